Source: an optimization exercise on an open RTL-to-GDS flow (aim: small area and a short achievable clock period). Production flows keep margins and buffers that such runs may drop.
Where RTL was checked, it was by simulation tests only, not by an equivalence proof against the original.
Runs are listed by start time; runs that overlapped did not see each other's results, and the first one shown may already differ from the original design.
The series may have gaps, and a smaller design here may also do less where the tests do not look.
Function not checked in runs 7, 9 and 11 to 13: the RTL went through the layout flow alone.
Power and IR drop assume default switching activity.

## flow/design.v

```verilog
module TLB(
    input clk,
    input reset,
    output io_req_ready,
    input  io_req_valid,
    input [6:0] io_req_bits_asid,
    input [27:0] io_req_bits_vpn,
    input  io_req_bits_passthrough,
    input  io_req_bits_instruction,
    input  io_req_bits_store,
    output io_resp_miss,
    output[19:0] io_resp_ppn,
    output io_resp_xcpt_ld,
    output io_resp_xcpt_st,
    output io_resp_xcpt_if,
    output[7:0] io_resp_hit_idx,
    input  io_ptw_req_ready,
    output io_ptw_req_valid,
    output[26:0] io_ptw_req_bits_addr,
    output[1:0] io_ptw_req_bits_prv,
    output io_ptw_req_bits_store,
    output io_ptw_req_bits_fetch,
    input  io_ptw_resp_valid,
    input  io_ptw_resp_bits_error,
    input [19:0] io_ptw_resp_bits_pte_ppn,
    input [2:0] io_ptw_resp_bits_pte_reserved_for_software,
    input  io_ptw_resp_bits_pte_d,
    input  io_ptw_resp_bits_pte_r,
    input [3:0] io_ptw_resp_bits_pte_typ,
    input  io_ptw_resp_bits_pte_v,
    input  io_ptw_status_sd,
    input [30:0] io_ptw_status_zero2,
    input  io_ptw_status_sd_rv32,
    input [8:0] io_ptw_status_zero1,
    input [4:0] io_ptw_status_vm,
    input  io_ptw_status_mprv,
    input [1:0] io_ptw_status_xs,
    input [1:0] io_ptw_status_fs,
    input [1:0] io_ptw_status_prv3,
    input  io_ptw_status_ie3,
    input [1:0] io_ptw_status_prv2,
    input  io_ptw_status_ie2,
    input [1:0] io_ptw_status_prv1,
    input  io_ptw_status_ie1,
    input [1:0] io_ptw_status_prv,
    input  io_ptw_status_ie,
    input  io_ptw_invalidate
);
  reg [1:0]   state;           
  reg [32:0]  refill_tag;      
  reg [2:0]   refill_idx;
  reg         refill_store;
  reg         refill_fetch;
  reg [7:1]   plru;
  reg [7:0]   vb;
  reg [32:0]  tag [0:7];
  reg [19:0]  ppn [0:7];
  reg [7:0]   f_low, f_a, f_ws, f_xs, f_xu, f_nds, f_b;
  wire [1:0] priv = (io_ptw_status_mprv & ~io_req_bits_instruction) ?
                    io_ptw_status_prv1 : io_ptw_status_prv;
  wire priv_s = (priv == 2'h1);
  wire vm_on = io_ptw_status_vm[3] & ~priv[1] & ~io_req_bits_passthrough;
  wire bad_va = io_req_bits_vpn[27] ^ io_req_bits_vpn[26];
  wire [32:0] key = {io_req_bits_asid[5:0], io_req_bits_vpn[26:0]};
  wire [7:0] hits;
  wire [7:0] dmiss;       
  wire [7:0] e_ld, e_st, e_if;
  wire [7:0] errv;
  genvar i;
  generate
    for (i = 0; i < 8; i = i + 1) begin : ent
      wire uok = priv_s | f_low[i];
      assign hits[i] = vb[i] & (tag[i][26:0] == key[26:0]) &
                       (tag[i][32:27] == key[32:27]) &
                       (tag[i][26] == io_req_bits_vpn[27]);
      assign dmiss[i] = io_req_bits_store & f_nds[i] & uok;
      assign e_ld[i] = ~(f_a[i] & uok);
      assign e_st[i] = ~(f_ws[i] & uok);
      assign e_if[i] = dmiss[i] ? ~f_b[i] : ~(priv_s ? f_xs[i] : f_xu[i]);
      assign errv[i] = ~f_nds[i] & f_b[i];
    end
  endgenerate
  wire [7:0] tag_hits = hits & ~dmiss;
  wire tag_hit = |tag_hits;
  reg [19:0] hit_ppn;
  integer k;
  always @(*) begin
    hit_ppn = 20'h0;
    for (k = 0; k < 8; k = k + 1)
      hit_ppn = hit_ppn | (hits[k] ? ppn[k] : 20'h0);
  end
  wire [19:0] va = io_req_bits_vpn[19:0];
  wire va_rx = (va[19:18] == 2'b00);
  wire va_r  = (va[19:3] == 17'h08000);
  wire va_rw = (va >= 20'h40008) & (va <= 20'h40010);
  assign io_resp_hit_idx = hits;
  assign io_resp_ppn = vm_on ? hit_ppn : va;
  assign io_resp_miss = vm_on & ~bad_va & ~tag_hit;
  assign io_resp_xcpt_ld = bad_va | (vm_on ? |(hits & e_ld) : ~(va_rx | va_r | va_rw));
  assign io_resp_xcpt_st = bad_va | (vm_on ? |(hits & e_st) : ~(va_rx | va_rw));
  assign io_resp_xcpt_if = bad_va | (vm_on ? |(hits & e_if) : ~va_rx);
  assign io_req_ready = (state == 2'h0);
  assign io_ptw_req_valid = (state == 2'h1);
  assign io_ptw_req_bits_addr = refill_tag[26:0];
  assign io_ptw_req_bits_prv = io_ptw_status_prv;
  assign io_ptw_req_bits_store = refill_store;
  assign io_ptw_req_bits_fetch = refill_fetch;
  wire hidx2 = |hits[7:4];
  wire hidx1 = hits[7] | hits[6] | hits[3] | hits[2];
  wire hidx0 = hits[7] | hits[5] | hits[3] | hits[1];
  wire v2 = plru[1];
  wire v1 = v2 ? plru[3] : plru[2];
  wire v0 = v2 ? (v1 ? plru[7] : plru[6]) : (v1 ? plru[5] : plru[4]);
  wire [2:0] first_inv = ~vb[0] ? 3'd0 : ~vb[1] ? 3'd1 : ~vb[2] ? 3'd2 :
                         ~vb[3] ? 3'd3 : ~vb[4] ? 3'd4 : ~vb[5] ? 3'd5 :
                         ~vb[6] ? 3'd6 : 3'd7;
  wire [2:0] repl = (&vb) ? {v2, v1, v0} : first_inv;
  wire [3:0] typ = io_ptw_resp_bits_pte_typ;
  wire [19:0] np = io_ptw_resp_bits_pte_ppn;
  wire n_rx = (np[19:18] == 2'b00);
  wire n_rw2 = (np >= 20'h40008) & (np <= 20'h40010);
  wire n_rr = n_rx | (np[19:3] == 17'h08000) | n_rw2;
  wire n_rw = n_rx | n_rw2;
  wire n_base = ~io_ptw_resp_bits_error & io_ptw_resp_bits_pte_v & (typ >= 4'h2);
  wire n_low = ~typ[3];
  wire n_a = n_base & n_rr;
  wire n_ws = n_base & typ[0] & n_rw;
  wire n_xs = n_base & typ[1] & (typ >= 4'h4) & n_rx;
  wire n_xu = n_base & n_low & typ[1] & n_rx;
  wire n_nds = n_base & typ[0] & ~io_ptw_resp_bits_pte_d;
  wire n_b = n_nds ? n_rx : io_ptw_resp_bits_error;
  wire accept = io_req_ready & io_req_valid;
  wire [7:0] clear_mask = io_ptw_invalidate ? 8'hff : (errv | (hits & dmiss));
  wire fill = (state == 2'h2) & io_ptw_resp_valid;
  integer j;
  always @(posedge clk) begin
    if (reset)
      state <= 2'h0;
    else if (io_ptw_resp_valid)
      state <= 2'h0;
    else if (state == 2'h2 && io_ptw_invalidate)
      state <= 2'h3;
    else if (state == 2'h1 && io_ptw_req_ready)
      state <= io_ptw_invalidate ? 2'h3 : 2'h2;
    else if (state == 2'h1 && io_ptw_invalidate)
      state <= 2'h0;
    else if (accept & io_resp_miss)
      state <= 2'h1;
    if (io_req_ready) begin
      refill_tag <= key;
      refill_idx <= repl;
      refill_store <= io_req_bits_store;
      refill_fetch <= io_req_bits_instruction;
    end
    if (reset)
      plru <= 7'h0;
    else if (io_req_valid & vm_on & tag_hit) begin
      plru[1] <= ~hidx2;
      if (~hidx2) plru[2] <= ~hidx1; else plru[3] <= ~hidx1;
      case ({hidx2, hidx1})
        2'd0: plru[4] <= ~hidx0;
        2'd1: plru[5] <= ~hidx0;
        2'd2: plru[6] <= ~hidx0;
        default: plru[7] <= ~hidx0;
      endcase
    end
    if (reset)
      vb <= 8'h0;
    else if (io_ptw_invalidate | accept)
      vb <= vb & ~clear_mask;
    else if (fill)
      vb[refill_idx] <= 1'b1;
    for (j = 0; j < 8; j = j + 1)
      if (io_ptw_resp_valid && refill_idx == j) begin
        tag[j] <= refill_tag;
        ppn[j] <= np;
        f_low[j] <= n_low;
        f_a[j] <= n_a;
        f_ws[j] <= n_ws;
        f_xs[j] <= n_xs;
        f_xu[j] <= n_xu;
        f_nds[j] <= n_nds;
        f_b[j] <= n_b;
      end
  end
endmodule
```

## flow/run.sh

```bash
#!/bin/bash
# synth_recipe.tcl (not shown) runs the flow's synth.tcl, then flattens the netlist and writes it again
# the make line also repeats each setting of config.mk as NAME=value (left out here)
make -C /OpenROAD-flow-scripts/flow DESIGN_CONFIG=/design/flow/config.mk WORK_HOME=/design/flow/orfs CLKGATE_MAP_FILE= SYNTH_SCRIPT=/design/flow/synth_recipe.tcl finish
```

## flow/config.mk

```make
export PLATFORM = sky130hd
export DESIGN_NAME = TLB
export DESIGN_NICKNAME = TLB
export VERILOG_FILES = /design/flow/design.v
export SDC_FILE = /design/flow/constraint.sdc
export NUM_CORES = 4
export LEC_CHECK = 0
export CAP_MARGIN = 20
export CORE_MARGIN = 2
export CORE_UTILIZATION = 40
export SLEW_MARGIN = 20
```

## flow/constraint.sdc

```tcl
create_clock -name core_clock -period 6.5 [get_ports {clk}]
set_input_delay 1.3000 -clock core_clock [delete_from_list [all_inputs] [get_ports {clk}]]
set_output_delay 1.3000 -clock core_clock [all_outputs]
set_load 0.01 [all_outputs]
```

==> results of run 1 <==
routing by layer:
| metal | global-route usage, % | vias to the layer above | part of all wire (%) |
|---|---|---|---|
| met5 | 0 | - | 0 |
| met4 | 5.02 | 0 | 2.0 |
| met3 | 2.96 | 91 | 6.1 |
| met2 | 34.6 | 484 | 47 |
| met1 | 31.6 | 6681 | 45 |
| li1 | - | 5743 | - |
worst paths after layout:
kind	to	slack, ns	cells after the start
worst max-delay path	io_resp_ppn[6]	0.11	11
worst min-delay path	plru[5]	0.49	2
worst max register to register	state[0]	3.67	8
worst min register to register	plru[5]	0.49	2
worst reg2reg max path: stages (launching register included):
cell	delay, ns
edfxtp_1	0.39
xnor2_1	0.16
nand4_1	0.23
nor2_1	0.09
nand4_1	0.29
o22ai_1	0.20
or4_1	0.61
or4_1	0.46
a2111oi_2	0.30
through the flow:
stage	setup slack (ns)	power (mW)	hold WS (ns)
global placement	0.291	4.35	0.464
finish	0.108	7.30	0.488
detailed placement	0.270	4.36	0.481
floorplan	1.92	4.14	0.448
CTS	0.237	7.36	0.494
global route	0.116	7.51	0.519
synth_stat cells, drive strengths merged (3+ instances only):
master | n | share of area [%]
and4 | 7 | 0.28
o21ai | 32 | 0.79
nor4 | 21 | 0.59
nand3b | 4 | 0.14
xor2 | 13 | 0.51
a31oi | 24 | 0.68
nor2b | 8 | 0.23
ha | 7 | 0.39
a22oi | 46 | 1.6
a22o | 23 | 0.91
a211oi | 7 | 0.24
a21o | 23 | 0.78
nor3b | 4 | 0.14
clkbuf | 29 | 0.49
nand2b | 14 | 0.39
inv | 17 | 0.29
and2 | 7 | 0.21
nand4 | 68 | 1.9
edfxtp | 518 | 70
a221oi | 23 | 0.91
o211ai | 3 | 0.10
dfxtp | 17 | 1.5
and3 | 6 | 0.17
o22ai | 4 | 0.14
nor2 | 36 | 0.61
buf | 68 | 2.3
o211a | 7 | 0.32
o2111ai | 3 | 0.12
mux2 | 7 | 0.35
nand2 | 21 | 0.35
xnor2 | 248 | 9.8
nand3 | 12 | 0.27
nor3 | 21 | 0.47
mux2i | 15 | 0.68
a21oi | 23 | 0.52
layout make-up:
cell class	instances	area (sq um)	area share [%]
Timing Repair Buffer	220	2150	8.13
Tap cell	748	936	3.55
Clock inverter	31	285	1.08
Inverter	17	63.8	0.242
Sequential cell	535	15900	60.2
Clock buffer	66	1420	5.36
Multi-Input combinational cell	756	5660	21.4
cell families after synthesis:
kind of cell	after synthesis
simple gates	239
fa+ha+maj	7
buf+inv	114
flops	535
xor+xnor	261
mux	22
compound gates	227
where the power goes:
part / switching [mW] / leakage, nW / total, mW / internal [mW]
Combinational: 0.222 / 2.54 / 0.401 / 0.179
Sequential: 0.0546 / 4.97 / 3.88 / 3.83
Clock: 1.28 / 0.823 / 3.02 / 1.74
Total: 1.56 / 8.33 / 7.30 / 5.75
sequential cells by signal, summed over array words and instances (netlist names):
signal,flops
f_xu,8
f_b,8
f_nds,8
state,2
f_xs,8
refill_tag,33
f_a,8
tag,264
refill_fetch,1
plru,7
f_ws,8
vb,8
refill_store,1
refill_idx,3
ppn,160
f_low,8
==> flow_summary.html, run 1 <==
<table>
<tr><th>Metric</th><th>Value</th></tr>
<tr><th colspan="2">Clock tree</th></tr>
<tr><td>Clock buffer count from CTS</td><td>between 50 and 60</td></tr>
<tr><td>Root buf cell</td><td>clkbuf_16</td></tr>
<tr><td>Maximum buffer depth of the clock tree</td><td>3</td></tr>
<tr><td>Clock sinks</td><td>approximately 540</td></tr>
<tr><td>Number of buffers inserted to repair setup after CTS</td><td>0</td></tr>
<tr><td>H-tree depth</td><td>2</td></tr>
<tr><td>Clock slew at the register clock pins of the worst setup and hold paths</td><td>0.06 ns</td></tr>
<tr><td>Count of hold buffers inserted by post-cts repair</td><td>0</td></tr>
<tr><td>Clock latency at the later pin of the worst-skew pair</td><td>0.60 ns</td></tr>
<tr><td>TritonCTS clock tree</td><td>built</td></tr>
<tr><td>Total of cells resized after clock tree synthesis</td><td>0</td></tr>
<tr><th colspan="2">Floorplanning</th></tr>
<tr><td>Die Area</td><td>about 0.057 sq mm</td></tr>
<tr><td>Core outline area</td><td>between 0.05 and 0.06 sq mm</td></tr>
<tr><td>Starting Density</td><td>40.4%</td></tr>
<tr><td>DIE HEIGHT</td><td>about 240 microns</td></tr>
<tr><td>Number of placed I/O pins</td><td>204</td></tr>
<tr><td>Width of the die</td><td>approximately 240 microns</td></tr>
<tr><td>Placement Rows</td><td>86</td></tr>
<tr><th colspan="2">STA</th></tr>
<tr><td>Final cycle utilization of the critical path</td><td>98.3%</td></tr>
<tr><td>Slew at the pin closest to its max-slew limit</td><td>around 1.1 ns</td></tr>
<tr><td>Final setup viols</td><td>0</td></tr>
<tr><td>Max-slew headroom</td><td>roughly 28%</td></tr>
<tr><td>Hold violation count in the final report</td><td>0</td></tr>
<tr><td>Period minus WS final</td><td>~6.4 ns</td></tr>
<tr><td>Final setup skew</td><td>approximately 0.03 ns</td></tr>
<tr><td>Unrepaired setup endpoints after global routing</td><td>no</td></tr>
<tr><td>Total Negative Setup Slacks</td><td>0 ns</td></tr>
<tr><td>Max-slew violation total from the final report</td><td>0</td></tr>
<tr><td>Fmax</td><td>~160 MHz</td></tr>
<tr><th colspan="2">Power and ir drop</th></tr>
<tr><td>Pwr Density</td><td>between 200 and 300 mW/mm^2</td></tr>
<tr><td>Leakage power</td><td>8.33 nW</td></tr>
<tr><td>Highest ir drop seen on vdd</td><td>180 uV</td></tr>
<tr><th colspan="2">Worst setup path</th></tr>
<tr><td>Startpoint-to-endpoint class of the critical path</td><td>primary input to output pin</td></tr>
<tr><td>Critical path startpoint</td><td>io_req_bits_asid[0]</td></tr>
<tr><td>Most frequent CP cell</td><td>clkdlybuf4s50_1</td></tr>
<tr><td>Data required, critical path</td><td>5.20 ns</td></tr>
<tr><td>Buffer and inverter count on the worst path</td><td>4</td></tr>
<tr><td>Arrival time of the worst setup path</td><td>around 5 ns</td></tr>
<tr><td>Ordered cell list for the critical path</td><td>clkdlybuf4s50_1, xnor2_1, nand4_1, nor2_1, and4_1, buf_12, a22oi_1, a31oi_1, buf_4, a21o_1, clkdlybuf4s50_1</td></tr>
<tr><td>CP max-delay cell</td><td>clkdlybuf4s50_1</td></tr>
<tr><td>Startpoint type of the worst setup path</td><td>primary input</td></tr>
<tr><td>Slowest stage delay, CP</td><td>0.73 ns</td></tr>
<tr><td>Kind of end point of the critical path</td><td>output pin</td></tr>
<tr><td>Startpoint of the most critical register-to-register path</td><td>tag[6][32]</td></tr>
<tr><td>Worst-path fanout max</td><td>25</td></tr>
<tr><td>Worst path top cell family by delay</td><td>buffers and inverters</td></tr>
<tr><th colspan="2">Layout</th></tr>
<tr><td>End-of-flow core utilization</td><td>approximately half</td></tr>
<tr><td>Total number of nets in the final design</td><td>roughly 1700</td></tr>
<tr><td>Syn-to-layout area delta</td><td>18.9%</td></tr>
<tr><td>Fill cell instance count of the final layout</td><td>approximately 4700</td></tr>
<tr><td>Leading cell type in the layout, fill and taps excluded</td><td>edfxtp_1</td></tr>
<tr><td>Final instance area</td><td>~0.026 sq mm</td></tr>
<tr><td>Count of inserted antenna diode cells</td><td>0</td></tr>
<tr><td>Most frequent cells in the layout</td><td>518 x edfxtp_1, 248 x xnor2_1, 140 x clkdlybuf4s50_1, 69 x buf_4, 67 x nand4_1</td></tr>
<tr><td>Finished Layout Cells</td><td>about 2400</td></tr>
<tr><td>Share of layout cells above drive strength 1</td><td>approximately 11%</td></tr>
<tr><th colspan="2">Synthesis</th></tr>
<tr><td>Xor/xnor share of the synthesized area</td><td>10.3%</td></tr>
<tr><td>Post-synthesis compound-gate area fraction</td><td>under 10%</td></tr>
<tr><td>Largest family of logic cells by synthesized area</td><td>XOR/XNOR gates</td></tr>
<tr><td>Total of warnings raised by yosys</td><td>3</td></tr>
<tr><td>Synth cell types</td><td>between 50 and 60</td></tr>
<tr><td>Gate Count Post-Synth</td><td>around 1400</td></tr>
<tr><td>Cell area after synthesis</td><td>between 0.02 and 0.025 sq mm</td></tr>
<tr><td>FF+latch count, synth</td><td>535</td></tr>
<tr><td>Adder-cell share of the synthesized area</td><td>0.394%</td></tr>
<tr><td>Avg Inst Size Synth</td><td>between 15 and 20 sq um</td></tr>
<tr><td>Post-synthesis simple-gate area fraction</td><td>just over 6%</td></tr>
<tr><td>Mux contribution to synthesized area</td><td>between 1 and 1.5%</td></tr>
<tr><td>Share of synthesized registers carrying an async set or reset</td><td>0%</td></tr>
<tr><td>Predominant post-synthesis flop cell</td><td>edfxtp_1</td></tr>
<tr><td>Sequential fraction of the synthesis area</td><td>71.6%</td></tr>
<tr><td>Count of flip-flops with a built-in enable after synthesis</td><td>between 500 and 600</td></tr>
<tr><th colspan="2">Placement</th></tr>
<tr><td>Routability congestion estimate from global placement</td><td>between 0.8 and 0.9</td></tr>
<tr><td>PortBufs</td><td>140</td></tr>
<tr><td>Half-perimeter wire length after placement</td><td>roughly 40000 microns</td></tr>
<tr><td>Placed instance count</td><td>around 2300</td></tr>
<tr><td>Post-placement cell area</td><td>roughly 0.025 sq mm</td></tr>
<tr><th colspan="2">Route</th></tr>
<tr><td>Overall routed net length</td><td>a little over 60000 microns</td></tr>
<tr><td>Via density per instance</td><td>between 5 and 6</td></tr>
<tr><td>WL per Instance</td><td>roughly 26 microns</td></tr>
<tr><td>Initial DRC count</td><td>around 1300</td></tr>
<tr><td>DRC Markers</td><td>0</td></tr>
<tr><td>TritonRoute pass-1 iters</td><td>5</td></tr>
<tr><td>Vias post-DR</td><td>13000</td></tr>
<tr><td>Final ANT Viol Nets</td><td>0</td></tr>
<tr><th colspan="2">Outcome</th></tr>
<tr><td>Run status</td><td>complete, no violations</td></tr>
<tr><th colspan="2">Run</th></tr>
<tr><td>Maxcap violations</td><td>0</td></tr>
<tr><th colspan="2">Worst hold path</th></tr>
<tr><td>Startpoint of the worst hold path</td><td>plru[5]</td></tr>
<tr><td>Path type of the worst min-delay path</td><td>flip-flop to flip-flop</td></tr>
<tr><th colspan="2">Global routing</th></tr>
<tr><td>Wire length of the first global-routing pass</td><td>about 90000 microns</td></tr>
<tr><td>Number of global-route vias before repair</td><td>roughly 13000</td></tr>
<tr><td>Maximum number of pins on one net before global-route repair</td><td>61</td></tr>
<tr><td>Total Routing Usage GR</td><td>21.7%</td></tr>
<tr><td>Initial antenna violation count</td><td>0</td></tr>
<tr><td>Overall overflow remaining after global route</td><td>0</td></tr>
</table>
==> inputs of run 2 (changes only) <==
--- a/flow/config.mk
+++ b/flow/config.mk
@@ -10,2 +10,3 @@
 export CORE_UTILIZATION = 40
+export SETUP_SLACK_MARGIN = 2.8
 export SLEW_MARGIN = 20
==> flow_summary.html, run 2 <==
<table>
<tr><th>Metric</th><th>Value</th></tr>
<tr><th colspan="2">Outcome</th></tr>
<tr><td>Run status</td><td>complete, no violations (unchanged)</td></tr>
<tr><th colspan="2">Synthesis</th></tr>
<tr><td>Proportion of netlist area held by the largest area contributor</td><td>70.0% (unchanged)</td></tr>
<tr><td>Sequential fraction of the synthesis area</td><td>71.6% (unchanged)</td></tr>
<tr><td>Post-synthesis simple-gate area fraction</td><td>6.17% (unchanged)</td></tr>
<tr><td>Mux contribution to synthesized area</td><td>1.03% (unchanged)</td></tr>
<tr><td>Adder-cell share of the synthesized area</td><td>0.394% (unchanged)</td></tr>
<tr><td>Largest family of logic cells by synthesized area</td><td>XOR/XNOR gates (unchanged)</td></tr>
<tr><td>Cell area after synthesis</td><td>0.0222 sq mm (unchanged)</td></tr>
<tr><td>Predominant post-synthesis flop cell</td><td>edfxtp_1 (unchanged)</td></tr>
<tr><td>Total of warnings raised by yosys</td><td>3 (unchanged)</td></tr>
<tr><td>Share of synthesized registers carrying an async set or reset</td><td>0% (unchanged)</td></tr>
<tr><td>Synth cell types</td><td>58 (unchanged)</td></tr>
<tr><td>Xor/xnor share of the synthesized area</td><td>10.3% (unchanged)</td></tr>
<tr><td>Count of flip-flops with a built-in enable after synthesis</td><td>518 (unchanged)</td></tr>
<tr><td>Post-synthesis compound-gate area fraction</td><td>7.43% (unchanged)</td></tr>
<tr><td>Avg Inst Size Synth</td><td>15.8 sq um (unchanged)</td></tr>
<tr><td>FF+latch count, synth</td><td>535 (unchanged)</td></tr>
<tr><td>Top cell types by occurrence after synthesis</td><td>518 x edfxtp_1, 248 x xnor2_1, 67 x nand4_1, 59 x buf_4, 46 x a22oi_1 (unchanged)</td></tr>
<tr><td>Post-synth top area cell</td><td>edfxtp_1 (unchanged)</td></tr>
<tr><td>Most frequent cell after synthesis</td><td>edfxtp_1 (unchanged)</td></tr>
<tr><td>Gate Count Post-Synth</td><td>1405 (unchanged)</td></tr>
<tr><td>Leading cell types by total area after synthesis</td><td>edfxtp_1 70%, xnor2_1 9.8%, buf_4 2.0%, nand4_1 1.9%, a22oi_1 1.6% (unchanged)</td></tr>
<tr><th colspan="2">Floorplanning</th></tr>
<tr><td>Width of the die</td><td>240 microns (unchanged)</td></tr>
<tr><td>Die Area</td><td>0.0574 sq mm (unchanged)</td></tr>
<tr><td>Starting Density</td><td>40.4% (unchanged)</td></tr>
<tr><td>DIE HEIGHT</td><td>240 microns (unchanged)</td></tr>
<tr><td>Placement Rows</td><td>86 (unchanged)</td></tr>
<tr><td>Core outline area</td><td>0.0550 sq mm (unchanged)</td></tr>
<tr><td>Number of placed I/O pins</td><td>204 (unchanged)</td></tr>
<tr><th colspan="2">Layout</th></tr>
<tr><td>Count of inserted antenna diode cells</td><td>0 (unchanged)</td></tr>
<tr><td>Total number of nets in the final design</td><td>1858 (was 1729)</td></tr>
<tr><td>End-of-flow core utilization</td><td>53.0% (was 48.0%)</td></tr>
<tr><td>Share of layout cells above drive strength 1</td><td>29.3% (was 11.1%)</td></tr>
<tr><td>Syn-to-layout area delta</td><td>31.1% (was 18.9%)</td></tr>
<tr><td>Register name with the most flops</td><td>tag (unchanged)</td></tr>
<tr><td>Most frequent cells in the layout</td><td>518 x edfxtp_1, 197 x xnor2_1, 115 x buf_4, 67 x nand4_1, 67 x clkdlybuf4s50_1 (was 518 x edfxtp_1, 248 x xnor2_1, 140 x clkdlybuf4s50_1, 69 x buf_4, 67 x nand4_1)</td></tr>
<tr><td>Leading cell type in the layout, fill and taps excluded</td><td>edfxtp_1 (unchanged)</td></tr>
<tr><td>Largest registers in the final layout</td><td>tag (264), ppn (160), refill_tag (33) (unchanged)</td></tr>
<tr><td>Number of flip-flops in the largest register</td><td>264 (unchanged)</td></tr>
<tr><td>Final instance area</td><td>0.0291 sq mm (was 0.0264 sq mm)</td></tr>
<tr><th colspan="2">STA</th></tr>
<tr><td>Max-slew violation total from the final report</td><td>0 (unchanged)</td></tr>
<tr><td>Unrepaired setup endpoints after global routing</td><td>yes (was no)</td></tr>
<tr><td>Fmax</td><td>199 MHz (was 156 MHz)</td></tr>
<tr><td>Final setup viols</td><td>0 (unchanged)</td></tr>
<tr><td>Total Negative Setup Slacks</td><td>0 ns (unchanged)</td></tr>
<tr><td>Slew at the pin closest to its max-slew limit</td><td>1.13 ns (was 1.08 ns)</td></tr>
<tr><td>Period minus WS final</td><td>5.03 ns (was 6.39 ns)</td></tr>
<tr><td>Max-slew headroom</td><td>24.7% (was 27.9%)</td></tr>
<tr><td>Final cycle utilization of the critical path</td><td>77.4% (was 98.3%)</td></tr>
<tr><td>Final setup skew</td><td>0.0365 ns (was 0.0301 ns)</td></tr>
<tr><td>Hold violation count in the final report</td><td>0 (unchanged)</td></tr>
<tr><th colspan="2">Route</th></tr>
<tr><td>Overall routed net length</td><td>68500 microns (was 62000 microns)</td></tr>
<tr><td>Vias post-DR</td><td>13900 (was 13000)</td></tr>
<tr><td>Via density per instance</td><td>5.55 (was 5.48)</td></tr>
<tr><td>TritonRoute pass-1 iters</td><td>5 (unchanged)</td></tr>
<tr><td>Initial DRC count</td><td>1574 (was 1297)</td></tr>
<tr><td>Final ANT Viol Nets</td><td>0 (unchanged)</td></tr>
<tr><td>DRC Markers</td><td>0 (unchanged)</td></tr>
<tr><td>WL per Instance</td><td>27.4 microns (was 26.1 microns)</td></tr>
<tr><th colspan="2">Clock tree</th></tr>
<tr><td>Clock slew at the register clock pins of the worst setup and hold paths</td><td>0.06 ns (about the same)</td></tr>
<tr><td>Count of hold buffers inserted by post-cts repair</td><td>0 (unchanged)</td></tr>
<tr><td>Clock sinks</td><td>535 (unchanged)</td></tr>
<tr><td>Clock latency at the later pin of the worst-skew pair</td><td>0.63 ns (was 0.60 ns)</td></tr>
<tr><td>TritonCTS clock tree</td><td>built (unchanged)</td></tr>
<tr><td>Maximum buffer depth of the clock tree</td><td>3 (unchanged)</td></tr>
<tr><td>Clock buffer count from CTS</td><td>54 (was 53)</td></tr>
<tr><td>Root buf cell</td><td>clkbuf_16 (unchanged)</td></tr>
<tr><td>H-tree depth</td><td>2 (unchanged)</td></tr>
<tr><th colspan="2">Worst setup path</th></tr>
<tr><td>FF-to-FF End</td><td>state[0] (unchanged)</td></tr>
<tr><td>Worst-case register-to-register setup slack</td><td>3.57 ns (was 3.67 ns)</td></tr>
<tr><td>Startpoint-to-endpoint class of the critical path</td><td>primary input to output pin (unchanged)</td></tr>
<tr><td>Worst-path fanout max</td><td>6 (was 25)</td></tr>
<tr><td>Slowest stage delay, CP</td><td>0.47 ns (was 0.73 ns)</td></tr>
<tr><td>Kind of end point of the critical path</td><td>output pin (unchanged)</td></tr>
<tr><td>Arrival time of the worst setup path</td><td>3.73 ns (was 5.09 ns)</td></tr>
<tr><td>Worst reg-to-reg path cell count</td><td>10 (was 8)</td></tr>
<tr><td>Startpoint of the most critical register-to-register path</td><td>tag[1][6] (was tag[6][32])</td></tr>
<tr><td>Critical path startpoint</td><td>io_req_bits_vpn[25] (was io_req_bits_asid[0])</td></tr>
<tr><td>Startpoint type of the worst setup path</td><td>primary input (unchanged)</td></tr>
<tr><td>CP max-delay cell</td><td>nor4_4 (was clkdlybuf4s50_1)</td></tr>
<tr><td>Ordered cell list for the critical path</td><td>buf_12, xnor2_4, nand4_1, nor4_4, and4_4, buf_6, buf_12, buf_16, buf_6, a221oi_2, a31oi_2, a21o_1, buf_2 (was clkdlybuf4s50_1, xnor2_1, nand4_1, nor2_1, and4_1, buf_12, a22oi_1, a31oi_1, buf_4, a21o_1, clkdlybuf4s50_1)</td></tr>
<tr><td>Data required, critical path</td><td>5.20 ns (about the same)</td></tr>
<tr><th colspan="2">Worst hold path</th></tr>
<tr><td>Worst Hold Endpoint</td><td>plru[6] (was plru[5])</td></tr>
<tr><td>Path type of the worst min-delay path</td><td>flip-flop to flip-flop (unchanged)</td></tr>
<tr><td>Cell depth of the worst hold path</td><td>2 (unchanged)</td></tr>
<tr><td>Startpoint of the worst hold path</td><td>plru[6] (was plru[5])</td></tr>
<tr><th colspan="2">Global routing</th></tr>
<tr><td>Wire length of the first global-routing pass</td><td>96400 microns (was 89400 microns)</td></tr>
<tr><td>Overall overflow remaining after global route</td><td>0 (unchanged)</td></tr>
<tr><td>Maximum number of pins on one net before global-route repair</td><td>61 (unchanged)</td></tr>
<tr><td>Number of global-route vias before repair</td><td>13700 (was 12600)</td></tr>
<tr><td>Total Routing Usage GR</td><td>23.8% (was 21.7%)</td></tr>
<tr><td>Initial antenna violation count</td><td>2 (was 0)</td></tr>
<tr><th colspan="2">Placement</th></tr>
<tr><td>Half-perimeter wire length after placement</td><td>39300 microns (was 40000 microns)</td></tr>
<tr><td>PortBufs</td><td>140 (unchanged)</td></tr>
<tr><td>Post-placement cell area</td><td>0.0248 sq mm (was 0.0247 sq mm)</td></tr>
<tr><td>Routability congestion estimate from global placement</td><td>0.864 (was 0.870)</td></tr>
<tr><th colspan="2">Power and ir drop</th></tr>
<tr><td>Leakage power</td><td>9.74 nW (was 8.33 nW)</td></tr>
<tr><td>Pwr Density</td><td>252 mW/mm^2 (was 277 mW/mm^2)</td></tr>
<tr><td>Highest ir drop seen on vdd</td><td>209 uV (was 180 uV)</td></tr>
<tr><th colspan="2">Run</th></tr>
<tr><td>Maxcap violations</td><td>0 (unchanged)</td></tr>
</table>
## run 2: cell counts after synthesis
Identical to the previous run, type by type.
## run 2: cell type report
| class | count | area [sq um] |
|---|---|---|
| fill | 4451 | 25900 |
| sequential | 535 | 15900 |
| multi-input combinational | 756 | 6660 |
| timing repair buffer | 348 | 3900 |
| clock buffer | 74 | 1460 |
| tap | 748 | 936 |
| clock inverter | 23 | 201 |
| inverter | 17 | 68.8 |
## run 2: cells by family after synthesis
| group | Yosys count |
|---|---|
| multiplexers | 22 |
| buffers and inverters | 114 |
| XOR/XNOR | 261 |
| AND/OR/NAND/NOR | 239 |
| adder cells (fa/ha/maj) | 7 |
| AO/OA/AOI/OAI | 227 |
| flip-flops | 535 |
## run 2: worst max-delay path by stage
stage / to
2_1_floorplan: io_resp_xcpt_ld
3_3_place_gp: io_resp_ppn[6]
3_5_place_dp: io_resp_ppn[6]
4_1_cts: io_resp_ppn[13]
5_1_grt: io_resp_ppn[7]
6_report: io_resp_ppn[5]
## run 2: report_power, final
group | leakage, nW | internal, mW | switching [mW]
Combinational | 3.96 | 0.228 | 0.247
Clock | 0.809 | 1.65 | 1.33
Sequential | 4.97 | 3.83 | 0.0573
## run 2: routing by layer
metal	wire [microns]	vias to the layer above	track usage, %
met5	0	-	0
met4	2210	0	8.14
met3	5420	117	4.64
met2	32200	622	37.7
met1	28700	7120	33.0
li1	-	6018	-
## run 2: what timing repair did
item	4_1_cts	5_1_grt
cloned	17	0
endpoints found under the setup margin	39	32
resized for setup	536	59
pin swaps	115	77
buffers inserted	113	22
## run 2: per-stage QoR
step	total power, mW	hold WS (ns)	instances	setup WS (ns)
global placement	4.36	0.461	2251	0.385
global route	7.54	0.510	2501	1.41
detailed placement	4.36	0.469	2251	0.377
finish	7.34	0.485	2501	1.47
CTS	7.36	0.483	2478	1.57
floorplan	4.16	0.448	1405	2.30
## run 2: worst max-delay path: cells and delay by family
kind	cells	cell delay (ns)
AO/OA/AOI/OAI	3	0.47
XOR/XNOR	1	0.17
buffers and inverters	6	0.72
AND/OR/NAND/NOR	3	1.06
==> inputs of run 3 (changes only) <==
--- a/flow/config.mk
+++ b/flow/config.mk
@@ -10,3 +10,3 @@
 export CORE_UTILIZATION = 40
-export SETUP_SLACK_MARGIN = 2.8
+export SETUP_SLACK_MARGIN = 2.0
 export SLEW_MARGIN = 20
==> flow_summary.html, run 3 <==
<table>
<tr><th>Metric</th><th>Value</th></tr>
<tr><th colspan="2">Outcome</th></tr>
<tr><td>Run status</td><td>complete, no violations (unchanged)</td></tr>
<tr><th colspan="2">Layout</th></tr>
<tr><td>Total area of multi-input combinational cells</td><td>0.00680 sq mm (was 0.00666 sq mm)</td></tr>
<tr><td>Syn-to-layout area delta</td><td>32.9% (was 31.1%)</td></tr>
<tr><td>Most frequent cells in the layout</td><td>518 x edfxtp_1, 177 x xnor2_1, 140 x buf_4, 67 x nand4_1, 67 x clkdlybuf4s50_1 (was 518 x edfxtp_1, 197 x xnor2_1, 115 x buf_4, 67 x nand4_1, 67 x clkdlybuf4s50_1)</td></tr>
<tr><td>Largest registers in the final layout</td><td>tag (264), ppn (160), refill_tag (33) (unchanged)</td></tr>
<tr><td>Count of inserted antenna diode cells</td><td>0 (unchanged)</td></tr>
<tr><td>Share of layout cells above drive strength 1</td><td>30.8% (was 29.3%)</td></tr>
<tr><td>Leading cell type in the layout, fill and taps excluded</td><td>edfxtp_1 (unchanged)</td></tr>
<tr><td>Register area</td><td>0.0159 sq mm (unchanged)</td></tr>
<tr><td>Total number of nets in the final design</td><td>1891 (was 1858)</td></tr>
<tr><td>Fill cell instance count of the final layout</td><td>4332 (was 4451)</td></tr>
<tr><td>Number of flip-flops in the largest register</td><td>264 (unchanged)</td></tr>
<tr><td>Register name with the most flops</td><td>tag (unchanged)</td></tr>
<tr><th colspan="2">Worst setup path</th></tr>
<tr><td>Most frequent CP cell</td><td>buf_6</td></tr>
<tr><td>Startpoint-to-endpoint class of the critical path</td><td>primary input to output pin (unchanged)</td></tr>
<tr><td>Worst-case register-to-register setup slack</td><td>3.45 ns (was 3.57 ns)</td></tr>
<tr><td>Buffer and inverter count on the worst path</td><td>8 (was 6)</td></tr>
<tr><td>Startpoint of the most critical register-to-register path</td><td>tag[0][25] (was tag[1][6])</td></tr>
<tr><td>Kind of end point of the critical path</td><td>output pin (unchanged)</td></tr>
<tr><td>Worst path top cell family by delay</td><td>buffers and inverters (was simple AND/OR/NAND/NOR gates)</td></tr>
<tr><td>Data required, critical path</td><td>5.20 ns (about the same)</td></tr>
<tr><td>Startpoint type of the worst setup path</td><td>primary input (unchanged)</td></tr>
<tr><td>Worst reg-to-reg path cell count</td><td>13 (was 10)</td></tr>
<tr><td>FF-to-FF End</td><td>state[0] (unchanged)</td></tr>
<tr><td>Worst-path fanout max</td><td>6 (unchanged)</td></tr>
<tr><td>Arrival time of the worst setup path</td><td>3.75 ns (was 3.73 ns)</td></tr>
<tr><td>Ordered cell list for the critical path</td><td>clkbuf_4, buf_8, xnor2_2, nand4_1, buf_6, nor4_4, and4_4, buf_6, buf_16, buf_12, a221oi_2, a31oi_1, buf_4, a21o_1, buf_2 (was buf_12, xnor2_4, nand4_1, nor4_4, and4_4, buf_6, buf_12, buf_16, buf_6, a221oi_2, a31oi_2, a21o_1, buf_2)</td></tr>
<tr><td>CP max-delay cell</td><td>and4_4 (was nor4_4)</td></tr>
<tr><td>Slowest stage delay, CP</td><td>0.34 ns (was 0.47 ns)</td></tr>
<tr><th colspan="2">Synthesis</th></tr>
<tr><td>Sequential fraction of the synthesis area</td><td>71.6% (unchanged)</td></tr>
<tr><td>Total of warnings raised by yosys</td><td>3 (unchanged)</td></tr>
<tr><td>Synth cell types</td><td>58 (unchanged)</td></tr>
<tr><td>Share of synthesized registers carrying an async set or reset</td><td>0% (unchanged)</td></tr>
<tr><td>Predominant post-synthesis flop cell</td><td>edfxtp_1 (unchanged)</td></tr>
<tr><td>Count of flip-flops with a built-in enable after synthesis</td><td>518 (unchanged)</td></tr>
<tr><td>Most frequent cell after synthesis</td><td>edfxtp_1 (unchanged)</td></tr>
<tr><td>Top cell types by occurrence after synthesis</td><td>518 x edfxtp_1, 248 x xnor2_1, 67 x nand4_1, 59 x buf_4, 46 x a22oi_1 (unchanged)</td></tr>
<tr><td>Avg Inst Size Synth</td><td>15.8 sq um (unchanged)</td></tr>
<tr><td>FF+latch count, synth</td><td>535 (unchanged)</td></tr>
<tr><td>Proportion of netlist area held by the largest area contributor</td><td>70.0% (unchanged)</td></tr>
<tr><td>Leading cell types by total area after synthesis</td><td>edfxtp_1 70%, xnor2_1 9.8%, buf_4 2.0%, nand4_1 1.9%, a22oi_1 1.6% (unchanged)</td></tr>
<tr><td>Cell area after synthesis</td><td>0.0222 sq mm (unchanged)</td></tr>
<tr><td>Gate Count Post-Synth</td><td>1405 (unchanged)</td></tr>
<tr><td>Post-synth top area cell</td><td>edfxtp_1 (unchanged)</td></tr>
<tr><th colspan="2">STA</th></tr>
<tr><td>Unrepaired setup endpoints after global routing</td><td>yes (unchanged)</td></tr>
<tr><td>Final cycle utilization of the critical path</td><td>77.6% (was 77.4%)</td></tr>
<tr><td>Post-route setup slack</td><td>1.45 ns (was 1.47 ns)</td></tr>
<tr><td>Hold violation count in the final report</td><td>0 (unchanged)</td></tr>
<tr><td>Final setup viols</td><td>0 (unchanged)</td></tr>
<tr><td>Final setup skew</td><td>0.0147 ns (was 0.0365 ns)</td></tr>
<tr><td>Period minus WS final</td><td>5.05 ns (was 5.03 ns)</td></tr>
<tr><td>Slew at the pin closest to its max-slew limit</td><td>1.14 ns (was 1.13 ns)</td></tr>
<tr><td>Max-slew headroom</td><td>23.8% (was 24.7%)</td></tr>
<tr><td>Total Negative Setup Slacks</td><td>0 ns (unchanged)</td></tr>
<tr><td>Max-slew violation total from the final report</td><td>0 (unchanged)</td></tr>
<tr><td>Fmax</td><td>198 MHz (was 199 MHz)</td></tr>
<tr><th colspan="2">Floorplanning</th></tr>
<tr><td>Width of the die</td><td>240 microns (unchanged)</td></tr>
<tr><td>Number of placed I/O pins</td><td>204 (unchanged)</td></tr>
<tr><td>Placement Rows</td><td>86 (unchanged)</td></tr>
<tr><td>Core outline area</td><td>0.0550 sq mm (unchanged)</td></tr>
<tr><td>Starting Density</td><td>40.4% (unchanged)</td></tr>
<tr><td>DIE HEIGHT</td><td>240 microns (unchanged)</td></tr>
<tr><td>Die Area</td><td>0.0574 sq mm (unchanged)</td></tr>
<tr><th colspan="2">Route</th></tr>
<tr><td>Overall routed net length</td><td>69500 microns (was 68500 microns)</td></tr>
<tr><td>Via density per instance</td><td>5.59 (was 5.55)</td></tr>
<tr><td>Final ANT Viol Nets</td><td>0 (unchanged)</td></tr>
<tr><td>TritonRoute pass-1 iters</td><td>6 (was 5)</td></tr>
<tr><td>DRC Markers</td><td>0 (unchanged)</td></tr>
<tr><td>WL per Instance</td><td>27.4 microns (about the same)</td></tr>
<tr><td>Vias post-DR</td><td>14200 (was 13900)</td></tr>
<tr><td>Initial DRC count</td><td>1671 (was 1574)</td></tr>
<tr><th colspan="2">Power and ir drop</th></tr>
<tr><td>Highest ir drop seen on vdd</td><td>179 uV (was 209 uV)</td></tr>
<tr><td>Pwr Density</td><td>247 mW/mm^2 (was 252 mW/mm^2)</td></tr>
<tr><td>Leakage power</td><td>10.0 nW (was 9.74 nW)</td></tr>
<tr><th colspan="2">Clock tree</th></tr>
<tr><td>Count of hold buffers inserted by post-cts repair</td><td>0 (unchanged)</td></tr>
<tr><td>Clock slew at the register clock pins of the worst setup and hold paths</td><td>0.06 ns (about the same)</td></tr>
<tr><td>Clock buffer count from CTS</td><td>52 (was 54)</td></tr>
<tr><td>H-tree depth</td><td>2 (unchanged)</td></tr>
<tr><td>TritonCTS clock tree</td><td>built (unchanged)</td></tr>
<tr><td>Maximum buffer depth of the clock tree</td><td>3 (unchanged)</td></tr>
<tr><td>Clock sinks</td><td>535 (unchanged)</td></tr>
<tr><td>Clock latency at the later pin of the worst-skew pair</td><td>0.62 ns (was 0.63 ns)</td></tr>
<tr><td>Root buf cell</td><td>clkbuf_16 (unchanged)</td></tr>
<tr><th colspan="2">Global routing</th></tr>
<tr><td>Maximum number of pins on one net before global-route repair</td><td>61 (unchanged)</td></tr>
<tr><td>Total Routing Usage GR</td><td>24.0% (was 23.8%)</td></tr>
<tr><td>Overall overflow remaining after global route</td><td>0 (unchanged)</td></tr>
<tr><td>Initial antenna violation count</td><td>1 (was 2)</td></tr>
<tr><td>Wire length of the first global-routing pass</td><td>97800 microns (was 96400 microns)</td></tr>
<tr><td>Number of global-route vias before repair</td><td>13700 (about the same)</td></tr>
<tr><th colspan="2">Worst hold path</th></tr>
<tr><td>Cell depth of the worst hold path</td><td>2 (unchanged)</td></tr>
<tr><td>Path type of the worst min-delay path</td><td>flip-flop to flip-flop (unchanged)</td></tr>
<tr><td>Startpoint of the worst hold path</td><td>plru[7] (was plru[6])</td></tr>
<tr><td>Worst Hold Endpoint</td><td>plru[7] (was plru[6])</td></tr>
<tr><th colspan="2">Placement</th></tr>
<tr><td>Half-perimeter wire length after placement</td><td>39400 microns (was 39300 microns)</td></tr>
<tr><td>PortBufs</td><td>140 (unchanged)</td></tr>
<tr><td>Setup WS pre-CTS</td><td>0.268 ns (was 0.377 ns)</td></tr>
<tr><td>Routability congestion estimate from global placement</td><td>0.817 (was 0.864)</td></tr>
<tr><th colspan="2">Run</th></tr>
<tr><td>Maxcap violations</td><td>0 (unchanged)</td></tr>
</table>
==> run 3: metal layers <==
layer | share of wire (%) | track usage [%]
met1 | 42 | 34.0
met2 | 47 | 37.7
met3 | 8.3 | 4.07
met4 | 3.0 | 7.73
met5 | 0.019 | 0
==> run 3: how the worst max path moves through the flow <==
stage | from | to | slack (ns) | cells after the start
2_1_floorplan | io_req_bits_vpn[7] | io_resp_ppn[17] | 2.03 | 11
3_3_place_gp | io_req_bits_vpn[24] | io_resp_ppn[19] | 0.25 | 12
3_5_place_dp | io_req_bits_vpn[24] | io_resp_ppn[19] | 0.27 | 12
4_1_cts | io_req_bits_asid[3] | io_resp_ppn[6] | 1.59 | 15
5_1_grt | io_req_bits_vpn[2] | io_resp_ppn[6] | 1.42 | 15
6_report | io_req_bits_vpn[2] | io_resp_ppn[6] | 1.45 | 15
==> run 3: area by class of cell <==
| cell class | instances | share of cell area [%] |
|---|---|---|
| Inverter | 17 | 0.225 |
| Clock inverter | 34 | 0.860 |
| Tap cell | 748 | 3.17 |
| Multi-Input combinational cell | 757 | 23.0 |
| Timing Repair Buffer | 382 | 14.3 |
| Sequential cell | 535 | 53.8 |
| Clock buffer | 63 | 4.55 |
==> run 3: where the power goes <==
group          internal, mW  switching, mW
Clock                  1.59           1.31
Sequential             3.83         0.0581
Combinational         0.258          0.261
==> run 3: cell families after synthesis <==
logic type      count (synthesis)  synth area share (%)
fa+ha+maj                       7                 0.394
flops                         535                  71.6
simple gates                  239                  6.17
xor+xnor                      261                  10.3
compound gates                227                  7.43
buf+inv                       114                  3.12
mux                            22                  1.03
==> run 3: what timing repair did <==
item,4_1_cts,5_1_grt
pin swaps,117,68
gates cloned,21,0
setup endpoints to repair,32,32
resized for setup,562,84
setup buffers,123,38
==> run 3: metrics by stage <==
stage          hold slack (ns)  cells  utilization, %  instance area (sq um)  power [mW]
2_1_floorplan            0.448   1405               -                  22200        4.14
3_3_place_gp             0.466   2256            44.6                  24500        4.35
3_5_place_dp             0.477   2256            44.6                  24500        4.35
4_1_cts                  0.486   2497            52.4                  28800        7.29
5_1_grt                  0.515   2536            53.7                  29500        7.49
6_report                 0.493   2536            53.7                  29500        7.31
==> run 3: worst reg2reg max path, delay by kind of cell (launching register included) <==
| family | cells | cell delay, ns |
|---|---|---|
| simple gates | 5 | 1.42 |
| buf+inv | 5 | 0.48 |
| flops | 1 | 0.46 |
| compound gates | 2 | 0.40 |
| xor+xnor | 1 | 0.18 |
==> inputs of run 4 (changes only) <==
--- a/flow/config.mk
+++ b/flow/config.mk
@@ -9,4 +9,5 @@
 export CORE_MARGIN = 2
-export CORE_UTILIZATION = 40
-export SETUP_SLACK_MARGIN = 2.0
+export CORE_UTILIZATION = 65
+export PLACE_DENSITY = 0.75
+export SETUP_SLACK_MARGIN = 2.8
 export SLEW_MARGIN = 20
==> flow_summary.html, run 4 <==
<table>
<tr><th>Metric</th><th>Value</th></tr>
<tr><th colspan="2">STA</th></tr>
<tr><td>Final cycle utilization of the critical path</td><td>80.9% (was 77.6%)</td></tr>
<tr><td>Period minus WS final</td><td>5.26 ns (was 5.05 ns)</td></tr>
<tr><td>Fmax</td><td>190 MHz (was 198 MHz)</td></tr>
<tr><td>Post-route setup slack</td><td>1.24 ns (was 1.45 ns)</td></tr>
<tr><td>Final setup viols</td><td>0 (unchanged)</td></tr>
<tr><td>Max-slew headroom</td><td>24.6% (was 23.8%)</td></tr>
<tr><td>Slew at the pin closest to its max-slew limit</td><td>1.13 ns (was 1.14 ns)</td></tr>
<tr><td>Total Negative Setup Slacks</td><td>0 ns (unchanged)</td></tr>
<tr><td>Hold violation count in the final report</td><td>0 (unchanged)</td></tr>
<tr><td>Final setup skew</td><td>0.0270 ns (was 0.0147 ns)</td></tr>
<tr><td>Max-slew violation total from the final report</td><td>0 (unchanged)</td></tr>
<tr><td>Unrepaired setup endpoints after global routing</td><td>yes (unchanged)</td></tr>
<tr><th colspan="2">Layout</th></tr>
<tr><td>Most frequent cells in the layout</td><td>518 x edfxtp_1, 182 x xnor2_1, 124 x buf_4, 67 x nand4_1, 67 x clkdlybuf4s50_1 (was 518 x edfxtp_1, 177 x xnor2_1, 140 x buf_4, 67 x nand4_1, 67 x clkdlybuf4s50_1)</td></tr>
<tr><td>End-of-flow core utilization</td><td>86.1% (was 53.7%)</td></tr>
<tr><td>Register name with the most flops</td><td>tag (unchanged)</td></tr>
<tr><td>Count of inserted antenna diode cells</td><td>0 (unchanged)</td></tr>
<tr><td>Total number of nets in the final design</td><td>1866 (was 1891)</td></tr>
<tr><td>Syn-to-layout area delta</td><td>30.3% (was 32.9%)</td></tr>
<tr><td>Leading cell type in the layout, fill and taps excluded</td><td>edfxtp_1 (unchanged)</td></tr>
<tr><td>Number of flip-flops in the largest register</td><td>264 (unchanged)</td></tr>
<tr><td>Largest registers in the final layout</td><td>tag (264), ppn (160), refill_tag (33) (unchanged)</td></tr>
<tr><td>Final instance area</td><td>0.0289 sq mm (was 0.0295 sq mm)</td></tr>
<tr><td>Share of layout cells above drive strength 1</td><td>30.5% (was 30.8%)</td></tr>
<tr><th colspan="2">Synthesis</th></tr>
<tr><td>Cell area after synthesis</td><td>0.0222 sq mm (unchanged)</td></tr>
<tr><td>FF+latch count, synth</td><td>535 (unchanged)</td></tr>
<tr><td>Total of warnings raised by yosys</td><td>3 (unchanged)</td></tr>
<tr><td>Proportion of netlist area held by the largest area contributor</td><td>70.0% (unchanged)</td></tr>
<tr><td>Share of synthesized registers carrying an async set or reset</td><td>0% (unchanged)</td></tr>
<tr><td>Predominant post-synthesis flop cell</td><td>edfxtp_1 (unchanged)</td></tr>
<tr><td>Top cell types by occurrence after synthesis</td><td>518 x edfxtp_1, 248 x xnor2_1, 67 x nand4_1, 59 x buf_4, 46 x a22oi_1 (unchanged)</td></tr>
<tr><td>Most frequent cell after synthesis</td><td>edfxtp_1 (unchanged)</td></tr>
<tr><td>Leading cell types by total area after synthesis</td><td>edfxtp_1 70%, xnor2_1 9.8%, buf_4 2.0%, nand4_1 1.9%, a22oi_1 1.6% (unchanged)</td></tr>
<tr><td>Count of flip-flops with a built-in enable after synthesis</td><td>518 (unchanged)</td></tr>
<tr><td>Avg Inst Size Synth</td><td>15.8 sq um (unchanged)</td></tr>
<tr><td>Sequential fraction of the synthesis area</td><td>71.6% (unchanged)</td></tr>
<tr><td>Gate Count Post-Synth</td><td>1405 (unchanged)</td></tr>
<tr><td>Synth cell types</td><td>58 (unchanged)</td></tr>
<tr><td>Post-synth top area cell</td><td>edfxtp_1 (unchanged)</td></tr>
<tr><th colspan="2">Worst setup path</th></tr>
<tr><td>Kind of end point of the critical path</td><td>output pin (unchanged)</td></tr>
<tr><td>Startpoint-to-endpoint class of the critical path</td><td>primary input to output pin (unchanged)</td></tr>
<tr><td>Startpoint of the most critical register-to-register path</td><td>tag[4][26] (was tag[0][25])</td></tr>
<tr><td>Data required, critical path</td><td>5.20 ns (about the same)</td></tr>
<tr><td>Worst reg-to-reg path cell count</td><td>11 (was 13)</td></tr>
<tr><td>Worst-case register-to-register setup slack</td><td>3.56 ns (was 3.45 ns)</td></tr>
<tr><td>FF-to-FF End</td><td>state[0] (unchanged)</td></tr>
<tr><td>Arrival time of the worst setup path</td><td>3.96 ns (was 3.75 ns)</td></tr>
<tr><td>Worst-path fanout max</td><td>6 (unchanged)</td></tr>
<tr><td>Startpoint type of the worst setup path</td><td>primary input (unchanged)</td></tr>
<tr><th colspan="2">Floorplanning</th></tr>
<tr><td>DIE HEIGHT</td><td>189 microns (was 240 microns)</td></tr>
<tr><td>Number of placed I/O pins</td><td>204 (unchanged)</td></tr>
<tr><td>Starting Density</td><td>66.1% (was 40.4%)</td></tr>
<tr><td>Placement Rows</td><td>67 (was 86)</td></tr>
<tr><td>Core outline area</td><td>0.0336 sq mm (was 0.0550 sq mm)</td></tr>
<tr><td>Die Area</td><td>0.0357 sq mm (was 0.0574 sq mm)</td></tr>
<tr><td>Width of the die</td><td>189 microns (was 240 microns)</td></tr>
<tr><th colspan="2">Placement</th></tr>
<tr><td>PortBufs</td><td>140 (unchanged)</td></tr>
<tr><td>Routability congestion estimate from global placement</td><td>0.887 (was 0.817)</td></tr>
<tr><td>Half-perimeter wire length after placement</td><td>36400 microns (was 39400 microns)</td></tr>
<tr><td>Post-placement cell area</td><td>0.0244 sq mm (was 0.0245 sq mm)</td></tr>
<tr><td>Setup WS pre-CTS</td><td>0.425 ns (was 0.268 ns)</td></tr>
<tr><th colspan="2">Global routing</th></tr>
<tr><td>Wire length of the first global-routing pass</td><td>96200 microns (was 97800 microns)</td></tr>
<tr><td>Overall overflow remaining after global route</td><td>0 (unchanged)</td></tr>
<tr><td>Initial antenna violation count</td><td>0 (was 1)</td></tr>
<tr><td>Maximum number of pins on one net before global-route repair</td><td>61 (unchanged)</td></tr>
<tr><td>Number of global-route vias before repair</td><td>14200 (was 13700)</td></tr>
<tr><td>Total Routing Usage GR</td><td>37.9% (was 24.0%)</td></tr>
<tr><th colspan="2">Outcome</th></tr>
<tr><td>Run status</td><td>complete, no violations (unchanged)</td></tr>
<tr><th colspan="2">Power and ir drop</th></tr>
<tr><td>Leakage power</td><td>9.88 nW (was 10.0 nW)</td></tr>
<tr><td>Highest ir drop seen on vdd</td><td>266 uV (was 179 uV)</td></tr>
<tr><td>Tot Pwr</td><td>7.40 mW (was 7.31 mW)</td></tr>
<tr><td>Pwr Density</td><td>256 mW/mm^2 (was 247 mW/mm^2)</td></tr>
<tr><th colspan="2">Route</th></tr>
<tr><td>Vias post-DR</td><td>15200 (was 14200)</td></tr>
<tr><td>TritonRoute pass-1 iters</td><td>6 (unchanged)</td></tr>
<tr><td>Final ANT Viol Nets</td><td>0 (unchanged)</td></tr>
<tr><td>Initial DRC count</td><td>2449 (was 1671)</td></tr>
<tr><td>WL per Instance</td><td>33.0 microns (was 27.4 microns)</td></tr>
<tr><td>Via density per instance</td><td>6.89 (was 5.59)</td></tr>
<tr><td>DRC Markers</td><td>0 (unchanged)</td></tr>
<tr><td>Overall routed net length</td><td>72800 microns (was 69500 microns)</td></tr>
<tr><th colspan="2">Worst hold path</th></tr>
<tr><td>Startpoint of the worst hold path</td><td>plru[4] (was plru[7])</td></tr>
<tr><td>Cell depth of the worst hold path</td><td>2 (unchanged)</td></tr>
<tr><td>Path type of the worst min-delay path</td><td>flip-flop to flip-flop (unchanged)</td></tr>
<tr><td>Worst Hold Endpoint</td><td>plru[4] (was plru[7])</td></tr>
<tr><th colspan="2">Clock tree</th></tr>
<tr><td>Maximum buffer depth of the clock tree</td><td>3 (unchanged)</td></tr>
<tr><td>Clock slew at the register clock pins of the worst setup and hold paths</td><td>0.06 ns (about the same)</td></tr>
<tr><td>Clock latency at the later pin of the worst-skew pair</td><td>0.60 ns (was 0.62 ns)</td></tr>
<tr><td>Count of hold buffers inserted by post-cts repair</td><td>0 (unchanged)</td></tr>
<tr><td>TritonCTS clock tree</td><td>built (unchanged)</td></tr>
<tr><td>H-tree depth</td><td>2 (unchanged)</td></tr>
<tr><td>Clock sinks</td><td>535 (unchanged)</td></tr>
<tr><td>Root buf cell</td><td>clkbuf_16 (unchanged)</td></tr>
<tr><td>Clock buffer count from CTS</td><td>52 (unchanged)</td></tr>
<tr><th colspan="2">Run</th></tr>
<tr><td>Maxcap violations</td><td>0 (unchanged)</td></tr>
</table>
==> run 4: cell counts after synthesis <==
No cell type changed its count.
==> run 4: power by group <==
part	switching, mW	leakage, nW	internal [mW]
sequential	0.0632	4.97	3.83
combinational	0.271	4.13	0.235
clock	1.32	0.788	1.69
==> run 4: critical path, cell delays in order <==
cell	delay [ns]
buf_8	0.10
buf_6	0.12
buf_6	0.12
buf_6	0.13
xnor2_4	0.16
nand4_1	0.23
nor4_2	0.40
and4_4	0.36
buf_6	0.13
buf_12	0.10
buf_16	0.14
a22oi_2	0.10
a31oi_2	0.24
a21o_1	0.18
buf_2	0.15
==> run 4: worst max path at each step <==
| stage | from | endpoint | slack (ns) | cells after the start |
|---|---|---|---|---|
| after detailed placement | io_req_bits_asid[3] | io_resp_xcpt_st | 0.42 | 11 |
| after floorplan | io_req_bits_vpn[26] | io_resp_xcpt_ld | 2.30 | 10 |
| after global routing | io_req_bits_vpn[24] | io_resp_ppn[6] | 1.25 | 15 |
| final | io_req_bits_vpn[24] | io_resp_ppn[6] | 1.24 | 15 |
| after global placement | io_req_bits_asid[3] | io_resp_xcpt_st | 0.45 | 11 |
| after CTS | io_req_bits_asid[1] | io_resp_ppn[8] | 1.55 | 14 |
==> run 4: layout make-up <==
type	count	area [sq um]
Inverter	17	66.3
Tap cell	448	561
Sequential cell	535	15900
Fill cell	1415	4670
Clock buffer	68	1380
Clock inverter	24	241
Timing Repair Buffer	356	3890
Multi-Input combinational cell	758	6910
==> run 4: cells by family (layout without fill, tap and decap cells) <==
| logic type | Yosys count | after routing | synth area share [%] |
|---|---|---|---|
| DFF | 535 | 535 | 71.6 |
| xor gates and xnor gates | 261 | 261 | 10.3 |
| and+or+nand+nor | 239 | 239 | 6.17 |
| AOI/OAI and AO/OA | 227 | 229 | 7.43 |
| buffers and inverters | 114 | 465 | 3.12 |
| muxes | 22 | 22 | 1.03 |
| adders and majority gates | 7 | 7 | 0.394 |
==> run 4: timing repair <==
action / CTS / global route
setup buffers: 104 / 43
cloned: 19 / 1
pin swaps: 104 / 79
gates resized for setup: 478 / 117
setup endpoints to repair: 39 / 32
endpoints found under the hold margin: 0 / 0
==> run 4: stage by stage <==
stage	hold slack, ns	cells
after floorplan	0.448	1405
after global placement	0.459	1947
after detailed placement	0.473	1947
after CTS	0.483	2162
after global routing	0.517	2206
final	0.485	2206
==> run 4: routing by layer <==
metal / wire length [microns] / vias to the layer above / global-route usage (%)
li1: - / 6038 / -
met1: 25300 / 7452 / 54.1
met2: 33300 / 1416 / 57.6
met3: 10300 / 291 / 8.74
met4: 3850 / 0 / 15.0
met5: 0 / - / 0
==> inputs of run 5 (changes only) <==
--- a/flow/config.mk
+++ b/flow/config.mk
@@ -9,4 +9,5 @@
 export CORE_MARGIN = 2
-export CORE_UTILIZATION = 65
-export PLACE_DENSITY = 0.75
+export CORE_UTILIZATION = 40
+export CTS_BUF_LIST = sky130_fd_sc_hd__clkbuf_8
+export CTS_CLUSTER_SIZE = 30
 export SETUP_SLACK_MARGIN = 2.8
==> flow_summary.html, run 5 <==
<table>
<tr><th>Metric</th><th>Value</th></tr>
<tr><th colspan="2">Synthesis</th></tr>
<tr><td>Post-synthesis simple-gate area fraction</td><td>6.17% (unchanged)</td></tr>
<tr><td>Leading cell types by total area after synthesis</td><td>edfxtp_1 70%, xnor2_1 9.8%, buf_4 2.0%, nand4_1 1.9%, a22oi_1 1.6% (unchanged)</td></tr>
<tr><td>Predominant post-synthesis flop cell</td><td>edfxtp_1 (unchanged)</td></tr>
<tr><td>Synth cell types</td><td>58 (unchanged)</td></tr>
<tr><td>Top cell types by occurrence after synthesis</td><td>518 x edfxtp_1, 248 x xnor2_1, 67 x nand4_1, 59 x buf_4, 46 x a22oi_1 (unchanged)</td></tr>
<tr><td>Post-synth top area cell</td><td>edfxtp_1 (unchanged)</td></tr>
<tr><td>Avg Inst Size Synth</td><td>15.8 sq um (unchanged)</td></tr>
<tr><td>Xor/xnor share of the synthesized area</td><td>10.3% (unchanged)</td></tr>
<tr><td>Largest family of logic cells by synthesized area</td><td>XOR/XNOR gates (unchanged)</td></tr>
<tr><td>Share of synthesized registers carrying an async set or reset</td><td>0% (unchanged)</td></tr>
<tr><td>Total of warnings raised by yosys</td><td>3 (unchanged)</td></tr>
<tr><td>Proportion of netlist area held by the largest area contributor</td><td>70.0% (unchanged)</td></tr>
<tr><td>FF+latch count, synth</td><td>535 (unchanged)</td></tr>
<tr><td>Post-synthesis compound-gate area fraction</td><td>7.43% (unchanged)</td></tr>
<tr><td>Count of flip-flops with a built-in enable after synthesis</td><td>518 (unchanged)</td></tr>
<tr><td>Sequential fraction of the synthesis area</td><td>71.6% (unchanged)</td></tr>
<tr><td>Adder-cell share of the synthesized area</td><td>0.394% (unchanged)</td></tr>
<tr><td>Most frequent cell after synthesis</td><td>edfxtp_1 (unchanged)</td></tr>
<tr><td>Cell area after synthesis</td><td>0.0222 sq mm (unchanged)</td></tr>
<tr><td>Gate Count Post-Synth</td><td>1405 (unchanged)</td></tr>
<tr><td>Mux contribution to synthesized area</td><td>1.03% (unchanged)</td></tr>
<tr><th colspan="2">STA</th></tr>
<tr><td>Unrepaired setup endpoints after global routing</td><td>yes (unchanged)</td></tr>
<tr><td>Hold violation count in the final report</td><td>0 (unchanged)</td></tr>
<tr><td>Final cycle utilization of the critical path</td><td>76.3% (was 80.9%)</td></tr>
<tr><td>Max-slew headroom</td><td>23.1% (was 24.6%)</td></tr>
<tr><td>Total Negative Setup Slacks</td><td>0 ns (unchanged)</td></tr>
<tr><td>Fmax</td><td>202 MHz (was 190 MHz)</td></tr>
<tr><td>Max-slew violation total from the final report</td><td>0 (unchanged)</td></tr>
<tr><td>Post-route setup slack</td><td>1.54 ns (was 1.24 ns)</td></tr>
<tr><td>Period minus WS final</td><td>4.96 ns (was 5.26 ns)</td></tr>
<tr><td>Final setup skew</td><td>0.0451 ns (was 0.0270 ns)</td></tr>
<tr><td>Final setup viols</td><td>0 (unchanged)</td></tr>
<tr><td>Slew at the pin closest to its max-slew limit</td><td>1.15 ns (was 1.13 ns)</td></tr>
<tr><th colspan="2">Route</th></tr>
<tr><td>Overall routed net length</td><td>68500 microns (was 72800 microns)</td></tr>
<tr><td>WL per Instance</td><td>26.7 microns (was 33.0 microns)</td></tr>
<tr><td>TritonRoute pass-1 iters</td><td>6 (unchanged)</td></tr>
<tr><td>Final ANT Viol Nets</td><td>0 (unchanged)</td></tr>
<tr><td>Initial DRC count</td><td>1533 (was 2449)</td></tr>
<tr><td>Vias post-DR</td><td>14100 (was 15200)</td></tr>
<tr><td>Via density per instance</td><td>5.50 (was 6.89)</td></tr>
<tr><td>DRC Markers</td><td>0 (unchanged)</td></tr>
<tr><th colspan="2">Worst setup path</th></tr>
<tr><td>FF-to-FF End</td><td>state[0] (unchanged)</td></tr>
<tr><td>Critical path startpoint</td><td>io_req_bits_vpn[5] (was io_req_bits_vpn[24])</td></tr>
<tr><td>Worst-case register-to-register setup slack</td><td>3.53 ns (was 3.56 ns)</td></tr>
<tr><td>Worst-path fanout max</td><td>5 (was 6)</td></tr>
<tr><td>Startpoint type of the worst setup path</td><td>primary input (unchanged)</td></tr>
<tr><td>Arrival time of the worst setup path</td><td>3.66 ns (was 3.96 ns)</td></tr>
<tr><td>Kind of end point of the critical path</td><td>output pin (unchanged)</td></tr>
<tr><td>Data required, critical path</td><td>5.20 ns (about the same)</td></tr>
<tr><td>Worst reg-to-reg path cell count</td><td>13 (was 11)</td></tr>
<tr><td>Startpoint-to-endpoint class of the critical path</td><td>primary input to output pin (unchanged)</td></tr>
<tr><td>Startpoint of the most critical register-to-register path</td><td>tag[0][25] (was tag[4][26])</td></tr>
<tr><td>Critical path endpoint</td><td>io_resp_ppn[6] (unchanged)</td></tr>
<tr><th colspan="2">Layout</th></tr>
<tr><td>Largest registers in the final layout</td><td>tag (264), ppn (160), refill_tag (33) (unchanged)</td></tr>
<tr><td>Total number of nets in the final design</td><td>1894 (was 1866)</td></tr>
<tr><td>Fill cell instance count of the final layout</td><td>4443 (was 1415)</td></tr>
<tr><td>Total area of multi-input combinational cells</td><td>0.00668 sq mm (was 0.00691 sq mm)</td></tr>
<tr><td>Finished Layout Cells</td><td>2566 (was 2206)</td></tr>
<tr><td>Share of layout cells above drive strength 1</td><td>30.5% (about the same)</td></tr>
<tr><td>Number of flip-flops in the largest register</td><td>264 (unchanged)</td></tr>
<tr><td>End-of-flow core utilization</td><td>52.9% (was 86.1%)</td></tr>
<tr><td>Syn-to-layout area delta</td><td>30.9% (was 30.3%)</td></tr>
<tr><td>Register area</td><td>0.0159 sq mm (unchanged)</td></tr>
<tr><td>Leading cell type in the layout, fill and taps excluded</td><td>edfxtp_1 (unchanged)</td></tr>
<tr><td>Most frequent cells in the layout</td><td>518 x edfxtp_1, 195 x xnor2_1, 113 x buf_4, 91 x clkbuf_8, 68 x buf_6 (was 518 x edfxtp_1, 182 x xnor2_1, 124 x buf_4, 67 x nand4_1, 67 x clkdlybuf4s50_1)</td></tr>
<tr><td>Register name with the most flops</td><td>tag (unchanged)</td></tr>
<tr><th colspan="2">Power and ir drop</th></tr>
<tr><td>Highest ir drop seen on vdd</td><td>155 uV (was 266 uV)</td></tr>
<tr><td>Pwr Density</td><td>243 mW/mm^2 (was 256 mW/mm^2)</td></tr>
<tr><td>Leakage power</td><td>9.87 nW (was 9.88 nW)</td></tr>
<tr><td>Tot Pwr</td><td>7.06 mW (was 7.40 mW)</td></tr>
<tr><th colspan="2">Floorplanning</th></tr>
<tr><td>Placement Rows</td><td>86 (was 67)</td></tr>
<tr><td>DIE HEIGHT</td><td>240 microns (was 189 microns)</td></tr>
<tr><td>Die Area</td><td>0.0574 sq mm (was 0.0357 sq mm)</td></tr>
<tr><td>Starting Density</td><td>40.4% (was 66.1%)</td></tr>
<tr><td>Number of placed I/O pins</td><td>204 (unchanged)</td></tr>
<tr><td>Core outline area</td><td>0.0550 sq mm (was 0.0336 sq mm)</td></tr>
<tr><td>Width of the die</td><td>240 microns (was 189 microns)</td></tr>
<tr><th colspan="2">Global routing</th></tr>
<tr><td>Overall overflow remaining after global route</td><td>0 (unchanged)</td></tr>
<tr><td>Number of global-route vias before repair</td><td>13900 (was 14200)</td></tr>
<tr><td>Total Routing Usage GR</td><td>23.9% (was 37.9%)</td></tr>
<tr><td>Maximum number of pins on one net before global-route repair</td><td>61 (unchanged)</td></tr>
<tr><td>Initial antenna violation count</td><td>3 (was 0)</td></tr>
<tr><td>Wire length of the first global-routing pass</td><td>97100 microns (was 96200 microns)</td></tr>
<tr><th colspan="2">Clock tree</th></tr>
<tr><td>Count of hold buffers inserted by post-cts repair</td><td>0 (unchanged)</td></tr>
<tr><td>TritonCTS clock tree</td><td>built (unchanged)</td></tr>
<tr><td>Clock latency at the later pin of the worst-skew pair</td><td>0.69 ns (was 0.60 ns)</td></tr>
<tr><td>Root buf cell</td><td>clkbuf_8 (was clkbuf_16)</td></tr>
<tr><td>H-tree depth</td><td>3 (was 2)</td></tr>
<tr><td>Clock slew at the register clock pins of the worst setup and hold paths</td><td>0.05 ns (was 0.06 ns)</td></tr>
<tr><td>Clock buffer count from CTS</td><td>87 (was 52)</td></tr>
<tr><td>Maximum buffer depth of the clock tree</td><td>3 (unchanged)</td></tr>
<tr><td>Clock sinks</td><td>535 (unchanged)</td></tr>
<tr><th colspan="2">Worst hold path</th></tr>
<tr><td>Cell depth of the worst hold path</td><td>2 (unchanged)</td></tr>
<tr><td>Path type of the worst min-delay path</td><td>flip-flop to flip-flop (unchanged)</td></tr>
<tr><th colspan="2">Placement</th></tr>
<tr><td>Half-perimeter wire length after placement</td><td>39300 microns (was 36400 microns)</td></tr>
<tr><td>Placed instance count</td><td>2251 (was 1947)</td></tr>
<tr><td>Routability congestion estimate from global placement</td><td>0.864 (was 0.887)</td></tr>
<tr><td>Setup WS pre-CTS</td><td>0.377 ns (was 0.425 ns)</td></tr>
<tr><td>PortBufs</td><td>140 (unchanged)</td></tr>
<tr><th colspan="2">Outcome</th></tr>
<tr><td>Run status</td><td>complete, no violations (unchanged)</td></tr>
<tr><th colspan="2">Run</th></tr>
<tr><td>Maxcap violations</td><td>0 (unchanged)</td></tr>
</table>
## run 5: cell counts after synthesis
Identical to the previous run, type by type.
## run 5: area by class of cell
| class | instances | area share (%) |
|---|---|---|
| multi-input cells | 756 | 23.0 |
| well taps | 748 | 3.22 |
| flip-flops and latches | 535 | 54.7 |
| clock inverters | 66 | 1.09 |
| clock buffers | 91 | 4.31 |
| diodes | 2 | 0.0172 |
| repair buffers | 351 | 13.4 |
| inverters | 17 | 0.245 |
## run 5: what timing repair did
item,CTS,global route
hold endpoints to repair,0,0
setup buffers,106,30
endpoints found under the setup margin,35,32
gates cloned,18,1
pin swaps,111,58
gates resized for setup,516,74
## run 5: power by group
group          total [mW]  internal (mW)  switching, mW
Sequential           3.89           3.83         0.0574
Combinational       0.476          0.228          0.248
Clock                2.69           1.34           1.35
Total                7.06           5.40           1.66
## run 5: how the worst min path moves through the flow
stage | from | end | slack [ns]
floorplan | plru[4] | plru[4] | 0.45
detailed placement | plru[7] | plru[7] | 0.47
finish | plru[6] | plru[6] | 0.48
CTS | plru[7] | plru[7] | 0.48
global placement | plru[4] | plru[4] | 0.46
global route | plru[7] | plru[7] | 0.51
## run 5: routing by layer
metal  wire [microns]  global-route usage, %
met5                7                      0
met4             1610                   7.80
met3             5110                   4.48
met2            32200                   37.7
met1            29500                   33.4
## run 5: cells by family after synthesis
group	Yosys count
AOI/OAI and AO/OA	227
adders and majority gates	7
and+or+nand+nor	239
DFF	535
xor gates and xnor gates	261
muxes	22
buffers and inverters	114
## run 5: critical path: stages
cell      delay, ns
buf_6          0.12
buf_8          0.13
xnor2_2        0.13
nand4_1        0.29
nor4_2         0.37
and3_4         0.28
buf_12         0.13
buf_16         0.12
a22o_1         0.15
a221oi_2       0.04
a31oi_2        0.26
a21o_1         0.18
buf_2          0.15
## run 5: per-stage QoR
| step | hold WS [ns] | cell area, sq um |
|---|---|---|
| CTS | 0.483 | 28400 |
| finish | 0.484 | 29100 |
| global route | 0.510 | 29100 |
| floorplan | 0.448 | 22900 |
| global placement | 0.461 | 24800 |
| detailed placement | 0.469 | 24800 |
==> inputs of run 6 (changes only) <==
--- a/flow/config.mk
+++ b/flow/config.mk
@@ -10,4 +10,5 @@
 export CORE_UTILIZATION = 40
-export CTS_BUF_LIST = sky130_fd_sc_hd__clkbuf_8
-export CTS_CLUSTER_SIZE = 30
+export CTS_BUF_LIST = sky130_fd_sc_hd__clkbuf_8 sky130_fd_sc_hd__clkbuf_16
+export CTS_CLUSTER_DIAMETER = 100
+export CTS_CLUSTER_SIZE = 20
 export SETUP_SLACK_MARGIN = 2.8
==> flow_summary.html, run 6 <==
<table>
<tr><th>Metric</th><th>Value</th></tr>
<tr><th colspan="2">Run</th></tr>
<tr><td>Maxcap violations</td><td>0 (unchanged)</td></tr>
<tr><th colspan="2">Placement</th></tr>
<tr><td>Half-perimeter wire length after placement</td><td>39300 microns (unchanged)</td></tr>
<tr><td>Routability congestion estimate from global placement</td><td>0.864 (unchanged)</td></tr>
<tr><td>PortBufs</td><td>140 (unchanged)</td></tr>
<tr><td>Setup WS pre-CTS</td><td>0.377 ns (unchanged)</td></tr>
<tr><th colspan="2">STA</th></tr>
<tr><td>Final hold slack</td><td>0.490 ns (was 0.484 ns)</td></tr>
<tr><td>Fmax</td><td>195 MHz (was 202 MHz)</td></tr>
<tr><td>Period minus WS final</td><td>5.13 ns (was 4.96 ns)</td></tr>
<tr><td>Max-slew violation total from the final report</td><td>0 (unchanged)</td></tr>
<tr><td>Final setup viols</td><td>0 (unchanged)</td></tr>
<tr><td>Final cycle utilization of the critical path</td><td>78.9% (was 76.3%)</td></tr>
<tr><td>Max-slew headroom</td><td>23.4% (was 23.1%)</td></tr>
<tr><td>Unrepaired setup endpoints after global routing</td><td>yes (unchanged)</td></tr>
<tr><td>Total Negative Setup Slacks</td><td>0 ns (unchanged)</td></tr>
<tr><td>Post-route setup slack</td><td>1.37 ns (was 1.54 ns)</td></tr>
<tr><td>Hold violation count in the final report</td><td>0 (unchanged)</td></tr>
<tr><td>Slew at the pin closest to its max-slew limit</td><td>1.15 ns (about the same)</td></tr>
<tr><td>Final setup skew</td><td>0.0307 ns (was 0.0451 ns)</td></tr>
<tr><th colspan="2">Global routing</th></tr>
<tr><td>Total Routing Usage GR</td><td>23.3% (was 23.9%)</td></tr>
<tr><td>Overall overflow remaining after global route</td><td>0 (unchanged)</td></tr>
<tr><td>Number of global-route vias before repair</td><td>13300 (was 13900)</td></tr>
<tr><td>Initial antenna violation count</td><td>2 (was 3)</td></tr>
<tr><td>Wire length of the first global-routing pass</td><td>95200 microns (was 97100 microns)</td></tr>
<tr><td>Maximum number of pins on one net before global-route repair</td><td>61 (unchanged)</td></tr>
<tr><th colspan="2">Route</th></tr>
<tr><td>TritonRoute pass-1 iters</td><td>5 (was 6)</td></tr>
<tr><td>DRC Markers</td><td>0 (unchanged)</td></tr>
<tr><td>Vias post-DR</td><td>13600 (was 14100)</td></tr>
<tr><td>Initial DRC count</td><td>1539 (was 1533)</td></tr>
<tr><td>WL per Instance</td><td>27.6 microns (was 26.7 microns)</td></tr>
<tr><td>Met3 layer wire length in the routed design</td><td>4890 microns (was 5110 microns)</td></tr>
<tr><td>Via density per instance</td><td>5.57 (was 5.50)</td></tr>
<tr><td>Max Used Layer</td><td>met4 (was met5)</td></tr>
<tr><td>DRT met1 WL</td><td>28900 microns (was 29500 microns)</td></tr>
<tr><td>Final ANT Viol Nets</td><td>0 (unchanged)</td></tr>
<tr><td>Overall routed net length</td><td>67600 microns (was 68500 microns)</td></tr>
<tr><td>Detailed route wirelength on metal2</td><td>32100 microns (was 32200 microns)</td></tr>
<tr><th colspan="2">Power and ir drop</th></tr>
<tr><td>Highest ir drop seen on vdd</td><td>216 uV (was 155 uV)</td></tr>
<tr><td>Leakage power</td><td>9.36 nW (was 9.87 nW)</td></tr>
<tr><td>Pwr Density</td><td>224 mW/mm^2 (was 243 mW/mm^2)</td></tr>
<tr><td>Tot Pwr</td><td>6.29 mW (was 7.06 mW)</td></tr>
<tr><th colspan="2">Layout</th></tr>
<tr><td>Syn-to-layout area delta</td><td>26.4% (was 30.9%)</td></tr>
<tr><td>Most frequent cells in the layout</td><td>518 x edfxtp_1, 201 x xnor2_1, 118 x buf_4, 67 x nand4_1, 67 x clkdlybuf4s50_1 (was 518 x edfxtp_1, 195 x xnor2_1, 113 x buf_4, 91 x clkbuf_8, 68 x buf_6)</td></tr>
<tr><td>Count of inserted antenna diode cells</td><td>0 (was 2)</td></tr>
<tr><td>Share of layout cells above drive strength 1</td><td>27.0% (was 30.5%)</td></tr>
<tr><td>Fill cell instance count of the final layout</td><td>4543 (was 4443)</td></tr>
<tr><td>Total number of nets in the final design</td><td>1826 (was 1894)</td></tr>
<tr><td>Largest registers in the final layout</td><td>tag (264), ppn (160), refill_tag (33) (unchanged)</td></tr>
<tr><td>Number of flip-flops in the largest register</td><td>264 (unchanged)</td></tr>
<tr><td>Register name with the most flops</td><td>tag (unchanged)</td></tr>
<tr><td>Leading cell type in the layout, fill and taps excluded</td><td>edfxtp_1 (unchanged)</td></tr>
<tr><th colspan="2">Synthesis</th></tr>
<tr><td>Gate Count Post-Synth</td><td>1405 (unchanged)</td></tr>
<tr><td>FF+latch count, synth</td><td>535 (unchanged)</td></tr>
<tr><td>Count of flip-flops with a built-in enable after synthesis</td><td>518 (unchanged)</td></tr>
<tr><td>Top cell types by occurrence after synthesis</td><td>518 x edfxtp_1, 248 x xnor2_1, 67 x nand4_1, 59 x buf_4, 46 x a22oi_1 (unchanged)</td></tr>
<tr><td>Sequential fraction of the synthesis area</td><td>71.6% (unchanged)</td></tr>
<tr><td>Share of synthesized registers carrying an async set or reset</td><td>0% (unchanged)</td></tr>
<tr><td>Post-synth top area cell</td><td>edfxtp_1 (unchanged)</td></tr>
<tr><td>Proportion of netlist area held by the largest area contributor</td><td>70.0% (unchanged)</td></tr>
<tr><td>Predominant post-synthesis flop cell</td><td>edfxtp_1 (unchanged)</td></tr>
<tr><td>Total of warnings raised by yosys</td><td>3 (unchanged)</td></tr>
<tr><td>Leading cell types by total area after synthesis</td><td>edfxtp_1 70%, xnor2_1 9.8%, buf_4 2.0%, nand4_1 1.9%, a22oi_1 1.6% (unchanged)</td></tr>
<tr><td>Avg Inst Size Synth</td><td>15.8 sq um (unchanged)</td></tr>
<tr><td>Synth cell types</td><td>58 (unchanged)</td></tr>
<tr><td>Most frequent cell after synthesis</td><td>edfxtp_1 (unchanged)</td></tr>
<tr><td>Cell area after synthesis</td><td>0.0222 sq mm (unchanged)</td></tr>
<tr><th colspan="2">Worst setup path</th></tr>
<tr><td>Startpoint type of the worst setup path</td><td>primary input (unchanged)</td></tr>
<tr><td>Worst-path fanout max</td><td>6 (was 5)</td></tr>
<tr><td>CP max-delay cell</td><td>nand4_1 (was nor4_2)</td></tr>
<tr><td>Kind of end point of the critical path</td><td>output pin (unchanged)</td></tr>
<tr><td>Arrival time of the worst setup path</td><td>3.83 ns (was 3.66 ns)</td></tr>
<tr><td>Startpoint-to-endpoint class of the critical path</td><td>primary input to output pin (unchanged)</td></tr>
<tr><td>Worst path top cell family by delay</td><td>buffers and inverters (was simple AND/OR/NAND/NOR gates)</td></tr>
<tr><td>Ordered cell list for the critical path</td><td>buf_6, buf_8, buf_4, xnor2_2, nand4_1, nor2_2, and4_4, buf_6, buf_12, buf_8, a22o_1, a221oi_2, a31oi_1, a21o_1, buf_2 (was buf_6, buf_8, xnor2_2, nand4_1, nor4_2, and3_4, buf_12, buf_16, a22o_1, a221oi_2, a31oi_2, a21o_1, buf_2)</td></tr>
<tr><td>Buffer and inverter count on the worst path</td><td>7 (was 5)</td></tr>
<tr><td>Slowest stage delay, CP</td><td>0.32 ns (was 0.37 ns)</td></tr>
<tr><td>Data required, critical path</td><td>5.20 ns (about the same)</td></tr>
<tr><th colspan="2">Clock tree</th></tr>
<tr><td>Root buf cell</td><td>clkbuf_16 (was clkbuf_8)</td></tr>
<tr><td>Maximum buffer depth of the clock tree</td><td>3 (unchanged)</td></tr>
<tr><td>Clock sinks</td><td>535 (unchanged)</td></tr>
<tr><td>TritonCTS clock tree</td><td>built (unchanged)</td></tr>
<tr><td>Count of hold buffers inserted by post-cts repair</td><td>0 (unchanged)</td></tr>
<tr><td>Clock slew at the register clock pins of the worst setup and hold paths</td><td>0.09 ns (was 0.05 ns)</td></tr>
<tr><td>H-tree depth</td><td>1 (was 3)</td></tr>
<tr><td>Clock buffer count from CTS</td><td>30 (was 87)</td></tr>
<tr><td>Clock latency at the later pin of the worst-skew pair</td><td>0.62 ns (was 0.69 ns)</td></tr>
<tr><th colspan="2">Floorplanning</th></tr>
<tr><td>Placement Rows</td><td>86 (unchanged)</td></tr>
<tr><td>Core outline area</td><td>0.0550 sq mm (unchanged)</td></tr>
<tr><td>DIE HEIGHT</td><td>240 microns (unchanged)</td></tr>
<tr><td>Die Area</td><td>0.0574 sq mm (unchanged)</td></tr>
<tr><td>Number of placed I/O pins</td><td>204 (unchanged)</td></tr>
<tr><td>Width of the die</td><td>240 microns (unchanged)</td></tr>
<tr><td>Starting Density</td><td>40.4% (unchanged)</td></tr>
<tr><th colspan="2">Worst hold path</th></tr>
<tr><td>Path type of the worst min-delay path</td><td>flip-flop to flip-flop (unchanged)</td></tr>
<tr><th colspan="2">Outcome</th></tr>
<tr><td>Run status</td><td>complete, no violations (unchanged)</td></tr>
</table>
[run 6: changes by cell type in the layout (fill, tap and decap cells not counted), sizes merged]
| cell | change |
|---|---|
| diode | -2 |
| dlygate4sd2 | +1 |
| bufinv | -1 |
| bufbuf | +2 |
| clkbuf | -60 |
| clkinv | -25 |
| inv | -13 |
| buf | -15 |
| clkinvlp | -1 |
[run 6: where the power goes]
part	internal, mW	switching (mW)	total [mW]
registers	3.82	0.0571	3.88
clock network	0.842	1.10	1.94
logic	0.226	0.248	0.474
[run 6: cell families after synthesis]
logic type	after synthesis	share of synthesized area [%]
adders and majority gates	7	0.394
AOI/OAI and AO/OA	227	7.43
and+or+nand+nor	239	6.17
xor gates and xnor gates	261	10.3
buffers and inverters	114	3.12
DFF	535	71.6
muxes	22	1.03
[run 6: worst paths after layout]
path                      start               to  slack, ns  cells after the start
min                     plru[7]          plru[7]       0.49                      2
max          io_req_bits_vpn[1]  io_resp_ppn[18]       1.37                     15
max reg2reg          tag[2][25]         state[0]       3.48                     11
min reg2reg             plru[7]          plru[7]       0.49                      2
[run 6: per-layer routing]
layer	track usage, %	vias up
li1	-	5926
met1	33.2	7068
met2	37.7	572
met3	3.22	82
met4	5.95	0
met5	0	-
[run 6: cell type report]
| type | instances | area, sq um | area share, % |
|---|---|---|---|
| clock inverter | 26 | 114 | 0.405 |
| tap | 748 | 936 | 3.33 |
| multi-input combinational | 756 | 6620 | 23.6 |
| sequential | 535 | 15900 | 56.6 |
| clock buffer | 30 | 751 | 2.67 |
| timing repair buffer | 340 | 3700 | 13.2 |
| inverter | 17 | 68.8 | 0.245 |
[run 6: worst reg2reg max path: stages, from the launching register on]
cell and delay [ns]:
edfxtp_1 0.46, xnor2_4 0.19, nand4_1 0.23, nor4_4 0.10
buf_4 0.15, buf_6 0.10, buf_6 0.10, nand4_1 0.21
o22ai_2 0.16, or4_4 0.47, or4_1 0.44, a2111oi_2 0.31
[run 6: what timing repair did]
| action | in CTS | in global routing |
|---|---|---|
| pin swaps | 117 | 69 |
| cloned | 15 | 1 |
| setup buffers | 102 | 26 |
| resized for setup | 524 | 43 |
| endpoints found under the setup margin | 39 | 32 |
[run 6: through the flow]
stage | utilization [%] | cells | instance area, sq um
2_1_floorplan | - | 1405 | 22900
3_3_place_gp | 45.0 | 2251 | 24800
3_5_place_dp | 45.0 | 2251 | 24800
4_1_cts | 50.2 | 2424 | 27600
5_1_grt | 51.1 | 2452 | 28100
6_report | 51.1 | 2452 | 28100
==> inputs of run 7 (changes only) <==
--- a/flow/design.v
+++ b/flow/design.v
@@ -64,3 +64,4 @@
   wire [32:0] key = {io_req_bits_asid[5:0], io_req_bits_vpn[26:0]};
-  wire [7:0] hits;
+  wire [7:0] hits;        
+  wire [7:0] vhits;       
   wire [7:0] dmiss;       
@@ -68,3 +69,4 @@
   wire [7:0] errv;
-  genvar i;
+  wire nvm = ~vm_on;
+  genvar i, b;
   generate
@@ -72,5 +74,2 @@
       wire uok = priv_s | f_low[i];
-      assign hits[i] = vb[i] & (tag[i][26:0] == key[26:0]) &
-                       (tag[i][32:27] == key[32:27]) &
-                       (tag[i][26] == io_req_bits_vpn[27]);
       assign dmiss[i] = io_req_bits_store & f_nds[i] & uok;
@@ -80,13 +79,38 @@
       assign errv[i] = ~f_nds[i] & f_b[i];
+      wire [35:0] m;
+      for (b = 0; b < 33; b = b + 1) begin : cmp
+        g_xnor2 x (.a(tag[i][b]), .b(key[b]), .y(m[b]));
+      end
+      g_xnor2 x27 (.a(tag[i][26]), .b(io_req_bits_vpn[27]), .y(m[33]));
+      assign m[34] = vb[i];
+      assign m[35] = 1'b1;
+      wire [8:0] gn;
+      for (b = 0; b < 8; b = b + 1) begin : l1
+        g_nand4 n (.a(m[4*b]), .b(m[4*b+1]), .c(m[4*b+2]), .d(m[4*b+3]), .y(gn[b]));
+      end
+      g_nand3 n8 (.a(m[32]), .b(m[33]), .c(m[34]), .y(gn[8]));
+      wire [2:0] h;
+      for (b = 0; b < 3; b = b + 1) begin : l2
+        g_nor3 o (.a(gn[3*b]), .b(gn[3*b+1]), .c(gn[3*b+2]), .y(h[b]));
+      end
+      g_and3 ha (.a(h[0]), .b(h[1]), .c(h[2]), .y(hits[i]));
+      g_and4 hv (.a(h[0]), .b(h[1]), .c(h[2]), .d(vm_on), .y(vhits[i]));
     end
   endgenerate
-  wire [7:0] tag_hits = hits & ~dmiss;
-  wire tag_hit = |tag_hits;
-  reg [19:0] hit_ppn;
-  integer k;
-  always @(*) begin
-    hit_ppn = 20'h0;
-    for (k = 0; k < 8; k = k + 1)
-      hit_ppn = hit_ppn | (hits[k] ? ppn[k] : 20'h0);
-  end
+  wire [7:0] ndm = ~dmiss;
+  wire taghit_vm, sel_ld, sel_st, sel_if;
+  g_sel8 s_th (.s(vhits), .d(ndm), .y(taghit_vm));
+  g_sel8 s_ld (.s(vhits), .d(e_ld), .y(sel_ld));
+  g_sel8 s_st (.s(vhits), .d(e_st), .y(sel_st));
+  g_sel8 s_if (.s(vhits), .d(e_if), .y(sel_if));
+  wire [19:0] sel_ppn;
+  generate
+    for (b = 0; b < 20; b = b + 1) begin : pb
+      g_sel8 s (.s(vhits),
+                .d({ppn[7][b], ppn[6][b], ppn[5][b], ppn[4][b],
+                    ppn[3][b], ppn[2][b], ppn[1][b], ppn[0][b]}),
+                .y(sel_ppn[b]));
+      g_ao21 o (.a1(nvm), .a2(io_req_bits_vpn[b]), .b1(sel_ppn[b]), .y(io_resp_ppn[b]));
+    end
+  endgenerate
   wire [19:0] va = io_req_bits_vpn[19:0];
@@ -96,7 +120,6 @@
   assign io_resp_hit_idx = hits;
-  assign io_resp_ppn = vm_on ? hit_ppn : va;
-  assign io_resp_miss = vm_on & ~bad_va & ~tag_hit;
-  assign io_resp_xcpt_ld = bad_va | (vm_on ? |(hits & e_ld) : ~(va_rx | va_r | va_rw));
-  assign io_resp_xcpt_st = bad_va | (vm_on ? |(hits & e_st) : ~(va_rx | va_rw));
-  assign io_resp_xcpt_if = bad_va | (vm_on ? |(hits & e_if) : ~va_rx);
+  assign io_resp_miss = vm_on & ~bad_va & ~taghit_vm;
+  assign io_resp_xcpt_ld = bad_va | sel_ld | (nvm & ~(va_rx | va_r | va_rw));
+  assign io_resp_xcpt_st = bad_va | sel_st | (nvm & ~(va_rx | va_rw));
+  assign io_resp_xcpt_if = bad_va | sel_if | (nvm & ~va_rx);
   assign io_req_ready = (state == 2'h0);
@@ -156,3 +179,3 @@
       plru <= 7'h0;
-    else if (io_req_valid & vm_on & tag_hit) begin
+    else if (io_req_valid & taghit_vm) begin
       plru[1] <= ~hidx2;
@@ -186 +209,33 @@
 endmodule
+module g_xnor2(input a, input b, output y);
+  assign y = ~(a ^ b);
+endmodule
+module g_nand4(input a, input b, input c, input d, output y);
+  assign y = ~(a & b & c & d);
+endmodule
+module g_nand3(input a, input b, input c, output y);
+  assign y = ~(a & b & c);
+endmodule
+module g_nor3(input a, input b, input c, output y);
+  assign y = ~(a | b | c);
+endmodule
+module g_and3(input a, input b, input c, output y);
+  assign y = a & b & c;
+endmodule
+module g_and4(input a, input b, input c, input d, output y);
+  assign y = a & b & c & d;
+endmodule
+module g_ao21(input a1, input a2, input b1, output y);
+  assign y = (a1 & a2) | b1;
+endmodule
+module g_sel8(input [7:0] s, input [7:0] d, output y);
+  wire [3:0] t;
+  g_a22oi a0 (.a1(s[0]), .a2(d[0]), .b1(s[1]), .b2(d[1]), .y(t[0]));
+  g_a22oi a1 (.a1(s[2]), .a2(d[2]), .b1(s[3]), .b2(d[3]), .y(t[1]));
+  g_a22oi a2 (.a1(s[4]), .a2(d[4]), .b1(s[5]), .b2(d[5]), .y(t[2]));
+  g_a22oi a3 (.a1(s[6]), .a2(d[6]), .b1(s[7]), .b2(d[7]), .y(t[3]));
+  g_nand4 n (.a(t[0]), .b(t[1]), .c(t[2]), .d(t[3]), .y(y));
+endmodule
+module g_a22oi(input a1, input a2, input b1, input b2, output y);
+  assign y = ~((a1 & a2) | (b1 & b2));
+endmodule
--- a/flow/config.mk
+++ b/flow/config.mk
@@ -15 +15,2 @@
 export SLEW_MARGIN = 20
+export SYNTH_HIERARCHICAL = 1
==> flow_summary.html, run 7 <==
<table>
<tr><th>Metric</th><th>Value</th></tr>
<tr><th colspan="2">Worst setup path</th></tr>
<tr><td>Slowest stage delay, CP</td><td>0.44 ns (was 0.32 ns)</td></tr>
<tr><td>Worst-case register-to-register setup slack</td><td>3.38 ns (was 3.48 ns)</td></tr>
<tr><td>Arrival time of the worst setup path</td><td>3.37 ns (was 3.83 ns)</td></tr>
<tr><td>CP max-delay cell</td><td>and4_4 (was nand4_1)</td></tr>
<tr><td>Ordered cell list for the critical path</td><td>buf_8, buf_8, xnor2_2, nand4_1, nor3_4, and4_4, buf_12, buf_6, a22oi_2, nand4_1, a21o_1, buf_2 (was buf_6, buf_8, buf_4, xnor2_2, nand4_1, nor2_2, and4_4, buf_6, buf_12, buf_8, a22o_1, a221oi_2, a31oi_1, a21o_1, buf_2)</td></tr>
<tr><td>Kind of end point of the critical path</td><td>output pin (unchanged)</td></tr>
<tr><td>Worst-path fanout max</td><td>8 (was 6)</td></tr>
<tr><td>FF-to-FF End</td><td>plru[7] (was state[0])</td></tr>
<tr><td>Startpoint of the most critical register-to-register path</td><td>tag[0][14] (was tag[2][25])</td></tr>
<tr><td>Worst reg-to-reg path cell count</td><td>14 (was 11)</td></tr>
<tr><td>Startpoint-to-endpoint class of the critical path</td><td>primary input to output pin (unchanged)</td></tr>
<tr><td>Startpoint type of the worst setup path</td><td>primary input (unchanged)</td></tr>
<tr><td>Data required, critical path</td><td>5.20 ns (about the same)</td></tr>
<tr><th colspan="2">STA</th></tr>
<tr><td>Final setup skew</td><td>0.0152 ns (was 0.0307 ns)</td></tr>
<tr><td>Period minus WS final</td><td>4.67 ns (was 5.13 ns)</td></tr>
<tr><td>Max-slew headroom</td><td>24.1% (was 23.4%)</td></tr>
<tr><td>Slew at the pin closest to its max-slew limit</td><td>1.14 ns (was 1.15 ns)</td></tr>
<tr><td>Final cycle utilization of the critical path</td><td>71.9% (was 78.9%)</td></tr>
<tr><td>Max-slew violation total from the final report</td><td>0 (unchanged)</td></tr>
<tr><td>Unrepaired setup endpoints after global routing</td><td>yes (unchanged)</td></tr>
<tr><td>Final setup viols</td><td>0 (unchanged)</td></tr>
<tr><td>Hold violation count in the final report</td><td>0 (unchanged)</td></tr>
<tr><td>Post-route setup slack</td><td>1.83 ns (was 1.37 ns)</td></tr>
<tr><td>Fmax</td><td>214 MHz (was 195 MHz)</td></tr>
<tr><td>Total Negative Setup Slacks</td><td>0 ns (unchanged)</td></tr>
<tr><th colspan="2">Placement</th></tr>
<tr><td>Post-placement cell area</td><td>0.0248 sq mm (about the same)</td></tr>
<tr><td>PortBufs</td><td>140 (unchanged)</td></tr>
<tr><td>Placed instance count</td><td>2213 (was 2251)</td></tr>
<tr><td>Half-perimeter wire length after placement</td><td>33900 microns (was 39300 microns)</td></tr>
<tr><td>Routability congestion estimate from global placement</td><td>0.802 (was 0.864)</td></tr>
<tr><td>Setup WS pre-CTS</td><td>0.397 ns (was 0.377 ns)</td></tr>
<tr><th colspan="2">Floorplanning</th></tr>
<tr><td>Number of placed I/O pins</td><td>204 (unchanged)</td></tr>
<tr><td>Starting Density</td><td>40.5% (was 40.4%)</td></tr>
<tr><td>Core outline area</td><td>0.0552 sq mm (was 0.0550 sq mm)</td></tr>
<tr><td>Die Area</td><td>0.0578 sq mm (was 0.0574 sq mm)</td></tr>
<tr><td>Width of the die</td><td>240 microns (about the same)</td></tr>
<tr><td>DIE HEIGHT</td><td>240 microns (about the same)</td></tr>
<tr><td>Placement Rows</td><td>86 (unchanged)</td></tr>
<tr><th colspan="2">Global routing</th></tr>
<tr><td>Wire length of the first global-routing pass</td><td>86600 microns (was 95200 microns)</td></tr>
<tr><td>Number of global-route vias before repair</td><td>13000 (was 13300)</td></tr>
<tr><td>Maximum number of pins on one net before global-route repair</td><td>61 (unchanged)</td></tr>
<tr><td>Initial antenna violation count</td><td>2 (unchanged)</td></tr>
<tr><td>Total Routing Usage GR</td><td>20.6% (was 23.3%)</td></tr>
<tr><td>Overall overflow remaining after global route</td><td>0 (unchanged)</td></tr>
<tr><th colspan="2">Synthesis</th></tr>
<tr><td>Avg Inst Size Synth</td><td>16.8 sq um (was 15.8 sq um)</td></tr>
<tr><td>Total of warnings raised by yosys</td><td>11 (was 3)</td></tr>
<tr><td>Predominant post-synthesis flop cell</td><td>edfxtp_1 (unchanged)</td></tr>
<tr><td>Proportion of netlist area held by the largest area contributor</td><td>69.6% (was 70.0%)</td></tr>
<tr><td>Most frequent cell after synthesis</td><td>edfxtp_1 (unchanged)</td></tr>
<tr><td>Sequential fraction of the synthesis area</td><td>71.1% (was 71.6%)</td></tr>
<tr><td>FF+latch count, synth</td><td>535 (unchanged)</td></tr>
<tr><td>Leading cell types by total area after synthesis</td><td>edfxtp_1 70%, xnor2_1 11%, a22oi_2 5.4%, nand4_1 2.6%, dfxtp_1 1.5% (was edfxtp_1 70%, xnor2_1 9.8%, buf_4 2.0%, nand4_1 1.9%, a22oi_1 1.6%)</td></tr>
<tr><td>Cell area after synthesis</td><td>0.0224 sq mm (was 0.0222 sq mm)</td></tr>
<tr><td>Post-synth top area cell</td><td>edfxtp_1 (unchanged)</td></tr>
<tr><td>Synth cell types</td><td>56 (was 58)</td></tr>
<tr><td>Share of synthesized registers carrying an async set or reset</td><td>0% (unchanged)</td></tr>
<tr><td>Top cell types by occurrence after synthesis</td><td>518 x edfxtp_1, 273 x xnor2_1, 96 x a22oi_2, 94 x nand4_1, 29 x buf_4 (was 518 x edfxtp_1, 248 x xnor2_1, 67 x nand4_1, 59 x buf_4, 46 x a22oi_1)</td></tr>
<tr><td>Gate Count Post-Synth</td><td>1330 (was 1405)</td></tr>
<tr><td>Count of flip-flops with a built-in enable after synthesis</td><td>518 (unchanged)</td></tr>
<tr><th colspan="2">Run</th></tr>
<tr><td>Maxcap violations</td><td>0 (unchanged)</td></tr>
<tr><th colspan="2">Clock tree</th></tr>
<tr><td>Clock sinks</td><td>535 (unchanged)</td></tr>
<tr><td>Clock latency at the later pin of the worst-skew pair</td><td>0.60 ns (was 0.62 ns)</td></tr>
<tr><td>TritonCTS clock tree</td><td>built (unchanged)</td></tr>
<tr><td>Maximum buffer depth of the clock tree</td><td>3 (unchanged)</td></tr>
<tr><td>Root buf cell</td><td>clkbuf_16 (unchanged)</td></tr>
<tr><td>Clock slew at the register clock pins of the worst setup and hold paths</td><td>0.09 ns (about the same)</td></tr>
<tr><td>Clock buffer count from CTS</td><td>30 (unchanged)</td></tr>
<tr><td>H-tree depth</td><td>1 (unchanged)</td></tr>
<tr><th colspan="2">Route</th></tr>
<tr><td>Vias post-DR</td><td>13000 (was 13600)</td></tr>
<tr><td>Overall routed net length</td><td>60000 microns (was 67600 microns)</td></tr>
<tr><td>Final ANT Viol Nets</td><td>0 (unchanged)</td></tr>
<tr><td>WL per Instance</td><td>25.0 microns (was 27.6 microns)</td></tr>
<tr><td>DRC Markers</td><td>0 (unchanged)</td></tr>
<tr><td>Initial DRC count</td><td>1063 (was 1539)</td></tr>
<tr><td>TritonRoute pass-1 iters</td><td>7 (was 5)</td></tr>
<tr><td>Via density per instance</td><td>5.43 (was 5.57)</td></tr>
<tr><th colspan="2">Layout</th></tr>
<tr><td>Final instance area</td><td>0.0279 sq mm (was 0.0281 sq mm)</td></tr>
<tr><td>Fill cell instance count of the final layout</td><td>4552 (was 4543)</td></tr>
<tr><td>Register name with the most flops</td><td>tag (unchanged)</td></tr>
<tr><td>Number of flip-flops in the largest register</td><td>264 (unchanged)</td></tr>
<tr><td>Syn-to-layout area delta</td><td>24.9% (was 26.4%)</td></tr>
<tr><td>Most frequent cells in the layout</td><td>518 x edfxtp_1, 223 x xnor2_1, 103 x buf_4, 96 x a22oi_2, 94 x nand4_1 (was 518 x edfxtp_1, 201 x xnor2_1, 118 x buf_4, 67 x nand4_1, 67 x clkdlybuf4s50_1)</td></tr>
<tr><td>Share of layout cells above drive strength 1</td><td>31.0% (was 27.0%)</td></tr>
<tr><td>Finished Layout Cells</td><td>2398 (was 2452)</td></tr>
<tr><td>End-of-flow core utilization</td><td>50.6% (was 51.1%)</td></tr>
<tr><td>Leading cell type in the layout, fill and taps excluded</td><td>edfxtp_1 (unchanged)</td></tr>
<tr><td>Count of inserted antenna diode cells</td><td>0 (unchanged)</td></tr>
<tr><td>Total number of nets in the final design</td><td>1785 (was 1826)</td></tr>
<tr><td>Largest registers in the final layout</td><td>tag (264), ppn (160), refill_tag (33) (unchanged)</td></tr>
<tr><th colspan="2">Power and ir drop</th></tr>
<tr><td>Highest ir drop seen on vdd</td><td>161 uV (was 216 uV)</td></tr>
<tr><td>Leakage power</td><td>9.23 nW (was 9.36 nW)</td></tr>
<tr><td>Pwr Density</td><td>223 mW/mm^2 (was 224 mW/mm^2)</td></tr>
<tr><th colspan="2">Worst hold path</th></tr>
<tr><td>Worst Hold Endpoint</td><td>plru[6] (was plru[7])</td></tr>
<tr><td>Path type of the worst min-delay path</td><td>flip-flop to flip-flop (unchanged)</td></tr>
<tr><td>Cell depth of the worst hold path</td><td>2 (unchanged)</td></tr>
<tr><td>Startpoint of the worst hold path</td><td>plru[6] (was plru[7])</td></tr>
<tr><th colspan="2">Outcome</th></tr>
<tr><td>Run status</td><td>complete, no violations (unchanged)</td></tr>
</table>
## run 7: cell count changes after synthesis, sizes merged, moves of 10 or more
| cell | delta |
|---|---|
| a31oi | -23 |
| nor2 | -16 |
| a221oi | -21 |
| a22o | -23 |
| a22oi | +50 |
| buf | -32 |
| clkbuf | -26 |
| nor4 | -10 |
| xnor2 | +25 |
| nor3 | +14 |
| nand2b | -10 |
| nand4 | +26 |
| xor2 | -12 |
| o21ai | -11 |
## run 7: per-module statistics from Yosys, one instance, submodules excluded, a selection
module,times used,flops+latches,area (sq um),cells inside
TLB,1,535,17700,806
g_a22oi,96,0,12.5,1
g_and3,8,0,6.26,1
g_and4,8,0,8.76,1
g_ao21,20,0,7.51,1
g_nand3,8,0,5.00,1
g_nand4,88,0,6.26,1
g_nor3,24,0,10.0,1
g_xnor2,272,0,8.76,1
## run 7: final cells by class
type	instances	area, sq um	share of cell area, %
timing repair inverter	1	6.26	0.0224
tap	748	936	3.35
inverter	22	87.6	0.314
sequential	535	15900	56.9
timing repair buffer	305	3210	11.5
clock inverter	12	47.5	0.170
clock buffer	31	776	2.78
multi-input combinational	744	6970	25.0
## run 7: power breakdown
part | switching [mW] | internal [mW] | leakage, nW
sequential | 0.0489 | 3.82 | 4.86
combinational | 0.228 | 0.207 | 3.93
clock | 1.06 | 0.853 | 0.445
total | 1.34 | 4.88 | 9.23
## run 7: how the worst max path moves through the flow
stage,startpoint,end,cells past startpoint
2_1_floorplan,io_req_bits_instruction,io_resp_miss,8
3_3_place_gp,io_req_bits_vpn[7],io_resp_ppn[4],11
3_5_place_dp,io_req_bits_vpn[7],io_resp_ppn[4],11
4_1_cts,io_req_bits_vpn[1],io_resp_ppn[19],12
5_1_grt,io_req_bits_vpn[3],io_resp_ppn[19],12
6_report,io_req_bits_vpn[3],io_resp_ppn[19],12
## run 7: worst max-delay path, delay by kind of cell
| kind | cells | cell delay [ns] |
|---|---|---|
| AOI/OAI and AO/OA | 2 | 0.19 |
| buffers and inverters | 5 | 0.66 |
| xor gates and xnor gates | 1 | 0.13 |
| and+or+nand+nor | 4 | 1.07 |
## run 7: kinds of logic after synthesis
kind of cell / synth area share (%)
compound gates: 8.49
xor+xnor: 10.7
fa+ha+maj: 0.392
buf+inv: 1.65
mux: 0.817
flops: 71.1
simple gates: 6.84
## run 7: per-stage QoR
stage / power, mW / hold WS, ns
global placement: 4.32 / 0.455
floorplan: 4.11 / 0.448
CTS: 6.24 / 0.490
global route: 6.41 / 0.517
detailed placement: 4.32 / 0.475
finish: 6.22 / 0.490
## run 7: timing repair
action	4_1_cts	5_1_grt
setup endpoints to repair	40	32
setup buffers	110	11
hold endpoints to repair	0	0
hold buffers	0	0
pin swaps	100	46
gates cloned	19	2
gates resized for setup	509	67
## run 7: metal layers
| layer | track usage, % | vias up | part of all wire [%] |
|---|---|---|---|
| met5 | 0 | - | 0.040 |
| met4 | 6.32 | 4 | 2.7 |
| met2 | 32.1 | 474 | 46 |
| met1 | 29.5 | 6653 | 44 |
| met3 | 3.75 | 90 | 7.3 |
| li1 | - | 5811 | - |
==> inputs of run 8 (changes only) <==
==> flow/design.v: back to that of run 1 <==
--- a/flow/config.mk
+++ b/flow/config.mk
@@ -7,2 +7,3 @@
 export LEC_CHECK = 0
+export ABC_AREA = 1
 export CAP_MARGIN = 20
@@ -15,2 +16 @@
 export SLEW_MARGIN = 20
-export SYNTH_HIERARCHICAL = 1
==> flow_summary.html, run 8 <==
<table>
<tr><th>Metric</th><th>Value</th></tr>
<tr><th colspan="2">Route</th></tr>
<tr><td>DRC Markers</td><td>0 (unchanged)</td></tr>
<tr><td>Vias post-DR</td><td>22800 (was 13000)</td></tr>
<tr><td>Final ANT Viol Nets</td><td>0 (unchanged)</td></tr>
<tr><td>Initial DRC count</td><td>3142 (was 1063)</td></tr>
<tr><td>TritonRoute pass-1 iters</td><td>6 (was 7)</td></tr>
<tr><td>Overall routed net length</td><td>116000 microns (was 60000 microns)</td></tr>
<tr><td>WL per Instance</td><td>28.2 microns (was 25.0 microns)</td></tr>
<tr><td>Via density per instance</td><td>5.57 (was 5.43)</td></tr>
<tr><th colspan="2">Global routing</th></tr>
<tr><td>Wire length of the first global-routing pass</td><td>158000 microns (was 86600 microns)</td></tr>
<tr><td>Number of global-route vias before repair</td><td>20700 (was 13000)</td></tr>
<tr><td>Initial antenna violation count</td><td>5 (was 2)</td></tr>
<tr><td>Overall overflow remaining after global route</td><td>0 (unchanged)</td></tr>
<tr><td>Maximum number of pins on one net before global-route repair</td><td>50 (was 61)</td></tr>
<tr><td>Total Routing Usage GR</td><td>33.8% (was 20.6%)</td></tr>
<tr><th colspan="2">Worst setup path</th></tr>
<tr><td>Worst reg-to-reg path cell count</td><td>17 (was 14)</td></tr>
<tr><td>Worst-case register-to-register setup slack</td><td>3.36 ns (was 3.38 ns)</td></tr>
<tr><td>Worst-path fanout max</td><td>5 (was 8)</td></tr>
<tr><td>Kind of end point of the critical path</td><td>output pin (unchanged)</td></tr>
<tr><td>Data required, critical path</td><td>5.20 ns (about the same)</td></tr>
<tr><td>Startpoint-to-endpoint class of the critical path</td><td>primary input to output pin (unchanged)</td></tr>
<tr><td>Arrival time of the worst setup path</td><td>3.48 ns (was 3.37 ns)</td></tr>
<tr><td>Critical path startpoint</td><td>io_req_bits_vpn[15] (was io_req_bits_vpn[3])</td></tr>
<tr><td>Startpoint of the most critical register-to-register path</td><td>tag[1][15] (was tag[0][14])</td></tr>
<tr><td>Startpoint type of the worst setup path</td><td>primary input (unchanged)</td></tr>
<tr><th colspan="2">Synthesis</th></tr>
<tr><td>Most frequent cell after synthesis</td><td>nand2_1 (was edfxtp_1)</td></tr>
<tr><td>Proportion of netlist area held by the largest area contributor</td><td>59.7% (was 69.6%)</td></tr>
<tr><td>Share of synthesized registers carrying an async set or reset</td><td>0% (unchanged)</td></tr>
<tr><td>Gate Count Post-Synth</td><td>2788 (was 1330)</td></tr>
<tr><td>Top cell types by occurrence after synthesis</td><td>1008 x nand2_1, 518 x edfxtp_1, 319 x inv_1, 278 x nor2_1, 109 x nand3_1 (was 518 x edfxtp_1, 273 x xnor2_1, 96 x a22oi_2, 94 x nand4_1, 29 x buf_4)</td></tr>
<tr><td>Count of flip-flops with a built-in enable after synthesis</td><td>518 (unchanged)</td></tr>
<tr><td>Avg Inst Size Synth</td><td>9.35 sq um (was 16.8 sq um)</td></tr>
<tr><td>Cell area after synthesis</td><td>0.0261 sq mm (was 0.0224 sq mm)</td></tr>
<tr><td>FF+latch count, synth</td><td>535 (unchanged)</td></tr>
<tr><td>Leading cell types by total area after synthesis</td><td>edfxtp_1 60%, nand2_1 15%, inv_1 4.6%, nor2_1 4.0%, nand4_1 2.4% (was edfxtp_1 70%, xnor2_1 11%, a22oi_2 5.4%, nand4_1 2.6%, dfxtp_1 1.5%)</td></tr>
<tr><td>Post-synth top area cell</td><td>edfxtp_1 (unchanged)</td></tr>
<tr><td>Synth cell types</td><td>49 (was 56)</td></tr>
<tr><td>Predominant post-synthesis flop cell</td><td>edfxtp_1 (unchanged)</td></tr>
<tr><td>Total of warnings raised by yosys</td><td>3 (was 11)</td></tr>
<tr><td>Sequential fraction of the synthesis area</td><td>61.0% (was 71.1%)</td></tr>
<tr><th colspan="2">STA</th></tr>
<tr><td>Final setup skew</td><td>0.0405 ns (was 0.0152 ns)</td></tr>
<tr><td>Post-route setup slack</td><td>1.72 ns (was 1.83 ns)</td></tr>
<tr><td>Fmax</td><td>209 MHz (was 214 MHz)</td></tr>
<tr><td>Hold violation count in the final report</td><td>0 (unchanged)</td></tr>
<tr><td>Total Negative Setup Slacks</td><td>0 ns (unchanged)</td></tr>
<tr><td>Final cycle utilization of the critical path</td><td>73.6% (was 71.9%)</td></tr>
<tr><td>Period minus WS final</td><td>4.78 ns (was 4.67 ns)</td></tr>
<tr><td>Max-slew headroom</td><td>31.4% (was 24.1%)</td></tr>
<tr><td>Max-slew violation total from the final report</td><td>0 (unchanged)</td></tr>
<tr><td>Final setup viols</td><td>0 (unchanged)</td></tr>
<tr><td>Unrepaired setup endpoints after global routing</td><td>yes (unchanged)</td></tr>
<tr><td>Slew at the pin closest to its max-slew limit</td><td>1.02 ns (was 1.14 ns)</td></tr>
<tr><th colspan="2">Placement</th></tr>
<tr><td>PortBufs</td><td>140 (unchanged)</td></tr>
<tr><td>Routability congestion estimate from global placement</td><td>1.02 (was 0.802)</td></tr>
<tr><td>Half-perimeter wire length after placement</td><td>82500 microns (was 33900 microns)</td></tr>
<tr><td>Setup WS pre-CTS</td><td>0.418 ns (was 0.397 ns)</td></tr>
<tr><td>Post-placement cell area</td><td>0.0298 sq mm (was 0.0248 sq mm)</td></tr>
<tr><th colspan="2">Layout</th></tr>
<tr><td>Most frequent cells in the layout</td><td>779 x nand2_1, 518 x edfxtp_1, 306 x inv_1, 212 x nor2_1, 208 x buf_4 (was 518 x edfxtp_1, 223 x xnor2_1, 103 x buf_4, 96 x a22oi_2, 94 x nand4_1)</td></tr>
<tr><td>End-of-flow core utilization</td><td>54.6% (was 50.6%)</td></tr>
<tr><td>Share of layout cells above drive strength 1</td><td>30.5% (was 31.0%)</td></tr>
<tr><td>Total number of nets in the final design</td><td>3371 (was 1785)</td></tr>
<tr><td>Leading cell type in the layout, fill and taps excluded</td><td>nand2_1 (was edfxtp_1)</td></tr>
<tr><td>Largest registers in the final layout</td><td>tag (264), ppn (160), refill_tag (33) (unchanged)</td></tr>
<tr><td>Number of flip-flops in the largest register</td><td>264 (unchanged)</td></tr>
<tr><td>Register name with the most flops</td><td>tag (unchanged)</td></tr>
<tr><td>Final instance area</td><td>0.0352 sq mm (was 0.0279 sq mm)</td></tr>
<tr><td>Syn-to-layout area delta</td><td>35.1% (was 24.9%)</td></tr>
<tr><th colspan="2">Floorplanning</th></tr>
<tr><td>Starting Density</td><td>40.4% (was 40.5%)</td></tr>
<tr><td>Die Area</td><td>0.0672 sq mm (was 0.0578 sq mm)</td></tr>
<tr><td>DIE HEIGHT</td><td>259 microns (was 240 microns)</td></tr>
<tr><td>Placement Rows</td><td>93 (was 86)</td></tr>
<tr><td>Width of the die</td><td>259 microns (was 240 microns)</td></tr>
<tr><td>Number of placed I/O pins</td><td>204 (unchanged)</td></tr>
<tr><td>Core outline area</td><td>0.0645 sq mm (was 0.0552 sq mm)</td></tr>
<tr><th colspan="2">Power and ir drop</th></tr>
<tr><td>Switching share of power</td><td>26.1% (was 21.5%)</td></tr>
<tr><td>Net switching component of the power</td><td>1.88 mW (was 1.34 mW)</td></tr>
<tr><td>Gate power share</td><td>12.2% (was 7.0%)</td></tr>
<tr><td>Clk network pwr share</td><td>33.2% (was 30.8%)</td></tr>
<tr><td>Tot Pwr</td><td>7.18 mW (was 6.22 mW)</td></tr>
<tr><td>Sequential Power Share</td><td>54.6% (was 62.2%)</td></tr>
<tr><td>Highest ir drop seen on vdd</td><td>228 uV (was 161 uV)</td></tr>
<tr><td>Pwr Density</td><td>204 mW/mm^2 (was 223 mW/mm^2)</td></tr>
<tr><td>Leakage power</td><td>14.8 nW (was 9.23 nW)</td></tr>
<tr><td>Internal Dissipation</td><td>5.30 mW (was 4.88 mW)</td></tr>
<tr><th colspan="2">Outcome</th></tr>
<tr><td>Run status</td><td>complete, no violations (unchanged)</td></tr>
<tr><th colspan="2">Clock tree</th></tr>
<tr><td>Clock buffer count from CTS</td><td>34 (was 30)</td></tr>
<tr><td>TritonCTS clock tree</td><td>built (unchanged)</td></tr>
<tr><td>Maximum buffer depth of the clock tree</td><td>3 (unchanged)</td></tr>
<tr><td>H-tree depth</td><td>2 (was 1)</td></tr>
<tr><td>Clock slew at the register clock pins of the worst setup and hold paths</td><td>0.08 ns (was 0.09 ns)</td></tr>
<tr><td>Clock sinks</td><td>535 (unchanged)</td></tr>
<tr><td>Root buf cell</td><td>clkbuf_16 (unchanged)</td></tr>
<tr><td>Clock latency at the later pin of the worst-skew pair</td><td>0.61 ns (was 0.60 ns)</td></tr>
<tr><td>Count of hold buffers inserted by post-cts repair</td><td>0 (unchanged)</td></tr>
<tr><th colspan="2">Run</th></tr>
<tr><td>Maxcap violations</td><td>0 (unchanged)</td></tr>
<tr><th colspan="2">Worst hold path</th></tr>
<tr><td>Startpoint of the worst hold path</td><td>plru[4] (was plru[6])</td></tr>
<tr><td>Path type of the worst min-delay path</td><td>flip-flop to flip-flop (unchanged)</td></tr>
<tr><td>Cell depth of the worst hold path</td><td>4 (was 2)</td></tr>
</table>
run 8: worst max-delay path, stage by stage:
cell and delay (ns):
buf_12 0.10, buf_8 0.12, nand2_4 0.05, buf_4 0.13
buf_6 0.10, buf_6 0.10, nand4_1 0.17, nor2_1 0.08
nand3_1 0.14, nor2_4 0.05, and2_4 0.18, buf_12 0.14
buf_16 0.14, nand2_2 0.05, nand4_1 0.16, o31ai_4 0.24
inv_1 0.06, buf_2 0.14
run 8: what timing repair did:
item,in CTS,in global routing
resized for setup,915,221
gates cloned,12,1
setup buffers,118,38
endpoints found under the setup margin,38,32
pin swaps,161,124
run 8: power by group through the flow:
stage                     Sequential, mW  Combinational (mW)  Clock, mW
after floorplan                     3.95               0.326          0
after global placement              3.99               0.667          0
after detailed placement            3.99               0.668          0
after CTS                           3.92               0.806       2.41
after global routing                3.92               0.909       2.52
final                               3.92               0.875       2.38
run 8: per-stage QoR:
| step | std cells | hold WS [ns] |
|---|---|---|
| after global placement | 3875 | 0.513 |
| after CTS | 4054 | 0.529 |
| after detailed placement | 3875 | 0.515 |
| after floorplan | 2788 | 0.479 |
| after global routing | 4093 | 0.571 |
| final | 4096 | 0.523 |
run 8: logic make-up (layout without fill, tap and decap cells):
kind of cell | Yosys count | count (layout) | share of synthesized area (%)
AOI/OAI and AO/OA | 149 | 149 | 3.57
muxes | 5 | 5 | 0.192
adders and majority gates | 7 | 7 | 0.336
other | 0 | 3 | 0
DFF | 535 | 535 | 61.0
xor gates and xnor gates | 53 | 53 | 1.78
and+or+nand+nor | 1598 | 1599 | 25.5
buffers and inverters | 441 | 890 | 7.66
run 8: cell type report:
type / count / area (sq um)
Sequential cell: 535 / 15900
Timing Repair inverter: 5 / 36.3
Clock inverter: 15 / 231
Fill cell: 5667 / 29300
Clock buffer: 34 / 851
Inverter: 354 / 1600
Antenna cell: 3 / 7.51
Multi-Input combinational cell: 1813 / 10600
Tap cell: 855 / 1070
Timing Repair Buffer: 482 / 4930
run 8: layer usage:
metal | part of all wire (%) | global-route usage (%)
met1 | 43 | 51.1
met2 | 43 | 50.6
met3 | 11 | 5.85
met4 | 2.7 | 8.13
met5 | 0.0095 | 0
run 8: final timing paths:
check / end
setup reg to reg: plru[5]
setup / recovery: io_resp_ppn[10]
hold / removal: plru[4]
hold reg to reg: plru[4]
==> inputs of run 9 (changes only) <==
--- a/flow/design.v
+++ b/flow/design.v
@@ -64,3 +64,4 @@
   wire [32:0] key = {io_req_bits_asid[5:0], io_req_bits_vpn[26:0]};
-  wire [7:0] hits;
+  wire [7:0] hits;        
+  wire [7:0] hits_b;      
   wire [7:0] dmiss;       
@@ -68,3 +69,3 @@
   wire [7:0] errv;
-  genvar i;
+  genvar i, b;
   generate
@@ -72,5 +73,2 @@
       wire uok = priv_s | f_low[i];
-      assign hits[i] = vb[i] & (tag[i][26:0] == key[26:0]) &
-                       (tag[i][32:27] == key[32:27]) &
-                       (tag[i][26] == io_req_bits_vpn[27]);
       assign dmiss[i] = io_req_bits_store & f_nds[i] & uok;
@@ -80,13 +78,38 @@
       assign errv[i] = ~f_nds[i] & f_b[i];
+      wire [35:0] m;
+      for (b = 0; b < 33; b = b + 1) begin : cmp
+        g_xnor2 x (.a(tag[i][b]), .b(key[b]), .y(m[b]));
+      end
+      g_xnor2 x27 (.a(tag[i][26]), .b(io_req_bits_vpn[27]), .y(m[33]));
+      assign m[34] = vb[i];
+      assign m[35] = 1'b1;
+      wire [8:0] gn;
+      for (b = 0; b < 8; b = b + 1) begin : l1
+        g_nand4 n (.a(m[4*b]), .b(m[4*b+1]), .c(m[4*b+2]), .d(m[4*b+3]), .y(gn[b]));
+      end
+      g_nand3 n8 (.a(m[32]), .b(m[33]), .c(m[34]), .y(gn[8]));
+      wire [2:0] h;
+      for (b = 0; b < 3; b = b + 1) begin : l2
+        g_nor3 o (.a(gn[3*b]), .b(gn[3*b+1]), .c(gn[3*b+2]), .y(h[b]));
+      end
+      g_and3 ha (.a(h[0]), .b(h[1]), .c(h[2]), .y(hits[i]));
+      g_and3 hb (.a(h[0]), .b(h[1]), .c(h[2]), .y(hits_b[i]));
     end
   endgenerate
-  wire [7:0] tag_hits = hits & ~dmiss;
-  wire tag_hit = |tag_hits;
-  reg [19:0] hit_ppn;
-  integer k;
-  always @(*) begin
-    hit_ppn = 20'h0;
-    for (k = 0; k < 8; k = k + 1)
-      hit_ppn = hit_ppn | (hits[k] ? ppn[k] : 20'h0);
-  end
+  wire [7:0] ndm = ~dmiss;
+  wire tag_hit, sel_ld, sel_st, sel_if;
+  g_sel8 s_th (.s(hits_b), .d(ndm), .y(tag_hit));
+  g_sel8 s_ld (.s(hits_b), .d(e_ld), .y(sel_ld));
+  g_sel8 s_st (.s(hits_b), .d(e_st), .y(sel_st));
+  g_sel8 s_if (.s(hits_b), .d(e_if), .y(sel_if));
+  wire [19:0] sel_ppn;
+  generate
+    for (b = 0; b < 20; b = b + 1) begin : pb
+      g_sel8 s (.s(b < 10 ? hits : hits_b),
+                .d({ppn[7][b], ppn[6][b], ppn[5][b], ppn[4][b],
+                    ppn[3][b], ppn[2][b], ppn[1][b], ppn[0][b]}),
+                .y(sel_ppn[b]));
+      g_mux2 o (.s(vm_on), .a1(sel_ppn[b]), .a0(io_req_bits_vpn[b]), .y(io_resp_ppn[b]));
+    end
+  endgenerate
   wire [19:0] va = io_req_bits_vpn[19:0];
@@ -96,7 +119,6 @@
   assign io_resp_hit_idx = hits;
-  assign io_resp_ppn = vm_on ? hit_ppn : va;
   assign io_resp_miss = vm_on & ~bad_va & ~tag_hit;
-  assign io_resp_xcpt_ld = bad_va | (vm_on ? |(hits & e_ld) : ~(va_rx | va_r | va_rw));
-  assign io_resp_xcpt_st = bad_va | (vm_on ? |(hits & e_st) : ~(va_rx | va_rw));
-  assign io_resp_xcpt_if = bad_va | (vm_on ? |(hits & e_if) : ~va_rx);
+  assign io_resp_xcpt_ld = bad_va | (vm_on ? sel_ld : ~(va_rx | va_r | va_rw));
+  assign io_resp_xcpt_st = bad_va | (vm_on ? sel_st : ~(va_rx | va_rw));
+  assign io_resp_xcpt_if = bad_va | (vm_on ? sel_if : ~va_rx);
   assign io_req_ready = (state == 2'h0);
@@ -186 +208,30 @@
 endmodule
+module g_xnor2(input a, input b, output y);
+  assign y = ~(a ^ b);
+endmodule
+module g_nand4(input a, input b, input c, input d, output y);
+  assign y = ~(a & b & c & d);
+endmodule
+module g_nand3(input a, input b, input c, output y);
+  assign y = ~(a & b & c);
+endmodule
+module g_nor3(input a, input b, input c, output y);
+  assign y = ~(a | b | c);
+endmodule
+module g_and3(input a, input b, input c, output y);
+  assign y = a & b & c;
+endmodule
+module g_mux2(input s, input a1, input a0, output y);
+  assign y = s ? a1 : a0;
+endmodule
+module g_sel8(input [7:0] s, input [7:0] d, output y);
+  wire [3:0] t;
+  g_a22oi a0 (.a1(s[0]), .a2(d[0]), .b1(s[1]), .b2(d[1]), .y(t[0]));
+  g_a22oi a1 (.a1(s[2]), .a2(d[2]), .b1(s[3]), .b2(d[3]), .y(t[1]));
+  g_a22oi a2 (.a1(s[4]), .a2(d[4]), .b1(s[5]), .b2(d[5]), .y(t[2]));
+  g_a22oi a3 (.a1(s[6]), .a2(d[6]), .b1(s[7]), .b2(d[7]), .y(t[3]));
+  g_nand4 n (.a(t[0]), .b(t[1]), .c(t[2]), .d(t[3]), .y(y));
+endmodule
+module g_a22oi(input a1, input a2, input b1, input b2, output y);
+  assign y = ~((a1 & a2) | (b1 & b2));
+endmodule
--- a/flow/config.mk
+++ b/flow/config.mk
@@ -7,3 +7,2 @@
 export LEC_CHECK = 0
-export ABC_AREA = 1
 export CAP_MARGIN = 20
@@ -16 +15,2 @@
 export SLEW_MARGIN = 20
+export SYNTH_HIERARCHICAL = 1
==> flow_summary.html, run 9 <==
<table>
<tr><th>Metric</th><th>Value</th></tr>
<tr><th colspan="2">Floorplanning</th></tr>
<tr><td>DIE HEIGHT</td><td>241 microns (was 259 microns)</td></tr>
<tr><td>Die Area</td><td>0.0581 sq mm (was 0.0672 sq mm)</td></tr>
<tr><td>Starting Density</td><td>40.6% (was 40.4%)</td></tr>
<tr><td>Placement Rows</td><td>86 (was 93)</td></tr>
<tr><td>Core outline area</td><td>0.0553 sq mm (was 0.0645 sq mm)</td></tr>
<tr><td>Width of the die</td><td>241 microns (was 259 microns)</td></tr>
<tr><td>Number of placed I/O pins</td><td>204 (unchanged)</td></tr>
<tr><th colspan="2">Route</th></tr>
<tr><td>DRC Markers</td><td>0 (unchanged)</td></tr>
<tr><td>Via density per instance</td><td>5.35 (was 5.57)</td></tr>
<tr><td>TritonRoute pass-1 iters</td><td>5 (was 6)</td></tr>
<tr><td>WL per Instance</td><td>24.1 microns (was 28.2 microns)</td></tr>
<tr><td>Overall routed net length</td><td>57600 microns (was 116000 microns)</td></tr>
<tr><td>Initial DRC count</td><td>1006 (was 3142)</td></tr>
<tr><td>Final ANT Viol Nets</td><td>0 (unchanged)</td></tr>
<tr><td>Vias post-DR</td><td>12800 (was 22800)</td></tr>
<tr><th colspan="2">Layout</th></tr>
<tr><td>Syn-to-layout area delta</td><td>25.8% (was 35.1%)</td></tr>
<tr><td>Most frequent cells in the layout</td><td>518 x edfxtp_1, 221 x xnor2_1, 111 x buf_4, 96 x a22oi_2, 92 x nand4_1 (was 779 x nand2_1, 518 x edfxtp_1, 306 x inv_1, 212 x nor2_1, 208 x buf_4)</td></tr>
<tr><td>Count of inserted antenna diode cells</td><td>0 (was 3)</td></tr>
<tr><td>Final instance area</td><td>0.0283 sq mm (was 0.0352 sq mm)</td></tr>
<tr><td>Share of layout cells above drive strength 1</td><td>32.7% (was 30.5%)</td></tr>
<tr><td>Largest registers in the final layout</td><td>tag (264), ppn (160), refill_tag (33) (unchanged)</td></tr>
<tr><td>Leading cell type in the layout, fill and taps excluded</td><td>edfxtp_1 (was nand2_1)</td></tr>
<tr><td>Register name with the most flops</td><td>tag (unchanged)</td></tr>
<tr><td>Total number of nets in the final design</td><td>1775 (was 3371)</td></tr>
<tr><td>End-of-flow core utilization</td><td>51.1% (was 54.6%)</td></tr>
<tr><td>Number of flip-flops in the largest register</td><td>264 (unchanged)</td></tr>
<tr><th colspan="2">Clock tree</th></tr>
<tr><td>Clock latency at the later pin of the worst-skew pair</td><td>0.62 ns (was 0.61 ns)</td></tr>
<tr><td>Clock buffer count from CTS</td><td>31 (was 34)</td></tr>
<tr><td>H-tree depth</td><td>1 (was 2)</td></tr>
<tr><td>Clock slew at the register clock pins of the worst setup and hold paths</td><td>0.09 ns (was 0.08 ns)</td></tr>
<tr><td>Count of hold buffers inserted by post-cts repair</td><td>0 (unchanged)</td></tr>
<tr><td>Clock sinks</td><td>535 (unchanged)</td></tr>
<tr><td>Maximum buffer depth of the clock tree</td><td>3 (unchanged)</td></tr>
<tr><td>TritonCTS clock tree</td><td>built (unchanged)</td></tr>
<tr><td>Root buf cell</td><td>clkbuf_16 (unchanged)</td></tr>
<tr><th colspan="2">Global routing</th></tr>
<tr><td>Overall overflow remaining after global route</td><td>0 (unchanged)</td></tr>
<tr><td>Maximum number of pins on one net before global-route repair</td><td>61 (was 50)</td></tr>
<tr><td>Number of global-route vias before repair</td><td>12500 (was 20700)</td></tr>
<tr><td>Total Routing Usage GR</td><td>19.5% (was 33.8%)</td></tr>
<tr><td>Initial antenna violation count</td><td>5 (unchanged)</td></tr>
<tr><td>Wire length of the first global-routing pass</td><td>82500 microns (was 158000 microns)</td></tr>
<tr><th colspan="2">Synthesis</th></tr>
<tr><td>Total of warnings raised by yosys</td><td>11 (was 3)</td></tr>
<tr><td>Post-synth top area cell</td><td>edfxtp_1 (unchanged)</td></tr>
<tr><td>Cell area after synthesis</td><td>0.0225 sq mm (was 0.0261 sq mm)</td></tr>
<tr><td>Count of flip-flops with a built-in enable after synthesis</td><td>518 (unchanged)</td></tr>
<tr><td>Share of synthesized registers carrying an async set or reset</td><td>0% (unchanged)</td></tr>
<tr><td>FF+latch count, synth</td><td>535 (unchanged)</td></tr>
<tr><td>Gate Count Post-Synth</td><td>1311 (was 2788)</td></tr>
<tr><td>Proportion of netlist area held by the largest area contributor</td><td>69.2% (was 59.7%)</td></tr>
<tr><td>Leading cell types by total area after synthesis</td><td>edfxtp_1 69%, xnor2_1 11%, a22oi_2 5.3%, nand4_1 2.6%, dfxtp_1 1.5% (was edfxtp_1 60%, nand2_1 15%, inv_1 4.6%, nor2_1 4.0%, nand4_1 2.4%)</td></tr>
<tr><td>Top cell types by occurrence after synthesis</td><td>518 x edfxtp_1, 273 x xnor2_1, 96 x a22oi_2, 92 x nand4_1, 29 x buf_4 (was 1008 x nand2_1, 518 x edfxtp_1, 319 x inv_1, 278 x nor2_1, 109 x nand3_1)</td></tr>
<tr><td>Predominant post-synthesis flop cell</td><td>edfxtp_1 (unchanged)</td></tr>
<tr><td>Avg Inst Size Synth</td><td>17.1 sq um (was 9.35 sq um)</td></tr>
<tr><td>Sequential fraction of the synthesis area</td><td>70.8% (was 61.0%)</td></tr>
<tr><td>Synth cell types</td><td>54 (was 49)</td></tr>
<tr><td>Most frequent cell after synthesis</td><td>edfxtp_1 (was nand2_1)</td></tr>
<tr><th colspan="2">Power and ir drop</th></tr>
<tr><td>Net switching component of the power</td><td>1.37 mW (was 1.88 mW)</td></tr>
<tr><td>Tot Pwr</td><td>6.30 mW (was 7.18 mW)</td></tr>
<tr><td>Gate power share</td><td>7.3% (was 12.2%)</td></tr>
<tr><td>Clk network pwr share</td><td>31.3% (was 33.2%)</td></tr>
<tr><td>Switching share of power</td><td>21.7% (was 26.1%)</td></tr>
<tr><td>Sequential Power Share</td><td>61.3% (was 54.6%)</td></tr>
<tr><td>Internal Dissipation</td><td>4.94 mW (was 5.30 mW)</td></tr>
<tr><td>Leakage power</td><td>9.44 nW (was 14.8 nW)</td></tr>
<tr><td>Pwr Density</td><td>223 mW/mm^2 (was 204 mW/mm^2)</td></tr>
<tr><td>Highest ir drop seen on vdd</td><td>236 uV (was 228 uV)</td></tr>
<tr><th colspan="2">Worst hold path</th></tr>
<tr><td>Path type of the worst min-delay path</td><td>flip-flop to flip-flop (unchanged)</td></tr>
<tr><td>Startpoint of the worst hold path</td><td>plru[5] (was plru[4])</td></tr>
<tr><td>Cell depth of the worst hold path</td><td>2 (was 4)</td></tr>
<tr><th colspan="2">Worst setup path</th></tr>
<tr><td>Worst-case register-to-register setup slack</td><td>2.25 ns (was 3.36 ns)</td></tr>
<tr><td>Startpoint-to-endpoint class of the critical path</td><td>primary input to output pin (unchanged)</td></tr>
<tr><td>Critical path startpoint</td><td>io_req_bits_vpn[10] (was io_req_bits_vpn[15])</td></tr>
<tr><td>Data required, critical path</td><td>5.20 ns (about the same)</td></tr>
<tr><td>Startpoint of the most critical register-to-register path</td><td>tag[2][11] (was tag[1][15])</td></tr>
<tr><td>Worst-path fanout max</td><td>6 (was 5)</td></tr>
<tr><td>Startpoint type of the worst setup path</td><td>primary input (unchanged)</td></tr>
<tr><td>Kind of end point of the critical path</td><td>output pin (unchanged)</td></tr>
<tr><td>Worst reg-to-reg path cell count</td><td>26 (was 17)</td></tr>
<tr><td>Arrival time of the worst setup path</td><td>3.32 ns (was 3.48 ns)</td></tr>
<tr><th colspan="2">Placement</th></tr>
<tr><td>Post-placement cell area</td><td>0.0250 sq mm (was 0.0298 sq mm)</td></tr>
<tr><td>PortBufs</td><td>140 (unchanged)</td></tr>
<tr><td>Setup WS pre-CTS</td><td>0.369 ns (was 0.418 ns)</td></tr>
<tr><td>Half-perimeter wire length after placement</td><td>34900 microns (was 82500 microns)</td></tr>
<tr><td>Routability congestion estimate from global placement</td><td>0.815 (was 1.02)</td></tr>
<tr><th colspan="2">STA</th></tr>
<tr><td>Post-route setup slack</td><td>1.88 ns (was 1.72 ns)</td></tr>
<tr><td>Final setup skew</td><td>0.0193 ns (was 0.0405 ns)</td></tr>
<tr><td>Total Negative Setup Slacks</td><td>0 ns (unchanged)</td></tr>
<tr><td>Final cycle utilization of the critical path</td><td>71.1% (was 73.6%)</td></tr>
<tr><td>Max-slew headroom</td><td>27.3% (was 31.4%)</td></tr>
<tr><td>Fmax</td><td>216 MHz (was 209 MHz)</td></tr>
<tr><td>Period minus WS final</td><td>4.62 ns (was 4.78 ns)</td></tr>
<tr><td>Max-slew violation total from the final report</td><td>0 (unchanged)</td></tr>
<tr><td>Slew at the pin closest to its max-slew limit</td><td>1.09 ns (was 1.02 ns)</td></tr>
<tr><td>Hold violation count in the final report</td><td>0 (unchanged)</td></tr>
<tr><td>Final setup viols</td><td>0 (unchanged)</td></tr>
<tr><td>Unrepaired setup endpoints after global routing</td><td>yes (unchanged)</td></tr>
<tr><th colspan="2">Outcome</th></tr>
<tr><td>Run status</td><td>complete, no violations (unchanged)</td></tr>
<tr><th colspan="2">Run</th></tr>
<tr><td>Maxcap violations</td><td>0 (unchanged)</td></tr>
</table>
run 9: changes by cell type in the layout (fill, tap and decap cells not counted), sizes merged, moves of 11 or more:
cell / delta
o21ai: -57
buf: -163
inv: -333
nand3: -87
nor2: -271
mux2: +28
xnor2: +227
a22oi: +96
mux2i: +11
and3: +17
or2: -21
nand2: -1003
o31ai: -11
nor2b: +15
run 9: what timing repair did:
| item | in CTS | in global routing |
|---|---|---|
| setup buffers | 103 | 19 |
| pin swaps | 114 | 71 |
| endpoints found under the setup margin | 43 | 34 |
| hold endpoints to repair | 0 | 0 |
| gates cloned | 7 | 2 |
| gates resized for setup | 589 | 68 |
run 9: through the flow:
| stage | std cells | hold slack, ns |
|---|---|---|
| floorplan | 1311 | 0.447 |
| global placement | 2213 | 0.461 |
| detailed placement | 2213 | 0.479 |
| CTS | 2369 | 0.494 |
| global route | 2390 | 0.518 |
| finish | 2390 | 0.491 |
run 9: layout make-up:
type	count	area (sq um)
clock buffers	32	790
clock inverters	14	77.6
fillers	4628	27100
inverters	8	30.0
multi-input cells	731	7120
flip-flops and latches	535	15900
well taps	748	936
repair buffers	322	3410
run 9: path summary, 6_finish.rpt:
kind                    end
max reg2reg        state[0]
min reg2reg         plru[5]
max          io_resp_ppn[9]
min                 plru[5]
run 9: kinds of logic (layout without fill, tap and decap cells):
logic type	count (synthesis)	in the layout	synth area share [%]
AO/OA/AOI/OAI	160	161	7.56
multiplexers	44	44	2.45
AND/OR/NAND/NOR	245	245	6.86
flip-flops	535	535	70.8
buffers and inverters	46	376	1.30
XOR/XNOR	274	274	10.7
adder cells (fa/ha/maj)	7	7	0.390
run 9: routing by layer:
| layer | vias to the layer above | share of wire, % | track usage, % |
|---|---|---|---|
| met2 | 385 | 49 | 32.2 |
| met5 | - | 0.11 | 0 |
| met4 | 10 | 2.4 | 4.49 |
| li1 | 5731 | - | - |
| met1 | 6587 | 43 | 27.5 |
| met3 | 73 | 5.8 | 2.62 |
run 9: per-module statistics from Yosys, one instance, submodules excluded, a selection:
module	copies in the design	cells	flip-flops and latches
g_nand3	8	1	0
g_nor3	24	1	0
TLB	1	787	535
g_xnor2	272	1	0
g_and3	16	1	0
g_mux2	20	1	0
g_nand4	88	1	0
g_a22oi	96	1	0
run 9: power groups by stage:
| stage | logic, mW | clock network (mW) | registers, mW |
|---|---|---|---|
| after floorplan | 0.183 | 0 | 3.93 |
| after global placement | 0.377 | 0 | 3.94 |
| after detailed placement | 0.381 | 0 | 3.95 |
| after CTS | 0.444 | 2.02 | 3.87 |
| after global routing | 0.491 | 2.12 | 3.87 |
| final | 0.462 | 1.97 | 3.87 |
run 9: worst max-delay path: stages:
cell and delay, ns:
buf_12 0.11, buf_12 0.14, buf_6 0.12, xnor2_2 0.11, nand4_1 0.14, nor3_4 0.07
and3_4 0.20, buf_12 0.14, buf_12 0.13, a22oi_2 0.13, nand4_1 0.23, mux2_4 0.35
buf_6 0.13
==> inputs of run 10 (changes only) <==
--- a/flow/design.v
+++ b/flow/design.v
@@ -61,3 +61,12 @@
   wire priv_s = (priv == 2'h1);
-  wire vm_on = io_ptw_status_vm[3] & ~priv[1] & ~io_req_bits_passthrough;
+  wire vm_on, vm_a, vm_b;
+  g_vm vm0 (.vm3(io_ptw_status_vm[3]), .pt(io_req_bits_passthrough), .mprv(io_ptw_status_mprv),
+            .instr(io_req_bits_instruction), .prv1_hi(io_ptw_status_prv1[1]),
+            .prv_hi(io_ptw_status_prv[1]), .y(vm_on));
+  g_vm vm1 (.vm3(io_ptw_status_vm[3]), .pt(io_req_bits_passthrough), .mprv(io_ptw_status_mprv),
+            .instr(io_req_bits_instruction), .prv1_hi(io_ptw_status_prv1[1]),
+            .prv_hi(io_ptw_status_prv[1]), .y(vm_a));
+  g_vm vm2 (.vm3(io_ptw_status_vm[3]), .pt(io_req_bits_passthrough), .mprv(io_ptw_status_mprv),
+            .instr(io_req_bits_instruction), .prv1_hi(io_ptw_status_prv1[1]),
+            .prv_hi(io_ptw_status_prv[1]), .y(vm_b));
   wire bad_va = io_req_bits_vpn[27] ^ io_req_bits_vpn[26];
@@ -65,3 +74,4 @@
   wire [7:0] hits;        
-  wire [7:0] hits_b;      
+  wire [7:0] vhits;       
+  wire [7:0] vhits_b;     
   wire [7:0] dmiss;       
@@ -69,2 +79,3 @@
   wire [7:0] errv;
+  wire nvm = ~vm_on;
   genvar i, b;
@@ -95,3 +106,4 @@
       g_and3 ha (.a(h[0]), .b(h[1]), .c(h[2]), .y(hits[i]));
-      g_and3 hb (.a(h[0]), .b(h[1]), .c(h[2]), .y(hits_b[i]));
+      g_and4 hv (.a(h[0]), .b(h[1]), .c(h[2]), .d(vm_a), .y(vhits[i]));
+      g_and4 hw (.a(h[0]), .b(h[1]), .c(h[2]), .d(vm_b), .y(vhits_b[i]));
     end
@@ -99,17 +111,2 @@
   wire [7:0] ndm = ~dmiss;
-  wire tag_hit, sel_ld, sel_st, sel_if;
-  g_sel8 s_th (.s(hits_b), .d(ndm), .y(tag_hit));
-  g_sel8 s_ld (.s(hits_b), .d(e_ld), .y(sel_ld));
-  g_sel8 s_st (.s(hits_b), .d(e_st), .y(sel_st));
-  g_sel8 s_if (.s(hits_b), .d(e_if), .y(sel_if));
-  wire [19:0] sel_ppn;
-  generate
-    for (b = 0; b < 20; b = b + 1) begin : pb
-      g_sel8 s (.s(b < 10 ? hits : hits_b),
-                .d({ppn[7][b], ppn[6][b], ppn[5][b], ppn[4][b],
-                    ppn[3][b], ppn[2][b], ppn[1][b], ppn[0][b]}),
-                .y(sel_ppn[b]));
-      g_mux2 o (.s(vm_on), .a1(sel_ppn[b]), .a0(io_req_bits_vpn[b]), .y(io_resp_ppn[b]));
-    end
-  endgenerate
   wire [19:0] va = io_req_bits_vpn[19:0];
@@ -118,7 +115,20 @@
   wire va_rw = (va >= 20'h40008) & (va <= 20'h40010);
+  wire c_ld = bad_va | (nvm & ~(va_rx | va_r | va_rw));
+  wire c_st = bad_va | (nvm & ~(va_rx | va_rw));
+  wire c_if = bad_va | (nvm & ~va_rx);
+  wire c_miss = nvm | bad_va;
+  g_sel8c s_ld (.s(vhits), .d(e_ld), .c(c_ld), .y(io_resp_xcpt_ld));
+  g_sel8c s_st (.s(vhits), .d(e_st), .c(c_st), .y(io_resp_xcpt_st));
+  g_sel8c s_if (.s(vhits_b), .d(e_if), .c(c_if), .y(io_resp_xcpt_if));
+  g_sel8cn s_m (.s(vhits_b), .d(ndm), .c(c_miss), .y(io_resp_miss));
+  generate
+    for (b = 0; b < 20; b = b + 1) begin : pb
+      g_sel8c s (.s(b < 10 ? vhits : vhits_b),
+                 .d({ppn[7][b], ppn[6][b], ppn[5][b], ppn[4][b],
+                     ppn[3][b], ppn[2][b], ppn[1][b], ppn[0][b]}),
+                 .c(nvm & va[b]), .y(io_resp_ppn[b]));
+    end
+  endgenerate
+  wire tlb_hit = vm_on & |(hits & ndm);
   assign io_resp_hit_idx = hits;
-  assign io_resp_miss = vm_on & ~bad_va & ~tag_hit;
-  assign io_resp_xcpt_ld = bad_va | (vm_on ? sel_ld : ~(va_rx | va_r | va_rw));
-  assign io_resp_xcpt_st = bad_va | (vm_on ? sel_st : ~(va_rx | va_rw));
-  assign io_resp_xcpt_if = bad_va | (vm_on ? sel_if : ~va_rx);
   assign io_req_ready = (state == 2'h0);
@@ -178,3 +188,3 @@
       plru <= 7'h0;
-    else if (io_req_valid & vm_on & tag_hit) begin
+    else if (io_req_valid & tlb_hit) begin
       plru[1] <= ~hidx2;
@@ -223,6 +233,10 @@
 endmodule
-module g_mux2(input s, input a1, input a0, output y);
-  assign y = s ? a1 : a0;
-endmodule
-module g_sel8(input [7:0] s, input [7:0] d, output y);
+module g_and4(input a, input b, input c, input d, output y);
+  assign y = a & b & c & d;
+endmodule
+module g_vm(input vm3, input pt, input mprv, input instr, input prv1_hi, input prv_hi,
+            output y);
+  assign y = vm3 & ~pt & ~((mprv & ~instr) ? prv1_hi : prv_hi);
+endmodule
+module g_sel8c(input [7:0] s, input [7:0] d, input c, output y);
   wire [3:0] t;
@@ -231,4 +245,15 @@
   g_a22oi a2 (.a1(s[4]), .a2(d[4]), .b1(s[5]), .b2(d[5]), .y(t[2]));
-  g_a22oi a3 (.a1(s[6]), .a2(d[6]), .b1(s[7]), .b2(d[7]), .y(t[3]));
+  g_a221oi a3 (.a1(s[6]), .a2(d[6]), .b1(s[7]), .b2(d[7]), .c1(c), .y(t[3]));
   g_nand4 n (.a(t[0]), .b(t[1]), .c(t[2]), .d(t[3]), .y(y));
+endmodule
+module g_sel8cn(input [7:0] s, input [7:0] d, input c, output y);
+  wire [3:0] t;
+  g_a22oi a0 (.a1(s[0]), .a2(d[0]), .b1(s[1]), .b2(d[1]), .y(t[0]));
+  g_a22oi a1 (.a1(s[2]), .a2(d[2]), .b1(s[3]), .b2(d[3]), .y(t[1]));
+  g_a22oi a2 (.a1(s[4]), .a2(d[4]), .b1(s[5]), .b2(d[5]), .y(t[2]));
+  g_a221oi a3 (.a1(s[6]), .a2(d[6]), .b1(s[7]), .b2(d[7]), .c1(c), .y(t[3]));
+  g_and4 n (.a(t[0]), .b(t[1]), .c(t[2]), .d(t[3]), .y(y));
+endmodule
+module g_a221oi(input a1, input a2, input b1, input b2, input c1, output y);
+  assign y = ~((a1 & a2) | (b1 & b2) | c1);
 endmodule
==> flow_summary.html, run 10 <==
<table>
<tr><th>Metric</th><th>Value</th></tr>
<tr><th colspan="2">Outcome</th></tr>
<tr><td>Run status</td><td>complete, no violations (unchanged)</td></tr>
<tr><th colspan="2">Worst setup path</th></tr>
<tr><td>Data required, critical path</td><td>5.20 ns (about the same)</td></tr>
<tr><td>Worst reg-to-reg path cell count</td><td>13 (was 26)</td></tr>
<tr><td>Startpoint-to-endpoint class of the critical path</td><td>primary input to output pin (unchanged)</td></tr>
<tr><td>Most frequent CP cell</td><td>nand4_1 (was buf_12)</td></tr>
<tr><td>CP max-delay cell</td><td>nor3_4 (was mux2_4)</td></tr>
<tr><td>Ordered cell list for the critical path</td><td>bufbuf_16, xnor2_1, nand4_1, nor3_4, and4_4, buf_12, buf_16, a221oi_2, nand4_1, buf_2 (was buf_12, buf_12, buf_6, xnor2_2, nand4_1, nor3_4, and3_4, buf_12, buf_12, a22oi_2, nand4_1, mux2_4, buf_6)</td></tr>
<tr><td>Startpoint type of the worst setup path</td><td>primary input (unchanged)</td></tr>
<tr><td>Kind of end point of the critical path</td><td>output pin (unchanged)</td></tr>
<tr><td>Worst-path fanout max</td><td>6 (unchanged)</td></tr>
<tr><td>Slowest stage delay, CP</td><td>0.39 ns (was 0.35 ns)</td></tr>
<tr><td>Arrival time of the worst setup path</td><td>3.28 ns (was 3.32 ns)</td></tr>
<tr><th colspan="2">Placement</th></tr>
<tr><td>PortBufs</td><td>140 (unchanged)</td></tr>
<tr><td>Half-perimeter wire length after placement</td><td>35400 microns (was 34900 microns)</td></tr>
<tr><td>Placed instance count</td><td>2225 (was 2213)</td></tr>
<tr><td>Setup WS pre-CTS</td><td>0.565 ns (was 0.369 ns)</td></tr>
<tr><td>Routability congestion estimate from global placement</td><td>0.850 (was 0.815)</td></tr>
<tr><td>Post-placement cell area</td><td>0.0249 sq mm (was 0.0250 sq mm)</td></tr>
<tr><th colspan="2">Floorplanning</th></tr>
<tr><td>Core outline area</td><td>0.0561 sq mm (was 0.0553 sq mm)</td></tr>
<tr><td>Number of placed I/O pins</td><td>204 (unchanged)</td></tr>
<tr><td>Width of the die</td><td>242 microns (was 241 microns)</td></tr>
<tr><td>Die Area</td><td>0.0584 sq mm (was 0.0581 sq mm)</td></tr>
<tr><td>Starting Density</td><td>40.3% (was 40.6%)</td></tr>
<tr><td>DIE HEIGHT</td><td>242 microns (was 241 microns)</td></tr>
<tr><td>Placement Rows</td><td>87 (was 86)</td></tr>
<tr><th colspan="2">Clock tree</th></tr>
<tr><td>Clock slew at the register clock pins of the worst setup and hold paths</td><td>0.09 ns (about the same)</td></tr>
<tr><td>Count of hold buffers inserted by post-cts repair</td><td>0 (unchanged)</td></tr>
<tr><td>Root buf cell</td><td>clkbuf_16 (unchanged)</td></tr>
<tr><td>Clock latency at the later pin of the worst-skew pair</td><td>0.60 ns (was 0.62 ns)</td></tr>
<tr><td>H-tree depth</td><td>1 (unchanged)</td></tr>
<tr><td>Clock sinks</td><td>535 (unchanged)</td></tr>
<tr><td>Clock buffer count from CTS</td><td>30 (was 31)</td></tr>
<tr><td>Maximum buffer depth of the clock tree</td><td>3 (unchanged)</td></tr>
<tr><td>TritonCTS clock tree</td><td>built (unchanged)</td></tr>
<tr><th colspan="2">Global routing</th></tr>
<tr><td>Overall overflow remaining after global route</td><td>0 (unchanged)</td></tr>
<tr><td>Wire length of the first global-routing pass</td><td>86100 microns (was 82500 microns)</td></tr>
<tr><td>Global routing usage on met1</td><td>27.3% (was 27.5%)</td></tr>
<tr><td>Initial antenna violation count</td><td>6 (was 5)</td></tr>
<tr><td>Number of global-route vias before repair</td><td>13000 (was 12500)</td></tr>
<tr><td>Maximum number of pins on one net before global-route repair</td><td>61 (unchanged)</td></tr>
<tr><td>GR peak layer</td><td>met2 (unchanged)</td></tr>
<tr><td>Met3 usage in global routing</td><td>2.60% (was 2.62%)</td></tr>
<tr><td>Met2 Use GR</td><td>33.0% (was 32.2%)</td></tr>
<tr><td>Total Routing Usage GR</td><td>19.7% (was 19.5%)</td></tr>
<tr><th colspan="2">Synthesis</th></tr>
<tr><td>Cell area after synthesis</td><td>0.0226 sq mm (was 0.0225 sq mm)</td></tr>
<tr><td>Total of warnings raised by yosys</td><td>11 (unchanged)</td></tr>
<tr><td>Post-synth top area cell</td><td>edfxtp_1 (unchanged)</td></tr>
<tr><td>Synth cell types</td><td>51 (was 54)</td></tr>
<tr><td>Gate Count Post-Synth</td><td>1350 (was 1311)</td></tr>
<tr><td>Sequential fraction of the synthesis area</td><td>70.4% (was 70.8%)</td></tr>
<tr><td>Share of synthesized registers carrying an async set or reset</td><td>0% (unchanged)</td></tr>
<tr><td>Count of flip-flops with a built-in enable after synthesis</td><td>518 (unchanged)</td></tr>
<tr><td>FF+latch count, synth</td><td>535 (unchanged)</td></tr>
<tr><td>Proportion of netlist area held by the largest area contributor</td><td>68.9% (was 69.2%)</td></tr>
<tr><td>Predominant post-synthesis flop cell</td><td>edfxtp_1 (unchanged)</td></tr>
<tr><td>Leading cell types by total area after synthesis</td><td>edfxtp_1 69%, xnor2_1 11%, a22oi_2 4.0%, nand4_1 2.5%, a221oi_2 1.6% (was edfxtp_1 69%, xnor2_1 11%, a22oi_2 5.3%, nand4_1 2.6%, dfxtp_1 1.5%)</td></tr>
<tr><td>Most frequent cell after synthesis</td><td>edfxtp_1 (unchanged)</td></tr>
<tr><td>Top cell types by occurrence after synthesis</td><td>518 x edfxtp_1, 274 x xnor2_1, 91 x nand4_1, 72 x a22oi_2, 29 x buf_4 (was 518 x edfxtp_1, 273 x xnor2_1, 96 x a22oi_2, 92 x nand4_1, 29 x buf_4)</td></tr>
<tr><td>Avg Inst Size Synth</td><td>16.7 sq um (was 17.1 sq um)</td></tr>
<tr><th colspan="2">Power and ir drop</th></tr>
<tr><td>Leakage power</td><td>9.46 nW (was 9.44 nW)</td></tr>
<tr><td>Pwr Density</td><td>221 mW/mm^2 (was 223 mW/mm^2)</td></tr>
<tr><td>Tot Pwr</td><td>6.28 mW (was 6.30 mW)</td></tr>
<tr><td>Highest ir drop seen on vdd</td><td>182 uV (was 236 uV)</td></tr>
<tr><th colspan="2">STA</th></tr>
<tr><td>Total Negative Setup Slacks</td><td>0 ns (unchanged)</td></tr>
<tr><td>Period minus WS final</td><td>4.58 ns (was 4.62 ns)</td></tr>
<tr><td>Slew at the pin closest to its max-slew limit</td><td>1.07 ns (was 1.09 ns)</td></tr>
<tr><td>Final cycle utilization of the critical path</td><td>70.4% (was 71.1%)</td></tr>
<tr><td>Max-slew headroom</td><td>28.6% (was 27.3%)</td></tr>
<tr><td>Post-route setup slack</td><td>1.92 ns (was 1.88 ns)</td></tr>
<tr><td>Unrepaired setup endpoints after global routing</td><td>yes (unchanged)</td></tr>
<tr><td>Max-slew violation total from the final report</td><td>0 (unchanged)</td></tr>
<tr><td>Final setup viols</td><td>0 (unchanged)</td></tr>
<tr><td>Hold violation count in the final report</td><td>0 (unchanged)</td></tr>
<tr><td>Final setup skew</td><td>0.0243 ns (was 0.0193 ns)</td></tr>
<tr><td>Final hold slack</td><td>0.482 ns (was 0.491 ns)</td></tr>
<tr><td>Fmax</td><td>219 MHz (was 216 MHz)</td></tr>
<tr><th colspan="2">Layout</th></tr>
<tr><td>Syn-to-layout area delta</td><td>25.7% (was 25.8%)</td></tr>
<tr><td>Share of layout cells above drive strength 1</td><td>30.0% (was 32.7%)</td></tr>
<tr><td>Count of inserted antenna diode cells</td><td>0 (unchanged)</td></tr>
<tr><td>Total number of nets in the final design</td><td>1777 (was 1775)</td></tr>
<tr><td>Leading cell type in the layout, fill and taps excluded</td><td>edfxtp_1 (unchanged)</td></tr>
<tr><td>Largest registers in the final layout</td><td>tag (264), ppn (160), refill_tag (33) (unchanged)</td></tr>
<tr><td>End-of-flow core utilization</td><td>50.6% (was 51.1%)</td></tr>
<tr><td>Number of flip-flops in the largest register</td><td>264 (unchanged)</td></tr>
<tr><td>Finished Layout Cells</td><td>2411 (was 2390)</td></tr>
<tr><td>Most frequent cells in the layout</td><td>518 x edfxtp_1, 215 x xnor2_1, 91 x nand4_1, 89 x buf_4, 72 x a22oi_2 (was 518 x edfxtp_1, 221 x xnor2_1, 111 x buf_4, 96 x a22oi_2, 92 x nand4_1)</td></tr>
<tr><td>Fill cell instance count of the final layout</td><td>4655 (was 4628)</td></tr>
<tr><td>Final instance area</td><td>0.0284 sq mm (was 0.0283 sq mm)</td></tr>
<tr><td>Register name with the most flops</td><td>tag (unchanged)</td></tr>
<tr><th colspan="2">Worst hold path</th></tr>
<tr><td>Cell depth of the worst hold path</td><td>2 (unchanged)</td></tr>
<tr><td>Path type of the worst min-delay path</td><td>flip-flop to flip-flop (unchanged)</td></tr>
<tr><th colspan="2">Route</th></tr>
<tr><td>Vias post-DR</td><td>13000 (was 12800)</td></tr>
<tr><td>Final ANT Viol Nets</td><td>0 (unchanged)</td></tr>
<tr><td>Via density per instance</td><td>5.38 (was 5.35)</td></tr>
<tr><td>WL per Instance</td><td>24.6 microns (was 24.1 microns)</td></tr>
<tr><td>Initial DRC count</td><td>1063 (was 1006)</td></tr>
<tr><td>DRC Markers</td><td>0 (unchanged)</td></tr>
<tr><td>Overall routed net length</td><td>59400 microns (was 57600 microns)</td></tr>
<tr><td>TritonRoute pass-1 iters</td><td>5 (unchanged)</td></tr>
<tr><th colspan="2">Run</th></tr>
<tr><td>Maxcap violations</td><td>0 (unchanged)</td></tr>
</table>
run 10: cell count changes in the layout (fill, tap and decap cells not counted), sizes merged, moves of 11 or more:
cell | before | now
buf | 243 | 210
inv | 22 | 50
a221oi | 2 | 24
a22oi | 96 | 74
mux2 | 28 | 9
o21ai | 7 | 26
and4 | 1 | 19
nor2b | 15 | 27
a21oi | 13 | 24
run 10: power breakdown:
| group | total [mW] | internal, mW | switching (mW) |
|---|---|---|---|
| Sequential | 3.87 | 3.82 | 0.0476 |
| Combinational | 0.465 | 0.234 | 0.231 |
| Clock | 1.95 | 0.864 | 1.08 |
| Total | 6.28 | 4.92 | 1.36 |
run 10: path summary, 6_finish.rpt:
path	start	to	slack, ns
setup reg to reg	tag[7][15]	plru[4]	3.37
setup / recovery	io_req_bits_vpn[2]	io_resp_xcpt_st	1.92
hold / removal	plru[6]	plru[6]	0.48
hold reg to reg	plru[6]	plru[6]	0.48
run 10: logic make-up (layout without fill, tap and decap cells):
kind of cell | after synthesis | in the layout | share of synthesized area (%)
flip-flops | 535 | 535 | 70.4
XOR/XNOR | 274 | 274 | 10.6
AND/OR/NAND/NOR | 263 | 264 | 7.62
AO/OA/AOI/OAI | 182 | 182 | 8.28
buffers and inverters | 64 | 368 | 1.55
multiplexers | 25 | 25 | 1.16
adder cells (fa/ha/maj) | 7 | 7 | 0.388
run 10: layer usage:
| metal | wire, microns | vias up |
|---|---|---|
| met3 | 3190 | 84 |
| met5 | 55 | - |
| met1 | 25900 | 6651 |
| li1 | - | 5815 |
| met2 | 29000 | 404 |
| met4 | 1140 | 10 |
run 10: per-module statistics from Yosys (local to each module, per instance), a selection:
module | times used | area [sq um] | flip-flops and latches | cells
g_nor3 | 24 | 10.0 | 0 | 1
g_and4 | 17 | 8.76 | 0 | 1
g_xnor2 | 272 | 8.76 | 0 | 1
g_nand4 | 87 | 6.26 | 0 | 1
g_and3 | 8 | 6.26 | 0 | 1
g_vm | 3 | 46.3 | 0 | 4
g_nand3 | 8 | 5.00 | 0 | 1
g_a221oi | 24 | 15.0 | 0 | 1
TLB | 1 | 17800 | 535 | 826
g_a22oi | 72 | 12.5 | 0 | 1
run 10: critical path, delay by kind of cell:
| family | cells | cell delay (ns) |
|---|---|---|
| compound gates | 1 | 0.07 |
| xor+xnor | 1 | 0.16 |
| buf+inv | 4 | 0.65 |
| simple gates | 4 | 1.09 |
run 10: final cells by class:
type | count | area [sq um] | area share, %
sequential | 535 | 15900 | 56.0
inverter | 25 | 93.8 | 0.331
clock buffer | 31 | 776 | 2.73
tap | 756 | 946 | 3.33
multi-input combinational | 752 | 7310 | 25.7
clock inverter | 25 | 96.3 | 0.339
timing repair buffer | 287 | 3270 | 11.5
run 10: repair_timing:
item	in CTS	in global routing
endpoints found under the setup margin	42	32
gates resized for setup	512	86
pin swaps	90	67
gates cloned	9	3
setup buffers	86	32
==> inputs of run 11 (changes only) <==
--- a/flow/design.v
+++ b/flow/design.v
@@ -74,4 +74,3 @@
   wire [7:0] hits;        
-  wire [7:0] vhits;       
-  wire [7:0] vhits_b;     
+  wire [7:0] vh [0:3];
   wire [7:0] dmiss;       
@@ -106,4 +105,6 @@
       g_and3 ha (.a(h[0]), .b(h[1]), .c(h[2]), .y(hits[i]));
-      g_and4 hv (.a(h[0]), .b(h[1]), .c(h[2]), .d(vm_a), .y(vhits[i]));
-      g_and4 hw (.a(h[0]), .b(h[1]), .c(h[2]), .d(vm_b), .y(vhits_b[i]));
+      g_and4 hv0 (.a(h[0]), .b(h[1]), .c(h[2]), .d(vm_a), .y(vh[0][i]));
+      g_and4 hv1 (.a(h[0]), .b(h[1]), .c(h[2]), .d(vm_a), .y(vh[1][i]));
+      g_and4 hv2 (.a(h[0]), .b(h[1]), .c(h[2]), .d(vm_b), .y(vh[2][i]));
+      g_and4 hv3 (.a(h[0]), .b(h[1]), .c(h[2]), .d(vm_b), .y(vh[3][i]));
     end
@@ -119,9 +120,9 @@
   wire c_miss = nvm | bad_va;
-  g_sel8c s_ld (.s(vhits), .d(e_ld), .c(c_ld), .y(io_resp_xcpt_ld));
-  g_sel8c s_st (.s(vhits), .d(e_st), .c(c_st), .y(io_resp_xcpt_st));
-  g_sel8c s_if (.s(vhits_b), .d(e_if), .c(c_if), .y(io_resp_xcpt_if));
-  g_sel8cn s_m (.s(vhits_b), .d(ndm), .c(c_miss), .y(io_resp_miss));
+  g_sel8c s_ld (.s(vh[0]), .d(e_ld), .c(c_ld), .y(io_resp_xcpt_ld));
+  g_sel8c s_st (.s(vh[1]), .d(e_st), .c(c_st), .y(io_resp_xcpt_st));
+  g_sel8c s_if (.s(vh[2]), .d(e_if), .c(c_if), .y(io_resp_xcpt_if));
+  g_sel8cn s_m (.s(vh[3]), .d(ndm), .c(c_miss), .y(io_resp_miss));
   generate
     for (b = 0; b < 20; b = b + 1) begin : pb
-      g_sel8c s (.s(b < 10 ? vhits : vhits_b),
+      g_sel8c s (.s(vh[b / 5]),
                  .d({ppn[7][b], ppn[6][b], ppn[5][b], ppn[4][b],
==> flow_summary.html, run 11 <==
<table>
<tr><th>Metric</th><th>Value</th></tr>
<tr><th colspan="2">Outcome</th></tr>
<tr><td>Run status</td><td>complete, no violations (unchanged)</td></tr>
<tr><th colspan="2">Worst setup path</th></tr>
<tr><td>CP max-delay cell</td><td>or4_4 (was nor3_4)</td></tr>
<tr><td>Worst-path fanout max</td><td>3 (was 6)</td></tr>
<tr><td>Startpoint type of the worst setup path</td><td>primary input (unchanged)</td></tr>
<tr><td>Critical path startpoint</td><td>io_req_bits_vpn[15] (was io_req_bits_vpn[2])</td></tr>
<tr><td>Kind of end point of the critical path</td><td>output pin (unchanged)</td></tr>
<tr><td>Startpoint of the most critical register-to-register path</td><td>tag[5][2] (was tag[7][15])</td></tr>
<tr><td>Startpoint-to-endpoint class of the critical path</td><td>primary input to output pin (unchanged)</td></tr>
<tr><td>Ordered cell list for the critical path</td><td>buf_12, or4_4, nor4b_4, and4_4, a21oi_4, a221oi_2, nand4_1, buf_2 (was bufbuf_16, xnor2_1, nand4_1, nor3_4, and4_4, buf_12, buf_16, a221oi_2, nand4_1, buf_2)</td></tr>
<tr><td>Data required, critical path</td><td>5.20 ns (about the same)</td></tr>
<tr><td>Arrival time of the worst setup path</td><td>3.27 ns (was 3.28 ns)</td></tr>
<tr><td>Worst reg-to-reg path cell count</td><td>12 (was 13)</td></tr>
<tr><td>Slowest stage delay, CP</td><td>0.56 ns (was 0.39 ns)</td></tr>
<tr><th colspan="2">Route</th></tr>
<tr><td>Via density per instance</td><td>5.42 (was 5.38)</td></tr>
<tr><td>Overall routed net length</td><td>60600 microns (was 59400 microns)</td></tr>
<tr><td>TritonRoute pass-1 iters</td><td>5 (unchanged)</td></tr>
<tr><td>DRC Markers</td><td>0 (unchanged)</td></tr>
<tr><td>Vias post-DR</td><td>13000 (about the same)</td></tr>
<tr><td>WL per Instance</td><td>25.2 microns (was 24.6 microns)</td></tr>
<tr><td>Initial DRC count</td><td>1115 (was 1063)</td></tr>
<tr><td>Final ANT Viol Nets</td><td>0 (unchanged)</td></tr>
<tr><th colspan="2">Power and ir drop</th></tr>
<tr><td>Net switching component of the power</td><td>1.38 mW (was 1.36 mW)</td></tr>
<tr><td>Clk network pwr share</td><td>31.0% (about the same)</td></tr>
<tr><td>Internal Dissipation</td><td>4.91 mW (was 4.92 mW)</td></tr>
<tr><td>Switching share of power</td><td>21.9% (was 21.7%)</td></tr>
<tr><td>Leakage power</td><td>9.30 nW (was 9.46 nW)</td></tr>
<tr><td>Gate power share</td><td>7.5% (was 7.4%)</td></tr>
<tr><td>Sequential Power Share</td><td>61.5% (was 61.6%)</td></tr>
<tr><td>Tot Pwr</td><td>6.29 mW (was 6.28 mW)</td></tr>
<tr><td>Pwr Density</td><td>224 mW/mm^2 (was 221 mW/mm^2)</td></tr>
<tr><td>Highest ir drop seen on vdd</td><td>187 uV (was 182 uV)</td></tr>
<tr><th colspan="2">Global routing</th></tr>
<tr><td>Initial antenna violation count</td><td>3 (was 6)</td></tr>
<tr><td>Maximum number of pins on one net before global-route repair</td><td>61 (unchanged)</td></tr>
<tr><td>Overall overflow remaining after global route</td><td>0 (unchanged)</td></tr>
<tr><td>Total Routing Usage GR</td><td>20.2% (was 19.7%)</td></tr>
<tr><td>Wire length of the first global-routing pass</td><td>88400 microns (was 86100 microns)</td></tr>
<tr><td>Number of global-route vias before repair</td><td>13100 (was 13000)</td></tr>
<tr><th colspan="2">Synthesis</th></tr>
<tr><td>Count of flip-flops with a built-in enable after synthesis</td><td>518 (unchanged)</td></tr>
<tr><td>Synth cell types</td><td>57 (was 51)</td></tr>
<tr><td>Post-synth top area cell</td><td>edfxtp_1 (unchanged)</td></tr>
<tr><td>Proportion of netlist area held by the largest area contributor</td><td>68.4% (was 68.9%)</td></tr>
<tr><td>FF+latch count, synth</td><td>535 (unchanged)</td></tr>
<tr><td>Leading cell types by total area after synthesis</td><td>edfxtp_1 68%, xnor2_1 11%, a22oi_2 4.0%, nand4_1 2.6%, a221oi_2 1.6% (was edfxtp_1 69%, xnor2_1 11%, a22oi_2 4.0%, nand4_1 2.5%, a221oi_2 1.6%)</td></tr>
<tr><td>Sequential fraction of the synthesis area</td><td>69.9% (was 70.4%)</td></tr>
<tr><td>Total of warnings raised by yosys</td><td>11 (unchanged)</td></tr>
<tr><td>Cell area after synthesis</td><td>0.0228 sq mm (was 0.0226 sq mm)</td></tr>
<tr><td>Avg Inst Size Synth</td><td>16.6 sq um (was 16.7 sq um)</td></tr>
<tr><td>Most frequent cell after synthesis</td><td>edfxtp_1 (unchanged)</td></tr>
<tr><td>Gate Count Post-Synth</td><td>1369 (was 1350)</td></tr>
<tr><td>Predominant post-synthesis flop cell</td><td>edfxtp_1 (unchanged)</td></tr>
<tr><td>Share of synthesized registers carrying an async set or reset</td><td>0% (unchanged)</td></tr>
<tr><td>Top cell types by occurrence after synthesis</td><td>518 x edfxtp_1, 273 x xnor2_1, 93 x nand4_1, 72 x a22oi_2, 34 x and4_1 (was 518 x edfxtp_1, 274 x xnor2_1, 91 x nand4_1, 72 x a22oi_2, 29 x buf_4)</td></tr>
<tr><th colspan="2">Clock tree</th></tr>
<tr><td>Clock sinks</td><td>535 (unchanged)</td></tr>
<tr><td>Count of hold buffers inserted by post-cts repair</td><td>0 (unchanged)</td></tr>
<tr><td>Clock buffer count from CTS</td><td>30 (unchanged)</td></tr>
<tr><td>Maximum buffer depth of the clock tree</td><td>3 (unchanged)</td></tr>
<tr><td>Clock latency at the later pin of the worst-skew pair</td><td>0.61 ns (was 0.60 ns)</td></tr>
<tr><td>TritonCTS clock tree</td><td>built (unchanged)</td></tr>
<tr><td>H-tree depth</td><td>1 (unchanged)</td></tr>
<tr><td>Root buf cell</td><td>clkbuf_16 (unchanged)</td></tr>
<tr><td>Clock slew at the register clock pins of the worst setup and hold paths</td><td>0.09 ns (about the same)</td></tr>
<tr><th colspan="2">Layout</th></tr>
<tr><td>Fill cell instance count of the final layout</td><td>4692 (was 4655)</td></tr>
<tr><td>Share of layout cells above drive strength 1</td><td>30.6% (was 30.0%)</td></tr>
<tr><td>Most frequent cells in the layout</td><td>518 x edfxtp_1, 202 x xnor2_1, 93 x nand4_1, 72 x a22oi_2, 69 x xnor2_2 (was 518 x edfxtp_1, 215 x xnor2_1, 91 x nand4_1, 89 x buf_4, 72 x a22oi_2)</td></tr>
<tr><td>Syn-to-layout area delta</td><td>23.7% (was 25.7%)</td></tr>
<tr><td>Register name with the most flops</td><td>tag (unchanged)</td></tr>
<tr><td>Largest registers in the final layout</td><td>tag (264), ppn (160), refill_tag (33) (unchanged)</td></tr>
<tr><td>Number of flip-flops in the largest register</td><td>264 (unchanged)</td></tr>
<tr><td>End-of-flow core utilization</td><td>50.0% (was 50.6%)</td></tr>
<tr><td>Finished Layout Cells</td><td>2402 (was 2411)</td></tr>
<tr><td>Count of inserted antenna diode cells</td><td>0 (unchanged)</td></tr>
<tr><td>Leading cell type in the layout, fill and taps excluded</td><td>edfxtp_1 (unchanged)</td></tr>
<tr><td>Final instance area</td><td>0.0281 sq mm (was 0.0284 sq mm)</td></tr>
<tr><td>Total number of nets in the final design</td><td>1768 (was 1777)</td></tr>
<tr><th colspan="2">STA</th></tr>
<tr><td>Period minus WS final</td><td>4.57 ns (was 4.58 ns)</td></tr>
<tr><td>Max-slew headroom</td><td>27.2% (was 28.6%)</td></tr>
<tr><td>Max-slew violation total from the final report</td><td>0 (unchanged)</td></tr>
<tr><td>Total Negative Setup Slacks</td><td>0 ns (unchanged)</td></tr>
<tr><td>Unrepaired setup endpoints after global routing</td><td>yes (unchanged)</td></tr>
<tr><td>Final setup viols</td><td>0 (unchanged)</td></tr>
<tr><td>Hold violation count in the final report</td><td>0 (unchanged)</td></tr>
<tr><td>Post-route setup slack</td><td>1.93 ns (was 1.92 ns)</td></tr>
<tr><td>Final cycle utilization of the critical path</td><td>70.3% (was 70.4%)</td></tr>
<tr><td>Slew at the pin closest to its max-slew limit</td><td>1.09 ns (was 1.07 ns)</td></tr>
<tr><td>Final setup skew</td><td>0.0309 ns (was 0.0243 ns)</td></tr>
<tr><td>Final hold slack</td><td>0.463 ns (was 0.482 ns)</td></tr>
<tr><td>Fmax</td><td>219 MHz (about the same)</td></tr>
<tr><th colspan="2">Worst hold path</th></tr>
<tr><td>Path type of the worst min-delay path</td><td>flip-flop to flip-flop (unchanged)</td></tr>
<tr><td>Startpoint of the worst hold path</td><td>plru[4] (was plru[6])</td></tr>
<tr><td>Cell depth of the worst hold path</td><td>2 (unchanged)</td></tr>
<tr><th colspan="2">Floorplanning</th></tr>
<tr><td>Placement Rows</td><td>87 (unchanged)</td></tr>
<tr><td>DIE HEIGHT</td><td>243 microns (was 242 microns)</td></tr>
<tr><td>Number of placed I/O pins</td><td>204 (unchanged)</td></tr>
<tr><td>Starting Density</td><td>40.4% (was 40.3%)</td></tr>
<tr><td>Die Area</td><td>0.0588 sq mm (was 0.0584 sq mm)</td></tr>
<tr><td>Width of the die</td><td>243 microns (was 242 microns)</td></tr>
<tr><td>Core outline area</td><td>0.0563 sq mm (was 0.0561 sq mm)</td></tr>
<tr><th colspan="2">Placement</th></tr>
<tr><td>Setup WS pre-CTS</td><td>0.592 ns (was 0.565 ns)</td></tr>
<tr><td>Post-placement cell area</td><td>0.0251 sq mm (was 0.0249 sq mm)</td></tr>
<tr><td>PortBufs</td><td>140 (unchanged)</td></tr>
<tr><td>Half-perimeter wire length after placement</td><td>37900 microns (was 35400 microns)</td></tr>
<tr><td>Routability congestion estimate from global placement</td><td>0.911 (was 0.850)</td></tr>
<tr><td>Placed instance count</td><td>2249 (was 2225)</td></tr>
<tr><th colspan="2">Run</th></tr>
<tr><td>Maxcap violations</td><td>0 (unchanged)</td></tr>
</table>
## run 11: cell type report
type	count	area [sq um]	area share, %
clock inverters	25	96.3	0.342
clock buffers	31	776	2.76
inverters	25	93.8	0.333
flip-flops and latches	535	15900	56.5
repair buffers	259	2830	10.0
well taps	756	946	3.36
multi-input cells	771	7510	26.7
## run 11: power groups by stage
stage / clock [mW] / combinational [mW] / sequential [mW]
finish: 1.95 / 0.472 / 3.87
global route: 2.11 / 0.501 / 3.88
CTS: 1.99 / 0.457 / 3.87
detailed placement: 0 / 0.392 / 3.95
global placement: 0 / 0.388 / 3.95
floorplan: 0 / 0.187 / 3.93
## run 11: worst max-delay path: cells and delay by family
family,cells,cell delay (ns)
AOI/OAI and AO/OA,2,0.26
buffers and inverters,2,0.33
and+or+nand+nor,4,1.39
## run 11: logic make-up (layout without fill, tap and decap cells)
| family | after synthesis | count (layout) | share of synthesized area [%] |
|---|---|---|---|
| AOI/OAI and AO/OA | 188 | 188 | 8.48 |
| xor gates and xnor gates | 274 | 274 | 10.5 |
| adders and majority gates | 7 | 7 | 0.385 |
| buffers and inverters | 63 | 340 | 1.52 |
| DFF | 535 | 535 | 69.9 |
| muxes | 22 | 22 | 1.01 |
| and+or+nand+nor | 280 | 280 | 8.20 |
## run 11: worst paths after layout
check | endpoint | slack (ns)
worst max-delay path | io_resp_xcpt_ld | 1.93
worst min-delay path | plru[4] | 0.46
worst max register to register | plru[4] | 3.45
worst min register to register | plru[4] | 0.46
## run 11: routing by layer
layer  vias up  routed length (microns)  GRT usage [%]  part of all wire, %
met5         -                       12              0                0.020
met2       404                    28800           32.8                   48
li1       5858                        -              -                    -
met4         2                     1140           4.63                  1.9
met1      6693                    26700           28.7                   44
met3        67                     3880           3.29                  6.4
## run 11: what timing repair did
| action | 4_1_cts | 5_1_grt |
|---|---|---|
| pin swaps | 134 | 90 |
| setup endpoints to repair | 41 | 32 |
| endpoints found under the hold margin | 0 | 0 |
| resized for setup | 607 | 59 |
| cloned | 7 | 0 |
| buffers inserted | 77 | 13 |
## run 11: modules after synthesis (local to each module, per instance), excerpt
module,area (sq um),flip-flops and latches
g_nor3,10.0,0
g_xnor2,8.76,0
g_nand4,6.26,0
g_and4,8.76,0
g_nand3,5.00,0
g_vm,46.3,0
g_a221oi,15.0,0
g_and3,6.26,0
g_a22oi,12.5,0
TLB,17800,535
==> inputs of run 12 (changes only) <==
--- a/flow/design.v
+++ b/flow/design.v
@@ -113,9 +113,5 @@
   wire [19:0] va = io_req_bits_vpn[19:0];
-  wire va_rx = (va[19:18] == 2'b00);
-  wire va_r  = (va[19:3] == 17'h08000);
-  wire va_rw = (va >= 20'h40008) & (va <= 20'h40010);
-  wire c_ld = bad_va | (nvm & ~(va_rx | va_r | va_rw));
-  wire c_st = bad_va | (nvm & ~(va_rx | va_rw));
-  wire c_if = bad_va | (nvm & ~va_rx);
-  wire c_miss = nvm | bad_va;
+  wire c_ld, c_st, c_if, c_miss;
+  g_cterms ct (.va(va), .v27(io_req_bits_vpn[27]), .v26(io_req_bits_vpn[26]), .vm(vm_on),
+               .c_ld(c_ld), .c_st(c_st), .c_if(c_if), .c_miss(c_miss));
   g_sel8c s_ld (.s(vh[0]), .d(e_ld), .c(c_ld), .y(io_resp_xcpt_ld));
@@ -257,2 +253,50 @@
 endmodule
+module g_cterms(input [19:0] va, input v27, input v26, input vm,
+                output c_ld, output c_st, output c_if, output c_miss);
+  wire bad, x_ok, n1, n2, n3, n4, n5, ha, hb, hi, lo_r, lo_w, z30;
+  g_xor2 xb (.a(v27), .b(v26), .y(bad));
+  g_nor2 xo (.a(va[19]), .b(va[18]), .y(x_ok));
+  g_nor3 o1 (.a(va[17]), .b(va[16]), .c(va[15]), .y(n1));
+  g_nor3 o2 (.a(va[14]), .b(va[13]), .c(va[12]), .y(n2));
+  g_nor3 o3 (.a(va[11]), .b(va[10]), .c(va[9]), .y(n3));
+  g_nor3 o4 (.a(va[8]), .b(va[7]), .c(va[6]), .y(n4));
+  g_nor3b o5 (.a(va[5]), .b(va[19]), .cn(va[18]), .y(n5));
+  g_nand3 a1 (.a(n1), .b(n2), .c(n3), .y(ha));
+  g_nand2 a2 (.a(n4), .b(n5), .y(hb));
+  g_nor2 hh (.a(ha), .b(hb), .y(hi));
+  g_nor4 z (.a(va[3]), .b(va[2]), .c(va[1]), .d(va[0]), .y(z30));
+  g_o41ai lr (.a1(va[3]), .a2(va[2]), .a3(va[1]), .a4(va[0]), .b1(va[4]), .y(lo_r));
+  g_mux2 lw (.s(va[4]), .a1(z30), .a0(va[3]), .y(lo_w));
+  g_cfin fl (.bad(bad), .vm(vm), .x_ok(x_ok), .hi(hi), .lo(lo_r), .y(c_ld));
+  g_cfin fs (.bad(bad), .vm(vm), .x_ok(x_ok), .hi(hi), .lo(lo_w), .y(c_st));
+  g_cfin fx (.bad(bad), .vm(vm), .x_ok(x_ok), .hi(1'b0), .lo(1'b0), .y(c_if));
+  g_or2b fm (.a(bad), .bn(vm), .y(c_miss));
+endmodule
+module g_cfin(input bad, input vm, input x_ok, input hi, input lo, output y);
+  assign y = bad | ~(vm | x_ok | (hi & lo));
+endmodule
+module g_xor2(input a, input b, output y);
+  assign y = a ^ b;
+endmodule
+module g_nor2(input a, input b, output y);
+  assign y = ~(a | b);
+endmodule
+module g_nand2(input a, input b, output y);
+  assign y = ~(a & b);
+endmodule
+module g_nor3b(input a, input b, input cn, output y);
+  assign y = ~(a | b | ~cn);
+endmodule
+module g_nor4(input a, input b, input c, input d, output y);
+  assign y = ~(a | b | c | d);
+endmodule
+module g_o41ai(input a1, input a2, input a3, input a4, input b1, output y);
+  assign y = ~((a1 | a2 | a3 | a4) & b1);
+endmodule
+module g_or2b(input a, input bn, output y);
+  assign y = a | ~bn;
+endmodule
+module g_mux2(input s, input a1, input a0, output y);
+  assign y = s ? a1 : a0;
+endmodule
 module g_a221oi(input a1, input a2, input b1, input b2, input c1, output y);
==> flow_summary.html, run 12 <==
<table>
<tr><th>Metric</th><th>Value</th></tr>
<tr><th colspan="2">STA</th></tr>
<tr><td>Period minus WS final</td><td>4.48 ns (was 4.57 ns)</td></tr>
<tr><td>Final hold slack</td><td>0.491 ns (was 0.463 ns)</td></tr>
<tr><td>Final cycle utilization of the critical path</td><td>68.9% (was 70.3%)</td></tr>
<tr><td>Post-route setup slack</td><td>2.02 ns (was 1.93 ns)</td></tr>
<tr><td>Slew at the pin closest to its max-slew limit</td><td>1.10 ns (was 1.09 ns)</td></tr>
<tr><td>Total Negative Setup Slacks</td><td>0 ns (unchanged)</td></tr>
<tr><td>Hold violation count in the final report</td><td>0 (unchanged)</td></tr>
<tr><td>Fmax</td><td>223 MHz (was 219 MHz)</td></tr>
<tr><td>Max-slew violation total from the final report</td><td>0 (unchanged)</td></tr>
<tr><td>Max-slew headroom</td><td>26.7% (was 27.2%)</td></tr>
<tr><td>Unrepaired setup endpoints after global routing</td><td>yes (unchanged)</td></tr>
<tr><td>Final setup skew</td><td>0.0250 ns (was 0.0309 ns)</td></tr>
<tr><td>Final setup viols</td><td>0 (unchanged)</td></tr>
<tr><th colspan="2">Synthesis</th></tr>
<tr><td>Post-synth top area cell</td><td>edfxtp_1 (unchanged)</td></tr>
<tr><td>Synth cell types</td><td>63 (was 57)</td></tr>
<tr><td>Leading cell types by total area after synthesis</td><td>edfxtp_1 68%, xnor2_1 10%, a22oi_2 3.9%, nand4_1 2.5%, a221oi_2 1.6% (was edfxtp_1 68%, xnor2_1 11%, a22oi_2 4.0%, nand4_1 2.6%, a221oi_2 1.6%)</td></tr>
<tr><td>Sequential fraction of the synthesis area</td><td>69.7% (was 69.9%)</td></tr>
<tr><td>FF+latch count, synth</td><td>535 (unchanged)</td></tr>
<tr><td>Gate Count Post-Synth</td><td>1372 (was 1369)</td></tr>
<tr><td>Top cell types by occurrence after synthesis</td><td>518 x edfxtp_1, 273 x xnor2_1, 90 x nand4_1, 72 x a22oi_2, 33 x and4_1 (was 518 x edfxtp_1, 273 x xnor2_1, 93 x nand4_1, 72 x a22oi_2, 34 x and4_1)</td></tr>
<tr><td>Proportion of netlist area held by the largest area contributor</td><td>68.2% (was 68.4%)</td></tr>
<tr><td>Predominant post-synthesis flop cell</td><td>edfxtp_1 (unchanged)</td></tr>
<tr><td>Total of warnings raised by yosys</td><td>11 (unchanged)</td></tr>
<tr><td>Count of flip-flops with a built-in enable after synthesis</td><td>518 (unchanged)</td></tr>
<tr><td>Avg Inst Size Synth</td><td>16.6 sq um (about the same)</td></tr>
<tr><td>Most frequent cell after synthesis</td><td>edfxtp_1 (unchanged)</td></tr>
<tr><td>Cell area after synthesis</td><td>0.0228 sq mm (about the same)</td></tr>
<tr><td>Share of synthesized registers carrying an async set or reset</td><td>0% (unchanged)</td></tr>
<tr><th colspan="2">Layout</th></tr>
<tr><td>Share of layout cells above drive strength 1</td><td>32.5% (was 30.6%)</td></tr>
<tr><td>Leading cell type in the layout, fill and taps excluded</td><td>edfxtp_1 (unchanged)</td></tr>
<tr><td>Fill cell instance count of the final layout</td><td>4762 (was 4692)</td></tr>
<tr><td>Most frequent cells in the layout</td><td>518 x edfxtp_1, 192 x xnor2_1, 90 x nand4_1, 87 x buf_4, 80 x xnor2_2 (was 518 x edfxtp_1, 202 x xnor2_1, 93 x nand4_1, 72 x a22oi_2, 69 x xnor2_2)</td></tr>
<tr><td>Number of flip-flops in the largest register</td><td>264 (unchanged)</td></tr>
<tr><td>Total area of multi-input combinational cells</td><td>0.00754 sq mm (was 0.00751 sq mm)</td></tr>
<tr><td>Syn-to-layout area delta</td><td>25.6% (was 23.7%)</td></tr>
<tr><td>Total number of nets in the final design</td><td>1808 (was 1768)</td></tr>
<tr><td>Register area</td><td>0.0159 sq mm (unchanged)</td></tr>
<tr><td>Register name with the most flops</td><td>tag (unchanged)</td></tr>
<tr><td>Largest registers in the final layout</td><td>tag (264), ppn (160), refill_tag (33) (unchanged)</td></tr>
<tr><td>Count of inserted antenna diode cells</td><td>0 (unchanged)</td></tr>
<tr><th colspan="2">Floorplanning</th></tr>
<tr><td>Die Area</td><td>0.0590 sq mm (was 0.0588 sq mm)</td></tr>
<tr><td>Core outline area</td><td>0.0564 sq mm (was 0.0563 sq mm)</td></tr>
<tr><td>Width of the die</td><td>243 microns (about the same)</td></tr>
<tr><td>DIE HEIGHT</td><td>243 microns (about the same)</td></tr>
<tr><td>Starting Density</td><td>40.5% (was 40.4%)</td></tr>
<tr><td>Number of placed I/O pins</td><td>204 (unchanged)</td></tr>
<tr><td>Placement Rows</td><td>87 (unchanged)</td></tr>
<tr><th colspan="2">Power and ir drop</th></tr>
<tr><td>Internal Dissipation</td><td>4.92 mW (was 4.91 mW)</td></tr>
<tr><td>Highest ir drop seen on vdd</td><td>206 uV (was 187 uV)</td></tr>
<tr><td>Gate power share</td><td>7.7% (was 7.5%)</td></tr>
<tr><td>Leakage power</td><td>9.63 nW (was 9.30 nW)</td></tr>
<tr><td>Pwr Density</td><td>219 mW/mm^2 (was 224 mW/mm^2)</td></tr>
<tr><td>Net switching component of the power</td><td>1.36 mW (was 1.38 mW)</td></tr>
<tr><td>Clk network pwr share</td><td>30.7% (was 31.0%)</td></tr>
<tr><td>Switching share of power</td><td>21.7% (was 21.9%)</td></tr>
<tr><td>Sequential Power Share</td><td>61.6% (was 61.5%)</td></tr>
<tr><td>Tot Pwr</td><td>6.28 mW (was 6.29 mW)</td></tr>
<tr><th colspan="2">Route</th></tr>
<tr><td>Via density per instance</td><td>5.45 (was 5.42)</td></tr>
<tr><td>Vias post-DR</td><td>13200 (was 13000)</td></tr>
<tr><td>TritonRoute pass-1 iters</td><td>5 (unchanged)</td></tr>
<tr><td>WL per Instance</td><td>24.9 microns (was 25.2 microns)</td></tr>
<tr><td>Overall routed net length</td><td>60500 microns (was 60600 microns)</td></tr>
<tr><td>DRC Markers</td><td>0 (unchanged)</td></tr>
<tr><td>Final ANT Viol Nets</td><td>0 (unchanged)</td></tr>
<tr><td>Initial DRC count</td><td>1151 (was 1115)</td></tr>
<tr><th colspan="2">Worst setup path</th></tr>
<tr><td>Slowest stage delay, CP</td><td>0.34 ns (was 0.56 ns)</td></tr>
<tr><td>Startpoint-to-endpoint class of the critical path</td><td>primary input to output pin (unchanged)</td></tr>
<tr><td>Worst reg-to-reg path cell count</td><td>13 (was 12)</td></tr>
<tr><td>Startpoint of the most critical register-to-register path</td><td>tag[1][21] (was tag[5][2])</td></tr>
<tr><td>Arrival time of the worst setup path</td><td>3.18 ns (was 3.27 ns)</td></tr>
<tr><td>Startpoint type of the worst setup path</td><td>primary input (unchanged)</td></tr>
<tr><td>Ordered cell list for the critical path</td><td>buf_8, nand2b_4, a2111oi_4, buf_6, buf_12, buf_16, buf_4, nor2b_1, a221oi_2, nand4_1, buf_2 (was buf_12, or4_4, nor4b_4, and4_4, a21oi_4, a221oi_2, nand4_1, buf_2)</td></tr>
<tr><td>Data required, critical path</td><td>5.20 ns (about the same)</td></tr>
<tr><td>Worst-case register-to-register setup slack</td><td>3.51 ns (was 3.45 ns)</td></tr>
<tr><td>CP max-delay cell</td><td>a2111oi_4 (was or4_4)</td></tr>
<tr><td>Kind of end point of the critical path</td><td>output pin (unchanged)</td></tr>
<tr><td>FF-to-FF End</td><td>plru[6] (was plru[4])</td></tr>
<tr><td>Worst-path fanout max</td><td>4 (was 3)</td></tr>
<tr><th colspan="2">Placement</th></tr>
<tr><td>Half-perimeter wire length after placement</td><td>36700 microns (was 37900 microns)</td></tr>
<tr><td>PortBufs</td><td>140 (unchanged)</td></tr>
<tr><td>Setup WS pre-CTS</td><td>0.598 ns (was 0.592 ns)</td></tr>
<tr><td>Routability congestion estimate from global placement</td><td>0.859 (was 0.911)</td></tr>
<tr><th colspan="2">Global routing</th></tr>
<tr><td>Wire length of the first global-routing pass</td><td>89000 microns (was 88400 microns)</td></tr>
<tr><td>Met2 Use GR</td><td>33.5% (was 32.8%)</td></tr>
<tr><td>Number of global-route vias before repair</td><td>13400 (was 13100)</td></tr>
<tr><td>Total Routing Usage GR</td><td>20.3% (was 20.2%)</td></tr>
<tr><td>Initial antenna violation count</td><td>4 (was 3)</td></tr>
<tr><td>Maximum number of pins on one net before global-route repair</td><td>61 (unchanged)</td></tr>
<tr><td>GR peak layer</td><td>met2 (unchanged)</td></tr>
<tr><td>Met3 usage in global routing</td><td>3.36% (was 3.29%)</td></tr>
<tr><td>Overall overflow remaining after global route</td><td>0 (unchanged)</td></tr>
<tr><td>Global routing usage on met1</td><td>28.1% (was 28.7%)</td></tr>
<tr><th colspan="2">Worst hold path</th></tr>
<tr><td>Path type of the worst min-delay path</td><td>flip-flop to flip-flop (unchanged)</td></tr>
<tr><td>Worst Hold Endpoint</td><td>plru[6] (was plru[4])</td></tr>
<tr><td>Startpoint of the worst hold path</td><td>plru[6] (was plru[4])</td></tr>
<tr><td>Cell depth of the worst hold path</td><td>2 (unchanged)</td></tr>
<tr><th colspan="2">Clock tree</th></tr>
<tr><td>Clock buffer count from CTS</td><td>30 (unchanged)</td></tr>
<tr><td>Clock slew at the register clock pins of the worst setup and hold paths</td><td>0.09 ns (about the same)</td></tr>
<tr><td>TritonCTS clock tree</td><td>built (unchanged)</td></tr>
<tr><td>Clock latency at the later pin of the worst-skew pair</td><td>0.61 ns (about the same)</td></tr>
<tr><td>Clock sinks</td><td>535 (unchanged)</td></tr>
<tr><td>Maximum buffer depth of the clock tree</td><td>3 (unchanged)</td></tr>
<tr><td>Root buf cell</td><td>clkbuf_16 (unchanged)</td></tr>
<tr><td>H-tree depth</td><td>1 (unchanged)</td></tr>
<tr><th colspan="2">Run</th></tr>
<tr><td>Maxcap violations</td><td>0 (unchanged)</td></tr>
<tr><th colspan="2">Outcome</th></tr>
<tr><td>Run status</td><td>complete, no violations (unchanged)</td></tr>
</table>
run 12: cell types whose count changed after synthesis, moves of 3 or more:
cell	before	now
or2b_1	0	5
mux2_1	4	0
mux2_2	4	8
nand2_1	17	8
or2_1	0	3
inv_1	24	28
nor3_2	24	28
a211oi_1	9	12
a21oi_1	22	15
nand4_1	93	90
nand2b_1	11	14
run 12: timing repair:
item	in CTS	in global routing
pin swaps	138	40
cloned	8	0
setup endpoints to repair	41	32
buffers inserted	120	15
gates resized for setup	635	24
hold buffers	0	0
run 12: cells by family (layout without fill, tap and decap cells):
kind of cell | after synthesis | count (layout) | synth area share, %
other | 1 | 2 | 0.0164
xor gates and xnor gates | 274 | 274 | 10.5
buffers and inverters | 67 | 369 | 1.59
adders and majority gates | 6 | 6 | 0.329
and+or+nand+nor | 279 | 279 | 8.33
AOI/OAI and AO/OA | 187 | 187 | 8.46
muxes | 23 | 23 | 1.08
DFF | 535 | 535 | 69.7
run 12: how the worst max path moves through the flow:
| stage | depth (start not counted) | start | end |
|---|---|---|---|
| after floorplan | 5 | io_ptw_status_prv1[1] | io_resp_miss |
| after global placement | 8 | io_req_bits_vpn[0] | io_resp_ppn[5] |
| after detailed placement | 8 | io_req_bits_vpn[2] | io_resp_ppn[5] |
| after CTS | 10 | io_req_bits_instruction | io_resp_xcpt_st |
| after global routing | 11 | io_req_bits_instruction | io_resp_xcpt_if |
| final | 11 | io_req_bits_instruction | io_resp_ppn[9] |
run 12: power by group through the flow:
stage | registers (mW) | logic [mW] | clock network (mW)
after floorplan | 3.93 | 0.188 | 0
after global placement | 3.95 | 0.386 | 0
after detailed placement | 3.95 | 0.389 | 0
after CTS | 3.87 | 0.472 | 1.97
after global routing | 3.88 | 0.513 | 2.08
final | 3.87 | 0.482 | 1.93
run 12: per-module statistics from Yosys, one instance, submodules excluded, excerpt:
module,flops+latches,copies in the design,cells
g_nand2,0,1,1
g_and4,0,33,1
g_xor2,0,1,1
g_cterms,0,1,1
g_or2b,0,1,1
g_a22oi,0,72,1
g_xnor2,0,272,1
run 12: per-stage QoR:
step | instance area (sq um) | cells | utilization (%)
2_1_floorplan | 22900 | 1373 | -
3_3_place_gp | 25100 | 2244 | 44.5
3_5_place_dp | 25100 | 2244 | 44.5
4_1_cts | 28400 | 2416 | 50.4
5_1_grt | 28600 | 2431 | 50.8
6_report | 28600 | 2431 | 50.8
run 12: area by class of cell:
type / count / share of cell area [%]
clock buffer: 31 / 2.71
clock inverter: 13 / 0.175
inverter: 28 / 0.367
multi-input combinational: 771 / 26.3
sequential: 535 / 55.5
tap: 756 / 3.30
timing repair buffer: 297 / 11.6
run 12: metal layers:
metal,vias to the layer above,wire length [microns]
met5,-,62
met4,8,1100
met3,67,3830
met2,425,29600
met1,6800,25900
li1,5943,-
run 12: critical path: cells and delay by family:
kind                   cells  cell delay [ns]
buffers and inverters      6             0.88
AOI/OAI and AO/OA          2             0.51
and+or+nand+nor            3             0.46
==> inputs of run 13 (changes only) <==
==> flow/flow/run.sh (new file) <==
#!/bin/bash
# The standard layout flow, except that the buffers put on the input and output
# ports are sky130_fd_sc_hd__buf_1 cells instead of the default delay buffer;
# timing repair resizes the ones on critical paths. The full output of the
# flow goes to standard.log in the folder this runs in.
set -euo pipefail
export BUFFER_PORTS_ARGS="-buffer_cell sky130_fd_sc_hd__buf_1"
bash standard.sh > standard.log 2>&1
==> flow/standard.sh (new file) <==
#!/bin/bash
# synth_recipe.tcl (not shown) runs the flow's synth.tcl, then flattens the netlist and writes it again
# the make line also repeats each setting of config.mk as NAME=value (left out here)
make -C /OpenROAD-flow-scripts/flow DESIGN_CONFIG=/design/flow/config.mk WORK_HOME=/design/flow/orfs CLKGATE_MAP_FILE= SYNTH_SCRIPT=/design/flow/synth_recipe.tcl "${@:-finish}"
removed: flow/run.sh
==> flow_summary.html, run 13 <==
<table>
<tr><th>Metric</th><th>Value</th></tr>
<tr><th colspan="2">Outcome</th></tr>
<tr><td>Run status</td><td>complete, no violations (unchanged)</td></tr>
<tr><th colspan="2">Clock tree</th></tr>
<tr><td>TritonCTS clock tree</td><td>built (unchanged)</td></tr>
<tr><td>Clock buffer count from CTS</td><td>30 (unchanged)</td></tr>
<tr><td>Clock slew at the register clock pins of the worst setup and hold paths</td><td>0.09 ns (about the same)</td></tr>
<tr><td>Maximum buffer depth of the clock tree</td><td>3 (unchanged)</td></tr>
<tr><td>Root buf cell</td><td>clkbuf_16 (unchanged)</td></tr>
<tr><td>Clock latency at the later pin of the worst-skew pair</td><td>0.60 ns (was 0.61 ns)</td></tr>
<tr><td>H-tree depth</td><td>1 (unchanged)</td></tr>
<tr><td>Clock sinks</td><td>535 (unchanged)</td></tr>
<tr><td>Count of hold buffers inserted by post-cts repair</td><td>0 (unchanged)</td></tr>
<tr><th colspan="2">Worst setup path</th></tr>
<tr><td>Startpoint-to-endpoint class of the critical path</td><td>primary input to output pin (unchanged)</td></tr>
<tr><td>Data required, critical path</td><td>5.20 ns (about the same)</td></tr>
<tr><td>Worst-case register-to-register setup slack</td><td>3.43 ns (was 3.51 ns)</td></tr>
<tr><td>Startpoint type of the worst setup path</td><td>primary input (unchanged)</td></tr>
<tr><td>Arrival time of the worst setup path</td><td>3.09 ns (was 3.18 ns)</td></tr>
<tr><td>Startpoint of the most critical register-to-register path</td><td>tag[5][9] (was tag[1][21])</td></tr>
<tr><td>Kind of end point of the critical path</td><td>output pin (unchanged)</td></tr>
<tr><td>FF-to-FF End</td><td>plru[6] (unchanged)</td></tr>
<tr><td>Worst reg-to-reg path cell count</td><td>15 (was 13)</td></tr>
<tr><td>Worst-path fanout max</td><td>11 (was 4)</td></tr>
<tr><th colspan="2">Power and ir drop</th></tr>
<tr><td>Internal Dissipation</td><td>4.90 mW (was 4.92 mW)</td></tr>
<tr><td>Highest ir drop seen on vdd</td><td>226 uV (was 206 uV)</td></tr>
<tr><td>Pwr Density</td><td>225 mW/mm^2 (was 219 mW/mm^2)</td></tr>
<tr><td>Switching share of power</td><td>21.7% (about the same)</td></tr>
<tr><td>Leakage power</td><td>9.24 nW (was 9.63 nW)</td></tr>
<tr><td>Sequential Power Share</td><td>61.8% (was 61.6%)</td></tr>
<tr><td>Clk network pwr share</td><td>30.9% (was 30.7%)</td></tr>
<tr><td>Gate power share</td><td>7.3% (was 7.7%)</td></tr>
<tr><td>Net switching component of the power</td><td>1.36 mW (about the same)</td></tr>
<tr><th colspan="2">Synthesis</th></tr>
<tr><td>Total of warnings raised by yosys</td><td>11 (unchanged)</td></tr>
<tr><td>Leading cell types by total area after synthesis</td><td>edfxtp_1 68%, xnor2_1 10%, a22oi_2 3.9%, nand4_1 2.5%, a221oi_2 1.6% (unchanged)</td></tr>
<tr><td>Top cell types by occurrence after synthesis</td><td>518 x edfxtp_1, 273 x xnor2_1, 90 x nand4_1, 72 x a22oi_2, 33 x and4_1 (unchanged)</td></tr>
<tr><td>Predominant post-synthesis flop cell</td><td>edfxtp_1 (unchanged)</td></tr>
<tr><td>Proportion of netlist area held by the largest area contributor</td><td>68.2% (unchanged)</td></tr>
<tr><td>Share of synthesized registers carrying an async set or reset</td><td>0% (unchanged)</td></tr>
<tr><td>Cell area after synthesis</td><td>0.0228 sq mm (unchanged)</td></tr>
<tr><td>Avg Inst Size Synth</td><td>16.6 sq um (unchanged)</td></tr>
<tr><td>Sequential fraction of the synthesis area</td><td>69.7% (unchanged)</td></tr>
<tr><td>Gate Count Post-Synth</td><td>1372 (unchanged)</td></tr>
<tr><td>Most frequent cell after synthesis</td><td>edfxtp_1 (unchanged)</td></tr>
<tr><td>Post-synth top area cell</td><td>edfxtp_1 (unchanged)</td></tr>
<tr><td>Count of flip-flops with a built-in enable after synthesis</td><td>518 (unchanged)</td></tr>
<tr><td>FF+latch count, synth</td><td>535 (unchanged)</td></tr>
<tr><td>Synth cell types</td><td>63 (unchanged)</td></tr>
<tr><th colspan="2">Route</th></tr>
<tr><td>Vias post-DR</td><td>13000 (was 13200)</td></tr>
<tr><td>TritonRoute pass-1 iters</td><td>5 (unchanged)</td></tr>
<tr><td>Initial DRC count</td><td>1080 (was 1151)</td></tr>
<tr><td>Final ANT Viol Nets</td><td>0 (unchanged)</td></tr>
<tr><td>Via density per instance</td><td>5.52 (was 5.45)</td></tr>
<tr><td>DRC Markers</td><td>0 (unchanged)</td></tr>
<tr><td>Overall routed net length</td><td>60300 microns (was 60500 microns)</td></tr>
<tr><td>WL per Instance</td><td>25.6 microns (was 24.9 microns)</td></tr>
<tr><th colspan="2">STA</th></tr>
<tr><td>Final setup skew</td><td>0.0130 ns (was 0.0250 ns)</td></tr>
<tr><td>Final cycle utilization of the critical path</td><td>67.6% (was 68.9%)</td></tr>
<tr><td>Fmax</td><td>228 MHz (was 223 MHz)</td></tr>
<tr><td>Period minus WS final</td><td>4.39 ns (was 4.48 ns)</td></tr>
<tr><td>Unrepaired setup endpoints after global routing</td><td>yes (unchanged)</td></tr>
<tr><td>Slew at the pin closest to its max-slew limit</td><td>1.11 ns (was 1.10 ns)</td></tr>
<tr><td>Final setup viols</td><td>0 (unchanged)</td></tr>
<tr><td>Hold violation count in the final report</td><td>0 (unchanged)</td></tr>
<tr><td>Max-slew violation total from the final report</td><td>0 (unchanged)</td></tr>
<tr><td>Max-slew headroom</td><td>25.8% (was 26.7%)</td></tr>
<tr><td>Total Negative Setup Slacks</td><td>0 ns (unchanged)</td></tr>
<tr><th colspan="2">Global routing</th></tr>
<tr><td>Overall overflow remaining after global route</td><td>0 (unchanged)</td></tr>
<tr><td>Wire length of the first global-routing pass</td><td>88100 microns (was 89000 microns)</td></tr>
<tr><td>Number of global-route vias before repair</td><td>13100 (was 13400)</td></tr>
<tr><td>Total Routing Usage GR</td><td>20.1% (was 20.3%)</td></tr>
<tr><td>Maximum number of pins on one net before global-route repair</td><td>61 (unchanged)</td></tr>
<tr><td>Initial antenna violation count</td><td>4 (unchanged)</td></tr>
<tr><th colspan="2">Layout</th></tr>
<tr><td>Total area of multi-input combinational cells</td><td>0.00783 sq mm (was 0.00754 sq mm)</td></tr>
<tr><td>Largest registers in the final layout</td><td>tag (264), ppn (160), refill_tag (33) (unchanged)</td></tr>
<tr><td>Count of inserted antenna diode cells</td><td>0 (unchanged)</td></tr>
<tr><td>Most frequent cells in the layout</td><td>518 x edfxtp_1, 167 x xnor2_1, 98 x xnor2_2, 90 x nand4_1, 72 x a22oi_2 (was 518 x edfxtp_1, 192 x xnor2_1, 90 x nand4_1, 87 x buf_4, 80 x xnor2_2)</td></tr>
<tr><td>Final instance area</td><td>0.0279 sq mm (was 0.0286 sq mm)</td></tr>
<tr><td>Finished Layout Cells</td><td>2359 (was 2431)</td></tr>
<tr><td>Share of layout cells above drive strength 1</td><td>30.9% (was 32.5%)</td></tr>
<tr><td>End-of-flow core utilization</td><td>49.5% (was 50.8%)</td></tr>
<tr><td>Register area</td><td>0.0159 sq mm (unchanged)</td></tr>
<tr><td>Leading cell type in the layout, fill and taps excluded</td><td>edfxtp_1 (unchanged)</td></tr>
<tr><td>Register name with the most flops</td><td>tag (unchanged)</td></tr>
<tr><td>Fill cell instance count of the final layout</td><td>4752 (was 4762)</td></tr>
<tr><td>Total number of nets in the final design</td><td>1737 (was 1808)</td></tr>
<tr><td>Syn-to-layout area delta</td><td>22.2% (was 25.6%)</td></tr>
<tr><td>Number of flip-flops in the largest register</td><td>264 (unchanged)</td></tr>
<tr><th colspan="2">Floorplanning</th></tr>
<tr><td>Starting Density</td><td>40.5% (unchanged)</td></tr>
<tr><td>Width of the die</td><td>243 microns (unchanged)</td></tr>
<tr><td>Number of placed I/O pins</td><td>204 (unchanged)</td></tr>
<tr><td>DIE HEIGHT</td><td>243 microns (unchanged)</td></tr>
<tr><td>Core outline area</td><td>0.0564 sq mm (unchanged)</td></tr>
<tr><td>Placement Rows</td><td>87 (unchanged)</td></tr>
<tr><td>Die Area</td><td>0.0590 sq mm (unchanged)</td></tr>
<tr><th colspan="2">Placement</th></tr>
<tr><td>Half-perimeter wire length after placement</td><td>36700 microns (about the same)</td></tr>
<tr><td>Routability congestion estimate from global placement</td><td>0.890 (was 0.859)</td></tr>
<tr><td>Placed instance count</td><td>2234 (was 2244)</td></tr>
<tr><td>PortBufs</td><td>140 (unchanged)</td></tr>
<tr><td>Post-placement cell area</td><td>0.0241 sq mm (was 0.0251 sq mm)</td></tr>
<tr><th colspan="2">Worst hold path</th></tr>
<tr><td>Worst Hold Endpoint</td><td>plru[6] (unchanged)</td></tr>
<tr><td>Startpoint of the worst hold path</td><td>plru[6] (unchanged)</td></tr>
<tr><td>Cell depth of the worst hold path</td><td>2 (unchanged)</td></tr>
<tr><td>Path type of the worst min-delay path</td><td>flip-flop to flip-flop (unchanged)</td></tr>
<tr><th colspan="2">Run</th></tr>
<tr><td>Maxcap violations</td><td>0 (unchanged)</td></tr>
</table>
## run 13: area by class of cell
class,instances,area share [%]
timing repair buffer,226,8.16
clock buffer,32,2.83
clock inverter,11,0.153
tap,756,3.39
multi-input combinational,771,28.1
sequential,535,57.0
inverter,28,0.377
## run 13: power groups by stage
stage	clock (mW)	sequential [mW]	combinational, mW
after floorplan	0	3.93	0.188
after global placement	0	3.95	0.324
after detailed placement	0	3.95	0.329
after CTS	1.97	3.87	0.421
after global routing	2.08	3.88	0.487
final	1.94	3.87	0.456
## run 13: per-layer routing
| metal | global-route usage [%] | vias up | wire length [microns] |
|---|---|---|---|
| met3 | 3.48 | 85 | 3540 |
| met1 | 27.7 | 6751 | 26000 |
| li1 | - | 5798 | - |
| met4 | 5.27 | 8 | 1450 |
| met2 | 32.9 | 377 | 29300 |
| met5 | 0 | - | 50 |
## run 13: timing repair
| action | CTS | global route |
|---|---|---|
| pin swaps | 161 | 85 |
| endpoints found under the hold margin | 0 | 0 |
| cloned | 5 | 6 |
| buffers inserted | 57 | 14 |
| resized for setup | 367 | 78 |
| endpoints found under the setup margin | 39 | 32 |
## run 13: how the worst max path moves through the flow
stage / start / depth (start not counted) / end
after CTS: io_req_bits_instruction / 10 / io_resp_xcpt_st
after detailed placement: io_req_bits_vpn[15] / 8 / io_resp_ppn[5]
final: io_req_bits_vpn[10] / 8 / io_resp_ppn[8]
after global routing: io_ptw_status_mprv / 10 / io_resp_xcpt_if
after floorplan: io_ptw_status_prv1[1] / 5 / io_resp_miss
after global placement: io_req_bits_vpn[18] / 8 / io_resp_ppn[4]
## run 13: logic make-up after synthesis
| logic type | Yosys count | synth area share, % |
|---|---|---|
| compound gates | 187 | 8.46 |
| xor+xnor | 274 | 10.5 |
| fa+ha+maj | 6 | 0.329 |
| buf+inv | 67 | 1.59 |
| flops | 535 | 69.7 |
| mux | 23 | 1.08 |
| other cells | 1 | 0.0164 |
| simple gates | 279 | 8.33 |
## run 13: critical path, stage by stage
cell and delay [ns]:
buf_16 0.14, xnor2_2 0.13, nand4_1 0.22, nor3_4 0.41
and4_4 0.38, a22oi_2 0.10, nand4_1 0.21, buf_2 0.18
## run 13: per-module statistics from Yosys, one instance, submodules excluded, a selection
module | times used | flip-flops and latches | area (sq um)
g_and3 | 8 | 0 | 6.26
g_and4 | 33 | 0 | 8.76
g_xor2 | 1 | 0 | 8.76
g_a22oi | 72 | 0 | 12.5
TLB | 1 | 535 | 17700
g_nand4 | 87 | 0 | 6.26
g_xnor2 | 272 | 0 | 8.76
g_mux2 | 1 | 0 | 15.0
g_nor4 | 1 | 0 | 12.5
g_cterms | 1 | 0 | 3.75
g_o41ai | 1 | 0 | 16.3
g_a221oi | 24 | 0 | 15.0
g_nand2 | 1 | 0 | 3.75
g_vm | 3 | 0 | 46.3
## run 13: per-stage QoR
step | setup WS (ns) | power, mW | hold slack (ns)
floorplan | 2.46 | 4.11 | 0.448
global placement | 1.25 | 4.27 | 0.459
detailed placement | 1.25 | 4.28 | 0.469
CTS | 2.12 | 6.26 | 0.481
global route | 2.05 | 6.45 | 0.496
finish | 2.11 | 6.26 | 0.480
==> inputs of run 14 (changes only) <==
==> flow/design.v: back to that of run 10 <==
==> flow_summary.html, run 14 <==
<table>
<tr><th>Metric</th><th>Value</th></tr>
<tr><th colspan="2">Clock tree</th></tr>
<tr><td>Clock latency at the later pin of the worst-skew pair</td><td>0.60 ns (about the same)</td></tr>
<tr><td>Root buf cell</td><td>clkbuf_16 (unchanged)</td></tr>
<tr><td>Clock slew at the register clock pins of the worst setup and hold paths</td><td>0.09 ns (about the same)</td></tr>
<tr><td>H-tree depth</td><td>1 (unchanged)</td></tr>
<tr><td>Clock sinks</td><td>535 (unchanged)</td></tr>
<tr><td>Clock buffer count from CTS</td><td>31 (was 30)</td></tr>
<tr><td>Maximum buffer depth of the clock tree</td><td>3 (unchanged)</td></tr>
<tr><td>TritonCTS clock tree</td><td>built (unchanged)</td></tr>
<tr><th colspan="2">Layout</th></tr>
<tr><td>Total number of nets in the final design</td><td>1715 (was 1737)</td></tr>
<tr><td>Syn-to-layout area delta</td><td>17.9% (was 22.2%)</td></tr>
<tr><td>End-of-flow core utilization</td><td>47.5% (was 49.5%)</td></tr>
<tr><td>Leading cell type in the layout, fill and taps excluded</td><td>edfxtp_1 (unchanged)</td></tr>
<tr><td>Share of layout cells above drive strength 1</td><td>25.3% (was 30.9%)</td></tr>
<tr><td>Count of inserted antenna diode cells</td><td>0 (unchanged)</td></tr>
<tr><td>Fill cell instance count of the final layout</td><td>4759 (was 4752)</td></tr>
<tr><td>Number of flip-flops in the largest register</td><td>264 (unchanged)</td></tr>
<tr><td>Register name with the most flops</td><td>tag (unchanged)</td></tr>
<tr><td>Largest registers in the final layout</td><td>tag (264), ppn (160), refill_tag (33) (unchanged)</td></tr>
<tr><td>Most frequent cells in the layout</td><td>518 x edfxtp_1, 238 x xnor2_1, 91 x nand4_1, 73 x buf_1, 72 x a22oi_2 (was 518 x edfxtp_1, 167 x xnor2_1, 98 x xnor2_2, 90 x nand4_1, 72 x a22oi_2)</td></tr>
<tr><th colspan="2">STA</th></tr>
<tr><td>Hold violation count in the final report</td><td>0 (unchanged)</td></tr>
<tr><td>Period minus WS final</td><td>4.57 ns (was 4.39 ns)</td></tr>
<tr><td>Final setup viols</td><td>0 (unchanged)</td></tr>
<tr><td>Final setup skew</td><td>0.0223 ns (was 0.0130 ns)</td></tr>
<tr><td>Final cycle utilization of the critical path</td><td>70.3% (was 67.6%)</td></tr>
<tr><td>Max-slew violation total from the final report</td><td>0 (unchanged)</td></tr>
<tr><td>Unrepaired setup endpoints after global routing</td><td>yes (unchanged)</td></tr>
<tr><td>Fmax</td><td>219 MHz (was 228 MHz)</td></tr>
<tr><td>Slew at the pin closest to its max-slew limit</td><td>1.08 ns (was 1.11 ns)</td></tr>
<tr><td>Total Negative Setup Slacks</td><td>0 ns (unchanged)</td></tr>
<tr><td>Max-slew headroom</td><td>27.7% (was 25.8%)</td></tr>
<tr><th colspan="2">Placement</th></tr>
<tr><td>Routability congestion estimate from global placement</td><td>0.848 (was 0.890)</td></tr>
<tr><td>PortBufs</td><td>140 (unchanged)</td></tr>
<tr><td>Half-perimeter wire length after placement</td><td>34900 microns (was 36700 microns)</td></tr>
<tr><th colspan="2">Synthesis</th></tr>
<tr><td>FF+latch count, synth</td><td>535 (unchanged)</td></tr>
<tr><td>Count of flip-flops with a built-in enable after synthesis</td><td>518 (unchanged)</td></tr>
<tr><td>Sequential fraction of the synthesis area</td><td>70.4% (was 69.7%)</td></tr>
<tr><td>Leading cell types by total area after synthesis</td><td>edfxtp_1 69%, xnor2_1 11%, a22oi_2 4.0%, nand4_1 2.5%, a221oi_2 1.6% (was edfxtp_1 68%, xnor2_1 10%, a22oi_2 3.9%, nand4_1 2.5%, a221oi_2 1.6%)</td></tr>
<tr><td>Synth cell types</td><td>51 (was 63)</td></tr>
<tr><td>Avg Inst Size Synth</td><td>16.7 sq um (was 16.6 sq um)</td></tr>
<tr><td>Cell area after synthesis</td><td>0.0226 sq mm (was 0.0228 sq mm)</td></tr>
<tr><td>Total of warnings raised by yosys</td><td>11 (unchanged)</td></tr>
<tr><td>Post-synth top area cell</td><td>edfxtp_1 (unchanged)</td></tr>
<tr><td>Top cell types by occurrence after synthesis</td><td>518 x edfxtp_1, 274 x xnor2_1, 91 x nand4_1, 72 x a22oi_2, 29 x buf_4 (was 518 x edfxtp_1, 273 x xnor2_1, 90 x nand4_1, 72 x a22oi_2, 33 x and4_1)</td></tr>
<tr><td>Gate Count Post-Synth</td><td>1350 (was 1372)</td></tr>
<tr><td>Share of synthesized registers carrying an async set or reset</td><td>0% (unchanged)</td></tr>
<tr><td>Predominant post-synthesis flop cell</td><td>edfxtp_1 (unchanged)</td></tr>
<tr><td>Most frequent cell after synthesis</td><td>edfxtp_1 (unchanged)</td></tr>
<tr><td>Proportion of netlist area held by the largest area contributor</td><td>68.9% (was 68.2%)</td></tr>
<tr><th colspan="2">Worst setup path</th></tr>
<tr><td>Kind of end point of the critical path</td><td>output pin (unchanged)</td></tr>
<tr><td>Startpoint type of the worst setup path</td><td>primary input (unchanged)</td></tr>
<tr><td>Worst path top cell family by delay</td><td>simple AND/OR/NAND/NOR gates (unchanged)</td></tr>
<tr><td>Ordered cell list for the critical path</td><td>buf_1, buf_6, xnor2_2, nand4_1, nor3_4, and4_4, buf_12, a221oi_2, nand4_1, buf_2 (was buf_16, xnor2_2, nand4_1, nor3_4, and4_4, a22oi_2, nand4_1, buf_2)</td></tr>
<tr><td>Arrival time of the worst setup path</td><td>3.27 ns (was 3.09 ns)</td></tr>
<tr><td>Data required, critical path</td><td>5.20 ns (about the same)</td></tr>
<tr><td>Buffer and inverter count on the worst path</td><td>4 (was 2)</td></tr>
<tr><td>Worst-path fanout max</td><td>8 (was 11)</td></tr>
<tr><td>CP max-delay cell</td><td>nor3_4 (unchanged)</td></tr>
<tr><td>Most frequent CP cell</td><td>nand4_1 (unchanged)</td></tr>
<tr><td>Slowest stage delay, CP</td><td>0.37 ns (was 0.41 ns)</td></tr>
<tr><td>Startpoint-to-endpoint class of the critical path</td><td>primary input to output pin (unchanged)</td></tr>
<tr><th colspan="2">Floorplanning</th></tr>
<tr><td>Starting Density</td><td>40.3% (was 40.5%)</td></tr>
<tr><td>Placement Rows</td><td>87 (unchanged)</td></tr>
<tr><td>Width of the die</td><td>242 microns (was 243 microns)</td></tr>
<tr><td>Number of placed I/O pins</td><td>204 (unchanged)</td></tr>
<tr><td>Core outline area</td><td>0.0561 sq mm (was 0.0564 sq mm)</td></tr>
<tr><td>DIE HEIGHT</td><td>242 microns (was 243 microns)</td></tr>
<tr><td>Die Area</td><td>0.0584 sq mm (was 0.0590 sq mm)</td></tr>
<tr><th colspan="2">Global routing</th></tr>
<tr><td>Number of global-route vias before repair</td><td>12600 (was 13100)</td></tr>
<tr><td>Overall overflow remaining after global route</td><td>0 (unchanged)</td></tr>
<tr><td>Total Routing Usage GR</td><td>19.0% (was 20.1%)</td></tr>
<tr><td>Wire length of the first global-routing pass</td><td>83000 microns (was 88100 microns)</td></tr>
<tr><td>Initial antenna violation count</td><td>6 (was 4)</td></tr>
<tr><td>Maximum number of pins on one net before global-route repair</td><td>61 (unchanged)</td></tr>
<tr><th colspan="2">Route</th></tr>
<tr><td>Via density per instance</td><td>5.32 (was 5.52)</td></tr>
<tr><td>Overall routed net length</td><td>56300 microns (was 60300 microns)</td></tr>
<tr><td>Vias post-DR</td><td>12500 (was 13000)</td></tr>
<tr><td>DRC Markers</td><td>0 (unchanged)</td></tr>
<tr><td>WL per Instance</td><td>24.0 microns (was 25.6 microns)</td></tr>
<tr><td>TritonRoute pass-1 iters</td><td>5 (unchanged)</td></tr>
<tr><td>Final ANT Viol Nets</td><td>0 (unchanged)</td></tr>
<tr><td>Initial DRC count</td><td>1018 (was 1080)</td></tr>
<tr><th colspan="2">Outcome</th></tr>
<tr><td>Run status</td><td>complete, no violations (unchanged)</td></tr>
<tr><th colspan="2">Run</th></tr>
<tr><td>Maxcap violations</td><td>0 (unchanged)</td></tr>
<tr><th colspan="2">Worst hold path</th></tr>
<tr><td>Path type of the worst min-delay path</td><td>flip-flop to flip-flop (unchanged)</td></tr>
<tr><th colspan="2">Power and ir drop</th></tr>
<tr><td>Tot Pwr</td><td>6.22 mW (was 6.26 mW)</td></tr>
<tr><td>Highest ir drop seen on vdd</td><td>167 uV (was 226 uV)</td></tr>
<tr><td>Pwr Density</td><td>233 mW/mm^2 (was 225 mW/mm^2)</td></tr>
<tr><td>Leakage power</td><td>8.60 nW (was 9.24 nW)</td></tr>
</table>
-- run 14: cells by family (layout without fill, tap and decap cells) --
kind of cell               count (synthesis)  in the layout  synth area share, %
DFF                                      535            535                 70.4
adders and majority gates                  7              7                0.388
AOI/OAI and AO/OA                        182            182                 8.28
and+or+nand+nor                          263            263                 7.62
buffers and inverters                     64            307                 1.55
xor gates and xnor gates                 274            274                 10.6
muxes                                     25             25                 1.16
-- run 14: layout make-up --
type | instances | area [sq um] | area share (%)
clock buffer | 31 | 776 | 2.91
clock inverter | 26 | 123 | 0.460
inverter | 25 | 93.8 | 0.352
multi-input combinational | 751 | 6950 | 26.1
sequential | 535 | 15900 | 59.7
tap | 756 | 946 | 3.55
timing repair buffer | 225 | 1850 | 6.94
-- run 14: per-layer routing --
layer	routed length (microns)	GRT usage, %	vias up
met1	24600	26.1	6402
met4	1290	4.40	10
met2	27300	31.6	328
met5	49	0	-
met3	3090	3.23	86
li1	-	-	5675
-- run 14: worst reg2reg max path: cells and delay by family, from the launching register on --
| kind | cells | cell delay [ns] |
|---|---|---|
| buffers and inverters | 4 | 0.51 |
| DFF | 1 | 0.39 |
| and+or+nand+nor | 4 | 1.05 |
| xor gates and xnor gates | 1 | 0.15 |
| muxes | 1 | 0.16 |
| AOI/OAI and AO/OA | 3 | 0.70 |
-- run 14: stage by stage --
step | cells | hold WS, ns | instance area (sq um) | setup WS [ns]
6_report | 2349 | 0.480 | 26600 | 1.93
5_1_grt | 2349 | 0.496 | 26600 | 1.88
4_1_cts | 2339 | 0.487 | 26300 | 1.95
3_5_place_dp | 2215 | 0.474 | 24000 | 1.24
3_3_place_gp | 2215 | 0.461 | 24000 | 1.24
2_1_floorplan | 1350 | 0.448 | 22700 | 2.50
-- run 14: power by group --
group | leakage (nW) | total, mW | internal, mW | switching (mW)
registers | 4.97 | 3.87 | 3.82 | 0.0458
logic | 3.11 | 0.374 | 0.156 | 0.217
clock network | 0.524 | 1.98 | 0.873 | 1.10
-- run 14: path summary, 6_finish.rpt --
check,startpoint,endpoint,slack [ns],depth (start not counted)
worst max-delay path,io_req_bits_vpn[12],io_resp_ppn[12],1.93,10
worst min register to register,plru[4],plru[4],0.48,2
worst min-delay path,plru[4],plru[4],0.48,2
worst max register to register,tag[7][13],plru[6],3.41,13
-- run 14: Yosys stat by module, one instance, submodules excluded, excerpt --
| module | cell area (sq um) | cells inside |
|---|---|---|
| TLB | 17800 | 826 |
| g_vm | 46.3 | 4 |
| g_a221oi | 15.0 | 1 |
| g_a22oi | 12.5 | 1 |
| g_nor3 | 10.0 | 1 |
| g_and4 | 8.76 | 1 |
| g_xnor2 | 8.76 | 1 |
| g_and3 | 6.26 | 1 |
| g_nand4 | 6.26 | 1 |
| g_nand3 | 5.00 | 1 |
-- run 14: what timing repair did --
| item | in CTS | in global routing |
|---|---|---|
| gates cloned | 2 | 0 |
| pin swaps | 79 | 33 |
| hold buffers | 0 | 0 |
| setup endpoints to repair | 40 | 32 |
| hold endpoints to repair | 0 | 0 |
| resized for setup | 216 | 40 |
| buffers inserted | 65 | 10 |
==> inputs of run 15 (changes only) <==
--- a/flow/design.v
+++ b/flow/design.v
@@ -74,4 +74,3 @@
   wire [7:0] hits;        
-  wire [7:0] vhits;       
-  wire [7:0] vhits_b;     
+  wire [7:0] vh [0:3];
   wire [7:0] dmiss;       
@@ -106,4 +105,6 @@
       g_and3 ha (.a(h[0]), .b(h[1]), .c(h[2]), .y(hits[i]));
-      g_and4 hv (.a(h[0]), .b(h[1]), .c(h[2]), .d(vm_a), .y(vhits[i]));
-      g_and4 hw (.a(h[0]), .b(h[1]), .c(h[2]), .d(vm_b), .y(vhits_b[i]));
+      g_and4 hv0 (.a(h[0]), .b(h[1]), .c(h[2]), .d(vm_a), .y(vh[0][i]));
+      g_and4 hv1 (.a(h[0]), .b(h[1]), .c(h[2]), .d(vm_a), .y(vh[1][i]));
+      g_and4 hv2 (.a(h[0]), .b(h[1]), .c(h[2]), .d(vm_b), .y(vh[2][i]));
+      g_and4 hv3 (.a(h[0]), .b(h[1]), .c(h[2]), .d(vm_b), .y(vh[3][i]));
     end
@@ -112,19 +113,23 @@
   wire [19:0] va = io_req_bits_vpn[19:0];
-  wire va_rx = (va[19:18] == 2'b00);
-  wire va_r  = (va[19:3] == 17'h08000);
-  wire va_rw = (va >= 20'h40008) & (va <= 20'h40010);
-  wire c_ld = bad_va | (nvm & ~(va_rx | va_r | va_rw));
-  wire c_st = bad_va | (nvm & ~(va_rx | va_rw));
-  wire c_if = bad_va | (nvm & ~va_rx);
-  wire c_miss = nvm | bad_va;
-  g_sel8c s_ld (.s(vhits), .d(e_ld), .c(c_ld), .y(io_resp_xcpt_ld));
-  g_sel8c s_st (.s(vhits), .d(e_st), .c(c_st), .y(io_resp_xcpt_st));
-  g_sel8c s_if (.s(vhits_b), .d(e_if), .c(c_if), .y(io_resp_xcpt_if));
-  g_sel8cn s_m (.s(vhits_b), .d(ndm), .c(c_miss), .y(io_resp_miss));
+  wire [3:0] vm_p;
+  generate
+    for (b = 0; b < 4; b = b + 1) begin : vmc
+      g_vm v (.vm3(io_ptw_status_vm[3]), .pt(io_req_bits_passthrough), .mprv(io_ptw_status_mprv),
+              .instr(io_req_bits_instruction), .prv1_hi(io_ptw_status_prv1[1]),
+              .prv_hi(io_ptw_status_prv[1]), .y(vm_p[b]));
+    end
+  endgenerate
+  wire c_ld, c_st, c_if, c_miss;
+  g_cterms ct (.va(va), .v27(io_req_bits_vpn[27]), .v26(io_req_bits_vpn[26]), .vm(vm_on),
+               .c_ld(c_ld), .c_st(c_st), .c_if(c_if), .c_miss(c_miss));
+  g_sel8c s_ld (.s(vh[0]), .d(e_ld), .c(c_ld), .y(io_resp_xcpt_ld));
+  g_sel8c s_st (.s(vh[1]), .d(e_st), .c(c_st), .y(io_resp_xcpt_st));
+  g_sel8c s_if (.s(vh[2]), .d(e_if), .c(c_if), .y(io_resp_xcpt_if));
+  g_sel8cn s_m (.s(vh[3]), .d(ndm), .c(c_miss), .y(io_resp_miss));
   generate
     for (b = 0; b < 20; b = b + 1) begin : pb
-      g_sel8c s (.s(b < 10 ? vhits : vhits_b),
+      g_sel8c s (.s(vh[b / 5]),
                  .d({ppn[7][b], ppn[6][b], ppn[5][b], ppn[4][b],
                      ppn[3][b], ppn[2][b], ppn[1][b], ppn[0][b]}),
-                 .c(nvm & va[b]), .y(io_resp_ppn[b]));
+                 .c(~vm_p[b / 5] & va[b]), .y(io_resp_ppn[b]));
     end
@@ -256,2 +261,50 @@
 endmodule
+module g_cterms(input [19:0] va, input v27, input v26, input vm,
+                output c_ld, output c_st, output c_if, output c_miss);
+  wire bad, x_ok, n1, n2, n3, n4, n5, ha, hb, hi, lo_r, lo_w, z30;
+  g_xor2 xb (.a(v27), .b(v26), .y(bad));
+  g_nor2 xo (.a(va[19]), .b(va[18]), .y(x_ok));
+  g_nor3 o1 (.a(va[17]), .b(va[16]), .c(va[15]), .y(n1));
+  g_nor3 o2 (.a(va[14]), .b(va[13]), .c(va[12]), .y(n2));
+  g_nor3 o3 (.a(va[11]), .b(va[10]), .c(va[9]), .y(n3));
+  g_nor3 o4 (.a(va[8]), .b(va[7]), .c(va[6]), .y(n4));
+  g_nor3b o5 (.a(va[5]), .b(va[19]), .cn(va[18]), .y(n5));
+  g_nand3 a1 (.a(n1), .b(n2), .c(n3), .y(ha));
+  g_nand2 a2 (.a(n4), .b(n5), .y(hb));
+  g_nor2 hh (.a(ha), .b(hb), .y(hi));
+  g_nor4 z (.a(va[3]), .b(va[2]), .c(va[1]), .d(va[0]), .y(z30));
+  g_o41ai lr (.a1(va[3]), .a2(va[2]), .a3(va[1]), .a4(va[0]), .b1(va[4]), .y(lo_r));
+  g_mux2 lw (.s(va[4]), .a1(z30), .a0(va[3]), .y(lo_w));
+  g_cfin fl (.bad(bad), .vm(vm), .x_ok(x_ok), .hi(hi), .lo(lo_r), .y(c_ld));
+  g_cfin fs (.bad(bad), .vm(vm), .x_ok(x_ok), .hi(hi), .lo(lo_w), .y(c_st));
+  g_cfin fx (.bad(bad), .vm(vm), .x_ok(x_ok), .hi(1'b0), .lo(1'b0), .y(c_if));
+  g_or2b fm (.a(bad), .bn(vm), .y(c_miss));
+endmodule
+module g_cfin(input bad, input vm, input x_ok, input hi, input lo, output y);
+  assign y = bad | ~(vm | x_ok | (hi & lo));
+endmodule
+module g_xor2(input a, input b, output y);
+  assign y = a ^ b;
+endmodule
+module g_nor2(input a, input b, output y);
+  assign y = ~(a | b);
+endmodule
+module g_nand2(input a, input b, output y);
+  assign y = ~(a & b);
+endmodule
+module g_nor3b(input a, input b, input cn, output y);
+  assign y = ~(a | b | ~cn);
+endmodule
+module g_nor4(input a, input b, input c, input d, output y);
+  assign y = ~(a | b | c | d);
+endmodule
+module g_o41ai(input a1, input a2, input a3, input a4, input b1, output y);
+  assign y = ~((a1 | a2 | a3 | a4) & b1);
+endmodule
+module g_or2b(input a, input bn, output y);
+  assign y = a | ~bn;
+endmodule
+module g_mux2(input s, input a1, input a0, output y);
+  assign y = s ? a1 : a0;
+endmodule
 module g_a221oi(input a1, input a2, input b1, input b2, input c1, output y);
==> flow/flow/run.sh (replaced) <==
#!/bin/bash
# The standard layout flow, except that:
#  - the buffers put on the input and output ports are sky130_fd_sc_hd__buf_1
#    cells instead of the default delay buffer (timing repair resizes the ones
#    on critical paths);
#  - clock tree synthesis uses clkbuf_8 buffers for clusters of up to 20
#    flip-flops and inserts no dummy loads.
# The full output of the flow goes to standard.log in the folder this runs in.
set -euo pipefail
export BUFFER_PORTS_ARGS="-buffer_cell sky130_fd_sc_hd__buf_1"
export CTS_ARGS="-sink_clustering_enable -repair_clock_nets -dont_use_dummy_load -buf_list sky130_fd_sc_hd__clkbuf_8 -sink_clustering_size 20 -sink_clustering_max_diameter 80"
bash standard.sh > standard.log 2>&1
==> flow_summary.html, run 15 <==
<table>
<tr><th>Metric</th><th>Value</th></tr>
<tr><th colspan="2">Outcome</th></tr>
<tr><td>Run status</td><td>complete, no violations (unchanged)</td></tr>
<tr><th colspan="2">Global routing</th></tr>
<tr><td>Wire length of the first global-routing pass</td><td>86500 microns (was 83000 microns)</td></tr>
<tr><td>Total Routing Usage GR</td><td>19.8% (was 19.0%)</td></tr>
<tr><td>Overall overflow remaining after global route</td><td>0 (unchanged)</td></tr>
<tr><td>Maximum number of pins on one net before global-route repair</td><td>61 (unchanged)</td></tr>
<tr><td>Number of global-route vias before repair</td><td>13000 (was 12600)</td></tr>
<tr><td>Initial antenna violation count</td><td>3 (was 6)</td></tr>
<tr><th colspan="2">Synthesis</th></tr>
<tr><td>Avg Inst Size Synth</td><td>16.6 sq um (was 16.7 sq um)</td></tr>
<tr><td>Synth cell types</td><td>57 (was 51)</td></tr>
<tr><td>Total of warnings raised by yosys</td><td>11 (unchanged)</td></tr>
<tr><td>Sequential fraction of the synthesis area</td><td>69.2% (was 70.4%)</td></tr>
<tr><td>Most frequent cell after synthesis</td><td>edfxtp_1 (unchanged)</td></tr>
<tr><td>FF+latch count, synth</td><td>535 (unchanged)</td></tr>
<tr><td>Leading cell types by total area after synthesis</td><td>edfxtp_1 68%, xnor2_1 10%, a22oi_2 3.9%, nand4_1 2.4%, a221oi_2 1.6% (was edfxtp_1 69%, xnor2_1 11%, a22oi_2 4.0%, nand4_1 2.5%, a221oi_2 1.6%)</td></tr>
<tr><td>Top cell types by occurrence after synthesis</td><td>518 x edfxtp_1, 273 x xnor2_1, 89 x nand4_1, 72 x a22oi_2, 33 x and4_1 (was 518 x edfxtp_1, 274 x xnor2_1, 91 x nand4_1, 72 x a22oi_2, 29 x buf_4)</td></tr>
<tr><td>Proportion of netlist area held by the largest area contributor</td><td>67.7% (was 68.9%)</td></tr>
<tr><td>Share of synthesized registers carrying an async set or reset</td><td>0% (unchanged)</td></tr>
<tr><td>Count of flip-flops with a built-in enable after synthesis</td><td>518 (unchanged)</td></tr>
<tr><td>Predominant post-synthesis flop cell</td><td>edfxtp_1 (unchanged)</td></tr>
<tr><td>Cell area after synthesis</td><td>0.0230 sq mm (was 0.0226 sq mm)</td></tr>
<tr><td>Gate Count Post-Synth</td><td>1383 (was 1350)</td></tr>
<tr><td>Post-synth top area cell</td><td>edfxtp_1 (unchanged)</td></tr>
<tr><th colspan="2">Worst setup path</th></tr>
<tr><td>Slowest stage delay, CP</td><td>0.41 ns (was 0.37 ns)</td></tr>
<tr><td>Crit path depth</td><td>10 (unchanged)</td></tr>
<tr><td>Critical path startpoint</td><td>io_ptw_status_prv[1] (was io_req_bits_vpn[12])</td></tr>
<tr><td>Most frequent CP cell</td><td>buf_6 (was nand4_1)</td></tr>
<tr><td>Worst reg-to-reg path cell count</td><td>12 (was 13)</td></tr>
<tr><td>Startpoint-to-endpoint class of the critical path</td><td>primary input to output pin (unchanged)</td></tr>
<tr><td>Kind of end point of the critical path</td><td>output pin (unchanged)</td></tr>
<tr><td>Arrival time of the worst setup path</td><td>3.12 ns (was 3.27 ns)</td></tr>
<tr><td>Worst-path fanout max</td><td>6 (was 8)</td></tr>
<tr><td>Worst path top cell family by delay</td><td>buffers and inverters (was simple AND/OR/NAND/NOR gates)</td></tr>
<tr><td>Data required, critical path</td><td>5.20 ns (about the same)</td></tr>
<tr><td>Startpoint of the most critical register-to-register path</td><td>tag[2][15] (was tag[7][13])</td></tr>
<tr><td>Critical path endpoint</td><td>io_resp_ppn[19] (was io_resp_ppn[12])</td></tr>
<tr><td>Startpoint type of the worst setup path</td><td>primary input (unchanged)</td></tr>
<tr><td>FF-to-FF End</td><td>plru[3] (was plru[6])</td></tr>
<tr><td>CP max-delay cell</td><td>a2111oi_4 (was nor3_4)</td></tr>
<tr><td>Ordered cell list for the critical path</td><td>buf_6, buf_6, buf_12, a2111oi_4, buf_6, buf_12, and4_4, a22oi_2, nand4_1, buf_2 (was buf_1, buf_6, xnor2_2, nand4_1, nor3_4, and4_4, buf_12, a221oi_2, nand4_1, buf_2)</td></tr>
<tr><td>Worst-case register-to-register setup slack</td><td>3.41 ns (about the same)</td></tr>
<tr><td>Buffer and inverter count on the worst path</td><td>6 (was 4)</td></tr>
<tr><th colspan="2">Power and ir drop</th></tr>
<tr><td>Switching share of power</td><td>22.4% (was 22.0%)</td></tr>
<tr><td>Gate power share</td><td>8.4% (was 6.0%)</td></tr>
<tr><td>Highest ir drop seen on vdd</td><td>177 uV (was 167 uV)</td></tr>
<tr><td>Tot Pwr</td><td>5.87 mW (was 6.22 mW)</td></tr>
<tr><td>Leakage power</td><td>9.37 nW (was 8.60 nW)</td></tr>
<tr><td>Pwr Density</td><td>208 mW/mm^2 (was 233 mW/mm^2)</td></tr>
<tr><td>Sequential Power Share</td><td>65.9% (was 62.2%)</td></tr>
<tr><td>Internal Dissipation</td><td>4.55 mW (was 4.85 mW)</td></tr>
<tr><td>Net switching component of the power</td><td>1.32 mW (was 1.37 mW)</td></tr>
<tr><td>Clk network pwr share</td><td>25.7% (was 31.8%)</td></tr>
<tr><th colspan="2">Layout</th></tr>
<tr><td>Register area</td><td>0.0159 sq mm (unchanged)</td></tr>
<tr><td>Most frequent cells in the layout</td><td>518 x edfxtp_1, 128 x xnor2_1, 127 x xnor2_2, 89 x nand4_1, 72 x a22oi_2 (was 518 x edfxtp_1, 238 x xnor2_1, 91 x nand4_1, 73 x buf_1, 72 x a22oi_2)</td></tr>
<tr><td>End-of-flow core utilization</td><td>49.9% (was 47.5%)</td></tr>
<tr><td>Share of layout cells above drive strength 1</td><td>34.3% (was 25.3%)</td></tr>
<tr><td>Fill cell instance count of the final layout</td><td>4694 (was 4759)</td></tr>
<tr><td>Total number of nets in the final design</td><td>1756 (was 1715)</td></tr>
<tr><td>Final instance area</td><td>0.0282 sq mm (was 0.0266 sq mm)</td></tr>
<tr><td>Register name with the most flops</td><td>tag (unchanged)</td></tr>
<tr><td>Number of flip-flops in the largest register</td><td>264 (unchanged)</td></tr>
<tr><td>Syn-to-layout area delta</td><td>22.9% (was 17.9%)</td></tr>
<tr><td>Largest registers in the final layout</td><td>tag (264), ppn (160), refill_tag (33) (unchanged)</td></tr>
<tr><td>Leading cell type in the layout, fill and taps excluded</td><td>edfxtp_1 (unchanged)</td></tr>
<tr><td>Total area of multi-input combinational cells</td><td>0.00842 sq mm (was 0.00695 sq mm)</td></tr>
<tr><th colspan="2">Route</th></tr>
<tr><td>Final ANT Viol Nets</td><td>0 (unchanged)</td></tr>
<tr><td>WL per Instance</td><td>25.3 microns (was 24.0 microns)</td></tr>
<tr><td>Vias post-DR</td><td>13000 (was 12500)</td></tr>
<tr><td>DRC Markers</td><td>0 (unchanged)</td></tr>
<tr><td>TritonRoute pass-1 iters</td><td>5 (unchanged)</td></tr>
<tr><td>Initial DRC count</td><td>1011 (was 1018)</td></tr>
<tr><td>Via density per instance</td><td>5.51 (was 5.32)</td></tr>
<tr><td>Overall routed net length</td><td>59800 microns (was 56300 microns)</td></tr>
<tr><th colspan="2">Floorplanning</th></tr>
<tr><td>Placement Rows</td><td>87 (unchanged)</td></tr>
<tr><td>Die Area</td><td>0.0594 sq mm (was 0.0584 sq mm)</td></tr>
<tr><td>Starting Density</td><td>40.6% (was 40.3%)</td></tr>
<tr><td>DIE HEIGHT</td><td>244 microns (was 242 microns)</td></tr>
<tr><td>Core outline area</td><td>0.0566 sq mm (was 0.0561 sq mm)</td></tr>
<tr><td>Number of placed I/O pins</td><td>204 (unchanged)</td></tr>
<tr><td>Width of the die</td><td>244 microns (was 242 microns)</td></tr>
<tr><th colspan="2">Placement</th></tr>
<tr><td>Post-placement cell area</td><td>0.0243 sq mm (was 0.0240 sq mm)</td></tr>
<tr><td>Routability congestion estimate from global placement</td><td>0.864 (was 0.848)</td></tr>
<tr><td>PortBufs</td><td>140 (unchanged)</td></tr>
<tr><td>Half-perimeter wire length after placement</td><td>37100 microns (was 34900 microns)</td></tr>
<tr><th colspan="2">STA</th></tr>
<tr><td>Final setup skew</td><td>0.0592 ns (was 0.0223 ns)</td></tr>
<tr><td>Hold violation count in the final report</td><td>0 (unchanged)</td></tr>
<tr><td>Final hold slack</td><td>0.484 ns (was 0.480 ns)</td></tr>
<tr><td>Final cycle utilization of the critical path</td><td>68.1% (was 70.3%)</td></tr>
<tr><td>Max-slew headroom</td><td>27.6% (was 27.7%)</td></tr>
<tr><td>Period minus WS final</td><td>4.42 ns (was 4.57 ns)</td></tr>
<tr><td>Slew at the pin closest to its max-slew limit</td><td>1.09 ns (was 1.08 ns)</td></tr>
<tr><td>Max-slew violation total from the final report</td><td>0 (unchanged)</td></tr>
<tr><td>Fmax</td><td>226 MHz (was 219 MHz)</td></tr>
<tr><td>Unrepaired setup endpoints after global routing</td><td>yes (unchanged)</td></tr>
<tr><td>Final setup viols</td><td>0 (unchanged)</td></tr>
<tr><td>Total Negative Setup Slacks</td><td>0 ns (unchanged)</td></tr>
<tr><th colspan="2">Clock tree</th></tr>
<tr><td>Clock sinks</td><td>535 (unchanged)</td></tr>
<tr><td>Clock latency at the later pin of the worst-skew pair</td><td>0.61 ns (was 0.60 ns)</td></tr>
<tr><td>Maximum buffer depth of the clock tree</td><td>3 (unchanged)</td></tr>
<tr><td>H-tree depth</td><td>2 (was 1)</td></tr>
<tr><td>Clock slew at the register clock pins of the worst setup and hold paths</td><td>0.10 ns (was 0.09 ns)</td></tr>
<tr><td>TritonCTS clock tree</td><td>built (unchanged)</td></tr>
<tr><td>Root buf cell</td><td>clkbuf_8 (was clkbuf_16)</td></tr>
<tr><td>Clock buffer count from CTS</td><td>35 (was 31)</td></tr>
<tr><th colspan="2">Worst hold path</th></tr>
<tr><td>Startpoint of the worst hold path</td><td>plru[4] (unchanged)</td></tr>
<tr><td>Path type of the worst min-delay path</td><td>flip-flop to flip-flop (unchanged)</td></tr>
<tr><th colspan="2">Run</th></tr>
<tr><td>Maxcap violations</td><td>0 (unchanged)</td></tr>
</table>
[run 15: cell types whose count changed after synthesis, sizes merged, moves of 3 or more]
cell and delta:
o22ai +4, a2111oi +3, and4 +15, a21oi -5, clkbuf -3, and3b +4, o21ai +4, inv +5
nor3 +4, or2 +3
[run 15: kinds of logic after synthesis]
group,Yosys count,synth area share (%)
flip-flops,535,69.2
XOR/XNOR,274,10.4
multiplexers,25,1.15
AO/OA/AOI/OAI,193,8.99
buffers and inverters,67,1.57
other,1,0.0163
AND/OR/NAND/NOR,281,8.29
adder cells (fa/ha/maj),7,0.381
[run 15: power by group through the flow]
| stage | clock [mW] | sequential [mW] | combinational (mW) |
|---|---|---|---|
| 2_1_floorplan | 0 | 3.93 | 0.195 |
| 3_3_place_gp | 0 | 3.94 | 0.338 |
| 3_5_place_dp | 0 | 3.95 | 0.343 |
| 4_1_cts | 1.54 | 3.87 | 0.464 |
| 5_1_grt | 1.65 | 3.88 | 0.523 |
| 6_report | 1.51 | 3.87 | 0.492 |
[run 15: stage by stage]
| step | cells | setup slack (ns) |
|---|---|---|
| after floorplan | 1384 | 2.46 |
| after global placement | 2247 | 1.25 |
| after detailed placement | 2247 | 1.21 |
| after CTS | 2347 | 2.13 |
| after global routing | 2364 | 2.02 |
| final | 2366 | 2.08 |
[run 15: tightest hold or removal path: stages, from the launching register on]
cell      delay (ns)
dfxtp_1         0.32
nand2b_1        0.06
mux2i_1         0.06
[run 15: worst min-delay path by stage]
stage,cells past startpoint,slack [ns],endpoint
after floorplan,2,0.45,plru[4]
after global placement,2,0.47,plru[5]
after detailed placement,2,0.47,plru[4]
after CTS,2,0.49,plru[4]
after global routing,2,0.52,plru[4]
final,2,0.48,plru[4]
[run 15: final cells by class]
class,instances,share of cell area [%]
timing repair buffer,226,8.44
inverter,30,0.399
antenna,2,0.0177
clock buffer,35,1.71
sequential,535,56.3
tap,756,3.35
multi-input combinational,782,29.8
[run 15: Yosys stat by module (local to each module, per instance), a selection]
module,copies in the design,area (sq um),cells
g_a22oi,72,12.5,1
g_nor3,28,10.0,1
g_or2b,1,6.26,1
g_nor2,2,3.75,1
g_nand4,87,6.26,1
TLB,1,17700,806
[run 15: metal layers]
| layer | global-route usage, % | up-vias | wire length [microns] |
|---|---|---|---|
| met5 | 0 | - | 14 |
| met1 | 27.3 | 6688 | 25500 |
| met3 | 2.62 | 76 | 3510 |
| met2 | 33.2 | 425 | 29500 |
| li1 | - | 5850 | - |
| met4 | 5.16 | 2 | 1210 |
[run 15: timing repair]
action / in CTS / in global routing
cloned: 10 / 4
resized for setup: 418 / 103
setup endpoints to repair: 39 / 32
pin swaps: 157 / 106
setup buffers: 55 / 12
hold buffers: 0 / 0
==> inputs of run 16 (changes only) <==
==> flow/flow/run.sh (replaced) <==
#!/bin/bash
# The standard layout flow, except that:
#  - the buffers put on the input and output ports are sky130_fd_sc_hd__buf_1
#    cells instead of the default delay buffer (timing repair resizes the ones
#    on critical paths);
#  - clock tree synthesis uses clkbuf_8 buffers for clusters of up to 16
#    flip-flops and inserts no dummy loads.
# The full output of the flow goes to standard.log in the folder this runs in.
set -euo pipefail
export BUFFER_PORTS_ARGS="-buffer_cell sky130_fd_sc_hd__buf_1"
export CTS_ARGS="-sink_clustering_enable -repair_clock_nets -dont_use_dummy_load -buf_list sky130_fd_sc_hd__clkbuf_8 -sink_clustering_size 16 -sink_clustering_max_diameter 70"
bash standard.sh > standard.log 2>&1
--- a/flow/config.mk
+++ b/flow/config.mk
@@ -13,3 +13,3 @@
 export CTS_CLUSTER_SIZE = 20
-export SETUP_SLACK_MARGIN = 2.8
+export SETUP_SLACK_MARGIN = 2.2
 export SLEW_MARGIN = 20
==> flow_summary.html, run 16 <==
<table>
<tr><th>Metric</th><th>Value</th></tr>
<tr><th colspan="2">Outcome</th></tr>
<tr><td>Run status</td><td>complete, no violations (unchanged)</td></tr>
<tr><th colspan="2">STA</th></tr>
<tr><td>Final setup skew</td><td>0.0737 ns (was 0.0592 ns)</td></tr>
<tr><td>Period minus WS final</td><td>4.44 ns (was 4.42 ns)</td></tr>
<tr><td>Final setup viols</td><td>0 (unchanged)</td></tr>
<tr><td>Max-slew headroom</td><td>29.1% (was 27.6%)</td></tr>
<tr><td>Total Negative Setup Slacks</td><td>0 ns (unchanged)</td></tr>
<tr><td>Unrepaired setup endpoints after global routing</td><td>yes (unchanged)</td></tr>
<tr><td>Slew at the pin closest to its max-slew limit</td><td>1.06 ns (was 1.09 ns)</td></tr>
<tr><td>Hold violation count in the final report</td><td>0 (unchanged)</td></tr>
<tr><td>Max-slew violation total from the final report</td><td>0 (unchanged)</td></tr>
<tr><td>Post-route setup slack</td><td>2.06 ns (was 2.08 ns)</td></tr>
<tr><td>Final cycle utilization of the critical path</td><td>68.3% (was 68.1%)</td></tr>
<tr><td>Fmax</td><td>225 MHz (was 226 MHz)</td></tr>
<tr><td>Final hold slack</td><td>0.486 ns (was 0.484 ns)</td></tr>
<tr><th colspan="2">Global routing</th></tr>
<tr><td>Number of global-route vias before repair</td><td>13000 (about the same)</td></tr>
<tr><td>Overall overflow remaining after global route</td><td>0 (unchanged)</td></tr>
<tr><td>Total Routing Usage GR</td><td>19.3% (was 19.8%)</td></tr>
<tr><td>Initial antenna violation count</td><td>5 (was 3)</td></tr>
<tr><td>Wire length of the first global-routing pass</td><td>85200 microns (was 86500 microns)</td></tr>
<tr><td>Maximum number of pins on one net before global-route repair</td><td>61 (unchanged)</td></tr>
<tr><th colspan="2">Worst setup path</th></tr>
<tr><td>Most frequent CP cell</td><td>buf_6 (unchanged)</td></tr>
<tr><td>Startpoint-to-endpoint class of the critical path</td><td>primary input to output pin (unchanged)</td></tr>
<tr><td>Worst path top cell family by delay</td><td>compound AO/OA/AOI/OAI gates (was buffers and inverters)</td></tr>
<tr><td>Kind of end point of the critical path</td><td>output pin (unchanged)</td></tr>
<tr><td>CP max-delay cell</td><td>a2111oi_4 (unchanged)</td></tr>
<tr><td>Worst-path fanout max</td><td>7 (was 6)</td></tr>
<tr><td>Slowest stage delay, CP</td><td>0.39 ns (was 0.41 ns)</td></tr>
<tr><td>Arrival time of the worst setup path</td><td>3.14 ns (was 3.12 ns)</td></tr>
<tr><td>Ordered cell list for the critical path</td><td>buf_6, buf_6, a2111oi_4, buf_4, a211oi_2, or2_1, a221oi_2, nand4_1, buf_2 (was buf_6, buf_6, buf_12, a2111oi_4, buf_6, buf_12, and4_4, a22oi_2, nand4_1, buf_2)</td></tr>
<tr><td>Data required, critical path</td><td>5.20 ns (about the same)</td></tr>
<tr><td>Buffer and inverter count on the worst path</td><td>4 (was 6)</td></tr>
<tr><td>Startpoint type of the worst setup path</td><td>primary input (unchanged)</td></tr>
<tr><td>Worst-case register-to-register setup slack</td><td>3.21 ns (was 3.41 ns)</td></tr>
<tr><th colspan="2">Layout</th></tr>
<tr><td>Register name with the most flops</td><td>tag (unchanged)</td></tr>
<tr><td>Total number of nets in the final design</td><td>1736 (was 1756)</td></tr>
<tr><td>Finished Layout Cells</td><td>2346 (was 2366)</td></tr>
<tr><td>Total area of multi-input combinational cells</td><td>0.00758 sq mm (was 0.00842 sq mm)</td></tr>
<tr><td>Largest registers in the final layout</td><td>tag (264), ppn (160), refill_tag (33) (unchanged)</td></tr>
<tr><td>Fill cell instance count of the final layout</td><td>4923 (was 4694)</td></tr>
<tr><td>Register area</td><td>0.0159 sq mm (unchanged)</td></tr>
<tr><td>Leading cell type in the layout, fill and taps excluded</td><td>edfxtp_1 (unchanged)</td></tr>
<tr><td>Syn-to-layout area delta</td><td>16.9% (was 22.9%)</td></tr>
<tr><td>Number of flip-flops in the largest register</td><td>264 (unchanged)</td></tr>
<tr><td>Share of layout cells above drive strength 1</td><td>27.0% (was 34.3%)</td></tr>
<tr><td>Most frequent cells in the layout</td><td>518 x edfxtp_1, 214 x xnor2_1, 89 x nand4_1, 76 x buf_1, 72 x a22oi_2 (was 518 x edfxtp_1, 128 x xnor2_1, 127 x xnor2_2, 89 x nand4_1, 72 x a22oi_2)</td></tr>
<tr><th colspan="2">Synthesis</th></tr>
<tr><td>Post-synth top area cell</td><td>edfxtp_1 (unchanged)</td></tr>
<tr><td>Leading cell types by total area after synthesis</td><td>edfxtp_1 68%, xnor2_1 10%, a22oi_2 3.9%, nand4_1 2.4%, a221oi_2 1.6% (unchanged)</td></tr>
<tr><td>Top cell types by occurrence after synthesis</td><td>518 x edfxtp_1, 273 x xnor2_1, 89 x nand4_1, 72 x a22oi_2, 33 x and4_1 (unchanged)</td></tr>
<tr><td>FF+latch count, synth</td><td>535 (unchanged)</td></tr>
<tr><td>Cell area after synthesis</td><td>0.0230 sq mm (unchanged)</td></tr>
<tr><td>Synth cell types</td><td>57 (unchanged)</td></tr>
<tr><td>Gate Count Post-Synth</td><td>1383 (unchanged)</td></tr>
<tr><td>Share of synthesized registers carrying an async set or reset</td><td>0% (unchanged)</td></tr>
<tr><td>Most frequent cell after synthesis</td><td>edfxtp_1 (unchanged)</td></tr>
<tr><td>Sequential fraction of the synthesis area</td><td>69.2% (unchanged)</td></tr>
<tr><td>Count of flip-flops with a built-in enable after synthesis</td><td>518 (unchanged)</td></tr>
<tr><td>Predominant post-synthesis flop cell</td><td>edfxtp_1 (unchanged)</td></tr>
<tr><td>Proportion of netlist area held by the largest area contributor</td><td>67.7% (unchanged)</td></tr>
<tr><td>Avg Inst Size Synth</td><td>16.6 sq um (unchanged)</td></tr>
<tr><td>Total of warnings raised by yosys</td><td>11 (unchanged)</td></tr>
<tr><th colspan="2">Placement</th></tr>
<tr><td>Routability congestion estimate from global placement</td><td>0.887 (was 0.864)</td></tr>
<tr><td>Setup WS pre-CTS</td><td>1.11 ns (was 1.21 ns)</td></tr>
<tr><td>Half-perimeter wire length after placement</td><td>37200 microns (was 37100 microns)</td></tr>
<tr><td>PortBufs</td><td>140 (unchanged)</td></tr>
<tr><td>Placed instance count</td><td>2247 (unchanged)</td></tr>
<tr><th colspan="2">Power and ir drop</th></tr>
<tr><td>Tot Pwr</td><td>5.90 mW (was 5.87 mW)</td></tr>
<tr><td>Leakage power</td><td>8.61 nW (was 9.37 nW)</td></tr>
<tr><td>Pwr Density</td><td>220 mW/mm^2 (was 208 mW/mm^2)</td></tr>
<tr><td>Highest ir drop seen on vdd</td><td>150 uV (was 177 uV)</td></tr>
<tr><th colspan="2">Run</th></tr>
<tr><td>Maxcap violations</td><td>0 (unchanged)</td></tr>
<tr><th colspan="2">Clock tree</th></tr>
<tr><td>TritonCTS clock tree</td><td>built (unchanged)</td></tr>
<tr><td>Clock buffer count from CTS</td><td>41 (was 35)</td></tr>
<tr><td>Clock slew at the register clock pins of the worst setup and hold paths</td><td>0.06 ns (was 0.10 ns)</td></tr>
<tr><td>Clock sinks</td><td>535 (unchanged)</td></tr>
<tr><td>H-tree depth</td><td>2 (unchanged)</td></tr>
<tr><td>Clock latency at the later pin of the worst-skew pair</td><td>0.65 ns (was 0.61 ns)</td></tr>
<tr><td>Maximum buffer depth of the clock tree</td><td>3 (unchanged)</td></tr>
<tr><td>Root buf cell</td><td>clkbuf_8 (unchanged)</td></tr>
<tr><th colspan="2">Route</th></tr>
<tr><td>Overall routed net length</td><td>58400 microns (was 59800 microns)</td></tr>
<tr><td>DRC Markers</td><td>0 (unchanged)</td></tr>
<tr><td>Via density per instance</td><td>5.52 (was 5.51)</td></tr>
<tr><td>TritonRoute pass-1 iters</td><td>6 (was 5)</td></tr>
<tr><td>Final ANT Viol Nets</td><td>0 (unchanged)</td></tr>
<tr><td>Vias post-DR</td><td>12900 (was 13000)</td></tr>
<tr><td>Initial DRC count</td><td>1112 (was 1011)</td></tr>
<tr><td>WL per Instance</td><td>24.9 microns (was 25.3 microns)</td></tr>
<tr><th colspan="2">Floorplanning</th></tr>
<tr><td>Width of the die</td><td>244 microns (unchanged)</td></tr>
<tr><td>Number of placed I/O pins</td><td>204 (unchanged)</td></tr>
<tr><td>Starting Density</td><td>40.6% (unchanged)</td></tr>
<tr><td>DIE HEIGHT</td><td>244 microns (unchanged)</td></tr>
<tr><td>Core outline area</td><td>0.0566 sq mm (unchanged)</td></tr>
<tr><td>Placement Rows</td><td>87 (unchanged)</td></tr>
<tr><td>Die Area</td><td>0.0594 sq mm (unchanged)</td></tr>
<tr><th colspan="2">Worst hold path</th></tr>
<tr><td>Path type of the worst min-delay path</td><td>flip-flop to flip-flop (unchanged)</td></tr>
</table>
-- run 16: logic make-up after synthesis --
| family | count (synthesis) | share of synthesized area (%) |
|---|---|---|
| flops | 535 | 69.2 |
| simple gates | 281 | 8.29 |
| xor+xnor | 274 | 10.4 |
| compound gates | 193 | 8.99 |
| buf+inv | 67 | 1.57 |
| mux | 25 | 1.15 |
| fa+ha+maj | 7 | 0.381 |
| other cells | 1 | 0.0163 |
-- run 16: timing repair --
item	CTS	global route
pin swaps	76	102
setup buffers	33	20
setup endpoints to repair	32	24
gates resized for setup	294	100
gates cloned	1	2
hold buffers	0	0
-- run 16: layout make-up --
type / count / area share [%]
timing repair buffer: 200 / 6.54
tap: 756 / 3.52
inverter: 30 / 0.419
clock buffer: 41 / 2.10
antenna: 2 / 0.0186
sequential: 535 / 59.2
multi-input combinational: 782 / 28.2
-- run 16: stage by stage --
stage | area (sq um) | utilization, %
2_1_floorplan | 23000 | -
3_3_place_gp | 24300 | 42.9
3_5_place_dp | 24300 | 42.9
4_1_cts | 26200 | 46.2
5_1_grt | 26900 | 47.4
6_report | 26900 | 47.5
-- run 16: modules after synthesis (local to each module, per instance), excerpt --
module,flops+latches,cell area (sq um),cells,times used
g_nor3,0,10.0,1,28
g_cterms,0,3.75,1,1
g_and3,0,6.26,1,8
g_xor2,0,8.76,1,1
TLB,535,17700,806,1
g_nand4,0,6.26,1,87
g_nand2,0,3.75,1,1
g_mux2,0,15.0,1,1
g_nor4,0,12.5,1,1
g_and4,0,8.76,1,33
g_vm,0,46.3,4,7
g_a22oi,0,12.5,1,72
g_nor2,0,3.75,1,2
g_cfin,0,13.8,2,3
g_nand3,0,5.00,1,9
-- run 16: worst paths after layout --
kind	startpoint	end	depth (start not counted)
setup / recovery	io_ptw_status_prv[1]	io_resp_xcpt_st	9
hold reg to reg	plru[4]	plru[4]	2
setup reg to reg	tag[2][2]	plru[4]	10
hold / removal	plru[4]	plru[4]	2
-- run 16: power breakdown --
part	internal [mW]	switching, mW	leakage [nW]
clock network	0.569	1.04	0.295
registers	3.82	0.0458	4.97
logic	0.185	0.238	3.35
total	4.57	1.33	8.61
-- run 16: routing by layer --
layer,track usage (%),vias up,share of wire [%]
met3,3.86,102,6.2
met1,26.2,6625,43
li1,-,5781,-
met5,0,-,0.098
met2,31.8,428,48
met4,5.13,10,2.6
-- run 16: worst min-delay path, stage by stage (launching register included) --
cell      delay [ns]
dfxtp_1         0.31
nand2b_1        0.06
mux2i_1         0.06
==> inputs of run 17 (changes only) <==
--- a/flow/config.mk
+++ b/flow/config.mk
@@ -13,3 +13,3 @@
 export CTS_CLUSTER_SIZE = 20
-export SETUP_SLACK_MARGIN = 2.2
+export SETUP_SLACK_MARGIN = 1.4
 export SLEW_MARGIN = 20
==> flow_summary.html, run 17 <==
<table>
<tr><th>Metric</th><th>Value</th></tr>
<tr><th colspan="2">Outcome</th></tr>
<tr><td>Run status</td><td>complete, no violations (unchanged)</td></tr>
<tr><th colspan="2">Clock tree</th></tr>
<tr><td>Maximum buffer depth of the clock tree</td><td>3 (unchanged)</td></tr>
<tr><td>Clock sinks</td><td>535 (unchanged)</td></tr>
<tr><td>H-tree depth</td><td>2 (unchanged)</td></tr>
<tr><td>Clock slew at the register clock pins of the worst setup and hold paths</td><td>0.07 ns (was 0.06 ns)</td></tr>
<tr><td>Count of hold buffers inserted by post-cts repair</td><td>0 (unchanged)</td></tr>
<tr><td>Clock latency at the later pin of the worst-skew pair</td><td>0.65 ns (about the same)</td></tr>
<tr><td>Root buf cell</td><td>clkbuf_8 (unchanged)</td></tr>
<tr><td>Clock buffer count from CTS</td><td>41 (unchanged)</td></tr>
<tr><td>TritonCTS clock tree</td><td>built (unchanged)</td></tr>
<tr><td>Number of buffers inserted to repair setup after CTS</td><td>0 (was 33)</td></tr>
<tr><th colspan="2">Floorplanning</th></tr>
<tr><td>Placement Rows</td><td>87 (unchanged)</td></tr>
<tr><td>Width of the die</td><td>244 microns (unchanged)</td></tr>
<tr><td>Number of placed I/O pins</td><td>204 (unchanged)</td></tr>
<tr><td>Core outline area</td><td>0.0566 sq mm (unchanged)</td></tr>
<tr><td>Die Area</td><td>0.0594 sq mm (unchanged)</td></tr>
<tr><td>Starting Density</td><td>40.6% (unchanged)</td></tr>
<tr><td>DIE HEIGHT</td><td>244 microns (unchanged)</td></tr>
<tr><th colspan="2">Layout</th></tr>
<tr><td>Final instance area</td><td>0.0250 sq mm (was 0.0269 sq mm)</td></tr>
<tr><td>Total number of nets in the final design</td><td>1680 (was 1736)</td></tr>
<tr><td>Syn-to-layout area delta</td><td>8.92% (was 16.9%)</td></tr>
<tr><td>Most frequent cells in the layout</td><td>518 x edfxtp_1, 273 x xnor2_1, 111 x buf_1, 89 x nand4_1, 72 x a22oi_2 (was 518 x edfxtp_1, 214 x xnor2_1, 89 x nand4_1, 76 x buf_1, 72 x a22oi_2)</td></tr>
<tr><td>Register name with the most flops</td><td>tag (unchanged)</td></tr>
<tr><td>Share of layout cells above drive strength 1</td><td>17.5% (was 27.0%)</td></tr>
<tr><td>Largest registers in the final layout</td><td>tag (264), ppn (160), refill_tag (33) (unchanged)</td></tr>
<tr><td>Number of flip-flops in the largest register</td><td>264 (unchanged)</td></tr>
<tr><td>Leading cell type in the layout, fill and taps excluded</td><td>edfxtp_1 (unchanged)</td></tr>
<tr><th colspan="2">Placement</th></tr>
<tr><td>PortBufs</td><td>140 (unchanged)</td></tr>
<tr><td>Post-placement cell area</td><td>0.0243 sq mm (unchanged)</td></tr>
<tr><td>Setup WS pre-CTS</td><td>1.11 ns (unchanged)</td></tr>
<tr><td>Routability congestion estimate from global placement</td><td>0.887 (unchanged)</td></tr>
<tr><td>Half-perimeter wire length after placement</td><td>37200 microns (unchanged)</td></tr>
<tr><th colspan="2">Synthesis</th></tr>
<tr><td>Post-synth top area cell</td><td>edfxtp_1 (unchanged)</td></tr>
<tr><td>Cell area after synthesis</td><td>0.0230 sq mm (unchanged)</td></tr>
<tr><td>Proportion of netlist area held by the largest area contributor</td><td>67.7% (unchanged)</td></tr>
<tr><td>Total of warnings raised by yosys</td><td>11 (unchanged)</td></tr>
<tr><td>Count of flip-flops with a built-in enable after synthesis</td><td>518 (unchanged)</td></tr>
<tr><td>Top cell types by occurrence after synthesis</td><td>518 x edfxtp_1, 273 x xnor2_1, 89 x nand4_1, 72 x a22oi_2, 33 x and4_1 (unchanged)</td></tr>
<tr><td>Avg Inst Size Synth</td><td>16.6 sq um (unchanged)</td></tr>
<tr><td>Gate Count Post-Synth</td><td>1383 (unchanged)</td></tr>
<tr><td>Share of synthesized registers carrying an async set or reset</td><td>0% (unchanged)</td></tr>
<tr><td>Sequential fraction of the synthesis area</td><td>69.2% (unchanged)</td></tr>
<tr><td>Leading cell types by total area after synthesis</td><td>edfxtp_1 68%, xnor2_1 10%, a22oi_2 3.9%, nand4_1 2.4%, a221oi_2 1.6% (unchanged)</td></tr>
<tr><td>FF+latch count, synth</td><td>535 (unchanged)</td></tr>
<tr><td>Most frequent cell after synthesis</td><td>edfxtp_1 (unchanged)</td></tr>
<tr><td>Synth cell types</td><td>57 (unchanged)</td></tr>
<tr><td>Predominant post-synthesis flop cell</td><td>edfxtp_1 (unchanged)</td></tr>
<tr><th colspan="2">STA</th></tr>
<tr><td>Unrepaired setup endpoints after global routing</td><td>no (was yes)</td></tr>
<tr><td>Final setup skew</td><td>0.0794 ns (was 0.0737 ns)</td></tr>
<tr><td>Post-route setup slack</td><td>1.50 ns (was 2.06 ns)</td></tr>
<tr><td>Hold violation count in the final report</td><td>0 (unchanged)</td></tr>
<tr><td>Period minus WS final</td><td>5.00 ns (was 4.44 ns)</td></tr>
<tr><td>Final cycle utilization of the critical path</td><td>76.9% (was 68.3%)</td></tr>
<tr><td>Fmax</td><td>200 MHz (was 225 MHz)</td></tr>
<tr><td>Max-slew violation total from the final report</td><td>0 (unchanged)</td></tr>
<tr><td>Max-slew headroom</td><td>29.3% (was 29.1%)</td></tr>
<tr><td>Total Negative Setup Slacks</td><td>0 ns (unchanged)</td></tr>
<tr><td>Final setup viols</td><td>0 (unchanged)</td></tr>
<tr><td>Slew at the pin closest to its max-slew limit</td><td>1.06 ns (about the same)</td></tr>
<tr><th colspan="2">Global routing</th></tr>
<tr><td>Wire length of the first global-routing pass</td><td>83400 microns (was 85200 microns)</td></tr>
<tr><td>Overall overflow remaining after global route</td><td>0 (unchanged)</td></tr>
<tr><td>Total Routing Usage GR</td><td>19.0% (was 19.3%)</td></tr>
<tr><td>Maximum number of pins on one net before global-route repair</td><td>61 (unchanged)</td></tr>
<tr><td>Initial antenna violation count</td><td>6 (was 5)</td></tr>
<tr><td>Number of global-route vias before repair</td><td>12600 (was 13000)</td></tr>
<tr><th colspan="2">Run</th></tr>
<tr><td>Maxcap violations</td><td>0 (unchanged)</td></tr>
<tr><th colspan="2">Route</th></tr>
<tr><td>TritonRoute pass-1 iters</td><td>7 (was 6)</td></tr>
<tr><td>WL per Instance</td><td>24.9 microns (about the same)</td></tr>
<tr><td>Final ANT Viol Nets</td><td>0 (unchanged)</td></tr>
<tr><td>Initial DRC count</td><td>975 (was 1112)</td></tr>
<tr><td>DRC Markers</td><td>0 (unchanged)</td></tr>
<tr><td>Via density per instance</td><td>5.47 (was 5.52)</td></tr>
<tr><td>Overall routed net length</td><td>56900 microns (was 58400 microns)</td></tr>
<tr><td>Vias post-DR</td><td>12500 (was 12900)</td></tr>
<tr><th colspan="2">Worst setup path</th></tr>
<tr><td>Worst-path fanout max</td><td>11 (was 7)</td></tr>
<tr><td>Data required, critical path</td><td>5.20 ns (about the same)</td></tr>
<tr><td>Arrival time of the worst setup path</td><td>3.70 ns (was 3.14 ns)</td></tr>
<tr><td>Startpoint type of the worst setup path</td><td>primary input (unchanged)</td></tr>
<tr><td>Startpoint-to-endpoint class of the critical path</td><td>primary input to output pin (unchanged)</td></tr>
<tr><td>Kind of end point of the critical path</td><td>output pin (unchanged)</td></tr>
<tr><th colspan="2">Power and ir drop</th></tr>
<tr><td>Leakage power</td><td>7.42 nW (was 8.61 nW)</td></tr>
<tr><td>Highest ir drop seen on vdd</td><td>147 uV (was 150 uV)</td></tr>
<tr><td>Tot Pwr</td><td>5.82 mW (was 5.90 mW)</td></tr>
<tr><td>Pwr Density</td><td>233 mW/mm^2 (was 220 mW/mm^2)</td></tr>
<tr><th colspan="2">Worst hold path</th></tr>
<tr><td>Path type of the worst min-delay path</td><td>flip-flop to flip-flop (unchanged)</td></tr>
</table>
[run 17: timing repair]
item                                    4_1_cts  5_1_grt
resized for setup                            56       36
pin swaps                                     1        0
endpoints found under the setup margin       24       24
[run 17: power breakdown]
group	switching [mW]	internal [mW]	total, mW
registers	0.0445	3.82	3.87
clock network	1.04	0.569	1.61
logic	0.220	0.125	0.345
total	1.31	4.51	5.82
[run 17: metal layers]
layer	share of wire, %	GRT usage (%)	wire length, microns
met1	44	25.9	24800
met2	48	30.8	27400
met3	5.8	3.81	3300
met4	2.4	5.29	1360
met5	0.10	0	58
[run 17: logic make-up after synthesis]
group | Yosys count | synth area share [%]
mux | 25 | 1.15
compound gates | 193 | 8.99
xor+xnor | 274 | 10.4
other cells | 1 | 0.0163
buf+inv | 67 | 1.57
fa+ha+maj | 7 | 0.381
simple gates | 281 | 8.29
flops | 535 | 69.2
[run 17: cell type report]
type                       count  area [sq um]
multi-input combinational    782          6870
antenna                        1          2.50
sequential                   535         15900
fill                        5080         31600
inverter                      30           113
clock buffer                  41           564
tap                          756           946
timing repair buffer         144           642
[run 17: metrics by stage]
step / utilization (%) / hold slack (ns) / cells
final: 44.2 / 0.486 / 2289
after floorplan: - / 0.452 / 1384
after global placement: 42.9 / 0.468 / 2247
after detailed placement: 42.9 / 0.475 / 2247
after CTS: 44.1 / 0.495 / 2288
after global routing: 44.2 / 0.529 / 2288
[run 17: worst max-delay path: stages]
cell and delay (ns):
buf_1 0.53, xnor2_1 0.21, nand4_1 0.16, nor3_2 0.43, and4_1 0.53, a22oi_2 0.14, nand4_1 0.21, buf_1 0.18
[run 17: per-module statistics from Yosys (local to each module, per instance), a selection]
module,cell area (sq um),cells,flops+latches,copies in the design
TLB,17700,806,535,1
g_mux2,15.0,1,0,1
g_nand2,3.75,1,0,1
g_nand3,5.00,1,0,9
g_nor3,10.0,1,0,28
g_or2b,6.26,1,0,1
g_nor3b,12.5,1,0,1
g_xnor2,8.76,1,0,272
[run 17: final timing paths]
check	from	end	slack (ns)	cells after the start
setup / recovery	io_req_bits_vpn[13]	io_resp_ppn[9]	1.50	8
hold / removal	plru[4]	plru[4]	0.49	2
setup reg to reg	tag[7][26]	plru[4]	3.17	10
hold reg to reg	plru[4]	plru[4]	0.49	2
==> inputs of run 18 (changes only) <==
--- a/flow/config.mk
+++ b/flow/config.mk
@@ -13,3 +13,3 @@
 export CTS_CLUSTER_SIZE = 20
-export SETUP_SLACK_MARGIN = 1.4
+export SETUP_SLACK_MARGIN = 1.8
 export SLEW_MARGIN = 20
==> flow_summary.html, run 18 <==
<table>
<tr><th>Metric</th><th>Value</th></tr>
<tr><th colspan="2">Route</th></tr>
<tr><td>Final ANT Viol Nets</td><td>0 (unchanged)</td></tr>
<tr><td>Via density per instance</td><td>5.51 (was 5.47)</td></tr>
<tr><td>Initial DRC count</td><td>1038 (was 975)</td></tr>
<tr><td>TritonRoute pass-1 iters</td><td>5 (was 7)</td></tr>
<tr><td>Overall routed net length</td><td>57200 microns (was 56900 microns)</td></tr>
<tr><td>WL per Instance</td><td>24.8 microns (was 24.9 microns)</td></tr>
<tr><td>DRC Markers</td><td>0 (unchanged)</td></tr>
<tr><td>Vias post-DR</td><td>12700 (was 12500)</td></tr>
<tr><th colspan="2">Floorplanning</th></tr>
<tr><td>Die Area</td><td>0.0594 sq mm (unchanged)</td></tr>
<tr><td>Width of the die</td><td>244 microns (unchanged)</td></tr>
<tr><td>Core outline area</td><td>0.0566 sq mm (unchanged)</td></tr>
<tr><td>Number of placed I/O pins</td><td>204 (unchanged)</td></tr>
<tr><td>DIE HEIGHT</td><td>244 microns (unchanged)</td></tr>
<tr><td>Starting Density</td><td>40.6% (unchanged)</td></tr>
<tr><td>Placement Rows</td><td>87 (unchanged)</td></tr>
<tr><th colspan="2">Clock tree</th></tr>
<tr><td>Maximum buffer depth of the clock tree</td><td>3 (unchanged)</td></tr>
<tr><td>Root buf cell</td><td>clkbuf_8 (unchanged)</td></tr>
<tr><td>H-tree depth</td><td>2 (unchanged)</td></tr>
<tr><td>Count of hold buffers inserted by post-cts repair</td><td>0 (unchanged)</td></tr>
<tr><td>Clock buffer count from CTS</td><td>41 (unchanged)</td></tr>
<tr><td>Clock sinks</td><td>535 (unchanged)</td></tr>
<tr><td>Clock latency at the later pin of the worst-skew pair</td><td>0.64 ns (was 0.65 ns)</td></tr>
<tr><td>Clock slew at the register clock pins of the worst setup and hold paths</td><td>0.06 ns (was 0.07 ns)</td></tr>
<tr><td>TritonCTS clock tree</td><td>built (unchanged)</td></tr>
<tr><th colspan="2">Synthesis</th></tr>
<tr><td>FF+latch count, synth</td><td>535 (unchanged)</td></tr>
<tr><td>Share of synthesized registers carrying an async set or reset</td><td>0% (unchanged)</td></tr>
<tr><td>Sequential fraction of the synthesis area</td><td>69.2% (unchanged)</td></tr>
<tr><td>Most frequent cell after synthesis</td><td>edfxtp_1 (unchanged)</td></tr>
<tr><td>Post-synth top area cell</td><td>edfxtp_1 (unchanged)</td></tr>
<tr><td>Gate Count Post-Synth</td><td>1383 (unchanged)</td></tr>
<tr><td>Total of warnings raised by yosys</td><td>11 (unchanged)</td></tr>
<tr><td>Proportion of netlist area held by the largest area contributor</td><td>67.7% (unchanged)</td></tr>
<tr><td>Xor/xnor share of the synthesized area</td><td>10.4% (unchanged)</td></tr>
<tr><td>Count of flip-flops with a built-in enable after synthesis</td><td>518 (unchanged)</td></tr>
<tr><td>Synth cell types</td><td>57 (unchanged)</td></tr>
<tr><td>Largest family of logic cells by synthesized area</td><td>XOR/XNOR gates (unchanged)</td></tr>
<tr><td>Adder-cell share of the synthesized area</td><td>0.381% (unchanged)</td></tr>
<tr><td>Post-synthesis simple-gate area fraction</td><td>8.29% (unchanged)</td></tr>
<tr><td>Top cell types by occurrence after synthesis</td><td>518 x edfxtp_1, 273 x xnor2_1, 89 x nand4_1, 72 x a22oi_2, 33 x and4_1 (unchanged)</td></tr>
<tr><td>Post-synthesis compound-gate area fraction</td><td>8.99% (unchanged)</td></tr>
<tr><td>Cell area after synthesis</td><td>0.0230 sq mm (unchanged)</td></tr>
<tr><td>Predominant post-synthesis flop cell</td><td>edfxtp_1 (unchanged)</td></tr>
<tr><td>Leading cell types by total area after synthesis</td><td>edfxtp_1 68%, xnor2_1 10%, a22oi_2 3.9%, nand4_1 2.4%, a221oi_2 1.6% (unchanged)</td></tr>
<tr><td>Mux contribution to synthesized area</td><td>1.15% (unchanged)</td></tr>
<tr><td>Avg Inst Size Synth</td><td>16.6 sq um (unchanged)</td></tr>
<tr><th colspan="2">Power and ir drop</th></tr>
<tr><td>Pwr Density</td><td>230 mW/mm^2 (was 233 mW/mm^2)</td></tr>
<tr><td>Highest ir drop seen on vdd</td><td>146 uV (was 147 uV)</td></tr>
<tr><td>Leakage power</td><td>7.78 nW (was 7.42 nW)</td></tr>
<tr><td>Tot Pwr</td><td>5.83 mW (was 5.82 mW)</td></tr>
<tr><th colspan="2">Worst setup path</th></tr>
<tr><td>Data required, critical path</td><td>5.20 ns (about the same)</td></tr>
<tr><td>Worst path top cell family by delay</td><td>simple AND/OR/NAND/NOR gates (unchanged)</td></tr>
<tr><td>Slowest stage delay, CP</td><td>0.47 ns (was 0.53 ns)</td></tr>
<tr><td>Startpoint-to-endpoint class of the critical path</td><td>primary input to output pin (unchanged)</td></tr>
<tr><td>Worst-path fanout max</td><td>9 (was 11)</td></tr>
<tr><td>Ordered cell list for the critical path</td><td>buf_2, xnor2_1, nand4_1, nor3_4, and4_4, a22oi_2, and4_1, buf_1 (was buf_1, xnor2_1, nand4_1, nor3_2, and4_1, a22oi_2, nand4_1, buf_1)</td></tr>
<tr><td>Arrival time of the worst setup path</td><td>3.32 ns (was 3.70 ns)</td></tr>
<tr><td>CP max-delay cell</td><td>nor3_4 (was buf_1)</td></tr>
<tr><td>Buffer and inverter count on the worst path</td><td>2 (unchanged)</td></tr>
<tr><td>Startpoint type of the worst setup path</td><td>primary input (unchanged)</td></tr>
<tr><td>Kind of end point of the critical path</td><td>output pin (unchanged)</td></tr>
<tr><th colspan="2">Layout</th></tr>
<tr><td>Number of flip-flops in the largest register</td><td>264 (unchanged)</td></tr>
<tr><td>Share of layout cells above drive strength 1</td><td>19.1% (was 17.5%)</td></tr>
<tr><td>Leading cell type in the layout, fill and taps excluded</td><td>edfxtp_1 (unchanged)</td></tr>
<tr><td>Fill cell instance count of the final layout</td><td>5071 (was 5080)</td></tr>
<tr><td>Register name with the most flops</td><td>tag (unchanged)</td></tr>
<tr><td>Largest registers in the final layout</td><td>tag (264), ppn (160), refill_tag (33) (unchanged)</td></tr>
<tr><td>Syn-to-layout area delta</td><td>10.3% (was 8.92%)</td></tr>
<tr><td>Total number of nets in the final design</td><td>1696 (was 1680)</td></tr>
<tr><td>Most frequent cells in the layout</td><td>518 x edfxtp_1, 271 x xnor2_1, 103 x buf_1, 89 x nand4_1, 72 x a22oi_2 (was 518 x edfxtp_1, 273 x xnor2_1, 111 x buf_1, 89 x nand4_1, 72 x a22oi_2)</td></tr>
<tr><th colspan="2">Global routing</th></tr>
<tr><td>Number of global-route vias before repair</td><td>12700 (was 12600)</td></tr>
<tr><td>Wire length of the first global-routing pass</td><td>83800 microns (was 83400 microns)</td></tr>
<tr><td>Overall overflow remaining after global route</td><td>0 (unchanged)</td></tr>
<tr><td>Maximum number of pins on one net before global-route repair</td><td>61 (unchanged)</td></tr>
<tr><td>Total Routing Usage GR</td><td>19.0% (about the same)</td></tr>
<tr><td>Initial antenna violation count</td><td>6 (unchanged)</td></tr>
<tr><th colspan="2">Worst hold path</th></tr>
<tr><td>Path type of the worst min-delay path</td><td>flip-flop to flip-flop (unchanged)</td></tr>
<tr><th colspan="2">STA</th></tr>
<tr><td>Unrepaired setup endpoints after global routing</td><td>no (unchanged)</td></tr>
<tr><td>Final setup viols</td><td>0 (unchanged)</td></tr>
<tr><td>Period minus WS final</td><td>4.62 ns (was 5.00 ns)</td></tr>
<tr><td>Total Negative Setup Slacks</td><td>0 ns (unchanged)</td></tr>
<tr><td>Max-slew violation total from the final report</td><td>0 (unchanged)</td></tr>
<tr><td>Final setup skew</td><td>0.0783 ns (was 0.0794 ns)</td></tr>
<tr><td>Hold violation count in the final report</td><td>0 (unchanged)</td></tr>
<tr><td>Max-slew headroom</td><td>28.6% (was 29.3%)</td></tr>
<tr><td>Fmax</td><td>216 MHz (was 200 MHz)</td></tr>
<tr><td>Slew at the pin closest to its max-slew limit</td><td>1.07 ns (was 1.06 ns)</td></tr>
<tr><td>Final cycle utilization of the critical path</td><td>71.1% (was 76.9%)</td></tr>
<tr><th colspan="2">Run</th></tr>
<tr><td>Maxcap violations</td><td>0 (unchanged)</td></tr>
<tr><th colspan="2">Placement</th></tr>
<tr><td>PortBufs</td><td>140 (unchanged)</td></tr>
<tr><td>Routability congestion estimate from global placement</td><td>0.887 (unchanged)</td></tr>
<tr><td>Half-perimeter wire length after placement</td><td>37200 microns (unchanged)</td></tr>
<tr><th colspan="2">Outcome</th></tr>
<tr><td>Run status</td><td>complete, no violations (unchanged)</td></tr>
</table>
## run 18: cell counts after synthesis
No cell type changed its count.
## run 18: kinds of logic (layout without fill, tap and decap cells)
| group | Yosys count | in the layout |
|---|---|---|
| AND/OR/NAND/NOR | 281 | 281 |
| flip-flops | 535 | 535 |
| adder cells (fa/ha/maj) | 7 | 7 |
| AO/OA/AOI/OAI | 193 | 193 |
| other | 1 | 3 |
| buffers and inverters | 67 | 231 |
| XOR/XNOR | 274 | 274 |
| multiplexers | 25 | 25 |
## run 18: cell type report
type | instances | area, sq um | area share, %
antenna | 1 | 2.50 | 0.00987
clock buffer | 41 | 564 | 2.23
inverter | 30 | 113 | 0.444
multi-input combinational | 782 | 7020 | 27.7
sequential | 535 | 15900 | 62.7
tap | 756 | 946 | 3.73
timing repair buffer | 160 | 805 | 3.17
## run 18: worst paths after layout
check	startpoint	slack [ns]	cells after the start	end
worst min register to register	plru[4]	0.49	2	plru[4]
worst min-delay path	plru[4]	0.49	2	plru[4]
worst max register to register	tag[5][29]	3.26	10	plru[4]
worst max-delay path	io_req_bits_asid[3]	1.88	8	io_resp_miss
## run 18: per-layer routing
metal	up-vias	global-route usage, %	wire (microns)
li1	5696	-	-
met1	6486	26.1	24800
met2	407	31.1	27700
met3	92	3.59	3340
met4	10	4.99	1360
met5	-	0	58
## run 18: worst min-delay path, delay by kind of cell (launching register included)
family / cells / cell delay [ns]
mux: 1 / 0.06
flops: 1 / 0.31
simple gates: 1 / 0.06
## run 18: what timing repair did
action                                  in CTS  in global routing
gates resized for setup                    141                 20
setup buffers                               11                  5
pin swaps                                   21                 11
endpoints found under the setup margin      31                 21
## run 18: per-module statistics from Yosys (local to each module, per instance), excerpt
module / area [sq um] / cells
g_nor3b: 12.5 / 1
g_xor2: 8.76 / 1
g_cfin: 13.8 / 2
g_and4: 8.76 / 1
g_nand4: 6.26 / 1
g_and3: 6.26 / 1
g_vm: 46.3 / 4
g_a22oi: 12.5 / 1
g_nor4: 12.5 / 1
g_mux2: 15.0 / 1
## run 18: metrics by stage
| step | worst slack [ns] | instances | cell area (sq um) | hold slack, ns | util, % |
|---|---|---|---|---|---|
| after floorplan | 2.40 | 1384 | 23000 | 0.452 | - |
| after detailed placement | 1.11 | 2247 | 24300 | 0.475 | 42.9 |
| after global placement | 1.19 | 2247 | 24300 | 0.468 | 42.9 |
| after global routing | 1.80 | 2305 | 25300 | 0.529 | 44.8 |
| after CTS | 1.80 | 2299 | 25300 | 0.495 | 44.6 |
| final | 1.88 | 2305 | 25300 | 0.485 | 44.8 |
## run 18: power by group
part	total (mW)	internal [mW]	switching, mW
combinational	0.352	0.128	0.224
clock	1.61	0.569	1.04
sequential	3.87	3.82	0.0446
total	5.83	4.52	1.31
==> inputs of run 19 (changes only) <==
--- a/flow/config.mk
+++ b/flow/config.mk
@@ -9,3 +9,3 @@
 export CORE_MARGIN = 2
-export CORE_UTILIZATION = 40
+export CORE_UTILIZATION = 55
 export CTS_BUF_LIST = sky130_fd_sc_hd__clkbuf_8 sky130_fd_sc_hd__clkbuf_16
==> flow_summary.html, run 19 <==
<table>
<tr><th>Metric</th><th>Value</th></tr>
<tr><th colspan="2">Synthesis</th></tr>
<tr><td>Synth cell types</td><td>57 (unchanged)</td></tr>
<tr><td>Total of warnings raised by yosys</td><td>11 (unchanged)</td></tr>
<tr><td>Most frequent cell after synthesis</td><td>edfxtp_1 (unchanged)</td></tr>
<tr><td>Gate Count Post-Synth</td><td>1383 (unchanged)</td></tr>
<tr><td>Post-synthesis compound-gate area fraction</td><td>8.99% (unchanged)</td></tr>
<tr><td>Adder-cell share of the synthesized area</td><td>0.381% (unchanged)</td></tr>
<tr><td>Largest family of logic cells by synthesized area</td><td>XOR/XNOR gates (unchanged)</td></tr>
<tr><td>FF+latch count, synth</td><td>535 (unchanged)</td></tr>
<tr><td>Proportion of netlist area held by the largest area contributor</td><td>67.7% (unchanged)</td></tr>
<tr><td>Count of flip-flops with a built-in enable after synthesis</td><td>518 (unchanged)</td></tr>
<tr><td>Sequential fraction of the synthesis area</td><td>69.2% (unchanged)</td></tr>
<tr><td>Xor/xnor share of the synthesized area</td><td>10.4% (unchanged)</td></tr>
<tr><td>Share of synthesized registers carrying an async set or reset</td><td>0% (unchanged)</td></tr>
<tr><td>Top cell types by occurrence after synthesis</td><td>518 x edfxtp_1, 273 x xnor2_1, 89 x nand4_1, 72 x a22oi_2, 33 x and4_1 (unchanged)</td></tr>
<tr><td>Avg Inst Size Synth</td><td>16.6 sq um (unchanged)</td></tr>
<tr><td>Post-synthesis simple-gate area fraction</td><td>8.29% (unchanged)</td></tr>
<tr><td>Post-synth top area cell</td><td>edfxtp_1 (unchanged)</td></tr>
<tr><td>Cell area after synthesis</td><td>0.0230 sq mm (unchanged)</td></tr>
<tr><td>Leading cell types by total area after synthesis</td><td>edfxtp_1 68%, xnor2_1 10%, a22oi_2 3.9%, nand4_1 2.4%, a221oi_2 1.6% (unchanged)</td></tr>
<tr><td>Predominant post-synthesis flop cell</td><td>edfxtp_1 (unchanged)</td></tr>
<tr><td>Mux contribution to synthesized area</td><td>1.15% (unchanged)</td></tr>
<tr><th colspan="2">Worst setup path</th></tr>
<tr><td>Critical path endpoint</td><td>io_resp_miss (unchanged)</td></tr>
<tr><td>Worst-case register-to-register setup slack</td><td>3.44 ns (was 3.26 ns)</td></tr>
<tr><td>Worst reg-to-reg path cell count</td><td>10 (unchanged)</td></tr>
<tr><td>Critical path startpoint</td><td>io_req_bits_vpn[26] (was io_req_bits_asid[3])</td></tr>
<tr><td>Startpoint-to-endpoint class of the critical path</td><td>primary input to output pin (unchanged)</td></tr>
<tr><td>Startpoint of the most critical register-to-register path</td><td>tag[7][26] (was tag[5][29])</td></tr>
<tr><td>Buffer and inverter count on the worst path</td><td>2 (unchanged)</td></tr>
<tr><td>Slowest stage delay, CP</td><td>0.40 ns (was 0.47 ns)</td></tr>
<tr><td>Startpoint type of the worst setup path</td><td>primary input (unchanged)</td></tr>
<tr><td>Crit path depth</td><td>8 (unchanged)</td></tr>
<tr><td>Kind of end point of the critical path</td><td>output pin (unchanged)</td></tr>
<tr><td>Ordered cell list for the critical path</td><td>buf_2, xnor2_1, nand4_1, nor3_4, and4_4, a22oi_2, and4_1, buf_1 (unchanged)</td></tr>
<tr><td>Worst path top cell family by delay</td><td>simple AND/OR/NAND/NOR gates (unchanged)</td></tr>
<tr><td>Arrival time of the worst setup path</td><td>3.32 ns (about the same)</td></tr>
<tr><td>CP max-delay cell</td><td>nor3_4 (unchanged)</td></tr>
<tr><td>FF-to-FF End</td><td>plru[4] (unchanged)</td></tr>
<tr><td>Data required, critical path</td><td>5.20 ns (about the same)</td></tr>
<tr><td>Worst-path fanout max</td><td>10 (was 9)</td></tr>
<tr><th colspan="2">Power and ir drop</th></tr>
<tr><td>Clk network pwr share</td><td>27.1% (was 27.6%)</td></tr>
<tr><td>Switching share of power</td><td>22.2% (was 22.5%)</td></tr>
<tr><td>Sequential Power Share</td><td>66.8% (was 66.3%)</td></tr>
<tr><td>Leakage power</td><td>7.82 nW (was 7.78 nW)</td></tr>
<tr><td>Pwr Density</td><td>230 mW/mm^2 (about the same)</td></tr>
<tr><td>Internal Dissipation</td><td>4.50 mW (was 4.52 mW)</td></tr>
<tr><td>Highest ir drop seen on vdd</td><td>185 uV (was 146 uV)</td></tr>
<tr><td>Net switching component of the power</td><td>1.28 mW (was 1.31 mW)</td></tr>
<tr><td>Gate power share</td><td>6.1% (was 6.0%)</td></tr>
<tr><th colspan="2">Clock tree</th></tr>
<tr><td>Maximum buffer depth of the clock tree</td><td>3 (unchanged)</td></tr>
<tr><td>Clock slew at the register clock pins of the worst setup and hold paths</td><td>0.09 ns (was 0.06 ns)</td></tr>
<tr><td>Clock sinks</td><td>535 (unchanged)</td></tr>
<tr><td>TritonCTS clock tree</td><td>built (unchanged)</td></tr>
<tr><td>Root buf cell</td><td>clkbuf_8 (unchanged)</td></tr>
<tr><td>Clock buffer count from CTS</td><td>40 (was 41)</td></tr>
<tr><td>H-tree depth</td><td>2 (unchanged)</td></tr>
<tr><td>Clock latency at the later pin of the worst-skew pair</td><td>0.64 ns (about the same)</td></tr>
<tr><th colspan="2">Route</th></tr>
<tr><td>Via density per instance</td><td>6.05 (was 5.51)</td></tr>
<tr><td>Vias post-DR</td><td>12700 (about the same)</td></tr>
<tr><td>DRC Markers</td><td>0 (unchanged)</td></tr>
<tr><td>Final ANT Viol Nets</td><td>0 (unchanged)</td></tr>
<tr><td>Overall routed net length</td><td>55800 microns (was 57200 microns)</td></tr>
<tr><td>TritonRoute pass-1 iters</td><td>5 (unchanged)</td></tr>
<tr><td>WL per Instance</td><td>26.7 microns (was 24.8 microns)</td></tr>
<tr><td>Initial DRC count</td><td>1077 (was 1038)</td></tr>
<tr><th colspan="2">Global routing</th></tr>
<tr><td>Number of global-route vias before repair</td><td>12600 (was 12700)</td></tr>
<tr><td>Maximum number of pins on one net before global-route repair</td><td>61 (unchanged)</td></tr>
<tr><td>Wire length of the first global-routing pass</td><td>82500 microns (was 83800 microns)</td></tr>
<tr><td>Total Routing Usage GR</td><td>26.1% (was 19.0%)</td></tr>
<tr><td>Overall overflow remaining after global route</td><td>0 (unchanged)</td></tr>
<tr><td>Initial antenna violation count</td><td>9 (was 6)</td></tr>
<tr><th colspan="2">Layout</th></tr>
<tr><td>Leading cell type in the layout, fill and taps excluded</td><td>edfxtp_1 (unchanged)</td></tr>
<tr><td>Total number of nets in the final design</td><td>1705 (was 1696)</td></tr>
<tr><td>Most frequent cells in the layout</td><td>518 x edfxtp_1, 273 x xnor2_1, 104 x buf_1, 89 x nand4_1, 72 x a22oi_2 (was 518 x edfxtp_1, 271 x xnor2_1, 103 x buf_1, 89 x nand4_1, 72 x a22oi_2)</td></tr>
<tr><td>Largest registers in the final layout</td><td>tag (264), ppn (160), refill_tag (33) (unchanged)</td></tr>
<tr><td>Register name with the most flops</td><td>tag (unchanged)</td></tr>
<tr><td>Syn-to-layout area delta</td><td>9.59% (was 10.3%)</td></tr>
<tr><td>Share of layout cells above drive strength 1</td><td>19.3% (was 19.1%)</td></tr>
<tr><td>Finished Layout Cells</td><td>2093 (was 2305)</td></tr>
<tr><td>Number of flip-flops in the largest register</td><td>264 (unchanged)</td></tr>
<tr><th colspan="2">Floorplanning</th></tr>
<tr><td>Placement Rows</td><td>74 (was 87)</td></tr>
<tr><td>Core outline area</td><td>0.0410 sq mm (was 0.0566 sq mm)</td></tr>
<tr><td>Die Area</td><td>0.0434 sq mm (was 0.0594 sq mm)</td></tr>
<tr><td>Number of placed I/O pins</td><td>204 (unchanged)</td></tr>
<tr><td>Width of the die</td><td>208 microns (was 244 microns)</td></tr>
<tr><td>DIE HEIGHT</td><td>208 microns (was 244 microns)</td></tr>
<tr><td>Starting Density</td><td>56.0% (was 40.6%)</td></tr>
<tr><th colspan="2">Placement</th></tr>
<tr><td>PortBufs</td><td>140 (unchanged)</td></tr>
<tr><td>Placed instance count</td><td>2027 (was 2247)</td></tr>
<tr><td>Half-perimeter wire length after placement</td><td>35800 microns (was 37200 microns)</td></tr>
<tr><td>Routability congestion estimate from global placement</td><td>0.926 (was 0.887)</td></tr>
<tr><th colspan="2">STA</th></tr>
<tr><td>Period minus WS final</td><td>4.62 ns (about the same)</td></tr>
<tr><td>Final setup skew</td><td>0.0639 ns (was 0.0783 ns)</td></tr>
<tr><td>Fmax</td><td>217 MHz (was 216 MHz)</td></tr>
<tr><td>Unrepaired setup endpoints after global routing</td><td>no (unchanged)</td></tr>
<tr><td>Total Negative Setup Slacks</td><td>0 ns (unchanged)</td></tr>
<tr><td>Hold violation count in the final report</td><td>0 (unchanged)</td></tr>
<tr><td>Final cycle utilization of the critical path</td><td>71.0% (was 71.1%)</td></tr>
<tr><td>Slew at the pin closest to its max-slew limit</td><td>1.07 ns (about the same)</td></tr>
<tr><td>Final setup viols</td><td>0 (unchanged)</td></tr>
<tr><td>Max-slew headroom</td><td>28.4% (was 28.6%)</td></tr>
<tr><td>Max-slew violation total from the final report</td><td>0 (unchanged)</td></tr>
<tr><th colspan="2">Outcome</th></tr>
<tr><td>Run status</td><td>complete, no violations (unchanged)</td></tr>
<tr><th colspan="2">Worst hold path</th></tr>
<tr><td>Path type of the worst min-delay path</td><td>flip-flop to flip-flop (unchanged)</td></tr>
<tr><th colspan="2">Run</th></tr>
<tr><td>Maxcap violations</td><td>0 (unchanged)</td></tr>
</table>
[run 19: per-layer routing]
metal	share of wire (%)	global-route usage [%]	wire length, microns
met2	48	42.2	26600
met3	6.8	6.05	3820
met1	43	36.2	24200
met4	2.0	6.15	1110
met5	0.20	1.00	114
[run 19: how the worst min path moves through the flow]
| stage | startpoint | slack (ns) | to | cells after the start |
|---|---|---|---|---|
| finish | plru[4] | 0.50 | plru[4] | 2 |
| global route | plru[4] | 0.53 | plru[4] | 2 |
| CTS | plru[4] | 0.50 | plru[4] | 2 |
| detailed placement | plru[4] | 0.48 | plru[4] | 2 |
| global placement | plru[4] | 0.46 | plru[4] | 2 |
| floorplan | plru[4] | 0.45 | plru[4] | 2 |
[run 19: logic make-up after synthesis]
| family | Yosys count |
|---|---|
| DFF | 535 |
| and+or+nand+nor | 281 |
| xor gates and xnor gates | 274 |
| AOI/OAI and AO/OA | 193 |
| buffers and inverters | 67 |
| muxes | 25 |
| adders and majority gates | 7 |
| other | 1 |
[run 19: power groups by stage]
stage	clock (mW)	combinational, mW	sequential (mW)
final	1.57	0.350	3.87
after global routing	1.72	0.378	3.87
after CTS	1.61	0.352	3.87
after detailed placement	0	0.337	3.95
after global placement	0	0.334	3.94
after floorplan	0	0.194	3.93
[run 19: repair_timing]
| item | in CTS | in global routing |
|---|---|---|
| buffers inserted | 19 | 2 |
| gates resized for setup | 130 | 24 |
| hold buffers | 0 | 0 |
| pin swaps | 18 | 6 |
| endpoints found under the setup margin | 31 | 24 |
[run 19: final cells by class]
cell class | instances | area [sq um]
Antenna cell | 4 | 10.0
Clock buffer | 40 | 551
Fill cell | 3169 | 15800
Inverter | 30 | 113
Multi-Input combinational cell | 782 | 7000
Sequential cell | 535 | 15900
Tap cell | 532 | 666
Timing Repair Buffer | 170 | 951
[run 19: tightest hold or removal path, stage by stage, from the launching register on]
cell and delay [ns]:
dfxtp_1 0.32, nand2b_1 0.07, mux2i_1 0.07
[run 19: stage by stage]
stage	util, %	power [mW]	cell area [sq um]	setup slack (ns)	hold slack (ns)
after CTS	61.2	5.83	25100	1.80	0.496
after detailed placement	58.6	4.28	24000	1.03	0.484
after global placement	58.6	4.28	24000	1.03	0.465
after floorplan	-	4.12	23000	2.40	0.452
after global routing	61.4	5.97	25200	1.81	0.528
final	61.4	5.79	25200	1.88	0.496
[run 19: per-module statistics from Yosys, one instance, submodules excluded, excerpt]
module | flops+latches | copies in the design | cells inside | cell area [sq um]
g_cterms | 0 | 1 | 1 | 3.75
g_xnor2 | 0 | 272 | 1 | 8.76
g_nor3b | 0 | 1 | 1 | 12.5
g_and4 | 0 | 33 | 1 | 8.76
g_nand4 | 0 | 87 | 1 | 6.26
g_nor2 | 0 | 2 | 1 | 3.75
g_mux2 | 0 | 1 | 1 | 15.0
g_or2b | 0 | 1 | 1 | 6.26
g_nand3 | 0 | 9 | 1 | 5.00
==> inputs of run 20 (changes only) <==
--- a/flow/config.mk
+++ b/flow/config.mk
@@ -9,3 +9,3 @@
 export CORE_MARGIN = 2
-export CORE_UTILIZATION = 55
+export CORE_UTILIZATION = 40
 export CTS_BUF_LIST = sky130_fd_sc_hd__clkbuf_8 sky130_fd_sc_hd__clkbuf_16
@@ -13,3 +13,3 @@
 export CTS_CLUSTER_SIZE = 20
-export SETUP_SLACK_MARGIN = 1.8
+export SETUP_SLACK_MARGIN = 2.0
 export SLEW_MARGIN = 20
==> flow_summary.html, run 20 <==
<table>
<tr><th>Metric</th><th>Value</th></tr>
<tr><th colspan="2">Synthesis</th></tr>
<tr><td>Cell area after synthesis</td><td>0.0230 sq mm (unchanged)</td></tr>
<tr><td>Sequential fraction of the synthesis area</td><td>69.2% (unchanged)</td></tr>
<tr><td>Top cell types by occurrence after synthesis</td><td>518 x edfxtp_1, 273 x xnor2_1, 89 x nand4_1, 72 x a22oi_2, 33 x and4_1 (unchanged)</td></tr>
<tr><td>Share of synthesized registers carrying an async set or reset</td><td>0% (unchanged)</td></tr>
<tr><td>FF+latch count, synth</td><td>535 (unchanged)</td></tr>
<tr><td>Gate Count Post-Synth</td><td>1383 (unchanged)</td></tr>
<tr><td>Total of warnings raised by yosys</td><td>11 (unchanged)</td></tr>
<tr><td>Predominant post-synthesis flop cell</td><td>edfxtp_1 (unchanged)</td></tr>
<tr><td>Avg Inst Size Synth</td><td>16.6 sq um (unchanged)</td></tr>
<tr><td>Proportion of netlist area held by the largest area contributor</td><td>67.7% (unchanged)</td></tr>
<tr><td>Leading cell types by total area after synthesis</td><td>edfxtp_1 68%, xnor2_1 10%, a22oi_2 3.9%, nand4_1 2.4%, a221oi_2 1.6% (unchanged)</td></tr>
<tr><td>Count of flip-flops with a built-in enable after synthesis</td><td>518 (unchanged)</td></tr>
<tr><td>Synth cell types</td><td>57 (unchanged)</td></tr>
<tr><td>Post-synth top area cell</td><td>edfxtp_1 (unchanged)</td></tr>
<tr><td>Most frequent cell after synthesis</td><td>edfxtp_1 (unchanged)</td></tr>
<tr><th colspan="2">Route</th></tr>
<tr><td>TritonRoute pass-1 iters</td><td>5 (unchanged)</td></tr>
<tr><td>Initial DRC count</td><td>1033 (was 1077)</td></tr>
<tr><td>Final ANT Viol Nets</td><td>0 (unchanged)</td></tr>
<tr><td>WL per Instance</td><td>24.8 microns (was 26.7 microns)</td></tr>
<tr><td>Overall routed net length</td><td>57800 microns (was 55800 microns)</td></tr>
<tr><td>DRC Markers</td><td>0 (unchanged)</td></tr>
<tr><td>Via density per instance</td><td>5.52 (was 6.05)</td></tr>
<tr><td>Vias post-DR</td><td>12900 (was 12700)</td></tr>
<tr><th colspan="2">Layout</th></tr>
<tr><td>Leading cell type in the layout, fill and taps excluded</td><td>edfxtp_1 (unchanged)</td></tr>
<tr><td>Total number of nets in the final design</td><td>1721 (was 1705)</td></tr>
<tr><td>Register name with the most flops</td><td>tag (unchanged)</td></tr>
<tr><td>Syn-to-layout area delta</td><td>13.5% (was 9.59%)</td></tr>
<tr><td>Number of flip-flops in the largest register</td><td>264 (unchanged)</td></tr>
<tr><td>Share of layout cells above drive strength 1</td><td>22.6% (was 19.3%)</td></tr>
<tr><td>Largest registers in the final layout</td><td>tag (264), ppn (160), refill_tag (33) (unchanged)</td></tr>
<tr><td>Fill cell instance count of the final layout</td><td>4997 (was 3169)</td></tr>
<tr><td>Most frequent cells in the layout</td><td>518 x edfxtp_1, 247 x xnor2_1, 97 x buf_1, 89 x nand4_1, 72 x a22oi_2 (was 518 x edfxtp_1, 273 x xnor2_1, 104 x buf_1, 89 x nand4_1, 72 x a22oi_2)</td></tr>
<tr><th colspan="2">Global routing</th></tr>
<tr><td>Number of global-route vias before repair</td><td>12900 (was 12600)</td></tr>
<tr><td>Maximum number of pins on one net before global-route repair</td><td>61 (unchanged)</td></tr>
<tr><td>Initial antenna violation count</td><td>5 (was 9)</td></tr>
<tr><td>Wire length of the first global-routing pass</td><td>84600 microns (was 82500 microns)</td></tr>
<tr><td>Overall overflow remaining after global route</td><td>0 (unchanged)</td></tr>
<tr><td>Total Routing Usage GR</td><td>19.2% (was 26.1%)</td></tr>
<tr><th colspan="2">Clock tree</th></tr>
<tr><td>Clock buffer count from CTS</td><td>41 (was 40)</td></tr>
<tr><td>Maximum buffer depth of the clock tree</td><td>3 (unchanged)</td></tr>
<tr><td>Clock slew at the register clock pins of the worst setup and hold paths</td><td>0.07 ns (was 0.09 ns)</td></tr>
<tr><td>Clock latency at the later pin of the worst-skew pair</td><td>0.64 ns (about the same)</td></tr>
<tr><td>Root buf cell</td><td>clkbuf_8 (unchanged)</td></tr>
<tr><td>Count of hold buffers inserted by post-cts repair</td><td>0 (unchanged)</td></tr>
<tr><td>Clock sinks</td><td>535 (unchanged)</td></tr>
<tr><td>TritonCTS clock tree</td><td>built (unchanged)</td></tr>
<tr><td>H-tree depth</td><td>2 (unchanged)</td></tr>
<tr><th colspan="2">Floorplanning</th></tr>
<tr><td>Starting Density</td><td>40.6% (was 56.0%)</td></tr>
<tr><td>Placement Rows</td><td>87 (was 74)</td></tr>
<tr><td>Die Area</td><td>0.0594 sq mm (was 0.0434 sq mm)</td></tr>
<tr><td>DIE HEIGHT</td><td>244 microns (was 208 microns)</td></tr>
<tr><td>Number of placed I/O pins</td><td>204 (unchanged)</td></tr>
<tr><td>Width of the die</td><td>244 microns (was 208 microns)</td></tr>
<tr><td>Core outline area</td><td>0.0566 sq mm (was 0.0410 sq mm)</td></tr>
<tr><th colspan="2">STA</th></tr>
<tr><td>Slew at the pin closest to its max-slew limit</td><td>1.07 ns (about the same)</td></tr>
<tr><td>Final cycle utilization of the critical path</td><td>68.7% (was 71.0%)</td></tr>
<tr><td>Max-slew headroom</td><td>28.5% (was 28.4%)</td></tr>
<tr><td>Max-slew violation total from the final report</td><td>0 (unchanged)</td></tr>
<tr><td>Final setup skew</td><td>0.0776 ns (was 0.0639 ns)</td></tr>
<tr><td>Hold violation count in the final report</td><td>0 (unchanged)</td></tr>
<tr><td>Final hold slack</td><td>0.488 ns (was 0.496 ns)</td></tr>
<tr><td>Total Negative Setup Slacks</td><td>0 ns (unchanged)</td></tr>
<tr><td>Final setup viols</td><td>0 (unchanged)</td></tr>
<tr><td>Unrepaired setup endpoints after global routing</td><td>yes (was no)</td></tr>
<tr><td>Fmax</td><td>224 MHz (was 217 MHz)</td></tr>
<tr><td>Period minus WS final</td><td>4.47 ns (was 4.62 ns)</td></tr>
<tr><th colspan="2">Power and ir drop</th></tr>
<tr><td>Pwr Density</td><td>224 mW/mm^2 (was 230 mW/mm^2)</td></tr>
<tr><td>Leakage power</td><td>8.16 nW (was 7.82 nW)</td></tr>
<tr><td>Highest ir drop seen on vdd</td><td>148 uV (was 185 uV)</td></tr>
<tr><th colspan="2">Worst setup path</th></tr>
<tr><td>Startpoint-to-endpoint class of the critical path</td><td>primary input to output pin (unchanged)</td></tr>
<tr><td>Data required, critical path</td><td>5.20 ns (about the same)</td></tr>
<tr><td>Kind of end point of the critical path</td><td>output pin (unchanged)</td></tr>
<tr><td>Worst-path fanout max</td><td>9 (was 10)</td></tr>
<tr><td>CP max-delay cell</td><td>and4_4 (was nor3_4)</td></tr>
<tr><td>Slowest stage delay, CP</td><td>0.39 ns (was 0.40 ns)</td></tr>
<tr><td>Ordered cell list for the critical path</td><td>buf_4, xnor2_2, nand4_1, nor3_4, and4_4, a22oi_2, nand4_1, buf_1 (was buf_2, xnor2_1, nand4_1, nor3_4, and4_4, a22oi_2, and4_1, buf_1)</td></tr>
<tr><td>Startpoint type of the worst setup path</td><td>primary input (unchanged)</td></tr>
<tr><td>Arrival time of the worst setup path</td><td>3.17 ns (was 3.32 ns)</td></tr>
<tr><td>Most frequent CP cell</td><td>nand4_1</td></tr>
<tr><th colspan="2">Run</th></tr>
<tr><td>Maxcap violations</td><td>0 (unchanged)</td></tr>
<tr><th colspan="2">Worst hold path</th></tr>
<tr><td>Path type of the worst min-delay path</td><td>flip-flop to flip-flop (unchanged)</td></tr>
<tr><th colspan="2">Placement</th></tr>
<tr><td>Routability congestion estimate from global placement</td><td>0.887 (was 0.926)</td></tr>
<tr><td>Half-perimeter wire length after placement</td><td>37200 microns (was 35800 microns)</td></tr>
<tr><td>PortBufs</td><td>140 (unchanged)</td></tr>
<tr><th colspan="2">Outcome</th></tr>
<tr><td>Run status</td><td>complete, no violations (unchanged)</td></tr>
</table>
run 20: stage by stage:
stage / power, mW / instances / worst slack (ns) / util [%] / instance area (sq um)
after floorplan: 4.12 / 1384 / 2.40 / - / 23000
after CTS: 5.89 / 2313 / 1.99 / 45.1 / 25600
after global routing: 6.06 / 2329 / 2.00 / 46.1 / 26100
after global placement: 4.28 / 2247 / 1.19 / 42.9 / 24300
final: 5.85 / 2330 / 2.03 / 46.1 / 26100
after detailed placement: 4.29 / 2247 / 1.11 / 42.9 / 24300
run 20: Yosys stat by module (local to each module, per instance), a selection:
module	times used	cell area, sq um	cells inside
g_nor3	28	10.0	1
g_o41ai	1	16.3	1
g_nor2	2	3.75	1
g_mux2	1	15.0	1
g_xor2	1	8.76	1
g_and4	33	8.76	1
g_xnor2	272	8.76	1
run 20: cells by family (layout without fill, tap and decap cells):
| logic type | after synthesis | after routing | synth area share, % |
|---|---|---|---|
| buffers and inverters | 67 | 256 | 1.57 |
| muxes | 25 | 25 | 1.15 |
| xor gates and xnor gates | 274 | 274 | 10.4 |
| adders and majority gates | 7 | 7 | 0.381 |
| AOI/OAI and AO/OA | 193 | 193 | 8.99 |
| other | 1 | 3 | 0.0163 |
| DFF | 535 | 535 | 69.2 |
| and+or+nand+nor | 281 | 281 | 8.29 |
run 20: what timing repair did:
| action | in CTS | in global routing |
|---|---|---|
| setup endpoints to repair | 32 | 22 |
| resized for setup | 184 | 79 |
| pin swaps | 41 | 53 |
| buffers inserted | 25 | 16 |
run 20: worst max-delay path: cells and delay by family:
| kind | cells | cell delay, ns |
|---|---|---|
| XOR/XNOR | 1 | 0.17 |
| buffers and inverters | 2 | 0.36 |
| AO/OA/AOI/OAI | 1 | 0.11 |
| AND/OR/NAND/NOR | 4 | 1.22 |
run 20: worst paths after layout:
path / from / endpoint / slack [ns] / cells after the start
max reg2reg: tag[5][25] / plru[4] / 3.32 / 10
min reg2reg: plru[4] / plru[4] / 0.49 / 2
min: plru[4] / plru[4] / 0.49 / 2
max: io_req_bits_vpn[20] / io_resp_ppn[9] / 2.03 / 8
run 20: per-layer routing:
layer | up-vias | part of all wire (%) | global-route usage (%)
met5 | - | 0.11 | 0
met4 | 10 | 2.5 | 5.18
met3 | 98 | 6.1 | 3.80
met2 | 418 | 48 | 31.3
met1 | 6581 | 43 | 26.2
li1 | 5746 | - | -
run 20: final cells by class:
cell class	count	area (sq um)	area share (%)
antenna	1	2.50	0.00959
inverter	30	113	0.432
timing repair buffer	185	1310	5.03
clock buffer	41	564	2.16
tap	756	946	3.63
multi-input combinational	782	7260	27.8
sequential	535	15900	60.9
run 20: power by group:
part	internal [mW]	switching [mW]	leakage [nW]
Sequential	3.82	0.0454	4.97
Clock	0.569	1.04	0.295
Combinational	0.148	0.231	2.89
==> inputs of run 21 (changes only) <==
==> flow/design.v: back to that of run 10 <==
--- a/flow/config.mk
+++ b/flow/config.mk
@@ -13,3 +13,3 @@
 export CTS_CLUSTER_SIZE = 20
-export SETUP_SLACK_MARGIN = 2.0
+export SETUP_SLACK_MARGIN = 1.8
 export SLEW_MARGIN = 20
==> flow_summary.html, run 21 <==
<table>
<tr><th>Metric</th><th>Value</th></tr>
<tr><th colspan="2">Outcome</th></tr>
<tr><td>Run status</td><td>complete, no violations (unchanged)</td></tr>
<tr><th colspan="2">STA</th></tr>
<tr><td>Final cycle utilization of the critical path</td><td>71.3% (was 68.7%)</td></tr>
<tr><td>Final setup viols</td><td>0 (unchanged)</td></tr>
<tr><td>Hold violation count in the final report</td><td>0 (unchanged)</td></tr>
<tr><td>Post-route setup slack</td><td>1.87 ns (was 2.03 ns)</td></tr>
<tr><td>Fmax</td><td>216 MHz (was 224 MHz)</td></tr>
<tr><td>Slew at the pin closest to its max-slew limit</td><td>1.06 ns (was 1.07 ns)</td></tr>
<tr><td>Max-slew violation total from the final report</td><td>0 (unchanged)</td></tr>
<tr><td>Unrepaired setup endpoints after global routing</td><td>yes (unchanged)</td></tr>
<tr><td>Final setup skew</td><td>0.0513 ns (was 0.0776 ns)</td></tr>
<tr><td>Total Negative Setup Slacks</td><td>0 ns (unchanged)</td></tr>
<tr><td>Period minus WS final</td><td>4.63 ns (was 4.47 ns)</td></tr>
<tr><td>Max-slew headroom</td><td>29.3% (was 28.5%)</td></tr>
<tr><th colspan="2">Worst setup path</th></tr>
<tr><td>Arrival time of the worst setup path</td><td>3.33 ns (was 3.17 ns)</td></tr>
<tr><td>CP max-delay cell</td><td>nor3_4 (was and4_4)</td></tr>
<tr><td>Ordered cell list for the critical path</td><td>buf_4, buf_4, xnor2_1, nand4_1, nor3_4, buf_4, and4_1, buf_12, a221oi_2, nand4_1, buf_1 (was buf_4, xnor2_2, nand4_1, nor3_4, and4_4, a22oi_2, nand4_1, buf_1)</td></tr>
<tr><td>Buffer and inverter count on the worst path</td><td>5 (was 2)</td></tr>
<tr><td>Worst path top cell family by delay</td><td>simple AND/OR/NAND/NOR gates (unchanged)</td></tr>
<tr><td>Most frequent CP cell</td><td>buf_4 (was nand4_1)</td></tr>
<tr><td>Worst-case register-to-register setup slack</td><td>3.50 ns (was 3.32 ns)</td></tr>
<tr><td>Data required, critical path</td><td>5.20 ns (about the same)</td></tr>
<tr><td>Kind of end point of the critical path</td><td>output pin (unchanged)</td></tr>
<tr><td>Worst-path fanout max</td><td>12 (was 9)</td></tr>
<tr><td>Startpoint-to-endpoint class of the critical path</td><td>primary input to output pin (unchanged)</td></tr>
<tr><td>Startpoint type of the worst setup path</td><td>primary input (unchanged)</td></tr>
<tr><td>Slowest stage delay, CP</td><td>0.32 ns (was 0.39 ns)</td></tr>
<tr><th colspan="2">Power and ir drop</th></tr>
<tr><td>Sequential Power Share</td><td>66.3% (was 66.1%)</td></tr>
<tr><td>Highest ir drop seen on vdd</td><td>128 uV (was 148 uV)</td></tr>
<tr><td>Net switching component of the power</td><td>1.30 mW (was 1.31 mW)</td></tr>
<tr><td>Leakage power</td><td>7.68 nW (was 8.16 nW)</td></tr>
<tr><td>Clk network pwr share</td><td>27.9% (was 27.5%)</td></tr>
<tr><td>Switching share of power</td><td>22.3% (was 22.5%)</td></tr>
<tr><td>Internal Dissipation</td><td>4.53 mW (was 4.54 mW)</td></tr>
<tr><td>Gate power share</td><td>5.8% (was 6.5%)</td></tr>
<tr><td>Pwr Density</td><td>232 mW/mm^2 (was 224 mW/mm^2)</td></tr>
<tr><th colspan="2">Clock tree</th></tr>
<tr><td>Root buf cell</td><td>clkbuf_8 (unchanged)</td></tr>
<tr><td>Clock latency at the later pin of the worst-skew pair</td><td>0.63 ns (was 0.64 ns)</td></tr>
<tr><td>Clock buffer count from CTS</td><td>42 (was 41)</td></tr>
<tr><td>Maximum buffer depth of the clock tree</td><td>3 (unchanged)</td></tr>
<tr><td>Clock sinks</td><td>535 (unchanged)</td></tr>
<tr><td>Count of hold buffers inserted by post-cts repair</td><td>0 (unchanged)</td></tr>
<tr><td>Clock slew at the register clock pins of the worst setup and hold paths</td><td>0.07 ns (about the same)</td></tr>
<tr><td>H-tree depth</td><td>2 (unchanged)</td></tr>
<tr><td>TritonCTS clock tree</td><td>built (unchanged)</td></tr>
<tr><th colspan="2">Layout</th></tr>
<tr><td>Syn-to-layout area delta</td><td>11.3% (was 13.5%)</td></tr>
<tr><td>Fill cell instance count of the final layout</td><td>4906 (was 4997)</td></tr>
<tr><td>Register name with the most flops</td><td>tag (unchanged)</td></tr>
<tr><td>Total number of nets in the final design</td><td>1686 (was 1721)</td></tr>
<tr><td>Share of layout cells above drive strength 1</td><td>18.5% (was 22.6%)</td></tr>
<tr><td>Leading cell type in the layout, fill and taps excluded</td><td>edfxtp_1 (unchanged)</td></tr>
<tr><td>Largest registers in the final layout</td><td>tag (264), ppn (160), refill_tag (33) (unchanged)</td></tr>
<tr><td>Most frequent cells in the layout</td><td>518 x edfxtp_1, 274 x xnor2_1, 101 x buf_1, 91 x nand4_1, 72 x a22oi_2 (was 518 x edfxtp_1, 247 x xnor2_1, 97 x buf_1, 89 x nand4_1, 72 x a22oi_2)</td></tr>
<tr><td>Number of flip-flops in the largest register</td><td>264 (unchanged)</td></tr>
<tr><th colspan="2">Floorplanning</th></tr>
<tr><td>DIE HEIGHT</td><td>242 microns (was 244 microns)</td></tr>
<tr><td>Placement Rows</td><td>87 (unchanged)</td></tr>
<tr><td>Core outline area</td><td>0.0561 sq mm (was 0.0566 sq mm)</td></tr>
<tr><td>Die Area</td><td>0.0584 sq mm (was 0.0594 sq mm)</td></tr>
<tr><td>Number of placed I/O pins</td><td>204 (unchanged)</td></tr>
<tr><td>Starting Density</td><td>40.3% (was 40.6%)</td></tr>
<tr><td>Width of the die</td><td>242 microns (was 244 microns)</td></tr>
<tr><th colspan="2">Route</th></tr>
<tr><td>Final ANT Viol Nets</td><td>0 (unchanged)</td></tr>
<tr><td>Via density per instance</td><td>5.28 (was 5.52)</td></tr>
<tr><td>Vias post-DR</td><td>12100 (was 12900)</td></tr>
<tr><td>DRC Markers</td><td>0 (unchanged)</td></tr>
<tr><td>WL per Instance</td><td>24.0 microns (was 24.8 microns)</td></tr>
<tr><td>TritonRoute pass-1 iters</td><td>4 (was 5)</td></tr>
<tr><td>Overall routed net length</td><td>55000 microns (was 57800 microns)</td></tr>
<tr><td>Initial DRC count</td><td>971 (was 1033)</td></tr>
<tr><th colspan="2">Placement</th></tr>
<tr><td>Routability congestion estimate from global placement</td><td>0.867 (was 0.887)</td></tr>
<tr><td>Half-perimeter wire length after placement</td><td>35200 microns (was 37200 microns)</td></tr>
<tr><td>Setup WS pre-CTS</td><td>1.02 ns (was 1.11 ns)</td></tr>
<tr><td>PortBufs</td><td>140 (unchanged)</td></tr>
<tr><th colspan="2">Synthesis</th></tr>
<tr><td>Post-synth top area cell</td><td>edfxtp_1 (unchanged)</td></tr>
<tr><td>Synth cell types</td><td>51 (was 57)</td></tr>
<tr><td>Share of synthesized registers carrying an async set or reset</td><td>0% (unchanged)</td></tr>
<tr><td>FF+latch count, synth</td><td>535 (unchanged)</td></tr>
<tr><td>Avg Inst Size Synth</td><td>16.7 sq um (was 16.6 sq um)</td></tr>
<tr><td>Top cell types by occurrence after synthesis</td><td>518 x edfxtp_1, 274 x xnor2_1, 91 x nand4_1, 72 x a22oi_2, 29 x buf_4 (was 518 x edfxtp_1, 273 x xnor2_1, 89 x nand4_1, 72 x a22oi_2, 33 x and4_1)</td></tr>
<tr><td>Gate Count Post-Synth</td><td>1350 (was 1383)</td></tr>
<tr><td>Total of warnings raised by yosys</td><td>11 (unchanged)</td></tr>
<tr><td>Cell area after synthesis</td><td>0.0226 sq mm (was 0.0230 sq mm)</td></tr>
<tr><td>Proportion of netlist area held by the largest area contributor</td><td>68.9% (was 67.7%)</td></tr>
<tr><td>Most frequent cell after synthesis</td><td>edfxtp_1 (unchanged)</td></tr>
<tr><td>Sequential fraction of the synthesis area</td><td>70.4% (was 69.2%)</td></tr>
<tr><td>Leading cell types by total area after synthesis</td><td>edfxtp_1 69%, xnor2_1 11%, a22oi_2 4.0%, nand4_1 2.5%, a221oi_2 1.6% (was edfxtp_1 68%, xnor2_1 10%, a22oi_2 3.9%, nand4_1 2.4%, a221oi_2 1.6%)</td></tr>
<tr><td>Predominant post-synthesis flop cell</td><td>edfxtp_1 (unchanged)</td></tr>
<tr><td>Count of flip-flops with a built-in enable after synthesis</td><td>518 (unchanged)</td></tr>
<tr><th colspan="2">Worst hold path</th></tr>
<tr><td>Path type of the worst min-delay path</td><td>flip-flop to flip-flop (unchanged)</td></tr>
<tr><th colspan="2">Global routing</th></tr>
<tr><td>Maximum number of pins on one net before global-route repair</td><td>61 (unchanged)</td></tr>
<tr><td>Number of global-route vias before repair</td><td>12200 (was 12900)</td></tr>
<tr><td>Overall overflow remaining after global route</td><td>0 (unchanged)</td></tr>
<tr><td>Wire length of the first global-routing pass</td><td>80700 microns (was 84600 microns)</td></tr>
<tr><td>Total Routing Usage GR</td><td>18.5% (was 19.2%)</td></tr>
<tr><td>Initial antenna violation count</td><td>4 (was 5)</td></tr>
<tr><th colspan="2">Run</th></tr>
<tr><td>Maxcap violations</td><td>0 (unchanged)</td></tr>
</table>
[run 21: changes by cell type after synthesis, sizes merged, moves of 3 or more]
cell,delta
o21ai,-4
or2,-3
and3b,-4
a21oi,+5
clkbuf,+3
and4,-15
nor3,-4
o22ai,-4
inv,-5
a2111oi,-3
[run 21: routing by layer]
| metal | track usage, % | up-vias | wire (microns) |
|---|---|---|---|
| met2 | 30.1 | 270 | 26100 |
| met3 | 3.82 | 56 | 2990 |
| li1 | - | 5585 | - |
| met5 | 0 | - | 34 |
| met4 | 3.73 | 6 | 952 |
| met1 | 25.9 | 6196 | 25000 |
[run 21: layout make-up]
cell class,count,area [sq um],share of cell area (%)
diodes,1,2.50,0.00996
repair buffers,185,1080,4.30
inverters,25,93.8,0.373
multi-input cells,751,6530,26.0
clock buffers,42,578,2.30
flip-flops and latches,535,15900,63.3
well taps,756,946,3.76
[run 21: path summary, 6_finish.rpt]
path / startpoint / to / cells after the start
worst max-delay path: io_req_bits_vpn[4] / io_resp_ppn[9] / 11
worst min-delay path: plru[4] / plru[4] / 2
worst max register to register: tag[6][10] / plru[4] / 11
worst min register to register: plru[4] / plru[4] / 2
[run 21: power groups by stage]
stage | clock network, mW | registers (mW) | logic [mW]
3_5_place_dp | 0 | 3.95 | 0.322
2_1_floorplan | 0 | 3.93 | 0.184
6_report | 1.63 | 3.87 | 0.339
5_1_grt | 1.79 | 3.88 | 0.369
4_1_cts | 1.68 | 3.87 | 0.337
3_3_place_gp | 0 | 3.94 | 0.318
[run 21: per-module statistics from Yosys, one instance, submodules excluded, a selection]
| module | times used | flip-flops and latches | cells |
|---|---|---|---|
| g_a221oi | 24 | 0 | 1 |
| g_nor3 | 24 | 0 | 1 |
| g_a22oi | 72 | 0 | 1 |
| g_vm | 3 | 0 | 4 |
| g_and4 | 17 | 0 | 1 |
| TLB | 1 | 535 | 826 |
| g_nand4 | 87 | 0 | 1 |
| g_and3 | 8 | 0 | 1 |
| g_nand3 | 8 | 0 | 1 |
| g_xnor2 | 272 | 0 | 1 |
[run 21: cells by family after synthesis]
family	synth area share (%)
AND/OR/NAND/NOR	7.62
flip-flops	70.4
buffers and inverters	1.55
multiplexers	1.16
XOR/XNOR	10.6
AO/OA/AOI/OAI	8.28
adder cells (fa/ha/maj)	0.388
[run 21: worst min-delay path: stages (launching register included)]
cell      delay, ns
dfxtp_1        0.31
nand2b_1       0.06
mux2i_1        0.06
[run 21: per-stage QoR]
stage               utilization, %  hold slack [ns]  std cells  power [mW]  area (sq um)
finish                        44.8            0.484       2295        5.83         25100
global route                  44.8            0.500       2294        6.03         25100
global placement              42.9            0.462       2231        4.26         24000
detailed placement            42.9            0.475       2231        4.27         24000
floorplan                        -            0.448       1350        4.11         22600
CTS                           44.6            0.485       2288        5.89         25000
[run 21: timing repair]
action / 4_1_cts / 5_1_grt
cloned: 2 / 1
pin swaps: 16 / 19
endpoints found under the setup margin: 31 / 20
setup buffers: 13 / 5
resized for setup: 124 / 25
==> inputs of run 22 (changes only) <==
--- a/flow/design.v
+++ b/flow/design.v
@@ -74,4 +74,3 @@
   wire [7:0] hits;        
-  wire [7:0] vhits;       
-  wire [7:0] vhits_b;     
+  wire [7:0] vh [0:3];
   wire [7:0] dmiss;       
@@ -106,4 +105,8 @@
       g_and3 ha (.a(h[0]), .b(h[1]), .c(h[2]), .y(hits[i]));
-      g_and4 hv (.a(h[0]), .b(h[1]), .c(h[2]), .d(vm_a), .y(vhits[i]));
-      g_and4 hw (.a(h[0]), .b(h[1]), .c(h[2]), .d(vm_b), .y(vhits_b[i]));
+      wire vhn;
+      g_nand4 hv (.a(h[0]), .b(h[1]), .c(h[2]), .d(i < 4 ? vm_a : vm_b), .y(vhn));
+      g_inv hv0 (.a(vhn), .y(vh[0][i]));
+      g_inv hv1 (.a(vhn), .y(vh[1][i]));
+      g_inv hv2 (.a(vhn), .y(vh[2][i]));
+      g_inv hv3 (.a(vhn), .y(vh[3][i]));
     end
@@ -112,19 +115,23 @@
   wire [19:0] va = io_req_bits_vpn[19:0];
-  wire va_rx = (va[19:18] == 2'b00);
-  wire va_r  = (va[19:3] == 17'h08000);
-  wire va_rw = (va >= 20'h40008) & (va <= 20'h40010);
-  wire c_ld = bad_va | (nvm & ~(va_rx | va_r | va_rw));
-  wire c_st = bad_va | (nvm & ~(va_rx | va_rw));
-  wire c_if = bad_va | (nvm & ~va_rx);
-  wire c_miss = nvm | bad_va;
-  g_sel8c s_ld (.s(vhits), .d(e_ld), .c(c_ld), .y(io_resp_xcpt_ld));
-  g_sel8c s_st (.s(vhits), .d(e_st), .c(c_st), .y(io_resp_xcpt_st));
-  g_sel8c s_if (.s(vhits_b), .d(e_if), .c(c_if), .y(io_resp_xcpt_if));
-  g_sel8cn s_m (.s(vhits_b), .d(ndm), .c(c_miss), .y(io_resp_miss));
+  wire [3:0] vm_p;
+  generate
+    for (b = 0; b < 4; b = b + 1) begin : vmc
+      g_vm v (.vm3(io_ptw_status_vm[3]), .pt(io_req_bits_passthrough), .mprv(io_ptw_status_mprv),
+              .instr(io_req_bits_instruction), .prv1_hi(io_ptw_status_prv1[1]),
+              .prv_hi(io_ptw_status_prv[1]), .y(vm_p[b]));
+    end
+  endgenerate
+  wire c_ld, c_st, c_if, c_miss;
+  g_cterms ct (.va(va), .v27(io_req_bits_vpn[27]), .v26(io_req_bits_vpn[26]), .vm(vm_on),
+               .c_ld(c_ld), .c_st(c_st), .c_if(c_if), .c_miss(c_miss));
+  g_sel8c s_ld (.s(vh[0]), .d(e_ld), .c(c_ld), .y(io_resp_xcpt_ld));
+  g_sel8c s_st (.s(vh[1]), .d(e_st), .c(c_st), .y(io_resp_xcpt_st));
+  g_sel8c s_if (.s(vh[2]), .d(e_if), .c(c_if), .y(io_resp_xcpt_if));
+  g_sel8cn s_m (.s(vh[3]), .d(ndm), .c(c_miss), .y(io_resp_miss));
   generate
     for (b = 0; b < 20; b = b + 1) begin : pb
-      g_sel8c s (.s(b < 10 ? vhits : vhits_b),
+      g_sel8c s (.s(vh[b / 5]),
                  .d({ppn[7][b], ppn[6][b], ppn[5][b], ppn[4][b],
                      ppn[3][b], ppn[2][b], ppn[1][b], ppn[0][b]}),
-                 .c(nvm & va[b]), .y(io_resp_ppn[b]));
+                 .c(~vm_p[b / 5] & va[b]), .y(io_resp_ppn[b]));
     end
@@ -233,2 +240,5 @@
 endmodule
+module g_inv(input a, output y);
+  assign y = ~a;
+endmodule
 module g_and4(input a, input b, input c, input d, output y);
@@ -256,2 +266,50 @@
 endmodule
+module g_cterms(input [19:0] va, input v27, input v26, input vm,
+                output c_ld, output c_st, output c_if, output c_miss);
+  wire bad, x_ok, n1, n2, n3, n4, n5, ha, hb, hi, lo_r, lo_w, z30;
+  g_xor2 xb (.a(v27), .b(v26), .y(bad));
+  g_nor2 xo (.a(va[19]), .b(va[18]), .y(x_ok));
+  g_nor3 o1 (.a(va[17]), .b(va[16]), .c(va[15]), .y(n1));
+  g_nor3 o2 (.a(va[14]), .b(va[13]), .c(va[12]), .y(n2));
+  g_nor3 o3 (.a(va[11]), .b(va[10]), .c(va[9]), .y(n3));
+  g_nor3 o4 (.a(va[8]), .b(va[7]), .c(va[6]), .y(n4));
+  g_nor3b o5 (.a(va[5]), .b(va[19]), .cn(va[18]), .y(n5));
+  g_nand3 a1 (.a(n1), .b(n2), .c(n3), .y(ha));
+  g_nand2 a2 (.a(n4), .b(n5), .y(hb));
+  g_nor2 hh (.a(ha), .b(hb), .y(hi));
+  g_nor4 z (.a(va[3]), .b(va[2]), .c(va[1]), .d(va[0]), .y(z30));
+  g_o41ai lr (.a1(va[3]), .a2(va[2]), .a3(va[1]), .a4(va[0]), .b1(va[4]), .y(lo_r));
+  g_mux2 lw (.s(va[4]), .a1(z30), .a0(va[3]), .y(lo_w));
+  g_cfin fl (.bad(bad), .vm(vm), .x_ok(x_ok), .hi(hi), .lo(lo_r), .y(c_ld));
+  g_cfin fs (.bad(bad), .vm(vm), .x_ok(x_ok), .hi(hi), .lo(lo_w), .y(c_st));
+  g_cfin fx (.bad(bad), .vm(vm), .x_ok(x_ok), .hi(1'b0), .lo(1'b0), .y(c_if));
+  g_or2b fm (.a(bad), .bn(vm), .y(c_miss));
+endmodule
+module g_cfin(input bad, input vm, input x_ok, input hi, input lo, output y);
+  assign y = bad | ~(vm | x_ok | (hi & lo));
+endmodule
+module g_xor2(input a, input b, output y);
+  assign y = a ^ b;
+endmodule
+module g_nor2(input a, input b, output y);
+  assign y = ~(a | b);
+endmodule
+module g_nand2(input a, input b, output y);
+  assign y = ~(a & b);
+endmodule
+module g_nor3b(input a, input b, input cn, output y);
+  assign y = ~(a | b | ~cn);
+endmodule
+module g_nor4(input a, input b, input c, input d, output y);
+  assign y = ~(a | b | c | d);
+endmodule
+module g_o41ai(input a1, input a2, input a3, input a4, input b1, output y);
+  assign y = ~((a1 | a2 | a3 | a4) & b1);
+endmodule
+module g_or2b(input a, input bn, output y);
+  assign y = a | ~bn;
+endmodule
+module g_mux2(input s, input a1, input a0, output y);
+  assign y = s ? a1 : a0;
+endmodule
 module g_a221oi(input a1, input a2, input b1, input b2, input c1, output y);
--- a/flow/config.mk
+++ b/flow/config.mk
@@ -13,3 +13,3 @@
 export CTS_CLUSTER_SIZE = 20
-export SETUP_SLACK_MARGIN = 1.8
+export SETUP_SLACK_MARGIN = 2.0
 export SLEW_MARGIN = 20
==> flow_summary.html, run 22 <==
<table>
<tr><th>Metric</th><th>Value</th></tr>
<tr><th colspan="2">Layout</th></tr>
<tr><td>Largest registers in the final layout</td><td>tag (264), ppn (160), refill_tag (33) (unchanged)</td></tr>
<tr><td>Total number of nets in the final design</td><td>1736 (was 1686)</td></tr>
<tr><td>Most frequent cells in the layout</td><td>518 x edfxtp_1, 262 x xnor2_1, 97 x nand4_1, 80 x buf_1, 72 x a22oi_2 (was 518 x edfxtp_1, 274 x xnor2_1, 101 x buf_1, 91 x nand4_1, 72 x a22oi_2)</td></tr>
<tr><td>End-of-flow core utilization</td><td>45.6% (was 44.8%)</td></tr>
<tr><td>Finished Layout Cells</td><td>2346 (was 2295)</td></tr>
<tr><td>Leading cell type in the layout, fill and taps excluded</td><td>edfxtp_1 (unchanged)</td></tr>
<tr><td>Number of flip-flops in the largest register</td><td>264 (unchanged)</td></tr>
<tr><td>Syn-to-layout area delta</td><td>12.6% (was 11.3%)</td></tr>
<tr><td>Register name with the most flops</td><td>tag (unchanged)</td></tr>
<tr><td>Share of layout cells above drive strength 1</td><td>22.1% (was 18.5%)</td></tr>
<tr><th colspan="2">Global routing</th></tr>
<tr><td>Overall overflow remaining after global route</td><td>0 (unchanged)</td></tr>
<tr><td>Initial antenna violation count</td><td>2 (was 4)</td></tr>
<tr><td>Wire length of the first global-routing pass</td><td>83500 microns (was 80700 microns)</td></tr>
<tr><td>Maximum number of pins on one net before global-route repair</td><td>61 (unchanged)</td></tr>
<tr><td>Number of global-route vias before repair</td><td>12700 (was 12200)</td></tr>
<tr><td>Total Routing Usage GR</td><td>19.1% (was 18.5%)</td></tr>
<tr><th colspan="2">Run</th></tr>
<tr><td>Maxcap violations</td><td>0 (unchanged)</td></tr>
<tr><th colspan="2">Floorplanning</th></tr>
<tr><td>Number of placed I/O pins</td><td>204 (unchanged)</td></tr>
<tr><td>Core outline area</td><td>0.0564 sq mm (was 0.0561 sq mm)</td></tr>
<tr><td>Width of the die</td><td>243 microns (was 242 microns)</td></tr>
<tr><td>Starting Density</td><td>40.5% (was 40.3%)</td></tr>
<tr><td>DIE HEIGHT</td><td>243 microns (was 242 microns)</td></tr>
<tr><td>Die Area</td><td>0.0590 sq mm (was 0.0584 sq mm)</td></tr>
<tr><td>Placement Rows</td><td>87 (unchanged)</td></tr>
<tr><th colspan="2">Worst hold path</th></tr>
<tr><td>Startpoint of the worst hold path</td><td>plru[7] (was plru[4])</td></tr>
<tr><td>Path type of the worst min-delay path</td><td>flip-flop to flip-flop (unchanged)</td></tr>
<tr><td>Worst Hold Endpoint</td><td>plru[7] (was plru[4])</td></tr>
<tr><td>Cell depth of the worst hold path</td><td>2 (unchanged)</td></tr>
<tr><th colspan="2">Placement</th></tr>
<tr><td>Placed instance count</td><td>2273 (was 2231)</td></tr>
<tr><td>PortBufs</td><td>140 (unchanged)</td></tr>
<tr><td>Half-perimeter wire length after placement</td><td>37500 microns (was 35200 microns)</td></tr>
<tr><td>Routability congestion estimate from global placement</td><td>0.906 (was 0.867)</td></tr>
<tr><th colspan="2">STA</th></tr>
<tr><td>Max-slew headroom</td><td>28.5% (was 29.3%)</td></tr>
<tr><td>Slew at the pin closest to its max-slew limit</td><td>1.07 ns (was 1.06 ns)</td></tr>
<tr><td>Final cycle utilization of the critical path</td><td>70.3% (was 71.3%)</td></tr>
<tr><td>Total Negative Setup Slacks</td><td>0 ns (unchanged)</td></tr>
<tr><td>Hold violation count in the final report</td><td>0 (unchanged)</td></tr>
<tr><td>Final setup viols</td><td>0 (unchanged)</td></tr>
<tr><td>Unrepaired setup endpoints after global routing</td><td>yes (unchanged)</td></tr>
<tr><td>Fmax</td><td>219 MHz (was 216 MHz)</td></tr>
<tr><td>Final setup skew</td><td>0.0620 ns (was 0.0513 ns)</td></tr>
<tr><td>Period minus WS final</td><td>4.57 ns (was 4.63 ns)</td></tr>
<tr><td>Max-slew violation total from the final report</td><td>0 (unchanged)</td></tr>
<tr><th colspan="2">Synthesis</th></tr>
<tr><td>Post-synthesis compound-gate area fraction</td><td>8.84% (was 8.28%)</td></tr>
<tr><td>Gate Count Post-Synth</td><td>1396 (was 1350)</td></tr>
<tr><td>Sequential fraction of the synthesis area</td><td>69.6% (was 70.4%)</td></tr>
<tr><td>Most frequent cell after synthesis</td><td>edfxtp_1 (unchanged)</td></tr>
<tr><td>Predominant post-synthesis flop cell</td><td>edfxtp_1 (unchanged)</td></tr>
<tr><td>Xor/xnor share of the synthesized area</td><td>10.5% (was 10.6%)</td></tr>
<tr><td>Cell area after synthesis</td><td>0.0228 sq mm (was 0.0226 sq mm)</td></tr>
<tr><td>Count of flip-flops with a built-in enable after synthesis</td><td>518 (unchanged)</td></tr>
<tr><td>Largest family of logic cells by synthesized area</td><td>XOR/XNOR gates (unchanged)</td></tr>
<tr><td>FF+latch count, synth</td><td>535 (unchanged)</td></tr>
<tr><td>Proportion of netlist area held by the largest area contributor</td><td>68.1% (was 68.9%)</td></tr>
<tr><td>Total of warnings raised by yosys</td><td>11 (unchanged)</td></tr>
<tr><td>Top cell types by occurrence after synthesis</td><td>518 x edfxtp_1, 273 x xnor2_1, 97 x nand4_1, 72 x a22oi_2, 60 x inv_1 (was 518 x edfxtp_1, 274 x xnor2_1, 91 x nand4_1, 72 x a22oi_2, 29 x buf_4)</td></tr>
<tr><td>Post-synth top area cell</td><td>edfxtp_1 (unchanged)</td></tr>
<tr><td>Post-synthesis simple-gate area fraction</td><td>7.60% (was 7.62%)</td></tr>
<tr><td>Share of synthesized registers carrying an async set or reset</td><td>0% (unchanged)</td></tr>
<tr><td>Mux contribution to synthesized area</td><td>1.07% (was 1.16%)</td></tr>
<tr><td>Leading cell types by total area after synthesis</td><td>edfxtp_1 68%, xnor2_1 10%, a22oi_2 3.9%, nand4_1 2.7%, a221oi_2 1.6% (was edfxtp_1 69%, xnor2_1 11%, a22oi_2 4.0%, nand4_1 2.5%, a221oi_2 1.6%)</td></tr>
<tr><td>Adder-cell share of the synthesized area</td><td>0.329% (was 0.388%)</td></tr>
<tr><td>Synth cell types</td><td>59 (was 51)</td></tr>
<tr><td>Avg Inst Size Synth</td><td>16.4 sq um (was 16.7 sq um)</td></tr>
<tr><th colspan="2">Power and ir drop</th></tr>
<tr><td>Gate power share</td><td>6.6% (was 5.8%)</td></tr>
<tr><td>Highest ir drop seen on vdd</td><td>117 uV (was 128 uV)</td></tr>
<tr><td>Leakage power</td><td>8.03 nW (was 7.68 nW)</td></tr>
<tr><td>Pwr Density</td><td>228 mW/mm^2 (was 232 mW/mm^2)</td></tr>
<tr><td>Switching share of power</td><td>22.5% (was 22.3%)</td></tr>
<tr><td>Internal Dissipation</td><td>4.55 mW (was 4.53 mW)</td></tr>
<tr><td>Net switching component of the power</td><td>1.32 mW (was 1.30 mW)</td></tr>
<tr><td>Sequential Power Share</td><td>65.9% (was 66.3%)</td></tr>
<tr><td>Clk network pwr share</td><td>27.4% (was 27.9%)</td></tr>
<tr><th colspan="2">Worst setup path</th></tr>
<tr><td>Data required, critical path</td><td>5.20 ns (about the same)</td></tr>
<tr><td>Kind of end point of the critical path</td><td>output pin (unchanged)</td></tr>
<tr><td>Worst reg-to-reg path cell count</td><td>11 (unchanged)</td></tr>
<tr><td>CP max-delay cell</td><td>nor3_4 (unchanged)</td></tr>
<tr><td>Arrival time of the worst setup path</td><td>3.27 ns (was 3.33 ns)</td></tr>
<tr><td>Startpoint type of the worst setup path</td><td>primary input (unchanged)</td></tr>
<tr><td>Worst path top cell family by delay</td><td>simple AND/OR/NAND/NOR gates (unchanged)</td></tr>
<tr><td>FF-to-FF End</td><td>plru[6] (was plru[4])</td></tr>
<tr><td>Startpoint-to-endpoint class of the critical path</td><td>primary input to output pin (unchanged)</td></tr>
<tr><td>Worst-case register-to-register setup slack</td><td>3.39 ns (was 3.50 ns)</td></tr>
<tr><td>Buffer and inverter count on the worst path</td><td>5 (unchanged)</td></tr>
<tr><td>Most frequent CP cell</td><td>nand4_1 (was buf_4)</td></tr>
<tr><td>Worst-path fanout max</td><td>7 (was 12)</td></tr>
<tr><td>Ordered cell list for the critical path</td><td>buf_4, buf_6, xnor2_1, nand4_1, nor3_4, nand4_1, buf_6, inv_8, a22oi_2, nand4_1, buf_2 (was buf_4, buf_4, xnor2_1, nand4_1, nor3_4, buf_4, and4_1, buf_12, a221oi_2, nand4_1, buf_1)</td></tr>
<tr><td>Startpoint of the most critical register-to-register path</td><td>tag[6][8] (was tag[6][10])</td></tr>
<tr><td>Slowest stage delay, CP</td><td>0.36 ns (was 0.32 ns)</td></tr>
<tr><th colspan="2">Route</th></tr>
<tr><td>DRC Markers</td><td>0 (unchanged)</td></tr>
<tr><td>Vias post-DR</td><td>12500 (was 12100)</td></tr>
<tr><td>WL per Instance</td><td>24.2 microns (was 24.0 microns)</td></tr>
<tr><td>Final ANT Viol Nets</td><td>0 (unchanged)</td></tr>
<tr><td>Via density per instance</td><td>5.32 (was 5.28)</td></tr>
<tr><td>Initial DRC count</td><td>871 (was 971)</td></tr>
<tr><td>Overall routed net length</td><td>56800 microns (was 55000 microns)</td></tr>
<tr><td>TritonRoute pass-1 iters</td><td>5 (was 4)</td></tr>
<tr><th colspan="2">Clock tree</th></tr>
<tr><td>Clock latency at the later pin of the worst-skew pair</td><td>0.65 ns (was 0.63 ns)</td></tr>
<tr><td>Maximum buffer depth of the clock tree</td><td>3 (unchanged)</td></tr>
<tr><td>H-tree depth</td><td>2 (unchanged)</td></tr>
<tr><td>TritonCTS clock tree</td><td>built (unchanged)</td></tr>
<tr><td>Clock buffer count from CTS</td><td>41 (was 42)</td></tr>
<tr><td>Clock sinks</td><td>535 (unchanged)</td></tr>
<tr><td>Clock slew at the register clock pins of the worst setup and hold paths</td><td>0.07 ns (about the same)</td></tr>
<tr><td>Root buf cell</td><td>clkbuf_8 (unchanged)</td></tr>
<tr><th colspan="2">Outcome</th></tr>
<tr><td>Run status</td><td>complete, no violations (unchanged)</td></tr>
</table>
[run 22: cell families (layout without fill, tap and decap cells)]
kind of cell,after synthesis,in the layout
AO/OA/AOI/OAI,190,190
AND/OR/NAND/NOR,271,271
flip-flops,535,535
buffers and inverters,96,288
other,1,3
multiplexers,23,23
adder cells (fa/ha/maj),6,6
XOR/XNOR,274,274
[run 22: final cells by class]
type / instances / area (sq um)
fill: 4969 / 30700
antenna: 1 / 2.50
multi-input combinational: 766 / 6740
timing repair buffer: 187 / 1190
clock buffer: 41 / 564
inverter: 60 / 384
sequential: 535 / 15900
tap: 756 / 946
[run 22: worst max-delay path by stage]
stage                              from         endpoint  slack [ns]  cells after the start
floorplan            io_ptw_status_mprv  io_resp_xcpt_if        2.41                      7
global placement    io_req_bits_vpn[11]     io_resp_miss        1.09                      9
detailed placement  io_req_bits_vpn[10]  io_resp_ppn[13]        1.10                      9
CTS                  io_req_bits_vpn[0]  io_resp_ppn[13]        1.99                     11
global route         io_req_bits_vpn[2]  io_resp_ppn[17]        1.92                     11
finish               io_req_bits_vpn[2]  io_resp_ppn[17]        1.93                     11
[run 22: through the flow]
step	setup slack [ns]	area (sq um)	hold slack (ns)	power (mW)
after detailed placement	1.10	24200	0.472	4.30
after global routing	1.92	25700	0.512	6.07
after CTS	1.99	25500	0.485	5.91
after floorplan	2.41	22800	0.448	4.12
final	1.93	25700	0.483	5.87
after global placement	1.09	24200	0.459	4.29
[run 22: routing by layer]
layer	global-route usage, %	vias to the layer above	routed length (microns)
li1	-	5712	-
met1	26.4	6338	25100
met2	31.5	355	27100
met3	3.60	82	3450
met4	4.06	4	1130
met5	0	-	22
[run 22: timing repair]
item,in CTS,in global routing
pin swaps,37,42
buffers inserted,25,5
resized for setup,228,51
hold buffers,0,0
setup endpoints to repair,32,24
gates cloned,1,0
endpoints found under the hold margin,0,0
[run 22: tightest hold or removal path: cells and delay by family, from the launching register on]
kind,cells,cell delay (ns)
simple gates,1,0.06
mux,1,0.06
flops,1,0.31
[run 22: power by group through the flow]
stage                     Clock (mW)  Combinational (mW)  Sequential [mW]
after floorplan                    0               0.196             3.93
after global placement             0               0.347             3.95
after detailed placement           0               0.352             3.95
after CTS                       1.65               0.383             3.87
after global routing            1.77               0.418             3.88
final                           1.61               0.389             3.87
[run 22: modules after synthesis, one instance, submodules excluded, excerpt]
module	cells	copies in the design	cell area, sq um	flip-flops and latches
TLB	811	1	17600	535
g_a221oi	1	24	15.0	0
g_and3	1	8	6.26	0
g_and4	1	1	8.76	0
g_cfin	2	3	13.8	0
g_cterms	1	1	3.75	0
g_nand2	1	1	3.75	0
g_nand3	1	9	5.00	0
g_nor2	1	2	3.75	0
g_nor3	1	28	10.0	0
g_nor3b	1	1	12.5	0
g_nor4	1	1	12.5	0
g_o41ai	1	1	16.3	0
g_vm	4	7	46.3	0
g_xnor2	1	272	8.76	0
g_xor2	1	1	8.76	0
==> inputs of run 23 (changes only) <==
--- a/flow/config.mk
+++ b/flow/config.mk
@@ -13,3 +13,3 @@
 export CTS_CLUSTER_SIZE = 20
-export SETUP_SLACK_MARGIN = 2.0
+export SETUP_SLACK_MARGIN = 1.8
 export SLEW_MARGIN = 20
==> flow_summary.html, run 23 <==
<table>
<tr><th>Metric</th><th>Value</th></tr>
<tr><th colspan="2">Layout</th></tr>
<tr><td>Share of layout cells above drive strength 1</td><td>19.7% (was 22.1%)</td></tr>
<tr><td>Syn-to-layout area delta</td><td>10.7% (was 12.6%)</td></tr>
<tr><td>End-of-flow core utilization</td><td>44.8% (was 45.6%)</td></tr>
<tr><td>Final instance area</td><td>0.0253 sq mm (was 0.0257 sq mm)</td></tr>
<tr><td>Leading cell type in the layout, fill and taps excluded</td><td>edfxtp_1 (unchanged)</td></tr>
<tr><td>Fill cell instance count of the final layout</td><td>5029 (was 4969)</td></tr>
<tr><td>Largest registers in the final layout</td><td>tag (264), ppn (160), refill_tag (33) (unchanged)</td></tr>
<tr><td>Number of flip-flops in the largest register</td><td>264 (unchanged)</td></tr>
<tr><td>Most frequent cells in the layout</td><td>518 x edfxtp_1, 273 x xnor2_1, 99 x buf_1, 97 x nand4_1, 72 x a22oi_2 (was 518 x edfxtp_1, 262 x xnor2_1, 97 x nand4_1, 80 x buf_1, 72 x a22oi_2)</td></tr>
<tr><td>Total number of nets in the final design</td><td>1729 (was 1736)</td></tr>
<tr><td>Register name with the most flops</td><td>tag (unchanged)</td></tr>
<tr><th colspan="2">Floorplanning</th></tr>
<tr><td>Width of the die</td><td>243 microns (unchanged)</td></tr>
<tr><td>Core outline area</td><td>0.0564 sq mm (unchanged)</td></tr>
<tr><td>Starting Density</td><td>40.5% (unchanged)</td></tr>
<tr><td>Number of placed I/O pins</td><td>204 (unchanged)</td></tr>
<tr><td>Placement Rows</td><td>87 (unchanged)</td></tr>
<tr><td>Die Area</td><td>0.0590 sq mm (unchanged)</td></tr>
<tr><td>DIE HEIGHT</td><td>243 microns (unchanged)</td></tr>
<tr><th colspan="2">Clock tree</th></tr>
<tr><td>Count of hold buffers inserted by post-cts repair</td><td>0 (unchanged)</td></tr>
<tr><td>Clock latency at the later pin of the worst-skew pair</td><td>0.65 ns (about the same)</td></tr>
<tr><td>Clock sinks</td><td>535 (unchanged)</td></tr>
<tr><td>TritonCTS clock tree</td><td>built (unchanged)</td></tr>
<tr><td>Root buf cell</td><td>clkbuf_8 (unchanged)</td></tr>
<tr><td>Clock buffer count from CTS</td><td>41 (unchanged)</td></tr>
<tr><td>H-tree depth</td><td>2 (unchanged)</td></tr>
<tr><td>Clock slew at the register clock pins of the worst setup and hold paths</td><td>0.07 ns (about the same)</td></tr>
<tr><td>Maximum buffer depth of the clock tree</td><td>3 (unchanged)</td></tr>
<tr><th colspan="2">Synthesis</th></tr>
<tr><td>Post-synthesis simple-gate area fraction</td><td>7.60% (unchanged)</td></tr>
<tr><td>Top cell types by occurrence after synthesis</td><td>518 x edfxtp_1, 273 x xnor2_1, 97 x nand4_1, 72 x a22oi_2, 60 x inv_1 (unchanged)</td></tr>
<tr><td>Synth cell types</td><td>59 (unchanged)</td></tr>
<tr><td>Post-synth top area cell</td><td>edfxtp_1 (unchanged)</td></tr>
<tr><td>FF+latch count, synth</td><td>535 (unchanged)</td></tr>
<tr><td>Adder-cell share of the synthesized area</td><td>0.329% (unchanged)</td></tr>
<tr><td>Predominant post-synthesis flop cell</td><td>edfxtp_1 (unchanged)</td></tr>
<tr><td>Most frequent cell after synthesis</td><td>edfxtp_1 (unchanged)</td></tr>
<tr><td>Sequential fraction of the synthesis area</td><td>69.6% (unchanged)</td></tr>
<tr><td>Proportion of netlist area held by the largest area contributor</td><td>68.1% (unchanged)</td></tr>
<tr><td>Count of flip-flops with a built-in enable after synthesis</td><td>518 (unchanged)</td></tr>
<tr><td>Gate Count Post-Synth</td><td>1396 (unchanged)</td></tr>
<tr><td>Share of synthesized registers carrying an async set or reset</td><td>0% (unchanged)</td></tr>
<tr><td>Xor/xnor share of the synthesized area</td><td>10.5% (unchanged)</td></tr>
<tr><td>Leading cell types by total area after synthesis</td><td>edfxtp_1 68%, xnor2_1 10%, a22oi_2 3.9%, nand4_1 2.7%, a221oi_2 1.6% (unchanged)</td></tr>
<tr><td>Avg Inst Size Synth</td><td>16.4 sq um (unchanged)</td></tr>
<tr><td>Mux contribution to synthesized area</td><td>1.07% (unchanged)</td></tr>
<tr><td>Post-synthesis compound-gate area fraction</td><td>8.84% (unchanged)</td></tr>
<tr><td>Total of warnings raised by yosys</td><td>11 (unchanged)</td></tr>
<tr><td>Cell area after synthesis</td><td>0.0228 sq mm (unchanged)</td></tr>
<tr><td>Largest family of logic cells by synthesized area</td><td>XOR/XNOR gates (unchanged)</td></tr>
<tr><th colspan="2">Placement</th></tr>
<tr><td>Routability congestion estimate from global placement</td><td>0.906 (unchanged)</td></tr>
<tr><td>Half-perimeter wire length after placement</td><td>37500 microns (unchanged)</td></tr>
<tr><td>Setup WS pre-CTS</td><td>1.10 ns (unchanged)</td></tr>
<tr><td>PortBufs</td><td>140 (unchanged)</td></tr>
<tr><td>Post-placement cell area</td><td>0.0242 sq mm (unchanged)</td></tr>
<tr><th colspan="2">Global routing</th></tr>
<tr><td>Overall overflow remaining after global route</td><td>0 (unchanged)</td></tr>
<tr><td>Initial antenna violation count</td><td>3 (was 2)</td></tr>
<tr><td>Maximum number of pins on one net before global-route repair</td><td>61 (unchanged)</td></tr>
<tr><td>Wire length of the first global-routing pass</td><td>83300 microns (was 83500 microns)</td></tr>
<tr><td>Total Routing Usage GR</td><td>19.0% (was 19.1%)</td></tr>
<tr><td>Number of global-route vias before repair</td><td>12700 (about the same)</td></tr>
<tr><th colspan="2">Route</th></tr>
<tr><td>DRC Markers</td><td>0 (unchanged)</td></tr>
<tr><td>WL per Instance</td><td>24.1 microns (was 24.2 microns)</td></tr>
<tr><td>Final ANT Viol Nets</td><td>0 (unchanged)</td></tr>
<tr><td>Overall routed net length</td><td>56400 microns (was 56800 microns)</td></tr>
<tr><td>Initial DRC count</td><td>920 (was 871)</td></tr>
<tr><td>Via density per instance</td><td>5.36 (was 5.32)</td></tr>
<tr><td>TritonRoute pass-1 iters</td><td>5 (unchanged)</td></tr>
<tr><td>Vias post-DR</td><td>12500 (about the same)</td></tr>
<tr><th colspan="2">Outcome</th></tr>
<tr><td>Run status</td><td>complete, no violations (unchanged)</td></tr>
<tr><th colspan="2">Worst setup path</th></tr>
<tr><td>Worst-case register-to-register setup slack</td><td>3.54 ns (was 3.39 ns)</td></tr>
<tr><td>Kind of end point of the critical path</td><td>output pin (unchanged)</td></tr>
<tr><td>Arrival time of the worst setup path</td><td>3.32 ns (was 3.27 ns)</td></tr>
<tr><td>Startpoint type of the worst setup path</td><td>primary input (unchanged)</td></tr>
<tr><td>Data required, critical path</td><td>5.20 ns (about the same)</td></tr>
<tr><td>Worst-path fanout max</td><td>9 (was 7)</td></tr>
<tr><td>Startpoint-to-endpoint class of the critical path</td><td>primary input to output pin (unchanged)</td></tr>
<tr><th colspan="2">STA</th></tr>
<tr><td>Total Negative Setup Slacks</td><td>0 ns (unchanged)</td></tr>
<tr><td>Post-route setup slack</td><td>1.88 ns (was 1.93 ns)</td></tr>
<tr><td>Unrepaired setup endpoints after global routing</td><td>yes (unchanged)</td></tr>
<tr><td>Slew at the pin closest to its max-slew limit</td><td>1.09 ns (was 1.07 ns)</td></tr>
<tr><td>Final cycle utilization of the critical path</td><td>71.1% (was 70.3%)</td></tr>
<tr><td>Max-slew headroom</td><td>27.3% (was 28.5%)</td></tr>
<tr><td>Max-slew violation total from the final report</td><td>0 (unchanged)</td></tr>
<tr><td>Period minus WS final</td><td>4.62 ns (was 4.57 ns)</td></tr>
<tr><td>Final setup viols</td><td>0 (unchanged)</td></tr>
<tr><td>Final setup skew</td><td>0.0599 ns (was 0.0620 ns)</td></tr>
<tr><td>Fmax</td><td>216 MHz (was 219 MHz)</td></tr>
<tr><td>Hold violation count in the final report</td><td>0 (unchanged)</td></tr>
<tr><th colspan="2">Power and ir drop</th></tr>
<tr><td>Tot Pwr</td><td>5.84 mW (was 5.87 mW)</td></tr>
<tr><td>Highest ir drop seen on vdd</td><td>115 uV (was 117 uV)</td></tr>
<tr><td>Pwr Density</td><td>231 mW/mm^2 (was 228 mW/mm^2)</td></tr>
<tr><td>Leakage power</td><td>7.79 nW (was 8.03 nW)</td></tr>
<tr><th colspan="2">Run</th></tr>
<tr><td>Maxcap violations</td><td>0 (unchanged)</td></tr>
<tr><th colspan="2">Worst hold path</th></tr>
<tr><td>Path type of the worst min-delay path</td><td>flip-flop to flip-flop (unchanged)</td></tr>
</table>
==> run 23: cell families after synthesis <==
family,Yosys count
simple gates,271
xor+xnor,274
other cells,1
flops,535
compound gates,190
buf+inv,96
mux,23
fa+ha+maj,6
==> run 23: where the power goes <==
group	internal (mW)	switching [mW]	leakage (nW)	total, mW
registers	3.82	0.0466	4.93	3.87
clock network	0.568	1.04	0.295	1.61
logic	0.142	0.226	2.56	0.368
total	4.53	1.31	7.79	5.84
==> run 23: per-stage QoR <==
step | std cells | hold slack [ns]
after floorplan | 1397 | 0.448
after global placement | 2273 | 0.459
after detailed placement | 2273 | 0.472
after CTS | 2331 | 0.485
after global routing | 2338 | 0.512
final | 2339 | 0.482
==> run 23: cell type report <==
type	count	area (sq um)	area share (%)
diodes	1	2.50	0.00990
clock buffers	41	564	2.23
flip-flops and latches	535	15900	62.9
repair buffers	180	985	3.89
multi-input cells	766	6630	26.2
well taps	756	946	3.74
inverters	60	267	1.05
==> run 23: worst max-delay path: stages <==
cell	delay [ns]
buf_2	0.25
xnor2_1	0.18
nand4_1	0.18
nor3_2	0.38
nand4_1	0.16
buf_4	0.20
inv_2	0.18
a22oi_2	0.08
nand4_1	0.22
buf_2	0.18
==> run 23: path summary, 6_finish.rpt <==
check,cells after the start,start,endpoint
worst max-delay path,10,io_req_bits_asid[3],io_resp_ppn[13]
worst min-delay path,2,plru[7],plru[7]
worst max register to register,11,tag[1][4],plru[6]
worst min register to register,2,plru[7],plru[7]
==> run 23: repair_timing <==
action	4_1_cts	5_1_grt
pin swaps	24	17
gates resized for setup	121	45
setup buffers	17	7
setup endpoints to repair	25	24
==> run 23: modules after synthesis, one instance, submodules excluded, a selection <==
module | copies in the design | flip-flops and latches | area, sq um | cells inside
TLB | 1 | 535 | 17600 | 811
g_o41ai | 1 | 0 | 16.3 | 1
g_mux2 | 1 | 0 | 15.0 | 1
g_a221oi | 24 | 0 | 15.0 | 1
g_cfin | 3 | 0 | 13.8 | 2
g_nor4 | 1 | 0 | 12.5 | 1
g_a22oi | 72 | 0 | 12.5 | 1
g_nor3 | 28 | 0 | 10.0 | 1
g_xor2 | 1 | 0 | 8.76 | 1
g_nand4 | 95 | 0 | 6.26 | 1
g_and3 | 8 | 0 | 6.26 | 1
g_or2b | 1 | 0 | 6.26 | 1
g_nand3 | 9 | 0 | 5.00 | 1
g_cterms | 1 | 0 | 3.75 | 1
g_nor2 | 2 | 0 | 3.75 | 1
g_inv | 32 | 0 | 3.75 | 1
==> run 23: metal layers <==
layer  global-route usage [%]  wire length [microns]
met1                     26.2                  24900
met2                     30.9                  26800
met3                     3.87                   3520
met4                     4.71                   1150
met5                        0                     22
==> inputs of run 24 (changes only) <==
--- a/flow/flow/run.sh
+++ b/flow/flow/run.sh
@@ -6,3 +6,4 @@
 #  - clock tree synthesis uses clkbuf_8 buffers for clusters of up to 16
-#    flip-flops and inserts no dummy loads.
+#    flip-flops and inserts no dummy loads;
+#  - timing-driven global placement weights critical nets more strongly.
 # The full output of the flow goes to standard.log in the folder this runs in.
@@ -11,2 +12,3 @@
 export CTS_ARGS="-sink_clustering_enable -repair_clock_nets -dont_use_dummy_load -buf_list sky130_fd_sc_hd__clkbuf_8 -sink_clustering_size 16 -sink_clustering_max_diameter 70"
+export GLOBAL_PLACEMENT_ARGS="-timing_driven_net_weight_max 4 -timing_driven_nets_percentage 20"
 bash standard.sh > standard.log 2>&1
--- a/flow/config.mk
+++ b/flow/config.mk
@@ -10,6 +10,3 @@
 export CORE_UTILIZATION = 40
-export CTS_BUF_LIST = sky130_fd_sc_hd__clkbuf_8 sky130_fd_sc_hd__clkbuf_16
-export CTS_CLUSTER_DIAMETER = 100
-export CTS_CLUSTER_SIZE = 20
-export SETUP_SLACK_MARGIN = 1.8
+export SETUP_SLACK_MARGIN = 2.0
 export SLEW_MARGIN = 20
==> flow_summary.html, run 24 <==
<table>
<tr><th>Metric</th><th>Value</th></tr>
<tr><th colspan="2">Layout</th></tr>
<tr><td>Most frequent cells in the layout</td><td>518 x edfxtp_1, 257 x xnor2_1, 97 x nand4_1, 79 x buf_1, 72 x a22oi_2 (was 518 x edfxtp_1, 273 x xnor2_1, 99 x buf_1, 97 x nand4_1, 72 x a22oi_2)</td></tr>
<tr><td>Fill cell instance count of the final layout</td><td>5021 (was 5029)</td></tr>
<tr><td>Final instance area</td><td>0.0259 sq mm (was 0.0253 sq mm)</td></tr>
<tr><td>Total area of multi-input combinational cells</td><td>0.00679 sq mm (was 0.00663 sq mm)</td></tr>
<tr><td>Largest registers in the final layout</td><td>tag (264), ppn (160), refill_tag (33) (unchanged)</td></tr>
<tr><td>Share of layout cells above drive strength 1</td><td>23.3% (was 19.7%)</td></tr>
<tr><td>Register area</td><td>0.0159 sq mm (unchanged)</td></tr>
<tr><td>Register name with the most flops</td><td>tag (unchanged)</td></tr>
<tr><td>End-of-flow core utilization</td><td>46.0% (was 44.8%)</td></tr>
<tr><td>Total number of nets in the final design</td><td>1753 (was 1729)</td></tr>
<tr><td>Syn-to-layout area delta</td><td>13.6% (was 10.7%)</td></tr>
<tr><td>Number of flip-flops in the largest register</td><td>264 (unchanged)</td></tr>
<tr><td>Leading cell type in the layout, fill and taps excluded</td><td>edfxtp_1 (unchanged)</td></tr>
<tr><th colspan="2">Worst setup path</th></tr>
<tr><td>Ordered cell list for the critical path</td><td>buf_8, buf_12, buf_6, xnor2_2, nand4_1, nor3_4, nand4_1, buf_6, clkinv_8, a22oi_2, nand4_1, buf_2 (was buf_2, xnor2_1, nand4_1, nor3_2, nand4_1, buf_4, inv_2, a22oi_2, nand4_1, buf_2)</td></tr>
<tr><td>Startpoint-to-endpoint class of the critical path</td><td>primary input to output pin (unchanged)</td></tr>
<tr><td>Arrival time of the worst setup path</td><td>3.27 ns (was 3.32 ns)</td></tr>
<tr><td>Data required, critical path</td><td>5.20 ns (about the same)</td></tr>
<tr><td>Startpoint type of the worst setup path</td><td>primary input (unchanged)</td></tr>
<tr><td>Most frequent CP cell</td><td>nand4_1 (unchanged)</td></tr>
<tr><td>Buffer and inverter count on the worst path</td><td>6 (was 4)</td></tr>
<tr><td>Worst-path fanout max</td><td>6 (was 9)</td></tr>
<tr><td>CP max-delay cell</td><td>nor3_4 (was nor3_2)</td></tr>
<tr><td>Worst path top cell family by delay</td><td>simple AND/OR/NAND/NOR gates (unchanged)</td></tr>
<tr><td>Slowest stage delay, CP</td><td>0.36 ns (was 0.38 ns)</td></tr>
<tr><td>Kind of end point of the critical path</td><td>output pin (unchanged)</td></tr>
<tr><th colspan="2">Clock tree</th></tr>
<tr><td>Clock slew at the register clock pins of the worst setup and hold paths</td><td>0.09 ns (was 0.07 ns)</td></tr>
<tr><td>H-tree depth</td><td>2 (unchanged)</td></tr>
<tr><td>Maximum buffer depth of the clock tree</td><td>3 (unchanged)</td></tr>
<tr><td>TritonCTS clock tree</td><td>built (unchanged)</td></tr>
<tr><td>Clock sinks</td><td>535 (unchanged)</td></tr>
<tr><td>Clock buffer count from CTS</td><td>40 (was 41)</td></tr>
<tr><td>Count of hold buffers inserted by post-cts repair</td><td>0 (unchanged)</td></tr>
<tr><td>Clock latency at the later pin of the worst-skew pair</td><td>0.63 ns (was 0.65 ns)</td></tr>
<tr><td>Root buf cell</td><td>clkbuf_8 (unchanged)</td></tr>
<tr><th colspan="2">Synthesis</th></tr>
<tr><td>Share of synthesized registers carrying an async set or reset</td><td>0% (unchanged)</td></tr>
<tr><td>FF+latch count, synth</td><td>535 (unchanged)</td></tr>
<tr><td>Post-synth top area cell</td><td>edfxtp_1 (unchanged)</td></tr>
<tr><td>Cell area after synthesis</td><td>0.0228 sq mm (unchanged)</td></tr>
<tr><td>Total of warnings raised by yosys</td><td>11 (unchanged)</td></tr>
<tr><td>Leading cell types by total area after synthesis</td><td>edfxtp_1 68%, xnor2_1 10%, a22oi_2 3.9%, nand4_1 2.7%, a221oi_2 1.6% (unchanged)</td></tr>
<tr><td>Top cell types by occurrence after synthesis</td><td>518 x edfxtp_1, 273 x xnor2_1, 97 x nand4_1, 72 x a22oi_2, 60 x inv_1 (unchanged)</td></tr>
<tr><td>Count of flip-flops with a built-in enable after synthesis</td><td>518 (unchanged)</td></tr>
<tr><td>Sequential fraction of the synthesis area</td><td>69.6% (unchanged)</td></tr>
<tr><td>Gate Count Post-Synth</td><td>1396 (unchanged)</td></tr>
<tr><td>Synth cell types</td><td>59 (unchanged)</td></tr>
<tr><td>Proportion of netlist area held by the largest area contributor</td><td>68.1% (unchanged)</td></tr>
<tr><td>Predominant post-synthesis flop cell</td><td>edfxtp_1 (unchanged)</td></tr>
<tr><td>Avg Inst Size Synth</td><td>16.4 sq um (unchanged)</td></tr>
<tr><td>Most frequent cell after synthesis</td><td>edfxtp_1 (unchanged)</td></tr>
<tr><th colspan="2">Floorplanning</th></tr>
<tr><td>Number of placed I/O pins</td><td>204 (unchanged)</td></tr>
<tr><td>Core outline area</td><td>0.0564 sq mm (unchanged)</td></tr>
<tr><td>Starting Density</td><td>40.5% (unchanged)</td></tr>
<tr><td>DIE HEIGHT</td><td>243 microns (unchanged)</td></tr>
<tr><td>Width of the die</td><td>243 microns (unchanged)</td></tr>
<tr><td>Placement Rows</td><td>87 (unchanged)</td></tr>
<tr><td>Die Area</td><td>0.0590 sq mm (unchanged)</td></tr>
<tr><th colspan="2">Global routing</th></tr>
<tr><td>Total Routing Usage GR</td><td>19.2% (was 19.0%)</td></tr>
<tr><td>Number of global-route vias before repair</td><td>12500 (was 12700)</td></tr>
<tr><td>Initial antenna violation count</td><td>6 (was 3)</td></tr>
<tr><td>Overall overflow remaining after global route</td><td>0 (unchanged)</td></tr>
<tr><td>Wire length of the first global-routing pass</td><td>83800 microns (was 83300 microns)</td></tr>
<tr><td>Maximum number of pins on one net before global-route repair</td><td>61 (unchanged)</td></tr>
<tr><th colspan="2">Route</th></tr>
<tr><td>Final ANT Viol Nets</td><td>0 (unchanged)</td></tr>
<tr><td>WL per Instance</td><td>24.5 microns (was 24.1 microns)</td></tr>
<tr><td>Initial DRC count</td><td>1064 (was 920)</td></tr>
<tr><td>Vias post-DR</td><td>12800 (was 12500)</td></tr>
<tr><td>DRC Markers</td><td>0 (unchanged)</td></tr>
<tr><td>Via density per instance</td><td>5.40 (was 5.36)</td></tr>
<tr><td>Overall routed net length</td><td>57900 microns (was 56400 microns)</td></tr>
<tr><td>TritonRoute pass-1 iters</td><td>5 (unchanged)</td></tr>
<tr><th colspan="2">STA</th></tr>
<tr><td>Total Negative Setup Slacks</td><td>0 ns (unchanged)</td></tr>
<tr><td>Max-slew headroom</td><td>27.8% (was 27.3%)</td></tr>
<tr><td>Slew at the pin closest to its max-slew limit</td><td>1.08 ns (was 1.09 ns)</td></tr>
<tr><td>Unrepaired setup endpoints after global routing</td><td>yes (unchanged)</td></tr>
<tr><td>Final setup viols</td><td>0 (unchanged)</td></tr>
<tr><td>Max-slew violation total from the final report</td><td>0 (unchanged)</td></tr>
<tr><td>Final cycle utilization of the critical path</td><td>70.3% (was 71.1%)</td></tr>
<tr><td>Hold violation count in the final report</td><td>0 (unchanged)</td></tr>
<tr><td>Final setup skew</td><td>0.0351 ns (was 0.0599 ns)</td></tr>
<tr><td>Fmax</td><td>219 MHz (was 216 MHz)</td></tr>
<tr><td>Period minus WS final</td><td>4.57 ns (was 4.62 ns)</td></tr>
<tr><th colspan="2">Placement</th></tr>
<tr><td>Post-placement cell area</td><td>0.0242 sq mm (about the same)</td></tr>
<tr><td>Routability congestion estimate from global placement</td><td>0.919 (was 0.906)</td></tr>
<tr><td>Half-perimeter wire length after placement</td><td>37200 microns (was 37500 microns)</td></tr>
<tr><td>PortBufs</td><td>140 (unchanged)</td></tr>
<tr><th colspan="2">Run</th></tr>
<tr><td>Maxcap violations</td><td>0 (unchanged)</td></tr>
<tr><th colspan="2">Power and ir drop</th></tr>
<tr><td>Leakage power</td><td>8.15 nW (was 7.79 nW)</td></tr>
<tr><td>Pwr Density</td><td>226 mW/mm^2 (was 231 mW/mm^2)</td></tr>
<tr><td>Highest ir drop seen on vdd</td><td>128 uV (was 115 uV)</td></tr>
<tr><th colspan="2">Worst hold path</th></tr>
<tr><td>Path type of the worst min-delay path</td><td>flip-flop to flip-flop (unchanged)</td></tr>
<tr><th colspan="2">Outcome</th></tr>
<tr><td>Run status</td><td>complete, no violations (unchanged)</td></tr>
</table>
==> run 24: cell counts after synthesis <==
Identical to the previous run, type by type.
==> run 24: final timing paths <==
| kind | startpoint | endpoint | slack (ns) | cells after the start |
|---|---|---|---|---|
| worst max-delay path | io_req_bits_vpn[5] | io_resp_ppn[17] | 1.93 | 12 |
| worst min-delay path | plru[7] | plru[7] | 0.50 | 2 |
| worst max register to register | tag[6][7] | plru[6] | 3.44 | 11 |
| worst min register to register | plru[7] | plru[7] | 0.50 | 2 |
==> run 24: timing repair <==
item | 4_1_cts | 5_1_grt
gates resized for setup | 198 | 94
pin swaps | 41 | 47
gates cloned | 3 | 4
endpoints found under the setup margin | 32 | 24
setup buffers | 32 | 12
==> run 24: metal layers <==
layer | vias to the layer above | global-route usage (%) | part of all wire (%)
met5 | - | 0 | 0.048
li1 | 5763 | - | -
met1 | 6481 | 26.7 | 44
met2 | 433 | 31.2 | 48
met3 | 76 | 3.05 | 5.9
met4 | 6 | 5.49 | 2.0
==> run 24: worst reg2reg max path, cell delays in order (launching register included) <==
cell and delay, ns:
edfxtp_1 0.43, xnor2_2 0.19, nand4_1 0.19, nor3_4 0.38
buf_4 0.17, and3_1 0.33, inv_1 0.17, o221ai_1 0.20
o21bai_1 0.12, a31o_1 0.25, or3_1 0.39, mux2i_1 0.13
==> run 24: final cells by class <==
| cell class | count | area share, % |
|---|---|---|
| clock buffers | 40 | 2.12 |
| repair buffers | 205 | 5.28 |
| diodes | 2 | 0.0193 |
| inverters | 60 | 1.48 |
| flip-flops and latches | 535 | 61.3 |
| multi-input cells | 766 | 26.2 |
| well taps | 756 | 3.65 |
==> run 24: logic make-up (layout without fill, tap and decap cells) <==
logic type                 after synthesis  in the layout  synth area share [%]
other                                    1              4                0.0164
AOI/OAI and AO/OA                      190            190                  8.84
DFF                                    535            535                  69.6
adders and majority gates                6              6                 0.329
and+or+nand+nor                        271            271                  7.60
muxes                                   23             23                  1.07
buffers and inverters                   96            305                  2.05
xor gates and xnor gates               274            274                  10.5
==> run 24: metrics by stage <==
stage | total power, mW | std cells | hold WS (ns) | setup WS, ns
3_3_place_gp | 4.29 | 2271 | 0.460 | 1.08
3_5_place_dp | 4.30 | 2271 | 0.481 | 1.02
4_1_cts | 5.89 | 2346 | 0.494 | 2.00
6_report | 5.86 | 2364 | 0.496 | 1.93
2_1_floorplan | 4.12 | 1397 | 0.448 | 2.41
5_1_grt | 6.05 | 2363 | 0.517 | 1.85
==> run 24: per-module statistics from Yosys, one instance, submodules excluded, excerpt <==
module,copies in the design,cells,cell area [sq um],flops+latches
g_a22oi,72,1,12.5,0
TLB,1,811,17600,535
g_and4,1,1,8.76,0
g_or2b,1,1,6.26,0
g_o41ai,1,1,16.3,0
g_a221oi,24,1,15.0,0
g_inv,32,1,3.75,0
g_cterms,1,1,3.75,0
g_cfin,3,2,13.8,0
g_nor3b,1,1,12.5,0
==> run 24: report_power, final <==
part / internal [mW] / switching [mW]
combinational: 0.168 / 0.236
sequential: 3.82 / 0.0479
clock: 0.555 / 1.03
total: 4.55 / 1.32
==> inputs of run 25 (changes only) <==
--- a/flow/flow/run.sh
+++ b/flow/flow/run.sh
@@ -6,4 +6,3 @@
 #  - clock tree synthesis uses clkbuf_8 buffers for clusters of up to 16
-#    flip-flops and inserts no dummy loads;
-#  - timing-driven global placement weights critical nets more strongly.
+#    flip-flops and inserts no dummy loads.
 # The full output of the flow goes to standard.log in the folder this runs in.
@@ -12,3 +11,2 @@
 export CTS_ARGS="-sink_clustering_enable -repair_clock_nets -dont_use_dummy_load -buf_list sky130_fd_sc_hd__clkbuf_8 -sink_clustering_size 16 -sink_clustering_max_diameter 70"
-export GLOBAL_PLACEMENT_ARGS="-timing_driven_net_weight_max 4 -timing_driven_nets_percentage 20"
 bash standard.sh > standard.log 2>&1
--- a/flow/config.mk
+++ b/flow/config.mk
@@ -7,7 +7,8 @@
 export LEC_CHECK = 0
-export CAP_MARGIN = 20
+export CAP_MARGIN = 5
 export CORE_MARGIN = 2
 export CORE_UTILIZATION = 40
+export PLACE_DENSITY = 0.8
 export SETUP_SLACK_MARGIN = 2.0
-export SLEW_MARGIN = 20
+export SLEW_MARGIN = 5
 export SYNTH_HIERARCHICAL = 1
==> flow_summary.html, run 25 <==
<table>
<tr><th>Metric</th><th>Value</th></tr>
<tr><th colspan="2">Layout</th></tr>
<tr><td>Final instance area</td><td>0.0254 sq mm (was 0.0259 sq mm)</td></tr>
<tr><td>Register area</td><td>0.0159 sq mm (unchanged)</td></tr>
<tr><td>End-of-flow core utilization</td><td>45.1% (was 46.0%)</td></tr>
<tr><td>Total number of nets in the final design</td><td>1724 (was 1753)</td></tr>
<tr><td>Leading cell type in the layout, fill and taps excluded</td><td>edfxtp_1 (unchanged)</td></tr>
<tr><td>Share of layout cells above drive strength 1</td><td>21.1% (was 23.3%)</td></tr>
<tr><td>Fill cell instance count of the final layout</td><td>4879 (was 5021)</td></tr>
<tr><td>Finished Layout Cells</td><td>2338 (was 2364)</td></tr>
<tr><td>Most frequent cells in the layout</td><td>518 x edfxtp_1, 269 x xnor2_1, 97 x nand4_1, 78 x buf_1, 72 x a22oi_2 (was 518 x edfxtp_1, 257 x xnor2_1, 97 x nand4_1, 79 x buf_1, 72 x a22oi_2)</td></tr>
<tr><td>Syn-to-layout area delta</td><td>11.2% (was 13.6%)</td></tr>
<tr><td>Largest registers in the final layout</td><td>tag (264), ppn (160), refill_tag (33) (unchanged)</td></tr>
<tr><td>Register name with the most flops</td><td>tag (unchanged)</td></tr>
<tr><td>Number of flip-flops in the largest register</td><td>264 (unchanged)</td></tr>
<tr><td>Total area of multi-input combinational cells</td><td>0.00668 sq mm (was 0.00679 sq mm)</td></tr>
<tr><th colspan="2">Synthesis</th></tr>
<tr><td>Top cell types by occurrence after synthesis</td><td>518 x edfxtp_1, 273 x xnor2_1, 97 x nand4_1, 72 x a22oi_2, 60 x inv_1 (unchanged)</td></tr>
<tr><td>Total of warnings raised by yosys</td><td>11 (unchanged)</td></tr>
<tr><td>Predominant post-synthesis flop cell</td><td>edfxtp_1 (unchanged)</td></tr>
<tr><td>Cell area after synthesis</td><td>0.0228 sq mm (unchanged)</td></tr>
<tr><td>Gate Count Post-Synth</td><td>1396 (unchanged)</td></tr>
<tr><td>Share of synthesized registers carrying an async set or reset</td><td>0% (unchanged)</td></tr>
<tr><td>Leading cell types by total area after synthesis</td><td>edfxtp_1 68%, xnor2_1 10%, a22oi_2 3.9%, nand4_1 2.7%, a221oi_2 1.6% (unchanged)</td></tr>
<tr><td>Sequential fraction of the synthesis area</td><td>69.6% (unchanged)</td></tr>
<tr><td>Avg Inst Size Synth</td><td>16.4 sq um (unchanged)</td></tr>
<tr><td>Most frequent cell after synthesis</td><td>edfxtp_1 (unchanged)</td></tr>
<tr><td>Post-synth top area cell</td><td>edfxtp_1 (unchanged)</td></tr>
<tr><td>Synth cell types</td><td>59 (unchanged)</td></tr>
<tr><td>Count of flip-flops with a built-in enable after synthesis</td><td>518 (unchanged)</td></tr>
<tr><td>FF+latch count, synth</td><td>535 (unchanged)</td></tr>
<tr><td>Proportion of netlist area held by the largest area contributor</td><td>68.1% (unchanged)</td></tr>
<tr><th colspan="2">Power and ir drop</th></tr>
<tr><td>Highest ir drop seen on vdd</td><td>95.1 uV (was 128 uV)</td></tr>
<tr><td>Switching share of power</td><td>21.8% (was 22.4%)</td></tr>
<tr><td>Clk network pwr share</td><td>26.4% (was 27.1%)</td></tr>
<tr><td>Sequential Power Share</td><td>67.1% (was 66.0%)</td></tr>
<tr><td>Internal Dissipation</td><td>4.51 mW (was 4.55 mW)</td></tr>
<tr><td>Pwr Density</td><td>227 mW/mm^2 (was 226 mW/mm^2)</td></tr>
<tr><td>Gate power share</td><td>6.5% (was 6.9%)</td></tr>
<tr><td>Net switching component of the power</td><td>1.25 mW (was 1.32 mW)</td></tr>
<tr><td>Leakage power</td><td>7.94 nW (was 8.15 nW)</td></tr>
<tr><th colspan="2">Placement</th></tr>
<tr><td>Placed instance count</td><td>2270 (was 2271)</td></tr>
<tr><td>Routability congestion estimate from global placement</td><td>0.922 (was 0.919)</td></tr>
<tr><td>Post-placement cell area</td><td>0.0242 sq mm (about the same)</td></tr>
<tr><td>Half-perimeter wire length after placement</td><td>37700 microns (was 37200 microns)</td></tr>
<tr><td>PortBufs</td><td>140 (unchanged)</td></tr>
<tr><td>Setup WS pre-CTS</td><td>1.03 ns (was 1.02 ns)</td></tr>
<tr><th colspan="2">Clock tree</th></tr>
<tr><td>Clock slew at the register clock pins of the worst setup and hold paths</td><td>0.10 ns (was 0.09 ns)</td></tr>
<tr><td>Root buf cell</td><td>clkbuf_8 (unchanged)</td></tr>
<tr><td>Maximum buffer depth of the clock tree</td><td>3 (unchanged)</td></tr>
<tr><td>Clock latency at the later pin of the worst-skew pair</td><td>0.62 ns (was 0.63 ns)</td></tr>
<tr><td>Clock buffer count from CTS</td><td>39 (was 40)</td></tr>
<tr><td>H-tree depth</td><td>2 (unchanged)</td></tr>
<tr><td>Clock sinks</td><td>535 (unchanged)</td></tr>
<tr><td>TritonCTS clock tree</td><td>built (unchanged)</td></tr>
<tr><th colspan="2">STA</th></tr>
<tr><td>Slew at the pin closest to its max-slew limit</td><td>1.02 ns (was 1.08 ns)</td></tr>
<tr><td>Period minus WS final</td><td>4.58 ns (was 4.57 ns)</td></tr>
<tr><td>Final cycle utilization of the critical path</td><td>70.5% (was 70.3%)</td></tr>
<tr><td>Fmax</td><td>218 MHz (was 219 MHz)</td></tr>
<tr><td>Final setup viols</td><td>0 (unchanged)</td></tr>
<tr><td>Max-slew headroom</td><td>32.0% (was 27.8%)</td></tr>
<tr><td>Post-route setup slack</td><td>1.92 ns (was 1.93 ns)</td></tr>
<tr><td>Max-slew violation total from the final report</td><td>0 (unchanged)</td></tr>
<tr><td>Hold violation count in the final report</td><td>0 (unchanged)</td></tr>
<tr><td>Unrepaired setup endpoints after global routing</td><td>yes (unchanged)</td></tr>
<tr><td>Final setup skew</td><td>0.0949 ns (was 0.0351 ns)</td></tr>
<tr><td>Total Negative Setup Slacks</td><td>0 ns (unchanged)</td></tr>
<tr><th colspan="2">Route</th></tr>
<tr><td>Met3 layer wire length in the routed design</td><td>4050 microns (was 3410 microns)</td></tr>
<tr><td>Overall routed net length</td><td>54900 microns (was 57900 microns)</td></tr>
<tr><td>DRT met1 WL</td><td>22600 microns (was 25700 microns)</td></tr>
<tr><td>Final ANT Viol Nets</td><td>0 (unchanged)</td></tr>
<tr><td>WL per Instance</td><td>23.5 microns (was 24.5 microns)</td></tr>
<tr><td>Detailed route wirelength on metal2</td><td>26400 microns (was 27600 microns)</td></tr>
<tr><td>Via density per instance</td><td>5.51 (was 5.40)</td></tr>
<tr><td>DRC Markers</td><td>0 (unchanged)</td></tr>
<tr><td>Max Used Layer</td><td>met5 (unchanged)</td></tr>
<tr><td>Vias post-DR</td><td>12900 (was 12800)</td></tr>
<tr><td>Initial DRC count</td><td>1278 (was 1064)</td></tr>
<tr><td>TritonRoute pass-1 iters</td><td>6 (was 5)</td></tr>
<tr><th colspan="2">Global routing</th></tr>
<tr><td>Maximum number of pins on one net before global-route repair</td><td>61 (unchanged)</td></tr>
<tr><td>Total Routing Usage GR</td><td>18.2% (was 19.2%)</td></tr>
<tr><td>Wire length of the first global-routing pass</td><td>81200 microns (was 83800 microns)</td></tr>
<tr><td>Initial antenna violation count</td><td>6 (unchanged)</td></tr>
<tr><td>Number of global-route vias before repair</td><td>12900 (was 12500)</td></tr>
<tr><td>Overall overflow remaining after global route</td><td>0 (unchanged)</td></tr>
<tr><th colspan="2">Floorplanning</th></tr>
<tr><td>Starting Density</td><td>40.5% (unchanged)</td></tr>
<tr><td>Number of placed I/O pins</td><td>204 (unchanged)</td></tr>
<tr><td>DIE HEIGHT</td><td>243 microns (unchanged)</td></tr>
<tr><td>Core outline area</td><td>0.0564 sq mm (unchanged)</td></tr>
<tr><td>Width of the die</td><td>243 microns (unchanged)</td></tr>
<tr><td>Die Area</td><td>0.0590 sq mm (unchanged)</td></tr>
<tr><td>Placement Rows</td><td>87 (unchanged)</td></tr>
<tr><th colspan="2">Worst hold path</th></tr>
<tr><td>Path type of the worst min-delay path</td><td>flip-flop to flip-flop (unchanged)</td></tr>
<tr><th colspan="2">Worst setup path</th></tr>
<tr><td>Buffer and inverter count on the worst path</td><td>5 (was 6)</td></tr>
<tr><td>CP max-delay cell</td><td>nor3_4 (unchanged)</td></tr>
<tr><td>Arrival time of the worst setup path</td><td>3.28 ns (was 3.27 ns)</td></tr>
<tr><td>Worst path top cell family by delay</td><td>simple AND/OR/NAND/NOR gates (unchanged)</td></tr>
<tr><td>Kind of end point of the critical path</td><td>output pin (unchanged)</td></tr>
<tr><td>Most frequent CP cell</td><td>nand4_1 (unchanged)</td></tr>
<tr><td>Ordered cell list for the critical path</td><td>buf_12, buf_8, xnor2_2, nand4_1, nor3_4, nand4_1, buf_6, inv_8, a22oi_2, nand4_1, buf_2 (was buf_8, buf_12, buf_6, xnor2_2, nand4_1, nor3_4, nand4_1, buf_6, clkinv_8, a22oi_2, nand4_1, buf_2)</td></tr>
<tr><td>Worst-path fanout max</td><td>7 (was 6)</td></tr>
<tr><td>Data required, critical path</td><td>5.20 ns (about the same)</td></tr>
<tr><td>Slowest stage delay, CP</td><td>0.37 ns (was 0.36 ns)</td></tr>
<tr><td>Startpoint type of the worst setup path</td><td>primary input (unchanged)</td></tr>
<tr><td>Startpoint-to-endpoint class of the critical path</td><td>primary input to output pin (unchanged)</td></tr>
<tr><th colspan="2">Outcome</th></tr>
<tr><td>Run status</td><td>complete, no violations (unchanged)</td></tr>
<tr><th colspan="2">Run</th></tr>
<tr><td>Maxcap violations</td><td>0 (unchanged)</td></tr>
</table>
## run 25: per-module statistics from Yosys, one instance, submodules excluded, excerpt
module | cell area [sq um] | times used | cells
g_vm | 46.3 | 7 | 4
g_o41ai | 16.3 | 1 | 1
g_mux2 | 15.0 | 1 | 1
g_cfin | 13.8 | 3 | 2
g_nor4 | 12.5 | 1 | 1
g_a22oi | 12.5 | 72 | 1
g_xor2 | 8.76 | 1 | 1
g_and4 | 8.76 | 1 | 1
g_nand4 | 6.26 | 95 | 1
g_nor2 | 3.75 | 2 | 1
g_cterms | 3.75 | 1 | 1
g_nand2 | 3.75 | 1 | 1
g_inv | 3.75 | 32 | 1
## run 25: per-stage QoR
stage | hold slack (ns) | power [mW]
floorplan | 0.448 | 4.12
global placement | 0.459 | 4.28
detailed placement | 0.490 | 4.29
CTS | 0.504 | 5.79
global route | 0.534 | 5.93
finish | 0.503 | 5.77
## run 25: layout make-up
class                   instances  area share, %
well taps                     756           3.72
clock buffers                  39           2.11
multi-input cells             766           26.3
repair buffers                177           4.11
diodes                          5         0.0492
flip-flops and latches        535           62.6
inverters                      60           1.14
## run 25: final timing paths
path,startpoint,to,cells after the start,slack (ns)
setup / recovery,io_req_bits_vpn[4],io_resp_ppn[13],11,1.92
hold reg to reg,plru[6],plru[6],2,0.50
hold / removal,plru[6],plru[6],2,0.50
setup reg to reg,tag[4][4],plru[6],9,3.53
## run 25: what timing repair did
action,4_1_cts,5_1_grt
gates resized for setup,170,57
setup endpoints to repair,32,24
setup buffers,19,5
hold buffers,0,0
pin swaps,36,31
## run 25: power groups by stage
| stage | registers [mW] | logic (mW) | clock network (mW) |
|---|---|---|---|
| after global routing | 3.88 | 0.404 | 1.65 |
| after detailed placement | 3.95 | 0.344 | 0 |
| after floorplan | 3.93 | 0.196 | 0 |
| after CTS | 3.87 | 0.366 | 1.56 |
| after global placement | 3.94 | 0.334 | 0 |
| final | 3.87 | 0.377 | 1.52 |
## run 25: tightest hold or removal path, delay by kind of cell, from the launching register on
| kind | cells | cell delay [ns] |
|---|---|---|
| and+or+nand+nor | 1 | 0.07 |
| muxes | 1 | 0.06 |
| DFF | 1 | 0.33 |
## run 25: metal layers
metal | vias up | track usage [%]
met5 | - | 0
met4 | 2 | 6.66
met3 | 126 | 3.28
met2 | 604 | 29.9
met1 | 6461 | 24.3
li1 | 5696 | -
## run 25: logic make-up after synthesis
logic type                 Yosys count  share of synthesized area (%)
xor gates and xnor gates           274                           10.5
and+or+nand+nor                    271                           7.60
muxes                               23                           1.07
buffers and inverters               96                           2.05
adders and majority gates            6                          0.329
DFF                                535                           69.6
other                                1                         0.0164
AOI/OAI and AO/OA                  190                           8.84
==> inputs of run 26 (changes only) <==
==> flow/flow/run.sh (replaced) <==
#!/bin/bash
# The standard layout flow, except that:
#  - the buffers put on the input and output ports are sky130_fd_sc_hd__buf_1
#    cells instead of the default delay buffer (timing repair resizes the ones
#    on critical paths);
#  - clock tree synthesis uses clkbuf_4 and clkbuf_8 buffers for clusters of up to 10
#    flip-flops and inserts no dummy loads.
# The full output of the flow goes to standard.log in the folder this runs in.
set -euo pipefail
export BUFFER_PORTS_ARGS="-buffer_cell sky130_fd_sc_hd__buf_1"
export CTS_ARGS="-sink_clustering_enable -repair_clock_nets -dont_use_dummy_load -buf_list {sky130_fd_sc_hd__clkbuf_4 sky130_fd_sc_hd__clkbuf_8} -sink_clustering_size 10 -sink_clustering_max_diameter 50"
bash standard.sh > standard.log 2>&1
--- a/flow/config.mk
+++ b/flow/config.mk
@@ -7,3 +7,3 @@
 export LEC_CHECK = 0
-export CAP_MARGIN = 5
+export CAP_MARGIN = 20
 export CORE_MARGIN = 2
@@ -12,3 +12,3 @@
 export SETUP_SLACK_MARGIN = 2.0
-export SLEW_MARGIN = 5
+export SLEW_MARGIN = 20
 export SYNTH_HIERARCHICAL = 1
==> flow_summary.html, run 26 <==
<table>
<tr><th>Metric</th><th>Value</th></tr>
<tr><th colspan="2">Floorplanning</th></tr>
<tr><td>Die Area</td><td>0.0590 sq mm (unchanged)</td></tr>
<tr><td>DIE HEIGHT</td><td>243 microns (unchanged)</td></tr>
<tr><td>Number of placed I/O pins</td><td>204 (unchanged)</td></tr>
<tr><td>Placement Rows</td><td>87 (unchanged)</td></tr>
<tr><td>Width of the die</td><td>243 microns (unchanged)</td></tr>
<tr><td>Core outline area</td><td>0.0564 sq mm (unchanged)</td></tr>
<tr><td>Starting Density</td><td>40.5% (unchanged)</td></tr>
<tr><th colspan="2">Layout</th></tr>
<tr><td>Total number of nets in the final design</td><td>1744 (was 1724)</td></tr>
<tr><td>Syn-to-layout area delta</td><td>13.9% (was 11.2%)</td></tr>
<tr><td>Leading cell type in the layout, fill and taps excluded</td><td>edfxtp_1 (unchanged)</td></tr>
<tr><td>Fill cell instance count of the final layout</td><td>4812 (was 4879)</td></tr>
<tr><td>Share of layout cells above drive strength 1</td><td>23.1% (was 21.1%)</td></tr>
<tr><td>Total area of multi-input combinational cells</td><td>0.00690 sq mm (was 0.00668 sq mm)</td></tr>
<tr><td>Register name with the most flops</td><td>tag (unchanged)</td></tr>
<tr><td>Most frequent cells in the layout</td><td>518 x edfxtp_1, 246 x xnor2_1, 97 x nand4_1, 87 x buf_1, 72 x a22oi_2 (was 518 x edfxtp_1, 269 x xnor2_1, 97 x nand4_1, 78 x buf_1, 72 x a22oi_2)</td></tr>
<tr><td>Register area</td><td>0.0159 sq mm (unchanged)</td></tr>
<tr><td>Largest registers in the final layout</td><td>tag (264), ppn (160), refill_tag (33) (unchanged)</td></tr>
<tr><td>Number of flip-flops in the largest register</td><td>264 (unchanged)</td></tr>
<tr><th colspan="2">Global routing</th></tr>
<tr><td>Met2 Use GR</td><td>29.9% (about the same)</td></tr>
<tr><td>Met3 usage in global routing</td><td>3.63% (was 3.28%)</td></tr>
<tr><td>Maximum number of pins on one net before global-route repair</td><td>61 (unchanged)</td></tr>
<tr><td>Initial antenna violation count</td><td>8 (was 6)</td></tr>
<tr><td>Wire length of the first global-routing pass</td><td>82000 microns (was 81200 microns)</td></tr>
<tr><td>Overall overflow remaining after global route</td><td>0 (unchanged)</td></tr>
<tr><td>Number of global-route vias before repair</td><td>13200 (was 12900)</td></tr>
<tr><td>Total Routing Usage GR</td><td>18.4% (was 18.2%)</td></tr>
<tr><td>Global routing usage on met1</td><td>24.1% (was 24.3%)</td></tr>
<tr><td>GR peak layer</td><td>met2 (unchanged)</td></tr>
<tr><th colspan="2">STA</th></tr>
<tr><td>Period minus WS final</td><td>4.56 ns (was 4.58 ns)</td></tr>
<tr><td>Hold violation count in the final report</td><td>0 (unchanged)</td></tr>
<tr><td>Max-slew violation total from the final report</td><td>0 (unchanged)</td></tr>
<tr><td>Total Negative Setup Slacks</td><td>0 ns (unchanged)</td></tr>
<tr><td>Slew at the pin closest to its max-slew limit</td><td>1.04 ns (was 1.02 ns)</td></tr>
<tr><td>Unrepaired setup endpoints after global routing</td><td>yes (unchanged)</td></tr>
<tr><td>Final setup viols</td><td>0 (unchanged)</td></tr>
<tr><td>Final setup skew</td><td>0.0746 ns (was 0.0949 ns)</td></tr>
<tr><td>Max-slew headroom</td><td>30.7% (was 32.0%)</td></tr>
<tr><td>Fmax</td><td>220 MHz (was 218 MHz)</td></tr>
<tr><td>Final cycle utilization of the critical path</td><td>70.1% (was 70.5%)</td></tr>
<tr><th colspan="2">Worst setup path</th></tr>
<tr><td>Worst reg-to-reg path cell count</td><td>10 (was 9)</td></tr>
<tr><td>Critical path endpoint</td><td>io_resp_ppn[13] (unchanged)</td></tr>
<tr><td>FF-to-FF End</td><td>plru[6] (unchanged)</td></tr>
<tr><td>Slowest stage delay, CP</td><td>0.36 ns (was 0.37 ns)</td></tr>
<tr><td>Startpoint of the most critical register-to-register path</td><td>tag[6][4] (was tag[4][4])</td></tr>
<tr><td>Crit path depth</td><td>10 (was 11)</td></tr>
<tr><td>Ordered cell list for the critical path</td><td>buf_6, xnor2_2, nand4_1, nor3_4, nand4_1, buf_6, inv_8, a22oi_2, nand4_1, buf_2 (was buf_12, buf_8, xnor2_2, nand4_1, nor3_4, nand4_1, buf_6, inv_8, a22oi_2, nand4_1, buf_2)</td></tr>
<tr><td>Buffer and inverter count on the worst path</td><td>4 (was 5)</td></tr>
<tr><td>CP max-delay cell</td><td>nor3_4 (unchanged)</td></tr>
<tr><td>Kind of end point of the critical path</td><td>output pin (unchanged)</td></tr>
<tr><td>Most frequent CP cell</td><td>nand4_1 (unchanged)</td></tr>
<tr><td>Worst path top cell family by delay</td><td>simple AND/OR/NAND/NOR gates (unchanged)</td></tr>
<tr><td>Data required, critical path</td><td>5.20 ns (about the same)</td></tr>
<tr><td>Startpoint type of the worst setup path</td><td>primary input (unchanged)</td></tr>
<tr><td>Worst-path fanout max</td><td>9 (was 7)</td></tr>
<tr><td>Worst-case register-to-register setup slack</td><td>3.59 ns (was 3.53 ns)</td></tr>
<tr><td>Startpoint-to-endpoint class of the critical path</td><td>primary input to output pin (unchanged)</td></tr>
<tr><td>Critical path startpoint</td><td>io_req_bits_vpn[22] (was io_req_bits_vpn[4])</td></tr>
<tr><td>Arrival time of the worst setup path</td><td>3.26 ns (was 3.28 ns)</td></tr>
<tr><th colspan="2">Power and ir drop</th></tr>
<tr><td>Switching share of power</td><td>21.9% (was 21.8%)</td></tr>
<tr><td>Leakage power</td><td>8.24 nW (was 7.94 nW)</td></tr>
<tr><td>Pwr Density</td><td>236 mW/mm^2 (was 227 mW/mm^2)</td></tr>
<tr><td>Clk network pwr share</td><td>30.6% (was 26.4%)</td></tr>
<tr><td>Tot Pwr</td><td>6.14 mW (was 5.77 mW)</td></tr>
<tr><td>Net switching component of the power</td><td>1.34 mW (was 1.25 mW)</td></tr>
<tr><td>Gate power share</td><td>6.4% (was 6.5%)</td></tr>
<tr><td>Highest ir drop seen on vdd</td><td>146 uV (was 95.1 uV)</td></tr>
<tr><td>Internal Dissipation</td><td>4.80 mW (was 4.51 mW)</td></tr>
<tr><td>Sequential Power Share</td><td>63.1% (was 67.1%)</td></tr>
<tr><th colspan="2">Synthesis</th></tr>
<tr><td>Cell area after synthesis</td><td>0.0228 sq mm (unchanged)</td></tr>
<tr><td>Gate Count Post-Synth</td><td>1396 (unchanged)</td></tr>
<tr><td>Proportion of netlist area held by the largest area contributor</td><td>68.1% (unchanged)</td></tr>
<tr><td>Post-synth top area cell</td><td>edfxtp_1 (unchanged)</td></tr>
<tr><td>Top cell types by occurrence after synthesis</td><td>518 x edfxtp_1, 273 x xnor2_1, 97 x nand4_1, 72 x a22oi_2, 60 x inv_1 (unchanged)</td></tr>
<tr><td>Predominant post-synthesis flop cell</td><td>edfxtp_1 (unchanged)</td></tr>
<tr><td>FF+latch count, synth</td><td>535 (unchanged)</td></tr>
<tr><td>Share of synthesized registers carrying an async set or reset</td><td>0% (unchanged)</td></tr>
<tr><td>Total of warnings raised by yosys</td><td>11 (unchanged)</td></tr>
<tr><td>Count of flip-flops with a built-in enable after synthesis</td><td>518 (unchanged)</td></tr>
<tr><td>Sequential fraction of the synthesis area</td><td>69.6% (unchanged)</td></tr>
<tr><td>Avg Inst Size Synth</td><td>16.4 sq um (unchanged)</td></tr>
<tr><td>Most frequent cell after synthesis</td><td>edfxtp_1 (unchanged)</td></tr>
<tr><td>Leading cell types by total area after synthesis</td><td>edfxtp_1 68%, xnor2_1 10%, a22oi_2 3.9%, nand4_1 2.7%, a221oi_2 1.6% (unchanged)</td></tr>
<tr><td>Synth cell types</td><td>59 (unchanged)</td></tr>
<tr><th colspan="2">Route</th></tr>
<tr><td>Overall routed net length</td><td>55900 microns (was 54900 microns)</td></tr>
<tr><td>WL per Instance</td><td>23.7 microns (was 23.5 microns)</td></tr>
<tr><td>Initial DRC count</td><td>1218 (was 1278)</td></tr>
<tr><td>Vias post-DR</td><td>13000 (was 12900)</td></tr>
<tr><td>Final ANT Viol Nets</td><td>0 (unchanged)</td></tr>
<tr><td>TritonRoute pass-1 iters</td><td>6 (unchanged)</td></tr>
<tr><td>DRC Markers</td><td>0 (unchanged)</td></tr>
<tr><td>Via density per instance</td><td>5.50 (was 5.51)</td></tr>
<tr><th colspan="2">Run</th></tr>
<tr><td>Maxcap violations</td><td>0 (unchanged)</td></tr>
<tr><th colspan="2">Placement</th></tr>
<tr><td>Routability congestion estimate from global placement</td><td>0.922 (unchanged)</td></tr>
<tr><td>PortBufs</td><td>140 (unchanged)</td></tr>
<tr><td>Half-perimeter wire length after placement</td><td>37700 microns (unchanged)</td></tr>
<tr><th colspan="2">Clock tree</th></tr>
<tr><td>Clock sinks</td><td>535 (unchanged)</td></tr>
<tr><td>H-tree depth</td><td>2 (unchanged)</td></tr>
<tr><td>Clock slew at the register clock pins of the worst setup and hold paths</td><td>0.07 ns (was 0.10 ns)</td></tr>
<tr><td>Count of hold buffers inserted by post-cts repair</td><td>0 (unchanged)</td></tr>
<tr><td>Maximum buffer depth of the clock tree</td><td>3 (unchanged)</td></tr>
<tr><td>TritonCTS clock tree</td><td>built (unchanged)</td></tr>
<tr><td>Clock latency at the later pin of the worst-skew pair</td><td>0.67 ns (was 0.62 ns)</td></tr>
<tr><td>Root buf cell</td><td>clkbuf_8 (unchanged)</td></tr>
<tr><td>Clock buffer count from CTS</td><td>60 (was 39)</td></tr>
<tr><th colspan="2">Worst hold path</th></tr>
<tr><td>Path type of the worst min-delay path</td><td>flip-flop to flip-flop (unchanged)</td></tr>
<tr><td>Startpoint of the worst hold path</td><td>plru[4] (was plru[6])</td></tr>
<tr><td>Cell depth of the worst hold path</td><td>2 (unchanged)</td></tr>
<tr><th colspan="2">Outcome</th></tr>
<tr><td>Run status</td><td>complete, no violations (unchanged)</td></tr>
</table>
==> run 26: worst min path at each step <==
stage	end	slack (ns)
after floorplan	plru[4]	0.45
after global placement	plru[4]	0.46
after detailed placement	plru[4]	0.49
after CTS	plru[4]	0.50
after global routing	plru[6]	0.53
final	plru[4]	0.50
==> run 26: through the flow <==
step | cells | hold slack (ns) | util [%] | cell area [sq um] | setup WS, ns
3_3_place_gp | 2270 | 0.459 | 42.9 | 24200 | 1.10
5_1_grt | 2358 | 0.530 | 46.2 | 26000 | 1.90
6_report | 2359 | 0.500 | 46.2 | 26000 | 1.94
3_5_place_dp | 2270 | 0.490 | 42.9 | 24200 | 1.03
4_1_cts | 2349 | 0.501 | 45.2 | 25500 | 2.00
2_1_floorplan | 1397 | 0.448 | - | 22800 | 2.41
==> run 26: kinds of logic after synthesis <==
logic type / Yosys count / share of synthesized area (%)
DFF: 535 / 69.6
xor gates and xnor gates: 274 / 10.5
and+or+nand+nor: 271 / 7.60
AOI/OAI and AO/OA: 190 / 8.84
buffers and inverters: 96 / 2.05
muxes: 23 / 1.07
adders and majority gates: 6 / 0.329
other: 1 / 0.0164
==> run 26: tightest hold or removal path, delay by kind of cell, from the launching register on <==
family,cells,cell delay [ns]
simple gates,1,0.07
flops,1,0.31
mux,1,0.07
==> run 26: power groups by stage <==
stage / logic [mW] / registers, mW / clock network, mW
3_3_place_gp: 0.334 / 3.94 / 0
2_1_floorplan: 0.196 / 3.93 / 0
4_1_cts: 0.366 / 3.87 / 1.92
3_5_place_dp: 0.344 / 3.95 / 0
6_report: 0.391 / 3.87 / 1.88
5_1_grt: 0.417 / 3.88 / 2.02
==> run 26: layout make-up <==
| type | instances | area share (%) |
|---|---|---|
| multi-input combinational | 766 | 26.5 |
| tap | 756 | 3.63 |
| antenna | 6 | 0.0577 |
| timing repair buffer | 176 | 4.32 |
| sequential | 535 | 61.1 |
| clock buffer | 60 | 3.17 |
| inverter | 60 | 1.23 |
==> run 26: modules after synthesis (local to each module, per instance), a selection <==
module    cells inside  flip-flops and latches
TLB                811                     535
g_and3               1                       0
g_and4               1                       0
g_cfin               2                       0
g_cterms             1                       0
g_inv                1                       0
g_mux2               1                       0
g_nand2              1                       0
g_nand3              1                       0
g_nand4              1                       0
g_nor2               1                       0
g_nor3               1                       0
g_nor3b              1                       0
g_or2b               1                       0
g_vm                 4                       0
==> run 26: what timing repair did <==
item	4_1_cts	5_1_grt
gates resized for setup	171	117
pin swaps	38	53
buffers inserted	19	4
setup endpoints to repair	32	24
==> run 26: routing by layer <==
layer  wire length [microns]  part of all wire [%]
met5                      20                 0.036
met4                    1940                   3.5
met3                    4310                   7.7
met2                   27200                    49
met1                   22400                    40
==> inputs of run 27 (changes only) <==
==> flow/flow/run.sh (replaced) <==
#!/bin/bash
# The standard layout flow, except that:
#  - the buffers put on the input and output ports are sky130_fd_sc_hd__buf_1
#    cells instead of the default delay buffer (timing repair resizes the ones
#    on critical paths);
#  - clock tree synthesis uses clkbuf_8 buffers for clusters of up to 16
#    flip-flops and inserts no dummy loads.
# The full output of the flow goes to standard.log in the folder this runs in.
set -euo pipefail
export BUFFER_PORTS_ARGS="-buffer_cell sky130_fd_sc_hd__buf_1"
export CTS_ARGS="-sink_clustering_enable -repair_clock_nets -dont_use_dummy_load -buf_list sky130_fd_sc_hd__clkbuf_8 -sink_clustering_size 16 -sink_clustering_max_diameter 70"
bash standard.sh > standard.log 2>&1
==> flow_summary.html, run 27 <==
<table>
<tr><th>Metric</th><th>Value</th></tr>
<tr><th colspan="2">Layout</th></tr>
<tr><td>Leading cell type in the layout, fill and taps excluded</td><td>edfxtp_1 (unchanged)</td></tr>
<tr><td>Share of layout cells above drive strength 1</td><td>21.1% (was 23.1%)</td></tr>
<tr><td>Register name with the most flops</td><td>tag (unchanged)</td></tr>
<tr><td>Largest registers in the final layout</td><td>tag (264), ppn (160), refill_tag (33) (unchanged)</td></tr>
<tr><td>Most frequent cells in the layout</td><td>518 x edfxtp_1, 269 x xnor2_1, 97 x nand4_1, 78 x buf_1, 72 x a22oi_2 (was 518 x edfxtp_1, 246 x xnor2_1, 97 x nand4_1, 87 x buf_1, 72 x a22oi_2)</td></tr>
<tr><td>Total number of nets in the final design</td><td>1724 (was 1744)</td></tr>
<tr><td>Number of flip-flops in the largest register</td><td>264 (unchanged)</td></tr>
<tr><td>Syn-to-layout area delta</td><td>11.2% (was 13.9%)</td></tr>
<tr><th colspan="2">Route</th></tr>
<tr><td>Final ANT Viol Nets</td><td>0 (unchanged)</td></tr>
<tr><td>Via density per instance</td><td>5.51 (was 5.50)</td></tr>
<tr><td>DRC Markers</td><td>0 (unchanged)</td></tr>
<tr><td>WL per Instance</td><td>23.5 microns (was 23.7 microns)</td></tr>
<tr><td>Initial DRC count</td><td>1278 (was 1218)</td></tr>
<tr><td>Overall routed net length</td><td>54900 microns (was 55900 microns)</td></tr>
<tr><td>TritonRoute pass-1 iters</td><td>6 (unchanged)</td></tr>
<tr><td>Vias post-DR</td><td>12900 (was 13000)</td></tr>
<tr><th colspan="2">Global routing</th></tr>
<tr><td>Total Routing Usage GR</td><td>18.2% (was 18.4%)</td></tr>
<tr><td>Overall overflow remaining after global route</td><td>0 (unchanged)</td></tr>
<tr><td>Initial antenna violation count</td><td>6 (was 8)</td></tr>
<tr><td>Maximum number of pins on one net before global-route repair</td><td>61 (unchanged)</td></tr>
<tr><td>Wire length of the first global-routing pass</td><td>81200 microns (was 82000 microns)</td></tr>
<tr><td>Number of global-route vias before repair</td><td>12900 (was 13200)</td></tr>
<tr><th colspan="2">STA</th></tr>
<tr><td>Final cycle utilization of the critical path</td><td>70.5% (was 70.1%)</td></tr>
<tr><td>Slew at the pin closest to its max-slew limit</td><td>1.02 ns (was 1.04 ns)</td></tr>
<tr><td>Final setup viols</td><td>0 (unchanged)</td></tr>
<tr><td>Max-slew headroom</td><td>32.0% (was 30.7%)</td></tr>
<tr><td>Hold violation count in the final report</td><td>0 (unchanged)</td></tr>
<tr><td>Total Negative Setup Slacks</td><td>0 ns (unchanged)</td></tr>
<tr><td>Final setup skew</td><td>0.0949 ns (was 0.0746 ns)</td></tr>
<tr><td>Fmax</td><td>218 MHz (was 220 MHz)</td></tr>
<tr><td>Max-slew violation total from the final report</td><td>0 (unchanged)</td></tr>
<tr><td>Period minus WS final</td><td>4.58 ns (was 4.56 ns)</td></tr>
<tr><td>Final hold slack</td><td>0.503 ns (was 0.500 ns)</td></tr>
<tr><td>Unrepaired setup endpoints after global routing</td><td>yes (unchanged)</td></tr>
<tr><th colspan="2">Power and ir drop</th></tr>
<tr><td>Net switching component of the power</td><td>1.25 mW (was 1.34 mW)</td></tr>
<tr><td>Internal Dissipation</td><td>4.51 mW (was 4.80 mW)</td></tr>
<tr><td>Sequential Power Share</td><td>67.1% (was 63.1%)</td></tr>
<tr><td>Clk network pwr share</td><td>26.4% (was 30.6%)</td></tr>
<tr><td>Gate power share</td><td>6.5% (was 6.4%)</td></tr>
<tr><td>Highest ir drop seen on vdd</td><td>95.1 uV (was 146 uV)</td></tr>
<tr><td>Switching share of power</td><td>21.8% (was 21.9%)</td></tr>
<tr><td>Pwr Density</td><td>227 mW/mm^2 (was 236 mW/mm^2)</td></tr>
<tr><td>Leakage power</td><td>7.94 nW (was 8.24 nW)</td></tr>
<tr><th colspan="2">Clock tree</th></tr>
<tr><td>Clock latency at the later pin of the worst-skew pair</td><td>0.62 ns (was 0.67 ns)</td></tr>
<tr><td>H-tree depth</td><td>2 (unchanged)</td></tr>
<tr><td>TritonCTS clock tree</td><td>built (unchanged)</td></tr>
<tr><td>Clock sinks</td><td>535 (unchanged)</td></tr>
<tr><td>Root buf cell</td><td>clkbuf_8 (unchanged)</td></tr>
<tr><td>Maximum buffer depth of the clock tree</td><td>3 (unchanged)</td></tr>
<tr><td>Clock slew at the register clock pins of the worst setup and hold paths</td><td>0.10 ns (was 0.07 ns)</td></tr>
<tr><td>Clock buffer count from CTS</td><td>39 (was 60)</td></tr>
<tr><th colspan="2">Floorplanning</th></tr>
<tr><td>Starting Density</td><td>40.5% (unchanged)</td></tr>
<tr><td>Core outline area</td><td>0.0564 sq mm (unchanged)</td></tr>
<tr><td>DIE HEIGHT</td><td>243 microns (unchanged)</td></tr>
<tr><td>Die Area</td><td>0.0590 sq mm (unchanged)</td></tr>
<tr><td>Placement Rows</td><td>87 (unchanged)</td></tr>
<tr><td>Width of the die</td><td>243 microns (unchanged)</td></tr>
<tr><td>Number of placed I/O pins</td><td>204 (unchanged)</td></tr>
<tr><th colspan="2">Worst setup path</th></tr>
<tr><td>Startpoint type of the worst setup path</td><td>primary input (unchanged)</td></tr>
<tr><td>Critical path startpoint</td><td>io_req_bits_vpn[4] (was io_req_bits_vpn[22])</td></tr>
<tr><td>Buffer and inverter count on the worst path</td><td>5 (was 4)</td></tr>
<tr><td>Arrival time of the worst setup path</td><td>3.28 ns (was 3.26 ns)</td></tr>
<tr><td>Startpoint of the most critical register-to-register path</td><td>tag[4][4] (was tag[6][4])</td></tr>
<tr><td>Ordered cell list for the critical path</td><td>buf_12, buf_8, xnor2_2, nand4_1, nor3_4, nand4_1, buf_6, inv_8, a22oi_2, nand4_1, buf_2 (was buf_6, xnor2_2, nand4_1, nor3_4, nand4_1, buf_6, inv_8, a22oi_2, nand4_1, buf_2)</td></tr>
<tr><td>Most frequent CP cell</td><td>nand4_1 (unchanged)</td></tr>
<tr><td>Worst-path fanout max</td><td>7 (was 9)</td></tr>
<tr><td>Startpoint-to-endpoint class of the critical path</td><td>primary input to output pin (unchanged)</td></tr>
<tr><td>Data required, critical path</td><td>5.20 ns (about the same)</td></tr>
<tr><td>CP max-delay cell</td><td>nor3_4 (unchanged)</td></tr>
<tr><td>Slowest stage delay, CP</td><td>0.37 ns (was 0.36 ns)</td></tr>
<tr><td>Kind of end point of the critical path</td><td>output pin (unchanged)</td></tr>
<tr><td>Worst path top cell family by delay</td><td>simple AND/OR/NAND/NOR gates (unchanged)</td></tr>
<tr><th colspan="2">Worst hold path</th></tr>
<tr><td>Path type of the worst min-delay path</td><td>flip-flop to flip-flop (unchanged)</td></tr>
<tr><td>Startpoint of the worst hold path</td><td>plru[6] (was plru[4])</td></tr>
<tr><th colspan="2">Synthesis</th></tr>
<tr><td>Top cell types by occurrence after synthesis</td><td>518 x edfxtp_1, 273 x xnor2_1, 97 x nand4_1, 72 x a22oi_2, 60 x inv_1 (unchanged)</td></tr>
<tr><td>Most frequent cell after synthesis</td><td>edfxtp_1 (unchanged)</td></tr>
<tr><td>Leading cell types by total area after synthesis</td><td>edfxtp_1 68%, xnor2_1 10%, a22oi_2 3.9%, nand4_1 2.7%, a221oi_2 1.6% (unchanged)</td></tr>
<tr><td>Post-synth top area cell</td><td>edfxtp_1 (unchanged)</td></tr>
<tr><td>Count of flip-flops with a built-in enable after synthesis</td><td>518 (unchanged)</td></tr>
<tr><td>Avg Inst Size Synth</td><td>16.4 sq um (unchanged)</td></tr>
<tr><td>Share of synthesized registers carrying an async set or reset</td><td>0% (unchanged)</td></tr>
<tr><td>FF+latch count, synth</td><td>535 (unchanged)</td></tr>
<tr><td>Sequential fraction of the synthesis area</td><td>69.6% (unchanged)</td></tr>
<tr><td>Proportion of netlist area held by the largest area contributor</td><td>68.1% (unchanged)</td></tr>
<tr><td>Synth cell types</td><td>59 (unchanged)</td></tr>
<tr><td>Gate Count Post-Synth</td><td>1396 (unchanged)</td></tr>
<tr><td>Predominant post-synthesis flop cell</td><td>edfxtp_1 (unchanged)</td></tr>
<tr><td>Cell area after synthesis</td><td>0.0228 sq mm (unchanged)</td></tr>
<tr><td>Total of warnings raised by yosys</td><td>11 (unchanged)</td></tr>
<tr><th colspan="2">Placement</th></tr>
<tr><td>Half-perimeter wire length after placement</td><td>37700 microns (unchanged)</td></tr>
<tr><td>PortBufs</td><td>140 (unchanged)</td></tr>
<tr><td>Routability congestion estimate from global placement</td><td>0.922 (unchanged)</td></tr>
<tr><th colspan="2">Run</th></tr>
<tr><td>Maxcap violations</td><td>0 (unchanged)</td></tr>
<tr><th colspan="2">Outcome</th></tr>
<tr><td>Run status</td><td>complete, no violations (unchanged)</td></tr>
</table>
==> run 27: cell counts after synthesis <==
No cell type changed its count.
==> run 27: final cells by class <==
cell class / count / area [sq um]
Antenna cell: 5 / 12.5
Clock buffer: 39 / 537
Fill cell: 4879 / 31000
Inverter: 60 / 289
Multi-Input combinational cell: 766 / 6680
Sequential cell: 535 / 15900
Tap cell: 756 / 946
Timing Repair Buffer: 177 / 1040
==> run 27: cells by family after synthesis <==
logic type      after synthesis  synth area share (%)
simple gates                271                  7.60
flops                       535                  69.6
fa+ha+maj                     6                 0.329
other cells                   1                0.0164
buf+inv                      96                  2.05
mux                          23                  1.07
xor+xnor                    274                  10.5
compound gates              190                  8.84
==> run 27: power groups by stage <==
stage	Clock, mW	Combinational [mW]	Sequential [mW]
detailed placement	0	0.344	3.95
global placement	0	0.334	3.94
CTS	1.56	0.366	3.87
global route	1.65	0.404	3.88
finish	1.52	0.377	3.87
floorplan	0	0.196	3.93
==> run 27: path summary, 6_finish.rpt <==
path                     endpoint  slack [ns]  cells after the start
setup / recovery  io_resp_ppn[13]        1.92                     11
hold / removal            plru[6]        0.50                      2
hold reg to reg           plru[6]        0.50                      2
setup reg to reg          plru[6]        3.53                      9
==> run 27: timing repair <==
action,4_1_cts,5_1_grt
gates resized for setup,170,57
setup endpoints to repair,32,24
pin swaps,36,31
hold buffers,0,0
endpoints found under the hold margin,0,0
setup buffers,19,5
==> run 27: modules after synthesis, one instance, submodules excluded, a selection <==
module / area (sq um) / copies in the design
g_nor3: 10.0 / 28
g_nand3: 5.00 / 9
TLB: 17600 / 1
g_nand2: 3.75 / 1
g_xnor2: 8.76 / 272
g_mux2: 15.0 / 1
g_a221oi: 15.0 / 24
g_or2b: 6.26 / 1
g_nor3b: 12.5 / 1
g_cterms: 3.75 / 1
g_o41ai: 16.3 / 1
g_and4: 8.76 / 1
g_cfin: 13.8 / 3
g_vm: 46.3 / 7
g_a22oi: 12.5 / 72
g_nor2: 3.75 / 2
==> run 27: per-stage QoR <==
step	total power [mW]	setup WS [ns]	cell area, sq um	cells	utilization [%]
final	5.77	1.92	25400	2338	45.1
after global routing	5.93	1.87	25400	2337	45.1
after CTS	5.79	2.00	25200	2328	44.7
after detailed placement	4.29	1.03	24200	2270	42.9
after global placement	4.28	1.10	24200	2270	42.9
after floorplan	4.12	2.41	22800	1397	-
==> run 27: tightest hold or removal path: stages, from the launching register on <==
cell	delay [ns]
dfxtp_1	0.33
nand2b_1	0.07
mux2i_1	0.06
==> run 27: layer usage <==
layer  GRT usage, %  vias to the layer above  wire length, microns
met5              0                        -                    10
met4           6.66                        2                  1810
met3           3.28                      126                  4050
met2           29.9                      604                 26400
met1           24.3                     6461                 22600
li1               -                     5696                     -
==> inputs of run 28 (changes only) <==
==> flow/design.v: back to that of run 10 <==
--- a/flow/flow/run.sh
+++ b/flow/flow/run.sh
@@ -6,3 +6,5 @@
 #  - clock tree synthesis uses clkbuf_8 buffers for clusters of up to 16
-#    flip-flops and inserts no dummy loads.
+#    flip-flops and inserts no dummy loads;
+#  - after global routing, cells on paths with the most slack are downsized
+#    (ORFS power recovery on 70% of the paths with positive slack).
 # The full output of the flow goes to standard.log in the folder this runs in.
@@ -11,2 +13,3 @@
 export CTS_ARGS="-sink_clustering_enable -repair_clock_nets -dont_use_dummy_load -buf_list sky130_fd_sc_hd__clkbuf_8 -sink_clustering_size 16 -sink_clustering_max_diameter 70"
+export RECOVER_POWER=70
 bash standard.sh > standard.log 2>&1
--- a/flow/config.mk
+++ b/flow/config.mk
@@ -11,3 +11,3 @@
 export PLACE_DENSITY = 0.8
-export SETUP_SLACK_MARGIN = 2.0
+export SETUP_SLACK_MARGIN = 1.9
 export SLEW_MARGIN = 20
==> flow_summary.html, run 28 <==
<table>
<tr><th>Metric</th><th>Value</th></tr>
<tr><th colspan="2">Route</th></tr>
<tr><td>WL per Instance</td><td>23.7 microns (was 23.5 microns)</td></tr>
<tr><td>Initial DRC count</td><td>1248 (was 1278)</td></tr>
<tr><td>Final ANT Viol Nets</td><td>0 (unchanged)</td></tr>
<tr><td>Vias post-DR</td><td>12700 (was 12900)</td></tr>
<tr><td>TritonRoute pass-1 iters</td><td>7 (was 6)</td></tr>
<tr><td>Via density per instance</td><td>5.51 (about the same)</td></tr>
<tr><td>DRC Markers</td><td>0 (unchanged)</td></tr>
<tr><td>Overall routed net length</td><td>54400 microns (was 54900 microns)</td></tr>
<tr><th colspan="2">STA</th></tr>
<tr><td>Final setup viols</td><td>0 (unchanged)</td></tr>
<tr><td>Final hold slack</td><td>0.499 ns (was 0.503 ns)</td></tr>
<tr><td>Fmax</td><td>196 MHz (was 218 MHz)</td></tr>
<tr><td>Hold violation count in the final report</td><td>0 (unchanged)</td></tr>
<tr><td>Unrepaired setup endpoints after global routing</td><td>yes (unchanged)</td></tr>
<tr><td>Period minus WS final</td><td>5.09 ns (was 4.58 ns)</td></tr>
<tr><td>Slew at the pin closest to its max-slew limit</td><td>4.70 ns (was 1.02 ns)</td></tr>
<tr><td>Final cycle utilization of the critical path</td><td>78.4% (was 70.5%)</td></tr>
<tr><td>Total Negative Setup Slacks</td><td>0 ns (unchanged)</td></tr>
<tr><td>Max-slew headroom</td><td>-213% (was 32.0%)</td></tr>
<tr><td>Final setup skew</td><td>0.0578 ns (was 0.0949 ns)</td></tr>
<tr><td>Max-slew violation total from the final report</td><td>346 (was 0)</td></tr>
<tr><th colspan="2">Worst setup path</th></tr>
<tr><td>Critical path startpoint</td><td>io_req_bits_vpn[7] (was io_req_bits_vpn[4])</td></tr>
<tr><td>FF-to-FF End</td><td>ppn[0][5] (was plru[6])</td></tr>
<tr><td>Most frequent CP cell</td><td>nand4_1 (unchanged)</td></tr>
<tr><td>Crit path depth</td><td>9 (was 11)</td></tr>
<tr><td>Worst path top cell family by delay</td><td>simple AND/OR/NAND/NOR gates (unchanged)</td></tr>
<tr><td>Buffer and inverter count on the worst path</td><td>3 (was 5)</td></tr>
<tr><td>Worst-case register-to-register setup slack</td><td>1.61 ns (was 3.53 ns)</td></tr>
<tr><td>Startpoint of the most critical register-to-register path</td><td>refill_idx[0] (was tag[4][4])</td></tr>
<tr><td>Worst-path fanout max</td><td>11 (was 7)</td></tr>
<tr><td>CP max-delay cell</td><td>clkbuf_1 (was nor3_4)</td></tr>
<tr><td>Worst reg-to-reg path cell count</td><td>4 (was 9)</td></tr>
<tr><td>Data required, critical path</td><td>5.20 ns (about the same)</td></tr>
<tr><td>Critical path endpoint</td><td>io_resp_ppn[17] (was io_resp_ppn[13])</td></tr>
<tr><td>Startpoint type of the worst setup path</td><td>primary input (unchanged)</td></tr>
<tr><td>Ordered cell list for the critical path</td><td>clkbuf_1, xnor2_1, nand4_1, nor3_4, and4_4, buf_12, a22oi_2, nand4_1, buf_2 (was buf_12, buf_8, xnor2_2, nand4_1, nor3_4, nand4_1, buf_6, inv_8, a22oi_2, nand4_1, buf_2)</td></tr>
<tr><td>Kind of end point of the critical path</td><td>output pin (unchanged)</td></tr>
<tr><td>Slowest stage delay, CP</td><td>0.66 ns (was 0.37 ns)</td></tr>
<tr><td>Arrival time of the worst setup path</td><td>3.79 ns (was 3.28 ns)</td></tr>
<tr><td>Startpoint-to-endpoint class of the critical path</td><td>primary input to output pin (unchanged)</td></tr>
<tr><th colspan="2">Synthesis</th></tr>
<tr><td>Share of synthesized registers carrying an async set or reset</td><td>0% (unchanged)</td></tr>
<tr><td>Avg Inst Size Synth</td><td>16.7 sq um (was 16.4 sq um)</td></tr>
<tr><td>Sequential fraction of the synthesis area</td><td>70.4% (was 69.6%)</td></tr>
<tr><td>Total of warnings raised by yosys</td><td>11 (unchanged)</td></tr>
<tr><td>Post-synthesis compound-gate area fraction</td><td>8.28% (was 8.84%)</td></tr>
<tr><td>Synth cell types</td><td>51 (was 59)</td></tr>
<tr><td>Mux contribution to synthesized area</td><td>1.16% (was 1.07%)</td></tr>
<tr><td>Predominant post-synthesis flop cell</td><td>edfxtp_1 (unchanged)</td></tr>
<tr><td>Most frequent cell after synthesis</td><td>edfxtp_1 (unchanged)</td></tr>
<tr><td>Leading cell types by total area after synthesis</td><td>edfxtp_1 69%, xnor2_1 11%, a22oi_2 4.0%, nand4_1 2.5%, a221oi_2 1.6% (was edfxtp_1 68%, xnor2_1 10%, a22oi_2 3.9%, nand4_1 2.7%, a221oi_2 1.6%)</td></tr>
<tr><td>Count of flip-flops with a built-in enable after synthesis</td><td>518 (unchanged)</td></tr>
<tr><td>Cell area after synthesis</td><td>0.0226 sq mm (was 0.0228 sq mm)</td></tr>
<tr><td>FF+latch count, synth</td><td>535 (unchanged)</td></tr>
<tr><td>Adder-cell share of the synthesized area</td><td>0.388% (was 0.329%)</td></tr>
<tr><td>Proportion of netlist area held by the largest area contributor</td><td>68.9% (was 68.1%)</td></tr>
<tr><td>Post-synth top area cell</td><td>edfxtp_1 (unchanged)</td></tr>
<tr><td>Xor/xnor share of the synthesized area</td><td>10.6% (was 10.5%)</td></tr>
<tr><td>Gate Count Post-Synth</td><td>1350 (was 1396)</td></tr>
<tr><td>Post-synthesis simple-gate area fraction</td><td>7.62% (was 7.60%)</td></tr>
<tr><td>Largest family of logic cells by synthesized area</td><td>XOR/XNOR gates (unchanged)</td></tr>
<tr><td>Top cell types by occurrence after synthesis</td><td>518 x edfxtp_1, 274 x xnor2_1, 91 x nand4_1, 72 x a22oi_2, 29 x buf_4 (was 518 x edfxtp_1, 273 x xnor2_1, 97 x nand4_1, 72 x a22oi_2, 60 x inv_1)</td></tr>
<tr><th colspan="2">Clock tree</th></tr>
<tr><td>Count of hold buffers inserted by post-cts repair</td><td>0 (unchanged)</td></tr>
<tr><td>Maximum buffer depth of the clock tree</td><td>3 (unchanged)</td></tr>
<tr><td>H-tree depth</td><td>2 (unchanged)</td></tr>
<tr><td>Clock buffer count from CTS</td><td>40 (was 39)</td></tr>
<tr><td>Root buf cell</td><td>clkbuf_8 (unchanged)</td></tr>
<tr><td>Clock slew at the register clock pins of the worst setup and hold paths</td><td>0.08 ns (was 0.10 ns)</td></tr>
<tr><td>Clock sinks</td><td>535 (unchanged)</td></tr>
<tr><td>Clock latency at the later pin of the worst-skew pair</td><td>0.62 ns (about the same)</td></tr>
<tr><td>TritonCTS clock tree</td><td>built (unchanged)</td></tr>
<tr><th colspan="2">Layout</th></tr>
<tr><td>Total number of nets in the final design</td><td>1689 (was 1724)</td></tr>
<tr><td>Final instance area</td><td>0.0251 sq mm (was 0.0254 sq mm)</td></tr>
<tr><td>Leading cell type in the layout, fill and taps excluded</td><td>edfxtp_1 (unchanged)</td></tr>
<tr><td>Register name with the most flops</td><td>tag (unchanged)</td></tr>
<tr><td>Syn-to-layout area delta</td><td>11.4% (was 11.2%)</td></tr>
<tr><td>Most frequent cells in the layout</td><td>518 x edfxtp_1, 266 x xnor2_1, 91 x nand4_1, 76 x buf_1, 72 x a22oi_2 (was 518 x edfxtp_1, 269 x xnor2_1, 97 x nand4_1, 78 x buf_1, 72 x a22oi_2)</td></tr>
<tr><td>Total area of multi-input combinational cells</td><td>0.00660 sq mm (was 0.00668 sq mm)</td></tr>
<tr><td>Fill cell instance count of the final layout</td><td>4760 (was 4879)</td></tr>
<tr><td>Largest registers in the final layout</td><td>tag (264), ppn (160), refill_tag (33) (unchanged)</td></tr>
<tr><td>Share of layout cells above drive strength 1</td><td>16.7% (was 21.1%)</td></tr>
<tr><td>Finished Layout Cells</td><td>2299 (was 2338)</td></tr>
<tr><td>Number of flip-flops in the largest register</td><td>264 (unchanged)</td></tr>
<tr><td>Register area</td><td>0.0159 sq mm (unchanged)</td></tr>
<tr><th colspan="2">Placement</th></tr>
<tr><td>Placed instance count</td><td>2232 (was 2270)</td></tr>
<tr><td>Half-perimeter wire length after placement</td><td>35000 microns (was 37700 microns)</td></tr>
<tr><td>PortBufs</td><td>140 (unchanged)</td></tr>
<tr><td>Routability congestion estimate from global placement</td><td>0.906 (was 0.922)</td></tr>
<tr><td>Post-placement cell area</td><td>0.0240 sq mm (was 0.0242 sq mm)</td></tr>
<tr><th colspan="2">Power and ir drop</th></tr>
<tr><td>Pwr Density</td><td>229 mW/mm^2 (was 227 mW/mm^2)</td></tr>
<tr><td>Highest ir drop seen on vdd</td><td>150 uV (was 95.1 uV)</td></tr>
<tr><td>Leakage power</td><td>7.67 nW (was 7.94 nW)</td></tr>
<tr><td>Tot Pwr</td><td>5.76 mW (was 5.77 mW)</td></tr>
<tr><th colspan="2">Outcome</th></tr>
<tr><td>Run status</td><td>failed layout checks (was complete, no violations)</td></tr>
<tr><td>Violated checks</td><td>capacitance limit, slew limit</td></tr>
<tr><th colspan="2">Floorplanning</th></tr>
<tr><td>Width of the die</td><td>242 microns (was 243 microns)</td></tr>
<tr><td>Starting Density</td><td>40.3% (was 40.5%)</td></tr>
<tr><td>DIE HEIGHT</td><td>242 microns (was 243 microns)</td></tr>
<tr><td>Core outline area</td><td>0.0561 sq mm (was 0.0564 sq mm)</td></tr>
<tr><td>Placement Rows</td><td>87 (unchanged)</td></tr>
<tr><td>Number of placed I/O pins</td><td>204 (unchanged)</td></tr>
<tr><td>Die Area</td><td>0.0584 sq mm (was 0.0590 sq mm)</td></tr>
<tr><th colspan="2">Global routing</th></tr>
<tr><td>Initial antenna violation count</td><td>4 (was 6)</td></tr>
<tr><td>Overall overflow remaining after global route</td><td>0 (unchanged)</td></tr>
<tr><td>Maximum number of pins on one net before global-route repair</td><td>61 (unchanged)</td></tr>
<tr><td>Total Routing Usage GR</td><td>18.2% (about the same)</td></tr>
<tr><td>Wire length of the first global-routing pass</td><td>80200 microns (was 81200 microns)</td></tr>
<tr><td>Number of global-route vias before repair</td><td>12900 (about the same)</td></tr>
<tr><th colspan="2">Run</th></tr>
<tr><td>Maxcap violations</td><td>6 (was 0)</td></tr>
<tr><th colspan="2">Worst hold path</th></tr>
<tr><td>Path type of the worst min-delay path</td><td>flip-flop to flip-flop (unchanged)</td></tr>
</table>
run 28: cell types whose count changed after synthesis, sizes merged, moves of 4 or more:
cell     change
and3b        -4
a21oi        +6
nor3         -6
and4        +17
nand4        -6
inv         -35
o2111ai      -4
nand2b       -7
run 28: layout make-up:
cell class                      count  share of cell area, %
Inverter                           25                  0.373
Tap cell                          756                   3.76
Multi-Input combinational cell    751                   26.2
Antenna cell                        2                 0.0199
Clock buffer                       40                   2.19
Timing Repair Buffer              190                   4.20
Sequential cell                   535                   63.2
run 28: cell families after synthesis:
logic type	after synthesis
AOI/OAI and AO/OA	182
DFF	535
buffers and inverters	64
and+or+nand+nor	263
xor gates and xnor gates	274
adders and majority gates	7
muxes	25
run 28: modules after synthesis, one instance, submodules excluded, a selection:
module | times used | flip-flops and latches | cells inside
TLB | 1 | 535 | 826
g_vm | 3 | 0 | 4
g_a221oi | 24 | 0 | 1
g_a22oi | 72 | 0 | 1
g_nor3 | 24 | 0 | 1
g_and4 | 17 | 0 | 1
g_xnor2 | 272 | 0 | 1
g_and3 | 8 | 0 | 1
g_nand4 | 87 | 0 | 1
g_nand3 | 8 | 0 | 1
run 28: what timing repair did:
action | 4_1_cts | 5_1_grt
cloned | 0 | 1
gates resized for setup | 97 | 63
pin swaps | 29 | 38
endpoints found under the setup margin | 32 | 23
setup buffers | 20 | 4
run 28: per-layer routing:
metal / track usage, % / routed length (microns) / vias up
li1: - / - / 5603
met1: 23.7 / 21300 / 6371
met2: 30.2 / 26800 / 572
met3: 4.00 / 4620 / 120
met4: 6.10 / 1660 / 6
met5: 0 / 37 / -
run 28: worst min-delay path by stage:
stage | from | to | slack [ns] | cells after the start
3_3_place_gp | plru[4] | plru[4] | 0.46 | 2
2_1_floorplan | plru[4] | plru[4] | 0.45 | 2
4_1_cts | plru[5] | plru[5] | 0.49 | 2
6_report | plru[5] | plru[5] | 0.50 | 2
3_5_place_dp | plru[5] | plru[5] | 0.48 | 2
5_1_grt | plru[6] | plru[6] | 0.52 | 2
run 28: power breakdown:
part           switching (mW)  internal (mW)
Sequential             0.0443           3.82
Clock                   0.999          0.555
Combinational           0.213          0.125
run 28: metrics by stage:
step / worst slack, ns / util [%]
2_1_floorplan: 2.23 / -
3_3_place_gp: 1.03 / 42.8
3_5_place_dp: 1.02 / 42.8
4_1_cts: 1.90 / 44.6
5_1_grt: 1.18 / 44.8
6_report: 1.41 / 44.9
run 28: worst register-to-register path, delay by kind of cell (launching register included):
family                     cells  cell delay (ns)
DFF                            1             0.48
adders and majority gates      2             0.31
and+or+nand+nor                1             3.31
buffers and inverters          1             0.14
==> inputs of run 29 (changes only) <==
--- a/flow/flow/run.sh
+++ b/flow/flow/run.sh
@@ -6,5 +6,3 @@
 #  - clock tree synthesis uses clkbuf_8 buffers for clusters of up to 16
-#    flip-flops and inserts no dummy loads;
-#  - after global routing, cells on paths with the most slack are downsized
-#    (ORFS power recovery on 70% of the paths with positive slack).
+#    flip-flops and inserts no dummy loads.
 # The full output of the flow goes to standard.log in the folder this runs in.
@@ -13,3 +11,2 @@
 export CTS_ARGS="-sink_clustering_enable -repair_clock_nets -dont_use_dummy_load -buf_list sky130_fd_sc_hd__clkbuf_8 -sink_clustering_size 16 -sink_clustering_max_diameter 70"
-export RECOVER_POWER=70
 bash standard.sh > standard.log 2>&1
==> flow_summary.html, run 29 <==
<table>
<tr><th>Metric</th><th>Value</th></tr>
<tr><th colspan="2">Clock tree</th></tr>
<tr><td>Clock latency at the later pin of the worst-skew pair</td><td>0.62 ns (about the same)</td></tr>
<tr><td>Clock buffer count from CTS</td><td>40 (unchanged)</td></tr>
<tr><td>Clock slew at the register clock pins of the worst setup and hold paths</td><td>0.08 ns (about the same)</td></tr>
<tr><td>Root buf cell</td><td>clkbuf_8 (unchanged)</td></tr>
<tr><td>Maximum buffer depth of the clock tree</td><td>3 (unchanged)</td></tr>
<tr><td>TritonCTS clock tree</td><td>built (unchanged)</td></tr>
<tr><td>Clock sinks</td><td>535 (unchanged)</td></tr>
<tr><td>H-tree depth</td><td>2 (unchanged)</td></tr>
<tr><th colspan="2">Synthesis</th></tr>
<tr><td>Synth cell types</td><td>51 (unchanged)</td></tr>
<tr><td>Count of flip-flops with a built-in enable after synthesis</td><td>518 (unchanged)</td></tr>
<tr><td>Cell area after synthesis</td><td>0.0226 sq mm (unchanged)</td></tr>
<tr><td>Avg Inst Size Synth</td><td>16.7 sq um (unchanged)</td></tr>
<tr><td>Post-synth top area cell</td><td>edfxtp_1 (unchanged)</td></tr>
<tr><td>FF+latch count, synth</td><td>535 (unchanged)</td></tr>
<tr><td>Gate Count Post-Synth</td><td>1350 (unchanged)</td></tr>
<tr><td>Sequential fraction of the synthesis area</td><td>70.4% (unchanged)</td></tr>
<tr><td>Total of warnings raised by yosys</td><td>11 (unchanged)</td></tr>
<tr><td>Predominant post-synthesis flop cell</td><td>edfxtp_1 (unchanged)</td></tr>
<tr><td>Top cell types by occurrence after synthesis</td><td>518 x edfxtp_1, 274 x xnor2_1, 91 x nand4_1, 72 x a22oi_2, 29 x buf_4 (unchanged)</td></tr>
<tr><td>Share of synthesized registers carrying an async set or reset</td><td>0% (unchanged)</td></tr>
<tr><td>Proportion of netlist area held by the largest area contributor</td><td>68.9% (unchanged)</td></tr>
<tr><td>Most frequent cell after synthesis</td><td>edfxtp_1 (unchanged)</td></tr>
<tr><td>Leading cell types by total area after synthesis</td><td>edfxtp_1 69%, xnor2_1 11%, a22oi_2 4.0%, nand4_1 2.5%, a221oi_2 1.6% (unchanged)</td></tr>
<tr><th colspan="2">Floorplanning</th></tr>
<tr><td>Starting Density</td><td>40.3% (unchanged)</td></tr>
<tr><td>Width of the die</td><td>242 microns (unchanged)</td></tr>
<tr><td>Die Area</td><td>0.0584 sq mm (unchanged)</td></tr>
<tr><td>Number of placed I/O pins</td><td>204 (unchanged)</td></tr>
<tr><td>Core outline area</td><td>0.0561 sq mm (unchanged)</td></tr>
<tr><td>DIE HEIGHT</td><td>242 microns (unchanged)</td></tr>
<tr><td>Placement Rows</td><td>87 (unchanged)</td></tr>
<tr><th colspan="2">STA</th></tr>
<tr><td>Period minus WS final</td><td>4.60 ns (was 5.09 ns)</td></tr>
<tr><td>Hold violation count in the final report</td><td>0 (unchanged)</td></tr>
<tr><td>Final cycle utilization of the critical path</td><td>70.8% (was 78.4%)</td></tr>
<tr><td>Final hold slack</td><td>0.500 ns (was 0.499 ns)</td></tr>
<tr><td>Unrepaired setup endpoints after global routing</td><td>yes (unchanged)</td></tr>
<tr><td>Fmax</td><td>217 MHz (was 196 MHz)</td></tr>
<tr><td>Slew at the pin closest to its max-slew limit</td><td>1.07 ns (was 4.70 ns)</td></tr>
<tr><td>Total Negative Setup Slacks</td><td>0 ns (unchanged)</td></tr>
<tr><td>Max-slew violation total from the final report</td><td>0 (was 346)</td></tr>
<tr><td>Max-slew headroom</td><td>28.7% (was -213%)</td></tr>
<tr><td>Final setup skew</td><td>0.0583 ns (was 0.0578 ns)</td></tr>
<tr><td>Final setup viols</td><td>0 (unchanged)</td></tr>
<tr><th colspan="2">Global routing</th></tr>
<tr><td>Met2 Use GR</td><td>30.2% (unchanged)</td></tr>
<tr><td>Initial antenna violation count</td><td>4 (unchanged)</td></tr>
<tr><td>Global routing usage on met1</td><td>23.7% (unchanged)</td></tr>
<tr><td>Met3 usage in global routing</td><td>4.00% (unchanged)</td></tr>
<tr><td>Wire length of the first global-routing pass</td><td>80200 microns (unchanged)</td></tr>
<tr><td>Maximum number of pins on one net before global-route repair</td><td>61 (unchanged)</td></tr>
<tr><td>Overall overflow remaining after global route</td><td>0 (unchanged)</td></tr>
<tr><td>Total Routing Usage GR</td><td>18.2% (unchanged)</td></tr>
<tr><td>GR peak layer</td><td>met2 (unchanged)</td></tr>
<tr><td>Number of global-route vias before repair</td><td>12900 (unchanged)</td></tr>
<tr><th colspan="2">Layout</th></tr>
<tr><td>Total number of nets in the final design</td><td>1689 (unchanged)</td></tr>
<tr><td>Finished Layout Cells</td><td>2298 (was 2299)</td></tr>
<tr><td>Register area</td><td>0.0159 sq mm (unchanged)</td></tr>
<tr><td>Leading cell type in the layout, fill and taps excluded</td><td>edfxtp_1 (unchanged)</td></tr>
<tr><td>Total area of multi-input combinational cells</td><td>0.00661 sq mm (was 0.00660 sq mm)</td></tr>
<tr><td>Syn-to-layout area delta</td><td>12.0% (was 11.4%)</td></tr>
<tr><td>Register name with the most flops</td><td>tag (unchanged)</td></tr>
<tr><td>Most frequent cells in the layout</td><td>518 x edfxtp_1, 266 x xnor2_1, 99 x buf_1, 91 x nand4_1, 72 x a22oi_2 (was 518 x edfxtp_1, 266 x xnor2_1, 91 x nand4_1, 76 x buf_1, 72 x a22oi_2)</td></tr>
<tr><td>Number of flip-flops in the largest register</td><td>264 (unchanged)</td></tr>
<tr><td>Share of layout cells above drive strength 1</td><td>19.3% (was 16.7%)</td></tr>
<tr><td>Fill cell instance count of the final layout</td><td>4731 (was 4760)</td></tr>
<tr><td>Final instance area</td><td>0.0253 sq mm (was 0.0251 sq mm)</td></tr>
<tr><td>Largest registers in the final layout</td><td>tag (264), ppn (160), refill_tag (33) (unchanged)</td></tr>
<tr><th colspan="2">Worst setup path</th></tr>
<tr><td>Worst reg-to-reg path cell count</td><td>10 (was 4)</td></tr>
<tr><td>Data required, critical path</td><td>5.20 ns (about the same)</td></tr>
<tr><td>Startpoint of the most critical register-to-register path</td><td>tag[5][4] (was refill_idx[0])</td></tr>
<tr><td>Kind of end point of the critical path</td><td>output pin (unchanged)</td></tr>
<tr><td>Critical path startpoint</td><td>io_req_bits_vpn[4] (was io_req_bits_vpn[7])</td></tr>
<tr><td>Startpoint type of the worst setup path</td><td>primary input (unchanged)</td></tr>
<tr><td>Arrival time of the worst setup path</td><td>3.30 ns (was 3.79 ns)</td></tr>
<tr><td>Worst-path fanout max</td><td>8 (was 11)</td></tr>
<tr><td>Worst-case register-to-register setup slack</td><td>3.54 ns (was 1.61 ns)</td></tr>
<tr><td>FF-to-FF End</td><td>plru[1] (was ppn[0][5])</td></tr>
<tr><td>Startpoint-to-endpoint class of the critical path</td><td>primary input to output pin (unchanged)</td></tr>
<tr><td>Critical path endpoint</td><td>io_resp_ppn[17] (unchanged)</td></tr>
<tr><th colspan="2">Placement</th></tr>
<tr><td>Post-placement cell area</td><td>0.0240 sq mm (unchanged)</td></tr>
<tr><td>Half-perimeter wire length after placement</td><td>35000 microns (unchanged)</td></tr>
<tr><td>PortBufs</td><td>140 (unchanged)</td></tr>
<tr><td>Placed instance count</td><td>2232 (unchanged)</td></tr>
<tr><td>Routability congestion estimate from global placement</td><td>0.906 (unchanged)</td></tr>
<tr><th colspan="2">Route</th></tr>
<tr><td>DRC Markers</td><td>0 (unchanged)</td></tr>
<tr><td>TritonRoute pass-1 iters</td><td>7 (unchanged)</td></tr>
<tr><td>Overall routed net length</td><td>54400 microns (about the same)</td></tr>
<tr><td>WL per Instance</td><td>23.7 microns (about the same)</td></tr>
<tr><td>Via density per instance</td><td>5.54 (was 5.51)</td></tr>
<tr><td>Final ANT Viol Nets</td><td>0 (unchanged)</td></tr>
<tr><td>Initial DRC count</td><td>1130 (was 1248)</td></tr>
<tr><td>Vias post-DR</td><td>12700 (about the same)</td></tr>
<tr><th colspan="2">Power and ir drop</th></tr>
<tr><td>Leakage power</td><td>7.81 nW (was 7.67 nW)</td></tr>
<tr><td>Highest ir drop seen on vdd</td><td>149 uV (was 150 uV)</td></tr>
<tr><td>Pwr Density</td><td>228 mW/mm^2 (was 229 mW/mm^2)</td></tr>
<tr><td>Tot Pwr</td><td>5.77 mW (was 5.76 mW)</td></tr>
<tr><th colspan="2">Run</th></tr>
<tr><td>Maxcap violations</td><td>0 (was 6)</td></tr>
<tr><th colspan="2">Worst hold path</th></tr>
<tr><td>Startpoint of the worst hold path</td><td>plru[5] (unchanged)</td></tr>
<tr><td>Path type of the worst min-delay path</td><td>flip-flop to flip-flop (unchanged)</td></tr>
<tr><th colspan="2">Outcome</th></tr>
<tr><td>Run status</td><td>complete, no violations (was failed layout checks)</td></tr>
</table>
run 29: metal layers:
| layer | up-vias | share of wire (%) |
|---|---|---|
| li1 | 5593 | - |
| met1 | 6438 | 39 |
| met2 | 570 | 49 |
| met3 | 113 | 8.2 |
| met4 | 6 | 3.0 |
| met5 | - | 0.079 |
run 29: layout make-up:
class / instances / share of cell area [%]
Antenna cell: 1 / 0.00989
Inverter: 25 / 0.371
Tap cell: 756 / 3.74
Multi-Input combinational cell: 751 / 26.1
Clock buffer: 40 / 2.18
Timing Repair Buffer: 190 / 4.71
Sequential cell: 535 / 62.9
run 29: how the worst min path moves through the flow:
stage	to	slack (ns)	depth (start not counted)
floorplan	plru[4]	0.45	2
global placement	plru[4]	0.46	2
detailed placement	plru[5]	0.48	2
CTS	plru[5]	0.49	2
global route	plru[6]	0.52	2
finish	plru[5]	0.50	2
run 29: per-stage QoR:
step,worst slack (ns),util [%]
after floorplan,2.23,-
after global placement,1.03,42.8
after detailed placement,1.02,42.8
after CTS,1.90,44.6
after global routing,1.88,45.1
final,1.90,45.1
run 29: per-module statistics from Yosys, one instance, submodules excluded, a selection:
module | area (sq um) | copies in the design
g_vm | 46.3 | 3
g_a22oi | 12.5 | 72
g_a221oi | 15.0 | 24
g_nand3 | 5.00 | 8
g_and3 | 6.26 | 8
TLB | 17800 | 1
g_and4 | 8.76 | 17
g_xnor2 | 8.76 | 272
g_nor3 | 10.0 | 24
run 29: cell families after synthesis:
logic type      count (synthesis)  share of synthesized area (%)
fa+ha+maj                       7                          0.388
buf+inv                        64                           1.55
flops                         535                           70.4
compound gates                182                           8.28
simple gates                  263                           7.62
mux                            25                           1.16
xor+xnor                      274                           10.6
run 29: critical path, cell delays in order:
cell and delay, ns:
buf_6 0.11, buf_12 0.14, xnor2_2 0.12, nand4_1 0.22
nor3_4 0.38, and4_4 0.32, buf_12 0.15, a22oi_2 0.08
nand4_1 0.26, buf_2 0.20
run 29: repair_timing:
action                                 CTS  global route
setup buffers                           20             4
hold buffers                             0             0
endpoints found under the hold margin    0             0
cloned                                   0             1
resized for setup                       97            63
setup endpoints to repair               32            23
pin swaps                               29            38
run 29: power by group:
group	switching [mW]	internal (mW)	leakage [nW]
Combinational	0.214	0.135	2.55
Sequential	0.0445	3.82	4.97
Clock	1.00	0.555	0.288
Total	1.26	4.51	7.81
==> inputs of run 30 (changes only) <==
--- a/flow/config.mk
+++ b/flow/config.mk
@@ -9,5 +9,5 @@
 export CORE_MARGIN = 2
-export CORE_UTILIZATION = 40
-export PLACE_DENSITY = 0.8
-export SETUP_SLACK_MARGIN = 1.9
+export CORE_UTILIZATION = 60
+export PLACE_DENSITY = 0.85
+export SETUP_SLACK_MARGIN = 2.1
 export SLEW_MARGIN = 20
==> flow_summary.html, run 30 <==
<table>
<tr><th>Metric</th><th>Value</th></tr>
<tr><th colspan="2">Layout</th></tr>
<tr><td>Most frequent cells in the layout</td><td>518 x edfxtp_1, 237 x xnor2_1, 91 x nand4_1, 82 x buf_1, 72 x a22oi_2 (was 518 x edfxtp_1, 266 x xnor2_1, 99 x buf_1, 91 x nand4_1, 72 x a22oi_2)</td></tr>
<tr><td>Leading cell type in the layout, fill and taps excluded</td><td>edfxtp_1 (unchanged)</td></tr>
<tr><td>Syn-to-layout area delta</td><td>14.0% (was 12.0%)</td></tr>
<tr><td>Number of flip-flops in the largest register</td><td>264 (unchanged)</td></tr>
<tr><td>Total number of nets in the final design</td><td>1701 (was 1689)</td></tr>
<tr><td>Share of layout cells above drive strength 1</td><td>23.8% (was 19.3%)</td></tr>
<tr><td>Total area of multi-input combinational cells</td><td>0.00693 sq mm (was 0.00661 sq mm)</td></tr>
<tr><td>Register area</td><td>0.0159 sq mm (unchanged)</td></tr>
<tr><td>End-of-flow core utilization</td><td>68.8% (was 45.1%)</td></tr>
<tr><td>Fill cell instance count of the final layout</td><td>2224 (was 4731)</td></tr>
<tr><td>Final instance area</td><td>0.0257 sq mm (was 0.0253 sq mm)</td></tr>
<tr><td>Register name with the most flops</td><td>tag (unchanged)</td></tr>
<tr><td>Largest registers in the final layout</td><td>tag (264), ppn (160), refill_tag (33) (unchanged)</td></tr>
<tr><th colspan="2">Placement</th></tr>
<tr><td>Half-perimeter wire length after placement</td><td>32200 microns (was 35000 microns)</td></tr>
<tr><td>Routability congestion estimate from global placement</td><td>0.904 (was 0.906)</td></tr>
<tr><td>PortBufs</td><td>140 (unchanged)</td></tr>
<tr><td>Post-placement cell area</td><td>0.0237 sq mm (was 0.0240 sq mm)</td></tr>
<tr><th colspan="2">STA</th></tr>
<tr><td>Final setup viols</td><td>0 (unchanged)</td></tr>
<tr><td>Total Negative Setup Slacks</td><td>0 ns (unchanged)</td></tr>
<tr><td>Final hold slack</td><td>0.486 ns (was 0.500 ns)</td></tr>
<tr><td>Max-slew headroom</td><td>29.8% (was 28.7%)</td></tr>
<tr><td>Final setup skew</td><td>0.0490 ns (was 0.0583 ns)</td></tr>
<tr><td>Max-slew violation total from the final report</td><td>0 (unchanged)</td></tr>
<tr><td>Final cycle utilization of the critical path</td><td>70.0% (was 70.8%)</td></tr>
<tr><td>Period minus WS final</td><td>4.55 ns (was 4.60 ns)</td></tr>
<tr><td>Hold violation count in the final report</td><td>0 (unchanged)</td></tr>
<tr><td>Fmax</td><td>220 MHz (was 217 MHz)</td></tr>
<tr><td>Unrepaired setup endpoints after global routing</td><td>yes (unchanged)</td></tr>
<tr><td>Slew at the pin closest to its max-slew limit</td><td>1.05 ns (was 1.07 ns)</td></tr>
<tr><th colspan="2">Clock tree</th></tr>
<tr><td>TritonCTS clock tree</td><td>built (unchanged)</td></tr>
<tr><td>Clock latency at the later pin of the worst-skew pair</td><td>0.60 ns (was 0.62 ns)</td></tr>
<tr><td>Clock slew at the register clock pins of the worst setup and hold paths</td><td>0.10 ns (was 0.08 ns)</td></tr>
<tr><td>Count of hold buffers inserted by post-cts repair</td><td>0 (unchanged)</td></tr>
<tr><td>Maximum buffer depth of the clock tree</td><td>3 (unchanged)</td></tr>
<tr><td>Clock sinks</td><td>535 (unchanged)</td></tr>
<tr><td>Clock buffer count from CTS</td><td>39 (was 40)</td></tr>
<tr><td>H-tree depth</td><td>2 (unchanged)</td></tr>
<tr><td>Root buf cell</td><td>clkbuf_8 (unchanged)</td></tr>
<tr><th colspan="2">Worst setup path</th></tr>
<tr><td>Data required, critical path</td><td>5.20 ns (about the same)</td></tr>
<tr><td>Startpoint-to-endpoint class of the critical path</td><td>primary input to output pin (unchanged)</td></tr>
<tr><td>Critical path startpoint</td><td>io_req_bits_vpn[14] (was io_req_bits_vpn[4])</td></tr>
<tr><td>Worst-path fanout max</td><td>12 (was 8)</td></tr>
<tr><td>Startpoint of the most critical register-to-register path</td><td>tag[7][2] (was tag[5][4])</td></tr>
<tr><td>Startpoint type of the worst setup path</td><td>primary input (unchanged)</td></tr>
<tr><td>Arrival time of the worst setup path</td><td>3.25 ns (was 3.30 ns)</td></tr>
<tr><td>Kind of end point of the critical path</td><td>output pin (unchanged)</td></tr>
<tr><th colspan="2">Route</th></tr>
<tr><td>TritonRoute pass-1 iters</td><td>5 (was 7)</td></tr>
<tr><td>WL per Instance</td><td>26.7 microns (was 23.7 microns)</td></tr>
<tr><td>Initial DRC count</td><td>1515 (was 1130)</td></tr>
<tr><td>DRC Markers</td><td>0 (unchanged)</td></tr>
<tr><td>Overall routed net length</td><td>55300 microns (was 54400 microns)</td></tr>
<tr><td>Vias post-DR</td><td>13100 (was 12700)</td></tr>
<tr><td>Via density per instance</td><td>6.32 (was 5.54)</td></tr>
<tr><td>Final ANT Viol Nets</td><td>0 (unchanged)</td></tr>
<tr><th colspan="2">Synthesis</th></tr>
<tr><td>Top cell types by occurrence after synthesis</td><td>518 x edfxtp_1, 274 x xnor2_1, 91 x nand4_1, 72 x a22oi_2, 29 x buf_4 (unchanged)</td></tr>
<tr><td>Leading cell types by total area after synthesis</td><td>edfxtp_1 69%, xnor2_1 11%, a22oi_2 4.0%, nand4_1 2.5%, a221oi_2 1.6% (unchanged)</td></tr>
<tr><td>Post-synth top area cell</td><td>edfxtp_1 (unchanged)</td></tr>
<tr><td>Predominant post-synthesis flop cell</td><td>edfxtp_1 (unchanged)</td></tr>
<tr><td>Gate Count Post-Synth</td><td>1350 (unchanged)</td></tr>
<tr><td>Cell area after synthesis</td><td>0.0226 sq mm (unchanged)</td></tr>
<tr><td>Synth cell types</td><td>51 (unchanged)</td></tr>
<tr><td>Total of warnings raised by yosys</td><td>11 (unchanged)</td></tr>
<tr><td>Share of synthesized registers carrying an async set or reset</td><td>0% (unchanged)</td></tr>
<tr><td>FF+latch count, synth</td><td>535 (unchanged)</td></tr>
<tr><td>Sequential fraction of the synthesis area</td><td>70.4% (unchanged)</td></tr>
<tr><td>Proportion of netlist area held by the largest area contributor</td><td>68.9% (unchanged)</td></tr>
<tr><td>Most frequent cell after synthesis</td><td>edfxtp_1 (unchanged)</td></tr>
<tr><td>Count of flip-flops with a built-in enable after synthesis</td><td>518 (unchanged)</td></tr>
<tr><td>Avg Inst Size Synth</td><td>16.7 sq um (unchanged)</td></tr>
<tr><th colspan="2">Outcome</th></tr>
<tr><td>Run status</td><td>complete, no violations (unchanged)</td></tr>
<tr><th colspan="2">Global routing</th></tr>
<tr><td>Overall overflow remaining after global route</td><td>0 (unchanged)</td></tr>
<tr><td>Number of global-route vias before repair</td><td>12900 (about the same)</td></tr>
<tr><td>Initial antenna violation count</td><td>5 (was 4)</td></tr>
<tr><td>Total Routing Usage GR</td><td>27.5% (was 18.2%)</td></tr>
<tr><td>Maximum number of pins on one net before global-route repair</td><td>61 (unchanged)</td></tr>
<tr><td>Wire length of the first global-routing pass</td><td>78400 microns (was 80200 microns)</td></tr>
<tr><th colspan="2">Power and ir drop</th></tr>
<tr><td>Switching share of power</td><td>21.8% (about the same)</td></tr>
<tr><td>Highest ir drop seen on vdd</td><td>170 uV (was 149 uV)</td></tr>
<tr><td>Sequential Power Share</td><td>66.7% (was 67.0%)</td></tr>
<tr><td>Net switching component of the power</td><td>1.27 mW (was 1.26 mW)</td></tr>
<tr><td>Pwr Density</td><td>225 mW/mm^2 (was 228 mW/mm^2)</td></tr>
<tr><td>Internal Dissipation</td><td>4.53 mW (was 4.51 mW)</td></tr>
<tr><td>Gate power share</td><td>6.8% (was 6.0%)</td></tr>
<tr><td>Clk network pwr share</td><td>26.5% (was 26.9%)</td></tr>
<tr><td>Leakage power</td><td>8.19 nW (was 7.81 nW)</td></tr>
<tr><th colspan="2">Worst hold path</th></tr>
<tr><td>Path type of the worst min-delay path</td><td>flip-flop to flip-flop (unchanged)</td></tr>
<tr><td>Startpoint of the worst hold path</td><td>plru[4] (was plru[5])</td></tr>
<tr><th colspan="2">Floorplanning</th></tr>
<tr><td>Number of placed I/O pins</td><td>204 (unchanged)</td></tr>
<tr><td>Placement Rows</td><td>71 (was 87)</td></tr>
<tr><td>Die Area</td><td>0.0392 sq mm (was 0.0584 sq mm)</td></tr>
<tr><td>Width of the die</td><td>198 microns (was 242 microns)</td></tr>
<tr><td>Core outline area</td><td>0.0374 sq mm (was 0.0561 sq mm)</td></tr>
<tr><td>DIE HEIGHT</td><td>198 microns (was 242 microns)</td></tr>
<tr><td>Starting Density</td><td>60.4% (was 40.3%)</td></tr>
<tr><th colspan="2">Run</th></tr>
<tr><td>Maxcap violations</td><td>0 (unchanged)</td></tr>
</table>
## run 30: Yosys stat by module (local to each module, per instance), a selection
module	cells inside	times used	area [sq um]
g_xnor2	1	272	8.76
g_nand4	1	87	6.26
g_and4	1	17	8.76
g_nor3	1	24	10.0
g_nand3	1	8	5.00
g_a221oi	1	24	15.0
g_and3	1	8	6.26
g_vm	4	3	46.3
g_a22oi	1	72	12.5
TLB	826	1	17800
## run 30: logic make-up after synthesis
family | count (synthesis) | share of synthesized area [%]
xor+xnor | 274 | 10.6
fa+ha+maj | 7 | 0.388
buf+inv | 64 | 1.55
mux | 25 | 1.16
flops | 535 | 70.4
compound gates | 182 | 8.28
simple gates | 263 | 7.62
## run 30: per-layer routing
layer	GRT usage, %	routed length [microns]	up-vias	share of wire [%]
li1	-	-	5621	-
met1	36.4	21100	6586	38
met2	45.8	27500	711	50
met3	4.75	4550	144	8.2
met4	11.0	2090	6	3.8
met5	0	35	-	0.063
## run 30: critical path: stages
cell	delay (ns)
buf_12	0.11
buf_4	0.15
xnor2_2	0.14
nand4_1	0.19
nor3_4	0.38
and4_1	0.34
buf_12	0.19
a22oi_2	0.08
nand4_1	0.17
buf_2	0.17
## run 30: layout make-up
cell class,count,area share [%]
Antenna cell,3,0.0292
Inverter,25,0.365
Tap cell,511,2.48
Timing Repair Buffer,203,6.35
Sequential cell,535,61.8
Clock buffer,39,2.09
Multi-Input combinational cell,751,26.9
## run 30: final timing paths
check	endpoint	slack [ns]	cells past startpoint
max reg2reg	plru[6]	3.54	10
min reg2reg	plru[4]	0.49	2
max	io_resp_ppn[9]	1.95	10
min	plru[4]	0.49	2
## run 30: power by group through the flow
stage               combinational [mW]  clock [mW]  sequential (mW)
finish                           0.394        1.53             3.87
floorplan                        0.184           0             3.93
global placement                 0.307           0             3.94
CTS                              0.361        1.54             3.87
detailed placement               0.316           0             3.95
global route                     0.415        1.66             3.87
## run 30: metrics by stage
step           setup WS (ns)  std cells  total power [mW]
3_5_place_dp            1.03       1980              4.26
6_report                1.95       2067              5.79
2_1_floorplan           2.23       1350              4.11
3_3_place_gp            1.02       1980              4.25
4_1_cts                 2.03       2057              5.77
5_1_grt                 1.94       2066              5.95
## run 30: timing repair
item                                    CTS  global route
endpoints found under the setup margin   32            24
gates resized for setup                 195            99
gates cloned                              1             1
setup buffers                            37             6
pin swaps                                51            54
==> inputs of run 31 (changes only) <==
--- a/flow/config.mk
+++ b/flow/config.mk
@@ -9,5 +9,6 @@
 export CORE_MARGIN = 2
-export CORE_UTILIZATION = 60
-export PLACE_DENSITY = 0.85
-export SETUP_SLACK_MARGIN = 2.1
+export CORE_UTILIZATION = 40
+export GPL_ROUTABILITY_DRIVEN = 0
+export PLACE_DENSITY = 0.8
+export SETUP_SLACK_MARGIN = 1.9
 export SLEW_MARGIN = 20
==> flow_summary.html, run 31 <==
<table>
<tr><th>Metric</th><th>Value</th></tr>
<tr><th colspan="2">STA</th></tr>
<tr><td>Final cycle utilization of the critical path</td><td>70.8% (was 70.0%)</td></tr>
<tr><td>Final setup skew</td><td>0.0583 ns (was 0.0490 ns)</td></tr>
<tr><td>Hold violation count in the final report</td><td>0 (unchanged)</td></tr>
<tr><td>Final setup viols</td><td>0 (unchanged)</td></tr>
<tr><td>Period minus WS final</td><td>4.60 ns (was 4.55 ns)</td></tr>
<tr><td>Max-slew violation total from the final report</td><td>0 (unchanged)</td></tr>
<tr><td>Max-slew headroom</td><td>28.7% (was 29.8%)</td></tr>
<tr><td>Slew at the pin closest to its max-slew limit</td><td>1.07 ns (was 1.05 ns)</td></tr>
<tr><td>Total Negative Setup Slacks</td><td>0 ns (unchanged)</td></tr>
<tr><td>Unrepaired setup endpoints after global routing</td><td>yes (unchanged)</td></tr>
<tr><td>Fmax</td><td>217 MHz (was 220 MHz)</td></tr>
<tr><th colspan="2">Synthesis</th></tr>
<tr><td>Avg Inst Size Synth</td><td>16.7 sq um (unchanged)</td></tr>
<tr><td>FF+latch count, synth</td><td>535 (unchanged)</td></tr>
<tr><td>Total of warnings raised by yosys</td><td>11 (unchanged)</td></tr>
<tr><td>Share of synthesized registers carrying an async set or reset</td><td>0% (unchanged)</td></tr>
<tr><td>Top cell types by occurrence after synthesis</td><td>518 x edfxtp_1, 274 x xnor2_1, 91 x nand4_1, 72 x a22oi_2, 29 x buf_4 (unchanged)</td></tr>
<tr><td>Post-synth top area cell</td><td>edfxtp_1 (unchanged)</td></tr>
<tr><td>Synth cell types</td><td>51 (unchanged)</td></tr>
<tr><td>Proportion of netlist area held by the largest area contributor</td><td>68.9% (unchanged)</td></tr>
<tr><td>Gate Count Post-Synth</td><td>1350 (unchanged)</td></tr>
<tr><td>Most frequent cell after synthesis</td><td>edfxtp_1 (unchanged)</td></tr>
<tr><td>Count of flip-flops with a built-in enable after synthesis</td><td>518 (unchanged)</td></tr>
<tr><td>Predominant post-synthesis flop cell</td><td>edfxtp_1 (unchanged)</td></tr>
<tr><td>Sequential fraction of the synthesis area</td><td>70.4% (unchanged)</td></tr>
<tr><td>Cell area after synthesis</td><td>0.0226 sq mm (unchanged)</td></tr>
<tr><td>Leading cell types by total area after synthesis</td><td>edfxtp_1 69%, xnor2_1 11%, a22oi_2 4.0%, nand4_1 2.5%, a221oi_2 1.6% (unchanged)</td></tr>
<tr><th colspan="2">Power and ir drop</th></tr>
<tr><td>Highest ir drop seen on vdd</td><td>149 uV (was 170 uV)</td></tr>
<tr><td>Pwr Density</td><td>228 mW/mm^2 (was 225 mW/mm^2)</td></tr>
<tr><td>Leakage power</td><td>7.81 nW (was 8.19 nW)</td></tr>
<tr><th colspan="2">Floorplanning</th></tr>
<tr><td>Placement Rows</td><td>87 (was 71)</td></tr>
<tr><td>Width of the die</td><td>242 microns (was 198 microns)</td></tr>
<tr><td>Die Area</td><td>0.0584 sq mm (was 0.0392 sq mm)</td></tr>
<tr><td>Starting Density</td><td>40.3% (was 60.4%)</td></tr>
<tr><td>DIE HEIGHT</td><td>242 microns (was 198 microns)</td></tr>
<tr><td>Number of placed I/O pins</td><td>204 (unchanged)</td></tr>
<tr><td>Core outline area</td><td>0.0561 sq mm (was 0.0374 sq mm)</td></tr>
<tr><th colspan="2">Worst setup path</th></tr>
<tr><td>Ordered cell list for the critical path</td><td>buf_6, buf_12, xnor2_2, nand4_1, nor3_4, and4_4, buf_12, a22oi_2, nand4_1, buf_2 (was buf_12, buf_4, xnor2_2, nand4_1, nor3_4, and4_1, buf_12, a22oi_2, nand4_1, buf_2)</td></tr>
<tr><td>Worst reg-to-reg path cell count</td><td>10 (unchanged)</td></tr>
<tr><td>Startpoint type of the worst setup path</td><td>primary input (unchanged)</td></tr>
<tr><td>Startpoint-to-endpoint class of the critical path</td><td>primary input to output pin (unchanged)</td></tr>
<tr><td>Worst-path fanout max</td><td>8 (was 12)</td></tr>
<tr><td>Startpoint of the most critical register-to-register path</td><td>tag[5][4] (was tag[7][2])</td></tr>
<tr><td>Data required, critical path</td><td>5.20 ns (about the same)</td></tr>
<tr><td>Arrival time of the worst setup path</td><td>3.30 ns (was 3.25 ns)</td></tr>
<tr><td>FF-to-FF End</td><td>plru[1] (was plru[6])</td></tr>
<tr><td>CP max-delay cell</td><td>nor3_4 (unchanged)</td></tr>
<tr><td>Worst-case register-to-register setup slack</td><td>3.54 ns (about the same)</td></tr>
<tr><td>Kind of end point of the critical path</td><td>output pin (unchanged)</td></tr>
<tr><td>Slowest stage delay, CP</td><td>0.38 ns (about the same)</td></tr>
<tr><th colspan="2">Route</th></tr>
<tr><td>Via density per instance</td><td>5.54 (was 6.32)</td></tr>
<tr><td>TritonRoute pass-1 iters</td><td>7 (was 5)</td></tr>
<tr><td>Initial DRC count</td><td>1130 (was 1515)</td></tr>
<tr><td>Overall routed net length</td><td>54400 microns (was 55300 microns)</td></tr>
<tr><td>Vias post-DR</td><td>12700 (was 13100)</td></tr>
<tr><td>WL per Instance</td><td>23.7 microns (was 26.7 microns)</td></tr>
<tr><td>DRC Markers</td><td>0 (unchanged)</td></tr>
<tr><td>Final ANT Viol Nets</td><td>0 (unchanged)</td></tr>
<tr><th colspan="2">Placement</th></tr>
<tr><td>PortBufs</td><td>140 (unchanged)</td></tr>
<tr><td>Half-perimeter wire length after placement</td><td>35000 microns (was 32200 microns)</td></tr>
<tr><td>Placed instance count</td><td>2232 (was 1980)</td></tr>
<tr><th colspan="2">Layout</th></tr>
<tr><td>Register name with the most flops</td><td>tag (unchanged)</td></tr>
<tr><td>Most frequent cells in the layout</td><td>518 x edfxtp_1, 266 x xnor2_1, 99 x buf_1, 91 x nand4_1, 72 x a22oi_2 (was 518 x edfxtp_1, 237 x xnor2_1, 91 x nand4_1, 82 x buf_1, 72 x a22oi_2)</td></tr>
<tr><td>Largest registers in the final layout</td><td>tag (264), ppn (160), refill_tag (33) (unchanged)</td></tr>
<tr><td>Total number of nets in the final design</td><td>1689 (was 1701)</td></tr>
<tr><td>Share of layout cells above drive strength 1</td><td>19.3% (was 23.8%)</td></tr>
<tr><td>Fill cell instance count of the final layout</td><td>4731 (was 2224)</td></tr>
<tr><td>Syn-to-layout area delta</td><td>12.0% (was 14.0%)</td></tr>
<tr><td>Number of flip-flops in the largest register</td><td>264 (unchanged)</td></tr>
<tr><td>Total area of multi-input combinational cells</td><td>0.00661 sq mm (was 0.00693 sq mm)</td></tr>
<tr><td>Finished Layout Cells</td><td>2298 (was 2067)</td></tr>
<tr><td>Leading cell type in the layout, fill and taps excluded</td><td>edfxtp_1 (unchanged)</td></tr>
<tr><td>Register area</td><td>0.0159 sq mm (unchanged)</td></tr>
<tr><th colspan="2">Clock tree</th></tr>
<tr><td>Root buf cell</td><td>clkbuf_8 (unchanged)</td></tr>
<tr><td>Clock sinks</td><td>535 (unchanged)</td></tr>
<tr><td>Clock slew at the register clock pins of the worst setup and hold paths</td><td>0.08 ns (was 0.10 ns)</td></tr>
<tr><td>TritonCTS clock tree</td><td>built (unchanged)</td></tr>
<tr><td>H-tree depth</td><td>2 (unchanged)</td></tr>
<tr><td>Clock buffer count from CTS</td><td>40 (was 39)</td></tr>
<tr><td>Maximum buffer depth of the clock tree</td><td>3 (unchanged)</td></tr>
<tr><td>Clock latency at the later pin of the worst-skew pair</td><td>0.62 ns (was 0.60 ns)</td></tr>
<tr><th colspan="2">Global routing</th></tr>
<tr><td>Initial antenna violation count</td><td>4 (was 5)</td></tr>
<tr><td>Number of global-route vias before repair</td><td>12900 (about the same)</td></tr>
<tr><td>Total Routing Usage GR</td><td>18.2% (was 27.5%)</td></tr>
<tr><td>Wire length of the first global-routing pass</td><td>80200 microns (was 78400 microns)</td></tr>
<tr><td>Maximum number of pins on one net before global-route repair</td><td>61 (unchanged)</td></tr>
<tr><td>Overall overflow remaining after global route</td><td>0 (unchanged)</td></tr>
<tr><th colspan="2">Outcome</th></tr>
<tr><td>Run status</td><td>complete, no violations (unchanged)</td></tr>
<tr><th colspan="2">Worst hold path</th></tr>
<tr><td>Cell depth of the worst hold path</td><td>2 (unchanged)</td></tr>
<tr><td>Startpoint of the worst hold path</td><td>plru[5] (was plru[4])</td></tr>
<tr><td>Worst Hold Endpoint</td><td>plru[5] (was plru[4])</td></tr>
<tr><td>Path type of the worst min-delay path</td><td>flip-flop to flip-flop (unchanged)</td></tr>
<tr><th colspan="2">Run</th></tr>
<tr><td>Maxcap violations</td><td>0 (unchanged)</td></tr>
</table>
==> run 31: cell counts after synthesis <==
Identical to the previous run, type by type.
==> run 31: worst max path at each step <==
| stage | from | endpoint | depth (start not counted) | slack, ns |
|---|---|---|---|---|
| finish | io_req_bits_vpn[4] | io_resp_ppn[17] | 10 | 1.90 |
| global route | io_req_bits_vpn[4] | io_resp_ppn[17] | 10 | 1.88 |
| CTS | io_req_bits_vpn[4] | io_resp_ppn[10] | 10 | 1.90 |
| detailed placement | io_req_bits_vpn[7] | io_resp_ppn[18] | 9 | 1.02 |
| global placement | io_req_bits_vpn[19] | io_resp_ppn[18] | 9 | 1.03 |
| floorplan | io_req_bits_instruction | io_resp_miss | 7 | 2.23 |
==> run 31: what timing repair did <==
item / CTS / global route
hold buffers: 0 / 0
setup buffers: 20 / 4
pin swaps: 29 / 38
gates resized for setup: 97 / 63
cloned: 0 / 1
setup endpoints to repair: 32 / 23
==> run 31: critical path: cells and delay by family <==
| kind | cells | cell delay, ns |
|---|---|---|
| buf+inv | 4 | 0.60 |
| xor+xnor | 1 | 0.12 |
| compound gates | 1 | 0.08 |
| simple gates | 4 | 1.18 |
==> run 31: cell type report <==
type                    count  area share, %
repair buffers            190           4.71
diodes                      1        0.00989
flip-flops and latches    535           62.9
clock buffers              40           2.18
inverters                  25          0.371
multi-input cells         751           26.1
well taps                 756           3.74
==> run 31: layer usage <==
| layer | share of wire (%) | up-vias | track usage, % |
|---|---|---|---|
| li1 | - | 5593 | - |
| met1 | 39 | 6438 | 23.7 |
| met2 | 49 | 570 | 30.2 |
| met3 | 8.2 | 113 | 4.00 |
| met4 | 3.0 | 6 | 6.10 |
| met5 | 0.079 | - | 0 |
==> run 31: power by group <==
| group | switching (mW) | internal (mW) | total [mW] |
|---|---|---|---|
| sequential | 0.0445 | 3.82 | 3.87 |
| combinational | 0.214 | 0.135 | 0.349 |
| clock | 1.00 | 0.555 | 1.55 |
==> run 31: logic make-up (layout without fill, tap and decap cells) <==
family	after synthesis	after routing	synth area share [%]
AO/OA/AOI/OAI	182	182	8.28
XOR/XNOR	274	274	10.6
adder cells (fa/ha/maj)	7	7	0.388
buffers and inverters	64	255	1.55
flip-flops	535	535	70.4
multiplexers	25	25	1.16
other	0	1	0
AND/OR/NAND/NOR	263	263	7.62
==> run 31: per-module statistics from Yosys (local to each module, per instance), excerpt <==
| module | times used | flops+latches |
|---|---|---|
| g_a22oi | 72 | 0 |
| g_a221oi | 24 | 0 |
| TLB | 1 | 535 |
| g_and3 | 8 | 0 |
| g_xnor2 | 272 | 0 |
| g_nor3 | 24 | 0 |
| g_vm | 3 | 0 |
| g_and4 | 17 | 0 |
| g_nand3 | 8 | 0 |
==> run 31: metrics by stage <==
| stage | setup slack [ns] | cell area (sq um) | hold WS (ns) | util, % | total power [mW] |
|---|---|---|---|---|---|
| final | 1.90 | 25300 | 0.500 | 45.1 | 5.77 |
| after global routing | 1.88 | 25300 | 0.521 | 45.1 | 5.96 |
| after CTS | 1.90 | 25000 | 0.487 | 44.6 | 5.80 |
| after detailed placement | 1.02 | 24000 | 0.476 | 42.8 | 4.26 |
| after global placement | 1.03 | 24000 | 0.460 | 42.8 | 4.25 |
| after floorplan | 2.23 | 22600 | 0.448 | - | 4.11 |
==> inputs of run 32 (changes only) <==
--- a/flow/design.v
+++ b/flow/design.v
@@ -241,16 +241,6 @@
 module g_sel8c(input [7:0] s, input [7:0] d, input c, output y);
-  wire [3:0] t;
-  g_a22oi a0 (.a1(s[0]), .a2(d[0]), .b1(s[1]), .b2(d[1]), .y(t[0]));
-  g_a22oi a1 (.a1(s[2]), .a2(d[2]), .b1(s[3]), .b2(d[3]), .y(t[1]));
-  g_a22oi a2 (.a1(s[4]), .a2(d[4]), .b1(s[5]), .b2(d[5]), .y(t[2]));
-  g_a221oi a3 (.a1(s[6]), .a2(d[6]), .b1(s[7]), .b2(d[7]), .c1(c), .y(t[3]));
-  g_nand4 n (.a(t[0]), .b(t[1]), .c(t[2]), .d(t[3]), .y(y));
+  assign y = (|(s & d)) | c;
 endmodule
 module g_sel8cn(input [7:0] s, input [7:0] d, input c, output y);
-  wire [3:0] t;
-  g_a22oi a0 (.a1(s[0]), .a2(d[0]), .b1(s[1]), .b2(d[1]), .y(t[0]));
-  g_a22oi a1 (.a1(s[2]), .a2(d[2]), .b1(s[3]), .b2(d[3]), .y(t[1]));
-  g_a22oi a2 (.a1(s[4]), .a2(d[4]), .b1(s[5]), .b2(d[5]), .y(t[2]));
-  g_a221oi a3 (.a1(s[6]), .a2(d[6]), .b1(s[7]), .b2(d[7]), .c1(c), .y(t[3]));
-  g_and4 n (.a(t[0]), .b(t[1]), .c(t[2]), .d(t[3]), .y(y));
+  assign y = ~((|(s & d)) | c);
 endmodule
--- a/flow/config.mk
+++ b/flow/config.mk
@@ -10,3 +10,2 @@
 export CORE_UTILIZATION = 40
-export GPL_ROUTABILITY_DRIVEN = 0
 export PLACE_DENSITY = 0.8
==> flow_summary.html, run 32 <==
<table>
<tr><th>Metric</th><th>Value</th></tr>
<tr><th colspan="2">Clock tree</th></tr>
<tr><td>Root buf cell</td><td>clkbuf_8 (unchanged)</td></tr>
<tr><td>Clock buffer count from CTS</td><td>40 (unchanged)</td></tr>
<tr><td>Clock sinks</td><td>535 (unchanged)</td></tr>
<tr><td>Maximum buffer depth of the clock tree</td><td>3 (unchanged)</td></tr>
<tr><td>TritonCTS clock tree</td><td>built (unchanged)</td></tr>
<tr><td>H-tree depth</td><td>2 (unchanged)</td></tr>
<tr><td>Clock latency at the later pin of the worst-skew pair</td><td>0.65 ns (was 0.62 ns)</td></tr>
<tr><td>Clock slew at the register clock pins of the worst setup and hold paths</td><td>0.10 ns (was 0.08 ns)</td></tr>
<tr><th colspan="2">Layout</th></tr>
<tr><td>Fill cell instance count of the final layout</td><td>4623 (was 4731)</td></tr>
<tr><td>Most frequent cells in the layout</td><td>518 x edfxtp_1, 273 x xnor2_1, 97 x buf_1, 68 x nand4_1, 46 x a21oi_1 (was 518 x edfxtp_1, 266 x xnor2_1, 99 x buf_1, 91 x nand4_1, 72 x a22oi_2)</td></tr>
<tr><td>Register area</td><td>0.0159 sq mm (unchanged)</td></tr>
<tr><td>Total area of multi-input combinational cells</td><td>0.00626 sq mm (was 0.00661 sq mm)</td></tr>
<tr><td>Share of layout cells above drive strength 1</td><td>14.6% (was 19.3%)</td></tr>
<tr><td>Syn-to-layout area delta</td><td>12.2% (was 12.0%)</td></tr>
<tr><td>Largest registers in the final layout</td><td>tag (264), ppn (160), refill_tag (33) (unchanged)</td></tr>
<tr><td>Leading cell type in the layout, fill and taps excluded</td><td>edfxtp_1 (unchanged)</td></tr>
<tr><td>Number of flip-flops in the largest register</td><td>264 (unchanged)</td></tr>
<tr><td>Total number of nets in the final design</td><td>1689 (unchanged)</td></tr>
<tr><td>Register name with the most flops</td><td>tag (unchanged)</td></tr>
<tr><th colspan="2">Synthesis</th></tr>
<tr><td>FF+latch count, synth</td><td>535 (unchanged)</td></tr>
<tr><td>Sequential fraction of the synthesis area</td><td>71.5% (was 70.4%)</td></tr>
<tr><td>Synth cell types</td><td>53 (was 51)</td></tr>
<tr><td>Share of synthesized registers carrying an async set or reset</td><td>0% (unchanged)</td></tr>
<tr><td>Gate Count Post-Synth</td><td>1350 (unchanged)</td></tr>
<tr><td>Total of warnings raised by yosys</td><td>11 (unchanged)</td></tr>
<tr><td>Proportion of netlist area held by the largest area contributor</td><td>70.0% (was 68.9%)</td></tr>
<tr><td>Cell area after synthesis</td><td>0.0222 sq mm (was 0.0226 sq mm)</td></tr>
<tr><td>Leading cell types by total area after synthesis</td><td>edfxtp_1 70%, xnor2_1 11%, nand4_1 1.9%, a221oi_2 1.6%, dfxtp_1 1.5% (was edfxtp_1 69%, xnor2_1 11%, a22oi_2 4.0%, nand4_1 2.5%, a221oi_2 1.6%)</td></tr>
<tr><td>Count of flip-flops with a built-in enable after synthesis</td><td>518 (unchanged)</td></tr>
<tr><td>Most frequent cell after synthesis</td><td>edfxtp_1 (unchanged)</td></tr>
<tr><td>Predominant post-synthesis flop cell</td><td>edfxtp_1 (unchanged)</td></tr>
<tr><td>Avg Inst Size Synth</td><td>16.5 sq um (was 16.7 sq um)</td></tr>
<tr><td>Top cell types by occurrence after synthesis</td><td>518 x edfxtp_1, 274 x xnor2_1, 68 x nand4_1, 46 x a21oi_1, 36 x nand3_1 (was 518 x edfxtp_1, 274 x xnor2_1, 91 x nand4_1, 72 x a22oi_2, 29 x buf_4)</td></tr>
<tr><td>Post-synth top area cell</td><td>edfxtp_1 (unchanged)</td></tr>
<tr><th colspan="2">Placement</th></tr>
<tr><td>Setup WS pre-CTS</td><td>1.06 ns (was 1.02 ns)</td></tr>
<tr><td>Routability congestion estimate from global placement</td><td>about 0.9</td></tr>
<tr><td>Half-perimeter wire length after placement</td><td>34500 microns (was 35000 microns)</td></tr>
<tr><td>PortBufs</td><td>140 (unchanged)</td></tr>
<tr><th colspan="2">STA</th></tr>
<tr><td>Total Negative Setup Slacks</td><td>0 ns (unchanged)</td></tr>
<tr><td>Period minus WS final</td><td>4.60 ns (about the same)</td></tr>
<tr><td>Max-slew headroom</td><td>29.5% (was 28.7%)</td></tr>
<tr><td>Final cycle utilization of the critical path</td><td>70.7% (was 70.8%)</td></tr>
<tr><td>Post-route setup slack</td><td>1.90 ns (about the same)</td></tr>
<tr><td>Unrepaired setup endpoints after global routing</td><td>no (was yes)</td></tr>
<tr><td>Final hold slack</td><td>0.486 ns (was 0.500 ns)</td></tr>
<tr><td>Final setup viols</td><td>0 (unchanged)</td></tr>
<tr><td>Final setup skew</td><td>0.0685 ns (was 0.0583 ns)</td></tr>
<tr><td>Hold violation count in the final report</td><td>0 (unchanged)</td></tr>
<tr><td>Slew at the pin closest to its max-slew limit</td><td>1.06 ns (was 1.07 ns)</td></tr>
<tr><td>Max-slew violation total from the final report</td><td>0 (unchanged)</td></tr>
<tr><td>Fmax</td><td>218 MHz (was 217 MHz)</td></tr>
<tr><th colspan="2">Worst setup path</th></tr>
<tr><td>Worst-path fanout max</td><td>9 (was 8)</td></tr>
<tr><td>Startpoint type of the worst setup path</td><td>primary input (unchanged)</td></tr>
<tr><td>Startpoint-to-endpoint class of the critical path</td><td>primary input to output pin (unchanged)</td></tr>
<tr><td>Arrival time of the worst setup path</td><td>3.30 ns (about the same)</td></tr>
<tr><td>Kind of end point of the critical path</td><td>output pin (unchanged)</td></tr>
<tr><td>Data required, critical path</td><td>5.20 ns (about the same)</td></tr>
<tr><th colspan="2">Global routing</th></tr>
<tr><td>Total Routing Usage GR</td><td>19.0% (was 18.2%)</td></tr>
<tr><td>Maximum number of pins on one net before global-route repair</td><td>61 (unchanged)</td></tr>
<tr><td>Wire length of the first global-routing pass</td><td>80800 microns (was 80200 microns)</td></tr>
<tr><td>Overall overflow remaining after global route</td><td>0 (unchanged)</td></tr>
<tr><td>Number of global-route vias before repair</td><td>12900 (about the same)</td></tr>
<tr><td>Initial antenna violation count</td><td>9 (was 4)</td></tr>
<tr><th colspan="2">Route</th></tr>
<tr><td>Initial DRC count</td><td>1788 (was 1130)</td></tr>
<tr><td>Overall routed net length</td><td>55300 microns (was 54400 microns)</td></tr>
<tr><td>TritonRoute pass-1 iters</td><td>7 (unchanged)</td></tr>
<tr><td>Via density per instance</td><td>5.68 (was 5.54)</td></tr>
<tr><td>DRC Markers</td><td>0 (unchanged)</td></tr>
<tr><td>Final ANT Viol Nets</td><td>0 (unchanged)</td></tr>
<tr><td>WL per Instance</td><td>24.2 microns (was 23.7 microns)</td></tr>
<tr><td>Vias post-DR</td><td>13000 (was 12700)</td></tr>
<tr><th colspan="2">Floorplanning</th></tr>
<tr><td>Placement Rows</td><td>86 (was 87)</td></tr>
<tr><td>Number of placed I/O pins</td><td>204 (unchanged)</td></tr>
<tr><td>DIE HEIGHT</td><td>240 microns (was 242 microns)</td></tr>
<tr><td>Starting Density</td><td>40.4% (was 40.3%)</td></tr>
<tr><td>Core outline area</td><td>0.0550 sq mm (was 0.0561 sq mm)</td></tr>
<tr><td>Die Area</td><td>0.0575 sq mm (was 0.0584 sq mm)</td></tr>
<tr><td>Width of the die</td><td>240 microns (was 242 microns)</td></tr>
<tr><th colspan="2">Worst hold path</th></tr>
<tr><td>Path type of the worst min-delay path</td><td>flip-flop to flip-flop (unchanged)</td></tr>
<tr><th colspan="2">Run</th></tr>
<tr><td>Maxcap violations</td><td>0 (unchanged)</td></tr>
<tr><th colspan="2">Power and ir drop</th></tr>
<tr><td>Leakage power</td><td>7.81 nW (about the same)</td></tr>
<tr><td>Pwr Density</td><td>231 mW/mm^2 (was 228 mW/mm^2)</td></tr>
<tr><td>Highest ir drop seen on vdd</td><td>240 uV (was 149 uV)</td></tr>
<tr><th colspan="2">Outcome</th></tr>
<tr><td>Run status</td><td>complete, no violations (unchanged)</td></tr>
</table>
run 32: Yosys stat by module, one instance, submodules excluded, excerpt:
module	cell area [sq um]	times used	cells
g_and3	6.26	8	1
g_sel8c	43.8	23	5
g_nand4	6.26	64	1
g_nor3	10.0	24	1
g_sel8cn	42.5	1	5
g_nand3	5.00	8	1
g_and4	8.76	16	1
TLB	17800	1	826
run 32: logic make-up after synthesis:
group | synth area share, %
adders and majority gates | 0.394
AOI/OAI and AO/OA | 6.92
xor gates and xnor gates | 10.8
buffers and inverters | 1.57
muxes | 1.18
DFF | 71.5
and+or+nand+nor | 7.60
run 32: worst paths after layout:
kind,from,endpoint,slack [ns],cells past startpoint
worst max-delay path,io_req_bits_instruction,io_resp_xcpt_ld,1.90,11
worst min-delay path,plru[7],plru[7],0.49,2
worst max register to register,tag[2][20],plru[4],3.25,11
worst min register to register,plru[7],plru[7],0.49,2
run 32: critical path: stages:
cell and delay [ns]:
clkbuf_2 0.14, nand2b_1 0.19, a2111oi_4 0.34, buf_4 0.23, nor2b_1 0.11, nor3b_2 0.20, buf_4 0.16, a21oi_1 0.05
a21oi_1 0.12, nand3_1 0.23, buf_1 0.21
run 32: routing by layer:
metal / part of all wire (%) / global-route usage, % / up-vias
met1: 38 / 24.6 / 6464
met3: 11 / 4.64 / 165
met2: 48 / 31.0 / 760
met5: 0.18 / 0 / -
li1: - / - / 5606
met4: 3.5 / 7.20 / 14
run 32: what timing repair did:
item,4_1_cts,5_1_grt
pin swaps,27,17
setup endpoints to repair,30,24
hold buffers,0,0
resized for setup,116,31
cloned,6,2
setup buffers,23,6
endpoints found under the hold margin,0,0
run 32: power breakdown:
part           total [mW]  internal [mW]  leakage, nW  switching [mW]
combinational       0.336          0.127         2.55           0.208
sequential           3.86           3.82         4.97          0.0432
clock                1.56          0.554        0.288            1.00
total                5.76           4.50         7.81            1.25
run 32: layout make-up:
| type | count | area share (%) |
|---|---|---|
| multi-input cells | 758 | 25.1 |
| diodes | 2 | 0.0201 |
| repair buffers | 183 | 4.78 |
| well taps | 748 | 3.75 |
| clock buffers | 40 | 2.21 |
| inverters | 25 | 0.376 |
| flip-flops and latches | 535 | 63.8 |
run 32: through the flow:
step                      cell area, sq um  instances  total power [mW]  utilization, %
after detailed placement             23500       2212              4.25            42.8
after floorplan                      22200       1350              4.10               -
after CTS                            24700       2281              5.78            45.0
final                                24900       2291              5.76            45.3
after global placement               23500       2212              4.24            42.8
after global routing                 24900       2289              5.94            45.3
==> inputs of run 33 (changes only) <==
--- a/flow/config.mk
+++ b/flow/config.mk
@@ -11,3 +11,3 @@
 export PLACE_DENSITY = 0.8
-export SETUP_SLACK_MARGIN = 1.9
+export SETUP_SLACK_MARGIN = 2.0
 export SLEW_MARGIN = 20
==> flow_summary.html, run 33 <==
<table>
<tr><th>Metric</th><th>Value</th></tr>
<tr><th colspan="2">Clock tree</th></tr>
<tr><td>Clock latency at the later pin of the worst-skew pair</td><td>0.65 ns (about the same)</td></tr>
<tr><td>H-tree depth</td><td>2 (unchanged)</td></tr>
<tr><td>Maximum buffer depth of the clock tree</td><td>3 (unchanged)</td></tr>
<tr><td>Count of hold buffers inserted by post-cts repair</td><td>0 (unchanged)</td></tr>
<tr><td>Root buf cell</td><td>clkbuf_8 (unchanged)</td></tr>
<tr><td>Clock sinks</td><td>535 (unchanged)</td></tr>
<tr><td>Clock buffer count from CTS</td><td>40 (unchanged)</td></tr>
<tr><td>Clock slew at the register clock pins of the worst setup and hold paths</td><td>0.10 ns (about the same)</td></tr>
<tr><td>TritonCTS clock tree</td><td>built (unchanged)</td></tr>
<tr><th colspan="2">Route</th></tr>
<tr><td>TritonRoute pass-1 iters</td><td>6 (was 7)</td></tr>
<tr><td>Final ANT Viol Nets</td><td>0 (unchanged)</td></tr>
<tr><td>Overall routed net length</td><td>56300 microns (was 55300 microns)</td></tr>
<tr><td>Initial DRC count</td><td>1718 (was 1788)</td></tr>
<tr><td>DRC Markers</td><td>0 (unchanged)</td></tr>
<tr><td>WL per Instance</td><td>24.5 microns (was 24.2 microns)</td></tr>
<tr><td>Via density per instance</td><td>5.71 (was 5.68)</td></tr>
<tr><td>Vias post-DR</td><td>13200 (was 13000)</td></tr>
<tr><th colspan="2">Floorplanning</th></tr>
<tr><td>Width of the die</td><td>240 microns (unchanged)</td></tr>
<tr><td>Number of placed I/O pins</td><td>204 (unchanged)</td></tr>
<tr><td>Core outline area</td><td>0.0550 sq mm (unchanged)</td></tr>
<tr><td>Die Area</td><td>0.0575 sq mm (unchanged)</td></tr>
<tr><td>DIE HEIGHT</td><td>240 microns (unchanged)</td></tr>
<tr><td>Starting Density</td><td>40.4% (unchanged)</td></tr>
<tr><td>Placement Rows</td><td>86 (unchanged)</td></tr>
<tr><th colspan="2">Synthesis</th></tr>
<tr><td>Predominant post-synthesis flop cell</td><td>edfxtp_1 (unchanged)</td></tr>
<tr><td>Cell area after synthesis</td><td>0.0222 sq mm (unchanged)</td></tr>
<tr><td>FF+latch count, synth</td><td>535 (unchanged)</td></tr>
<tr><td>Most frequent cell after synthesis</td><td>edfxtp_1 (unchanged)</td></tr>
<tr><td>Leading cell types by total area after synthesis</td><td>edfxtp_1 70%, xnor2_1 11%, nand4_1 1.9%, a221oi_2 1.6%, dfxtp_1 1.5% (unchanged)</td></tr>
<tr><td>Count of flip-flops with a built-in enable after synthesis</td><td>518 (unchanged)</td></tr>
<tr><td>Post-synth top area cell</td><td>edfxtp_1 (unchanged)</td></tr>
<tr><td>Total of warnings raised by yosys</td><td>11 (unchanged)</td></tr>
<tr><td>Gate Count Post-Synth</td><td>1350 (unchanged)</td></tr>
<tr><td>Top cell types by occurrence after synthesis</td><td>518 x edfxtp_1, 274 x xnor2_1, 68 x nand4_1, 46 x a21oi_1, 36 x nand3_1 (unchanged)</td></tr>
<tr><td>Avg Inst Size Synth</td><td>16.5 sq um (unchanged)</td></tr>
<tr><td>Synth cell types</td><td>53 (unchanged)</td></tr>
<tr><td>Sequential fraction of the synthesis area</td><td>71.5% (unchanged)</td></tr>
<tr><td>Share of synthesized registers carrying an async set or reset</td><td>0% (unchanged)</td></tr>
<tr><td>Proportion of netlist area held by the largest area contributor</td><td>70.0% (unchanged)</td></tr>
<tr><th colspan="2">Worst setup path</th></tr>
<tr><td>Slowest stage delay, CP</td><td>0.36 ns (was 0.34 ns)</td></tr>
<tr><td>Data required, critical path</td><td>5.20 ns (about the same)</td></tr>
<tr><td>Worst path top cell family by delay</td><td>simple AND/OR/NAND/NOR gates (was buffers and inverters)</td></tr>
<tr><td>Kind of end point of the critical path</td><td>output pin (unchanged)</td></tr>
<tr><td>CP max-delay cell</td><td>nor3_4 (was a2111oi_4)</td></tr>
<tr><td>Ordered cell list for the critical path</td><td>buf_4, xnor2_1, nand4_1, nor3_4, and4_1, buf_12, a22oi_1, nand3_1, a211oi_2, buf_4 (was clkbuf_2, nand2b_1, a2111oi_4, buf_4, nor2b_1, nor3b_2, buf_4, a21oi_1, a21oi_1, nand3_1, buf_1)</td></tr>
<tr><td>Worst-case register-to-register setup slack</td><td>3.28 ns (was 3.25 ns)</td></tr>
<tr><td>Most frequent CP cell</td><td>buf_4</td></tr>
<tr><td>Startpoint type of the worst setup path</td><td>primary input (unchanged)</td></tr>
<tr><td>Buffer and inverter count on the worst path</td><td>3 (was 4)</td></tr>
<tr><td>Startpoint-to-endpoint class of the critical path</td><td>primary input to output pin (unchanged)</td></tr>
<tr><td>Arrival time of the worst setup path</td><td>3.19 ns (was 3.30 ns)</td></tr>
<tr><td>Worst-path fanout max</td><td>12 (was 9)</td></tr>
<tr><th colspan="2">Global routing</th></tr>
<tr><td>Initial antenna violation count</td><td>7 (was 9)</td></tr>
<tr><td>Maximum number of pins on one net before global-route repair</td><td>61 (unchanged)</td></tr>
<tr><td>Overall overflow remaining after global route</td><td>0 (unchanged)</td></tr>
<tr><td>Wire length of the first global-routing pass</td><td>80800 microns (about the same)</td></tr>
<tr><td>Total Routing Usage GR</td><td>19.1% (was 19.0%)</td></tr>
<tr><td>Number of global-route vias before repair</td><td>12900 (about the same)</td></tr>
<tr><th colspan="2">STA</th></tr>
<tr><td>Final setup skew</td><td>0.0704 ns (was 0.0685 ns)</td></tr>
<tr><td>Slew at the pin closest to its max-slew limit</td><td>1.04 ns (was 1.06 ns)</td></tr>
<tr><td>Total Negative Setup Slacks</td><td>0 ns (unchanged)</td></tr>
<tr><td>Max-slew violation total from the final report</td><td>0 (unchanged)</td></tr>
<tr><td>Final setup viols</td><td>0 (unchanged)</td></tr>
<tr><td>Final cycle utilization of the critical path</td><td>69.1% (was 70.7%)</td></tr>
<tr><td>Max-slew headroom</td><td>30.4% (was 29.5%)</td></tr>
<tr><td>Fmax</td><td>223 MHz (was 218 MHz)</td></tr>
<tr><td>Post-route setup slack</td><td>2.01 ns (was 1.90 ns)</td></tr>
<tr><td>Unrepaired setup endpoints after global routing</td><td>yes (was no)</td></tr>
<tr><td>Period minus WS final</td><td>4.49 ns (was 4.60 ns)</td></tr>
<tr><td>Hold violation count in the final report</td><td>0 (unchanged)</td></tr>
<tr><th colspan="2">Power and ir drop</th></tr>
<tr><td>Leakage power</td><td>8.05 nW (was 7.81 nW)</td></tr>
<tr><td>Highest ir drop seen on vdd</td><td>242 uV (was 240 uV)</td></tr>
<tr><td>Switching share of power</td><td>21.8% (about the same)</td></tr>
<tr><td>Gate power share</td><td>6.2% (was 5.8%)</td></tr>
<tr><td>Internal Dissipation</td><td>4.52 mW (was 4.50 mW)</td></tr>
<tr><td>Pwr Density</td><td>228 mW/mm^2 (was 231 mW/mm^2)</td></tr>
<tr><td>Net switching component of the power</td><td>1.26 mW (was 1.25 mW)</td></tr>
<tr><td>Sequential Power Share</td><td>66.8% (was 67.1%)</td></tr>
<tr><td>Clk network pwr share</td><td>27.0% (was 27.1%)</td></tr>
<tr><th colspan="2">Outcome</th></tr>
<tr><td>Run status</td><td>complete, no violations (unchanged)</td></tr>
<tr><th colspan="2">Placement</th></tr>
<tr><td>Routability congestion estimate from global placement</td><td>0.905 (unchanged)</td></tr>
<tr><td>Post-placement cell area</td><td>0.0235 sq mm (unchanged)</td></tr>
<tr><td>PortBufs</td><td>140 (unchanged)</td></tr>
<tr><td>Setup WS pre-CTS</td><td>1.06 ns (unchanged)</td></tr>
<tr><td>Half-perimeter wire length after placement</td><td>34500 microns (unchanged)</td></tr>
<tr><th colspan="2">Layout</th></tr>
<tr><td>Register name with the most flops</td><td>tag (unchanged)</td></tr>
<tr><td>End-of-flow core utilization</td><td>46.1% (was 45.3%)</td></tr>
<tr><td>Total number of nets in the final design</td><td>1701 (was 1689)</td></tr>
<tr><td>Leading cell type in the layout, fill and taps excluded</td><td>edfxtp_1 (unchanged)</td></tr>
<tr><td>Share of layout cells above drive strength 1</td><td>17.2% (was 14.6%)</td></tr>
<tr><td>Most frequent cells in the layout</td><td>518 x edfxtp_1, 261 x xnor2_1, 90 x buf_1, 68 x nand4_1, 45 x a21oi_1 (was 518 x edfxtp_1, 273 x xnor2_1, 97 x buf_1, 68 x nand4_1, 46 x a21oi_1)</td></tr>
<tr><td>Fill cell instance count of the final layout</td><td>4564 (was 4623)</td></tr>
<tr><td>Number of flip-flops in the largest register</td><td>264 (unchanged)</td></tr>
<tr><td>Largest registers in the final layout</td><td>tag (264), ppn (160), refill_tag (33) (unchanged)</td></tr>
<tr><td>Syn-to-layout area delta</td><td>14.2% (was 12.2%)</td></tr>
<tr><td>Final instance area</td><td>0.0254 sq mm (was 0.0249 sq mm)</td></tr>
<tr><th colspan="2">Worst hold path</th></tr>
<tr><td>Path type of the worst min-delay path</td><td>flip-flop to flip-flop (unchanged)</td></tr>
<tr><th colspan="2">Run</th></tr>
<tr><td>Maxcap violations</td><td>0 (unchanged)</td></tr>
</table>
[run 33: cell counts after synthesis]
No cell type changed its count.
[run 33: stage by stage]
stage / power (mW) / hold WS (ns) / cells
after floorplan: 4.10 / 0.448 / 1350
final: 5.78 / 0.487 / 2302
after global placement: 4.24 / 0.463 / 2212
after detailed placement: 4.25 / 0.476 / 2212
after global routing: 5.96 / 0.527 / 2301
after CTS: 5.78 / 0.496 / 2286
[run 33: modules after synthesis (local to each module, per instance)]
module	flip-flops and latches	cells	times used
g_and4	0	1	16
g_and3	0	1	8
TLB	535	826	1
g_nor3	0	1	24
g_sel8cn	0	5	1
g_nand3	0	1	8
g_vm	0	4	3
g_xnor2	0	1	272
g_nand4	0	1	64
g_sel8c	0	5	23
[run 33: metal layers]
layer	track usage, %	up-vias	share of wire (%)
li1	-	5635	-
met1	24.4	6526	37
met2	31.1	806	48
met3	4.85	174	11
met4	7.35	10	3.8
met5	0	-	0.13
[run 33: worst register-to-register path, stage by stage (launching register included)]
cell and delay (ns):
edfxtp_1 0.43, xnor2_2 0.14, nand4_1 0.18, nor3_4 0.34, buf_4 0.17, and3_1 0.41, nor2_1 0.13, a31oi_1 0.34
and4b_1 0.27, a31oi_4 0.31, nand3_1 0.21, mux2i_1 0.21
[run 33: power groups by stage]
stage	clock (mW)	combinational, mW	sequential (mW)
finish	1.56	0.359	3.86
global route	1.71	0.383	3.87
CTS	1.59	0.331	3.86
detailed placement	0	0.308	3.94
global placement	0	0.297	3.94
floorplan	0	0.176	3.93
[run 33: layout make-up]
| cell class | instances | area [sq um] | share of cell area [%] |
|---|---|---|---|
| sequential | 535 | 15900 | 62.7 |
| multi-input combinational | 758 | 6410 | 25.3 |
| timing repair buffer | 195 | 1480 | 5.82 |
| tap | 748 | 936 | 3.69 |
| clock buffer | 40 | 551 | 2.17 |
| inverter | 25 | 93.8 | 0.370 |
| antenna | 1 | 2.50 | 0.00986 |
[run 33: cell families after synthesis]
logic type	Yosys count	share of synthesized area, %
AOI/OAI and AO/OA	182	6.92
xor gates and xnor gates	274	10.8
adders and majority gates	7	0.394
buffers and inverters	64	1.57
DFF	535	71.5
muxes	25	1.18
and+or+nand+nor	263	7.60
[run 33: path summary, 6_finish.rpt]
check,start,to,cells past startpoint
max,io_req_bits_vpn[19],io_resp_miss,10
min reg2reg,plru[7],plru[7],2
max reg2reg,tag[2][20],plru[4],11
min,plru[7],plru[7],2
[run 33: timing repair]
| action | in CTS | in global routing |
|---|---|---|
| buffers inserted | 27 | 12 |
| gates cloned | 7 | 3 |
| pin swaps | 37 | 51 |
| resized for setup | 138 | 92 |
| setup endpoints to repair | 32 | 24 |
==> inputs of run 34 (changes only) <==
--- a/flow/config.mk
+++ b/flow/config.mk
@@ -11,3 +11,3 @@
 export PLACE_DENSITY = 0.8
-export SETUP_SLACK_MARGIN = 2.0
+export SETUP_SLACK_MARGIN = 2.1
 export SLEW_MARGIN = 20
==> flow_summary.html, run 34 <==
<table>
<tr><th>Metric</th><th>Value</th></tr>
<tr><th colspan="2">Outcome</th></tr>
<tr><td>Run status</td><td>complete, no violations (unchanged)</td></tr>
<tr><th colspan="2">Global routing</th></tr>
<tr><td>Overall overflow remaining after global route</td><td>0 (unchanged)</td></tr>
<tr><td>Maximum number of pins on one net before global-route repair</td><td>61 (unchanged)</td></tr>
<tr><td>Wire length of the first global-routing pass</td><td>82600 microns (was 80800 microns)</td></tr>
<tr><td>Initial antenna violation count</td><td>7 (unchanged)</td></tr>
<tr><td>Total Routing Usage GR</td><td>19.4% (was 19.1%)</td></tr>
<tr><td>Number of global-route vias before repair</td><td>13200 (was 12900)</td></tr>
<tr><th colspan="2">Route</th></tr>
<tr><td>TritonRoute pass-1 iters</td><td>5 (was 6)</td></tr>
<tr><td>DRC Markers</td><td>0 (unchanged)</td></tr>
<tr><td>Initial DRC count</td><td>1825 (was 1718)</td></tr>
<tr><td>Final ANT Viol Nets</td><td>0 (unchanged)</td></tr>
<tr><td>Via density per instance</td><td>5.78 (was 5.71)</td></tr>
<tr><td>Overall routed net length</td><td>59100 microns (was 56300 microns)</td></tr>
<tr><td>WL per Instance</td><td>25.4 microns (was 24.5 microns)</td></tr>
<tr><td>Vias post-DR</td><td>13500 (was 13200)</td></tr>
<tr><th colspan="2">Worst setup path</th></tr>
<tr><td>Startpoint-to-endpoint class of the critical path</td><td>primary input to output pin (unchanged)</td></tr>
<tr><td>Kind of end point of the critical path</td><td>output pin (unchanged)</td></tr>
<tr><td>Worst-path fanout max</td><td>12 (unchanged)</td></tr>
<tr><td>Most frequent CP cell</td><td>buf_4 (unchanged)</td></tr>
<tr><td>Slowest stage delay, CP</td><td>0.30 ns (was 0.36 ns)</td></tr>
<tr><td>Worst-case register-to-register setup slack</td><td>3.29 ns (was 3.28 ns)</td></tr>
<tr><td>Buffer and inverter count on the worst path</td><td>4 (was 3)</td></tr>
<tr><td>Startpoint type of the worst setup path</td><td>primary input (unchanged)</td></tr>
<tr><td>Arrival time of the worst setup path</td><td>3.17 ns (was 3.19 ns)</td></tr>
<tr><td>Worst path top cell family by delay</td><td>simple AND/OR/NAND/NOR gates (unchanged)</td></tr>
<tr><td>Ordered cell list for the critical path</td><td>buf_16, buf_4, xnor2_1, nand4_1, nor3_2, and4_4, buf_12, a22oi_2, nand3_2, a211oi_2, buf_4 (was buf_4, xnor2_1, nand4_1, nor3_4, and4_1, buf_12, a22oi_1, nand3_1, a211oi_2, buf_4)</td></tr>
<tr><td>CP max-delay cell</td><td>nor3_2 (was nor3_4)</td></tr>
<tr><td>Data required, critical path</td><td>5.20 ns (about the same)</td></tr>
<tr><th colspan="2">STA</th></tr>
<tr><td>Total Negative Setup Slacks</td><td>0 ns (unchanged)</td></tr>
<tr><td>Fmax</td><td>224 MHz (was 223 MHz)</td></tr>
<tr><td>Final hold slack</td><td>0.487 ns (about the same)</td></tr>
<tr><td>Final cycle utilization of the critical path</td><td>68.8% (was 69.1%)</td></tr>
<tr><td>Final setup skew</td><td>0.0688 ns (was 0.0704 ns)</td></tr>
<tr><td>Max-slew violation total from the final report</td><td>0 (unchanged)</td></tr>
<tr><td>Unrepaired setup endpoints after global routing</td><td>yes (unchanged)</td></tr>
<tr><td>Final setup viols</td><td>0 (unchanged)</td></tr>
<tr><td>Period minus WS final</td><td>4.47 ns (was 4.49 ns)</td></tr>
<tr><td>Slew at the pin closest to its max-slew limit</td><td>1.04 ns (about the same)</td></tr>
<tr><td>Max-slew headroom</td><td>30.5% (was 30.4%)</td></tr>
<tr><td>Hold violation count in the final report</td><td>0 (unchanged)</td></tr>
<tr><td>Post-route setup slack</td><td>2.03 ns (was 2.01 ns)</td></tr>
<tr><th colspan="2">Clock tree</th></tr>
<tr><td>Root buf cell</td><td>clkbuf_8 (unchanged)</td></tr>
<tr><td>Clock sinks</td><td>535 (unchanged)</td></tr>
<tr><td>Maximum buffer depth of the clock tree</td><td>3 (unchanged)</td></tr>
<tr><td>Clock buffer count from CTS</td><td>40 (unchanged)</td></tr>
<tr><td>TritonCTS clock tree</td><td>built (unchanged)</td></tr>
<tr><td>Clock slew at the register clock pins of the worst setup and hold paths</td><td>0.10 ns (about the same)</td></tr>
<tr><td>Clock latency at the later pin of the worst-skew pair</td><td>0.64 ns (was 0.65 ns)</td></tr>
<tr><td>H-tree depth</td><td>2 (unchanged)</td></tr>
<tr><td>Count of hold buffers inserted by post-cts repair</td><td>0 (unchanged)</td></tr>
<tr><th colspan="2">Synthesis</th></tr>
<tr><td>FF+latch count, synth</td><td>535 (unchanged)</td></tr>
<tr><td>Post-synth top area cell</td><td>edfxtp_1 (unchanged)</td></tr>
<tr><td>Leading cell types by total area after synthesis</td><td>edfxtp_1 70%, xnor2_1 11%, nand4_1 1.9%, a221oi_2 1.6%, dfxtp_1 1.5% (unchanged)</td></tr>
<tr><td>Cell area after synthesis</td><td>0.0222 sq mm (unchanged)</td></tr>
<tr><td>Share of synthesized registers carrying an async set or reset</td><td>0% (unchanged)</td></tr>
<tr><td>Predominant post-synthesis flop cell</td><td>edfxtp_1 (unchanged)</td></tr>
<tr><td>Avg Inst Size Synth</td><td>16.5 sq um (unchanged)</td></tr>
<tr><td>Most frequent cell after synthesis</td><td>edfxtp_1 (unchanged)</td></tr>
<tr><td>Top cell types by occurrence after synthesis</td><td>518 x edfxtp_1, 274 x xnor2_1, 68 x nand4_1, 46 x a21oi_1, 36 x nand3_1 (unchanged)</td></tr>
<tr><td>Gate Count Post-Synth</td><td>1350 (unchanged)</td></tr>
<tr><td>Synth cell types</td><td>53 (unchanged)</td></tr>
<tr><td>Sequential fraction of the synthesis area</td><td>71.5% (unchanged)</td></tr>
<tr><td>Count of flip-flops with a built-in enable after synthesis</td><td>518 (unchanged)</td></tr>
<tr><td>Proportion of netlist area held by the largest area contributor</td><td>70.0% (unchanged)</td></tr>
<tr><td>Total of warnings raised by yosys</td><td>11 (unchanged)</td></tr>
<tr><th colspan="2">Placement</th></tr>
<tr><td>PortBufs</td><td>140 (unchanged)</td></tr>
<tr><td>Setup WS pre-CTS</td><td>1.06 ns (unchanged)</td></tr>
<tr><td>Routability congestion estimate from global placement</td><td>0.905 (unchanged)</td></tr>
<tr><td>Half-perimeter wire length after placement</td><td>34500 microns (unchanged)</td></tr>
<tr><td>Post-placement cell area</td><td>0.0235 sq mm (unchanged)</td></tr>
<tr><th colspan="2">Power and ir drop</th></tr>
<tr><td>Leakage power</td><td>8.59 nW (was 8.05 nW)</td></tr>
<tr><td>Highest ir drop seen on vdd</td><td>242 uV (about the same)</td></tr>
<tr><td>Tot Pwr</td><td>5.84 mW (was 5.78 mW)</td></tr>
<tr><td>Pwr Density</td><td>222 mW/mm^2 (was 228 mW/mm^2)</td></tr>
<tr><th colspan="2">Floorplanning</th></tr>
<tr><td>Starting Density</td><td>40.4% (unchanged)</td></tr>
<tr><td>DIE HEIGHT</td><td>240 microns (unchanged)</td></tr>
<tr><td>Core outline area</td><td>0.0550 sq mm (unchanged)</td></tr>
<tr><td>Placement Rows</td><td>86 (unchanged)</td></tr>
<tr><td>Number of placed I/O pins</td><td>204 (unchanged)</td></tr>
<tr><td>Die Area</td><td>0.0575 sq mm (unchanged)</td></tr>
<tr><td>Width of the die</td><td>240 microns (unchanged)</td></tr>
<tr><th colspan="2">Worst hold path</th></tr>
<tr><td>Path type of the worst min-delay path</td><td>flip-flop to flip-flop (unchanged)</td></tr>
<tr><th colspan="2">Layout</th></tr>
<tr><td>Number of flip-flops in the largest register</td><td>264 (unchanged)</td></tr>
<tr><td>Most frequent cells in the layout</td><td>518 x edfxtp_1, 236 x xnor2_1, 82 x buf_1, 68 x nand4_1, 46 x buf_4 (was 518 x edfxtp_1, 261 x xnor2_1, 90 x buf_1, 68 x nand4_1, 45 x a21oi_1)</td></tr>
<tr><td>Leading cell type in the layout, fill and taps excluded</td><td>edfxtp_1 (unchanged)</td></tr>
<tr><td>Largest registers in the final layout</td><td>tag (264), ppn (160), refill_tag (33) (unchanged)</td></tr>
<tr><td>Share of layout cells above drive strength 1</td><td>21.5% (was 17.2%)</td></tr>
<tr><td>Count of inserted antenna diode cells</td><td>0 (was 1)</td></tr>
<tr><td>Final instance area</td><td>0.0264 sq mm (was 0.0254 sq mm)</td></tr>
<tr><td>Register name with the most flops</td><td>tag (unchanged)</td></tr>
<tr><td>Syn-to-layout area delta</td><td>18.7% (was 14.2%)</td></tr>
<tr><td>Total number of nets in the final design</td><td>1731 (was 1701)</td></tr>
<tr><th colspan="2">Run</th></tr>
<tr><td>Maxcap violations</td><td>0 (unchanged)</td></tr>
</table>
[run 34: cell families (layout without fill, tap and decap cells)]
family	after synthesis	count (layout)	synth area share [%]
AOI/OAI and AO/OA	182	182	6.92
xor gates and xnor gates	274	274	10.8
DFF	535	535	71.5
adders and majority gates	7	7	0.394
and+or+nand+nor	263	272	7.60
buffers and inverters	64	288	1.57
muxes	25	25	1.18
[run 34: per-stage QoR]
| step | std cells | util [%] |
|---|---|---|
| 6_report | 2331 | 48.0 |
| 5_1_grt | 2331 | 48.0 |
| 4_1_cts | 2303 | 46.2 |
| 3_5_place_dp | 2212 | 42.8 |
| 3_3_place_gp | 2212 | 42.8 |
| 2_1_floorplan | 1350 | - |
[run 34: worst paths after layout]
kind / startpoint / to / depth (start not counted)
worst max register to register: tag[2][20] / plru[4] / 11
worst min register to register: plru[7] / plru[7] / 2
worst max-delay path: io_req_bits_vpn[1] / io_resp_miss / 11
worst min-delay path: plru[7] / plru[7] / 2
[run 34: power by group]
group,internal [mW],switching [mW],leakage (nW)
logic,0.184,0.226,3.33
registers,3.82,0.0441,4.97
clock network,0.555,1.02,0.288
total,4.56,1.29,8.59
[run 34: metal layers]
layer	vias up	share of wire [%]	track usage, %	wire length, microns
met1	6704	37	24.7	21700
met2	874	48	31.8	28200
li1	5704	-	-	-
met4	14	3.8	6.99	2250
met5	-	0.19	0	111
met3	180	12	5.53	6840
[run 34: repair_timing]
action                                  4_1_cts  5_1_grt
cloned                                        9        6
resized for setup                           219      123
pin swaps                                    67       86
buffers inserted                             42       22
endpoints found under the setup margin       32       24
[run 34: cell type report]
type	count	area, sq um
Fill cell	4376	28600
Sequential cell	535	15900
Multi-Input combinational cell	760	6790
Timing Repair Buffer	223	2120
Tap cell	748	936
Clock buffer	40	551
Inverter	25	93.8
[run 34: per-module statistics from Yosys, one instance, submodules excluded]
module    flip-flops and latches  times used  cells
g_nand4                        0          64      1
g_nand3                        0           8      1
g_xnor2                        0         272      1
g_and4                         0          16      1
g_sel8cn                       0           1      5
g_and3                         0           8      1
g_vm                           0           3      4
g_nor3                         0          24      1
TLB                          535           1    826
g_sel8c                        0          23      5
[run 34: worst reg2reg max path, stage by stage (launching register included)]
cell and delay (ns):
edfxtp_1 0.44, xnor2_2 0.17, nand4_1 0.20, nor3_4 0.35, buf_4 0.17, and3_1 0.38, nor2_1 0.12, a31oi_1 0.31
and4b_1 0.26, a31oi_4 0.30, nand3_1 0.21, mux2i_1 0.21

-- afterwards: timing with drivers on the ports --
The results above use ideal ports. As a check the final layouts listed here were re-extracted and re-timed, cells and wires unchanged.
Step 1 sets driving cells, clkbuf_16 on the clock port and buf_2 on the other inputs (assumed; they add their load-dependent delay and slew).
Step 2 moves the port delays by t, midway between the first and last clock arrival at a register: inputs arrive t later, outputs are due t later. That takes back most of the time a late clock gives input paths.
Three values: ideal ports, drivers, drivers and shift; two values: the first two.
run | t, ns | setup WS [ns] | hold slack, ns | worst data-port slew with drivers (ns)
run 1 | 0.643 | 0.108 / 0.084 / 0.084 | 0.488 / 0.488 / 0.488 | 0.06
run 2 | 0.665 | 1.466 / 1.411 / 1.411 | 0.485 / 0.485 / 0.485 | 0.07
run 3 | 0.663 | 1.453 / 1.418 / 1.418 | 0.493 / 0.493 / 0.493 | 0.07
run 4 | 0.640 | 1.240 / 1.167 / 1.167 | 0.485 / 0.485 / 0.485 | 0.10
run 5 | 0.722 | 1.539 / 1.507 / 1.507 | 0.484 / 0.484 / 0.484 | 0.07
run 6 | 0.665 | 1.374 / 1.339 / 1.339 | 0.490 / 0.490 / 0.490 | 0.06
run 7 | 0.647 | 1.825 / 1.778 / 1.778 | 0.490 / 0.490 / 0.490 | 0.08
run 8 | 0.655 | 1.716 / 1.653 / 1.653 | 0.523 / 0.523 / 0.523 | 0.09
run 9 | 0.665 | 1.878 / 1.829 / 1.260 | 0.491 / 0.491 / 0.491 | 0.14
run 10 | 0.643 | 1.924 / 1.839 / 1.839 | 0.482 / 0.482 / 0.482 | 0.19
run 11 | 0.657 | 1.930 / 1.884 / 1.884 | 0.463 / 0.463 / 0.463 | 0.09
run 12 | 0.658 | 2.025 / 1.946 / 1.946 | 0.491 / 0.491 / 0.491 | 0.18
run 13 | 0.659 | 2.107 / 1.978 / 1.978 | 0.480 / 0.480 / 0.480 | 0.19
run 14 | 0.651 | 1.929 / 1.901 / 1.901 | 0.480 / 0.480 / 0.480 | 0.11
run 15 | 0.645 | 2.075 / 2.029 / 2.029 | 0.484 / 0.484 / 0.484 | 0.19
run 16 | 0.667 | 2.064 / 1.928 / 1.928 | 0.486 / 0.486 / 0.486 | 0.17
run 17 | 0.661 | 1.504 / 1.475 / 1.475 | 0.486 / 0.486 / 0.486 | 0.11
run 18 | 0.658 | 1.877 / 1.812 / 1.812 | 0.485 / 0.485 / 0.485 | 0.12
run 19 | 0.667 | 1.882 / 1.829 / 1.829 | 0.496 / 0.496 / 0.496 | 0.08
run 20 | 0.661 | 2.033 / 2.002 / 2.002 | 0.488 / 0.488 / 0.488 | 0.11
run 21 | 0.665 | 1.868 / 1.840 / 1.840 | 0.484 / 0.484 / 0.484 | 0.11
run 22 | 0.670 | 1.928 / 1.904 / 1.904 | 0.483 / 0.483 / 0.483 | 0.11
run 23 | 0.672 | 1.878 / 1.858 / 1.858 | 0.482 / 0.482 / 0.482 | 0.12
run 24 | 0.677 | 1.928 / 1.890 / 1.890 | 0.496 / 0.496 / 0.496 | 0.10
run 25 | 0.629 | 1.916 / 1.870 / 1.870 | 0.503 / 0.503 / 0.503 | 0.10
run 26 | 0.686 | 1.945 / 1.889 / 1.889 | 0.500 / 0.500 / 0.500 | 0.11
run 27 | 0.629 | 1.916 / 1.870 / 1.870 | 0.503 / 0.503 / 0.503 | 0.10
run 28 | 0.645 | 1.406 / 1.375 / 0.875 | 0.499 / 0.499 / 0.499 | 0.10
run 29 | 0.647 | 1.898 / 1.866 / 1.866 | 0.500 / 0.500 / 0.500 | 0.11
run 30 | 0.624 | 1.951 / 1.905 / 1.905 | 0.486 / 0.486 / 0.486 | 0.10
run 31 | 0.647 | 1.898 / 1.866 / 1.866 | 0.500 / 0.500 / 0.500 | 0.11
run 32 | 0.664 | 1.904 / 1.883 / 1.883 | 0.486 / 0.486 / 0.486 | 0.09
run 33 | 0.663 | 2.007 / 1.975 / 1.975 | 0.487 / 0.487 / 0.487 | 0.10
run 34 | 0.661 | 2.028 / 1.934 / 1.934 | 0.487 / 0.487 / 0.487 | 0.14
The setup slack of run 9, which loses most, moves by -0.049 ns with the drivers and by -0.618 ns with both steps.
